This is an optimization exercise on Yosys and OpenROAD, whose aim is small area, not a production implementation.
Where RTL was checked, it was by simulation tests only, not by an equivalence proof against the original.
The runs stand in the order in which they began. Some may have run side by side, so a run need not build on the results above it, and the first need not be the original design.
The series may have gaps, and a smaller design here may also do less where the tests do not look.
The RTL of run 1 was laid out without a check of its function.

--- flow/design.v ---
`timescale 1ns / 1ps
module delta_mod#(
    parameter DATA_WIDTH = 11,
    parameter STEP_SIZE = 4,  
    parameter MAX_VAL = 2047,
    parameter MIN_VAL = 0
)(
    input logic clk,
    input logic rst_n,
    input logic [DATA_WIDTH-1:0] ecg_in,
    output logic [1:0] dm_spike_out,          
    output logic [DATA_WIDTH-1:0] signal
);
    logic init;
    logic last_cycle_spiked;
    wire [DATA_WIDTH:0] signal_plus = {1'b0, signal} + STEP_SIZE;
    wire [DATA_WIDTH:0] signal_minus = {1'b0, signal} - STEP_SIZE;
    wire [DATA_WIDTH-1:0] next_up = (signal_plus > MAX_VAL) ? MAX_VAL[DATA_WIDTH-1:0] : signal_plus[DATA_WIDTH-1:0];
    wire [DATA_WIDTH-1:0] next_down = (signal < STEP_SIZE) ? MIN_VAL[DATA_WIDTH-1:0] : signal_minus[DATA_WIDTH-1:0];
    always_ff @(posedge clk or negedge rst_n) begin
        if (!rst_n) begin
            signal <= '0;
            dm_spike_out[0] <= 1'b0;
            dm_spike_out[1] <= 1'b0;
            init <= 1'b0;
            last_cycle_spiked <= 1'b0;
        end else begin
            dm_spike_out[0] <= 1'b0;
            dm_spike_out[1] <= 1'b0;
            if (!init) begin
                signal <= ecg_in;
                init <= 1'b1;
            end else if (last_cycle_spiked) begin
                last_cycle_spiked <= 1'b0;
            end else begin
                if ({1'b0, ecg_in} > signal_plus) begin
                    dm_spike_out[0] <= 1'b1;
                    last_cycle_spiked <= 1'b1;
                    signal <= next_up;
                end else if ({1'b0, ecg_in} < signal_minus) begin
                    dm_spike_out[1] <= 1'b1;
                    last_cycle_spiked <= 1'b1;
                    signal <= next_down;
                end
            end
        end    
    end
endmodule
module aer_handler #(
    parameter int NUM_NEURONS = 16
)(
    input  logic                            clk,
    input  logic                            rst_n,
    input  logic                            step_rst,
    input  logic [NUM_NEURONS-1:0]          spike_vec,
    output logic [$clog2(NUM_NEURONS)-1:0]  aer_addr,
    output logic                            aer_valid
);
    localparam int ADDR_WIDTH = $clog2(NUM_NEURONS);
    logic [NUM_NEURONS-1:0]  serviced;
    logic [NUM_NEURONS-1:0]  pending;
    logic [ADDR_WIDTH-1:0]   grant_idx;
    logic                    any_pending;
    assign pending = spike_vec & ~serviced;
    always_comb begin
        grant_idx   = '0;
        any_pending = 1'b0;
        for (int i = 0; i < NUM_NEURONS; i++) begin
            if (pending[i] && !any_pending) begin
                grant_idx   = ADDR_WIDTH'(i);
                any_pending = 1'b1;
            end
        end
    end
    always_ff @(posedge clk or negedge rst_n) begin
        if (!rst_n)
            serviced <= '0;
        else if (step_rst)
            serviced <= '0;
        else if (any_pending)
            serviced[grant_idx] <= 1'b1;
    end
    assign aer_addr  = grant_idx;
    assign aer_valid = any_pending;
endmodule
module synapse_accumulator #(
    parameter int NUM_SYNAPSES = 256,
    parameter int WEIGHT_WIDTH = 8,
    parameter int ACCUM_WIDTH  = 16,
    parameter logic signed [(WEIGHT_WIDTH*NUM_SYNAPSES)-1:0] WEIGHTS = '0
)(
    input  logic                              clk,
    input  logic                              rst_n,
    input  logic                              accum_rst,
    input  logic                              spike_valid,
    input  logic [$clog2(NUM_SYNAPSES)-1:0]   spike_addr,
    output logic signed [ACCUM_WIDTH-1:0]     accum_out
);
    localparam logic signed [ACCUM_WIDTH-1:0] MAX_VAL = {1'b0, {(ACCUM_WIDTH-1){1'b1}}};
    localparam logic signed [ACCUM_WIDTH-1:0] MIN_VAL = {1'b1, {(ACCUM_WIDTH-1){1'b0}}};
    logic signed [ACCUM_WIDTH-1:0] accum_reg;
    logic signed [ACCUM_WIDTH-1:0] next_accum;
    logic signed [ACCUM_WIDTH:0] accum_wide;
    logic signed [WEIGHT_WIDTH-1:0] current_weight;
    assign current_weight = $signed(WEIGHTS[WEIGHT_WIDTH*spike_addr +: WEIGHT_WIDTH]);
    always_comb begin
        accum_wide = '0;
        next_accum = accum_reg;
        if (spike_valid) begin
            accum_wide = accum_reg + ACCUM_WIDTH'(current_weight);
            if (accum_wide > $signed({1'b0, MAX_VAL}))
                next_accum = MAX_VAL;
            else if (accum_wide < $signed({1'b1, MIN_VAL}))
                next_accum = MIN_VAL;
            else
                next_accum = accum_wide[ACCUM_WIDTH-1:0];
        end 
    end
    always_ff @(posedge clk or negedge rst_n) begin
        if (!rst_n)
            accum_reg <= '0;
        else if (accum_rst)
            accum_reg <= '0;
        else
            accum_reg <= next_accum;
    end
    assign accum_out = accum_reg;
endmodule
module lif_neuron_fixed #(
    parameter int I_WIDTH      = 16,
    parameter int I_FRAC_WIDTH = 8,
    parameter int WIDTH        = 16,
    parameter int FRAC_WIDTH   = 8
)(
    input  logic                      clk,
    input  logic                      rst_n,
    input  logic                      en,
    input  logic signed [I_WIDTH-1:0] input_current,
    output logic                      spike
);
    localparam int DECAY_WIDTH = WIDTH + 10;
    localparam int ACCUM_WIDTH = DECAY_WIDTH + 1;
    typedef logic signed [WIDTH-1:0]       state_t;
    typedef logic signed [ACCUM_WIDTH-1:0] accum_t;
    typedef logic signed [DECAY_WIDTH-1:0] decay_t;
    localparam state_t V_RESET = state_t'($signed({1'b1, {(WIDTH-1){1'b0}}}) >>> 1);  
    localparam state_t MAX_VAL = {1'b0, {(WIDTH-1){1'b1}}};
    localparam state_t MIN_VAL = {1'b1, {(WIDTH-1){1'b0}}};
    state_t v_reg, v_next;
    logic   spike_next;
    accum_t term_decay, term_input, v_next_pre;
    decay_t decay_x512, decay_x2, decay_x510;
    always_comb begin
        decay_x512 = decay_t'($signed(v_reg)) <<< 9;
        decay_x2   = decay_t'($signed(v_reg)) <<< 1;
        decay_x510 = decay_x512 - decay_x2;
        term_decay = accum_t'(decay_x510 >>> 9);
        term_input = accum_t'($signed(input_current)) <<< (FRAC_WIDTH - I_FRAC_WIDTH);
        v_next_pre = term_decay + term_input;
        if (v_next_pre >= accum_t'(MAX_VAL)) begin
            v_next     = V_RESET;
            spike_next = 1'b1;
        end else if (v_next_pre <= accum_t'(MIN_VAL)) begin
            v_next     = MIN_VAL;
            spike_next = 1'b0;
        end else begin
            v_next     = state_t'(v_next_pre[WIDTH-1:0]);
            spike_next = 1'b0;
        end
    end
    always_ff @(posedge clk or negedge rst_n) begin
        if (!rst_n) begin
            v_reg <= '0;
            spike <= 1'b0;
        end else if (en) begin
            v_reg <= v_next;
            spike <= spike_next;
        end
    end
endmodule
`timescale 1ns / 1ps
module lpf_unit #(
    parameter int WIDTH = 16,
    parameter int FRAC_WIDTH = 8
)(
    input logic clk,
    input logic rst_n,
    input logic spike_in,
    output logic signed [WIDTH-1:0] y_out
);
    typedef logic signed [WIDTH+10-1:0] decay_t;
    typedef logic signed [(2*WIDTH)+2-1:0] accum_t; 
    logic [WIDTH-1:0] y_reg;
    logic [WIDTH-1:0] y_next;
    decay_t decay_x512, decay_x2, decay_x510;
    accum_t term_decay, term_input, y_next_pre;
    localparam logic [WIDTH-1:0] MAX_VAL = {1'b0, {(WIDTH-1){1'b1}}};
    localparam logic [WIDTH-1:0] MIN_VAL = '0;
    always_comb begin
        decay_x512 = decay_t'($signed(y_reg)) <<< 9;
        decay_x2   = decay_t'($signed(y_reg)) <<< 1;
        decay_x510 = decay_x512 - decay_x2;
        term_decay = accum_t'(decay_x510 >>> 9);
        term_input = spike_in ? (accum_t'(1) << FRAC_WIDTH) : '0;
        y_next_pre = term_decay + term_input;
        if (y_next_pre >= accum_t'(MAX_VAL))
            y_next = MAX_VAL;
        else if (y_next_pre <= accum_t'(MIN_VAL))
            y_next = MIN_VAL;
        else
            y_next = y_next_pre[WIDTH-1:0];
    end
    always_ff @(posedge clk or negedge rst_n) begin
        if (!rst_n) begin
            y_reg <= 16'h0000;
            y_out <= 16'h0000;
        end else begin
            y_reg <= y_next;
            y_out <= y_next;
        end
    end
endmodule
`timescale 1ns / 1ps
module output_decoder#(
    parameter int NUM_NEURONS = 16,
    parameter int WIDTH = 16,
    parameter int FRAC_WIDTH = 8,
    parameter int ADDR_WIDTH = 4,
    parameter logic signed [31:0] THRESHOLD = 32'h0001_0000
)(
    input logic clk,
    input logic rst_n,
    input logic [NUM_NEURONS-1:0] spike_in,
    input logic weight_en,
    input logic [ADDR_WIDTH-1:0] weight_addr,
    input logic signed [WIDTH-1:0] weight_data,
    input logic start,
    output logic done,
    output logic signed [31:0] prediction,
    output logic match
);
    localparam int GUARD_BITS = $clog2(NUM_NEURONS);
    localparam int ACCUM_WIDTH = (2 * WIDTH) + GUARD_BITS;
    logic signed [WIDTH-1:0] lpf_outputs [NUM_NEURONS];
    logic signed [WIDTH-1:0] lpf_snapshot [NUM_NEURONS];
    genvar i;
    generate
        for (i = 0; i < NUM_NEURONS; i++) begin : bank
            lpf_unit #(.WIDTH(WIDTH), .FRAC_WIDTH(FRAC_WIDTH)) lpf_inst (
                .clk(clk), .rst_n(rst_n), .spike_in(spike_in[i]), .y_out(lpf_outputs[i])
            );
        end
    endgenerate
    logic signed [WIDTH-1:0] weights [NUM_NEURONS];
    always_ff @(posedge clk) begin
        if (weight_en)
            weights[weight_addr] <= weight_data;
    end
    typedef enum logic [1:0] {IDLE, COMPUTE, FINISH} out_dec_state_t;
    out_dec_state_t state;
    logic [ADDR_WIDTH-1:0] ptr;
    logic signed [ACCUM_WIDTH-1:0] accum;  
    always_ff @(posedge clk or negedge rst_n) begin
        if (!rst_n) begin
            state <= IDLE;
            prediction <= '0;
            done <= '0;
            match <= '0;
            accum <= '0;
            ptr <= '0;
            for (int idx = 0; idx < NUM_NEURONS; idx++) begin
                lpf_snapshot[idx] <= '0;
            end
        end else begin
            case (state)
                IDLE: begin
                    done <= '0;
                    if (start) begin
                        ptr <= '0;
                        accum <= '0;
                        for (int idx = 0; idx < NUM_NEURONS; idx++) begin
                            lpf_snapshot[idx] <= lpf_outputs[idx];
                        end
                        state <= COMPUTE;
                    end
                end
                COMPUTE: begin
                    accum <= accum + ($signed({1'b0, lpf_snapshot[ptr]}) * weights[ptr]);
                    if (ptr == (ADDR_WIDTH'(NUM_NEURONS - 1)))
                        state <= FINISH;
                    else
                        ptr <= ptr + 1;
                end
                FINISH: begin
                    logic signed [31:0] val_sat;
                    if (accum > 36'sh0_7FFF_FFFF) begin
                        val_sat = 32'sh7FFF_FFFF; 
                    end else if (accum < 36'shF_8000_0000) begin
                        val_sat = 32'sh8000_0000;
                    end else begin
                        val_sat = accum[31:0];
                    end
                    prediction <= val_sat;
                    if ($signed(val_sat) > THRESHOLD)
                        match <= 1'b1;
                    else
                        match <= 1'b0;
                    done <= 1'b1;
                    state <= IDLE;
                end
                default: begin
                    state <= IDLE;
                end
            endcase
        end
    end
endmodule
module snn_top #(
    parameter int ECG_WIDTH          = 11,   
    parameter int DM_STEP_SIZE       = 4,    
    parameter int NUM_HIDDEN_LAYERS  = 4,
    parameter int NEURONS_PER_LAYER  = 8,
    parameter int NEURON_WIDTH       = 16,   
    parameter int NEURON_FRAC_WIDTH  = 8,    
    parameter int CURRENT_WIDTH      = 16,
    parameter int CURRENT_FRAC_WIDTH = 1,
    parameter int WEIGHT_WIDTH       = 8,
    parameter int NUM_TIMESTEPS      = 10,   
    parameter logic signed [31:0] MATCH_THRESHOLD = 32'h0001_0000
)(
    input  logic                                        clk,
    input  logic                                        rst_n,
    input  logic [ECG_WIDTH-1:0]                        ecg_in,
    input  logic                                        inference_start,
    output logic                                        inference_done,
    output logic                                        match,
    output logic [1:0]                                  dm_spike_raster,  
    output logic [NUM_HIDDEN_LAYERS*NEURONS_PER_LAYER-1:0] spike_raster,
    output logic signed [31:0]                          prediction,
    input  logic                                        weight_en,
    input  logic [$clog2(NEURONS_PER_LAYER)-1:0]        weight_addr,
    input  logic signed [NEURON_WIDTH-1:0]              weight_data
);
    localparam logic [127:0] INPUT_WEIGHTS_FLAT = {
        8'sd86,  -8'sd128,  
        -8'sd16,  8'sd112,  
        8'sd104,  8'sd70,   
        8'sd112, -8'sd88,   
        -8'sd86,  8'sd92,   
        8'sd80,   8'sd98,   
        8'sd74,   8'sd120,  
        -8'sd94,  8'sd96    
    };
    localparam logic [511:0] L1_WEIGHTS = {
        -8'sd32,  8'sd56,  8'sd96, -8'sd24,  8'sd48,  8'sd40,  8'sd64,  8'sd16,   
         8'sd20,  8'sd110, 8'sd18,  8'sd80,  8'sd56,  8'sd84,  8'sd102, 8'sd52,   
         8'sd80,  8'sd40, -8'sd88,  8'sd48,  8'sd32,  8'sd104, 8'sd16,  8'sd56,   
         8'sd16,  8'sd64,  8'sd24,  8'sd40,  8'sd88,  8'sd8,   8'sd48,  8'sd72,   
         8'sd64,  8'sd8,   8'sd32,  8'sd112, -8'sd80, 8'sd40,  8'sd56,  8'sd24,   
         8'sd48,  8'sd24,  8'sd72,  8'sd16,  8'sd64,  8'sd96,  8'sd32,  8'sd48,   
         8'sd8,   8'sd88,  8'sd56,  8'sd24,  8'sd40,  8'sd16,  8'sd80,  8'sd64,   
         8'sd48,  8'sd16,  8'sd32,  8'sd72,  8'sd8,   8'sd56, -8'sd24,  8'sd40    
    };
    localparam logic [511:0] L2_WEIGHTS = {
        -8'sd56,  8'sd64,  8'sd88, -8'sd16,  8'sd24,  8'sd48,  8'sd40,  8'sd32,   
         8'sd104, -8'sd72, 8'sd40,  8'sd24,  8'sd32,  8'sd16,  8'sd64,  8'sd56,   
         8'sd16,  8'sd32,  8'sd24,  8'sd88, -8'sd56, 8'sd64,  8'sd48,  8'sd8,    
         8'sd24,  8'sd56,  8'sd40,  8'sd48,  8'sd72,  8'sd32,  8'sd16,  8'sd80,   
         8'sd64,  8'sd8,  -8'sd80,  8'sd56,  8'sd24,  8'sd96,  8'sd32,  8'sd48,   
         8'sd72,  8'sd16,  8'sd64,  8'sd8,   8'sd40,  8'sd88,  8'sd56,  8'sd24,   
         8'sd24,  8'sd80,  8'sd48,  8'sd32,  8'sd64,  8'sd8,   8'sd72,  8'sd40,   
         8'sd40,  8'sd8,   8'sd24,  8'sd56,  8'sd16,  8'sd48, -8'sd32,  8'sd64    
    };
    localparam logic [511:0] L3_WEIGHTS = {
        -8'sd16,  8'sd40,  8'sd80, -8'sd56,  8'sd64,  8'sd24,  8'sd8,   8'sd48,   
         8'sd72, -8'sd88,  8'sd8,   8'sd64,  8'sd48,  8'sd32,  8'sd56,  8'sd16,   
         8'sd88,  8'sd24, -8'sd16,  8'sd48,  8'sd72,  8'sd40,  8'sd32,  8'sd64,   
         8'sd64,  8'sd40,  8'sd8,   8'sd32,  8'sd80,  8'sd48,  8'sd24,  8'sd56,   
         8'sd32,  8'sd56,  8'sd96,  8'sd24, -8'sd40, 8'sd72,  8'sd48,  8'sd16,   
         8'sd24,  8'sd8,   8'sd40,  8'sd64,  8'sd16,  8'sd56,  8'sd80,  8'sd32,   
         8'sd48,  8'sd96,  8'sd56,  8'sd40,  8'sd8,   8'sd64,  8'sd24,  8'sd72,   
         8'sd8,   8'sd32,  8'sd48,  8'sd16,  8'sd56,  8'sd24, -8'sd40,  8'sd88    
    };
    localparam logic [1535:0] HIDDEN_WEIGHTS_FLAT = {L3_WEIGHTS, L2_WEIGHTS, L1_WEIGHTS};
    localparam int NEURON_ADDR_WIDTH = $clog2(NEURONS_PER_LAYER);
    localparam int DM_CHANNELS       = 2;
    localparam int DM_ADDR_WIDTH     = $clog2(DM_CHANNELS);
    typedef enum logic [2:0] {
        S_IDLE, S_SAMPLE, S_PROCESS, S_UPDATE, S_OUTPUT, S_DONE
    } fsm_state_t;
    fsm_state_t state, state_next;
    logic [$clog2(NUM_TIMESTEPS)-1:0] timestep, timestep_next;
    logic neuron_en, timestep_rst, synapse_rst, output_start;
    logic [1:0]           dm_spikes;
    logic [ECG_WIDTH-1:0] dm_reconstructed;
    delta_mod #(
        .DATA_WIDTH(ECG_WIDTH),
        .STEP_SIZE(DM_STEP_SIZE),
        .MAX_VAL((1 << ECG_WIDTH) - 1),
        .MIN_VAL(0)
    ) u_delta_mod (
        .clk        (clk),
        .rst_n      (rst_n),
        .ecg_in     (ecg_in),
        .dm_spike_out(dm_spikes),
        .signal     (dm_reconstructed)
    );
    assign dm_spike_raster = dm_spikes;
    logic [NUM_HIDDEN_LAYERS*NEURONS_PER_LAYER-1:0] layer_spikes_flat;
    logic [NEURONS_PER_LAYER*CURRENT_WIDTH-1:0] layer0_current_flat;
    logic [(NUM_HIDDEN_LAYERS-1)*NEURON_ADDR_WIDTH-1:0] hidden_aer_addr_flat;
    logic [NUM_HIDDEN_LAYERS-1:1] hidden_aer_valid_flat;
    logic [(NUM_HIDDEN_LAYERS-1)*NEURONS_PER_LAYER*CURRENT_WIDTH-1:0] hidden_current_flat;
    logic [NUM_HIDDEN_LAYERS-1:0] layer_aer_active; 
    logic [DM_ADDR_WIDTH-1:0] input_aer_addr;
    logic                     input_aer_valid;
    aer_handler #(
        .NUM_NEURONS(DM_CHANNELS)
    ) u_input_aer (
        .clk        (clk),
        .rst_n      (rst_n),
        .step_rst   (timestep_rst),
        .spike_vec  (dm_spikes),
        .aer_addr   (input_aer_addr),
        .aer_valid  (input_aer_valid)
    );
    assign layer_aer_active[0] = input_aer_valid;
    genvar n;
    generate
        for (n = 0; n < NEURONS_PER_LAYER; n++) begin : gen_layer0_accum
            synapse_accumulator #(
                .NUM_SYNAPSES(DM_CHANNELS),
                .WEIGHT_WIDTH(WEIGHT_WIDTH),
                .ACCUM_WIDTH(CURRENT_WIDTH),
                .WEIGHTS(INPUT_WEIGHTS_FLAT[16*n +: 16])
            ) u_accum (
                .clk        (clk),
                .rst_n      (rst_n),
                .accum_rst  (synapse_rst),
                .spike_valid(input_aer_valid),
                .spike_addr (input_aer_addr),
                .accum_out  (layer0_current_flat[n*CURRENT_WIDTH +: CURRENT_WIDTH])
            );
        end
        for (n = 0; n < NEURONS_PER_LAYER; n++) begin : gen_layer0_neuron
            lif_neuron_fixed #(
                .I_WIDTH(CURRENT_WIDTH),
                .I_FRAC_WIDTH(CURRENT_FRAC_WIDTH),
                .WIDTH(NEURON_WIDTH),
                .FRAC_WIDTH(NEURON_FRAC_WIDTH)
            ) u_neuron (
                .clk          (clk),
                .rst_n        (rst_n),
                .en           (neuron_en),
                .input_current(layer0_current_flat[n*CURRENT_WIDTH +: CURRENT_WIDTH]),
                .spike        (layer_spikes_flat[n])
            );
        end
    endgenerate
    generate
        for (genvar L = 1; L < NUM_HIDDEN_LAYERS; L++) begin : gen_hidden_layer
            aer_handler #(
                .NUM_NEURONS(NEURONS_PER_LAYER)
            ) u_aer (
                .clk       (clk),
                .rst_n     (rst_n),
                .step_rst  (timestep_rst),
                .spike_vec (layer_spikes_flat[(L-1)*NEURONS_PER_LAYER +: NEURONS_PER_LAYER]),
                .aer_addr  (hidden_aer_addr_flat[(L-1)*NEURON_ADDR_WIDTH +: NEURON_ADDR_WIDTH]),
                .aer_valid (hidden_aer_valid_flat[L])
            );
            assign layer_aer_active[L] = hidden_aer_valid_flat[L];
            for (genvar N = 0; N < NEURONS_PER_LAYER; N++) begin : gen_accum
                synapse_accumulator #(
                    .NUM_SYNAPSES(NEURONS_PER_LAYER),
                    .WEIGHT_WIDTH(WEIGHT_WIDTH),
                    .ACCUM_WIDTH(CURRENT_WIDTH),
                    .WEIGHTS(HIDDEN_WEIGHTS_FLAT[((L-1)*512) + (N*64) +: 64])
                ) u_accum (
                    .clk        (clk),
                    .rst_n      (rst_n),
                    .accum_rst  (synapse_rst),
                    .spike_valid(hidden_aer_valid_flat[L]),
                    .spike_addr (hidden_aer_addr_flat[(L-1)*NEURON_ADDR_WIDTH +: NEURON_ADDR_WIDTH]),
                    .accum_out  (hidden_current_flat[((L-1)*NEURONS_PER_LAYER + N)*CURRENT_WIDTH +: CURRENT_WIDTH])
                );
            end
            for (genvar N = 0; N < NEURONS_PER_LAYER; N++) begin : gen_neuron
                lif_neuron_fixed #(
                    .I_WIDTH(CURRENT_WIDTH),
                    .I_FRAC_WIDTH(CURRENT_FRAC_WIDTH),
                    .WIDTH(NEURON_WIDTH),
                    .FRAC_WIDTH(NEURON_FRAC_WIDTH)
                ) u_neuron (
                    .clk          (clk),
                    .rst_n        (rst_n),
                    .en           (neuron_en),
                    .input_current(hidden_current_flat[((L-1)*NEURONS_PER_LAYER + N)*CURRENT_WIDTH +: CURRENT_WIDTH]),
                    .spike        (layer_spikes_flat[L*NEURONS_PER_LAYER + N])
                );
            end
        end
    endgenerate
    logic output_done;
    output_decoder #(
        .NUM_NEURONS(NEURONS_PER_LAYER),
        .WIDTH(NEURON_WIDTH),
        .FRAC_WIDTH(NEURON_FRAC_WIDTH),
        .ADDR_WIDTH(NEURON_ADDR_WIDTH),
        .THRESHOLD(MATCH_THRESHOLD)
    ) u_output_decoder (
        .clk        (clk),
        .rst_n      (rst_n),
        .spike_in   (layer_spikes_flat[(NUM_HIDDEN_LAYERS-1)*NEURONS_PER_LAYER +: NEURONS_PER_LAYER]),
        .weight_en  (weight_en),
        .weight_addr(weight_addr),
        .weight_data(weight_data),
        .start      (output_start),
        .done       (output_done),
        .prediction (prediction),
        .match      (match)
    );
    assign spike_raster = layer_spikes_flat;
    logic all_aer_done;
    logic output_done_seen;
    assign all_aer_done = (layer_aer_active == '0);
    always_comb begin
        state_next     = state;
        timestep_next  = timestep;
        neuron_en      = 1'b0;
        timestep_rst   = 1'b0;
        synapse_rst    = 1'b0;
        output_start   = 1'b0;
        inference_done = 1'b0;
        case (state)
            S_IDLE:
                if (inference_start) begin
                    timestep_next = '0;
                    state_next    = S_SAMPLE;
                end
            S_SAMPLE: begin
                timestep_rst = 1'b1;
                synapse_rst  = 1'b1;
                output_start = 1'b1;
                state_next   = S_PROCESS;
            end
            S_PROCESS:
                if (all_aer_done && (output_done || output_done_seen)) state_next = S_UPDATE;
            S_UPDATE: begin
                neuron_en     = 1'b1;
                timestep_next = timestep + 1;
                if (timestep + 1 >= NUM_TIMESTEPS)
                    state_next = S_OUTPUT;
                else
                    state_next = S_SAMPLE;
            end
            S_OUTPUT: begin
                output_start = 1'b1;
                if (output_done) state_next = S_DONE;
            end
            S_DONE: begin
                inference_done = 1'b1;
                state_next     = S_IDLE;
            end
            default: state_next = S_IDLE;
        endcase
    end
    always_ff @(posedge clk or negedge rst_n) begin
        if (!rst_n) begin
            state    <= S_IDLE;
            timestep <= '0;
            output_done_seen <= 1'b0;
        end else begin
            state    <= state_next;
            timestep <= timestep_next;
            if (state == S_SAMPLE)
                output_done_seen <= 1'b0;
            else if (state == S_PROCESS && output_done)
                output_done_seen <= 1'b1;
        end
    end
endmodule
--- flow/run.sh ---
#!/bin/bash
# synth_recipe.tcl (not shown) runs the flow's synth.tcl, then flattens the netlist and writes it again
# the make line also repeats each setting of config.mk as NAME=value (left out here)
make -C /OpenROAD-flow-scripts/flow DESIGN_CONFIG=/design/flow/config.mk WORK_HOME=/design/flow/orfs CLKGATE_MAP_FILE= SYNTH_SCRIPT=/design/flow/synth_recipe.tcl finish
--- flow/config.mk ---
export PLATFORM = sky130hd
export DESIGN_NAME = snn_top
export DESIGN_NICKNAME = snn_top
export VERILOG_FILES = /design/flow/design.v
export SDC_FILE = /design/flow/constraint.sdc
export NUM_CORES = 4
export LEC_CHECK = 0
export CAP_MARGIN = 20
export CORE_MARGIN = 2
export CORE_UTILIZATION = 40
export PLACE_DENSITY = 0.6
export SLEW_MARGIN = 20
--- flow/constraint.sdc ---
create_clock -name core_clock -period 14.0 [get_ports {clk}]
set_input_delay 2.8000 -clock core_clock [delete_from_list [all_inputs] [get_ports {clk}]]
set_output_delay 2.8000 -clock core_clock [all_outputs]
set_load 0.01 [all_outputs]
==> results.cfg, run 1 <==
[run_status]
outcome = finished clean

[final_layout]
largest_register_ffs = 384
final_core_util_pct = 43.9
drive_above_1_share_pct = 4.80
postLayoutCellArea_sq_um = 148000
areaGrowthSynthToFinish_pct = 9.45
nNetsFinal = 17766

[grt]
gr-total-overflow = 0
grt_start_max_net_pins = 143
antenna_found_initial = 9
grt_pass1_vias = 109621
gr-usage-all-layers_pct = 20.2
grt_pass1_wl_mm = 578

[floorplan]
die_h_microns = 585
pin_count = 102
dieArea_sq_um = 342000
dieWidth_microns = 585
core-area_sq_um = 336000
start_util_pct = 40.1
rows = 213

[route]
top_layer = met5
wl_met2_mm = 158
avgRoutedWirePerCell_microns = 17.1
vias = 113401
post_drt_via_cell_ratio = 5.53
wl_met1_mm = 172
first_iter_violations = 6975
ant_nets = 0
routed_wl_mm = 352
drc = 0
wl_met3_mm = 13.7
dr.pass1.iters = 7

[timing]
fmax_mhz = 85.7
setup_viol = 0
fin_crit_sh_pct = 83.3
fin_skew_ps = 46.3
relSlewSlack_pct = 26.5
hold_violations = 0
worst_pin_slew_ps = 1100
finalSetupTns_ps = 0
grt_setup_unrepaired = false
period_minus_slack_ps = 11670
slew_viol_final = 0

[job]
drv_cap = 0

[clock_network]
cts_root_buf = clkbuf_16
clk_latency_ps = 900
tritoncts = yes
cts_resized = 0
path_clk_slew_ps = 70
numCtsBuffers = 196
h-tree-depth = 4
cts_setup_buffers = 0
hold_buffers = 0
clock_sinks = 1512
clk_path_buf_depth = 4

[critical_path]
max_stage_delay_ps = 1020
path_delay_family = adder cells
r2r_slack_ps = 2330
rr_worst_depth = 37
crit_top_cell = fa_1
crit_slowest_cell = dfrtp_2
r2r_end = u_output_decoder.accum[34]$_DFFE_PN0P_
worstPathRequired_ps = 14800
cp_max_fo = 36
r2r_start = u_output_decoder.ptr[1]$_DFFE_PN0P_
cp.buffers_inverters = 5
crit_path_start_kind = flop
path_class = flop to flop
arrival_ps = 12460
end_kind = flop

[logic_synthesis]
synth.most_common_cell = nand2_1
yosysSeqAreaShare_pct = 28.5
syn_avg_cell_area_sq_um = 8.52
ys.flop_type = dfrtp_1
synthTopCellsByCount = nand2_1, ha_1, dfrtp_1, inv_1, nor2_1
synth_top_area_cell = dfrtp_1
ys_top_cells_by_area = dfrtp_1, ha_1, nand2_1
yosysUniqueCellTypes = 111
yosys_warnings = 42
async_flop_share_pct = 91.5
ys_ff_latch = 1512
synthCells = 15853
synth-edff-count = 128
synth_top_area_share_pct = 25.6
syn-cell-area_sq_um = 135000

[placed_design]
io_buffer_count = 101
placed_area_sq_um = 141000
gp_congestion = 0.882
dp_hpwl_mm = 265

[min_path]
hp-class = flop to flop
worst_hold_path.endpoint = u_output_decoder.lpf_snapshot[6][7]$_DFFE_PN0P_
whs_path_depth = 2
hp-start = u_output_decoder.lpf_snapshot[6][7]$_DFFE_PN0P_
==> cell families after synthesis <==
logic type	count (synthesis)	share of synthesized area [%]
buf+inv	1710	4.87
other cells	2	0.00556
flops	1512	28.5
compound gates	4212	20.3
simple gates	5263	18.8
mux	117	1.22
fa+ha+maj	1892	18.9
xor+xnor	1145	7.44
==> layout by cell type, fill, tap and decap left out, drive strengths merged, types with 108 or more instances in the layout <==
| master | instances |
|---|---|
| nand2 | 1731 |
| ha | 1635 |
| dfrtp | 1384 |
| inv | 1287 |
| nor2 | 1208 |
| o21ai | 1097 |
| a21oi | 935 |
| xnor2 | 676 |
| xor2 | 469 |
| nor3 | 351 |
| nand3 | 347 |
| a21o | 317 |
| clkbuf | 267 |
| nor2b | 266 |
| fa | 255 |
| o21a | 246 |
| nand2b | 237 |
| nor4 | 208 |
| o22ai | 192 |
| nand4 | 165 |
| a31oi | 145 |
| and3 | 142 |
| edfxtp | 128 |
| o31ai | 123 |
| o21bai | 115 |
| buf | 115 |
| a211oi | 108 |
==> cell type report <==
class | instances | area, sq um
clock buffer | 266 | 5510
inverter | 1278 | 4800
tap | 4515 | 5650
clock inverter | 93 | 1180
sequential | 1512 | 38500
multi-input combinational | 12638 | 90200
timing repair buffer | 216 | 1960
antenna | 6 | 15.0
fill | 33414 | 189000
==> layer usage <==
metal  global-route usage [%]  vias to the layer above
met5                        0                        -
met4                     4.50                        4
met3                     2.28                      379
met2                     33.0                     1772
met1                     28.7                    54217
li1                         -                    57029
==> worst max path at each step <==
stage                                        endpoint                           startpoint  cells past startpoint
2_1_floorplan  u_output_decoder.accum[34]$_DFFE_PN0P_  u_output_decoder.ptr[0]$_DFFE_PN0P_                     43
3_3_place_gp   u_output_decoder.accum[34]$_DFFE_PN0P_  u_output_decoder.ptr[1]$_DFFE_PN0P_                     37
3_5_place_dp   u_output_decoder.accum[34]$_DFFE_PN0P_  u_output_decoder.ptr[1]$_DFFE_PN0P_                     37
4_1_cts        u_output_decoder.accum[34]$_DFFE_PN0P_  u_output_decoder.ptr[1]$_DFFE_PN0P_                     37
5_1_grt        u_output_decoder.accum[34]$_DFFE_PN0P_  u_output_decoder.ptr[1]$_DFFE_PN0P_                     38
6_report       u_output_decoder.accum[34]$_DFFE_PN0P_  u_output_decoder.ptr[1]$_DFFE_PN0P_                     37
==> metrics by stage <==
stage	hold slack [ps]	setup WS, ps	std cells
after global routing	499	1820	20520
after floorplan	440	3760	15860
after CTS	475	2490	20516
final	471	2330	20524
after global placement	456	2630	20157
after detailed placement	460	2550	20157
==> tightest hold or removal path: cells and delay by family (launching register included) <==
kind,cells,cell delay [ps]
DFF,1,340
and+or+nand+nor,2,100
Power of run 1 is left out: the tool's default activity adds up to more than one toggle a clock period on the data nets, which glitch-free logic cannot reach.
==> run 2: too many edits to list; what changed since run 1 <==
flow/design.v: 582 -> 2557 lines; modules unchanged: 0
  delta_mod: edited, 47 -> 56 lines
  aer_input2: new, 22 lines
  aer_hidden_busy: new, 24 lines
  synapse_sum_L1: new, 303 lines, not shown
  synapse_sum_L2: new, 275 lines
  synapse_sum_L3: new, 275 lines
  mac_step: new, 1095 lines, shown in part
  popcount8: new, 38 lines
  rca: new, 19 lines
  lif_decay: new, 9 lines
  lif_addsat: new, 21 lines
  lif_spike_ge: new, 14 lines
  lpf_unit: edited, 41 -> 27 lines
  output_decoder: edited, 94 -> 83 lines
  snn_top: edited, 265 -> 296 lines, not shown
  removed: aer_handler, synapse_accumulator, lif_neuron_fixed
  code outside the modules changed too, not shown
==> module delta_mod as of run 2 <==
module delta_mod #(
    parameter DATA_WIDTH = 11,
    parameter STEP_SIZE = 4,
    parameter MAX_VAL = 2047,
    parameter MIN_VAL = 0
)(
    input  logic clk,
    input  logic rst_n,
    input  logic [DATA_WIDTH-1:0] ecg_in,
    output logic [1:0] dm_spike_out,          
    output logic [DATA_WIDTH-1:0] signal
);
    logic init;
    logic last_cycle_spiked;
    logic [11:0] diff;    
    logic unused0;
    rca #(.W(12)) u_diff (
        .a({1'b0, ecg_in}), .b(~{1'b0, signal}), .cin(1'b1), .s(diff), .cout(unused0)
    );
    logic lt4, up, down;
    assign lt4  = ~|signal[10:2];
    assign up   = !diff[11] && ((|diff[10:3]) || (diff[2] && (diff[1] || diff[0])));
    assign down = lt4 || (diff[11] && (!(&diff[10:3]) || !diff[2]));
    logic [8:0] step_hi;
    logic unused1;
    rca #(.W(9)) u_step (
        .a(signal[10:2]), .b({9{~up}}), .cin(up), .s(step_hi), .cout(unused1)
    );
    logic [10:0] next_up, next_down;
    assign next_up   = (&signal[10:2]) ? 11'h7ff : {step_hi, signal[1:0]};
    assign next_down = lt4 ? 11'h000 : {step_hi, signal[1:0]};
    always_ff @(posedge clk or negedge rst_n) begin
        if (!rst_n) begin
            signal <= '0;
            dm_spike_out <= 2'b00;
            init <= 1'b0;
            last_cycle_spiked <= 1'b0;
        end else begin
            dm_spike_out <= 2'b00;
            if (!init) begin
                signal <= ecg_in;
                init <= 1'b1;
            end else if (last_cycle_spiked) begin
                last_cycle_spiked <= 1'b0;
            end else if (up) begin
                dm_spike_out[0] <= 1'b1;
                last_cycle_spiked <= 1'b1;
                signal <= next_up;
            end else if (down) begin
                dm_spike_out[1] <= 1'b1;
                last_cycle_spiked <= 1'b1;
                signal <= next_down;
            end
        end
    end
endmodule
==> module aer_input2 as of run 2 <==
module aer_input2 (
    input  logic       clk,
    input  logic       rst_n,
    input  logic       step_rst,
    input  logic [1:0] spike_vec,
    output logic [1:0] serviced,
    output logic       busy
);
    logic [1:0] pending;
    assign pending = spike_vec & ~serviced;
    assign busy    = |pending;
    always_ff @(posedge clk or negedge rst_n) begin
        if (!rst_n)
            serviced <= '0;
        else if (step_rst)
            serviced <= '0;
        else begin
            serviced[0] <= serviced[0] | pending[0];
            serviced[1] <= serviced[1] | (pending[1] & ~pending[0]);
        end
    end
endmodule
==> module aer_hidden_busy as of run 2 <==
module aer_hidden_busy (
    input  logic        clk,
    input  logic        rst_n,
    input  logic        step_rst,
    input  logic [23:0] spike_vec,    
    output logic        busy
);
    logic [3:0] served;    
    always_ff @(posedge clk or negedge rst_n) begin
        if (!rst_n)
            served <= '0;
        else if (step_rst)
            served <= '0;
        else if (!served[3])
            served <= served + 4'd1;
    end
    logic [3:0] cnt [3];
    generate
        for (genvar l = 0; l < 3; l++) begin : pc
            popcount8 u_pc (.v(spike_vec[8*l +: 8]), .n(cnt[l]));
        end
    endgenerate
    assign busy = (cnt[0] > served) | (cnt[1] > served) | (cnt[2] > served);
endmodule
==> module synapse_sum_L2 as of run 2 <==
module synapse_sum_L2 (
    input  logic [2:0] sel,
    input  logic [7:0] spikes,
    output logic signed [10:0] sum
);
    logic [3:0] w0, g0;
    always_comb begin
        case (sel)
            3'd0: w0 = 4'h8;
            3'd1: w0 = 4'h5;
            3'd2: w0 = 4'h3;
            3'd3: w0 = 4'h6;
            3'd4: w0 = 4'ha;
            3'd5: w0 = 4'h1;
            3'd6: w0 = 4'h7;
            3'd7: w0 = 4'h4;
            default: w0 = '0;
        endcase
    end
    assign g0 = spikes[0] ? w0 : '0;
    logic [4:0] w1, g1;
    always_comb begin
        case (sel)
            3'd0: w1 = 5'h1c;
            3'd1: w1 = 5'h9;
            3'd2: w1 = 5'h7;
            3'd3: w1 = 5'h4;
            3'd4: w1 = 5'h2;
            3'd5: w1 = 5'h6;
            3'd6: w1 = 5'h8;
            3'd7: w1 = 5'h5;
            default: w1 = '0;
        endcase
    end
    assign g1 = spikes[1] ? w1 : '0;
    logic [3:0] w2, g2;
    always_comb begin
        case (sel)
            3'd0: w2 = 4'h6;
            3'd1: w2 = 4'h1;
            3'd2: w2 = 4'hb;
            3'd3: w2 = 4'hc;
            3'd4: w2 = 4'h4;
            3'd5: w2 = 4'h8;
            3'd6: w2 = 4'h2;
            3'd7: w2 = 4'h6;
            default: w2 = '0;
        endcase
    end
    assign g2 = spikes[2] ? w2 : '0;
    logic [4:0] w3, g3;
    always_comb begin
        case (sel)
            3'd0: w3 = 5'h2;
            3'd1: w3 = 5'h8;
            3'd2: w3 = 5'h5;
            3'd3: w3 = 5'h3;
            3'd4: w3 = 5'h9;
            3'd5: w3 = 5'h19;
            3'd6: w3 = 5'h4;
            3'd7: w3 = 5'h3;
            default: w3 = '0;
        endcase
    end
    assign g3 = spikes[3] ? w3 : '0;
    logic [4:0] w4, g4;
    always_comb begin
        case (sel)
            3'd0: w4 = 5'h7;
            3'd1: w4 = 5'h4;
            3'd2: w4 = 5'h1;
            3'd3: w4 = 5'h7;
            3'd4: w4 = 5'h6;
            3'd5: w4 = 5'hb;
            3'd6: w4 = 5'h3;
            3'd7: w4 = 5'h1e;
            default: w4 = '0;
        endcase
    end
    assign g4 = spikes[4] ? w4 : '0;
    logic [4:0] w5, g5;
    always_comb begin
        case (sel)
            3'd0: w5 = 5'h3;
            3'd1: w5 = 5'h6;
            3'd2: w5 = 5'h8;
            3'd3: w5 = 5'h16;
            3'd4: w5 = 5'h5;
            3'd5: w5 = 5'h3;
            3'd6: w5 = 5'h5;
            3'd7: w5 = 5'hb;
            default: w5 = '0;
        endcase
    end
    assign g5 = spikes[5] ? w5 : '0;
    logic [4:0] w6, g6;
    always_comb begin
        case (sel)
            3'd0: w6 = 5'h1;
            3'd1: w6 = 5'ha;
            3'd2: w6 = 5'h2;
            3'd3: w6 = 5'h1;
            3'd4: w6 = 5'h7;
            3'd5: w6 = 5'h4;
            3'd6: w6 = 5'h17;
            3'd7: w6 = 5'h8;
            default: w6 = '0;
        endcase
    end
    assign g6 = spikes[6] ? w6 : '0;
    logic [4:0] w7, g7;
    always_comb begin
        case (sel)
            3'd0: w7 = 5'h5;
            3'd1: w7 = 5'h3;
            3'd2: w7 = 5'h9;
            3'd3: w7 = 5'h8;
            3'd4: w7 = 5'h3;
            3'd5: w7 = 5'h2;
            3'd6: w7 = 5'hd;
            3'd7: w7 = 5'h19;
            default: w7 = '0;
        endcase
    end
    assign g7 = spikes[7] ? w7 : '0;
    logic t_1;
    logic t_2;
    logic t_3;
    logic t_4;
    logic t_5;
    logic t_6;
    logic t_7;
    logic t_8;
    logic t_9;
    logic t_10;
    logic t_11;
    logic t_12;
    logic t_13;
    logic t_14;
    logic t_15;
    logic t_16;
    logic t_17;
    logic t_18;
    logic t_19;
    logic t_20;
    logic t_21;
    logic t_22;
    logic t_23;
    logic t_24;
    logic t_25;
    logic t_26;
    logic t_27;
    logic t_28;
    logic t_29;
    logic t_30;
    logic t_31;
    logic t_32;
    logic t_33;
    logic t_34;
    logic t_35;
    logic t_36;
    logic t_37;
    logic t_38;
    logic t_39;
    logic t_40;
    logic t_41;
    logic t_42;
    logic t_43;
    logic t_44;
    logic t_45;
    logic t_46;
    logic t_47;
    logic t_48;
    logic t_49;
    logic t_50;
    logic t_51;
    logic t_52;
    logic t_53;
    logic t_54;
    logic t_55;
    logic t_56;
    logic t_57;
    logic t_58;
    logic t_59;
    logic t_60;
    logic t_61;
    logic t_62;
    logic t_63;
    logic t_64;
    logic t_65;
    logic t_66;
    logic t_67;
    logic t_68;
    logic t_69;
    logic t_70;
    logic t_71;
    logic t_72;
    logic t_73;
    logic t_74;
    assign t_1 = g0[0] ^ g1[0] ^ g2[0];
    assign t_2 = (g0[0] & g1[0]) | (g0[0] & g2[0]) | (g1[0] & g2[0]);
    assign t_3 = g0[1] ^ g1[1] ^ g2[1];
    assign t_4 = (g0[1] & g1[1]) | (g0[1] & g2[1]) | (g1[1] & g2[1]);
    assign t_5 = g3[1] ^ g4[1];
    assign t_6 = g3[1] & g4[1];
    assign t_7 = g0[2] ^ g1[2] ^ g2[2];
    assign t_8 = (g0[2] & g1[2]) | (g0[2] & g2[2]) | (g1[2] & g2[2]);
    assign t_9 = g3[2] ^ g4[2] ^ g5[2];
    assign t_10 = (g3[2] & g4[2]) | (g3[2] & g5[2]) | (g4[2] & g5[2]);
    assign t_11 = g0[3] ^ g1[3] ^ g2[3];
    assign t_12 = (g0[3] & g1[3]) | (g0[3] & g2[3]) | (g1[3] & g2[3]);
    assign t_13 = g3[3] ^ g4[3] ^ g5[3];
    assign t_14 = (g3[3] & g4[3]) | (g3[3] & g5[3]) | (g4[3] & g5[3]);
    assign t_15 = ~g1[4] ^ ~g3[4] ^ ~g4[4];
    assign t_16 = (~g1[4] & ~g3[4]) | (~g1[4] & ~g4[4]) | (~g3[4] & ~g4[4]);
    assign t_17 = t_1 ^ g3[0] ^ g4[0];
    assign t_18 = (t_1 & g3[0]) | (t_1 & g4[0]) | (g3[0] & g4[0]);
    assign t_19 = t_2 ^ t_3 ^ t_5;
    assign t_20 = (t_2 & t_3) | (t_2 & t_5) | (t_3 & t_5);
    assign t_21 = g5[1] ^ g6[1];
    assign t_22 = g5[1] & g6[1];
    assign t_23 = t_4 ^ t_6 ^ t_7;
    assign t_24 = (t_4 & t_6) | (t_4 & t_7) | (t_6 & t_7);
    assign t_25 = t_9 ^ g6[2] ^ g7[2];
    assign t_26 = (t_9 & g6[2]) | (t_9 & g7[2]) | (g6[2] & g7[2]);
    assign t_27 = t_8 ^ t_10 ^ t_11;
    assign t_28 = (t_8 & t_10) | (t_8 & t_11) | (t_10 & t_11);
    assign t_29 = t_13 ^ g6[3] ^ g7[3];
    assign t_30 = (t_13 & g6[3]) | (t_13 & g7[3]) | (g6[3] & g7[3]);
    assign t_31 = t_12 ^ t_14 ^ t_15;
    assign t_32 = (t_12 & t_14) | (t_12 & t_15) | (t_14 & t_15);
    assign t_33 = ~g5[4] ^ ~g6[4] ^ ~g7[4];
    assign t_34 = (~g5[4] & ~g6[4]) | (~g5[4] & ~g7[4]) | (~g6[4] & ~g7[4]);
    assign t_35 = t_17 ^ g5[0];
    assign t_36 = t_17 & g5[0];
    assign t_37 = t_18 ^ t_19 ^ t_21;
    assign t_38 = (t_18 & t_19) | (t_18 & t_21) | (t_19 & t_21);
    assign t_39 = t_20 ^ t_22 ^ t_23;
    assign t_40 = (t_20 & t_22) | (t_20 & t_23) | (t_22 & t_23);
    assign t_41 = t_24 ^ t_26 ^ t_27;
    assign t_42 = (t_24 & t_26) | (t_24 & t_27) | (t_26 & t_27);
    assign t_43 = t_28 ^ t_30 ^ t_31;
    assign t_44 = (t_28 & t_30) | (t_28 & t_31) | (t_30 & t_31);
    assign t_45 = t_32 ^ t_34 ^ t_16;
    assign t_46 = (t_32 & t_34) | (t_32 & t_16) | (t_34 & t_16);
    assign t_47 = t_35 ^ g6[0];
    assign t_48 = t_35 & g6[0];
    assign t_49 = t_36 ^ t_37 ^ g7[1];
    assign t_50 = (t_36 & t_37) | (t_36 & g7[1]) | (t_37 & g7[1]);
    assign t_51 = t_38 ^ t_39 ^ t_25;
    assign t_52 = (t_38 & t_39) | (t_38 & t_25) | (t_39 & t_25);
    assign t_53 = t_40 ^ t_41 ^ t_29;
    assign t_54 = (t_40 & t_41) | (t_40 & t_29) | (t_41 & t_29);
    assign t_55 = t_42 ^ t_43 ^ t_33;
    assign t_56 = (t_42 & t_43) | (t_42 & t_33) | (t_43 & t_33);
    assign t_57 = t_44 ^ t_45 ^ 1'b1;
    assign t_58 = (t_44 & t_45) | (t_44 & 1'b1) | (t_45 & 1'b1);
    assign t_59 = t_47 ^ g7[0];
    assign t_60 = t_47 & g7[0];
    assign t_61 = t_48 ^ t_49 ^ t_60;
    assign t_62 = (t_48 & t_49) | (t_48 & t_60) | (t_49 & t_60);
    assign t_63 = t_50 ^ t_51 ^ t_62;
    assign t_64 = (t_50 & t_51) | (t_50 & t_62) | (t_51 & t_62);
    assign t_65 = t_52 ^ t_53 ^ t_64;
    assign t_66 = (t_52 & t_53) | (t_52 & t_64) | (t_53 & t_64);
    assign t_67 = t_54 ^ t_55 ^ t_66;
    assign t_68 = (t_54 & t_55) | (t_54 & t_66) | (t_55 & t_66);
    assign t_69 = t_56 ^ t_57 ^ t_68;
    assign t_70 = (t_56 & t_57) | (t_56 & t_68) | (t_57 & t_68);
    assign t_71 = t_58 ^ t_46 ^ t_70;
    assign t_72 = (t_58 & t_46) | (t_58 & t_70) | (t_46 & t_70);
    assign t_73 = 1'b1 ^ t_72;
    assign t_74 = 1'b1 & t_72;
    assign sum = {t_73, t_71, t_69, t_67, t_65, t_63, t_61, t_59, 3'b0};
endmodule
==> module synapse_sum_L3 as of run 2 <==
module synapse_sum_L3 (
    input  logic [2:0] sel,
    input  logic [7:0] spikes,
    output logic signed [10:0] sum
);
    logic [3:0] w0, g0;
    always_comb begin
        case (sel)
            3'd0: w0 = 4'hb;
            3'd1: w0 = 4'h9;
            3'd2: w0 = 4'h4;
            3'd3: w0 = 4'h2;
            3'd4: w0 = 4'h7;
            3'd5: w0 = 4'h8;
            3'd6: w0 = 4'h2;
            3'd7: w0 = 4'h6;
            default: w0 = '0;
        endcase
    end
    assign g0 = spikes[0] ? w0 : '0;
    logic [4:0] w1, g1;
    always_comb begin
        case (sel)
            3'd0: w1 = 5'h1b;
            3'd1: w1 = 5'h3;
            3'd2: w1 = 5'ha;
            3'd3: w1 = 5'h6;
            3'd4: w1 = 5'h3;
            3'd5: w1 = 5'h4;
            3'd6: w1 = 5'h7;
            3'd7: w1 = 5'h1;
            default: w1 = '0;
        endcase
    end
    assign g1 = spikes[1] ? w1 : '0;
    logic [3:0] w2, g2;
    always_comb begin
        case (sel)
            3'd0: w2 = 4'h3;
            3'd1: w2 = 4'h8;
            3'd2: w2 = 4'h7;
            3'd3: w2 = 4'h9;
            3'd4: w2 = 4'h6;
            3'd5: w2 = 4'h5;
            3'd6: w2 = 4'h4;
            3'd7: w2 = 4'h3;
            default: w2 = '0;
        endcase
    end
    assign g2 = spikes[2] ? w2 : '0;
    logic [4:0] w3, g3;
    always_comb begin
        case (sel)
            3'd0: w3 = 5'h7;
            3'd1: w3 = 5'h1;
            3'd2: w3 = 5'h2;
            3'd3: w3 = 5'h1b;
            3'd4: w3 = 5'ha;
            3'd5: w3 = 5'h9;
            3'd6: w3 = 5'h6;
            3'd7: w3 = 5'h8;
            default: w3 = '0;
        endcase
    end
    assign g3 = spikes[3] ? w3 : '0;
    logic [4:0] w4, g4;
    always_comb begin
        case (sel)
            3'd0: w4 = 5'h2;
            3'd1: w4 = 5'h5;
            3'd2: w4 = 5'h8;
            3'd3: w4 = 5'h3;
            3'd4: w4 = 5'h4;
            3'd5: w4 = 5'h6;
            3'd6: w4 = 5'h8;
            3'd7: w4 = 5'h19;
            default: w4 = '0;
        endcase
    end
    assign g4 = spikes[4] ? w4 : '0;
    logic [4:0] w5, g5;
    always_comb begin
        case (sel)
            3'd0: w5 = 5'h6;
            3'd1: w5 = 5'h7;
            3'd2: w5 = 5'h5;
            3'd3: w5 = 5'hc;
            3'd4: w5 = 5'h1;
            3'd5: w5 = 5'h1e;
            3'd6: w5 = 5'h1;
            3'd7: w5 = 5'ha;
            default: w5 = '0;
        endcase
    end
    assign g5 = spikes[5] ? w5 : '0;
    logic [4:0] w6, g6;
    always_comb begin
        case (sel)
            3'd0: w6 = 5'h4;
            3'd1: w6 = 5'hc;
            3'd2: w6 = 5'h1;
            3'd3: w6 = 5'h7;
            3'd4: w6 = 5'h5;
            3'd5: w6 = 5'h3;
            3'd6: w6 = 5'h15;
            3'd7: w6 = 5'h5;
            default: w6 = '0;
        endcase
    end
    assign g6 = spikes[6] ? w6 : '0;
    logic [4:0] w7, g7;
    always_comb begin
        case (sel)
            3'd0: w7 = 5'h1;
            3'd1: w7 = 5'h6;
            3'd2: w7 = 5'h3;
            3'd3: w7 = 5'h4;
            3'd4: w7 = 5'h8;
            3'd5: w7 = 5'hb;
            3'd6: w7 = 5'h9;
            3'd7: w7 = 5'h1e;
            default: w7 = '0;
        endcase
    end
    assign g7 = spikes[7] ? w7 : '0;
    logic t_1;
    logic t_2;
    logic t_3;
    logic t_4;
    logic t_5;
    logic t_6;
    logic t_7;
    logic t_8;
    logic t_9;
    logic t_10;
    logic t_11;
    logic t_12;
    logic t_13;
    logic t_14;
    logic t_15;
    logic t_16;
    logic t_17;
    logic t_18;
    logic t_19;
    logic t_20;
    logic t_21;
    logic t_22;
    logic t_23;
    logic t_24;
    logic t_25;
    logic t_26;
    logic t_27;
    logic t_28;
    logic t_29;
    logic t_30;
    logic t_31;
    logic t_32;
    logic t_33;
    logic t_34;
    logic t_35;
    logic t_36;
    logic t_37;
    logic t_38;
    logic t_39;
    logic t_40;
    logic t_41;
    logic t_42;
    logic t_43;
    logic t_44;
    logic t_45;
    logic t_46;
    logic t_47;
    logic t_48;
    logic t_49;
    logic t_50;
    logic t_51;
    logic t_52;
    logic t_53;
    logic t_54;
    logic t_55;
    logic t_56;
    logic t_57;
    logic t_58;
    logic t_59;
    logic t_60;
    logic t_61;
    logic t_62;
    logic t_63;
    logic t_64;
    logic t_65;
    logic t_66;
    logic t_67;
    logic t_68;
    logic t_69;
    logic t_70;
    logic t_71;
    logic t_72;
    logic t_73;
    logic t_74;
    assign t_1 = g0[0] ^ g1[0] ^ g2[0];
    assign t_2 = (g0[0] & g1[0]) | (g0[0] & g2[0]) | (g1[0] & g2[0]);
    assign t_3 = g0[1] ^ g1[1] ^ g2[1];
    assign t_4 = (g0[1] & g1[1]) | (g0[1] & g2[1]) | (g1[1] & g2[1]);
    assign t_5 = g3[1] ^ g4[1];
    assign t_6 = g3[1] & g4[1];
    assign t_7 = g0[2] ^ g1[2] ^ g2[2];
    assign t_8 = (g0[2] & g1[2]) | (g0[2] & g2[2]) | (g1[2] & g2[2]);
    assign t_9 = g3[2] ^ g4[2] ^ g5[2];
    assign t_10 = (g3[2] & g4[2]) | (g3[2] & g5[2]) | (g4[2] & g5[2]);
    assign t_11 = g0[3] ^ g1[3] ^ g2[3];
    assign t_12 = (g0[3] & g1[3]) | (g0[3] & g2[3]) | (g1[3] & g2[3]);
    assign t_13 = g3[3] ^ g4[3] ^ g5[3];
    assign t_14 = (g3[3] & g4[3]) | (g3[3] & g5[3]) | (g4[3] & g5[3]);
    assign t_15 = ~g1[4] ^ ~g3[4] ^ ~g4[4];
    assign t_16 = (~g1[4] & ~g3[4]) | (~g1[4] & ~g4[4]) | (~g3[4] & ~g4[4]);
    assign t_17 = t_1 ^ g3[0] ^ g4[0];
    assign t_18 = (t_1 & g3[0]) | (t_1 & g4[0]) | (g3[0] & g4[0]);
    assign t_19 = t_2 ^ t_3 ^ t_5;
    assign t_20 = (t_2 & t_3) | (t_2 & t_5) | (t_3 & t_5);
    assign t_21 = g5[1] ^ g6[1];
    assign t_22 = g5[1] & g6[1];
    assign t_23 = t_4 ^ t_6 ^ t_7;
    assign t_24 = (t_4 & t_6) | (t_4 & t_7) | (t_6 & t_7);
    assign t_25 = t_9 ^ g6[2] ^ g7[2];
    assign t_26 = (t_9 & g6[2]) | (t_9 & g7[2]) | (g6[2] & g7[2]);
    assign t_27 = t_8 ^ t_10 ^ t_11;
    assign t_28 = (t_8 & t_10) | (t_8 & t_11) | (t_10 & t_11);
    assign t_29 = t_13 ^ g6[3] ^ g7[3];
    assign t_30 = (t_13 & g6[3]) | (t_13 & g7[3]) | (g6[3] & g7[3]);
    assign t_31 = t_12 ^ t_14 ^ t_15;
    assign t_32 = (t_12 & t_14) | (t_12 & t_15) | (t_14 & t_15);
    assign t_33 = ~g5[4] ^ ~g6[4] ^ ~g7[4];
    assign t_34 = (~g5[4] & ~g6[4]) | (~g5[4] & ~g7[4]) | (~g6[4] & ~g7[4]);
    assign t_35 = t_17 ^ g5[0];
    assign t_36 = t_17 & g5[0];
    assign t_37 = t_18 ^ t_19 ^ t_21;
    assign t_38 = (t_18 & t_19) | (t_18 & t_21) | (t_19 & t_21);
    assign t_39 = t_20 ^ t_22 ^ t_23;
    assign t_40 = (t_20 & t_22) | (t_20 & t_23) | (t_22 & t_23);
    assign t_41 = t_24 ^ t_26 ^ t_27;
    assign t_42 = (t_24 & t_26) | (t_24 & t_27) | (t_26 & t_27);
    assign t_43 = t_28 ^ t_30 ^ t_31;
    assign t_44 = (t_28 & t_30) | (t_28 & t_31) | (t_30 & t_31);
    assign t_45 = t_32 ^ t_34 ^ t_16;
    assign t_46 = (t_32 & t_34) | (t_32 & t_16) | (t_34 & t_16);
    assign t_47 = t_35 ^ g6[0];
    assign t_48 = t_35 & g6[0];
    assign t_49 = t_36 ^ t_37 ^ g7[1];
    assign t_50 = (t_36 & t_37) | (t_36 & g7[1]) | (t_37 & g7[1]);
    assign t_51 = t_38 ^ t_39 ^ t_25;
    assign t_52 = (t_38 & t_39) | (t_38 & t_25) | (t_39 & t_25);
    assign t_53 = t_40 ^ t_41 ^ t_29;
    assign t_54 = (t_40 & t_41) | (t_40 & t_29) | (t_41 & t_29);
    assign t_55 = t_42 ^ t_43 ^ t_33;
    assign t_56 = (t_42 & t_43) | (t_42 & t_33) | (t_43 & t_33);
    assign t_57 = t_44 ^ t_45 ^ 1'b1;
    assign t_58 = (t_44 & t_45) | (t_44 & 1'b1) | (t_45 & 1'b1);
    assign t_59 = t_47 ^ g7[0];
    assign t_60 = t_47 & g7[0];
    assign t_61 = t_48 ^ t_49 ^ t_60;
    assign t_62 = (t_48 & t_49) | (t_48 & t_60) | (t_49 & t_60);
    assign t_63 = t_50 ^ t_51 ^ t_62;
    assign t_64 = (t_50 & t_51) | (t_50 & t_62) | (t_51 & t_62);
    assign t_65 = t_52 ^ t_53 ^ t_64;
    assign t_66 = (t_52 & t_53) | (t_52 & t_64) | (t_53 & t_64);
    assign t_67 = t_54 ^ t_55 ^ t_66;
    assign t_68 = (t_54 & t_55) | (t_54 & t_66) | (t_55 & t_66);
    assign t_69 = t_56 ^ t_57 ^ t_68;
    assign t_70 = (t_56 & t_57) | (t_56 & t_68) | (t_57 & t_68);
    assign t_71 = t_58 ^ t_46 ^ t_70;
    assign t_72 = (t_58 & t_46) | (t_58 & t_70) | (t_46 & t_70);
    assign t_73 = 1'b1 ^ t_72;
    assign t_74 = 1'b1 & t_72;
    assign sum = {t_73, t_71, t_69, t_67, t_65, t_63, t_61, t_59, 3'b0};
endmodule
==> module mac_step as of run 2, first 107 of 1095 lines <==
module mac_step (
    input  logic [14:0] z,
    input  logic [15:0] w,
    input  logic [33:0] s_in,
    input  logic [33:17] c_in,
    input  logic cm_in,
    output logic [33:0] s_out,
    output logic [33:17] c_out,
    output logic cm_out
);
    logic m_1;
    logic m_2;
    logic m_3;
    logic m_4;
    logic m_5;
    logic m_6;
    logic m_7;
    logic m_8;
    logic m_9;
    logic m_10;
    logic m_11;
    logic m_12;
    logic m_13;
    logic m_14;
    logic m_15;
    logic m_16;
    logic m_17;
    logic m_18;
    logic m_19;
    logic m_20;
    logic m_21;
    logic m_22;
    logic m_23;
    logic m_24;
    logic m_25;
    logic m_26;
    logic m_27;
    logic m_28;
    logic m_29;
    logic m_30;
    logic m_31;
    logic m_32;
    logic m_33;
    logic m_34;
    logic m_35;
    logic m_36;
    logic m_37;
    logic m_38;
    logic m_39;
    logic m_40;
    logic m_41;
    logic m_42;
    logic m_43;
    logic m_44;
    logic m_45;
    logic m_46;
    logic m_47;
    logic m_48;
    logic m_49;
    logic m_50;
    logic m_51;
    logic m_52;
    logic m_53;
    logic m_54;
    logic m_55;
    logic m_56;
    logic m_57;
    logic m_58;
    logic m_59;
    logic m_60;
    logic m_61;
    logic m_62;
    logic m_63;
    logic m_64;
    logic m_65;
    logic m_66;
    logic m_67;
    logic m_68;
    logic m_69;
    logic m_70;
    logic m_71;
    logic m_72;
    logic m_73;
    logic m_74;
    logic m_75;
    logic m_76;
    logic m_77;
    logic m_78;
    logic m_79;
    logic m_80;
    logic m_81;
    logic m_82;
    logic m_83;
    logic m_84;
    logic m_85;
    logic m_86;
    logic m_87;
    logic m_88;
    logic m_89;
    logic m_90;
    logic m_91;
    logic m_92;
    logic m_93;
    logic m_94;
    logic m_95;
    logic m_96;
    logic m_97;
==> module popcount8 as of run 2 <==
module popcount8 (
    input  logic [7:0] v,
    output logic [3:0] n
);
    logic p_1;
    logic p_2;
    logic p_3;
    logic p_4;
    logic p_5;
    logic p_6;
    logic p_7;
    logic p_8;
    logic p_9;
    logic p_10;
    logic p_11;
    logic p_12;
    logic p_13;
    logic p_14;
    logic p_15;
    logic p_16;
    assign p_1 = v[0] ^ v[1] ^ v[2];
    assign p_2 = (v[0] & v[1]) | (v[0] & v[2]) | (v[1] & v[2]);
    assign p_3 = p_1 ^ v[3] ^ v[4];
    assign p_4 = (p_1 & v[3]) | (p_1 & v[4]) | (v[3] & v[4]);
    assign p_5 = p_3 ^ v[5];
    assign p_6 = p_3 & v[5];
    assign p_7 = p_5 ^ v[6];
    assign p_8 = p_5 & v[6];
    assign p_9 = p_6 ^ p_4 ^ p_2;
    assign p_10 = (p_6 & p_4) | (p_6 & p_2) | (p_4 & p_2);
    assign p_11 = p_7 ^ v[7];
    assign p_12 = p_7 & v[7];
    assign p_13 = p_8 ^ p_9 ^ p_12;
    assign p_14 = (p_8 & p_9) | (p_8 & p_12) | (p_9 & p_12);
    assign p_15 = p_10 ^ p_14;
    assign p_16 = p_10 & p_14;
    assign n = {p_16, p_15, p_13, p_11};
endmodule
==> module rca as of run 2 <==
module rca #(
    parameter int W = 8
)(
    input  logic [W-1:0] a,
    input  logic [W-1:0] b,
    input  logic         cin,
    output logic [W-1:0] s,
    output logic         cout
);
    logic [W:0] c;
    assign c[0] = cin;
    generate
        for (genvar i = 0; i < W; i++) begin : bit_
            assign s[i]   = a[i] ^ b[i] ^ c[i];
            assign c[i+1] = (a[i] & b[i]) | (a[i] & c[i]) | (b[i] & c[i]);
        end
    endgenerate
    assign cout = c[W];
endmodule
==> module lif_decay as of run 2 <==
module lif_decay (
    input  logic signed [15:0] v,
    output logic signed [15:0] d
);
    logic unused;
    rca #(.W(16)) u_add (
        .a(v), .b(~{{8{v[15]}}, v[15:8]}), .cin(~(|v[7:0])), .s(d), .cout(unused)
    );
endmodule
==> module lif_addsat as of run 2 <==
module lif_addsat #(
    parameter int I_WIDTH = 11
)(
    input  logic signed [15:0]        d,
    input  logic signed [I_WIDTH-1:0] cur,
    output logic signed [15:0]        v_next,
    output logic                      spike
);
    logic [11:0] r;
    logic unused;
    rca #(.W(12)) u_add (
        .a({{3{d[15]}}, d[15:7]}), .b(12'($signed(cur))), .cin(1'b0), .s(r), .cout(unused)
    );
    logic [6:0] lo;
    logic minsat;
    assign lo = d[6:0];
    assign spike  = (!r[11] && (|r[10:8])) || (r[11:8] == 4'h0 && (&r[7:0]) && (&lo));
    assign minsat = (r[11] && !(&r[10:8])) || (r[11:8] == 4'hf && r[7:0] == 8'h00 && lo == 7'h00);
    assign v_next = spike  ? 16'shc000 :
                    minsat ? 16'sh8000 : {r[8:0], lo};
endmodule
==> module lif_spike_ge as of run 2 <==
module lif_spike_ge (
    input  logic signed [15:0] d,
    input  logic [7:0]         q_hi,     
    output logic               spike
);
    logic [8:0] c;
    assign c[0] = &d[6:0];
    generate
        for (genvar i = 0; i < 8; i++) begin : bit_
            assign c[i+1] = (d[7+i] & ~q_hi[i]) | (d[7+i] & c[i]) | (~q_hi[i] & c[i]);
        end
    endgenerate
    assign spike = !d[15] && c[8];
endmodule
==> module lpf_unit as of run 2 <==
module lpf_unit (
    input  logic        clk,
    input  logic        rst_n,
    input  logic        spike_in,
    output logic [14:0] y
);
    logic [7:0] lo;
    logic       co;
    rca #(.W(8)) u_lo (
        .a(y[7:0]), .b({1'b1, ~y[14:8]}), .cin(~(|y[7:0])), .s(lo), .cout(co)
    );
    logic inc, dec, ov;
    assign inc = spike_in & co;
    assign dec = ~spike_in & ~co;
    logic [6:0] hi;
    logic unused;
    rca #(.W(7)) u_hi (
        .a(y[14:8]), .b({7{dec}}), .cin(inc), .s(hi), .cout(unused)
    );
    assign ov = inc & (&y[14:8]);    
    always_ff @(posedge clk or negedge rst_n) begin
        if (!rst_n)
            y <= '0;
        else
            y <= {hi, lo} | {15{ov}};
    end
endmodule
==> module output_decoder as of run 2 <==
module output_decoder #(
    parameter logic signed [31:0] THRESHOLD = 32'h0001_0000
)(
    input  logic               clk,
    input  logic               rst_n,
    input  logic [7:0]         lpf_spike,      
    input  logic               weight_en,
    input  logic [2:0]         weight_addr,
    input  logic signed [15:0] weight_data,
    input  logic               start,
    output logic               done,
    output logic signed [31:0] prediction,
    output logic               match
);
    logic [14:0] z [8];
    genvar i;
    generate
        for (i = 0; i < 8; i++) begin : bank
            lpf_unit lpf_inst (.clk(clk), .rst_n(rst_n), .spike_in(lpf_spike[i]), .y(z[i]));
        end
    endgenerate
    logic signed [15:0] weights [8];
    always_ff @(posedge clk) begin
        if (weight_en)
            weights[weight_addr] <= weight_data;
    end
    logic [3:0] dc;
    logic idle;
    assign idle = (dc == 4'd0) || (dc == 4'd10);
    assign done = (dc == 4'd10);
    always_ff @(posedge clk or negedge rst_n) begin
        if (!rst_n)
            dc <= 4'd0;
        else if (idle)
            dc <= start ? 4'd1 : 4'd0;
        else if (dc == 4'd9)
            dc <= 4'd10;
        else
            dc <= dc + 4'd1;
    end
    logic [2:0] ptr;
    assign ptr = dc[2:0] - 3'd1;
    localparam logic [33:0] ACC_INIT = 34'h2_0004_0000;    
    logic [33:0]  s_acc, s_nx;
    logic [33:17] c_acc, c_nx;
    logic         cm, cm_nx;
    mac_step u_mac (
        .z(z[ptr]), .w(weights[ptr]),
        .s_in(s_acc), .c_in(c_acc), .cm_in(cm),
        .s_out(s_nx), .c_out(c_nx), .cm_out(cm_nx)
    );
    always_ff @(posedge clk) begin
        if (idle) begin
            s_acc <= ACC_INIT;
            c_acc <= '0;
            cm    <= 1'b0;
        end else begin
            s_acc <= s_nx;
            c_acc <= c_nx;
            cm    <= cm_nx;
        end
    end
    logic [33:17] acc_hi;
    logic unused;
    rca #(.W(17)) u_final (
        .a(s_acc[33:17]), .b(c_acc), .cin(cm), .s(acc_hi), .cout(unused)
    );
    logic [31:0] val_sat;
    always_comb begin
        if (acc_hi[33:31] != 3'b000 && acc_hi[33:31] != 3'b111)
            val_sat = acc_hi[33] ? 32'h8000_0000 : 32'h7FFF_FFFF;
        else
            val_sat = {acc_hi[31:17], s_acc[16:0]};
    end
    always_ff @(posedge clk or negedge rst_n) begin
        if (!rst_n)
            prediction <= '0;
        else if (dc == 4'd9)
            prediction <= val_sat;
    end
    assign match = !prediction[31] &&
                   ((|prediction[30:17]) || (prediction[16] && (|prediction[15:0])));
endmodule
==> run 2 against run 1 <==
  * Sequential cell count is 543 lower
  * Register-to-register slack got worse by 1600 ps
  * Worst setup slack lost 1600 ps
  * Global-route usage fell by 2.0 points
  * Core utilization is 1.7 points higher
  * Still clean on timing, DRC and antenna
  * Sequential share of layout area rose by 15 points
  * Non-clock buffer count is 58 lower
  * Via count fell by 74%
  * Synthesized cell count down 74%
  * Cell count shrank 71%
  * Design area decreased by 63%
==> results.cfg, run 2 <==
[placed_design]
post-place-ws_ps = 823
io_buffer_count = 101
gp_congestion = 0.919
dp_hpwl_mm = 79.6
dp_cells = 5745

[logic_synthesis]
synth_top_area_cell = fa_1
synth_simple_gate_area_share_pct = 11.6
synthCells = 4114
synth_top_family_by_area = adder cells
ys.flop_type = dfxtp_1
synth.most_common_cell = inv_1
yosysSeqAreaShare_pct = 46.1
synth_top_area_share_pct = 23.7
yosys.area_share.adder_pct = 26.8
ys_top_cells_by_area = fa_1, dfxtp_1, dfrtp_1
async_flop_share_pct = 24.3
synthTopCellsByCount = inv_1, fa_1, dfxtp_1, nand2_1, nor2_1
ys_ff_latch = 969
syn_avg_cell_area_sq_um = 11.8
syn-cell-area_sq_um = 48300
yosysUniqueCellTypes = 84
yosys_warnings = 51
synth_compound_area_share_pct = 5.43
synth-edff-count = 170
synth.mux.area_fraction_pct = 3.19
synthXorXnorAreaFrac_pct = 0.655

[timing]
period_minus_slack_ps = 13280
relSlewSlack_pct = 32.3
grt_setup_unrepaired = false
hold_violations = 0
worst_slack_ps = 724
finalSetupTns_ps = 0
fmax_mhz = 75.3
setup_viol = 0
fin_skew_ps = 61.3
worst_pin_slew_ps = 1020
slew_viol_final = 0
fin_crit_sh_pct = 94.8

[min_path]
hp-start = ring[9][15]$_DFF_P_
hp-class = flop to flop

[route]
first_iter_violations = 2111
dr.pass1.iters = 10
routed_wl_mm = 108
drc = 0
ant_nets = 0
post_drt_via_cell_ratio = 4.90
vias = 29085
avgRoutedWirePerCell_microns = 18.3

[final_layout]
diodes = 0
final_cells = 5935
areaGrowthSynthToFinish_pct = 13.3
drive_above_1_share_pct = 8.37
fillerInstances = 11039
nNetsFinal = 4960
final_core_util_pct = 45.7
largest_register_ffs = 512
final_cell_mix = inv_1, fa_1, dfxtp_1, nand2_1, nor2_1
layout_commonest_cell = inv_1

[clock_network]
path_clk_slew_ps = 70
clk_latency_ps = 720
cts_setup_buffers = 0
hold_buffers = 0
numCtsBuffers = 101
tritoncts = yes
clk_path_buf_depth = 3
clock_sinks = 969
h-tree-depth = 3
cts_root_buf = clkbuf_16

[grt]
gr-total-overflow = 0
antenna_found_initial = 7
grt_pass1_wl_mm = 175
grt_start_max_net_pins = 113
grt_pass1_vias = 30808
gr-usage-all-layers_pct = 18.3

[critical_path]
arrival_ps = 13830
r2r_start = ph[0]$_DFF_PN0_
path_delay_family = adder cells
crit_top_cell = fa_1
cp_max_fo = 23
max_stage_delay_ps = 690
cp.buffers_inverters = 11
startpoint = ph[0]$_DFF_PN0_
crit_slowest_cell = dfrtp_1
worstPathRequired_ps = 14560
end_kind = flop
crit_path_start_kind = flop
path_class = flop to flop

[floorplan]
start_util_pct = 40.3
pin_count = 102
rows = 127
dieWidth_microns = 352
die_h_microns = 352
dieArea_sq_um = 124000
core-area_sq_um = 120000

[job]
drv_cap = 0

[run_status]
outcome = finished clean
run 2: per-layer routing:
layer / routed length, microns / GRT usage [%]
met1: 50300 / 25.9
met2: 49300 / 28.5
met3: 5910 / 3.06
met4: 2720 / 5.90
met5: 82 / 0
run 2: layout make-up:
cell class	count	area, sq um	share of cell area [%]
multi-input combinational	2389	23100	42.2
clock inverter	62	726	1.33
clock buffer	128	2880	5.25
inverter	617	2320	4.23
tap	1612	2020	3.68
timing repair buffer	158	1440	2.64
sequential	969	22300	40.7
run 2: timing repair:
action / 4_1_cts / 5_1_grt
endpoints found under the setup margin: 0 / 11
resized for setup: 0 / 2
hold endpoints to repair: 0 / 0
run 2: logic make-up after synthesis:
family          count (synthesis)
compound gates                379
xor+xnor                       34
fa+ha+maj                     694
buf+inv                       756
flops                         969
mux                           108
other cells                     1
simple gates                 1173
run 2: worst paths after layout:
| path | end | slack [ps] | cells past startpoint |
|---|---|---|---|
| setup / recovery | l0_cand[1][3]$_DFFE_PP_ | 720 | 47 |
| hold / removal | ring[8][15]$_DFF_P_ | 310 | 0 |
| setup reg to reg | l0_cand[1][3]$_DFFE_PP_ | 720 | 47 |
| hold reg to reg | ring[8][15]$_DFF_P_ | 310 | 0 |
| max in group asynchronous | u_delta_mod.signal[7]$_DFFE_PN0P_ | 10160 | 2 |
| min in group asynchronous | u_output_decoder.bank[4].lpf_inst.y[12]$_DFF_PN0_ | 2150 | 1 |
run 2: metrics by stage:
stage	instance area [sq um]	hold WS, ps
finish	54800	309
global route	54800	313
CTS	54800	308
detailed placement	51200	312
global placement	51200	310
floorplan	48300	310
Power of run 2 is left out for the same reason.
==> run 3: changes to the inputs <==
--- a/flow/config.mk
+++ b/flow/config.mk
@@ -8,5 +8,7 @@
 export CAP_MARGIN = 20
 export CORE_MARGIN = 2
 export CORE_UTILIZATION = 40
+export CTS_BUF_LIST = sky130_fd_sc_hd__clkbuf_4 sky130_fd_sc_hd__clkbuf_8
+export CTS_CLUSTER_SIZE = 30
 export PLACE_DENSITY = 0.6
 export SLEW_MARGIN = 20
==> run 3 against run 2 <==
  * Synthesized cell count stayed put
  * Die area stayed put
  * Global-route usage is 0.27 points higher
  * Core utilization is 0.064 points higher
  * First-iteration DRC count is 2.8% lower
  * Clock skew is 16 ps lower
  * Non-clock buffer count stayed put
  * Register-to-register slack hardly changed
  * Via count is 0.99% higher
  * Critical endpoint is now l0_cand[6][3]$_DFFE_PP_
  * Largest cell class unchanged
  * Routed wire length is 1.3% higher
  * Sequential cell count stayed put
  * Worst setup slack better by 7.6 ps
==> results.cfg, run 3 <==
[run_status]
outcome = finished clean

[route]
ant_nets = 0
vias = 29372
first_iter_violations = 2051
dr.pass1.iters = 8
post_drt_via_cell_ratio = 4.86
drc = 0
avgRoutedWirePerCell_microns = 18.2
routed_wl_mm = 110

[timing]
slew_viol_final = 0
grt_setup_unrepaired = false
fmax_mhz = 75.4
period_minus_slack_ps = 13270
worst_pin_slew_ps = 1020
setup_viol = 0
relSlewSlack_pct = 32.2
finalSetupTns_ps = 0
fin_crit_sh_pct = 94.8
fin_skew_ps = 45.4
hold_violations = 0
whs_ps = 290

[clock_network]
numCtsBuffers = 160
clk_latency_ps = 840
clock_sinks = 969
cts_setup_buffers = 0
path_clk_slew_ps = 60
hold_buffers = 0
h-tree-depth = 4
tritoncts = yes
clk_path_buf_depth = 3
cts_root_buf = clkbuf_8
cts_resized = 0

[grt]
antenna_found_initial = 8
grt_pass1_vias = 31410
gr-total-overflow = 0
gr-usage-all-layers_pct = 18.5
grt_start_max_net_pins = 113
grt_pass1_wl_mm = 177

[final_layout]
nNetsFinal = 5019
drive_above_1_share_pct = 10.6
final-seq-area_sq_um = 22300
final_core_util_pct = 45.7
fillerInstances = 11070
final_cell_mix = inv_1, fa_1, dfxtp_1, nand2_1, nor2_1
multi_input_area_sq_um = 23100
layout_commonest_cell = inv_1
largest_register_ffs = 512
postLayoutCellArea_sq_um = 54800
areaGrowthSynthToFinish_pct = 13.4

[logic_synthesis]
synth_top_area_share_pct = 23.7
yosysUniqueCellTypes = 84
syn_avg_cell_area_sq_um = 11.8
synthTopCellsByCount = inv_1, fa_1, dfxtp_1, nand2_1, nor2_1
ys_ff_latch = 969
syn-cell-area_sq_um = 48300
yosysSeqAreaShare_pct = 46.1
synthCells = 4114
synth_top_area_cell = fa_1
ys.flop_type = dfxtp_1
yosys_warnings = 51
synth.most_common_cell = inv_1
synth-edff-count = 170
async_flop_share_pct = 24.3
ys_top_cells_by_area = fa_1, dfxtp_1, dfrtp_1

[floorplan]
start_util_pct = 40.3
dieWidth_microns = 352
dieArea_sq_um = 124000
die_h_microns = 352
core-area_sq_um = 120000
pin_count = 102
rows = 127

[placed_design]
dp_hpwl_mm = 79.6
io_buffer_count = 101
placed_area_sq_um = 51200
gp_congestion = 0.919

[critical_path]
startpoint = ph[0]$_DFF_PN0_
arrival_ps = 13960
path_class = flop to flop
crit_path_start_kind = flop
end_kind = flop
crit_top_cell = fa_1
max_stage_delay_ps = 670
cp_max_fo = 23
crit_slowest_cell = dfrtp_1
worstPathRequired_ps = 14690
r2r_start = ph[0]$_DFF_PN0_

[min_path]
hp-start = ring[13][11]$_DFF_P_
hp-class = flop to flop

[job]
drv_cap = 0
run 3: cell counts after synthesis:
Identical to the previous run, type by type.
run 3: metrics by stage:
stage                     worst slack (ps)  instances
after floorplan                       1610       4114
after global placement                1070       5745
after detailed placement               823       5745
after CTS                              791       6041
after global routing                  9.38       6044
final                                  731       6044
run 3: cell type report:
| class | instances | share of cell area [%] |
|---|---|---|
| timing repair buffer | 158 | 2.63 |
| tap | 1612 | 3.68 |
| multi-input combinational | 2389 | 42.1 |
| clock inverter | 61 | 1.34 |
| antenna | 3 | 0.0137 |
| clock buffer | 235 | 5.35 |
| inverter | 617 | 4.22 |
| sequential | 969 | 40.6 |
run 3: final timing paths:
kind,endpoint,slack (ps),cells after the start
setup / recovery,l0_cand[6][3]$_DFFE_PP_,730,48
hold / removal,ring[12][11]$_DFF_P_,290,0
setup reg to reg,l0_cand[6][3]$_DFFE_PP_,730,48
hold reg to reg,ring[12][11]$_DFF_P_,290,0
max in group asynchronous,u_delta_mod.signal[8]$_DFFE_PN0P_,10300,2
min in group asynchronous,u_output_decoder.bank[4].lpf_inst.y[12]$_DFF_PN0_,2060,1
run 3: worst max-delay path, delay by kind of cell, from the launching register on:
family	cells	cell delay [ps]
buf+inv	11	1140
flops	1	670
compound gates	5	840
simple gates	6	1260
fa+ha+maj	26	9200
run 3: logic make-up after synthesis:
family / after synthesis / share of synthesized area [%]
xor+xnor: 34 / 0.655
other cells: 1 / 0.00776
fa+ha+maj: 694 / 26.8
buf+inv: 756 / 6.21
mux: 108 / 3.19
simple gates: 1173 / 11.6
compound gates: 379 / 5.43
flops: 969 / 46.1
run 3: routing by layer:
| layer | track usage (%) | vias up | share of wire, % |
|---|---|---|---|
| met5 | 0 | - | 0.082 |
| met4 | 5.98 | 12 | 2.4 |
| met3 | 3.84 | 195 | 5.6 |
| met2 | 28.8 | 759 | 46 |
| met1 | 25.9 | 14880 | 46 |
| li1 | - | 13526 | - |
Power of run 3 is left out for the same reason.
==> run 4: changes to the inputs <==
==> flow/config.mk (replaced) <==
export PLATFORM = sky130hd
export DESIGN_NAME = snn_top
export DESIGN_NICKNAME = snn_top
export VERILOG_FILES = /design/flow/design.v
export SDC_FILE = /design/flow/constraint.sdc
export NUM_CORES = 4
export LEC_CHECK = 0
export CAP_MARGIN = 20
export CORE_MARGIN = 2
export CORE_UTILIZATION = 55
export CTS_BUF_LIST = sky130_fd_sc_hd__clkbuf_16
export CTS_CLUSTER_DIAMETER = 60
export CTS_CLUSTER_SIZE = 24
export PLACE_DENSITY = 0.7
export SLEW_MARGIN = 20
==> run 4 against run 3 <==
  * First-iteration DRC count is 6.7% higher
  * Still clean
  * Cell count is 10% lower
  * Design area is 2.8% lower
  * Count of clock-buffer cells in the layout is 157 lower
  * Clock skew is 15 ps lower
==> results.cfg, run 4 <==
[clock_network]
clock_sinks = 969
hold_buffers = 0
numCtsBuffers = 75
clk_path_buf_depth = 3
cts_resized = 0
path_clk_slew_ps = 90
h-tree-depth = 3
cts_root_buf = clkbuf_16
clk_latency_ps = 650
cts_setup_buffers = 0
tritoncts = yes

[logic_synthesis]
ys.flop_type = dfxtp_1
async_flop_share_pct = 24.3
ys_ff_latch = 969
synth.most_common_cell = inv_1
syn-cell-area_sq_um = 48300
synth-edff-count = 170
synth_top_area_cell = fa_1
synthTopCellsByCount = inv_1, fa_1, dfxtp_1, nand2_1, nor2_1
synth_top_area_share_pct = 23.7
yosys_warnings = 51
syn_avg_cell_area_sq_um = 11.8
synthCells = 4114
yosysUniqueCellTypes = 84
ys_top_cells_by_area = fa_1, dfxtp_1, dfrtp_1
yosysSeqAreaShare_pct = 46.1

[critical_path]
end_kind = flop
startpoint = ph[1]$_DFF_PN0_
rr_worst_depth = 46
crit_path_start_kind = flop
worstPathRequired_ps = 14500
path_delay_family = adder cells
max_stage_delay_ps = 710
crit_cells = 46
crit_path_end = l0_cand[3][3]$_DFFE_PP_
cp.buffers_inverters = 10
r2r_end = l0_cand[3][3]$_DFFE_PP_
path_class = flop to flop
crit_top_cell = fa_1
r2r_slack_ps = 830
r2r_start = ph[1]$_DFF_PN0_
arrival_ps = 13670
cp_max_fo = 18
crit_slowest_cell = dfrtp_1

[grt]
gr-total-overflow = 0
grt_pass1_vias = 30466
grt_start_max_net_pins = 115
antenna_found_initial = 3
gr-usage-all-layers_pct = 23.8
grt_pass1_wl_mm = 168

[route]
dr.pass1.iters = 6
routed_wl_mm = 103
post_drt_via_cell_ratio = 5.37
vias = 29085
ant_nets = 0
drc = 0
avgRoutedWirePerCell_microns = 19.0
first_iter_violations = 2188

[placed_design]
io_buffer_count = 101
dp_hpwl_mm = 76.0
gp_congestion = 0.941

[final_layout]
drive_above_1_share_pct = 7.11
final_cell_mix = inv_1, fa_1, dfxtp_1, nand2_1, nor2_1
largest_register_ffs = 512
nNetsFinal = 4928
layout_commonest_cell = inv_1
fillerInstances = 6893
areaGrowthSynthToFinish_pct = 10.3

[run_status]
outcome = finished clean

[timing]
fin_skew_ps = 30.0
relSlewSlack_pct = 32.1
fin_crit_sh_pct = 94.1
period_minus_slack_ps = 13170
grt_setup_unrepaired = false
setup_viol = 0
fmax_mhz = 75.9
worst_pin_slew_ps = 1020
finalSetupTns_ps = 0
hold_violations = 0
slew_viol_final = 0

[floorplan]
rows = 108
start_util_pct = 55.6
dieWidth_microns = 300
core-area_sq_um = 86900
dieArea_sq_um = 90300
pin_count = 102
die_h_microns = 300

[min_path]
hp-class = flop to flop

[job]
drv_cap = 0
## run 4: worst min path at each step
stage,cells after the start,to,start
final,0,ring[22][14]$_DFF_P_,ring[23][14]$_DFF_P_
after global routing,0,ring[22][14]$_DFF_P_,ring[23][14]$_DFF_P_
after CTS,0,ring[22][14]$_DFF_P_,ring[23][14]$_DFF_P_
after detailed placement,0,ring[10][11]$_DFF_P_,ring[11][11]$_DFF_P_
after global placement,0,ring[8][8]$_DFF_P_,ring[9][8]$_DFF_P_
after floorplan,0,ring[0][0]$_DFF_P_,ring[1][0]$_DFF_P_
## run 4: layout make-up
class                      count  area (sq um)  share of cell area, %
clock inverter                57           807                   1.51
tap                         1155          1450                   2.71
clock buffer                  78          1950                   3.66
antenna                        1          2.50                0.00469
inverter                     617          2320                   4.34
multi-input combinational   2389         23100                   43.3
timing repair buffer         152          1400                   2.63
sequential                   969         22300                   41.8
## run 4: per-layer routing
metal,global-route usage (%),vias to the layer above,wire (microns)
li1,-,13293,-
met2,37.7,834,48300
met5,0,-,39
met3,3.79,179,6380
met1,34.5,14773,45800
met4,6.61,6,2350
## run 4: cell families (layout without fill, tap and decap cells)
kind of cell / after synthesis / in the layout / synth area share, %
other cells: 1 / 2 / 0.00776
buf+inv: 756 / 904 / 6.21
fa+ha+maj: 694 / 694 / 26.8
flops: 969 / 969 / 46.1
mux: 108 / 108 / 3.19
xor+xnor: 34 / 34 / 0.655
simple gates: 1173 / 1173 / 11.6
compound gates: 379 / 379 / 5.43
## run 4: per-stage QoR
stage | hold slack, ps | utilization, % | cells | setup WS (ps) | instance area, sq um
after floorplan | 310 | - | 4114 | 1610 | 48300
after global placement | 310 | 58.2 | 5282 | 1040 | 50500
after detailed placement | 312 | 58.2 | 5282 | 636 | 50500
after CTS | 307 | 61.3 | 5417 | 648 | 53300
after global routing | 302 | 61.4 | 5417 | 84.3 | 53300
final | 307 | 61.4 | 5418 | 829 | 53300
Power of run 4 is left out for the same reason.
==> run 5: changes to the inputs <==
--- a/flow/config.mk
+++ b/flow/config.mk
@@ -8,8 +8,8 @@
 export CAP_MARGIN = 20
 export CORE_MARGIN = 2
 export CORE_UTILIZATION = 55
-export CTS_BUF_LIST = sky130_fd_sc_hd__clkbuf_16
-export CTS_CLUSTER_DIAMETER = 60
-export CTS_CLUSTER_SIZE = 24
+export CTS_BUF_LIST = sky130_fd_sc_hd__clkbuf_8
+export CTS_CLUSTER_DIAMETER = 50
+export CTS_CLUSTER_SIZE = 14
 export PLACE_DENSITY = 0.7
 export SLEW_MARGIN = 20
==> run 5 against run 4 <==
  * Die area did not move
  * Critical path depth did not move
  * Register-to-register slack barely moved
  * Global-route usage barely moved
  * Core utilization fell by 0.68 points
  * Still clean
  * Largest cell class unchanged
  * Cell count rose by 0.92%
  * Sequential share of layout area rose by 0.47 points
  * Synthesized cell count did not move
  * Via count rose by 0.51%
  * Non-clock buffer count did not move
  * Routed wire length fell by 0.25%
==> results.cfg, run 5 <==
[logic_synthesis]
synth_top_area_cell = fa_1
syn-cell-area_sq_um = 48300
synthCells = 4114
yosysUniqueCellTypes = 84
ys.flop_type = dfxtp_1
synth_top_area_share_pct = 23.7
yosysSeqAreaShare_pct = 46.1
yosys_warnings = 51
synth.most_common_cell = inv_1
async_flop_share_pct = 24.3
synth-edff-count = 170
syn_avg_cell_area_sq_um = 11.8
ys_ff_latch = 969
ys_top_cells_by_area = fa_1, dfxtp_1, dfrtp_1
synthTopCellsByCount = inv_1, fa_1, dfxtp_1, nand2_1, nor2_1

[route]
drc = 0
post_drt_via_cell_ratio = 5.35
ant_nets = 0
routed_wl_mm = 103
avgRoutedWirePerCell_microns = 18.8
dr.pass1.iters = 7
first_iter_violations = 2592
vias = 29233

[placed_design]
io_buffer_count = 101
gp_congestion = 0.941
dp_hpwl_mm = 76.0
post-place-ws_ps = 636

[critical_path]
max_stage_delay_ps = 700
end_kind = flop
crit_slowest_cell = dfrtp_1
r2r_start = ph[1]$_DFF_PN0_
path_class = flop to flop
cp_max_fo = 18
rr_worst_depth = 46
cp.buffers_inverters = 10
worstPathRequired_ps = 14630
crit_top_cell = fa_1
path_delay_family = adder cells
r2r_end = l0_cand[3][3]$_DFFE_PP_
arrival_ps = 13810
r2r_slack_ps = 810
startpoint = ph[1]$_DFF_PN0_
crit_path_start_kind = flop

[timing]
slew_viol_final = 0
worst_slack_ps = 815
worst_pin_slew_ps = 959
hold_violations = 0
period_minus_slack_ps = 13190
fmax_mhz = 75.8
setup_viol = 0
grt_setup_unrepaired = false
finalSetupTns_ps = 0
relSlewSlack_pct = 36.1
fin_skew_ps = 46.6
fin_crit_sh_pct = 94.2

[clock_network]
cts_root_buf = clkbuf_8
cts_resized = 0
cts_setup_buffers = 0
path_clk_slew_ps = 80
clk_path_buf_depth = 3
clk_latency_ps = 790
tritoncts = yes
h-tree-depth = 3
hold_buffers = 0
clock_sinks = 969
numCtsBuffers = 103

[grt]
grt_pass1_wl_mm = 168
antenna_found_initial = 3
grt_start_max_net_pins = 115
gr-total-overflow = 0
gr-usage-all-layers_pct = 23.8
grt_pass1_vias = 30704

[final_layout]
final_core_util_pct = 60.7
nNetsFinal = 4956
fillerInstances = 7014
areaGrowthSynthToFinish_pct = 9.06
final-seq-area_sq_um = 22300
layout_commonest_cell = inv_1
final_cell_mix = inv_1, fa_1, dfxtp_1, nand2_1, nor2_1
largest_register_ffs = 512
drive_above_1_share_pct = 7.84
multi_input_area_sq_um = 23100

[floorplan]
rows = 108
core-area_sq_um = 86900
die_h_microns = 300
dieArea_sq_um = 90300
pin_count = 102
start_util_pct = 55.6
dieWidth_microns = 300

[run_status]
outcome = finished clean

[min_path]
hp-start = ring[9][2]$_DFF_P_
hp-class = flop to flop
worst_hold_path.endpoint = ring[8][2]$_DFF_P_
whs_path_depth = 0

[job]
drv_cap = 0
## run 5: cell counts after synthesis
No cell type changed its count.
## run 5: final cells by class
class | count | share of cell area (%)
inverter | 617 | 4.39
timing repair buffer | 152 | 2.66
antenna | 3 | 0.0142
multi-input combinational | 2389 | 43.8
clock buffer | 108 | 2.82
clock inverter | 75 | 1.28
tap | 1155 | 2.74
sequential | 969 | 42.3
## run 5: cell families (layout without fill, tap and decap cells)
kind of cell | after synthesis | count (layout) | synth area share, %
other | 1 | 4 | 0.00776
DFF | 969 | 969 | 46.1
and+or+nand+nor | 1173 | 1173 | 11.6
muxes | 108 | 108 | 3.19
AOI/OAI and AO/OA | 379 | 379 | 5.43
xor gates and xnor gates | 34 | 34 | 0.655
adders and majority gates | 694 | 694 | 26.8
buffers and inverters | 756 | 952 | 6.21
## run 5: per-layer routing
layer	global-route usage [%]	wire length, microns
met5	0	23
met4	7.40	2820
met3	3.82	6140
met2	37.4	48000
met1	34.3	45700
## run 5: worst max path at each step
stage	cells past startpoint	slack (ps)	end
6_report	46	810	l0_cand[3][3]$_DFFE_PP_
5_1_grt	46	80	l0_cand[3][3]$_DFFE_PP_
4_1_cts	45	660	l0_cand[0][1]$_DFFE_PP_
3_5_place_dp	45	640	l0_cand[5][1]$_DFFE_PP_
3_3_place_gp	45	1040	l0_cand[2][1]$_DFFE_PP_
2_1_floorplan	47	1610	l0_cand[0][3]$_DFFE_PP_
## run 5: per-stage QoR
step           cells  instance area, sq um  hold slack [ps]
6_report        5468                 52700              314
3_3_place_gp    5282                 50500              310
5_1_grt         5468                 52700              315
4_1_cts         5465                 52700              301
3_5_place_dp    5282                 50500              312
2_1_floorplan   4114                 48300              310
Power of run 5 is left out for the same reason.
==> run 6: changes to the inputs <==
--- a/flow/design.v
+++ b/flow/design.v
@@ -100,11 +100,14 @@
     endgenerate
     assign busy = (cnt[0] > served) | (cnt[1] > served) | (cnt[2] > served);
 endmodule
-module synapse_sum_L1 (
+module lif_hidden_L1 (
+    input  logic [15:0] v,
     input  logic [2:0] sel,
     input  logic [7:0] spikes,
-    output logic signed [10:0] sum
+    output logic [18:0] p
 );
+    logic nz_n;
+    assign nz_n = ~(|v[7:0]);
     logic [5:0] w0, g0;
     always_comb begin
         case (sel)
@@ -225,189 +228,320 @@
         endcase
     end
     assign g7 = spikes[7] ? w7 : '0;
-    logic t_1;
-    logic t_2;
-    logic t_3;
-    logic t_4;
-    logic t_5;
-    logic t_6;
-    logic t_7;
-    logic t_8;
-    logic t_9;
-    logic t_10;
-    logic t_11;
-    logic t_12;
-    logic t_13;
-    logic t_14;
-    logic t_15;
-    logic t_16;
-    logic t_17;
-    logic t_18;
-    logic t_19;
-    logic t_20;
-    logic t_21;
-    logic t_22;
-    logic t_23;
-    logic t_24;
-    logic t_25;
-    logic t_26;
-    logic t_27;
-    logic t_28;
-    logic t_29;
-    logic t_30;
-    logic t_31;
-    logic t_32;
-    logic t_33;
-    logic t_34;
-    logic t_35;
-    logic t_36;
-    logic t_37;
-    logic t_38;
-    logic t_39;
-    logic t_40;
-    logic t_41;
-    logic t_42;
-    logic t_43;
-    logic t_44;
-    logic t_45;
-    logic t_46;
-    logic t_47;
-    logic t_48;
-    logic t_49;
-    logic t_50;
-    logic t_51;
-    logic t_52;
-    logic t_53;
-    logic t_54;
-    logic t_55;
-    logic t_56;
-    logic t_57;
-    logic t_58;
-    logic t_59;
-    logic t_60;
-    logic t_61;
-    logic t_62;
-    logic t_63;
-    logic t_64;
-    logic t_65;
-    logic t_66;
-    logic t_67;
-    logic t_68;
-    logic t_69;
-    logic t_70;
-    logic t_71;
-    logic t_72;
-    logic t_73;
-    logic t_74;
-    logic t_75;
-    logic t_76;
-    logic t_77;
-    logic t_78;
-    logic t_79;
-    logic t_80;
-    logic t_81;
-    logic t_82;
-    logic t_83;
-    logic t_84;
-    logic t_85;
-    logic t_86;
-    logic t_87;
-    logic t_88;
-    assign t_1 = g0[2] ^ g1[2] ^ g2[2];
-    assign t_2 = (g0[2] & g1[2]) | (g0[2] & g2[2]) | (g1[2] & g2[2]);
-    assign t_3 = g0[3] ^ g1[3] ^ g2[3];
-    assign t_4 = (g0[3] & g1[3]) | (g0[3] & g2[3]) | (g1[3] & g2[3]);
-    assign t_5 = g3[3] ^ g4[3];
-    assign t_6 = g3[3] & g4[3];
-    assign t_7 = g0[4] ^ g1[4] ^ g2[4];
-    assign t_8 = (g0[4] & g1[4]) | (g0[4] & g2[4]) | (g1[4] & g2[4]);
-    assign t_9 = g3[4] ^ g4[4] ^ g5[4];
-    assign t_10 = (g3[4] & g4[4]) | (g3[4] & g5[4]) | (g4[4] & g5[4]);
-    assign t_11 = g0[5] ^ g1[5] ^ g2[5];
-    assign t_12 = (g0[5] & g1[5]) | (g0[5] & g2[5]) | (g1[5] & g2[5]);
-    assign t_13 = g3[5] ^ g4[5] ^ g5[5];
-    assign t_14 = (g3[5] & g4[5]) | (g3[5] & g5[5]) | (g4[5] & g5[5]);
-    assign t_15 = ~g1[6] ^ ~g3[6] ^ ~g4[6];
-    assign t_16 = (~g1[6] & ~g3[6]) | (~g1[6] & ~g4[6]) | (~g3[6] & ~g4[6]);
-    assign t_17 = g0[1] ^ g1[1];
-    assign t_18 = g0[1] & g1[1];
-    assign t_19 = t_1 ^ g3[2] ^ g4[2];
-    assign t_20 = (t_1 & g3[2]) | (t_1 & g4[2]) | (g3[2] & g4[2]);
-    assign t_21 = g5[2] ^ g6[2];
-    assign t_22 = g5[2] & g6[2];
-    assign t_23 = t_2 ^ t_3 ^ t_5;
-    assign t_24 = (t_2 & t_3) | (t_2 & t_5) | (t_3 & t_5);
-    assign t_25 = g5[3] ^ g6[3] ^ g7[3];
-    assign t_26 = (g5[3] & g6[3]) | (g5[3] & g7[3]) | (g6[3] & g7[3]);
-    assign t_27 = t_4 ^ t_6 ^ t_7;
-    assign t_28 = (t_4 & t_6) | (t_4 & t_7) | (t_6 & t_7);
-    assign t_29 = t_9 ^ g6[4] ^ g7[4];
-    assign t_30 = (t_9 & g6[4]) | (t_9 & g7[4]) | (g6[4] & g7[4]);
-    assign t_31 = t_8 ^ t_10 ^ t_11;
-    assign t_32 = (t_8 & t_10) | (t_8 & t_11) | (t_10 & t_11);
-    assign t_33 = t_13 ^ g6[5] ^ g7[5];
-    assign t_34 = (t_13 & g6[5]) | (t_13 & g7[5]) | (g6[5] & g7[5]);
-    assign t_35 = t_12 ^ t_14 ^ t_15;
-    assign t_36 = (t_12 & t_14) | (t_12 & t_15) | (t_14 & t_15);
-    assign t_37 = ~g5[6] ^ ~g7[6] ^ 1'b1;
-    assign t_38 = (~g5[6] & ~g7[6]) | (~g5[6] & 1'b1) | (~g7[6] & 1'b1);
-    assign t_39 = t_17 ^ g2[1];
-    assign t_40 = t_17 & g2[1];
-    assign t_41 = t_18 ^ t_19 ^ t_21;
-    assign t_42 = (t_18 & t_19) | (t_18 & t_21) | (t_19 & t_21);
-    assign t_43 = t_20 ^ t_22 ^ t_23;
-    assign t_44 = (t_20 & t_22) | (t_20 & t_23) | (t_22 & t_23);
-    assign t_45 = t_24 ^ t_26 ^ t_27;
-    assign t_46 = (t_24 & t_26) | (t_24 & t_27) | (t_26 & t_27);
-    assign t_47 = t_28 ^ t_30 ^ t_31;
-    assign t_48 = (t_28 & t_30) | (t_28 & t_31) | (t_30 & t_31);
-    assign t_49 = t_32 ^ t_34 ^ t_35;
-    assign t_50 = (t_32 & t_34) | (t_32 & t_35) | (t_34 & t_35);
-    assign t_51 = t_36 ^ t_38 ^ t_16;
-    assign t_52 = (t_36 & t_38) | (t_36 & t_16) | (t_38 & t_16);
-    assign t_53 = g1[0] ^ g5[0];
-    assign t_54 = g1[0] & g5[0];
-    assign t_55 = t_39 ^ g6[1] ^ g7[1];
-    assign t_56 = (t_39 & g6[1]) | (t_39 & g7[1]) | (g6[1] & g7[1]);
-    assign t_57 = t_40 ^ t_41 ^ g7[2];
-    assign t_58 = (t_40 & t_41) | (t_40 & g7[2]) | (t_41 & g7[2]);
-    assign t_59 = t_42 ^ t_43 ^ t_25;
-    assign t_60 = (t_42 & t_43) | (t_42 & t_25) | (t_43 & t_25);
-    assign t_61 = t_44 ^ t_45 ^ t_29;
-    assign t_62 = (t_44 & t_45) | (t_44 & t_29) | (t_45 & t_29);
-    assign t_63 = t_46 ^ t_47 ^ t_33;
-    assign t_64 = (t_46 & t_47) | (t_46 & t_33) | (t_47 & t_33);
-    assign t_65 = t_48 ^ t_49 ^ t_37;
-    assign t_66 = (t_48 & t_49) | (t_48 & t_37) | (t_49 & t_37);
-    assign t_67 = t_50 ^ t_51 ^ 1'b1;
-    assign t_68 = (t_50 & t_51) | (t_50 & 1'b1) | (t_51 & 1'b1);
-    assign t_69 = t_53 ^ g6[0];
-    assign t_70 = t_53 & g6[0];
-    assign t_71 = t_54 ^ t_55 ^ t_70;
-    assign t_72 = (t_54 & t_55) | (t_54 & t_70) | (t_55 & t_70);
-    assign t_73 = t_56 ^ t_57 ^ t_72;
-    assign t_74 = (t_56 & t_57) | (t_56 & t_72) | (t_57 & t_72);
-    assign t_75 = t_58 ^ t_59 ^ t_74;
-    assign t_76 = (t_58 & t_59) | (t_58 & t_74) | (t_59 & t_74);
-    assign t_77 = t_60 ^ t_61 ^ t_76;
-    assign t_78 = (t_60 & t_61) | (t_60 & t_76) | (t_61 & t_76);
-    assign t_79 = t_62 ^ t_63 ^ t_78;
-    assign t_80 = (t_62 & t_63) | (t_62 & t_78) | (t_63 & t_78);
-    assign t_81 = t_64 ^ t_65 ^ t_80;
-    assign t_82 = (t_64 & t_65) | (t_64 & t_80) | (t_65 & t_80);
-    assign t_83 = t_66 ^ t_67 ^ t_82;
-    assign t_84 = (t_66 & t_67) | (t_66 & t_82) | (t_67 & t_82);
-    assign t_85 = t_68 ^ t_52 ^ t_84;
-    assign t_86 = (t_68 & t_52) | (t_68 & t_84) | (t_52 & t_84);
-    assign t_87 = 1'b1 ^ t_86;
-    assign t_88 = 1'b1 & t_86;
-    assign sum = {t_87, t_85, t_83, t_81, t_79, t_77, t_75, t_73, t_71, t_69, 1'b0};
+    logic h_1;
+    logic h_2;
+    logic h_3;
+    logic h_4;
+    logic h_5;
+    logic h_6;
+    logic h_7;
+    logic h_8;
+    logic h_9;
+    logic h_10;
+    logic h_11;
+    logic h_12;
+    logic h_13;
+    logic h_14;
+    logic h_15;
+    logic h_16;
+    logic h_17;
+    logic h_18;
+    logic h_19;
+    logic h_20;
+    logic h_21;
+    logic h_22;
+    logic h_23;
+    logic h_24;
+    logic h_25;
+    logic h_26;
+    logic h_27;
+    logic h_28;
+    logic h_29;
+    logic h_30;
+    logic h_31;
+    logic h_32;
+    logic h_33;
+    logic h_34;
+    logic h_35;
+    logic h_36;
+    logic h_37;
+    logic h_38;
+    logic h_39;
+    logic h_40;
+    logic h_41;
+    logic h_42;
+    logic h_43;
+    logic h_44;
+    logic h_45;
+    logic h_46;
+    logic h_47;
+    logic h_48;
+    logic h_49;
+    logic h_50;
+    logic h_51;
+    logic h_52;
+    logic h_53;
+    logic h_54;
+    logic h_55;
+    logic h_56;
+    logic h_57;
+    logic h_58;
+    logic h_59;
+    logic h_60;
+    logic h_61;
+    logic h_62;
+    logic h_63;
+    logic h_64;
+    logic h_65;
+    logic h_66;
+    logic h_67;
+    logic h_68;
+    logic h_69;
+    logic h_70;
+    logic h_71;
+    logic h_72;
+    logic h_73;
+    logic h_74;
+    logic h_75;
+    logic h_76;
+    logic h_77;
+    logic h_78;
+    logic h_79;
+    logic h_80;
+    logic h_81;
+    logic h_82;
+    logic h_83;
+    logic h_84;
+    logic h_85;
+    logic h_86;
+    logic h_87;
+    logic h_88;
+    logic h_89;
+    logic h_90;
+    logic h_91;
+    logic h_92;
+    logic h_93;
+    logic h_94;
+    logic h_95;
+    logic h_96;
+    logic h_97;
+    logic h_98;
+    logic h_99;
+    logic h_100;
+    logic h_101;
+    logic h_102;
+    logic h_103;
+    logic h_104;
+    logic h_105;
+    logic h_106;
+    logic h_107;
+    logic h_108;
+    logic h_109;
+    logic h_110;
+    logic h_111;
+    logic h_112;
+    logic h_113;
+    logic h_114;
+    logic h_115;
+    logic h_116;
+    logic h_117;
+    logic h_118;
+    logic h_119;
+    logic h_120;
+    logic h_121;
+    logic h_122;
+    logic h_123;
+    logic h_124;
+    logic h_125;
+    logic h_126;
+    logic h_127;
+    logic h_128;
+    logic h_129;
+    logic h_130;
+    logic h_131;
+    logic h_132;
+    logic h_133;
+    logic h_134;
+    logic h_135;
+    logic h_136;
+    logic h_137;
+    logic h_138;
+    logic h_139;
+    logic h_140;
+    logic h_141;
+    logic h_142;
+    logic h_143;
+    logic h_144;
+    logic h_145;
+    logic h_146;
+    logic h_147;
+    logic h_148;
+    logic h_149;
+    logic h_150;
+    logic h_151;
+    logic h_152;
+    assign h_1 = v[10] ^ g0[2];
+    assign h_2 = v[10] & g0[2];
+    assign h_3 = v[11] ^ g0[3] ^ g1[3];
+    assign h_4 = (v[11] & g0[3]) | (v[11] & g1[3]) | (g0[3] & g1[3]);
+    assign h_5 = v[12] ^ g0[4] ^ g1[4];
+    assign h_6 = (v[12] & g0[4]) | (v[12] & g1[4]) | (g0[4] & g1[4]);
+    assign h_7 = v[13] ^ g0[5] ^ g1[5];
+    assign h_8 = (v[13] & g0[5]) | (v[13] & g1[5]) | (g0[5] & g1[5]);
+    assign h_9 = v[9] ^ g0[1];
+    assign h_10 = v[9] & g0[1];
+    assign h_11 = h_1 ^ g1[2] ^ g2[2];
+    assign h_12 = (h_1 & g1[2]) | (h_1 & g2[2]) | (g1[2] & g2[2]);
+    assign h_13 = g3[2] ^ g4[2] ^ g5[2];
+    assign h_14 = (g3[2] & g4[2]) | (g3[2] & g5[2]) | (g4[2] & g5[2]);
+    assign h_15 = h_2 ^ h_3 ^ g2[3];
+    assign h_16 = (h_2 & h_3) | (h_2 & g2[3]) | (h_3 & g2[3]);
+    assign h_17 = g3[3] ^ g4[3] ^ g5[3];
+    assign h_18 = (g3[3] & g4[3]) | (g3[3] & g5[3]) | (g4[3] & g5[3]);
+    assign h_19 = g6[3] ^ g7[3];
+    assign h_20 = g6[3] & g7[3];
+    assign h_21 = h_4 ^ h_5 ^ g2[4];
+    assign h_22 = (h_4 & h_5) | (h_4 & g2[4]) | (h_5 & g2[4]);
+    assign h_23 = g3[4] ^ g4[4] ^ g5[4];
+    assign h_24 = (g3[4] & g4[4]) | (g3[4] & g5[4]) | (g4[4] & g5[4]);
+    assign h_25 = g6[4] ^ g7[4] ^ 1'b1;
+    assign h_26 = (g6[4] & g7[4]) | (g6[4] & 1'b1) | (g7[4] & 1'b1);
+    assign h_27 = h_6 ^ h_7 ^ g2[5];
+    assign h_28 = (h_6 & h_7) | (h_6 & g2[5]) | (h_7 & g2[5]);
+    assign h_29 = g3[5] ^ g4[5] ^ g5[5];
+    assign h_30 = (g3[5] & g4[5]) | (g3[5] & g5[5]) | (g4[5] & g5[5]);
+    assign h_31 = g6[5] ^ g7[5] ^ 1'b1;
+    assign h_32 = (g6[5] & g7[5]) | (g6[5] & 1'b1) | (g7[5] & 1'b1);
+    assign h_33 = h_8 ^ v[14] ^ ~g1[6];
+    assign h_34 = (h_8 & v[14]) | (h_8 & ~g1[6]) | (v[14] & ~g1[6]);
+    assign h_35 = ~g3[6] ^ ~g4[6] ^ ~g5[6];
+    assign h_36 = (~g3[6] & ~g4[6]) | (~g3[6] & ~g5[6]) | (~g4[6] & ~g5[6]);
+    assign h_37 = v[8] ^ g1[0];
+    assign h_38 = v[8] & g1[0];
+    assign h_39 = h_9 ^ g1[1] ^ g2[1];
+    assign h_40 = (h_9 & g1[1]) | (h_9 & g2[1]) | (g1[1] & g2[1]);
+    assign h_41 = g6[1] ^ g7[1];
+    assign h_42 = g6[1] & g7[1];
+    assign h_43 = h_10 ^ h_11 ^ h_13;
+    assign h_44 = (h_10 & h_11) | (h_10 & h_13) | (h_11 & h_13);
+    assign h_45 = g6[2] ^ g7[2] ^ 1'b1;
+    assign h_46 = (g6[2] & g7[2]) | (g6[2] & 1'b1) | (g7[2] & 1'b1);
+    assign h_47 = h_12 ^ h_14 ^ h_15;
+    assign h_48 = (h_12 & h_14) | (h_12 & h_15) | (h_14 & h_15);
+    assign h_49 = h_17 ^ h_19 ^ 1'b1;
+    assign h_50 = (h_17 & h_19) | (h_17 & 1'b1) | (h_19 & 1'b1);
+    assign h_51 = h_16 ^ h_18 ^ h_20;
+    assign h_52 = (h_16 & h_18) | (h_16 & h_20) | (h_18 & h_20);
+    assign h_53 = h_21 ^ h_23 ^ h_25;
+    assign h_54 = (h_21 & h_23) | (h_21 & h_25) | (h_23 & h_25);
+    assign h_55 = h_22 ^ h_24 ^ h_26;
+    assign h_56 = (h_22 & h_24) | (h_22 & h_26) | (h_24 & h_26);
+    assign h_57 = h_27 ^ h_29 ^ h_31;
+    assign h_58 = (h_27 & h_29) | (h_27 & h_31) | (h_29 & h_31);
+    assign h_59 = h_28 ^ h_30 ^ h_32;
+    assign h_60 = (h_28 & h_30) | (h_28 & h_32) | (h_30 & h_32);
+    assign h_61 = h_33 ^ h_35 ^ ~g7[6];
+    assign h_62 = (h_33 & h_35) | (h_33 & ~g7[6]) | (h_35 & ~g7[6]);
+    assign h_63 = h_34 ^ h_36;
+    assign h_64 = h_34 & h_36;
+    assign h_65 = h_37 ^ g5[0];
+    assign h_66 = h_37 & g5[0];
+    assign h_67 = h_38 ^ h_39 ^ h_41;
+    assign h_68 = (h_38 & h_39) | (h_38 & h_41) | (h_39 & h_41);
+    assign h_69 = h_40 ^ h_42 ^ h_43;
+    assign h_70 = (h_40 & h_42) | (h_40 & h_43) | (h_42 & h_43);
+    assign h_71 = h_44 ^ h_46 ^ h_47;
+    assign h_72 = (h_44 & h_46) | (h_44 & h_47) | (h_46 & h_47);
+    assign h_73 = h_48 ^ h_50 ^ h_51;
+    assign h_74 = (h_48 & h_50) | (h_48 & h_51) | (h_50 & h_51);
+    assign h_75 = h_52 ^ h_54 ^ h_55;
+    assign h_76 = (h_52 & h_54) | (h_52 & h_55) | (h_54 & h_55);
+    assign h_77 = h_56 ^ h_58 ^ h_59;
+    assign h_78 = (h_56 & h_58) | (h_56 & h_59) | (h_58 & h_59);
+    assign h_79 = h_60 ^ h_62 ^ h_63;
+    assign h_80 = (h_60 & h_62) | (h_60 & h_63) | (h_62 & h_63);
+    assign h_81 = v[0] ^ ~v[8];
+    assign h_82 = v[0] & ~v[8];
+    assign h_83 = v[1] ^ ~v[9];
+    assign h_84 = v[1] & ~v[9];
+    assign h_85 = v[2] ^ ~v[10];
+    assign h_86 = v[2] & ~v[10];
+    assign h_87 = v[3] ^ ~v[11];
+    assign h_88 = v[3] & ~v[11];
+    assign h_89 = v[4] ^ ~v[12];
+    assign h_90 = v[4] & ~v[12];
+    assign h_91 = v[5] ^ ~v[13];
+    assign h_92 = v[5] & ~v[13];
+    assign h_93 = v[6] ^ ~v[14];
+    assign h_94 = v[6] & ~v[14];
+    assign h_95 = v[7] ^ v[15] ^ 1'b1;
+    assign h_96 = (v[7] & v[15]) | (v[7] & 1'b1) | (v[15] & 1'b1);
+    assign h_97 = h_65 ^ g6[0] ^ 1'b1;
+    assign h_98 = (h_65 & g6[0]) | (h_65 & 1'b1) | (g6[0] & 1'b1);
+    assign h_99 = h_66 ^ h_67 ^ 1'b1;
+    assign h_100 = (h_66 & h_67) | (h_66 & 1'b1) | (h_67 & 1'b1);
+    assign h_101 = h_68 ^ h_69 ^ h_45;
+    assign h_102 = (h_68 & h_69) | (h_68 & h_45) | (h_69 & h_45);
+    assign h_103 = h_70 ^ h_71 ^ h_49;
+    assign h_104 = (h_70 & h_71) | (h_70 & h_49) | (h_71 & h_49);
+    assign h_105 = h_72 ^ h_73 ^ h_53;
+    assign h_106 = (h_72 & h_73) | (h_72 & h_53) | (h_73 & h_53);
+    assign h_107 = h_74 ^ h_75 ^ h_57;
+    assign h_108 = (h_74 & h_75) | (h_74 & h_57) | (h_75 & h_57);
+    assign h_109 = h_76 ^ h_77 ^ h_61;
+    assign h_110 = (h_76 & h_77) | (h_76 & h_61) | (h_77 & h_61);
+    assign h_111 = h_78 ^ h_79 ^ ~v[15];
+    assign h_112 = (h_78 & h_79) | (h_78 & ~v[15]) | (h_79 & ~v[15]);
+    assign h_113 = h_80 ^ h_64;
+    assign h_114 = h_80 & h_64;
+    assign h_115 = h_81 ^ nz_n;
+    assign h_116 = h_81 & nz_n;
+    assign h_117 = h_82 ^ h_83 ^ h_116;
+    assign h_118 = (h_82 & h_83) | (h_82 & h_116) | (h_83 & h_116);
+    assign h_119 = h_84 ^ h_85 ^ h_118;
+    assign h_120 = (h_84 & h_85) | (h_84 & h_118) | (h_85 & h_118);
+    assign h_121 = h_86 ^ h_87 ^ h_120;
+    assign h_122 = (h_86 & h_87) | (h_86 & h_120) | (h_87 & h_120);
+    assign h_123 = h_88 ^ h_89 ^ h_122;
+    assign h_124 = (h_88 & h_89) | (h_88 & h_122) | (h_89 & h_122);
+    assign h_125 = h_90 ^ h_91 ^ h_124;
+    assign h_126 = (h_90 & h_91) | (h_90 & h_124) | (h_91 & h_124);
+    assign h_127 = h_92 ^ h_93 ^ h_126;
+    assign h_128 = (h_92 & h_93) | (h_92 & h_126) | (h_93 & h_126);
+    assign h_129 = h_94 ^ h_95 ^ h_128;
+    assign h_130 = (h_94 & h_95) | (h_94 & h_128) | (h_95 & h_128);
+    assign h_131 = h_96 ^ h_97 ^ h_130;
+    assign h_132 = (h_96 & h_97) | (h_96 & h_130) | (h_97 & h_130);
+    assign h_133 = h_98 ^ h_99 ^ h_132;
+    assign h_134 = (h_98 & h_99) | (h_98 & h_132) | (h_99 & h_132);
+    assign h_135 = h_100 ^ h_101 ^ h_134;
+    assign h_136 = (h_100 & h_101) | (h_100 & h_134) | (h_101 & h_134);
+    assign h_137 = h_102 ^ h_103 ^ h_136;
+    assign h_138 = (h_102 & h_103) | (h_102 & h_136) | (h_103 & h_136);
+    assign h_139 = h_104 ^ h_105 ^ h_138;
+    assign h_140 = (h_104 & h_105) | (h_104 & h_138) | (h_105 & h_138);
+    assign h_141 = h_106 ^ h_107 ^ h_140;
+    assign h_142 = (h_106 & h_107) | (h_106 & h_140) | (h_107 & h_140);
+    assign h_143 = h_108 ^ h_109 ^ h_142;
+    assign h_144 = (h_108 & h_109) | (h_108 & h_142) | (h_109 & h_142);
+    assign h_145 = h_110 ^ h_111 ^ h_144;
+    assign h_146 = (h_110 & h_111) | (h_110 & h_144) | (h_111 & h_144);
+    assign h_147 = h_112 ^ h_113 ^ h_146;
+    assign h_148 = (h_112 & h_113) | (h_112 & h_146) | (h_113 & h_146);
+    assign h_149 = h_114 ^ 1'b1 ^ h_148;
+    assign h_150 = (h_114 & 1'b1) | (h_114 & h_148) | (1'b1 & h_148);
+    assign h_151 = 1'b1 ^ h_150;
+    assign h_152 = 1'b1 & h_150;
+    assign p = {h_151, h_149, h_147, h_145, h_143, h_141, h_139, h_137, h_135, h_133, h_131, h_129, h_127, h_125, h_123, h_121, h_119, h_117, h_115};
 endmodule
-module synapse_sum_L2 (
+module lif_hidden_L2 (
+    input  logic [15:0] v,
     input  logic [2:0] sel,
     input  logic [7:0] spikes,
-    output logic signed [10:0] sum
+    output logic [18:0] p
 );
+    logic nz_n;
+    assign nz_n = ~(|v[7:0]);
     logic [3:0] w0, g0;
     always_comb begin
         case (sel)
@@ -528,161 +662,304 @@
         endcase
     end
     assign g7 = spikes[7] ? w7 : '0;
-    logic t_1;
-    logic t_2;
-    logic t_3;
-    logic t_4;
-    logic t_5;
-    logic t_6;
-    logic t_7;
-    logic t_8;
-    logic t_9;
-    logic t_10;
-    logic t_11;
-    logic t_12;
-    logic t_13;
-    logic t_14;
-    logic t_15;
-    logic t_16;
-    logic t_17;
-    logic t_18;
-    logic t_19;
-    logic t_20;
-    logic t_21;
-    logic t_22;
-    logic t_23;
-    logic t_24;
-    logic t_25;
-    logic t_26;
-    logic t_27;
-    logic t_28;
-    logic t_29;
-    logic t_30;
-    logic t_31;
-    logic t_32;
-    logic t_33;
-    logic t_34;
-    logic t_35;
-    logic t_36;
-    logic t_37;
-    logic t_38;
-    logic t_39;
-    logic t_40;
-    logic t_41;
-    logic t_42;
-    logic t_43;
-    logic t_44;
-    logic t_45;
-    logic t_46;
-    logic t_47;
-    logic t_48;
-    logic t_49;
-    logic t_50;
-    logic t_51;
-    logic t_52;
-    logic t_53;
-    logic t_54;
-    logic t_55;
-    logic t_56;
-    logic t_57;
-    logic t_58;
-    logic t_59;
-    logic t_60;
-    logic t_61;
-    logic t_62;
-    logic t_63;
-    logic t_64;
-    logic t_65;
-    logic t_66;
-    logic t_67;
-    logic t_68;
-    logic t_69;
-    logic t_70;
-    logic t_71;
-    logic t_72;
-    logic t_73;
-    logic t_74;
-    assign t_1 = g0[0] ^ g1[0] ^ g2[0];
-    assign t_2 = (g0[0] & g1[0]) | (g0[0] & g2[0]) | (g1[0] & g2[0]);
-    assign t_3 = g0[1] ^ g1[1] ^ g2[1];
-    assign t_4 = (g0[1] & g1[1]) | (g0[1] & g2[1]) | (g1[1] & g2[1]);
-    assign t_5 = g3[1] ^ g4[1];
-    assign t_6 = g3[1] & g4[1];
-    assign t_7 = g0[2] ^ g1[2] ^ g2[2];
-    assign t_8 = (g0[2] & g1[2]) | (g0[2] & g2[2]) | (g1[2] & g2[2]);
-    assign t_9 = g3[2] ^ g4[2] ^ g5[2];
-    assign t_10 = (g3[2] & g4[2]) | (g3[2] & g5[2]) | (g4[2] & g5[2]);
-    assign t_11 = g0[3] ^ g1[3] ^ g2[3];
-    assign t_12 = (g0[3] & g1[3]) | (g0[3] & g2[3]) | (g1[3] & g2[3]);
-    assign t_13 = g3[3] ^ g4[3] ^ g5[3];
-    assign t_14 = (g3[3] & g4[3]) | (g3[3] & g5[3]) | (g4[3] & g5[3]);
-    assign t_15 = ~g1[4] ^ ~g3[4] ^ ~g4[4];
-    assign t_16 = (~g1[4] & ~g3[4]) | (~g1[4] & ~g4[4]) | (~g3[4] & ~g4[4]);
-    assign t_17 = t_1 ^ g3[0] ^ g4[0];
-    assign t_18 = (t_1 & g3[0]) | (t_1 & g4[0]) | (g3[0] & g4[0]);
-    assign t_19 = t_2 ^ t_3 ^ t_5;
-    assign t_20 = (t_2 & t_3) | (t_2 & t_5) | (t_3 & t_5);
-    assign t_21 = g5[1] ^ g6[1];
-    assign t_22 = g5[1] & g6[1];
-    assign t_23 = t_4 ^ t_6 ^ t_7;
-    assign t_24 = (t_4 & t_6) | (t_4 & t_7) | (t_6 & t_7);
-    assign t_25 = t_9 ^ g6[2] ^ g7[2];
-    assign t_26 = (t_9 & g6[2]) | (t_9 & g7[2]) | (g6[2] & g7[2]);
-    assign t_27 = t_8 ^ t_10 ^ t_11;
-    assign t_28 = (t_8 & t_10) | (t_8 & t_11) | (t_10 & t_11);
-    assign t_29 = t_13 ^ g6[3] ^ g7[3];
-    assign t_30 = (t_13 & g6[3]) | (t_13 & g7[3]) | (g6[3] & g7[3]);
-    assign t_31 = t_12 ^ t_14 ^ t_15;
-    assign t_32 = (t_12 & t_14) | (t_12 & t_15) | (t_14 & t_15);
-    assign t_33 = ~g5[4] ^ ~g6[4] ^ ~g7[4];
-    assign t_34 = (~g5[4] & ~g6[4]) | (~g5[4] & ~g7[4]) | (~g6[4] & ~g7[4]);
-    assign t_35 = t_17 ^ g5[0];
-    assign t_36 = t_17 & g5[0];
-    assign t_37 = t_18 ^ t_19 ^ t_21;
-    assign t_38 = (t_18 & t_19) | (t_18 & t_21) | (t_19 & t_21);
-    assign t_39 = t_20 ^ t_22 ^ t_23;
-    assign t_40 = (t_20 & t_22) | (t_20 & t_23) | (t_22 & t_23);
-    assign t_41 = t_24 ^ t_26 ^ t_27;
-    assign t_42 = (t_24 & t_26) | (t_24 & t_27) | (t_26 & t_27);
-    assign t_43 = t_28 ^ t_30 ^ t_31;
-    assign t_44 = (t_28 & t_30) | (t_28 & t_31) | (t_30 & t_31);
-    assign t_45 = t_32 ^ t_34 ^ t_16;
-    assign t_46 = (t_32 & t_34) | (t_32 & t_16) | (t_34 & t_16);
-    assign t_47 = t_35 ^ g6[0];
-    assign t_48 = t_35 & g6[0];
-    assign t_49 = t_36 ^ t_37 ^ g7[1];
-    assign t_50 = (t_36 & t_37) | (t_36 & g7[1]) | (t_37 & g7[1]);
-    assign t_51 = t_38 ^ t_39 ^ t_25;
-    assign t_52 = (t_38 & t_39) | (t_38 & t_25) | (t_39 & t_25);
-    assign t_53 = t_40 ^ t_41 ^ t_29;
-    assign t_54 = (t_40 & t_41) | (t_40 & t_29) | (t_41 & t_29);
-    assign t_55 = t_42 ^ t_43 ^ t_33;
-    assign t_56 = (t_42 & t_43) | (t_42 & t_33) | (t_43 & t_33);
-    assign t_57 = t_44 ^ t_45 ^ 1'b1;
-    assign t_58 = (t_44 & t_45) | (t_44 & 1'b1) | (t_45 & 1'b1);
-    assign t_59 = t_47 ^ g7[0];
-    assign t_60 = t_47 & g7[0];
-    assign t_61 = t_48 ^ t_49 ^ t_60;
-    assign t_62 = (t_48 & t_49) | (t_48 & t_60) | (t_49 & t_60);
-    assign t_63 = t_50 ^ t_51 ^ t_62;
-    assign t_64 = (t_50 & t_51) | (t_50 & t_62) | (t_51 & t_62);
-    assign t_65 = t_52 ^ t_53 ^ t_64;
-    assign t_66 = (t_52 & t_53) | (t_52 & t_64) | (t_53 & t_64);
-    assign t_67 = t_54 ^ t_55 ^ t_66;
-    assign t_68 = (t_54 & t_55) | (t_54 & t_66) | (t_55 & t_66);
-    assign t_69 = t_56 ^ t_57 ^ t_68;
-    assign t_70 = (t_56 & t_57) | (t_56 & t_68) | (t_57 & t_68);
-    assign t_71 = t_58 ^ t_46 ^ t_70;
-    assign t_72 = (t_58 & t_46) | (t_58 & t_70) | (t_46 & t_70);
-    assign t_73 = 1'b1 ^ t_72;
-    assign t_74 = 1'b1 & t_72;
-    assign sum = {t_73, t_71, t_69, t_67, t_65, t_63, t_61, t_59, 3'b0};
+    logic h_1;
+    logic h_2;
+    logic h_3;
+    logic h_4;
+    logic h_5;
+    logic h_6;
+    logic h_7;
+    logic h_8;
+    logic h_9;
+    logic h_10;
+    logic h_11;
+    logic h_12;
+    logic h_13;
+    logic h_14;
+    logic h_15;
+    logic h_16;
+    logic h_17;
+    logic h_18;
+    logic h_19;
+    logic h_20;
+    logic h_21;
+    logic h_22;
+    logic h_23;
+    logic h_24;
+    logic h_25;
+    logic h_26;
+    logic h_27;
+    logic h_28;
+    logic h_29;
+    logic h_30;
+    logic h_31;
+    logic h_32;
+    logic h_33;
+    logic h_34;
+    logic h_35;
+    logic h_36;
+    logic h_37;
+    logic h_38;
+    logic h_39;
+    logic h_40;
+    logic h_41;
+    logic h_42;
+    logic h_43;
+    logic h_44;
+    logic h_45;
+    logic h_46;
+    logic h_47;
+    logic h_48;
+    logic h_49;
+    logic h_50;
+    logic h_51;
+    logic h_52;
+    logic h_53;
+    logic h_54;
+    logic h_55;
+    logic h_56;
+    logic h_57;
+    logic h_58;
+    logic h_59;
+    logic h_60;
+    logic h_61;
+    logic h_62;
+    logic h_63;
+    logic h_64;
+    logic h_65;
+    logic h_66;
+    logic h_67;
+    logic h_68;
+    logic h_69;
+    logic h_70;
+    logic h_71;
+    logic h_72;
+    logic h_73;
+    logic h_74;
+    logic h_75;
+    logic h_76;
+    logic h_77;
+    logic h_78;
+    logic h_79;
+    logic h_80;
+    logic h_81;
+    logic h_82;
+    logic h_83;
+    logic h_84;
+    logic h_85;
+    logic h_86;
+    logic h_87;
+    logic h_88;
+    logic h_89;
+    logic h_90;
+    logic h_91;
+    logic h_92;
+    logic h_93;
+    logic h_94;
+    logic h_95;
+    logic h_96;
+    logic h_97;
+    logic h_98;
+    logic h_99;
+    logic h_100;
+    logic h_101;
+    logic h_102;
+    logic h_103;
+    logic h_104;
+    logic h_105;
+    logic h_106;
+    logic h_107;
+    logic h_108;
+    logic h_109;
+    logic h_110;
+    logic h_111;
+    logic h_112;
+    logic h_113;
+    logic h_114;
+    logic h_115;
+    logic h_116;
+    logic h_117;
+    logic h_118;
+    logic h_119;
+    logic h_120;
+    logic h_121;
+    logic h_122;
+    logic h_123;
+    logic h_124;
+    logic h_125;
+    logic h_126;
+    logic h_127;
+    logic h_128;
+    logic h_129;
+    logic h_130;
+    logic h_131;
+    logic h_132;
+    logic h_133;
+    logic h_134;
+    logic h_135;
+    logic h_136;
+    logic h_137;
+    logic h_138;
+    logic h_139;
+    logic h_140;
+    logic h_141;
+    logic h_142;
+    logic h_143;
+    logic h_144;
+    assign h_1 = v[10] ^ g0[0];
+    assign h_2 = v[10] & g0[0];
+    assign h_3 = v[11] ^ g0[1] ^ g1[1];
+    assign h_4 = (v[11] & g0[1]) | (v[11] & g1[1]) | (g0[1] & g1[1]);
+    assign h_5 = v[12] ^ g0[2] ^ g1[2];
+    assign h_6 = (v[12] & g0[2]) | (v[12] & g1[2]) | (g0[2] & g1[2]);
+    assign h_7 = v[13] ^ g0[3] ^ g1[3];
+    assign h_8 = (v[13] & g0[3]) | (v[13] & g1[3]) | (g0[3] & g1[3]);
+    assign h_9 = h_1 ^ g1[0] ^ g2[0];
+    assign h_10 = (h_1 & g1[0]) | (h_1 & g2[0]) | (g1[0] & g2[0]);
+    assign h_11 = g3[0] ^ g4[0];
+    assign h_12 = g3[0] & g4[0];
+    assign h_13 = h_2 ^ h_3 ^ g2[1];
+    assign h_14 = (h_2 & h_3) | (h_2 & g2[1]) | (h_3 & g2[1]);
+    assign h_15 = g3[1] ^ g4[1] ^ g5[1];
+    assign h_16 = (g3[1] & g4[1]) | (g3[1] & g5[1]) | (g4[1] & g5[1]);
+    assign h_17 = g6[1] ^ g7[1];
+    assign h_18 = g6[1] & g7[1];
+    assign h_19 = h_4 ^ h_5 ^ g2[2];
+    assign h_20 = (h_4 & h_5) | (h_4 & g2[2]) | (h_5 & g2[2]);
+    assign h_21 = g3[2] ^ g4[2] ^ g5[2];
+    assign h_22 = (g3[2] & g4[2]) | (g3[2] & g5[2]) | (g4[2] & g5[2]);
+    assign h_23 = g6[2] ^ g7[2] ^ 1'b1;
+    assign h_24 = (g6[2] & g7[2]) | (g6[2] & 1'b1) | (g7[2] & 1'b1);
+    assign h_25 = h_6 ^ h_7 ^ g2[3];
+    assign h_26 = (h_6 & h_7) | (h_6 & g2[3]) | (h_7 & g2[3]);
+    assign h_27 = g3[3] ^ g4[3] ^ g5[3];
+    assign h_28 = (g3[3] & g4[3]) | (g3[3] & g5[3]) | (g4[3] & g5[3]);
+    assign h_29 = g6[3] ^ g7[3] ^ 1'b1;
+    assign h_30 = (g6[3] & g7[3]) | (g6[3] & 1'b1) | (g7[3] & 1'b1);
+    assign h_31 = h_8 ^ v[14] ^ ~g1[4];
+    assign h_32 = (h_8 & v[14]) | (h_8 & ~g1[4]) | (v[14] & ~g1[4]);
+    assign h_33 = ~g3[4] ^ ~g4[4] ^ ~g5[4];
+    assign h_34 = (~g3[4] & ~g4[4]) | (~g3[4] & ~g5[4]) | (~g4[4] & ~g5[4]);
+    assign h_35 = ~g6[4] ^ ~g7[4] ^ 1'b1;
+    assign h_36 = (~g6[4] & ~g7[4]) | (~g6[4] & 1'b1) | (~g7[4] & 1'b1);
+    assign h_37 = h_9 ^ h_11 ^ g5[0];
+    assign h_38 = (h_9 & h_11) | (h_9 & g5[0]) | (h_11 & g5[0]);
+    assign h_39 = h_10 ^ h_12 ^ h_13;
+    assign h_40 = (h_10 & h_12) | (h_10 & h_13) | (h_12 & h_13);
+    assign h_41 = h_15 ^ h_17;
+    assign h_42 = h_15 & h_17;
+    assign h_43 = h_14 ^ h_16 ^ h_18;
+    assign h_44 = (h_14 & h_16) | (h_14 & h_18) | (h_16 & h_18);
+    assign h_45 = h_19 ^ h_21 ^ h_23;
+    assign h_46 = (h_19 & h_21) | (h_19 & h_23) | (h_21 & h_23);
+    assign h_47 = h_20 ^ h_22 ^ h_24;
+    assign h_48 = (h_20 & h_22) | (h_20 & h_24) | (h_22 & h_24);
+    assign h_49 = h_25 ^ h_27 ^ h_29;
+    assign h_50 = (h_25 & h_27) | (h_25 & h_29) | (h_27 & h_29);
+    assign h_51 = h_26 ^ h_28 ^ h_30;
+    assign h_52 = (h_26 & h_28) | (h_26 & h_30) | (h_28 & h_30);
+    assign h_53 = h_31 ^ h_33 ^ h_35;
+    assign h_54 = (h_31 & h_33) | (h_31 & h_35) | (h_33 & h_35);
+    assign h_55 = h_32 ^ h_34 ^ h_36;
+    assign h_56 = (h_32 & h_34) | (h_32 & h_36) | (h_34 & h_36);
+    assign h_57 = ~v[15] ^ 1'b1;
+    assign h_58 = ~v[15] & 1'b1;
+    assign h_59 = h_37 ^ g6[0];
+    assign h_60 = h_37 & g6[0];
+    assign h_61 = h_38 ^ h_39 ^ h_41;
+    assign h_62 = (h_38 & h_39) | (h_38 & h_41) | (h_39 & h_41);
+    assign h_63 = h_40 ^ h_42 ^ h_43;
+    assign h_64 = (h_40 & h_42) | (h_40 & h_43) | (h_42 & h_43);
+    assign h_65 = h_44 ^ h_46 ^ h_47;
+    assign h_66 = (h_44 & h_46) | (h_44 & h_47) | (h_46 & h_47);
+    assign h_67 = h_48 ^ h_50 ^ h_51;
+    assign h_68 = (h_48 & h_50) | (h_48 & h_51) | (h_50 & h_51);
+    assign h_69 = h_52 ^ h_54 ^ h_55;
+    assign h_70 = (h_52 & h_54) | (h_52 & h_55) | (h_54 & h_55);
+    assign h_71 = h_56 ^ h_58;
+    assign h_72 = h_56 & h_58;
+    assign h_73 = v[0] ^ ~v[8];
+    assign h_74 = v[0] & ~v[8];
+    assign h_75 = v[1] ^ ~v[9];
+    assign h_76 = v[1] & ~v[9];
+    assign h_77 = v[2] ^ ~v[10];
+    assign h_78 = v[2] & ~v[10];
+    assign h_79 = v[3] ^ ~v[11];
+    assign h_80 = v[3] & ~v[11];
+    assign h_81 = v[4] ^ ~v[12];
+    assign h_82 = v[4] & ~v[12];
+    assign h_83 = v[5] ^ ~v[13];
+    assign h_84 = v[5] & ~v[13];
+    assign h_85 = v[6] ^ ~v[14];
+    assign h_86 = v[6] & ~v[14];
+    assign h_87 = v[7] ^ v[15] ^ 1'b1;
+    assign h_88 = (v[7] & v[15]) | (v[7] & 1'b1) | (v[15] & 1'b1);
+    assign h_89 = v[8] ^ 1'b1;
+    assign h_90 = v[8] & 1'b1;
+    assign h_91 = v[9] ^ 1'b1;
+    assign h_92 = v[9] & 1'b1;
+    assign h_93 = h_59 ^ g7[0] ^ 1'b1;
+    assign h_94 = (h_59 & g7[0]) | (h_59 & 1'b1) | (g7[0] & 1'b1);
+    assign h_95 = h_60 ^ h_61 ^ 1'b1;
+    assign h_96 = (h_60 & h_61) | (h_60 & 1'b1) | (h_61 & 1'b1);
+    assign h_97 = h_62 ^ h_63 ^ h_45;
+    assign h_98 = (h_62 & h_63) | (h_62 & h_45) | (h_63 & h_45);
+    assign h_99 = h_64 ^ h_65 ^ h_49;
+    assign h_100 = (h_64 & h_65) | (h_64 & h_49) | (h_65 & h_49);
+    assign h_101 = h_66 ^ h_67 ^ h_53;
+    assign h_102 = (h_66 & h_67) | (h_66 & h_53) | (h_67 & h_53);
+    assign h_103 = h_68 ^ h_69 ^ h_57;
+    assign h_104 = (h_68 & h_69) | (h_68 & h_57) | (h_69 & h_57);
+    assign h_105 = h_70 ^ h_71 ^ 1'b1;
+    assign h_106 = (h_70 & h_71) | (h_70 & 1'b1) | (h_71 & 1'b1);
+    assign h_107 = h_73 ^ nz_n;
+    assign h_108 = h_73 & nz_n;
+    assign h_109 = h_74 ^ h_75 ^ h_108;
+    assign h_110 = (h_74 & h_75) | (h_74 & h_108) | (h_75 & h_108);
+    assign h_111 = h_76 ^ h_77 ^ h_110;
+    assign h_112 = (h_76 & h_77) | (h_76 & h_110) | (h_77 & h_110);
+    assign h_113 = h_78 ^ h_79 ^ h_112;
+    assign h_114 = (h_78 & h_79) | (h_78 & h_112) | (h_79 & h_112);
+    assign h_115 = h_80 ^ h_81 ^ h_114;
+    assign h_116 = (h_80 & h_81) | (h_80 & h_114) | (h_81 & h_114);
+    assign h_117 = h_82 ^ h_83 ^ h_116;
+    assign h_118 = (h_82 & h_83) | (h_82 & h_116) | (h_83 & h_116);
+    assign h_119 = h_84 ^ h_85 ^ h_118;
+    assign h_120 = (h_84 & h_85) | (h_84 & h_118) | (h_85 & h_118);
+    assign h_121 = h_86 ^ h_87 ^ h_120;
+    assign h_122 = (h_86 & h_87) | (h_86 & h_120) | (h_87 & h_120);
+    assign h_123 = h_88 ^ h_89 ^ h_122;
+    assign h_124 = (h_88 & h_89) | (h_88 & h_122) | (h_89 & h_122);
+    assign h_125 = h_90 ^ h_91 ^ h_124;
+    assign h_126 = (h_90 & h_91) | (h_90 & h_124) | (h_91 & h_124);
+    assign h_127 = h_92 ^ h_93 ^ h_126;
+    assign h_128 = (h_92 & h_93) | (h_92 & h_126) | (h_93 & h_126);
+    assign h_129 = h_94 ^ h_95 ^ h_128;
+    assign h_130 = (h_94 & h_95) | (h_94 & h_128) | (h_95 & h_128);
+    assign h_131 = h_96 ^ h_97 ^ h_130;
+    assign h_132 = (h_96 & h_97) | (h_96 & h_130) | (h_97 & h_130);
+    assign h_133 = h_98 ^ h_99 ^ h_132;
+    assign h_134 = (h_98 & h_99) | (h_98 & h_132) | (h_99 & h_132);
+    assign h_135 = h_100 ^ h_101 ^ h_134;
+    assign h_136 = (h_100 & h_101) | (h_100 & h_134) | (h_101 & h_134);
+    assign h_137 = h_102 ^ h_103 ^ h_136;
+    assign h_138 = (h_102 & h_103) | (h_102 & h_136) | (h_103 & h_136);
+    assign h_139 = h_104 ^ h_105 ^ h_138;
+    assign h_140 = (h_104 & h_105) | (h_104 & h_138) | (h_105 & h_138);
+    assign h_141 = h_106 ^ h_72 ^ h_140;
+    assign h_142 = (h_106 & h_72) | (h_106 & h_140) | (h_72 & h_140);
+    assign h_143 = 1'b1 ^ h_142;
+    assign h_144 = 1'b1 & h_142;
+    assign p = {h_143, h_141, h_139, h_137, h_135, h_133, h_131, h_129, h_127, h_125, h_123, h_121, h_119, h_117, h_115, h_113, h_111, h_109, h_107};
 endmodule
-module synapse_sum_L3 (
+module lif_hidden_L3 (
+    input  logic [15:0] v,
     input  logic [2:0] sel,
     input  logic [7:0] spikes,
-    output logic signed [10:0] sum
+    output logic [18:0] p
 );
+    logic nz_n;
+    assign nz_n = ~(|v[7:0]);
     logic [3:0] w0, g0;
     always_comb begin
         case (sel)
@@ -803,155 +1080,295 @@
         endcase
     end
     assign g7 = spikes[7] ? w7 : '0;
-    logic t_1;
-    logic t_2;
-    logic t_3;
-    logic t_4;
-    logic t_5;
-    logic t_6;
-    logic t_7;
-    logic t_8;
-    logic t_9;
-    logic t_10;
-    logic t_11;
-    logic t_12;
-    logic t_13;
-    logic t_14;
-    logic t_15;
-    logic t_16;
-    logic t_17;
-    logic t_18;
-    logic t_19;
-    logic t_20;
-    logic t_21;
-    logic t_22;
-    logic t_23;
-    logic t_24;
-    logic t_25;
-    logic t_26;
-    logic t_27;
-    logic t_28;
-    logic t_29;
-    logic t_30;
-    logic t_31;
-    logic t_32;
-    logic t_33;
-    logic t_34;
-    logic t_35;
-    logic t_36;
-    logic t_37;
-    logic t_38;
-    logic t_39;
-    logic t_40;
-    logic t_41;
-    logic t_42;
-    logic t_43;
-    logic t_44;
-    logic t_45;
-    logic t_46;
-    logic t_47;
-    logic t_48;
-    logic t_49;
-    logic t_50;
-    logic t_51;
-    logic t_52;
-    logic t_53;
-    logic t_54;
-    logic t_55;
-    logic t_56;
-    logic t_57;
-    logic t_58;
-    logic t_59;
-    logic t_60;
-    logic t_61;
-    logic t_62;
-    logic t_63;
-    logic t_64;
-    logic t_65;
-    logic t_66;
-    logic t_67;
-    logic t_68;
-    logic t_69;
-    logic t_70;
-    logic t_71;
-    logic t_72;
-    logic t_73;
-    logic t_74;
-    assign t_1 = g0[0] ^ g1[0] ^ g2[0];
-    assign t_2 = (g0[0] & g1[0]) | (g0[0] & g2[0]) | (g1[0] & g2[0]);
-    assign t_3 = g0[1] ^ g1[1] ^ g2[1];
-    assign t_4 = (g0[1] & g1[1]) | (g0[1] & g2[1]) | (g1[1] & g2[1]);
-    assign t_5 = g3[1] ^ g4[1];
-    assign t_6 = g3[1] & g4[1];
-    assign t_7 = g0[2] ^ g1[2] ^ g2[2];
-    assign t_8 = (g0[2] & g1[2]) | (g0[2] & g2[2]) | (g1[2] & g2[2]);
-    assign t_9 = g3[2] ^ g4[2] ^ g5[2];
-    assign t_10 = (g3[2] & g4[2]) | (g3[2] & g5[2]) | (g4[2] & g5[2]);
-    assign t_11 = g0[3] ^ g1[3] ^ g2[3];
-    assign t_12 = (g0[3] & g1[3]) | (g0[3] & g2[3]) | (g1[3] & g2[3]);
-    assign t_13 = g3[3] ^ g4[3] ^ g5[3];
-    assign t_14 = (g3[3] & g4[3]) | (g3[3] & g5[3]) | (g4[3] & g5[3]);
-    assign t_15 = ~g1[4] ^ ~g3[4] ^ ~g4[4];
-    assign t_16 = (~g1[4] & ~g3[4]) | (~g1[4] & ~g4[4]) | (~g3[4] & ~g4[4]);
-    assign t_17 = t_1 ^ g3[0] ^ g4[0];
-    assign t_18 = (t_1 & g3[0]) | (t_1 & g4[0]) | (g3[0] & g4[0]);
-    assign t_19 = t_2 ^ t_3 ^ t_5;
-    assign t_20 = (t_2 & t_3) | (t_2 & t_5) | (t_3 & t_5);
-    assign t_21 = g5[1] ^ g6[1];
-    assign t_22 = g5[1] & g6[1];
-    assign t_23 = t_4 ^ t_6 ^ t_7;
-    assign t_24 = (t_4 & t_6) | (t_4 & t_7) | (t_6 & t_7);
-    assign t_25 = t_9 ^ g6[2] ^ g7[2];
-    assign t_26 = (t_9 & g6[2]) | (t_9 & g7[2]) | (g6[2] & g7[2]);
-    assign t_27 = t_8 ^ t_10 ^ t_11;
-    assign t_28 = (t_8 & t_10) | (t_8 & t_11) | (t_10 & t_11);
-    assign t_29 = t_13 ^ g6[3] ^ g7[3];
-    assign t_30 = (t_13 & g6[3]) | (t_13 & g7[3]) | (g6[3] & g7[3]);
-    assign t_31 = t_12 ^ t_14 ^ t_15;
-    assign t_32 = (t_12 & t_14) | (t_12 & t_15) | (t_14 & t_15);
-    assign t_33 = ~g5[4] ^ ~g6[4] ^ ~g7[4];
-    assign t_34 = (~g5[4] & ~g6[4]) | (~g5[4] & ~g7[4]) | (~g6[4] & ~g7[4]);
-    assign t_35 = t_17 ^ g5[0];
-    assign t_36 = t_17 & g5[0];
-    assign t_37 = t_18 ^ t_19 ^ t_21;
-    assign t_38 = (t_18 & t_19) | (t_18 & t_21) | (t_19 & t_21);
-    assign t_39 = t_20 ^ t_22 ^ t_23;
-    assign t_40 = (t_20 & t_22) | (t_20 & t_23) | (t_22 & t_23);
-    assign t_41 = t_24 ^ t_26 ^ t_27;
-    assign t_42 = (t_24 & t_26) | (t_24 & t_27) | (t_26 & t_27);
-    assign t_43 = t_28 ^ t_30 ^ t_31;
-    assign t_44 = (t_28 & t_30) | (t_28 & t_31) | (t_30 & t_31);
-    assign t_45 = t_32 ^ t_34 ^ t_16;
-    assign t_46 = (t_32 & t_34) | (t_32 & t_16) | (t_34 & t_16);
-    assign t_47 = t_35 ^ g6[0];
-    assign t_48 = t_35 & g6[0];
-    assign t_49 = t_36 ^ t_37 ^ g7[1];
-    assign t_50 = (t_36 & t_37) | (t_36 & g7[1]) | (t_37 & g7[1]);
-    assign t_51 = t_38 ^ t_39 ^ t_25;
-    assign t_52 = (t_38 & t_39) | (t_38 & t_25) | (t_39 & t_25);
-    assign t_53 = t_40 ^ t_41 ^ t_29;
-    assign t_54 = (t_40 & t_41) | (t_40 & t_29) | (t_41 & t_29);
-    assign t_55 = t_42 ^ t_43 ^ t_33;
-    assign t_56 = (t_42 & t_43) | (t_42 & t_33) | (t_43 & t_33);
-    assign t_57 = t_44 ^ t_45 ^ 1'b1;
-    assign t_58 = (t_44 & t_45) | (t_44 & 1'b1) | (t_45 & 1'b1);
-    assign t_59 = t_47 ^ g7[0];
-    assign t_60 = t_47 & g7[0];
-    assign t_61 = t_48 ^ t_49 ^ t_60;
-    assign t_62 = (t_48 & t_49) | (t_48 & t_60) | (t_49 & t_60);
-    assign t_63 = t_50 ^ t_51 ^ t_62;
-    assign t_64 = (t_50 & t_51) | (t_50 & t_62) | (t_51 & t_62);
-    assign t_65 = t_52 ^ t_53 ^ t_64;
-    assign t_66 = (t_52 & t_53) | (t_52 & t_64) | (t_53 & t_64);
-    assign t_67 = t_54 ^ t_55 ^ t_66;
-    assign t_68 = (t_54 & t_55) | (t_54 & t_66) | (t_55 & t_66);
-    assign t_69 = t_56 ^ t_57 ^ t_68;
-    assign t_70 = (t_56 & t_57) | (t_56 & t_68) | (t_57 & t_68);
-    assign t_71 = t_58 ^ t_46 ^ t_70;
-    assign t_72 = (t_58 & t_46) | (t_58 & t_70) | (t_46 & t_70);
-    assign t_73 = 1'b1 ^ t_72;
-    assign t_74 = 1'b1 & t_72;
-    assign sum = {t_73, t_71, t_69, t_67, t_65, t_63, t_61, t_59, 3'b0};
+    logic h_1;
+    logic h_2;
+    logic h_3;
+    logic h_4;
+    logic h_5;
+    logic h_6;
+    logic h_7;
+    logic h_8;
+    logic h_9;
+    logic h_10;
+    logic h_11;
+    logic h_12;
+    logic h_13;
+    logic h_14;
+    logic h_15;
+    logic h_16;
+    logic h_17;
+    logic h_18;
+    logic h_19;
+    logic h_20;
+    logic h_21;
+    logic h_22;
+    logic h_23;
+    logic h_24;
+    logic h_25;
+    logic h_26;
+    logic h_27;
+    logic h_28;
+    logic h_29;
+    logic h_30;
+    logic h_31;
+    logic h_32;
+    logic h_33;
+    logic h_34;
+    logic h_35;
+    logic h_36;
+    logic h_37;
+    logic h_38;
+    logic h_39;
+    logic h_40;
+    logic h_41;
+    logic h_42;
+    logic h_43;
+    logic h_44;
+    logic h_45;
+    logic h_46;
+    logic h_47;
+    logic h_48;
+    logic h_49;
+    logic h_50;
+    logic h_51;
+    logic h_52;
+    logic h_53;
+    logic h_54;
+    logic h_55;
+    logic h_56;
+    logic h_57;
+    logic h_58;
+    logic h_59;
+    logic h_60;
+    logic h_61;
+    logic h_62;
+    logic h_63;
+    logic h_64;
+    logic h_65;
+    logic h_66;
+    logic h_67;
+    logic h_68;
+    logic h_69;
+    logic h_70;
+    logic h_71;
+    logic h_72;
+    logic h_73;
+    logic h_74;
+    logic h_75;
+    logic h_76;
+    logic h_77;
+    logic h_78;
+    logic h_79;
+    logic h_80;
+    logic h_81;
+    logic h_82;
+    logic h_83;
+    logic h_84;
+    logic h_85;
+    logic h_86;
+    logic h_87;
+    logic h_88;
+    logic h_89;
+    logic h_90;
+    logic h_91;
+    logic h_92;
+    logic h_93;
+    logic h_94;
+    logic h_95;
+    logic h_96;
+    logic h_97;
+    logic h_98;
+    logic h_99;
+    logic h_100;
+    logic h_101;
+    logic h_102;
+    logic h_103;
+    logic h_104;
+    logic h_105;
+    logic h_106;
+    logic h_107;
+    logic h_108;
+    logic h_109;
+    logic h_110;
+    logic h_111;
+    logic h_112;
+    logic h_113;
+    logic h_114;
+    logic h_115;
+    logic h_116;
+    logic h_117;
+    logic h_118;
+    logic h_119;
+    logic h_120;
+    logic h_121;
+    logic h_122;
+    logic h_123;
+    logic h_124;
+    logic h_125;
+    logic h_126;
+    logic h_127;
+    logic h_128;
+    logic h_129;
+    logic h_130;
+    logic h_131;
+    logic h_132;
+    logic h_133;
+    logic h_134;
+    logic h_135;
+    logic h_136;
+    logic h_137;
+    logic h_138;
+    logic h_139;
+    logic h_140;
+    logic h_141;
+    logic h_142;
+    logic h_143;
+    logic h_144;
+    assign h_1 = v[10] ^ g0[0];
+    assign h_2 = v[10] & g0[0];
+    assign h_3 = v[11] ^ g0[1] ^ g1[1];
+    assign h_4 = (v[11] & g0[1]) | (v[11] & g1[1]) | (g0[1] & g1[1]);
+    assign h_5 = v[12] ^ g0[2] ^ g1[2];
+    assign h_6 = (v[12] & g0[2]) | (v[12] & g1[2]) | (g0[2] & g1[2]);
+    assign h_7 = v[13] ^ g0[3] ^ g1[3];
+    assign h_8 = (v[13] & g0[3]) | (v[13] & g1[3]) | (g0[3] & g1[3]);
+    assign h_9 = h_1 ^ g1[0] ^ g2[0];
+    assign h_10 = (h_1 & g1[0]) | (h_1 & g2[0]) | (g1[0] & g2[0]);
+    assign h_11 = g3[0] ^ g4[0];
+    assign h_12 = g3[0] & g4[0];
+    assign h_13 = h_2 ^ h_3 ^ g2[1];
+    assign h_14 = (h_2 & h_3) | (h_2 & g2[1]) | (h_3 & g2[1]);
+    assign h_15 = g3[1] ^ g4[1] ^ g5[1];
+    assign h_16 = (g3[1] & g4[1]) | (g3[1] & g5[1]) | (g4[1] & g5[1]);
+    assign h_17 = g6[1] ^ g7[1];
+    assign h_18 = g6[1] & g7[1];
+    assign h_19 = h_4 ^ h_5 ^ g2[2];
+    assign h_20 = (h_4 & h_5) | (h_4 & g2[2]) | (h_5 & g2[2]);
+    assign h_21 = g3[2] ^ g4[2] ^ g5[2];
+    assign h_22 = (g3[2] & g4[2]) | (g3[2] & g5[2]) | (g4[2] & g5[2]);
+    assign h_23 = g6[2] ^ g7[2] ^ 1'b1;
+    assign h_24 = (g6[2] & g7[2]) | (g6[2] & 1'b1) | (g7[2] & 1'b1);
+    assign h_25 = h_6 ^ h_7 ^ g2[3];
+    assign h_26 = (h_6 & h_7) | (h_6 & g2[3]) | (h_7 & g2[3]);
+    assign h_27 = g3[3] ^ g4[3] ^ g5[3];
+    assign h_28 = (g3[3] & g4[3]) | (g3[3] & g5[3]) | (g4[3] & g5[3]);
+    assign h_29 = g6[3] ^ g7[3] ^ 1'b1;
+    assign h_30 = (g6[3] & g7[3]) | (g6[3] & 1'b1) | (g7[3] & 1'b1);
+    assign h_31 = h_8 ^ v[14] ^ ~g1[4];
+    assign h_32 = (h_8 & v[14]) | (h_8 & ~g1[4]) | (v[14] & ~g1[4]);
+    assign h_33 = ~g3[4] ^ ~g4[4] ^ ~g5[4];
+    assign h_34 = (~g3[4] & ~g4[4]) | (~g3[4] & ~g5[4]) | (~g4[4] & ~g5[4]);
+    assign h_35 = ~g6[4] ^ ~g7[4] ^ 1'b1;
+    assign h_36 = (~g6[4] & ~g7[4]) | (~g6[4] & 1'b1) | (~g7[4] & 1'b1);
+    assign h_37 = h_9 ^ h_11 ^ g5[0];
+    assign h_38 = (h_9 & h_11) | (h_9 & g5[0]) | (h_11 & g5[0]);
+    assign h_39 = h_10 ^ h_12 ^ h_13;
+    assign h_40 = (h_10 & h_12) | (h_10 & h_13) | (h_12 & h_13);
+    assign h_41 = h_15 ^ h_17;
+    assign h_42 = h_15 & h_17;
+    assign h_43 = h_14 ^ h_16 ^ h_18;
+    assign h_44 = (h_14 & h_16) | (h_14 & h_18) | (h_16 & h_18);
+    assign h_45 = h_19 ^ h_21 ^ h_23;
+    assign h_46 = (h_19 & h_21) | (h_19 & h_23) | (h_21 & h_23);
+    assign h_47 = h_20 ^ h_22 ^ h_24;
+    assign h_48 = (h_20 & h_22) | (h_20 & h_24) | (h_22 & h_24);
+    assign h_49 = h_25 ^ h_27 ^ h_29;
+    assign h_50 = (h_25 & h_27) | (h_25 & h_29) | (h_27 & h_29);
+    assign h_51 = h_26 ^ h_28 ^ h_30;
+    assign h_52 = (h_26 & h_28) | (h_26 & h_30) | (h_28 & h_30);
+    assign h_53 = h_31 ^ h_33 ^ h_35;
+    assign h_54 = (h_31 & h_33) | (h_31 & h_35) | (h_33 & h_35);
+    assign h_55 = h_32 ^ h_34 ^ h_36;
+    assign h_56 = (h_32 & h_34) | (h_32 & h_36) | (h_34 & h_36);
+    assign h_57 = ~v[15] ^ 1'b1;
+    assign h_58 = ~v[15] & 1'b1;
+    assign h_59 = h_37 ^ g6[0];
+    assign h_60 = h_37 & g6[0];
+    assign h_61 = h_38 ^ h_39 ^ h_41;
+    assign h_62 = (h_38 & h_39) | (h_38 & h_41) | (h_39 & h_41);
+    assign h_63 = h_40 ^ h_42 ^ h_43;
+    assign h_64 = (h_40 & h_42) | (h_40 & h_43) | (h_42 & h_43);
+    assign h_65 = h_44 ^ h_46 ^ h_47;
+    assign h_66 = (h_44 & h_46) | (h_44 & h_47) | (h_46 & h_47);
+    assign h_67 = h_48 ^ h_50 ^ h_51;
+    assign h_68 = (h_48 & h_50) | (h_48 & h_51) | (h_50 & h_51);
+    assign h_69 = h_52 ^ h_54 ^ h_55;
+    assign h_70 = (h_52 & h_54) | (h_52 & h_55) | (h_54 & h_55);
+    assign h_71 = h_56 ^ h_58;
+    assign h_72 = h_56 & h_58;
+    assign h_73 = v[0] ^ ~v[8];
+    assign h_74 = v[0] & ~v[8];
+    assign h_75 = v[1] ^ ~v[9];
+    assign h_76 = v[1] & ~v[9];
+    assign h_77 = v[2] ^ ~v[10];
+    assign h_78 = v[2] & ~v[10];
+    assign h_79 = v[3] ^ ~v[11];
+    assign h_80 = v[3] & ~v[11];
+    assign h_81 = v[4] ^ ~v[12];
+    assign h_82 = v[4] & ~v[12];
+    assign h_83 = v[5] ^ ~v[13];
+    assign h_84 = v[5] & ~v[13];
+    assign h_85 = v[6] ^ ~v[14];
+    assign h_86 = v[6] & ~v[14];
+    assign h_87 = v[7] ^ v[15] ^ 1'b1;
+    assign h_88 = (v[7] & v[15]) | (v[7] & 1'b1) | (v[15] & 1'b1);
+    assign h_89 = v[8] ^ 1'b1;
+    assign h_90 = v[8] & 1'b1;
+    assign h_91 = v[9] ^ 1'b1;
+    assign h_92 = v[9] & 1'b1;
+    assign h_93 = h_59 ^ g7[0] ^ 1'b1;
+    assign h_94 = (h_59 & g7[0]) | (h_59 & 1'b1) | (g7[0] & 1'b1);
+    assign h_95 = h_60 ^ h_61 ^ 1'b1;
+    assign h_96 = (h_60 & h_61) | (h_60 & 1'b1) | (h_61 & 1'b1);
+    assign h_97 = h_62 ^ h_63 ^ h_45;
+    assign h_98 = (h_62 & h_63) | (h_62 & h_45) | (h_63 & h_45);
+    assign h_99 = h_64 ^ h_65 ^ h_49;
+    assign h_100 = (h_64 & h_65) | (h_64 & h_49) | (h_65 & h_49);
+    assign h_101 = h_66 ^ h_67 ^ h_53;
+    assign h_102 = (h_66 & h_67) | (h_66 & h_53) | (h_67 & h_53);
+    assign h_103 = h_68 ^ h_69 ^ h_57;
+    assign h_104 = (h_68 & h_69) | (h_68 & h_57) | (h_69 & h_57);
+    assign h_105 = h_70 ^ h_71 ^ 1'b1;
+    assign h_106 = (h_70 & h_71) | (h_70 & 1'b1) | (h_71 & 1'b1);
+    assign h_107 = h_73 ^ nz_n;
+    assign h_108 = h_73 & nz_n;
+    assign h_109 = h_74 ^ h_75 ^ h_108;
+    assign h_110 = (h_74 & h_75) | (h_74 & h_108) | (h_75 & h_108);
+    assign h_111 = h_76 ^ h_77 ^ h_110;
+    assign h_112 = (h_76 & h_77) | (h_76 & h_110) | (h_77 & h_110);
+    assign h_113 = h_78 ^ h_79 ^ h_112;
+    assign h_114 = (h_78 & h_79) | (h_78 & h_112) | (h_79 & h_112);
+    assign h_115 = h_80 ^ h_81 ^ h_114;
+    assign h_116 = (h_80 & h_81) | (h_80 & h_114) | (h_81 & h_114);
+    assign h_117 = h_82 ^ h_83 ^ h_116;
+    assign h_118 = (h_82 & h_83) | (h_82 & h_116) | (h_83 & h_116);
+    assign h_119 = h_84 ^ h_85 ^ h_118;
+    assign h_120 = (h_84 & h_85) | (h_84 & h_118) | (h_85 & h_118);
+    assign h_121 = h_86 ^ h_87 ^ h_120;
+    assign h_122 = (h_86 & h_87) | (h_86 & h_120) | (h_87 & h_120);
+    assign h_123 = h_88 ^ h_89 ^ h_122;
+    assign h_124 = (h_88 & h_89) | (h_88 & h_122) | (h_89 & h_122);
+    assign h_125 = h_90 ^ h_91 ^ h_124;
+    assign h_126 = (h_90 & h_91) | (h_90 & h_124) | (h_91 & h_124);
+    assign h_127 = h_92 ^ h_93 ^ h_126;
+    assign h_128 = (h_92 & h_93) | (h_92 & h_126) | (h_93 & h_126);
+    assign h_129 = h_94 ^ h_95 ^ h_128;
+    assign h_130 = (h_94 & h_95) | (h_94 & h_128) | (h_95 & h_128);
+    assign h_131 = h_96 ^ h_97 ^ h_130;
+    assign h_132 = (h_96 & h_97) | (h_96 & h_130) | (h_97 & h_130);
+    assign h_133 = h_98 ^ h_99 ^ h_132;
+    assign h_134 = (h_98 & h_99) | (h_98 & h_132) | (h_99 & h_132);
+    assign h_135 = h_100 ^ h_101 ^ h_134;
+    assign h_136 = (h_100 & h_101) | (h_100 & h_134) | (h_101 & h_134);
+    assign h_137 = h_102 ^ h_103 ^ h_136;
+    assign h_138 = (h_102 & h_103) | (h_102 & h_136) | (h_103 & h_136);
+    assign h_139 = h_104 ^ h_105 ^ h_138;
+    assign h_140 = (h_104 & h_105) | (h_104 & h_138) | (h_105 & h_138);
+    assign h_141 = h_106 ^ h_72 ^ h_140;
+    assign h_142 = (h_106 & h_72) | (h_106 & h_140) | (h_72 & h_140);
+    assign h_143 = 1'b1 ^ h_142;
+    assign h_144 = 1'b1 & h_142;
+    assign p = {h_143, h_141, h_139, h_137, h_135, h_133, h_131, h_129, h_127, h_125, h_123, h_121, h_119, h_117, h_115, h_113, h_111, h_109, h_107};
 endmodule
 module mac_step (
     input  logic [14:0] z,
@@ -2149,6 +2566,17 @@
     endgenerate
     assign spike = !d[15] && c[8];
 endmodule
+module lif_sat (
+    input  logic [18:0]        p,
+    output logic signed [15:0] v_next,
+    output logic               spike
+);
+    logic minsat;
+    assign spike  = !p[18] && ((|p[17:15]) || (&p[14:0]));
+    assign minsat = p[18] && (!(&p[17:15]) || !(|p[14:0]));
+    assign v_next = spike  ? 16'shc000 :
+                    minsat ? 16'sh8000 : p[15:0];
+endmodule
 module lpf_unit (
     input  logic        clk,
     input  logic        rst_n,
@@ -2161,19 +2589,19 @@
         .a(y[7:0]), .b({1'b1, ~y[14:8]}), .cin(~(|y[7:0])), .s(lo), .cout(co)
     );
     logic inc, dec, ov;
-    assign inc = spike_in & co;
+    assign ov  = spike_in & co & (&y[14:8]);
+    assign inc = spike_in & co & ~(&y[14:8]);
     assign dec = ~spike_in & ~co;
     logic [6:0] hi;
     logic unused;
     rca #(.W(7)) u_hi (
         .a(y[14:8]), .b({7{dec}}), .cin(inc), .s(hi), .cout(unused)
     );
-    assign ov = inc & (&y[14:8]);    
     always_ff @(posedge clk or negedge rst_n) begin
         if (!rst_n)
             y <= '0;
         else
-            y <= {hi, lo} | {15{ov}};
+            y <= {hi, lo | {8{ov}}};
     end
 endmodule
 module output_decoder #(
@@ -2388,11 +2816,12 @@
     logic signed [15:0] upd  [NUM_HIDDEN_LAYERS];
     generate
         for (genvar L = 0; L < NUM_HIDDEN_LAYERS; L++) begin : gen_ring
-            assign head[L] = zmode ? 16'sd0 : ring[L][0];
+            assign head[L] = ring[L][0];
             always_ff @(posedge clk) begin
                 for (int i = 0; i < NEURONS_PER_LAYER-1; i++)
                     ring[L][i] <= ring[L][i+1];
-                ring[L][NEURONS_PER_LAYER-1] <= pass ? upd[L] : ring[L][0];
+                ring[L][NEURONS_PER_LAYER-1] <= !pass ? ring[L][0] :
+                                                zmode ? 16'sd0 : upd[L];
             end
         end
     endgenerate
@@ -2441,7 +2870,7 @@
                 if (IC > 0) begin : g_reg
                     always_ff @(posedge clk) begin
                         if (pass && ph == 3'(n))
-                            l0_cand[n][c] <= l0_test[c];
+                            l0_cand[n][c] <= l0_test[c] & ~zmode;
                     end
                 end else begin : g_zero
                     assign l0_cand[n][c] = 1'b0;
@@ -2450,19 +2879,17 @@
         end
     endgenerate
     logic [NEURONS_PER_LAYER-1:0] hid_next [1:NUM_HIDDEN_LAYERS-1];
-    logic signed [10:0] hid_cur [1:NUM_HIDDEN_LAYERS-1];
-    synapse_sum_L1 u_sum1 (.sel(ph), .spikes(spk[7:0]),   .sum(hid_cur[1]));
-    synapse_sum_L2 u_sum2 (.sel(ph), .spikes(spk[15:8]),  .sum(hid_cur[2]));
-    synapse_sum_L3 u_sum3 (.sel(ph), .spikes(spk[23:16]), .sum(hid_cur[3]));
+    logic [18:0] hid_p [1:NUM_HIDDEN_LAYERS-1];
+    lif_hidden_L1 u_lif1 (.v(head[1]), .sel(ph), .spikes(spk[7:0]),   .p(hid_p[1]));
+    lif_hidden_L2 u_lif2 (.v(head[2]), .sel(ph), .spikes(spk[15:8]),  .p(hid_p[2]));
+    lif_hidden_L3 u_lif3 (.v(head[3]), .sel(ph), .spikes(spk[23:16]), .p(hid_p[3]));
     generate
         for (genvar L = 1; L < NUM_HIDDEN_LAYERS; L++) begin : gen_hidden
             logic sp;
-            logic signed [15:0] d;
-            lif_decay u_decay (.v(head[L]), .d(d));
-            lif_addsat #(.I_WIDTH(11)) u_add (.d(d), .cur(hid_cur[L]), .v_next(upd[L]), .spike(sp));
+            lif_sat u_sat (.p(hid_p[L]), .v_next(upd[L]), .spike(sp));
             always_ff @(posedge clk) begin
                 if (pass)
-                    hid_next[L][ph] <= sp;
+                    hid_next[L][ph] <= sp & ~zmode;
             end
         end
     endgenerate
--- a/flow/config.mk
+++ b/flow/config.mk
@@ -8,8 +8,8 @@
 export CAP_MARGIN = 20
 export CORE_MARGIN = 2
 export CORE_UTILIZATION = 55
-export CTS_BUF_LIST = sky130_fd_sc_hd__clkbuf_8
-export CTS_CLUSTER_DIAMETER = 50
-export CTS_CLUSTER_SIZE = 14
+export CTS_BUF_LIST = sky130_fd_sc_hd__clkbuf_4
+export CTS_CLUSTER_DIAMETER = 40
+export CTS_CLUSTER_SIZE = 10
 export PLACE_DENSITY = 0.7
 export SLEW_MARGIN = 20
==> run 6 against run 5 <==
  * Core utilization fell by 0.54 points
  * Fmax rose by 2.3%
  * Design area fell by 1.2%
  * Critical endpoint is now l0_cand[5][3]$_DFFE_PP_
==> results.cfg, run 6 <==
[min_path]
whs_path_depth = 0
hp-start = ring[6][15]$_DFF_P_
hp-class = flop to flop
worst_hold_path.endpoint = ring[5][15]$_DFF_P_

[job]
drv_cap = 0

[logic_synthesis]
yosysUniqueCellTypes = 82
async_flop_share_pct = 24.3
syn_avg_cell_area_sq_um = 11.7
syn-cell-area_sq_um = 47900
synth.most_common_cell = inv_1
ys.flop_type = dfxtp_1
synthCells = 4111
synth_top_area_share_pct = 23.6
synth-edff-count = 170
ys_top_cells_by_area = dfxtp_1, fa_1, dfrtp_1
synthTopCellsByCount = inv_1, dfxtp_1, fa_1, nand2_1, nor2_1
yosys_warnings = 51
ys_ff_latch = 969
synth_top_area_cell = dfxtp_1
yosysSeqAreaShare_pct = 46.5

[timing]
relSlewSlack_pct = 24.9
setup_viol = 0
period_minus_slack_ps = 12880
fmax_mhz = 77.6
worst_pin_slew_ps = 1130
fin_crit_sh_pct = 92.0
fin_skew_ps = 70.8
finalSetupTns_ps = 0
grt_setup_unrepaired = false
slew_viol_final = 0
hold_violations = 0
worst_slack_ps = 1120

[clock_network]
tritoncts = yes
clock_sinks = 969
clk_latency_ps = 1080
h-tree-depth = 4
cts_resized = 0
clk_path_buf_depth = 3
hold_buffers = 0
cts_setup_buffers = 0
cts_root_buf = clkbuf_4
numCtsBuffers = 139
path_clk_slew_ps = 110

[floorplan]
pin_count = 102
rows = 108
start_util_pct = 55.3
die_h_microns = 299
core-area_sq_um = 86600
dieWidth_microns = 299
dieArea_sq_um = 89500

[final_layout]
largest_register_ffs = 512
nNetsFinal = 5011
final_cell_mix = inv_1, dfxtp_1, fa_1, nand2_1, nor2_1
areaGrowthSynthToFinish_pct = 8.68
drive_above_1_share_pct = 8.67
fillerInstances = 6968
layout_commonest_cell = inv_1

[critical_path]
crit_path_start_kind = flop
cp_max_fo = 22
rr_worst_depth = 40
startpoint = ph[0]$_DFF_PN0_
r2r_end = l0_cand[5][3]$_DFFE_PP_
crit_top_cell = fa_1
max_stage_delay_ps = 910
end_kind = flop
path_class = flop to flop
arrival_ps = 13570
r2r_start = ph[0]$_DFF_PN0_
worstPathRequired_ps = 14690
crit_slowest_cell = dfrtp_1
r2r_slack_ps = 1120

[route]
ant_nets = 0
first_iter_violations = 2391
avgRoutedWirePerCell_microns = 18.8
vias = 29647
routed_wl_mm = 104
dr.pass1.iters = 6
drc = 0
post_drt_via_cell_ratio = 5.37

[placed_design]
gp_congestion = 0.942
dp_hpwl_mm = 77.1
post-place-ws_ps = 1370
io_buffer_count = 101

[grt]
antenna_found_initial = 5
grt_pass1_vias = 31125
grt_start_max_net_pins = 75
grt_pass1_wl_mm = 170
gr-total-overflow = 0
gr-usage-all-layers_pct = 24.4

[run_status]
outcome = finished clean
-- run 6: cell types whose count changed in the layout (fill, tap and decap cells not counted), sizes merged, moves of 13 or more --
cell    change
clkbuf     +62
nand2b     -47
nand2      -13
nor2       +23
mux2       -17
and3       -17
fa         -21
nor2b      -39
inv        +40
mux2i      -15
ha         +42
-- run 6: layer usage --
| metal | wire (microns) | GRT usage (%) |
|---|---|---|
| met5 | 24 | 0 |
| met4 | 3260 | 9.07 |
| met2 | 47000 | 37.1 |
| met1 | 46300 | 34.8 |
| met3 | 7250 | 5.18 |
-- run 6: worst max path at each step --
stage | to | slack, ps | cells after the start
floorplan | l0_cand[0][3]$_DFFE_PP_ | 2770 | 45
finish | l0_cand[5][3]$_DFFE_PP_ | 1120 | 40
global route | l0_cand[5][1]$_DFFE_PP_ | 380 | 42
detailed placement | l0_cand[0][3]$_DFFE_PP_ | 1370 | 40
global placement | l0_cand[6][3]$_DFFE_PP_ | 1710 | 40
CTS | l0_cand[5][3]$_DFFE_PP_ | 1280 | 40
-- run 6: logic make-up (layout without fill, tap and decap cells) --
| logic type | count (synthesis) | count (layout) | synth area share (%) |
|---|---|---|---|
| and+or+nand+nor | 1078 | 1078 | 10.5 |
| DFF | 969 | 969 | 46.5 |
| buffers and inverters | 817 | 1064 | 6.55 |
| adders and majority gates | 715 | 715 | 27.3 |
| AOI/OAI and AO/OA | 418 | 418 | 5.96 |
| muxes | 76 | 76 | 2.47 |
| xor gates and xnor gates | 37 | 37 | 0.715 |
| other | 1 | 11 | 0.00782 |
-- run 6: layout make-up --
| type | count | area (sq um) | share of cell area [%] |
|---|---|---|---|
| multi-input cells | 2325 | 22600 | 43.3 |
| flip-flops and latches | 969 | 22300 | 42.8 |
| inverters | 685 | 2570 | 4.94 |
| well taps | 1155 | 1450 | 2.77 |
| repair buffers | 146 | 1350 | 2.60 |
| clock buffers | 170 | 1280 | 2.45 |
| clock inverters | 63 | 586 | 1.12 |
| diodes | 10 | 25.0 | 0.0480 |
-- run 6: per-stage QoR --
stage	std cells	hold WS, ps	util, %	instance area (sq um)
2_1_floorplan	4111	310	-	47900
3_3_place_gp	5280	310	58.0	50200
3_5_place_dp	5280	312	58.0	50200
4_1_cts	5513	287	60.1	52100
5_1_grt	5522	298	60.1	52100
6_report	5523	288	60.1	52100
-- run 6: critical path: cells and delay by family (launching register included) --
| family | cells | cell delay (ps) |
|---|---|---|
| compound gates | 7 | 2150 |
| fa+ha+maj | 22 | 7630 |
| buf+inv | 6 | 600 |
| flops | 1 | 910 |
| simple gates | 5 | 1230 |
Power of run 6 is left out for the same reason.
==> run 7: changes to the inputs <==
--- a/flow/config.mk
+++ b/flow/config.mk
@@ -8,8 +8,8 @@
 export CAP_MARGIN = 20
 export CORE_MARGIN = 2
 export CORE_UTILIZATION = 55
-export CTS_BUF_LIST = sky130_fd_sc_hd__clkbuf_4
-export CTS_CLUSTER_DIAMETER = 40
-export CTS_CLUSTER_SIZE = 10
+export CTS_BUF_LIST = sky130_fd_sc_hd__clkbuf_8
+export CTS_CLUSTER_DIAMETER = 60
+export CTS_CLUSTER_SIZE = 18
 export PLACE_DENSITY = 0.7
 export SLEW_MARGIN = 20
==> run 7 against run 6 <==
  * Clock skew decreased by 21 ps
  * Cell count decreased by 1.9%
  * Core utilization decreased by 0.28 points
  * Via count decreased by 1.4%
  * Area after synthesis unchanged
  * Largest cell class unchanged
==> results.cfg, run 7 <==
[route]
routed_wl_mm = 103
post_drt_via_cell_ratio = 5.40
dr.pass1.iters = 8
ant_nets = 0
drc = 0
vias = 29242
first_iter_violations = 2325
avgRoutedWirePerCell_microns = 19.1

[clock_network]
clk_path_buf_depth = 3
h-tree-depth = 3
cts_setup_buffers = 0
numCtsBuffers = 79
cts_root_buf = clkbuf_8
tritoncts = yes
hold_buffers = 0
clock_sinks = 969
cts_resized = 0
path_clk_slew_ps = 110
clk_latency_ps = 760

[final_layout]
drive_above_1_share_pct = 6.41
nNetsFinal = 4951
fillerInstances = 6970
areaGrowthSynthToFinish_pct = 8.17
final_core_util_pct = 59.9
final_cell_mix = inv_1, dfxtp_1, fa_1, nand2_1, nor2_1
largest_register_ffs = 512
layout_commonest_cell = inv_1
postLayoutCellArea_sq_um = 51800

[timing]
grt_setup_unrepaired = false
slew_viol_final = 0
fmax_mhz = 78.3
setup_viol = 0
fin_skew_ps = 49.5
finalSetupTns_ps = 0
period_minus_slack_ps = 12770
fin_crit_sh_pct = 91.2
worst_pin_slew_ps = 1120
relSlewSlack_pct = 25.4
hold_violations = 0

[grt]
grt_pass1_vias = 30497
gr-usage-all-layers_pct = 24.0
grt_pass1_wl_mm = 168
gr-total-overflow = 0
grt_start_max_net_pins = 75
antenna_found_initial = 6

[critical_path]
rr_worst_depth = 40
crit_slowest_cell = dfrtp_1
r2r_start = ph[0]$_DFF_PN0_
crit_top_cell = fa_1
r2r_slack_ps = 1230
end_kind = flop
path_class = flop to flop
worstPathRequired_ps = 14400
crit_path_start_kind = flop
r2r_end = l0_cand[3][3]$_DFFE_PP_
cp_max_fo = 22
max_stage_delay_ps = 880
arrival_ps = 13170

[logic_synthesis]
synthXorXnorAreaFrac_pct = 0.715
syn-cell-area_sq_um = 47900
synthCells = 4111
synth.most_common_cell = inv_1
synth-edff-count = 170
synth_top_area_cell = dfxtp_1
ys_top_cells_by_area = dfxtp_1, fa_1, dfrtp_1
async_flop_share_pct = 24.3
synthTopCellsByCount = inv_1, dfxtp_1, fa_1, nand2_1, nor2_1
synth_top_area_share_pct = 23.6
syn_avg_cell_area_sq_um = 11.7
synth.mux.area_fraction_pct = 2.47
ys_ff_latch = 969
yosys.area_share.adder_pct = 27.3
yosys_warnings = 51
synth_top_family_by_area = adder cells
synth_simple_gate_area_share_pct = 10.5
yosysUniqueCellTypes = 82
yosysSeqAreaShare_pct = 46.5
ys.flop_type = dfxtp_1
synth_compound_area_share_pct = 5.96

[floorplan]
start_util_pct = 55.3
rows = 108
core-area_sq_um = 86600
pin_count = 102
die_h_microns = 299
dieWidth_microns = 299
dieArea_sq_um = 89500

[job]
drv_cap = 0

[min_path]
whs_path_depth = 0
hp-start = ring[17][11]$_DFF_P_
hp-class = flop to flop
worst_hold_path.endpoint = ring[16][11]$_DFF_P_

[placed_design]
dp_hpwl_mm = 77.1
io_buffer_count = 101
placed_area_sq_um = 50200
gp_congestion = 0.942

[run_status]
outcome = finished clean
-- run 7: worst max-delay path by stage --
stage | end | slack [ps] | from | depth (start not counted)
finish | l0_cand[3][3]$_DFFE_PP_ | 1230 | ph[0]$_DFF_PN0_ | 40
global route | l0_cand[0][1]$_DFFE_PP_ | 430 | ph[0]$_DFF_PN0_ | 42
detailed placement | l0_cand[0][3]$_DFFE_PP_ | 1370 | ph[0]$_DFF_PN0_ | 40
CTS | l0_cand[6][3]$_DFFE_PP_ | 1350 | ph[0]$_DFF_PN0_ | 40
global placement | l0_cand[6][3]$_DFFE_PP_ | 1710 | ph[0]$_DFF_PN0_ | 40
floorplan | l0_cand[0][3]$_DFFE_PP_ | 2770 | ph[1]$_DFF_PN0_ | 45
-- run 7: final cells by class --
class,instances,area (sq um),share of cell area [%]
Timing Repair Buffer,146,1350,2.61
Multi-Input combinational cell,2325,22600,43.5
Clock buffer,81,1110,2.15
Inverter,685,2570,4.96
Antenna cell,3,7.51,0.0145
Clock inverter,53,520,1.00
Sequential cell,969,22300,43.0
Tap cell,1155,1450,2.79
-- run 7: stage by stage --
stage                     setup WS [ps]  hold slack (ps)  instances
after floorplan                    2770              310       4111
after global placement             1710              310       5280
after detailed placement           1370              312       5280
after CTS                          1350              316       5414
after global routing                430              317       5417
final                              1230              308       5417
-- run 7: kinds of logic after synthesis --
| logic type | after synthesis |
|---|---|
| DFF | 969 |
| adders and majority gates | 715 |
| buffers and inverters | 817 |
| AOI/OAI and AO/OA | 418 |
| xor gates and xnor gates | 37 |
| and+or+nand+nor | 1078 |
| other | 1 |
| muxes | 76 |
-- run 7: critical path, delay by kind of cell (launching register included) --
family          cells  cell delay, ps
flops               1             880
compound gates      7            2120
simple gates        5            1210
fa+ha+maj          22            7610
buf+inv             6             600
-- run 7: per-layer routing --
layer,vias to the layer above,global-route usage [%],part of all wire [%]
li1,13255,-,-
met2,1085,36.5,45
met3,220,4.84,7.9
met1,14678,34.6,44
met4,4,8.69,3.3
met5,-,0,0.023
Power of run 7 is left out for the same reason.
==> run 8: changes to the inputs <==
--- a/flow/config.mk
+++ b/flow/config.mk
@@ -9,7 +9,7 @@
 export CORE_MARGIN = 2
 export CORE_UTILIZATION = 55
 export CTS_BUF_LIST = sky130_fd_sc_hd__clkbuf_8
-export CTS_CLUSTER_DIAMETER = 60
-export CTS_CLUSTER_SIZE = 18
+export CTS_CLUSTER_DIAMETER = 70
+export CTS_CLUSTER_SIZE = 16
 export PLACE_DENSITY = 0.7
 export SLEW_MARGIN = 20
==> run 8 against run 7 <==
  * Largest cell class unchanged
  * Design area down 0.63%
  * Count of clock-buffer cells in the layout down 1
  * Worst setup slack worse by 93 ps
  * Fmax down 0.72%
  * Synthesized cell count unchanged
  * Die area unchanged
  * Sequential share of layout area up 0.27 points
  * Sequential cell count unchanged
  * Clock skew up 1.8 ps
  * Via count down 0.26%
==> results.cfg, run 8 <==
[critical_path]
crit_top_cell = fa_1
end_kind = flop
crit_slowest_cell = dfrtp_1
worstPathRequired_ps = 14380
r2r_slack_ps = 1140
arrival_ps = 13240
crit_path_start_kind = flop
max_stage_delay_ps = 890
path_class = flop to flop
cp_max_fo = 22

[final_layout]
layout_commonest_cell = inv_1
final_cell_mix = inv_1, dfxtp_1, fa_1, nand2_1, nor2_1
largest_register_ffs = 512
nNetsFinal = 4947
drive_above_1_share_pct = 5.84
areaGrowthSynthToFinish_pct = 7.49
final_cells = 5402
fillerInstances = 6990

[clock_network]
h-tree-depth = 3
tritoncts = yes
path_clk_slew_ps = 110
clk_latency_ps = 750
clk_path_buf_depth = 3
cts_resized = 0
numCtsBuffers = 75
clock_sinks = 969
cts_setup_buffers = 0
hold_buffers = 0
cts_root_buf = clkbuf_8

[logic_synthesis]
synth-edff-count = 170
yosysSeqAreaShare_pct = 46.5
yosys_warnings = 51
yosysUniqueCellTypes = 82
synth_top_area_share_pct = 23.6
synthCells = 4111
synth.most_common_cell = inv_1
ys.flop_type = dfxtp_1
synthTopCellsByCount = inv_1, dfxtp_1, fa_1, nand2_1, nor2_1
ys_ff_latch = 969
ys_top_cells_by_area = dfxtp_1, fa_1, dfrtp_1
syn_avg_cell_area_sq_um = 11.7
syn-cell-area_sq_um = 47900
async_flop_share_pct = 24.3
synth_top_area_cell = dfxtp_1

[floorplan]
start_util_pct = 55.3
die_h_microns = 299
pin_count = 102
rows = 108
core-area_sq_um = 86600
dieWidth_microns = 299
dieArea_sq_um = 89500

[route]
routed_wl_mm = 103
post_drt_via_cell_ratio = 5.40
dr.pass1.iters = 6
avgRoutedWirePerCell_microns = 19.1
ant_nets = 0
first_iter_violations = 2307
vias = 29166
drc = 0

[timing]
grt_setup_unrepaired = false
setup_viol = 0
fmax_mhz = 77.8
worst_pin_slew_ps = 1120
whs_ps = 293
finalSetupTns_ps = 0
period_minus_slack_ps = 12860
relSlewSlack_pct = 25.3
hold_violations = 0
slew_viol_final = 0
fin_skew_ps = 51.2
fin_crit_sh_pct = 91.8

[placed_design]
gp_congestion = 0.942
dp_hpwl_mm = 77.1
io_buffer_count = 101
dp_cells = 5280

[grt]
grt_pass1_wl_mm = 167
antenna_found_initial = 6
gr-usage-all-layers_pct = 24.0
gr-total-overflow = 0
grt_pass1_vias = 30364
grt_start_max_net_pins = 75

[run_status]
outcome = finished clean

[min_path]
hp-class = flop to flop

[job]
drv_cap = 0
run 8: cell count changes in the layout (fill, tap and decap cells not counted), moves of 2 or more:
| cell | previous run | this run |
|---|---|---|
| inv_1 | 698 | 708 |
| inv_8 | 9 | 1 |
| inv_6 | 10 | 4 |
| clkinv_8 | 5 | 0 |
| bufinv_16 | 3 | 0 |
| clkinv_2 | 2 | 4 |
| clkinv_4 | 2 | 0 |
| inv_12 | 3 | 1 |
run 8: cell type report:
type	instances	area [sq um]	area share, %
timing repair buffer	146	1350	2.63
clock inverter	40	209	0.406
tap	1155	1450	2.81
inverter	685	2570	4.99
antenna	2	5.00	0.00971
multi-input combinational	2325	22600	43.8
sequential	969	22300	43.2
clock buffer	80	1100	2.14
run 8: routing by layer:
metal	vias to the layer above	track usage (%)	wire (microns)
li1	13227	-	-
met4	6	8.00	3630
met3	251	5.04	7620
met1	14684	34.5	45500
met5	-	0	38
met2	998	36.7	46200
run 8: kinds of logic after synthesis:
family,after synthesis,share of synthesized area (%)
DFF,969,46.5
AOI/OAI and AO/OA,418,5.96
other,1,0.00782
and+or+nand+nor,1078,10.5
buffers and inverters,817,6.55
muxes,76,2.47
xor gates and xnor gates,37,0.715
adders and majority gates,715,27.3
run 8: final timing paths:
check / cells past startpoint / endpoint / from
max in group asynchronous: 3 / u_hidden_aer.served[1]$_DFFE_PN0P_ / rst_n
setup / recovery: 40 / l0_cand[3][3]$_DFFE_PP_ / ph[0]$_DFF_PN0_
setup reg to reg: 40 / l0_cand[3][3]$_DFFE_PP_ / ph[0]$_DFF_PN0_
hold / removal: 0 / ring[0][1]$_DFF_P_ / ring[1][1]$_DFF_P_
min in group asynchronous: 1 / u_output_decoder.bank[5].lpf_inst.y[10]$_DFF_PN0_ / rst_n
hold reg to reg: 0 / ring[0][1]$_DFF_P_ / ring[1][1]$_DFF_P_
run 8: per-stage QoR:
step           worst slack [ps]  util [%]  area, sq um
2_1_floorplan              2770         -        47900
3_3_place_gp               1710      58.0        50200
3_5_place_dp               1370      58.0        50200
4_1_cts                    1300      59.5        51500
5_1_grt                     389      59.5        51500
6_report                   1140      59.5        51500
run 8: critical path: cells and delay by family, from the launching register on:
kind / cells / cell delay (ps)
and+or+nand+nor: 5 / 1220
buffers and inverters: 6 / 630
AOI/OAI and AO/OA: 7 / 2150
DFF: 1 / 890
adders and majority gates: 22 / 7610
Power of run 8 is left out for the same reason.
==> run 9: changes to the inputs <==
==> flow/flow/run.sh (new file) <==
#!/bin/bash
# Layout: the standard flow (standard.sh, the standard synthesis included),
# with one change: the input and output port buffers are the smallest buffer
# cell (buf_1) rather than the delay buffer the flow picks by default.
set -euo pipefail
export BUFFER_PORTS_ARGS="-buffer_cell sky130_fd_sc_hd__buf_1"
bash standard.sh > standard_flow.log 2>&1
==> flow/standard.sh (new file) <==
#!/bin/bash
# synth_recipe.tcl (not shown) runs the flow's synth.tcl, then flattens the netlist and writes it again
# the make line also repeats each setting of config.mk as NAME=value (left out here)
make -C /OpenROAD-flow-scripts/flow DESIGN_CONFIG=/design/flow/config.mk WORK_HOME=/design/flow/orfs CLKGATE_MAP_FILE= SYNTH_SCRIPT=/design/flow/synth_recipe.tcl "${@:-finish}"
removed: flow/run.sh
==> run 9 against run 8 <==
  * Still clean on timing, DRC and antenna
  * Sequential share of layout area is 0.43 points higher
  * Worst hold slack improved by 11 ps
  * Cell count increased by 0.11%
  * First-iteration DRC count decreased by 1.4%
  * Clock skew down 4.3 ps
  * Core utilization fell by 0.58 points
  * Global-route usage increased by 0.080 points
  * Synthesized cell count unchanged
  * Critical endpoint unchanged
  * Largest cell class unchanged
==> results.cfg, run 9 <==
[timing]
period_minus_slack_ps = 12610
setup_viol = 0
grt_setup_unrepaired = false
whs_ps = 304
finalSetupTns_ps = 0
fmax_mhz = 79.3
fin_skew_ps = 46.9
worst_pin_slew_ps = 990
slew_viol_final = 0
relSlewSlack_pct = 34.0
fin_crit_sh_pct = 90.1
hold_violations = 0

[critical_path]
crit_path_start_kind = flop
r2r_slack_ps = 1390
worstPathRequired_ps = 14420
rr_worst_depth = 40
arrival_ps = 13030
crit_slowest_cell = dfrtp_1
cp_max_fo = 22
max_stage_delay_ps = 830
crit_top_cell = fa_1
path_class = flop to flop
r2r_start = ph[0]$_DFF_PN0_
end_kind = flop
r2r_end = l0_cand[3][3]$_DFFE_PP_

[logic_synthesis]
synthCells = 4111
syn-cell-area_sq_um = 47900
ys_top_cells_by_area = dfxtp_1, fa_1, dfrtp_1
synthTopCellsByCount = inv_1, dfxtp_1, fa_1, nand2_1, nor2_1
yosys_warnings = 51
yosysSeqAreaShare_pct = 46.5
synth_top_area_share_pct = 23.6
synth.most_common_cell = inv_1
ys.flop_type = dfxtp_1
synth_top_area_cell = dfxtp_1
yosysUniqueCellTypes = 82
syn_avg_cell_area_sq_um = 11.7
synth-edff-count = 170
async_flop_share_pct = 24.3
ys_ff_latch = 969

[floorplan]
pin_count = 102
start_util_pct = 55.3
rows = 108
core-area_sq_um = 86600
die_h_microns = 299
dieArea_sq_um = 89500
dieWidth_microns = 299

[clock_network]
cts_resized = 0
cts_setup_buffers = 0
numCtsBuffers = 77
tritoncts = yes
clk_path_buf_depth = 3
hold_buffers = 0
h-tree-depth = 3
path_clk_slew_ps = 110
clk_latency_ps = 740
clock_sinks = 969
cts_root_buf = clkbuf_8

[final_layout]
final_cells = 5408
layout_commonest_cell = inv_1
drive_above_1_share_pct = 5.93
largest_register_ffs = 512
nNetsFinal = 4948
final_cell_mix = inv_1, dfxtp_1, fa_1, nand2_1, nor2_1
areaGrowthSynthToFinish_pct = 6.44

[job]
drv_cap = 0

[route]
vias = 29108
drc = 0
dr.pass1.iters = 8
routed_wl_mm = 103
ant_nets = 0
first_iter_violations = 2274
post_drt_via_cell_ratio = 5.38
avgRoutedWirePerCell_microns = 19.0

[min_path]
worst_hold_path.endpoint = ring[2][9]$_DFF_P_
hp-class = flop to flop
hp-start = ring[3][9]$_DFF_P_
whs_path_depth = 0

[grt]
gr-usage-all-layers_pct = 24.1
grt_start_max_net_pins = 69
grt_pass1_wl_mm = 169
grt_pass1_vias = 30500
gr-total-overflow = 0
antenna_found_initial = 7

[placed_design]
io_buffer_count = 101
gp_congestion = 0.948
dp_hpwl_mm = 76.8
dp_cells = 5278

[run_status]
outcome = finished clean
-- run 9: worst max path at each step --
stage | start | endpoint | cells after the start
global placement | ph[0]$_DFF_PN0_ | l0_cand[6][3]$_DFFE_PP_ | 40
finish | ph[0]$_DFF_PN0_ | l0_cand[3][3]$_DFFE_PP_ | 40
detailed placement | ph[0]$_DFF_PN0_ | l0_cand[2][3]$_DFFE_PP_ | 40
global route | ph[0]$_DFF_PN0_ | l0_cand[1][3]$_DFFE_PP_ | 43
CTS | ph[0]$_DFF_PN0_ | l0_cand[1][3]$_DFFE_PP_ | 40
floorplan | ph[1]$_DFF_PN0_ | l0_cand[0][3]$_DFFE_PP_ | 45
-- run 9: metrics by stage --
step	area (sq um)	setup slack, ps	util, %
4_1_cts	51000	1480	58.9
6_report	51000	1390	58.9
2_1_floorplan	47900	2770	-
3_5_place_dp	49600	1540	57.2
5_1_grt	51000	531	58.9
3_3_place_gp	49600	1750	57.2
-- run 9: area by class of cell --
type	count	area, sq um
Clock buffer	80	1100
Timing Repair Buffer	145	726
Fill cell	7103	35600
Sequential cell	969	22300
Multi-Input combinational cell	2325	22600
Antenna cell	2	5.00
Tap cell	1155	1450
Clock inverter	47	335
Inverter	685	2570
-- run 9: metal layers --
layer	GRT usage, %	routed length, microns
met1	35.4	46100
met2	36.6	46500
met3	4.46	7300
met4	7.55	2800
met5	0	75
-- run 9: logic make-up after synthesis --
| group | count (synthesis) | share of synthesized area, % |
|---|---|---|
| multiplexers | 76 | 2.47 |
| AO/OA/AOI/OAI | 418 | 5.96 |
| flip-flops | 969 | 46.5 |
| AND/OR/NAND/NOR | 1078 | 10.5 |
| adder cells (fa/ha/maj) | 715 | 27.3 |
| buffers and inverters | 817 | 6.55 |
| other | 1 | 0.00782 |
| XOR/XNOR | 37 | 0.715 |
-- run 9: worst max-delay path: cells and delay by family, from the launching register on --
kind,cells,cell delay [ps]
flip-flops,1,830
AO/OA/AOI/OAI,7,2000
adder cells (fa/ha/maj),22,7640
AND/OR/NAND/NOR,5,1220
buffers and inverters,6,630
Power of run 9 is left out for the same reason.
==> run 10: changes to the inputs <==
==> flow/flow/run.sh (replaced) <==
#!/bin/bash
# Layout: the standard flow (standard.sh), with two changes:
#  - after the standard synthesis, flow/polarity.py chooses the polarity of
#    each full-adder cell so that fewer inverters are needed between adders
#    (combinational cells only; every register is left as synthesized);
#  - the input and output port buffers are the smallest buffer cell (buf_1)
#    rather than the delay buffer the flow picks by default.
# Each step writes its full output to its own log file in this folder.
set -euo pipefail
export BUFFER_PORTS_ARGS="-buffer_cell sky130_fd_sc_hd__buf_1"
R=orfs/results/sky130hd/snn_top/base
bash standard.sh synth > standard_synth.log 2>&1
cp "$R/1_2_yosys.v" 1_2_yosys.standard.v
python3 flow/polarity.py 1_2_yosys.standard.v "$R/1_2_yosys.v" > polarity.log 2>&1
touch "$R/1_2_yosys.v"
bash standard.sh > standard_flow.log 2>&1
==> flow/flow/polarity.py (new file) <==
#!/usr/bin/env python3
"""Polarity optimisation of full-adder cells in a mapped sky130 netlist.

A full adder is self-dual: FA(~a, ~b, ~c) = (~sum, ~cout). Synthesis leaves
many inverters between adder cells; choosing, for each full adder, whether it
works on true or complemented signals lets most of them go. Every inverter
(except those driving output ports) is removed, each adder is given a
polarity, and one inverter is added for each signal whose other polarity is
still needed. Only combinational cells change; flip-flops keep their cells,
names and connections' logic values.

usage: polarity.py in.v out.v
"""
import re
import sys

OUT_PINS = {"X", "Y", "Q", "Q_N", "SUM", "COUT", "HI", "LO"}


def is_inv(t):
    return re.match(r"sky130_fd_sc_hd__(inv|clkinv)_\d+$", t) is not None


def is_fa(t):
    return re.match(r"sky130_fd_sc_hd__fa_\d+$", t) is not None


def is_const(n):
    return re.match(r"^1'[bh][01]$", n) is not None


def const_not(n):
    return "1'b1" if n.endswith("0") else "1'b0"


def main():
    src = open(sys.argv[1]).read()
    m = re.search(r"^(module\s.*?;\n)(.*?)(^endmodule)", src, re.S | re.M)
    head, body = m.group(1), m.group(2)
    cell_re = re.compile(r"^  (sky130_fd_sc_hd__\w+)\s+(\S+)\s*\((.*?)\);\n", re.S | re.M)
    decls = []
    cells = []
    pos = 0
    for cm in cell_re.finditer(body):
        pre = body[pos:cm.start()]
        decls.append(pre)
        pins = [(p, n.strip()) for p, n in re.findall(r"\.(\w+)\(([^()]*)\)", cm.group(3))]
        cells.append([cm.group(1), cm.group(2), pins])
        pos = cm.end()
    tail = body[pos:]
    decl_text = "".join(decls) + tail
    assert "assign" not in decl_text, "assign statements not supported"

    outputs = set()
    for om in re.finditer(r"^\s*output\s+(\[(\d+):(\d+)\]\s+)?(\S+);", head + decl_text, re.M):
        name = om.group(4)
        if om.group(1):
            hi, lo = int(om.group(2)), int(om.group(3))
            for i in range(min(hi, lo), max(hi, lo) + 1):
                outputs.add(f"{name}[{i}]")
        else:
            outputs.add(name)

    driver = {}
    for ci, (t, name, pins) in enumerate(cells):
        for p, n in pins:
            if p in OUT_PINS and n:
                driver[n] = (ci, p)

    # inverters kept as ordinary cells: those driving output ports
    removable = set()
    for ci, (t, name, pins) in enumerate(cells):
        if is_inv(t):
            y = dict(pins)["Y"]
            if y not in outputs:
                removable.add(ci)

    memo = {}

    def root(n):
        if is_const(n):
            return (n, 0)
        if n in memo:
            return memo[n]
        d = driver.get(n)
        if d is not None and d[0] in removable:
            a = dict(cells[d[0]][2])["A"]
            r, p = root(a)
            res = (r, p ^ 1)
        else:
            res = (n, 0)
        memo[n] = res
        return res

    fa_ids = [ci for ci, c in enumerate(cells) if is_fa(c[0])]
    flip = {ci: 0 for ci in fa_ids}
    # FAs driving output ports keep their polarity
    fixed = set()
    for ci in fa_ids:
        for p, n in cells[ci][2]:
            if p in OUT_PINS and n in outputs:
                fixed.add(ci)

    # demand counts: dem[r] = [count true, count complement]
    dem = {}
    uses = []   # (ci, pin index, root, pol)
    for ci, (t, name, pins) in enumerate(cells):
        if ci in removable:
            continue
        for k, (p, n) in enumerate(pins):
            if p in OUT_PINS or not n:
                continue
            r, pol = root(n)
            uses.append((ci, k, r, pol))
    for n in outputs:
        pass  # output port nets are driven directly (never renamed)

    fa_in = {ci: [] for ci in fa_ids}
    for (ci, k, r, pol) in uses:
        if ci in flip:
            fa_in[ci].append((r, pol))
    for (ci, k, r, pol) in uses:
        eff = pol ^ flip.get(ci, 0)
        dem.setdefault(r, [0, 0])[eff] += 1

    def natural(r):
        d = driver.get(r)
        if d is not None and d[0] in flip:
            return flip[d[0]]
        return 0

    def cost(r):
        if is_const(r):
            return 0
        dd = dem.get(r, [0, 0])
        return 1 if dd[natural(r) ^ 1] > 0 else 0

    fa_out = {}
    for ci in fa_ids:
        fa_out[ci] = [n for p, n in cells[ci][2] if p in OUT_PINS and n]

    def delta(ci):
        ins = fa_in[ci]
        outs = fa_out[ci]
        touched = set(r for r, _ in ins) | set(outs)
        before = sum(cost(r) for r in touched)
        f = flip[ci]
        for r, pol in ins:
            dem[r][pol ^ f] -= 1
            dem[r][pol ^ f ^ 1] += 1
        flip[ci] ^= 1
        after = sum(cost(r) for r in touched)
        # undo
        flip[ci] ^= 1
        for r, pol in ins:
            dem[r][pol ^ f ^ 1] -= 1
            dem[r][pol ^ f] += 1
        return after - before

    def do_flip(ci):
        f = flip[ci]
        for r, pol in fa_in[ci]:
            dem[r][pol ^ f] -= 1
            dem[r][pol ^ f ^ 1] += 1
        flip[ci] ^= 1

    roots = set(dem) | set(n for ci in fa_ids for n in fa_out[ci])
    start = sum(cost(r) for r in roots)
    improved = True
    passes = 0
    while improved and passes < 50:
        improved = False
        passes += 1
        for ci in fa_ids:
            if ci in fixed:
                continue
            if delta(ci) < 0:
                do_flip(ci)
                improved = True
    end = sum(cost(r) for r in roots)
    print(f"polarity: {len(removable)} inverters before, {end} after "
          f"({sum(flip.values())} of {len(fa_ids)} adders flipped; {start} without flips)",
          file=sys.stderr)

    # ---- rebuild
    new_wires = []
    new_cells = []
    comp_net = {}   # root -> complement net name
    true_net = {}   # root -> true net name
    cnt = [0]

    def fresh():
        cnt[0] += 1
        w = f"_pol{cnt[0]}_"
        new_wires.append(w)
        return w

    for r in roots:
        if is_const(r):
            true_net[r] = r
            comp_net[r] = const_not(r)
            continue
        dd = dem.get(r, [0, 0])
        if natural(r) == 0:
            true_net[r] = r
            if dd[1] > 0:
                c = fresh()
                comp_net[r] = c
                new_cells.append((r, c))
        else:
            c = fresh()
            comp_net[r] = c
            if dd[0] > 0:
                true_net[r] = r
                new_cells.append((c, r))

    # rewire
    for (ci, k, r, pol) in uses:
        eff = pol ^ flip.get(ci, 0)
        if r not in true_net:   # root with no flip involvement (not in roots)
            true_net[r] = r
        if eff == 0:
            net = true_net[r]
        else:
            if r not in comp_net:
                if is_const(r):
                    comp_net[r] = const_not(r)
                else:
                    c = fresh()
                    comp_net[r] = c
                    new_cells.append((r, c))
            net = comp_net[r]
        p, _ = cells[ci][2][k]
        cells[ci][2][k] = (p, net)
    for ci in fa_ids:
        if flip[ci]:
            pins = cells[ci][2]
            for k, (p, n) in enumerate(pins):
                if p in OUT_PINS and n:
                    pins[k] = (p, comp_net[n])

    def v(n):
        return n + " " if n.startswith("\\") else n

    out = [head]
    out.append(decl_text.rstrip("\n") + "\n" if decl_text.strip() else "")
    for w in new_wires:
        out.append(f"  wire {w};\n")
    for ci, (t, name, pins) in enumerate(cells):
        if ci in removable:
            continue
        pl = ",\n".join(f"    .{p}({v(n)})" for p, n in pins)
        out.append(f"  {t} {name} (\n{pl}\n  );\n")
    for i, (a, y) in enumerate(new_cells):
        out.append(f"  sky130_fd_sc_hd__inv_1 _polinv{i}_ (\n    .A({v(a)}),\n    .Y({v(y)})\n  );\n")
    out.append("endmodule\n")
    open(sys.argv[2], "w").write(src[:m.start()] + "".join(out) + src[m.end():])


main()
==> run 10 against run 9 <==
  * Non-clock buffer count down 1
  * Synthesized cell count fell by 7.0%
  * Critical endpoint is now l0_cand[5][3]$_DFFE_PP_
  * Global-route usage is 0.099 points higher
  * Die area fell by 2.2%
  * Critical path depth up 5
  * Count of clock-buffer cells in the layout unchanged
  * Fmax decreased by 2.6%
  * Design area down 2.1%
  * Routed wire length down 0.63%
  * First-iteration DRC count down 11%
  * Area after synthesis fell by 2.3%
==> results.cfg, run 10 <==
[placed_design]
io_buffer_count = 101
gp_congestion = 0.963
post-place-ws_ps = 1170
dp_hpwl_mm = 75.6

[final_layout]
final-seq-area_sq_um = 22300
fillerInstances = 6823
areaGrowthSynthToFinish_pct = 6.58
final_cell_mix = dfxtp_1, fa_1, inv_1, nand2_1, nor2_1
layout_commonest_cell = dfxtp_1
nNetsFinal = 4659
multi_input_area_sq_um = 22600
drive_above_1_share_pct = 6.39
largest_register_ffs = 512

[route]
post_drt_via_cell_ratio = 5.47
dr.pass1.iters = 6
avgRoutedWirePerCell_microns = 20.0
drc = 0
vias = 27932
first_iter_violations = 2034
routed_wl_mm = 102
ant_nets = 0

[critical_path]
worstPathRequired_ps = 14380
crit_top_cell = fa_1
max_stage_delay_ps = 900
rr_worst_depth = 45
crit_path_start_kind = flop
crit_slowest_cell = dfrtp_1
arrival_ps = 13330
cp_max_fo = 24
path_class = flop to flop
end_kind = flop

[floorplan]
core-area_sq_um = 84700
pin_count = 102
dieWidth_microns = 296
dieArea_sq_um = 87500
die_h_microns = 296
rows = 107
start_util_pct = 55.3

[timing]
setup_viol = 0
finalSetupTns_ps = 0
worst_pin_slew_ps = 1040
worst_slack_ps = 1050
grt_setup_unrepaired = false
fin_skew_ps = 59.3
slew_viol_final = 0
hold_violations = 0
relSlewSlack_pct = 30.5
period_minus_slack_ps = 12950
fin_crit_sh_pct = 92.5
fmax_mhz = 77.2

[clock_network]
cts_setup_buffers = 0
cts_root_buf = clkbuf_8
cts_resized = 0
h-tree-depth = 3
path_clk_slew_ps = 100
numCtsBuffers = 78
clk_latency_ps = 750
hold_buffers = 0
clk_path_buf_depth = 3
tritoncts = yes
clock_sinks = 969

[logic_synthesis]
synthCells = 3822
syn_avg_cell_area_sq_um = 12.3
yosys_warnings = 51
syn-cell-area_sq_um = 46800

[grt]
grt_pass1_vias = 29159
grt_pass1_wl_mm = 163
busiest_layer = met2
grt_util_met2_pct = 39.0
grt_start_max_net_pins = 69
grtUsageMet1_pct = 33.2
gr-usage-met3_pct = 4.35
antenna_found_initial = 4
gr-usage-all-layers_pct = 24.2
gr-total-overflow = 0

[min_path]
hp-class = flop to flop
whs_path_depth = 0

[job]
drv_cap = 0

[run_status]
outcome = finished clean
[run 10: changes by cell type in the layout (fill, tap and decap cells not counted), sizes merged]
cell and delta:
buf -1, bufinv +1, clkinv -5, diode +2
inv -286
[run 10: final timing paths]
| kind | end | slack [ps] | startpoint |
|---|---|---|---|
| max | l0_cand[5][3]$_DFFE_PP_ | 1050 | ph[0]$_DFF_PN0_ |
| min | ring[18][12]$_DFF_P_ | 280 | ring[19][12]$_DFF_P_ |
| max reg2reg | l0_cand[5][3]$_DFFE_PP_ | 1050 | ph[0]$_DFF_PN0_ |
| min reg2reg | ring[18][12]$_DFF_P_ | 280 | ring[19][12]$_DFF_P_ |
| max in group asynchronous | u_delta_mod.signal[9]$_DFFE_PN0P_ | 9630 | rst_n |
| min in group asynchronous | u_output_decoder.bank[7].lpf_inst.y[8]$_DFF_PN0_ | 2150 | rst_n |
[run 10: layer usage]
layer  up-vias  routed length [microns]
met3       214                     6650
li1      12666                        -
met4         2                     3240
met2       919                    48600
met1     14131                    43600
met5         -                       11
[run 10: layout make-up]
type	instances	area share [%]
antenna	4	0.0200
clock buffer	80	2.21
clock inverter	46	0.699
inverter	396	2.98
multi-input combinational	2325	45.2
sequential	969	44.6
tap	1144	2.87
timing repair buffer	144	1.41
[run 10: critical path: cells and delay by family (launching register included)]
| family | cells | cell delay, ps |
|---|---|---|
| adders and majority gates | 24 | 7210 |
| AOI/OAI and AO/OA | 8 | 2430 |
| and+or+nand+nor | 4 | 1040 |
| buffers and inverters | 9 | 1030 |
| DFF | 1 | 900 |
[run 10: through the flow]
stage	cells	hold slack [ps]	cell area (sq um)	util, %
2_1_floorplan	3822	310	46800	-
3_3_place_gp	4978	310	48500	57.2
6_report	5108	285	49900	58.9
3_5_place_dp	4978	312	48500	57.2
5_1_grt	5108	307	49900	58.9
4_1_cts	5104	296	49900	58.9
Power of run 10 is left out for the same reason.
==> run 11: changes to the inputs <==
--- a/flow/config.mk
+++ b/flow/config.mk
@@ -7,9 +7,9 @@
 export LEC_CHECK = 0
 export CAP_MARGIN = 20
 export CORE_MARGIN = 2
-export CORE_UTILIZATION = 55
+export CORE_UTILIZATION = 65
 export CTS_BUF_LIST = sky130_fd_sc_hd__clkbuf_8
 export CTS_CLUSTER_DIAMETER = 70
 export CTS_CLUSTER_SIZE = 16
-export PLACE_DENSITY = 0.7
+export PLACE_DENSITY = 0.75
 export SLEW_MARGIN = 20
==> run 11 against run 10 <==
  * Cell count down 3.8%
  * Global-route usage up 4.2 points
  * First-iteration DRC count up 19%
  * Sequential cell count unchanged
  * Sequential share of layout area up 0.28 points
  * Clock skew down 16 ps
  * Via count up 0.93%
  * Synthesized cell count unchanged
  * Critical endpoint is now l0_cand[1][1]$_DFFE_PP_
==> results.cfg, run 11 <==
[clock_network]
cts_resized = 0
clk_latency_ps = 720
cts_root_buf = clkbuf_8
tritoncts = yes
numCtsBuffers = 75
cts_setup_buffers = 0
hold_buffers = 0
path_clk_slew_ps = 110
h-tree-depth = 3
clk_path_buf_depth = 3
clock_sinks = 969

[floorplan]
pin_count = 102
dieWidth_microns = 272
start_util_pct = 65.6
core-area_sq_um = 71400
dieArea_sq_um = 74200
die_h_microns = 272
rows = 98

[final_layout]
final_cell_mix = dfxtp_1, fa_1, inv_1, nand2_1, nor2_1
layout_commonest_cell = dfxtp_1
nNetsFinal = 4661
areaGrowthSynthToFinish_pct = 5.92
largest_register_ffs = 512
drive_above_1_share_pct = 6.39

[run_status]
outcome = finished clean

[logic_synthesis]
syn_avg_cell_area_sq_um = 12.3
syn-cell-area_sq_um = 46800
yosys_warnings = 51
synthCells = 3822

[critical_path]
end_kind = flop
arrival_ps = 13140
crit_top_cell = fa_1
worstPathRequired_ps = 14430
crit_path_start_kind = flop
crit_slowest_cell = dfrtp_1
path_class = flop to flop
cp_max_fo = 22
max_stage_delay_ps = 860

[timing]
period_minus_slack_ps = 12710
worst_pin_slew_ps = 1060
fin_crit_sh_pct = 90.8
setup_viol = 0
slew_viol_final = 0
relSlewSlack_pct = 29.3
hold_violations = 0
fmax_mhz = 78.7
fin_skew_ps = 43.4
finalSetupTns_ps = 0
grt_setup_unrepaired = false

[route]
routed_wl_mm = 101
drc = 0
ant_nets = 0
vias = 28193
dr.pass1.iters = 9
avgRoutedWirePerCell_microns = 20.5
post_drt_via_cell_ratio = 5.74
first_iter_violations = 2421

[grt]
grt_start_max_net_pins = 76
grt_pass1_vias = 29551
gr-usage-all-layers_pct = 28.4
gr-total-overflow = 0
antenna_found_initial = 3
grt_pass1_wl_mm = 164

[min_path]
hp-class = flop to flop

[placed_design]
gp_congestion = 0.991
dp_hpwl_mm = 75.1
io_buffer_count = 101

[job]
drv_cap = 0
run 11: changes by cell type in the layout (fill, tap and decap cells not counted), sizes merged:
| cell | before | now |
|---|---|---|
| buf | 143 | 148 |
| clkinvlp | 1 | 4 |
| clkbuf | 81 | 77 |
| bufinv | 2 | 1 |
| diode | 4 | 3 |
| inv | 436 | 434 |
run 11: area by class of cell:
cell class	count	area (sq um)
clock buffers	76	1050
fillers	5100	21700
diodes	3	7.51
well taps	950	1190
clock inverters	46	305
multi-input cells	2325	22600
inverters	396	1490
repair buffers	149	743
flip-flops and latches	969	22300
run 11: final timing paths:
check	cells past startpoint	startpoint	slack (ps)	endpoint
worst max-delay path	38	ph[0]$_DFF_PN0_	1290	l0_cand[1][1]$_DFFE_PP_
worst min-delay path	0	ring[25][6]$_DFF_P_	310	ring[24][6]$_DFF_P_
worst max register to register	38	ph[0]$_DFF_PN0_	1290	l0_cand[1][1]$_DFFE_PP_
worst min register to register	0	ring[25][6]$_DFF_P_	310	ring[24][6]$_DFF_P_
max in group asynchronous	3	rst_n	9740	u_output_decoder.dc[0]$_DFF_PN0_
min in group asynchronous	1	rst_n	2060	u_output_decoder.bank[3].lpf_inst.y[1]$_DFF_PN0_
run 11: through the flow:
step | instances | cell area [sq um] | worst slack (ps) | utilization, % | hold WS, ps
after floorplan | 3822 | 46800 | 2770 | - | 310
after global placement | 4789 | 48200 | 1670 | 67.6 | 310
after detailed placement | 4789 | 48200 | 1420 | 67.6 | 312
after CTS | 4911 | 49600 | 1390 | 69.5 | 323
after global routing | 4914 | 49600 | 578 | 69.5 | 328
final | 4914 | 49600 | 1290 | 69.5 | 311
run 11: critical path: cells and delay by family, from the launching register on:
kind | cells | cell delay [ps]
AOI/OAI and AO/OA | 5 | 1660
buffers and inverters | 6 | 640
and+or+nand+nor | 5 | 1590
adders and majority gates | 22 | 7670
DFF | 1 | 860
run 11: layer usage:
layer	wire length [microns]	GRT usage, %
met1	43400	40.7
met2	46900	44.2
met3	6970	5.17
met4	3400	10.2
met5	0	0
Power of run 11 is left out for the same reason.
==> run 12: changes to the inputs <==
--- a/flow/flow/polarity.py
+++ b/flow/flow/polarity.py
@@ -239,6 +239,42 @@
                 if p in OUT_PINS and n:
                     pins[k] = (p, comp_net[n])
 
+    # adders with an unused output: a half adder whose sum is unused is an
+    # AND gate, a full adder whose sum is unused is a majority gate, a half
+    # adder whose carry is unused is an XOR gate
+    loads = {}
+    for ci, (t, name, pins) in enumerate(cells):
+        if ci in removable:
+            continue
+        for p, n in pins:
+            if p not in OUT_PINS and n:
+                loads[n] = loads.get(n, 0) + 1
+    for a, y in new_cells:
+        loads[a] = loads.get(a, 0) + 1
+
+    def unused(n):
+        return (not n) or (loads.get(n, 0) == 0 and n not in outputs)
+
+    nrep = 0
+    for ci, c in enumerate(cells):
+        t, name, pins = c
+        pd = dict(pins)
+        if re.match(r"sky130_fd_sc_hd__ha_\d+$", t):
+            if unused(pd.get("SUM")) and not unused(pd.get("COUT")):
+                c[0] = "sky130_fd_sc_hd__and2_1"
+                c[2] = [("A", pd["A"]), ("B", pd["B"]), ("X", pd["COUT"])]
+                nrep += 1
+            elif unused(pd.get("COUT")) and not unused(pd.get("SUM")):
+                c[0] = "sky130_fd_sc_hd__xor2_1"
+                c[2] = [("A", pd["A"]), ("B", pd["B"]), ("X", pd["SUM"])]
+                nrep += 1
+        elif is_fa(t):
+            if unused(pd.get("SUM")) and not unused(pd.get("COUT")):
+                c[0] = "sky130_fd_sc_hd__maj3_1"
+                c[2] = [("A", pd["A"]), ("B", pd["B"]), ("C", pd["CIN"]), ("X", pd["COUT"])]
+                nrep += 1
+    print(f"polarity: {nrep} adders with an unused output replaced by smaller gates", file=sys.stderr)
+
     def v(n):
         return n + " " if n.startswith("\\") else n
 
==> run 12 against run 11 <==
  * Critical path depth is the same
  * Sequential share of layout area increased by 0.20 points
  * Design area decreased by 0.43%
==> results.cfg, run 12 <==
[critical_path]
r2r_slack_ps = 1470
cp.buffers_inverters = 6
r2r_end = l0_cand[0][1]$_DFFE_PP_
rr_worst_depth = 38
path_class = flop to flop
path_delay_family = adder cells
r2r_start = ph[0]$_DFF_PN0_
max_stage_delay_ps = 810
cp_max_fo = 22
end_kind = flop
crit_top_cell = fa_1
crit_slowest_cell = dfrtp_1
worstPathRequired_ps = 14400
arrival_ps = 12930
crit_path_start_kind = flop

[timing]
fin_skew_ps = 44.2
period_minus_slack_ps = 12530
worst_pin_slew_ps = 1080
relSlewSlack_pct = 28.0
hold_violations = 0
slew_viol_final = 0
finalSetupTns_ps = 0
grt_setup_unrepaired = false
setup_viol = 0
fin_crit_sh_pct = 89.5
fmax_mhz = 79.8

[floorplan]
dieArea_sq_um = 73900
rows = 98
pin_count = 102
start_util_pct = 65.5
dieWidth_microns = 272
die_h_microns = 272
core-area_sq_um = 71200

[route]
post_drt_via_cell_ratio = 5.76
routed_wl_mm = 101
avgRoutedWirePerCell_microns = 20.6
ant_nets = 0
drc = 0
first_iter_violations = 2615
dr.pass1.iters = 7
vias = 28297

[min_path]
worst_hold_path.endpoint = ring[16][9]$_DFF_P_
hp-start = ring[17][9]$_DFF_P_
whs_path_depth = 0
hp-class = flop to flop

[logic_synthesis]
syn_avg_cell_area_sq_um = 12.2
synthCells = 3822
syn-cell-area_sq_um = 46700
yosys_warnings = 51

[final_layout]
largest_register_ffs = 512
final_cells = 4909
final_core_util_pct = 69.3
nNetsFinal = 4628
fillerInstances = 5097
areaGrowthSynthToFinish_pct = 5.87
layout_commonest_cell = dfxtp_1
final_cell_mix = dfxtp_1, fa_1, inv_1, nand2_1, nor2_1
drive_above_1_share_pct = 6.32

[grt]
gr-total-overflow = 0
grt_pass1_vias = 29752
grt_start_max_net_pins = 137
gr-usage-all-layers_pct = 28.7
grt_pass1_wl_mm = 164
antenna_found_initial = 3

[placed_design]
io_buffer_count = 101
dp_hpwl_mm = 75.4
dp_cells = 4785
gp_congestion = 0.982

[clock_network]
numCtsBuffers = 74
clk_path_buf_depth = 3
clk_latency_ps = 720
clock_sinks = 969
path_clk_slew_ps = 100
tritoncts = yes
hold_buffers = 0
cts_resized = 0
cts_root_buf = clkbuf_8
h-tree-depth = 3
cts_setup_buffers = 0

[job]
drv_cap = 0

[run_status]
outcome = finished clean
## run 12: final cells by class
cell class / count / area (sq um) / area share (%)
Clock inverter: 44 / 283 / 0.572
Timing Repair Buffer: 145 / 726 / 1.47
Tap cell: 950 / 1190 / 2.41
Antenna cell: 4 / 10.0 / 0.0203
Sequential cell: 969 / 22300 / 45.1
Clock buffer: 76 / 1050 / 2.12
Inverter: 396 / 1490 / 3.01
Multi-Input combinational cell: 2325 / 22400 / 45.3
## run 12: through the flow
stage | setup slack, ps | area, sq um | hold slack [ps]
2_1_floorplan | 2870 | 46700 | 310
3_3_place_gp | 1860 | 48000 | 310
3_5_place_dp | 1510 | 48100 | 312
4_1_cts | 1500 | 49400 | 301
5_1_grt | 776 | 49400 | 314
6_report | 1470 | 49400 | 302
## run 12: worst max path at each step
stage	slack (ps)	to	from	depth (start not counted)
after detailed placement	1510	l0_cand[3][1]$_DFFE_PP_	ph[0]$_DFF_PN0_	38
final	1470	l0_cand[0][1]$_DFFE_PP_	ph[0]$_DFF_PN0_	38
after global placement	1860	l0_cand[0][3]$_DFFE_PP_	ph[0]$_DFF_PN0_	40
after global routing	780	l0_cand[0][1]$_DFFE_PP_	ph[0]$_DFF_PN0_	38
after CTS	1500	l0_cand[6][1]$_DFFE_PP_	ph[0]$_DFF_PN0_	38
after floorplan	2870	l0_cand[0][3]$_DFFE_PP_	ph[1]$_DFF_PN0_	45
## run 12: routing by layer
metal / vias up / track usage, % / share of wire, %
met5: - / 0 / 0
met3: 229 / 4.65 / 7.2
li1: 12653 / - / -
met1: 14326 / 41.4 / 43
met4: 0 / 10.6 / 3.3
met2: 1089 / 44.5 / 47
Power of run 12 is left out for the same reason.
==> run 13: changes to the inputs <==
--- a/flow/flow/run.sh
+++ b/flow/flow/run.sh
@@ -8,6 +8,7 @@
 # Each step writes its full output to its own log file in this folder.
 set -euo pipefail
 export BUFFER_PORTS_ARGS="-buffer_cell sky130_fd_sc_hd__buf_1"
+export CTS_ARGS="-sink_clustering_enable -repair_clock_nets -sink_clustering_size 16 -sink_clustering_max_diameter 70 -buf_list sky130_fd_sc_hd__clkbuf_8 -dont_use_dummy_load"
 R=orfs/results/sky130hd/snn_top/base
 bash standard.sh synth > standard_synth.log 2>&1
 cp "$R/1_2_yosys.v" 1_2_yosys.standard.v
--- a/flow/config.mk
+++ b/flow/config.mk
@@ -5,11 +5,11 @@
 export SDC_FILE = /design/flow/constraint.sdc
 export NUM_CORES = 4
 export LEC_CHECK = 0
-export CAP_MARGIN = 20
+export CAP_MARGIN = 10
 export CORE_MARGIN = 2
 export CORE_UTILIZATION = 65
 export CTS_BUF_LIST = sky130_fd_sc_hd__clkbuf_8
 export CTS_CLUSTER_DIAMETER = 70
 export CTS_CLUSTER_SIZE = 16
 export PLACE_DENSITY = 0.75
-export SLEW_MARGIN = 20
+export SLEW_MARGIN = 10
==> run 13 against run 12 <==
  * Register-to-register slack got worse by 360 ps
  * Global-route usage barely moved
  * Highest routed layer unchanged
  * Clock skew rose by 15 ps
  * Routed wire length rose by 0.22%
  * Design area fell by 0.70%
  * First-iteration DRC count fell by 4.8%
==> results.cfg, run 13 <==
[floorplan]
dieArea_sq_um = 73900
rows = 98
pin_count = 102
core-area_sq_um = 71200
dieWidth_microns = 272
start_util_pct = 65.5
die_h_microns = 272

[timing]
relSlewSlack_pct = 23.5
fin_skew_ps = 59.2
grt_setup_unrepaired = false
hold_violations = 0
slew_viol_final = 0
finalSetupTns_ps = 0
fmax_mhz = 77.6
fin_crit_sh_pct = 92.0
worst_pin_slew_ps = 1150
setup_viol = 0
period_minus_slack_ps = 12890
worst_slack_ps = 1110

[critical_path]
path_class = flop to flop
r2r_slack_ps = 1110
arrival_ps = 13250
end_kind = flop
cp_max_fo = 24
cp.buffers_inverters = 8
crit_path_start_kind = flop
crit_top_cell = fa_1
crit_slowest_cell = and2_1
max_stage_delay_ps = 760
rr_worst_depth = 42
worstPathRequired_ps = 14370
path_delay_family = adder cells
r2r_end = l0_cand[5][1]$_DFFE_PP_
r2r_start = ph[0]$_DFF_PN0_

[clock_network]
tritoncts = yes
clk_latency_ps = 690
h-tree-depth = 3
hold_buffers = 0
clk_path_buf_depth = 3
path_clk_slew_ps = 90
cts_setup_buffers = 0
cts_resized = 0
cts_root_buf = clkbuf_8
clock_sinks = 969
numCtsBuffers = 72

[grt]
gr-total-overflow = 0
grt_start_max_net_pins = 76
gr-usage-all-layers_pct = 28.7
antenna_found_initial = 3
grt_pass1_wl_mm = 164
grt_pass1_vias = 29529

[route]
routed_wl_mm = 101
vias = 28163
ant_nets = 0
avgRoutedWirePerCell_microns = 20.8
first_iter_violations = 2489
post_drt_via_cell_ratio = 5.79
drc = 0
dr.pass1.iters = 6

[placed_design]
io_buffer_count = 101
dp_hpwl_mm = 75.7
dp_cells = 4788
placed_area_sq_um = 48100
post-place-ws_ps = 1270
gp_congestion = 0.946

[job]
drv_cap = 0

[logic_synthesis]
yosys_warnings = 51
syn_avg_cell_area_sq_um = 12.2
syn-cell-area_sq_um = 46700
synthCells = 3822

[min_path]
worst_hold_path.endpoint = ring[26][9]$_DFF_P_
hp-class = flop to flop
hp-start = ring[27][9]$_DFF_P_
whs_path_depth = 0

[final_layout]
final_cells = 4863
nNetsFinal = 4629
drive_above_1_share_pct = 5.83
layout_commonest_cell = dfxtp_1
areaGrowthSynthToFinish_pct = 5.14
postLayoutCellArea_sq_um = 49100
largest_register_ffs = 512
final_cell_mix = dfxtp_1, fa_1, nand2_1, inv_1, nor2_1
fillerInstances = 5103

[run_status]
outcome = finished clean
[run 13: per-stage QoR]
| step | util, % | hold slack [ps] |
|---|---|---|
| 4_1_cts | 68.8 | 294 |
| 5_1_grt | 68.9 | 288 |
| 3_3_place_gp | 67.5 | 309 |
| 6_report | 68.9 | 292 |
| 2_1_floorplan | - | 310 |
| 3_5_place_dp | 67.5 | 312 |
[run 13: worst max path at each step]
| stage | startpoint | end | slack [ps] | cells after the start |
|---|---|---|---|---|
| after floorplan | ph[1]$_DFF_PN0_ | l0_cand[0][3]$_DFFE_PP_ | 2870 | 45 |
| after global placement | ph[0]$_DFF_PN0_ | l0_cand[5][1]$_DFFE_PP_ | 1620 | 42 |
| after detailed placement | ph[0]$_DFF_PN0_ | l0_cand[2][1]$_DFFE_PP_ | 1270 | 42 |
| after CTS | ph[0]$_DFF_PN0_ | l0_cand[5][1]$_DFFE_PP_ | 1240 | 42 |
| after global routing | ph[0]$_DFF_PN0_ | l0_cand[4][3]$_DFFE_PP_ | 340 | 44 |
| final | ph[0]$_DFF_PN0_ | l0_cand[5][1]$_DFFE_PP_ | 1110 | 42 |
[run 13: area by class of cell]
type                    count  area [sq um]  area share, %
diodes                      3          7.51         0.0153
clock buffers              72           991           2.02
inverters                 396          1490           3.03
multi-input cells        2325         22400           45.6
flip-flops and latches    969         22300           45.4
well taps                 950          1190           2.42
repair buffers            148           736           1.50
[run 13: layer usage]
layer | GRT usage [%] | part of all wire [%] | up-vias
met5 | 0 | 0 | -
met4 | 10.1 | 3.9 | 0
li1 | - | - | 12604
met3 | 5.13 | 7.4 | 284
met2 | 44.0 | 46 | 1125
met1 | 41.9 | 43 | 14150
Power of run 13 is left out for the same reason.
==> run 14: changes to the inputs <==
--- a/flow/flow/polarity.py
+++ b/flow/flow/polarity.py
@@ -177,6 +177,35 @@
             if delta(ci) < 0:
                 do_flip(ci)
                 improved = True
+    # then a deterministic annealing search, keeping the best assignment
+    import math
+    import random
+    rng = random.Random(1)
+    cur = sum(cost(r) for r in roots)
+    best = cur
+    best_flip = dict(flip)
+    free = [ci for ci in fa_ids if ci not in fixed]
+    steps = 40 * len(free)
+    for it in range(steps):
+        temp = 1.0 * (1 - it / steps) + 0.02
+        ci = free[rng.randrange(len(free))]
+        dlt = delta(ci)
+        if dlt <= 0 or rng.random() < math.exp(-dlt / temp):
+            do_flip(ci)
+            cur += dlt
+            if cur < best:
+                best = cur
+                best_flip = dict(flip)
+    for ci in fa_ids:
+        if flip[ci] != best_flip[ci]:
+            do_flip(ci)
+    improved = True
+    while improved:
+        improved = False
+        for ci in free:
+            if delta(ci) < 0:
+                do_flip(ci)
+                improved = True
     end = sum(cost(r) for r in roots)
     print(f"polarity: {len(removable)} inverters before, {end} after "
           f"({sum(flip.values())} of {len(fa_ids)} adders flipped; {start} without flips)",
==> run 14 against run 13 <==
  * Non-clock buffer count decreased by 5
  * Routed wire length decreased by 0.32%
  * Sequential cell count stayed put
  * Count of clock-buffer cells in the layout increased by 3
  * Worst hold slack worse by 3.9 ps
  * Core utilization fell by 0.11 points
  * Fmax decreased by 0.23%
  * Register-to-register slack worse by 30 ps
  * Worst setup slack got worse by 30 ps
  * Critical path type unchanged
  * Critical endpoint is now l0_cand[5][3]$_DFFE_PP_
==> results.cfg, run 14 <==
[run_status]
outcome = finished clean

[timing]
fin_skew_ps = 61.6
fmax_mhz = 77.4
relSlewSlack_pct = 26.0
grt_setup_unrepaired = false
setup_viol = 0
slew_viol_final = 0
hold_violations = 0
fin_crit_sh_pct = 92.2
period_minus_slack_ps = 12910
whs_ps = 288
finalSetupTns_ps = 0
worst_pin_slew_ps = 1110

[critical_path]
r2r_end = l0_cand[5][3]$_DFFE_PP_
r2r_slack_ps = 1090
end_kind = flop
cp_max_fo = 24
rr_worst_depth = 42
startpoint = ph[0]$_DFF_PN0_
crit_top_cell = fa_1
r2r_start = ph[0]$_DFF_PN0_
worstPathRequired_ps = 14380
arrival_ps = 13300
path_class = flop to flop
max_stage_delay_ps = 810
crit_slowest_cell = dfrtp_1
crit_path_start_kind = flop

[clock_network]
h-tree-depth = 3
numCtsBuffers = 75
path_clk_slew_ps = 90
hold_buffers = 0
clk_latency_ps = 700
clock_sinks = 969
tritoncts = yes
cts_root_buf = clkbuf_8
cts_setup_buffers = 0
clk_path_buf_depth = 3
cts_resized = 0

[min_path]
worst_hold_path.endpoint = ring[5][8]$_DFF_P_
whs_path_depth = 0
hp-start = ring[6][8]$_DFF_P_
hp-class = flop to flop

[grt]
gr-total-overflow = 0
grt_start_max_net_pins = 75
gr-usage-all-layers_pct = 28.6
grt_pass1_vias = 29521
grt_pass1_wl_mm = 163
antenna_found_initial = 2

[logic_synthesis]
syn_avg_cell_area_sq_um = 12.3
yosys_warnings = 51
synthCells = 3801
syn-cell-area_sq_um = 46600

[route]
routed_wl_mm = 101
dr.pass1.iters = 7
ant_nets = 0
vias = 28132
post_drt_via_cell_ratio = 5.81
drc = 0
first_iter_violations = 2719
avgRoutedWirePerCell_microns = 20.9

[job]
drv_cap = 0

[final_layout]
largest_register_ffs = 512
nNetsFinal = 4606
fillerInstances = 5135
final_cell_mix = dfxtp_1, fa_1, nand2_1, inv_1, nor2_1
areaGrowthSynthToFinish_pct = 5.14
drive_above_1_share_pct = 5.79
layout_commonest_cell = dfxtp_1

[floorplan]
core-area_sq_um = 71200
die_h_microns = 272
pin_count = 102
dieWidth_microns = 272
start_util_pct = 65.4
dieArea_sq_um = 73800
rows = 98

[placed_design]
io_buffer_count = 101
gp_congestion = 0.957
dp_hpwl_mm = 75.1
## run 14: final cells by class
type                            instances  area [sq um]  share of cell area (%)
Inverter                              375          1410                    2.87
Sequential cell                       969         22300                    45.5
Clock buffer                           75          1030                    2.11
Tap cell                              950          1190                    2.43
Antenna cell                            2          5.00                  0.0102
Multi-Input combinational cell       2325         22400                    45.7
Timing Repair Buffer                  143           698                    1.43
## run 14: worst max path at each step
stage,endpoint,slack (ps),cells after the start
floorplan,l0_cand[0][3]$_DFFE_PP_,3010,44
detailed placement,l0_cand[5][3]$_DFFE_PP_,1130,42
CTS,l0_cand[1][3]$_DFFE_PP_,1190,42
global placement,l0_cand[0][3]$_DFFE_PP_,1610,42
global route,l0_cand[6][3]$_DFFE_PP_,350,42
finish,l0_cand[5][3]$_DFFE_PP_,1090,42
## run 14: layer usage
layer / up-vias / track usage, % / part of all wire (%)
met5: - / 0 / 0
met4: 0 / 9.64 / 3.6
met3: 266 / 5.56 / 7.5
met2: 1078 / 45.4 / 47
met1: 14226 / 40.0 / 42
li1: 12562 / - / -
## run 14: critical path, delay by kind of cell (launching register included)
| kind | cells | cell delay [ps] |
|---|---|---|
| simple gates | 5 | 1560 |
| flops | 1 | 810 |
| buf+inv | 6 | 670 |
| compound gates | 8 | 2550 |
| fa+ha+maj | 23 | 7020 |
## run 14: metrics by stage
stage                     cells  util, %  setup slack (ps)  instance area (sq um)
after floorplan            3801        -              3010                  46600
after global placement     4762     67.3              1610                  47900
after detailed placement   4762     67.3              1130                  47900
after CTS                  4837     68.7              1190                  49000
after global routing       4839     68.8               349                  49000
final                      4839     68.8              1090                  49000
Power of run 14 is left out for the same reason.
==> run 15: changes to the inputs <==
==> flow/flow/run.sh (replaced) <==
#!/bin/bash
# Layout: the standard flow (standard.sh), with these changes:
#  - after the standard synthesis, flow/polarity.py chooses the polarity of
#    each full-adder cell so that fewer inverters are needed between adders,
#    then flow/reabc.sh re-maps the other combinational logic with ABC
#    (combinational cells only; every register is left as synthesized);
#  - the input and output port buffers are the smallest buffer cell (buf_1)
#    rather than the delay buffer the flow picks by default;
#  - clock tree synthesis runs without dummy loads (CTS_ARGS repeats the
#    flow's CTS settings from config.mk and adds -dont_use_dummy_load).
# Each step writes its full output to its own log file in this folder.
set -euo pipefail
export BUFFER_PORTS_ARGS="-buffer_cell sky130_fd_sc_hd__buf_1"
export CTS_ARGS="-sink_clustering_enable -repair_clock_nets -sink_clustering_size 16 -sink_clustering_max_diameter 70 -buf_list sky130_fd_sc_hd__clkbuf_8 -dont_use_dummy_load"
R=orfs/results/sky130hd/snn_top/base
bash standard.sh synth > standard_synth.log 2>&1
cp "$R/1_2_yosys.v" 1_2_yosys.standard.v
python3 flow/polarity.py 1_2_yosys.standard.v 1_2_yosys.polarity.v > polarity.log 2>&1
bash flow/reabc.sh 1_2_yosys.polarity.v "$R/1_2_yosys.v" > reabc.log 2>&1
touch "$R/1_2_yosys.v"
bash standard.sh > standard_flow.log 2>&1
==> flow/flow/reabc.sh (new file) <==
#!/bin/bash
# reabc.sh IN.v OUT.v : re-map the netlist's plain combinational logic with
# ABC (as ORFS's synthesis does, same script, liberty and don't-use cells),
# keeping every flip-flop, tie cell and adder cell (fa/ha) as it is.
# Run after polarity.py, so that ABC can fold the inverters that pass added
# into the surrounding logic.
set -euo pipefail
IN=$1
OUT=$2
P=$FLOW_HOME/platforms/sky130hd
LIB=$P/lib/sky130_fd_sc_hd__tt_025C_1v80.lib
YOSYS=${YOSYS_EXE:-$FLOW_HOME/../tools/install/yosys/bin/yosys}
DONT_USE=""
for c in $(sed -n '/^export DONT_USE_CELLS/,/^$/p' $P/config.mk | tr -d '\\' | tr ' ' '\n' | grep '^sky130_'); do
  DONT_USE="$DONT_USE -dont_use $c"
done
cat > reabc.ys <<EOT
read_liberty -ignore_miss_func $LIB
read_verilog $IN
hierarchy -top snn_top
setattr -mod -set keep_hierarchy 1 sky130_fd_sc_hd__fa_* sky130_fd_sc_hd__ha_* sky130_fd_sc_hd__df* sky130_fd_sc_hd__edf* sky130_fd_sc_hd__conb_1
flatten
opt -purge
abc -script $FLOW_HOME/scripts/abc_speed.script -liberty $LIB $DONT_USE -D 14000
setundef -zero
splitnets
opt_clean -purge
hilomap -singleton -hicell sky130_fd_sc_hd__conb_1 HI -locell sky130_fd_sc_hd__conb_1 LO
insbuf -buf sky130_fd_sc_hd__buf_1 A X
opt_clean -purge
select snn_top
write_verilog -noattr -noexpr -nohex -nodec -selected $OUT
EOT
$YOSYS -s reabc.ys
==> run 15 against run 14 <==
  * Still clean
  * Worst hold slack better by 0.86 ps
  * Sequential share of layout area grew 0.14 points
  * Critical path depth increased by 4
  * Fmax increased by 1.7%
  * Worst setup slack better by 220 ps
  * Die area down 0.40%
  * Clock skew rose by 21 ps
  * Register-to-register slack better by 220 ps
==> results.cfg, run 15 <==
[route]
routed_wl_mm = 103
vias = 27869
dr.pass1.iters = 7
ant_nets = 0
drc = 0
avgRoutedWirePerCell_microns = 21.6
first_iter_violations = 2380
post_drt_via_cell_ratio = 5.87

[timing]
grt_setup_unrepaired = false
hold_violations = 0
worst_pin_slew_ps = 1130
fmax_mhz = 78.8
slew_viol_final = 0
fin_crit_sh_pct = 90.7
period_minus_slack_ps = 12690
setup_viol = 0
relSlewSlack_pct = 24.6
finalSetupTns_ps = 0
fin_skew_ps = 82.2

[placed_design]
gp_congestion = 0.965
dp_hpwl_mm = 75.2
placed_area_sq_um = 47800
io_buffer_count = 101

[critical_path]
crit_top_cell = fa_1
r2r_slack_ps = 1310
crit_slowest_cell = dfrtp_1
end_kind = flop
path_class = flop to flop
crit_path_start_kind = flop
cp_max_fo = 23
max_stage_delay_ps = 800
worstPathRequired_ps = 14390
arrival_ps = 13090

[grt]
gr-total-overflow = 0
grt_pass1_wl_mm = 165
grt_start_max_net_pins = 165
grt_pass1_vias = 29763
gr-usage-all-layers_pct = 29.2
antenna_found_initial = 3

[final_layout]
areaGrowthSynthToFinish_pct = 5.26
postLayoutCellArea_sq_um = 48800
nNetsFinal = 4528
largest_register_ffs = 512
final_cell_mix = dfxtp_1, fa_1, nand2_1, nor2_1, inv_1
drive_above_1_share_pct = 6.46
layout_commonest_cell = dfxtp_1

[floorplan]
dieWidth_microns = 271
pin_count = 102
die_h_microns = 271
dieArea_sq_um = 73500
start_util_pct = 65.9
rows = 97
core-area_sq_um = 70400

[clock_network]
tritoncts = yes
numCtsBuffers = 73
clock_sinks = 969
clk_path_buf_depth = 3
cts_root_buf = clkbuf_8
h-tree-depth = 3
path_clk_slew_ps = 110
cts_resized = 0
cts_setup_buffers = 0
clk_latency_ps = 700
hold_buffers = 0

[run_status]
outcome = finished clean

[min_path]
hp-class = flop to flop

[logic_synthesis]
synthCells = 3719
yosys_warnings = 51
syn_avg_cell_area_sq_um = 12.5
syn-cell-area_sq_um = 46400

[job]
drv_cap = 0
run 15: final timing paths:
kind	from	end	cells past startpoint
worst max register to register	ph[0]$_DFF_PN0_	l0_cand[4][3]$_DFFE_PP_	46
min in group asynchronous	rst_n	u_output_decoder.bank[5].lpf_inst.y[12]$_DFF_PN0_	1
worst min register to register	ring[7][8]$_DFF_P_	ring[6][8]$_DFF_P_	0
worst min-delay path	ring[7][8]$_DFF_P_	ring[6][8]$_DFF_P_	0
worst max-delay path	ph[0]$_DFF_PN0_	l0_cand[4][3]$_DFFE_PP_	46
max in group asynchronous	rst_n	u_output_decoder.dc[0]$_DFF_PN0_	2
run 15: metal layers:
layer	wire length, microns	share of wire, %	global-route usage, %
met1	42700	42	40.5
met2	47700	46	45.9
met3	8710	8.5	6.99
met4	3560	3.5	9.99
met5	16	0.016	0
run 15: stage by stage:
stage / cells / hold WS, ps / setup slack, ps / util (%)
after floorplan: 3719 / 310 / 1800 / -
after global placement: 4676 / 310 / 1880 / 67.9
after detailed placement: 4676 / 312 / 1510 / 67.9
after CTS: 4749 / 280 / 1470 / 69.4
after global routing: 4750 / 285 / 756 / 69.4
final: 4750 / 289 / 1310 / 69.4
run 15: critical path: cells and delay by family, from the launching register on:
| family | cells | cell delay (ps) |
|---|---|---|
| AOI/OAI and AO/OA | 9 | 2050 |
| DFF | 1 | 800 |
| buffers and inverters | 9 | 1280 |
| adders and majority gates | 24 | 7400 |
| and+or+nand+nor | 4 | 810 |
run 15: final cells by class:
class / count / area, sq um
Antenna cell: 1 / 2.50
Tap cell: 940 / 1180
Inverter: 281 / 1050
Sequential cell: 969 / 22300
Clock buffer: 73 / 1000
Fill cell: 5095 / 21600
Multi-Input combinational cell: 2331 / 22500
Timing Repair Buffer: 155 / 801
Power of run 15 is left out for the same reason.
==> run 16: changes to the inputs <==
--- a/flow/flow/run.sh
+++ b/flow/flow/run.sh
@@ -11,7 +11,7 @@
 # Each step writes its full output to its own log file in this folder.
 set -euo pipefail
 export BUFFER_PORTS_ARGS="-buffer_cell sky130_fd_sc_hd__buf_1"
-export CTS_ARGS="-sink_clustering_enable -repair_clock_nets -sink_clustering_size 16 -sink_clustering_max_diameter 70 -buf_list sky130_fd_sc_hd__clkbuf_8 -dont_use_dummy_load"
+export CTS_ARGS="-sink_clustering_enable -repair_clock_nets -sink_clustering_size 20 -sink_clustering_max_diameter 55 -buf_list sky130_fd_sc_hd__clkbuf_8 -dont_use_dummy_load"
 R=orfs/results/sky130hd/snn_top/base
 bash standard.sh synth > standard_synth.log 2>&1
 cp "$R/1_2_yosys.v" 1_2_yosys.standard.v
--- a/flow/config.mk
+++ b/flow/config.mk
@@ -9,7 +9,7 @@
 export CORE_MARGIN = 2
 export CORE_UTILIZATION = 65
 export CTS_BUF_LIST = sky130_fd_sc_hd__clkbuf_8
-export CTS_CLUSTER_DIAMETER = 70
-export CTS_CLUSTER_SIZE = 16
+export CTS_CLUSTER_DIAMETER = 55
+export CTS_CLUSTER_SIZE = 20
 export PLACE_DENSITY = 0.75
 export SLEW_MARGIN = 10
==> run 16 against run 15 <==
  * Worst setup slack improved by 160 ps
  * Via count increased by 0.49%
  * Sequential cell count unchanged
  * Routed wire length increased by 0.32%
  * Critical endpoint is now l0_cand[1][3]$_DFFE_PP_
  * Worst hold slack got worse by 20 ps
  * Cell count about the same
  * Non-clock buffer count increased by 10
  * Count of clock-buffer cells in the layout increased by 3
  * Design area increased by 0.14%
  * Die area about the same
  * Synthesized cell count decreased by 0.30%
  * Clock skew decreased by 5.1 ps
==> results.cfg, run 16 <==
[run_status]
outcome = finished clean

[final_layout]
multi_input_area_sq_um = 22500
layout_commonest_cell = dfxtp_1
postLayoutCellArea_sq_um = 48900
final_cell_mix = dfxtp_1, fa_1, nand2_1, nor2_1, inv_1
nNetsFinal = 4530
drive_above_1_share_pct = 6.66
areaGrowthSynthToFinish_pct = 5.50
largest_register_ffs = 512
final-seq-area_sq_um = 22300
fillerInstances = 5057

[job]
drv_cap = 0

[logic_synthesis]
syn-cell-area_sq_um = 46300
synthCells = 3708
yosys_warnings = 51
syn_avg_cell_area_sq_um = 12.5

[grt]
grt_util_met2_pct = 44.5
gr-total-overflow = 0
gr-usage-all-layers_pct = 29.2
grt_start_max_net_pins = 71
grtUsageMet1_pct = 41.9
antenna_found_initial = 2
gr-usage-met3_pct = 6.43
grt_pass1_vias = 29398
grt_pass1_wl_mm = 164
busiest_layer = met2

[floorplan]
dieWidth_microns = 271
pin_count = 102
rows = 97
dieArea_sq_um = 73500
core-area_sq_um = 70300
die_h_microns = 271
start_util_pct = 66.0

[route]
routed_wl_mm = 103
post_drt_via_cell_ratio = 5.89
vias = 28006
avgRoutedWirePerCell_microns = 21.7
dr.pass1.iters = 6
ant_nets = 0
first_iter_violations = 2462
drc = 0

[timing]
fin_crit_sh_pct = 89.6
whs_ps = 269
slew_viol_final = 0
hold_violations = 0
finalSetupTns_ps = 0
grt_setup_unrepaired = false
period_minus_slack_ps = 12540
worst_pin_slew_ps = 1150
fmax_mhz = 79.8
relSlewSlack_pct = 22.9
fin_skew_ps = 77.1
setup_viol = 0
worst_slack_ps = 1460

[placed_design]
post-place-ws_ps = 1640
placed_area_sq_um = 47800
gp_congestion = 0.970
io_buffer_count = 101
dp_hpwl_mm = 75.8

[clock_network]
cts_root_buf = clkbuf_8
numCtsBuffers = 76
clk_latency_ps = 710
clock_sinks = 969
clk_path_buf_depth = 3
cts_resized = 0
h-tree-depth = 3
path_clk_slew_ps = 120
hold_buffers = 0
cts_setup_buffers = 0
tritoncts = yes

[critical_path]
worstPathRequired_ps = 14390
path_class = flop to flop
crit_path_start_kind = flop
crit_top_cell = fa_1
crit_slowest_cell = dfrtp_1
max_stage_delay_ps = 810
end_kind = flop
path_delay_family = adder cells
arrival_ps = 12930
cp_max_fo = 19
cp.buffers_inverters = 7

[min_path]
hp-class = flop to flop
-- run 16: metrics by stage --
step / util [%] / std cells
floorplan: - / 3708
global placement: 68.1 / 4675
detailed placement: 68.1 / 4675
CTS: 69.6 / 4751
global route: 69.6 / 4752
finish: 69.6 / 4752
-- run 16: metal layers --
layer | vias up | share of wire (%)
met5 | - | 0
met4 | 0 | 3.7
met3 | 250 | 8.6
met2 | 1119 | 45
met1 | 14217 | 42
li1 | 12420 | -
-- run 16: final timing paths --
kind,startpoint,slack (ps),end,cells past startpoint
max in group asynchronous,rst_n,9520,u_delta_mod.signal[10]$_DFFE_PN0P_,3
min reg2reg,ring[15][11]$_DFF_P_,270,ring[14][11]$_DFF_P_,0
min in group asynchronous,rst_n,2180,u_output_decoder.bank[5].lpf_inst.y[7]$_DFF_PN0_,1
min,ring[15][11]$_DFF_P_,270,ring[14][11]$_DFF_P_,0
max reg2reg,ph[1]$_DFF_PN0_,1460,l0_cand[1][3]$_DFFE_PP_,44
max,ph[1]$_DFF_PN0_,1460,l0_cand[1][3]$_DFFE_PP_,44
-- run 16: area by class of cell --
class,instances,area share [%]
antenna,1,0.00512
clock buffer,76,2.14
inverter,277,2.13
multi-input combinational,2324,46.0
sequential,969,45.6
tap,940,2.41
timing repair buffer,165,1.77
-- run 16: worst register-to-register path, delay by kind of cell (launching register included) --
kind / cells / cell delay, ps
adder cells (fa/ha/maj): 24 / 7490
AO/OA/AOI/OAI: 8 / 2010
AND/OR/NAND/NOR: 5 / 980
buffers and inverters: 7 / 900
flip-flops: 1 / 810
Power of run 16 is left out for the same reason.
==> run 17: changes to the inputs <==
--- a/flow/flow/run.sh
+++ b/flow/flow/run.sh
@@ -11,11 +11,11 @@
 # Each step writes its full output to its own log file in this folder.
 set -euo pipefail
 export BUFFER_PORTS_ARGS="-buffer_cell sky130_fd_sc_hd__buf_1"
-export CTS_ARGS="-sink_clustering_enable -repair_clock_nets -sink_clustering_size 20 -sink_clustering_max_diameter 55 -buf_list sky130_fd_sc_hd__clkbuf_8 -dont_use_dummy_load"
+export CTS_ARGS="-sink_clustering_enable -repair_clock_nets -sink_clustering_size 16 -sink_clustering_max_diameter 70 -buf_list sky130_fd_sc_hd__clkbuf_8 -dont_use_dummy_load"
 R=orfs/results/sky130hd/snn_top/base
 bash standard.sh synth > standard_synth.log 2>&1
 cp "$R/1_2_yosys.v" 1_2_yosys.standard.v
-python3 flow/polarity.py 1_2_yosys.standard.v 1_2_yosys.polarity.v > polarity.log 2>&1
+python3 flow/polarity.py 1_2_yosys.standard.v 1_2_yosys.polarity.v --remap > polarity.log 2>&1
 bash flow/reabc.sh 1_2_yosys.polarity.v "$R/1_2_yosys.v" > reabc.log 2>&1
 touch "$R/1_2_yosys.v"
 bash standard.sh > standard_flow.log 2>&1
--- a/flow/flow/polarity.py
+++ b/flow/flow/polarity.py
@@ -9,7 +9,7 @@
 still needed. Only combinational cells change; flip-flops keep their cells,
 names and connections' logic values.
 
-usage: polarity.py in.v out.v
+usage: polarity.py in.v out.v [--remap]
 """
 import re
 import sys
@@ -119,9 +119,13 @@
     for (ci, k, r, pol) in uses:
         if ci in flip:
             fa_in[ci].append((r, pol))
+    fa_dem = {}
     for (ci, k, r, pol) in uses:
         eff = pol ^ flip.get(ci, 0)
         dem.setdefault(r, [0, 0])[eff] += 1
+        fa_dem.setdefault(r, [0, 0])
+        if ci in flip:
+            fa_dem[r][eff] += 1
 
     def natural(r):
         d = driver.get(r)
@@ -129,10 +133,24 @@
             return flip[d[0]]
         return 0
 
+    remap = "--remap" in sys.argv
+
+    def boxed(r):
+        # driven by a cell the re-mapping keeps (or an input port)
+        d = driver.get(r)
+        if d is None:
+            return True
+        t = cells[d[0]][0]
+        return is_fa(t) or re.match(r"sky130_fd_sc_hd__(df|edf|sdf|dl|conb)", t) is not None
+
     def cost(r):
         if is_const(r):
             return 0
         dd = dem.get(r, [0, 0])
+        if remap:
+            if not boxed(r):
+                return 0
+            dd = fa_dem.get(r, [0, 0])
         return 1 if dd[natural(r) ^ 1] > 0 else 0
 
     fa_out = {}
@@ -148,6 +166,8 @@
         for r, pol in ins:
             dem[r][pol ^ f] -= 1
             dem[r][pol ^ f ^ 1] += 1
+            fa_dem[r][pol ^ f] -= 1
+            fa_dem[r][pol ^ f ^ 1] += 1
         flip[ci] ^= 1
         after = sum(cost(r) for r in touched)
         # undo
@@ -155,6 +175,8 @@
         for r, pol in ins:
             dem[r][pol ^ f ^ 1] -= 1
             dem[r][pol ^ f] += 1
+            fa_dem[r][pol ^ f ^ 1] -= 1
+            fa_dem[r][pol ^ f] += 1
         return after - before
 
     def do_flip(ci):
@@ -162,6 +184,8 @@
         for r, pol in fa_in[ci]:
             dem[r][pol ^ f] -= 1
             dem[r][pol ^ f ^ 1] += 1
+            fa_dem[r][pol ^ f] -= 1
+            fa_dem[r][pol ^ f ^ 1] += 1
         flip[ci] ^= 1
 
     roots = set(dem) | set(n for ci in fa_ids for n in fa_out[ci])
--- a/flow/flow/reabc.sh
+++ b/flow/flow/reabc.sh
@@ -1,7 +1,8 @@
 #!/bin/bash
 # reabc.sh IN.v OUT.v : re-map the netlist's plain combinational logic with
 # ABC (as ORFS's synthesis does, same script, liberty and don't-use cells),
-# keeping every flip-flop, tie cell and adder cell (fa/ha) as it is.
+# keeping every flip-flop, tie cell and full-adder cell as it is (half
+# adders are re-mapped with the logic around them).
 # Run after polarity.py, so that ABC can fold the inverters that pass added
 # into the surrounding logic.
 set -euo pipefail
@@ -18,7 +19,7 @@
 read_liberty -ignore_miss_func $LIB
 read_verilog $IN
 hierarchy -top snn_top
-setattr -mod -set keep_hierarchy 1 sky130_fd_sc_hd__fa_* sky130_fd_sc_hd__ha_* sky130_fd_sc_hd__df* sky130_fd_sc_hd__edf* sky130_fd_sc_hd__conb_1
+setattr -mod -set keep_hierarchy 1 sky130_fd_sc_hd__fa_* sky130_fd_sc_hd__df* sky130_fd_sc_hd__edf* sky130_fd_sc_hd__conb_1
 flatten
 opt -purge
 abc -script $FLOW_HOME/scripts/abc_speed.script -liberty $LIB $DONT_USE -D 14000
--- a/flow/config.mk
+++ b/flow/config.mk
@@ -9,7 +9,7 @@
 export CORE_MARGIN = 2
 export CORE_UTILIZATION = 65
 export CTS_BUF_LIST = sky130_fd_sc_hd__clkbuf_8
-export CTS_CLUSTER_DIAMETER = 55
-export CTS_CLUSTER_SIZE = 20
+export CTS_CLUSTER_DIAMETER = 70
+export CTS_CLUSTER_SIZE = 16
 export PLACE_DENSITY = 0.75
 export SLEW_MARGIN = 10
==> run 17 against run 16 <==
  * Via count hardly changed
  * Sequential share of layout area is 0.77 points higher
  * Still clean
  * Largest cell class unchanged
  * Non-clock buffer count down 2
  * Design area decreased by 1.6%
==> results.cfg, run 17 <==
[timing]
grt_setup_unrepaired = false
period_minus_slack_ps = 13210
slew_viol_final = 0
fmax_mhz = 75.7
relSlewSlack_pct = 20.1
worst_pin_slew_ps = 1200
fin_skew_ps = 95.7
hold_violations = 0
fin_crit_sh_pct = 94.4
finalSetupTns_ps = 0
setup_viol = 0

[critical_path]
path_class = flop to flop
cp_max_fo = 27
max_stage_delay_ps = 810
arrival_ps = 13590
crit_top_cell = fa_1
end_kind = flop
worstPathRequired_ps = 14380
crit_path_start_kind = flop
crit_slowest_cell = fa_1

[job]
drv_cap = 0

[floorplan]
start_util_pct = 65.3
rows = 97
dieWidth_microns = 269
die_h_microns = 269
pin_count = 102
dieArea_sq_um = 72200
core-area_sq_um = 69700

[placed_design]
gp_congestion = 0.920
dp_hpwl_mm = 76.0
io_buffer_count = 101
dp_cells = 4630

[clock_network]
path_clk_slew_ps = 90
clock_sinks = 969
cts_root_buf = clkbuf_8
numCtsBuffers = 75
clk_path_buf_depth = 3
clk_latency_ps = 690
tritoncts = yes
h-tree-depth = 3
cts_setup_buffers = 0

[final_layout]
final_cells = 4709
layout_commonest_cell = dfxtp_1
areaGrowthSynthToFinish_pct = 5.67
fillerInstances = 5033
final-seq-area_sq_um = 22300
drive_above_1_share_pct = 7.01
final_cell_mix = dfxtp_1, fa_1, nor2_1, nand2_1, dfrtp_1
largest_register_ffs = 512
nNetsFinal = 4350
multi_input_area_sq_um = 22400

[route]
first_iter_violations = 2494
drc = 0
ant_nets = 0
vias = 28023
dr.pass1.iters = 6
routed_wl_mm = 105
post_drt_via_cell_ratio = 5.95
avgRoutedWirePerCell_microns = 22.3

[logic_synthesis]
synthCells = 3679
syn-cell-area_sq_um = 45500
syn_avg_cell_area_sq_um = 12.4
yosys_warnings = 51

[grt]
grt_pass1_wl_mm = 167
grt_start_max_net_pins = 167
antenna_found_initial = 5
gr-usage-all-layers_pct = 30.3
grt_pass1_vias = 29981
gr-total-overflow = 0

[run_status]
outcome = finished clean

[min_path]
hp-class = flop to flop
## run 17: cell types whose count changed in the layout (fill, tap and decap cells not counted), sizes merged, moves of 23 or more
cell / delta
a21boi: +23
o21ai: +37
a21oi: +25
mux2: -23
xnor2: +25
or2: +27
nor2: +144
ha: -135
xor2: +52
inv: -180
nand2: -40
## run 17: area by class of cell
class / count / share of cell area (%)
diodes: 3 / 0.0156
clock buffers: 75 / 2.15
inverters: 98 / 0.765
multi-input cells: 2461 / 46.5
flip-flops and latches: 969 / 46.3
well taps: 940 / 2.45
repair buffers: 163 / 1.81
## run 17: path summary, 6_finish.rpt
| path | startpoint | end | slack, ps | depth (start not counted) |
|---|---|---|---|---|
| worst max-delay path | ph[1]$_DFF_PN0_ | l0_cand[4][3]$_DFFE_PP_ | 790 | 34 |
| worst min-delay path | ring[6][0]$_DFF_P_ | ring[5][0]$_DFF_P_ | 270 | 0 |
| worst max register to register | ph[1]$_DFF_PN0_ | l0_cand[4][3]$_DFFE_PP_ | 790 | 34 |
| worst min register to register | ring[6][0]$_DFF_P_ | ring[5][0]$_DFF_P_ | 270 | 0 |
| max in group asynchronous | rst_n | u_output_decoder.dc[1]$_DFF_PN0_ | 10070 | 2 |
| min in group asynchronous | rst_n | u_output_decoder.bank[1].lpf_inst.y[9]$_DFF_PN0_ | 2290 | 1 |
## run 17: layer usage
metal  global-route usage [%]  part of all wire, %
met1                     39.9                   41
met2                     50.8                   49
met3                     5.36                  6.4
met4                     11.2                  3.8
met5                        0                0.020
## run 17: critical path: cells and delay by family, from the launching register on
family | cells | cell delay (ps)
fa+ha+maj | 21 | 8990
compound gates | 8 | 1860
simple gates | 5 | 1370
flops | 1 | 670
## run 17: metrics by stage
step	worst slack [ps]	hold WS (ps)	util (%)	area (sq um)
2_1_floorplan	895	310	-	45500
3_3_place_gp	929	309	67.5	47000
3_5_place_dp	704	312	67.5	47000
4_1_cts	648	269	69.0	48100
5_1_grt	8.83	280	69.0	48100
6_report	789	274	69.0	48100
## run 17: repair_timing
action                     4_1_cts  5_1_grt
resized for setup                0        2
hold buffers                     0        0
setup endpoints to repair        0       11
Power of run 17 is left out for the same reason.
==> run 18: changes to the inputs <==
--- a/flow/config.mk
+++ b/flow/config.mk
@@ -7,9 +7,9 @@
 export LEC_CHECK = 0
 export CAP_MARGIN = 10
 export CORE_MARGIN = 2
-export CORE_UTILIZATION = 65
+export CORE_UTILIZATION = 72
 export CTS_BUF_LIST = sky130_fd_sc_hd__clkbuf_8
 export CTS_CLUSTER_DIAMETER = 70
 export CTS_CLUSTER_SIZE = 16
-export PLACE_DENSITY = 0.75
+export PLACE_DENSITY = 0.8
 export SLEW_MARGIN = 10
==> run 18 against run 17 <==
  * Still clean
  * Synthesized cell count grew 0.19%
  * Sequential share of layout area is 0.21 points higher
  * Count of clock-buffer cells in the layout shrank 3
==> results.cfg, run 18 <==
[floorplan]
pin_count = 102
die_h_microns = 256
core-area_sq_um = 62900
dieArea_sq_um = 65400
start_util_pct = 72.6
dieWidth_microns = 256
rows = 92

[critical_path]
cp_max_fo = 35
path_class = flop to flop
crit_top_cell = fa_1
r2r_end = l0_cand[0][1]$_DFFE_PP_
r2r_slack_ps = 850
arrival_ps = 13520
rr_worst_depth = 36
crit_slowest_cell = fa_1
crit_path_start_kind = flop
r2r_start = ph[2]$_DFF_PN0_
worstPathRequired_ps = 14370
max_stage_delay_ps = 860
end_kind = flop

[grt]
grt_pass1_vias = 30797
gr-total-overflow = 0
grt_start_max_net_pins = 165
grt_pass1_wl_mm = 174
antenna_found_initial = 5
gr-usage-all-layers_pct = 34.5

[final_layout]
final_core_util_pct = 76.2
layout_commonest_cell = dfxtp_1
final_cells = 4607
fillerInstances = 3922
nNetsFinal = 4343
drive_above_1_share_pct = 6.73
areaGrowthSynthToFinish_pct = 5.00
final-seq-area_sq_um = 22300
largest_register_ffs = 512
postLayoutCellArea_sq_um = 47900
multi_input_area_sq_um = 22400
final_cell_mix = dfxtp_1, fa_1, nor2_1, nand2_1, dfrtp_1

[timing]
setup_viol = 0
relSlewSlack_pct = 14.7
finalSetupTns_ps = 0
hold_violations = 0
fin_crit_sh_pct = 93.9
period_minus_slack_ps = 13150
worst_pin_slew_ps = 1280
fmax_mhz = 76.0
slew_viol_final = 0
grt_setup_unrepaired = false
fin_skew_ps = 84.9

[clock_network]
clk_path_buf_depth = 3
tritoncts = yes
h-tree-depth = 3
clk_latency_ps = 730
cts_root_buf = clkbuf_8
numCtsBuffers = 72
cts_setup_buffers = 0
cts_resized = 0
hold_buffers = 0
path_clk_slew_ps = 100
clock_sinks = 969

[route]
post_drt_via_cell_ratio = 6.33
drc = 0
first_iter_violations = 3312
dr.pass1.iters = 8
avgRoutedWirePerCell_microns = 23.8
ant_nets = 0
vias = 29160
routed_wl_mm = 110

[run_status]
outcome = finished clean

[placed_design]
dp_hpwl_mm = 79.7
placed_area_sq_um = 46900
dp_cells = 4533
io_buffer_count = 101
gp_congestion = 0.943

[job]
drv_cap = 0

[logic_synthesis]
synthCells = 3686
syn-cell-area_sq_um = 45600
syn_avg_cell_area_sq_um = 12.4
yosys_warnings = 51

[min_path]
worst_hold_path.endpoint = ring[13][0]$_DFF_P_
hp-start = ring[14][0]$_DFF_P_
hp-class = flop to flop
whs_path_depth = 0
==> run 18: worst max path at each step <==
stage,from,to,depth (start not counted)
2_1_floorplan,ph[1]$_DFF_PN0_,l0_cand[0][3]$_DFFE_PP_,37
6_report,ph[2]$_DFF_PN0_,l0_cand[0][1]$_DFFE_PP_,36
5_1_grt,ph[2]$_DFF_PN0_,l0_cand[0][1]$_DFFE_PP_,34
3_5_place_dp,ph[2]$_DFF_PN0_,l0_cand[2][1]$_DFFE_PP_,36
4_1_cts,ph[2]$_DFF_PN0_,l0_cand[2][1]$_DFFE_PP_,36
3_3_place_gp,ph[2]$_DFF_PN0_,l0_cand[0][1]$_DFFE_PP_,36
==> run 18: through the flow <==
step / hold WS [ps] / setup WS [ps]
floorplan: 310 / 914
finish: 286 / 847
global route: 282 / 216
detailed placement: 312 / 920
CTS: 284 / 904
global placement: 310 / 1070
==> run 18: cell type report <==
type | instances | area share, %
clock buffers | 72 | 2.07
flip-flops and latches | 969 | 46.5
well taps | 846 | 2.21
inverters | 98 | 0.768
repair buffers | 153 | 1.64
diodes | 2 | 0.0105
multi-input cells | 2467 | 46.8
==> run 18: per-layer routing <==
metal | GRT usage (%) | vias to the layer above | routed length (microns)
met5 | 0 | - | 23
met4 | 9.84 | 4 | 3200
met3 | 7.92 | 305 | 10500
met2 | 53.7 | 1598 | 51200
met1 | 49.9 | 14839 | 44600
li1 | - | 12414 | -
==> run 18: critical path: cells and delay by family (launching register included) <==
family                     cells  cell delay (ps)
AOI/OAI and AO/OA             10             2390
adders and majority gates     21             8960
and+or+nand+nor                4              720
DFF                            1              670
buffers and inverters          1              120
Power of run 18 is left out for the same reason.
==> run 19: changes to the inputs <==
--- a/flow/flow/run.sh
+++ b/flow/flow/run.sh
@@ -11,7 +11,7 @@
 # Each step writes its full output to its own log file in this folder.
 set -euo pipefail
 export BUFFER_PORTS_ARGS="-buffer_cell sky130_fd_sc_hd__buf_1"
-export CTS_ARGS="-sink_clustering_enable -repair_clock_nets -sink_clustering_size 16 -sink_clustering_max_diameter 70 -buf_list sky130_fd_sc_hd__clkbuf_8 -dont_use_dummy_load"
+export CTS_ARGS="-sink_clustering_enable -repair_clock_nets -sink_clustering_size 18 -sink_clustering_max_diameter 60 -buf_list sky130_fd_sc_hd__clkbuf_8 -dont_use_dummy_load"
 R=orfs/results/sky130hd/snn_top/base
 bash standard.sh synth > standard_synth.log 2>&1
 cp "$R/1_2_yosys.v" 1_2_yosys.standard.v
--- a/flow/config.mk
+++ b/flow/config.mk
@@ -7,9 +7,9 @@
 export LEC_CHECK = 0
 export CAP_MARGIN = 10
 export CORE_MARGIN = 2
-export CORE_UTILIZATION = 72
+export CORE_UTILIZATION = 65
 export CTS_BUF_LIST = sky130_fd_sc_hd__clkbuf_8
-export CTS_CLUSTER_DIAMETER = 70
-export CTS_CLUSTER_SIZE = 16
-export PLACE_DENSITY = 0.8
+export CTS_CLUSTER_DIAMETER = 60
+export CTS_CLUSTER_SIZE = 18
+export PLACE_DENSITY = 0.75
 export SLEW_MARGIN = 10
==> run 19 against run 18 <==
  * Core utilization down 7.2 points
  * Critical path depth unchanged
  * Non-clock buffer count up 14
  * Area after synthesis down 0.16%
  * Critical endpoint is now l0_cand[6][1]$_DFFE_PP_
==> results.cfg, run 19 <==
[job]
drv_cap = 0

[final_layout]
nNetsFinal = 4362
postLayoutCellArea_sq_um = 48000
multi_input_area_sq_um = 22300
final-seq-area_sq_um = 22300
areaGrowthSynthToFinish_pct = 5.53
final_cell_mix = dfxtp_1, fa_1, nor2_1, nand2_1, dfrtp_1
drive_above_1_share_pct = 7.01
fillerInstances = 5037
layout_commonest_cell = dfxtp_1
largest_register_ffs = 512

[grt]
grt_pass1_vias = 28388
antenna_found_initial = 1
gr-usage-all-layers_pct = 28.9
gr-total-overflow = 0
grt_pass1_wl_mm = 160
grt_start_max_net_pins = 150

[logic_synthesis]
syn_avg_cell_area_sq_um = 12.3
synthCells = 3687
yosys_warnings = 51
syn-cell-area_sq_um = 45500

[clock_network]
h-tree-depth = 3
hold_buffers = 0
numCtsBuffers = 72
cts_setup_buffers = 0
cts_root_buf = clkbuf_8
cts_resized = 0
tritoncts = yes
clock_sinks = 969
path_clk_slew_ps = 100
clk_path_buf_depth = 3
clk_latency_ps = 710

[critical_path]
crit_path_start_kind = flop
end_kind = flop
crit_slowest_cell = dfrtp_2
path_class = flop to flop
arrival_ps = 13680
max_stage_delay_ps = 890
crit_top_cell = fa_1
worstPathRequired_ps = 14530
cp_max_fo = 43

[timing]
worst_pin_slew_ps = 1190
relSlewSlack_pct = 20.5
fin_crit_sh_pct = 94.0
slew_viol_final = 0
fin_skew_ps = 75.1
hold_violations = 0
fmax_mhz = 76.0
period_minus_slack_ps = 13150
setup_viol = 0
grt_setup_unrepaired = false
whs_ps = 258
finalSetupTns_ps = 0

[route]
routed_wl_mm = 100
post_drt_via_cell_ratio = 5.91
vias = 27883
avgRoutedWirePerCell_microns = 21.3
dr.pass1.iters = 6
ant_nets = 0
first_iter_violations = 2725
drc = 0

[placed_design]
io_buffer_count = 101
gp_congestion = 0.953
dp_hpwl_mm = 72.0
placed_area_sq_um = 47100

[min_path]
hp-class = flop to flop

[floorplan]
rows = 97
dieArea_sq_um = 72200
start_util_pct = 65.4
die_h_microns = 269
dieWidth_microns = 269
core-area_sq_um = 69700
pin_count = 102

[run_status]
outcome = finished clean
==> run 19: stage by stage <==
stage               instances  setup slack [ps]  util [%]
floorplan                3688               981         -
global placement         4646              1110      67.5
detailed placement       4646               968      67.5
CTS                      4718               931      69.0
global route             4719               268      69.0
finish                   4719               847      69.0
==> run 19: path summary, 6_finish.rpt <==
check | endpoint | cells after the start | slack [ps] | start
worst max-delay path | l0_cand[6][1]$_DFFE_PP_ | 36 | 850 | ph[1]$_DFF_PN0_
worst min-delay path | ring[3][8]$_DFF_P_ | 0 | 260 | ring[4][8]$_DFF_P_
worst max register to register | l0_cand[6][1]$_DFFE_PP_ | 36 | 850 | ph[1]$_DFF_PN0_
worst min register to register | ring[3][8]$_DFF_P_ | 0 | 260 | ring[4][8]$_DFF_P_
max in group asynchronous | ph[1]$_DFF_PN0_ | 3 | 9860 | rst_n
min in group asynchronous | u_output_decoder.prediction[23]$_DFFE_PN0P_ | 1 | 2120 | rst_n
==> run 19: worst max-delay path: cells and delay by family, from the launching register on <==
family / cells / cell delay (ps)
AND/OR/NAND/NOR: 7 / 1370
adder cells (fa/ha/maj): 21 / 8890
flip-flops: 1 / 890
AO/OA/AOI/OAI: 7 / 1600
buffers and inverters: 1 / 220
==> run 19: area by class of cell <==
| class | count | share of cell area (%) |
|---|---|---|
| Multi-Input combinational cell | 2468 | 46.4 |
| Sequential cell | 969 | 46.4 |
| Tap cell | 940 | 2.45 |
| Clock buffer | 72 | 2.06 |
| Timing Repair Buffer | 167 | 1.85 |
| Inverter | 102 | 0.797 |
| Antenna cell | 1 | 0.00521 |
==> run 19: routing by layer <==
metal	vias to the layer above	GRT usage (%)	wire (microns)
li1	12423	-	-
met1	14014	44.4	44100
met2	1260	41.7	43600
met3	186	7.11	10400
met4	0	7.66	2260
met5	-	0	0
Power of run 19 is left out for the same reason.
==> run 20: changes to the inputs <==
--- a/flow/design.v
+++ b/flow/design.v
@@ -29,27 +29,31 @@
     logic [10:0] next_up, next_down;
     assign next_up   = (&signal[10:2]) ? 11'h7ff : {step_hi, signal[1:0]};
     assign next_down = lt4 ? 11'h000 : {step_hi, signal[1:0]};
+    always_ff @(posedge clk) begin
+        if (!init)
+            signal <= ecg_in;
+        else if (!last_cycle_spiked && up)
+            signal <= next_up;
+        else if (!last_cycle_spiked && down)
+            signal <= next_down;
+    end
     always_ff @(posedge clk or negedge rst_n) begin
         if (!rst_n) begin
-            signal <= '0;
             dm_spike_out <= 2'b00;
             init <= 1'b0;
             last_cycle_spiked <= 1'b0;
         end else begin
             dm_spike_out <= 2'b00;
             if (!init) begin
-                signal <= ecg_in;
                 init <= 1'b1;
             end else if (last_cycle_spiked) begin
                 last_cycle_spiked <= 1'b0;
             end else if (up) begin
                 dm_spike_out[0] <= 1'b1;
                 last_cycle_spiked <= 1'b1;
-                signal <= next_up;
             end else if (down) begin
                 dm_spike_out[1] <= 1'b1;
                 last_cycle_spiked <= 1'b1;
-                signal <= next_down;
             end
         end
     end
@@ -84,10 +88,8 @@
     output logic        busy
 );
     logic [3:0] served;    
-    always_ff @(posedge clk or negedge rst_n) begin
-        if (!rst_n)
-            served <= '0;
-        else if (step_rst)
+    always_ff @(posedge clk) begin
+        if (step_rst)
             served <= '0;
         else if (!served[3])
             served <= served + 4'd1;
@@ -2826,10 +2828,8 @@
         end
     endgenerate
     logic [1:0] s_lat;      
-    always_ff @(posedge clk or negedge rst_n) begin
-        if (!rst_n)
-            s_lat <= '0;
-        else if (neuron_en)
+    always_ff @(posedge clk) begin
+        if (neuron_en)
             s_lat <= in_serviced;
     end
     logic signed [10:0] itab [4][NEURONS_PER_LAYER];
@@ -2967,14 +2967,14 @@
             default: state_next = S_IDLE;
         endcase
     end
+    always_ff @(posedge clk)
+        timestep <= timestep_next;
     always_ff @(posedge clk or negedge rst_n) begin
         if (!rst_n) begin
             state    <= S_IDLE;
-            timestep <= '0;
             output_done_seen <= 1'b0;
         end else begin
             state    <= state_next;
-            timestep <= timestep_next;
             if (state == S_SAMPLE)
                 output_done_seen <= 1'b0;
             else if (state == S_PROCESS && output_done)
--- a/flow/flow/run.sh
+++ b/flow/flow/run.sh
@@ -11,7 +11,7 @@
 # Each step writes its full output to its own log file in this folder.
 set -euo pipefail
 export BUFFER_PORTS_ARGS="-buffer_cell sky130_fd_sc_hd__buf_1"
-export CTS_ARGS="-sink_clustering_enable -repair_clock_nets -sink_clustering_size 18 -sink_clustering_max_diameter 60 -buf_list sky130_fd_sc_hd__clkbuf_8 -dont_use_dummy_load"
+export CTS_ARGS="-sink_clustering_enable -repair_clock_nets -sink_clustering_size 16 -sink_clustering_max_diameter 70 -buf_list sky130_fd_sc_hd__clkbuf_8 -dont_use_dummy_load"
 R=orfs/results/sky130hd/snn_top/base
 bash standard.sh synth > standard_synth.log 2>&1
 cp "$R/1_2_yosys.v" 1_2_yosys.standard.v
--- a/flow/config.mk
+++ b/flow/config.mk
@@ -9,7 +9,7 @@
 export CORE_MARGIN = 2
 export CORE_UTILIZATION = 65
 export CTS_BUF_LIST = sky130_fd_sc_hd__clkbuf_8
-export CTS_CLUSTER_DIAMETER = 60
-export CTS_CLUSTER_SIZE = 18
+export CTS_CLUSTER_DIAMETER = 70
+export CTS_CLUSTER_SIZE = 16
 export PLACE_DENSITY = 0.75
 export SLEW_MARGIN = 10
==> run 20 against run 19 <==
  * Cell count down 1.0%
  * First-iteration DRC count shrank 4.9%
  * Global-route usage increased by 1.2 points
  * Register-to-register slack gained 1200 ps
  * Critical endpoint is now l0_cand[7][2]$_DFFE_PP_
==> results.cfg, run 20 <==
[run_status]
outcome = finished clean

[min_path]
hp-class = flop to flop
worst_hold_path.endpoint = ring[24][14]$_DFF_P_
whs_path_depth = 0
hp-start = ring[25][14]$_DFF_P_

[placed_design]
gp_congestion = 0.923
io_buffer_count = 101
dp_hpwl_mm = 75.8
dp_cells = 4596

[clock_network]
path_clk_slew_ps = 100
clk_latency_ps = 700
cts_root_buf = clkbuf_8
clock_sinks = 969
numCtsBuffers = 74
h-tree-depth = 3
clk_path_buf_depth = 3
tritoncts = yes
hold_buffers = 0
cts_setup_buffers = 0
cts_resized = 0

[critical_path]
crit_top_cell = fa_1
end_kind = flop
max_stage_delay_ps = 790
cp_max_fo = 41
crit_slowest_cell = dfrtp_2
r2r_slack_ps = 2040
worstPathRequired_ps = 14480
path_class = flop to flop
r2r_end = l0_cand[7][2]$_DFFE_PP_
crit_path_start_kind = flop
r2r_start = ph[0]$_DFF_PN0_
rr_worst_depth = 36
arrival_ps = 12440

[floorplan]
die_h_microns = 268
start_util_pct = 65.7
dieWidth_microns = 268
dieArea_sq_um = 71600
rows = 96
pin_count = 102
core-area_sq_um = 68700

[timing]
worst_pin_slew_ps = 1150
grt_setup_unrepaired = false
slew_viol_final = 0
hold_violations = 0
setup_viol = 0
fin_crit_sh_pct = 85.5
fmax_mhz = 83.6
period_minus_slack_ps = 11960
fin_skew_ps = 67.6
finalSetupTns_ps = 0
relSlewSlack_pct = 23.2

[route]
wl_met3_mm = 10.0
first_iter_violations = 2591
drc = 0
dr.pass1.iters = 6
vias = 28125
routed_wl_mm = 104
wl_met1_mm = 44.6
post_drt_via_cell_ratio = 6.02
top_layer = met5
wl_met2_mm = 46.9
avgRoutedWirePerCell_microns = 22.2
ant_nets = 0

[final_layout]
final_cells = 4672
layout_commonest_cell = dfxtp_1
drive_above_1_share_pct = 6.82
fillerInstances = 4976
nNetsFinal = 4323
final_cell_mix = dfxtp_1, fa_1, nor2_1, nand2_1, dfrtp_1
areaGrowthSynthToFinish_pct = 5.57
largest_register_ffs = 512

[grt]
grt_start_max_net_pins = 83
gr-total-overflow = 0
antenna_found_initial = 4
grt_pass1_wl_mm = 164
grt_pass1_vias = 29445
gr-usage-all-layers_pct = 30.1

[logic_synthesis]
synthCells = 3649
syn-cell-area_sq_um = 45200
syn_avg_cell_area_sq_um = 12.4
yosys_warnings = 51

[job]
drv_cap = 0
run 20: worst max-delay path by stage:
stage	slack (ps)	from	depth (start not counted)	endpoint
2_1_floorplan	2470	ph[0]$_DFF_PN0_	39	l0_cand[0][1]$_DFFE_PP_
3_3_place_gp	2470	ph[0]$_DFF_PN0_	36	l0_cand[2][2]$_DFFE_PP_
3_5_place_dp	2150	ph[0]$_DFF_PN0_	36	l0_cand[7][2]$_DFFE_PP_
4_1_cts	2150	ph[0]$_DFF_PN0_	36	l0_cand[4][2]$_DFFE_PP_
5_1_grt	1390	ph[0]$_DFF_PN0_	36	l0_cand[4][2]$_DFFE_PP_
6_report	2040	ph[0]$_DFF_PN0_	36	l0_cand[7][2]$_DFFE_PP_
run 20: routing by layer:
metal | vias up | track usage (%)
li1 | 12265 | -
met3 | 176 | 6.63
met5 | - | 0
met1 | 14346 | 44.9
met4 | 4 | 8.14
met2 | 1334 | 45.4
run 20: stage by stage:
stage	hold slack (ps)	area [sq um]	utilization, %	setup slack (ps)
after CTS	295	47700	69.4	2150
final	295	47700	69.4	2040
after global routing	296	47700	69.4	1390
after floorplan	310	45200	-	2470
after detailed placement	312	46600	67.9	2150
after global placement	310	46600	67.9	2470
run 20: cell type report:
class | count | area (sq um) | share of cell area (%)
antenna | 2 | 5.00 | 0.0105
multi-input combinational | 2408 | 21800 | 45.7
clock buffer | 74 | 1020 | 2.14
timing repair buffer | 166 | 871 | 1.83
inverter | 122 | 458 | 0.961
tap | 931 | 1160 | 2.44
sequential | 969 | 22400 | 46.9
run 20: worst max-delay path, delay by kind of cell, from the launching register on:
kind | cells | cell delay (ps)
AOI/OAI and AO/OA | 10 | 2800
adders and majority gates | 21 | 7350
buffers and inverters | 2 | 200
DFF | 1 | 790
and+or+nand+nor | 3 | 640
Power of run 20 is left out for the same reason.
==> run 21: changes to the inputs <==
==> flow/flow/abc_remap.script (new file) <==
&get -n
&st
&dch
&nf
&st
&syn2
&if -g -K 6
&synch2
&nf
&st
&syn2
&if -g -K 6
&synch2
&nf
&st
&syn2
&if -g -K 6
&synch2
&nf
&st
&syn2
&if -g -K 6
&synch2
&nf
&st
&syn2
&if -g -K 6
&synch2
&nf
&put
topo
stime -c
dnsize -c
--- a/flow/flow/reabc.sh
+++ b/flow/flow/reabc.sh
@@ -1,6 +1,8 @@
 #!/bin/bash
 # reabc.sh IN.v OUT.v : re-map the netlist's plain combinational logic with
-# ABC (as ORFS's synthesis does, same script, liberty and don't-use cells),
+# ABC (ORFS's speed script without its buffering and upsizing, which the
+# layout's own timing repair does where needed; same liberty and
+# don't-use cells),
 # keeping every flip-flop, tie cell and full-adder cell as it is (half
 # adders are re-mapped with the logic around them).
 # Run after polarity.py, so that ABC can fold the inverters that pass added
@@ -22,7 +24,7 @@
 setattr -mod -set keep_hierarchy 1 sky130_fd_sc_hd__fa_* sky130_fd_sc_hd__df* sky130_fd_sc_hd__edf* sky130_fd_sc_hd__conb_1
 flatten
 opt -purge
-abc -script $FLOW_HOME/scripts/abc_speed.script -liberty $LIB $DONT_USE -D 14000
+abc -script $(pwd)/flow/abc_remap.script -liberty $LIB $DONT_USE -D 14000
 setundef -zero
 splitnets
 opt_clean -purge
==> run 21 against run 20 <==
  * Count of clock-buffer cells in the layout unchanged
  * Still clean
  * Non-clock buffer count unchanged
  * Routed wire length up 0.30%
  * Design area about the same
  * Via count down 0.20%
  * Critical path type unchanged
  * Area after synthesis down 0.67%
  * Worst setup slack worse by 1200 ps
==> results.cfg, run 21 <==
[run_status]
outcome = finished clean

[grt]
gr-usage-all-layers_pct = 30.6
grt_pass1_vias = 29559
grt_pass1_wl_mm = 165
grt_start_max_net_pins = 73
antenna_found_initial = 2
gr-total-overflow = 0

[min_path]
worst_hold_path.endpoint = ring[24][13]$_DFF_P_
hp-class = flop to flop
whs_path_depth = 0
hp-start = ring[25][13]$_DFF_P_

[route]
post_drt_via_cell_ratio = 6.04
vias = 28070
drc = 0
first_iter_violations = 2651
dr.pass1.iters = 7
ant_nets = 0
wl_met2_mm = 47.3
wl_met3_mm = 8.88
routed_wl_mm = 104
avgRoutedWirePerCell_microns = 22.4
top_layer = met5
wl_met1_mm = 45.2

[critical_path]
cp_max_fo = 25
r2r_end = l0_cand[7][2]$_DFFE_PP_
rr_worst_depth = 35
end_kind = flop
arrival_ps = 13530
worstPathRequired_ps = 14400
crit_slowest_cell = nor4b_1
crit_path_start_kind = flop
path_class = flop to flop
max_stage_delay_ps = 870
r2r_slack_ps = 870
crit_top_cell = fa_1
r2r_start = ph[1]$_DFF_PN0_

[clock_network]
cts_resized = 0
clk_path_buf_depth = 3
cts_root_buf = clkbuf_8
tritoncts = yes
path_clk_slew_ps = 90
h-tree-depth = 3
hold_buffers = 0
cts_setup_buffers = 0
clk_latency_ps = 710
clock_sinks = 969
numCtsBuffers = 74

[logic_synthesis]
synthCells = 3588
syn_avg_cell_area_sq_um = 12.5
syn-cell-area_sq_um = 44800
yosys_warnings = 51

[final_layout]
final_cells = 4646
fillerInstances = 4930
layout_commonest_cell = dfxtp_1
postLayoutCellArea_sq_um = 47700
drive_above_1_share_pct = 5.34
largest_register_ffs = 512
final_cell_mix = dfxtp_1, fa_1, nor2_1, nand2_1, dfrtp_1
areaGrowthSynthToFinish_pct = 6.32
nNetsFinal = 4347

[timing]
worst_slack_ps = 873
hold_violations = 0
worst_pin_slew_ps = 1170
grt_setup_unrepaired = false
setup_viol = 0
period_minus_slack_ps = 13130
fin_crit_sh_pct = 93.8
relSlewSlack_pct = 21.1
fmax_mhz = 76.2
slew_viol_final = 0
fin_skew_ps = 75.7
finalSetupTns_ps = 0

[floorplan]
dieArea_sq_um = 71100
die_h_microns = 267
dieWidth_microns = 267
core-area_sq_um = 68500
pin_count = 102
rows = 96
start_util_pct = 65.5

[placed_design]
dp_cells = 4570
gp_congestion = 0.928
placed_area_sq_um = 46600
post-place-ws_ps = 969
io_buffer_count = 101
dp_hpwl_mm = 75.5

[job]
drv_cap = 0
==> run 21: routing by layer <==
layer  global-route usage (%)  vias to the layer above
met5                        0                        -
li1                         -                    12346
met3                     6.23                      240
met4                     9.05                        2
met1                     45.2                    14304
met2                     46.4                     1178
==> run 21: area by class of cell <==
class,count,area [sq um],share of cell area (%)
timing repair buffer,166,878,1.84
inverter,119,447,0.937
clock buffer,74,1020,2.14
multi-input combinational,2435,21900,45.9
antenna,1,2.50,0.00525
tap,882,1100,2.31
sequential,969,22400,46.9
==> run 21: metrics by stage <==
stage | util [%] | hold slack (ps)
2_1_floorplan | - | 310
4_1_cts | 69.6 | 280
5_1_grt | 69.6 | 279
3_5_place_dp | 68.1 | 312
3_3_place_gp | 68.1 | 310
6_report | 69.6 | 280
==> run 21: how the worst max path moves through the flow <==
stage,from,endpoint,slack [ps],cells past startpoint
after floorplan,u_output_decoder.dc[1]$_DFF_PN0_,u_output_decoder.s_acc[16]$_SDFF_PN0_,980,22
after global placement,ph[1]$_DFF_PN0_,l0_cand[4][2]$_DFFE_PP_,1320,37
after detailed placement,ph[1]$_DFF_PN0_,l0_cand[5][2]$_DFFE_PP_,970,35
after CTS,ph[1]$_DFF_PN0_,l0_cand[5][2]$_DFFE_PP_,1020,35
after global routing,ph[1]$_DFF_PN0_,l0_cand[5][2]$_DFFE_PP_,310,35
final,ph[1]$_DFF_PN0_,l0_cand[7][2]$_DFFE_PP_,870,35
==> run 21: worst max-delay path, delay by kind of cell, from the launching register on <==
kind                       cells  cell delay [ps]
AOI/OAI and AO/OA              6             1760
DFF                            1              660
adders and majority gates     22             8140
and+or+nand+nor                5             1670
buffers and inverters          2              670
Power of run 21 is left out for the same reason.
==> run 22: changes to the inputs <==
--- a/flow/flow/run.sh
+++ b/flow/flow/run.sh
@@ -11,7 +11,7 @@
 # Each step writes its full output to its own log file in this folder.
 set -euo pipefail
 export BUFFER_PORTS_ARGS="-buffer_cell sky130_fd_sc_hd__buf_1"
-export CTS_ARGS="-sink_clustering_enable -repair_clock_nets -sink_clustering_size 16 -sink_clustering_max_diameter 70 -buf_list sky130_fd_sc_hd__clkbuf_8 -dont_use_dummy_load"
+export CTS_ARGS="-sink_clustering_enable -repair_clock_nets -sink_clustering_size 17 -sink_clustering_max_diameter 70 -buf_list sky130_fd_sc_hd__clkbuf_8 -dont_use_dummy_load"
 R=orfs/results/sky130hd/snn_top/base
 bash standard.sh synth > standard_synth.log 2>&1
 cp "$R/1_2_yosys.v" 1_2_yosys.standard.v
--- a/flow/flow/reabc.sh
+++ b/flow/flow/reabc.sh
@@ -1,8 +1,6 @@
 #!/bin/bash
 # reabc.sh IN.v OUT.v : re-map the netlist's plain combinational logic with
-# ABC (ORFS's speed script without its buffering and upsizing, which the
-# layout's own timing repair does where needed; same liberty and
-# don't-use cells),
+# ABC (as ORFS's synthesis does, same script, liberty and don't-use cells),
 # keeping every flip-flop, tie cell and full-adder cell as it is (half
 # adders are re-mapped with the logic around them).
 # Run after polarity.py, so that ABC can fold the inverters that pass added
@@ -24,7 +22,7 @@
 setattr -mod -set keep_hierarchy 1 sky130_fd_sc_hd__fa_* sky130_fd_sc_hd__df* sky130_fd_sc_hd__edf* sky130_fd_sc_hd__conb_1
 flatten
 opt -purge
-abc -script $(pwd)/flow/abc_remap.script -liberty $LIB $DONT_USE -D 14000
+abc -script $FLOW_HOME/scripts/abc_speed.script -liberty $LIB $DONT_USE -D 14000
 setundef -zero
 splitnets
 opt_clean -purge
--- a/flow/config.mk
+++ b/flow/config.mk
@@ -10,6 +10,6 @@
 export CORE_UTILIZATION = 65
 export CTS_BUF_LIST = sky130_fd_sc_hd__clkbuf_8
 export CTS_CLUSTER_DIAMETER = 70
-export CTS_CLUSTER_SIZE = 16
+export CTS_CLUSTER_SIZE = 17
 export PLACE_DENSITY = 0.75
 export SLEW_MARGIN = 10
removed: flow/flow/abc_remap.script
==> run 22 against run 21 <==
  * Die area rose by 0.84%
  * Critical path type unchanged
  * Routed wire length rose by 0.38%
  * Highest routed layer is now met4
  * Critical endpoint is now l0_cand[0][3]$_DFFE_PP_
  * Global-route usage fell by 0.27 points
==> results.cfg, run 22 <==
[run_status]
outcome = finished clean

[timing]
setup_viol = 0
hold_violations = 0
finalSetupTns_ps = 0
worst_pin_slew_ps = 1150
fin_crit_sh_pct = 92.0
period_minus_slack_ps = 12880
worst_slack_ps = 1120
fin_skew_ps = 81.6
grt_setup_unrepaired = false
fmax_mhz = 77.6
relSlewSlack_pct = 23.5
slew_viol_final = 0

[clock_network]
hold_buffers = 0
tritoncts = yes
clock_sinks = 969
h-tree-depth = 3
numCtsBuffers = 70
path_clk_slew_ps = 100
cts_resized = 0
cts_root_buf = clkbuf_8
cts_setup_buffers = 0
clk_path_buf_depth = 3
clk_latency_ps = 720

[logic_synthesis]
yosys_warnings = 51
syn_avg_cell_area_sq_um = 12.4
syn-cell-area_sq_um = 45200
synthCells = 3661

[critical_path]
max_stage_delay_ps = 780
end_kind = flop
crit_path_start_kind = flop
path_class = flop to flop
r2r_slack_ps = 1120
r2r_end = l0_cand[0][3]$_DFFE_PP_
r2r_start = ph[2]$_DFF_PN0_
cp_max_fo = 35
worstPathRequired_ps = 14410
crit_slowest_cell = dfrtp_2
crit_top_cell = fa_1
rr_worst_depth = 37
arrival_ps = 13290

[grt]
antenna_found_initial = 4
grt_pass1_wl_mm = 165
grt_start_max_net_pins = 78
gr-total-overflow = 0
grt_pass1_vias = 29424
gr-usage-all-layers_pct = 30.3

[final_layout]
layout_commonest_cell = dfxtp_1
largest_register_ffs = 512
multi_input_area_sq_um = 21900
final_core_util_pct = 69.4
fillerInstances = 4930
areaGrowthSynthToFinish_pct = 5.47
nNetsFinal = 4331
final-seq-area_sq_um = 22400
drive_above_1_share_pct = 6.99
final_cell_mix = dfxtp_1, fa_1, nor2_1, nand2_1, dfrtp_1

[floorplan]
die_h_microns = 268
dieArea_sq_um = 71700
start_util_pct = 65.8
core-area_sq_um = 68700
rows = 96
dieWidth_microns = 268
pin_count = 102

[min_path]
hp-start = ring[6][12]$_DFF_P_
worst_hold_path.endpoint = ring[5][12]$_DFF_P_
whs_path_depth = 0
hp-class = flop to flop

[route]
avgRoutedWirePerCell_microns = 22.3
post_drt_via_cell_ratio = 6.00
dr.pass1.iters = 7
routed_wl_mm = 105
ant_nets = 0
first_iter_violations = 2551
vias = 28101
drc = 0

[placed_design]
post-place-ws_ps = 1210
gp_congestion = 0.935
io_buffer_count = 101
dp_hpwl_mm = 76.2

[job]
drv_cap = 0
## run 22: worst max-delay path: cells and delay by family, from the launching register on
family | cells | cell delay (ps)
AND/OR/NAND/NOR | 6 | 1410
adder cells (fa/ha/maj) | 22 | 7910
flip-flops | 1 | 780
buffers and inverters | 2 | 160
AO/OA/AOI/OAI | 7 | 2340
## run 22: metal layers
layer | up-vias | global-route usage (%) | part of all wire, %
met5 | - | 0 | 0
met4 | 0 | 8.18 | 2.6
met3 | 210 | 6.66 | 8.4
met2 | 1230 | 46.6 | 46
met1 | 14371 | 44.3 | 43
li1 | 12290 | - | -
## run 22: cell type report
type	instances	area share, %
flip-flops and latches	969	46.9
multi-input cells	2427	45.9
well taps	931	2.44
clock buffers	70	2.02
repair buffers	164	1.81
inverters	117	0.921
diodes	4	0.0210
## run 22: stage by stage
| step | cell area (sq um) | std cells | hold slack [ps] |
|---|---|---|---|
| 3_5_place_dp | 46700 | 4607 | 312 |
| 6_report | 47700 | 4682 | 304 |
| 4_1_cts | 47700 | 4677 | 308 |
| 2_1_floorplan | 45200 | 3662 | 310 |
| 5_1_grt | 47700 | 4681 | 302 |
| 3_3_place_gp | 46700 | 4607 | 310 |
## run 22: worst max-delay path by stage
stage	start	end	slack (ps)
6_report	ph[2]$_DFF_PN0_	l0_cand[0][3]$_DFFE_PP_	1120
5_1_grt	ph[2]$_DFF_PN0_	l0_cand[5][3]$_DFFE_PP_	380
3_3_place_gp	ph[2]$_DFF_PN0_	l0_cand[1][2]$_DFFE_PP_	1430
3_5_place_dp	ph[2]$_DFF_PN0_	l0_cand[0][3]$_DFFE_PP_	1210
4_1_cts	ph[2]$_DFF_PN0_	l0_cand[0][3]$_DFFE_PP_	1210
2_1_floorplan	ph[0]$_DFF_PN0_	l0_cand[1][2]$_DFFE_PP_	1810
Power of run 22 is left out for the same reason.
==> run 23: changes to the inputs <==
--- a/flow/flow/run.sh
+++ b/flow/flow/run.sh
@@ -11,7 +11,7 @@
 # Each step writes its full output to its own log file in this folder.
 set -euo pipefail
 export BUFFER_PORTS_ARGS="-buffer_cell sky130_fd_sc_hd__buf_1"
-export CTS_ARGS="-sink_clustering_enable -repair_clock_nets -sink_clustering_size 17 -sink_clustering_max_diameter 70 -buf_list sky130_fd_sc_hd__clkbuf_8 -dont_use_dummy_load"
+export CTS_ARGS="-sink_clustering_enable -repair_clock_nets -sink_clustering_size 18 -sink_clustering_max_diameter 80 -buf_list sky130_fd_sc_hd__clkbuf_8 -dont_use_dummy_load"
 R=orfs/results/sky130hd/snn_top/base
 bash standard.sh synth > standard_synth.log 2>&1
 cp "$R/1_2_yosys.v" 1_2_yosys.standard.v
--- a/flow/config.mk
+++ b/flow/config.mk
@@ -9,7 +9,7 @@
 export CORE_MARGIN = 2
 export CORE_UTILIZATION = 65
 export CTS_BUF_LIST = sky130_fd_sc_hd__clkbuf_8
-export CTS_CLUSTER_DIAMETER = 70
-export CTS_CLUSTER_SIZE = 17
+export CTS_CLUSTER_DIAMETER = 80
+export CTS_CLUSTER_SIZE = 18
 export PLACE_DENSITY = 0.75
 export SLEW_MARGIN = 10
==> run 23 against run 22 <==
  * First-iteration DRC count is 6.1% lower
  * Synthesized cell count is 0.22% lower
  * Cell count fell by 0.41%
  * Worst setup slack worse by 5.9 ps
  * Global-route usage grew 0.17 points
  * Count of clock-buffer cells in the layout decreased by 4
  * Die area about the same
  * Clock skew is 16 ps higher
  * Worst hold slack got worse by 12 ps
  * Via count shrank 0.76%
  * Fmax hardly changed
  * Critical path depth rose by 1
  * Critical endpoint is now l0_cand[1][2]$_DFFE_PP_
  * Largest cell class unchanged
==> results.cfg, run 23 <==
[critical_path]
end_kind = flop
max_stage_delay_ps = 760
cp.buffers_inverters = 3
cp_max_fo = 23
worstPathRequired_ps = 14560
arrival_ps = 13450
path_class = flop to flop
crit_path_start_kind = flop
crit_top_cell = fa_1
path_delay_family = adder cells
crit_slowest_cell = dfrtp_1

[timing]
setup_viol = 0
fin_crit_sh_pct = 92.1
fin_skew_ps = 97.8
hold_violations = 0
worst_pin_slew_ps = 1160
period_minus_slack_ps = 12890
relSlewSlack_pct = 22.5
whs_ps = 292
fmax_mhz = 77.6
finalSetupTns_ps = 0
slew_viol_final = 0
grt_setup_unrepaired = false

[floorplan]
core-area_sq_um = 68700
start_util_pct = 65.8
pin_count = 102
rows = 96
die_h_microns = 268
dieWidth_microns = 268
dieArea_sq_um = 71700

[clock_network]
hold_buffers = 0
clk_path_buf_depth = 3
tritoncts = yes
clk_latency_ps = 710
clock_sinks = 969
cts_root_buf = clkbuf_8
numCtsBuffers = 66
cts_setup_buffers = 0
path_clk_slew_ps = 110
cts_resized = 0
h-tree-depth = 3

[route]
routed_wl_mm = 105
ant_nets = 0
dr.pass1.iters = 6
avgRoutedWirePerCell_microns = 22.5
post_drt_via_cell_ratio = 5.98
vias = 27887
first_iter_violations = 2395
drc = 0

[grt]
grt_pass1_wl_mm = 166
gr-total-overflow = 0
antenna_found_initial = 3
grt_start_max_net_pins = 170
grt_pass1_vias = 29560
gr-usage-all-layers_pct = 30.5

[min_path]
hp-class = flop to flop

[final_layout]
layout_commonest_cell = dfxtp_1
fillerInstances = 4981
nNetsFinal = 4314
final_cells = 4663
areaGrowthSynthToFinish_pct = 5.28
final_core_util_pct = 69.3
final_cell_mix = dfxtp_1, fa_1, nor2_1, nand2_1, dfrtp_1
largest_register_ffs = 512
drive_above_1_share_pct = 6.86

[placed_design]
dp_cells = 4595
gp_congestion = 0.945
dp_hpwl_mm = 75.9
io_buffer_count = 101

[run_status]
outcome = finished clean

[logic_synthesis]
synthCells = 3653
yosys_warnings = 51
syn_avg_cell_area_sq_um = 12.4
syn-cell-area_sq_um = 45200

[job]
drv_cap = 0
## run 23: cell count changes in the layout (fill, tap and decap cells not counted), sizes merged, moves of 5 or more
| cell | change |
|---|---|
| nand2 | -13 |
| inv | +8 |
| nor2 | +6 |
| a22oi | +5 |
| and3 | -5 |
| nand3b | +5 |
## run 23: worst paths after layout
| path | startpoint | endpoint | slack (ps) | cells after the start |
|---|---|---|---|---|
| max in group asynchronous | rst_n | u_output_decoder.dc[1]$_DFF_PN0_ | 10360 | 2 |
| min in group asynchronous | rst_n | u_output_decoder.prediction[22]$_DFFE_PN0P_ | 2160 | 1 |
| hold reg to reg | ring[2][9]$_DFF_P_ | ring[1][9]$_DFF_P_ | 290 | 0 |
| hold / removal | ring[2][9]$_DFF_P_ | ring[1][9]$_DFF_P_ | 290 | 0 |
| setup / recovery | ph[2]$_DFF_PN0_ | l0_cand[1][2]$_DFFE_PP_ | 1110 | 38 |
| setup reg to reg | ph[2]$_DFF_PN0_ | l0_cand[1][2]$_DFFE_PP_ | 1110 | 38 |
## run 23: final cells by class
| cell class | instances | area [sq um] | share of cell area (%) |
|---|---|---|---|
| antenna | 2 | 5.00 | 0.0105 |
| clock buffer | 66 | 908 | 1.91 |
| inverter | 125 | 469 | 0.986 |
| multi-input combinational | 2410 | 21800 | 45.9 |
| sequential | 969 | 22400 | 47.0 |
| tap | 931 | 1160 | 2.45 |
| timing repair buffer | 160 | 838 | 1.76 |
## run 23: per-stage QoR
step	area (sq um)	setup slack [ps]
after floorplan	45200	1580
after global placement	46700	1410
after detailed placement	46700	1110
after CTS	47600	1140
after global routing	47600	352
final	47600	1110
## run 23: per-layer routing
| metal | routed length (microns) | track usage [%] | vias to the layer above |
|---|---|---|---|
| met2 | 48000 | 47.1 | 1229 |
| met5 | 11 | 0 | - |
| met3 | 9320 | 6.71 | 205 |
| met1 | 44200 | 43.7 | 14230 |
| li1 | - | - | 12221 |
| met4 | 3240 | 9.57 | 2 |
Power of run 23 is left out for the same reason.
==> run 24: changes to the inputs <==
--- a/flow/design.v
+++ b/flow/design.v
@@ -1376,10 +1376,10 @@
     input  logic [14:0] z,
     input  logic [15:0] w,
     input  logic [33:0] s_in,
-    input  logic [33:17] c_in,
+    input  logic [33:21] c_in,
     input  logic cm_in,
     output logic [33:0] s_out,
-    output logic [33:17] c_out,
+    output logic [33:21] c_out,
     output logic cm_out
 );
     logic m_1;
@@ -1926,464 +1926,464 @@
     assign m_26 = ((z[14] & w[3]) & (z[13] & w[4])) | ((z[14] & w[3]) & (z[12] & w[5])) | ((z[13] & w[4]) & (z[12] & w[5]));
     assign m_27 = (z[11] & w[6]) ^ (z[10] & w[7]) ^ (z[9] & w[8]);
     assign m_28 = ((z[11] & w[6]) & (z[10] & w[7])) | ((z[11] & w[6]) & (z[9] & w[8])) | ((z[10] & w[7]) & (z[9] & w[8]));
-    assign m_29 = (z[8] & w[9]) ^ (z[7] & w[10]) ^ (z[6] & w[11]);
-    assign m_30 = ((z[8] & w[9]) & (z[7] & w[10])) | ((z[8] & w[9]) & (z[6] & w[11])) | ((z[7] & w[10]) & (z[6] & w[11]));
-    assign m_31 = (z[14] & w[4]) ^ (z[13] & w[5]) ^ (z[12] & w[6]);
-    assign m_32 = ((z[14] & w[4]) & (z[13] & w[5])) | ((z[14] & w[4]) & (z[12] & w[6])) | ((z[13] & w[5]) & (z[12] & w[6]));
-    assign m_33 = (z[11] & w[7]) ^ (z[10] & w[8]) ^ (z[9] & w[9]);
-    assign m_34 = ((z[11] & w[7]) & (z[10] & w[8])) | ((z[11] & w[7]) & (z[9] & w[9])) | ((z[10] & w[8]) & (z[9] & w[9]));
-    assign m_35 = (z[14] & w[5]) ^ (z[13] & w[6]) ^ (z[12] & w[7]);
-    assign m_36 = ((z[14] & w[5]) & (z[13] & w[6])) | ((z[14] & w[5]) & (z[12] & w[7])) | ((z[13] & w[6]) & (z[12] & w[7]));
-    assign m_37 = (z[8] & w[0]) ^ (z[7] & w[1]);
-    assign m_38 = (z[8] & w[0]) & (z[7] & w[1]);
-    assign m_39 = (z[9] & w[0]) ^ (z[8] & w[1]) ^ (z[7] & w[2]);
-    assign m_40 = ((z[9] & w[0]) & (z[8] & w[1])) | ((z[9] & w[0]) & (z[7] & w[2])) | ((z[8] & w[1]) & (z[7] & w[2]));
-    assign m_41 = (z[6] & w[3]) ^ (z[5] & w[4]);
-    assign m_42 = (z[6] & w[3]) & (z[5] & w[4]);
-    assign m_43 = (z[10] & w[0]) ^ (z[9] & w[1]) ^ (z[8] & w[2]);
-    assign m_44 = ((z[10] & w[0]) & (z[9] & w[1])) | ((z[10] & w[0]) & (z[8] & w[2])) | ((z[9] & w[1]) & (z[8] & w[2]));
-    assign m_45 = (z[7] & w[3]) ^ (z[6] & w[4]) ^ (z[5] & w[5]);
-    assign m_46 = ((z[7] & w[3]) & (z[6] & w[4])) | ((z[7] & w[3]) & (z[5] & w[5])) | ((z[6] & w[4]) & (z[5] & w[5]));
-    assign m_47 = (z[4] & w[6]) ^ (z[3] & w[7]);
-    assign m_48 = (z[4] & w[6]) & (z[3] & w[7]);
-    assign m_49 = (z[11] & w[0]) ^ (z[10] & w[1]) ^ (z[9] & w[2]);
-    assign m_50 = ((z[11] & w[0]) & (z[10] & w[1])) | ((z[11] & w[0]) & (z[9] & w[2])) | ((z[10] & w[1]) & (z[9] & w[2]));
-    assign m_51 = (z[8] & w[3]) ^ (z[7] & w[4]) ^ (z[6] & w[5]);
-    assign m_52 = ((z[8] & w[3]) & (z[7] & w[4])) | ((z[8] & w[3]) & (z[6] & w[5])) | ((z[7] & w[4]) & (z[6] & w[5]));
-    assign m_53 = (z[5] & w[6]) ^ (z[4] & w[7]) ^ (z[3] & w[8]);
-    assign m_54 = ((z[5] & w[6]) & (z[4] & w[7])) | ((z[5] & w[6]) & (z[3] & w[8])) | ((z[4] & w[7]) & (z[3] & w[8]));
-    assign m_55 = (z[2] & w[9]) ^ (z[1] & w[10]);
-    assign m_56 = (z[2] & w[9]) & (z[1] & w[10]);
-    assign m_57 = m_1 ^ (z[10] & w[2]) ^ (z[9] & w[3]);
-    assign m_58 = (m_1 & (z[10] & w[2])) | (m_1 & (z[9] & w[3])) | ((z[10] & w[2]) & (z[9] & w[3]));
-    assign m_59 = (z[8] & w[4]) ^ (z[7] & w[5]) ^ (z[6] & w[6]);
-    assign m_60 = ((z[8] & w[4]) & (z[7] & w[5])) | ((z[8] & w[4]) & (z[6] & w[6])) | ((z[7] & w[5]) & (z[6] & w[6]));
-    assign m_61 = (z[5] & w[7]) ^ (z[4] & w[8]) ^ (z[3] & w[9]);
-    assign m_62 = ((z[5] & w[7]) & (z[4] & w[8])) | ((z[5] & w[7]) & (z[3] & w[9])) | ((z[4] & w[8]) & (z[3] & w[9]));
-    assign m_63 = (z[2] & w[10]) ^ (z[1] & w[11]) ^ (z[0] & w[12]);
-    assign m_64 = ((z[2] & w[10]) & (z[1] & w[11])) | ((z[2] & w[10]) & (z[0] & w[12])) | ((z[1] & w[11]) & (z[0] & w[12]));
-    assign m_65 = m_2 ^ m_3 ^ m_5;
-    assign m_66 = (m_2 & m_3) | (m_2 & m_5) | (m_3 & m_5);
-    assign m_67 = (z[8] & w[5]) ^ (z[7] & w[6]) ^ (z[6] & w[7]);
-    assign m_68 = ((z[8] & w[5]) & (z[7] & w[6])) | ((z[8] & w[5]) & (z[6] & w[7])) | ((z[7] & w[6]) & (z[6] & w[7]));
-    assign m_69 = (z[5] & w[8]) ^ (z[4] & w[9]) ^ (z[3] & w[10]);
-    assign m_70 = ((z[5] & w[8]) & (z[4] & w[9])) | ((z[5] & w[8]) & (z[3] & w[10])) | ((z[4] & w[9]) & (z[3] & w[10]));
-    assign m_71 = (z[2] & w[11]) ^ (z[1] & w[12]) ^ (z[0] & w[13]);
-    assign m_72 = ((z[2] & w[11]) & (z[1] & w[12])) | ((z[2] & w[11]) & (z[0] & w[13])) | ((z[1] & w[12]) & (z[0] & w[13]));
-    assign m_73 = m_4 ^ m_6 ^ m_7;
-    assign m_74 = (m_4 & m_6) | (m_4 & m_7) | (m_6 & m_7);
-    assign m_75 = m_9 ^ m_11 ^ (z[6] & w[8]);
-    assign m_76 = (m_9 & m_11) | (m_9 & (z[6] & w[8])) | (m_11 & (z[6] & w[8]));
-    assign m_77 = (z[5] & w[9]) ^ (z[4] & w[10]) ^ (z[3] & w[11]);
-    assign m_78 = ((z[5] & w[9]) & (z[4] & w[10])) | ((z[5] & w[9]) & (z[3] & w[11])) | ((z[4] & w[10]) & (z[3] & w[11]));
-    assign m_79 = (z[2] & w[12]) ^ (z[1] & w[13]) ^ (z[0] & w[14]);
-    assign m_80 = ((z[2] & w[12]) & (z[1] & w[13])) | ((z[2] & w[12]) & (z[0] & w[14])) | ((z[1] & w[13]) & (z[0] & w[14]));
-    assign m_81 = m_8 ^ m_10 ^ m_12;
-    assign m_82 = (m_8 & m_10) | (m_8 & m_12) | (m_10 & m_12);
-    assign m_83 = m_13 ^ m_15 ^ m_17;
-    assign m_84 = (m_13 & m_15) | (m_13 & m_17) | (m_15 & m_17);
-    assign m_85 = (z[5] & w[10]) ^ (z[4] & w[11]) ^ (z[3] & w[12]);
-    assign m_86 = ((z[5] & w[10]) & (z[4] & w[11])) | ((z[5] & w[10]) & (z[3] & w[12])) | ((z[4] & w[11]) & (z[3] & w[12]));
-    assign m_87 = (z[2] & w[13]) ^ (z[1] & w[14]) ^ ~(z[0] & w[15]);
-    assign m_88 = ((z[2] & w[13]) & (z[1] & w[14])) | ((z[2] & w[13]) & ~(z[0] & w[15])) | ((z[1] & w[14]) & ~(z[0] & w[15]));
-    assign m_89 = m_14 ^ m_16 ^ m_18;
-    assign m_90 = (m_14 & m_16) | (m_14 & m_18) | (m_16 & m_18);
-    assign m_91 = m_19 ^ m_21 ^ m_23;
-    assign m_92 = (m_19 & m_21) | (m_19 & m_23) | (m_21 & m_23);
-    assign m_93 = (z[6] & w[10]) ^ (z[5] & w[11]) ^ (z[4] & w[12]);
-    assign m_94 = ((z[6] & w[10]) & (z[5] & w[11])) | ((z[6] & w[10]) & (z[4] & w[12])) | ((z[5] & w[11]) & (z[4] & w[12]));
-    assign m_95 = (z[3] & w[13]) ^ (z[2] & w[14]) ^ ~(z[1] & w[15]);
-    assign m_96 = ((z[3] & w[13]) & (z[2] & w[14])) | ((z[3] & w[13]) & ~(z[1] & w[15])) | ((z[2] & w[14]) & ~(z[1] & w[15]));
-    assign m_97 = m_20 ^ m_22 ^ m_24;
-    assign m_98 = (m_20 & m_22) | (m_20 & m_24) | (m_22 & m_24);
-    assign m_99 = m_25 ^ m_27 ^ m_29;
-    assign m_100 = (m_25 & m_27) | (m_25 & m_29) | (m_27 & m_29);
-    assign m_101 = (z[5] & w[12]) ^ (z[4] & w[13]) ^ (z[3] & w[14]);
-    assign m_102 = ((z[5] & w[12]) & (z[4] & w[13])) | ((z[5] & w[12]) & (z[3] & w[14])) | ((z[4] & w[13]) & (z[3] & w[14]));
-    assign m_103 = ~(z[2] & w[15]) ^ s_in[17] ^ c_in[17];
-    assign m_104 = (~(z[2] & w[15]) & s_in[17]) | (~(z[2] & w[15]) & c_in[17]) | (s_in[17] & c_in[17]);
-    assign m_105 = m_26 ^ m_28 ^ m_30;
-    assign m_106 = (m_26 & m_28) | (m_26 & m_30) | (m_28 & m_30);
-    assign m_107 = m_31 ^ m_33 ^ (z[8] & w[10]);
-    assign m_108 = (m_31 & m_33) | (m_31 & (z[8] & w[10])) | (m_33 & (z[8] & w[10]));
-    assign m_109 = (z[7] & w[11]) ^ (z[6] & w[12]) ^ (z[5] & w[13]);
-    assign m_110 = ((z[7] & w[11]) & (z[6] & w[12])) | ((z[7] & w[11]) & (z[5] & w[13])) | ((z[6] & w[12]) & (z[5] & w[13]));
-    assign m_111 = (z[4] & w[14]) ^ ~(z[3] & w[15]) ^ s_in[18];
-    assign m_112 = ((z[4] & w[14]) & ~(z[3] & w[15])) | ((z[4] & w[14]) & s_in[18]) | (~(z[3] & w[15]) & s_in[18]);
-    assign m_113 = m_32 ^ m_34 ^ m_35;
-    assign m_114 = (m_32 & m_34) | (m_32 & m_35) | (m_34 & m_35);
-    assign m_115 = (z[11] & w[8]) ^ (z[10] & w[9]) ^ (z[9] & w[10]);
-    assign m_116 = ((z[11] & w[8]) & (z[10] & w[9])) | ((z[11] & w[8]) & (z[9] & w[10])) | ((z[10] & w[9]) & (z[9] & w[10]));
-    assign m_117 = (z[8] & w[11]) ^ (z[7] & w[12]) ^ (z[6] & w[13]);
-    assign m_118 = ((z[8] & w[11]) & (z[7] & w[12])) | ((z[8] & w[11]) & (z[6] & w[13])) | ((z[7] & w[12]) & (z[6] & w[13]));
-    assign m_119 = (z[5] & w[14]) ^ ~(z[4] & w[15]) ^ s_in[19];
-    assign m_120 = ((z[5] & w[14]) & ~(z[4] & w[15])) | ((z[5] & w[14]) & s_in[19]) | (~(z[4] & w[15]) & s_in[19]);
-    assign m_121 = m_36 ^ (z[14] & w[6]) ^ (z[13] & w[7]);
-    assign m_122 = (m_36 & (z[14] & w[6])) | (m_36 & (z[13] & w[7])) | ((z[14] & w[6]) & (z[13] & w[7]));
-    assign m_123 = (z[12] & w[8]) ^ (z[11] & w[9]) ^ (z[10] & w[10]);
-    assign m_124 = ((z[12] & w[8]) & (z[11] & w[9])) | ((z[12] & w[8]) & (z[10] & w[10])) | ((z[11] & w[9]) & (z[10] & w[10]));
-    assign m_125 = (z[9] & w[11]) ^ (z[8] & w[12]) ^ (z[7] & w[13]);
-    assign m_126 = ((z[9] & w[11]) & (z[8] & w[12])) | ((z[9] & w[11]) & (z[7] & w[13])) | ((z[8] & w[12]) & (z[7] & w[13]));
-    assign m_127 = (z[6] & w[14]) ^ ~(z[5] & w[15]) ^ s_in[20];
-    assign m_128 = ((z[6] & w[14]) & ~(z[5] & w[15])) | ((z[6] & w[14]) & s_in[20]) | (~(z[5] & w[15]) & s_in[20]);
-    assign m_129 = (z[14] & w[7]) ^ (z[13] & w[8]) ^ (z[12] & w[9]);
-    assign m_130 = ((z[14] & w[7]) & (z[13] & w[8])) | ((z[14] & w[7]) & (z[12] & w[9])) | ((z[13] & w[8]) & (z[12] & w[9]));
-    assign m_131 = (z[11] & w[10]) ^ (z[10] & w[11]) ^ (z[9] & w[12]);
-    assign m_132 = ((z[11] & w[10]) & (z[10] & w[11])) | ((z[11] & w[10]) & (z[9] & w[12])) | ((z[10] & w[11]) & (z[9] & w[12]));
-    assign m_133 = (z[8] & w[13]) ^ (z[7] & w[14]) ^ ~(z[6] & w[15]);
-    assign m_134 = ((z[8] & w[13]) & (z[7] & w[14])) | ((z[8] & w[13]) & ~(z[6] & w[15])) | ((z[7] & w[14]) & ~(z[6] & w[15]));
-    assign m_135 = (z[14] & w[8]) ^ (z[13] & w[9]) ^ (z[12] & w[10]);
-    assign m_136 = ((z[14] & w[8]) & (z[13] & w[9])) | ((z[14] & w[8]) & (z[12] & w[10])) | ((z[13] & w[9]) & (z[12] & w[10]));
-    assign m_137 = (z[11] & w[11]) ^ (z[10] & w[12]) ^ (z[9] & w[13]);
-    assign m_138 = ((z[11] & w[11]) & (z[10] & w[12])) | ((z[11] & w[11]) & (z[9] & w[13])) | ((z[10] & w[12]) & (z[9] & w[13]));
-    assign m_139 = (z[14] & w[9]) ^ (z[13] & w[10]) ^ (z[12] & w[11]);
-    assign m_140 = ((z[14] & w[9]) & (z[13] & w[10])) | ((z[14] & w[9]) & (z[12] & w[11])) | ((z[13] & w[10]) & (z[12] & w[11]));
-    assign m_141 = (z[5] & w[0]) ^ (z[4] & w[1]);
-    assign m_142 = (z[5] & w[0]) & (z[4] & w[1]);
-    assign m_143 = (z[6] & w[0]) ^ (z[5] & w[1]) ^ (z[4] & w[2]);
-    assign m_144 = ((z[6] & w[0]) & (z[5] & w[1])) | ((z[6] & w[0]) & (z[4] & w[2])) | ((z[5] & w[1]) & (z[4] & w[2]));
-    assign m_145 = (z[3] & w[3]) ^ (z[2] & w[4]);
-    assign m_146 = (z[3] & w[3]) & (z[2] & w[4]);
-    assign m_147 = (z[7] & w[0]) ^ (z[6] & w[1]) ^ (z[5] & w[2]);
-    assign m_148 = ((z[7] & w[0]) & (z[6] & w[1])) | ((z[7] & w[0]) & (z[5] & w[2])) | ((z[6] & w[1]) & (z[5] & w[2]));
-    assign m_149 = (z[4] & w[3]) ^ (z[3] & w[4]) ^ (z[2] & w[5]);
-    assign m_150 = ((z[4] & w[3]) & (z[3] & w[4])) | ((z[4] & w[3]) & (z[2] & w[5])) | ((z[3] & w[4]) & (z[2] & w[5]));
-    assign m_151 = (z[1] & w[6]) ^ (z[0] & w[7]);
-    assign m_152 = (z[1] & w[6]) & (z[0] & w[7]);
-    assign m_153 = m_37 ^ (z[6] & w[2]) ^ (z[5] & w[3]);
-    assign m_154 = (m_37 & (z[6] & w[2])) | (m_37 & (z[5] & w[3])) | ((z[6] & w[2]) & (z[5] & w[3]));
-    assign m_155 = (z[4] & w[4]) ^ (z[3] & w[5]) ^ (z[2] & w[6]);
-    assign m_156 = ((z[4] & w[4]) & (z[3] & w[5])) | ((z[4] & w[4]) & (z[2] & w[6])) | ((z[3] & w[5]) & (z[2] & w[6]));
-    assign m_157 = (z[1] & w[7]) ^ (z[0] & w[8]) ^ s_in[8];
-    assign m_158 = ((z[1] & w[7]) & (z[0] & w[8])) | ((z[1] & w[7]) & s_in[8]) | ((z[0] & w[8]) & s_in[8]);
-    assign m_159 = m_38 ^ m_39 ^ m_41;
-    assign m_160 = (m_38 & m_39) | (m_38 & m_41) | (m_39 & m_41);
-    assign m_161 = (z[4] & w[5]) ^ (z[3] & w[6]) ^ (z[2] & w[7]);
-    assign m_162 = ((z[4] & w[5]) & (z[3] & w[6])) | ((z[4] & w[5]) & (z[2] & w[7])) | ((z[3] & w[6]) & (z[2] & w[7]));
-    assign m_163 = (z[1] & w[8]) ^ (z[0] & w[9]) ^ s_in[9];
-    assign m_164 = ((z[1] & w[8]) & (z[0] & w[9])) | ((z[1] & w[8]) & s_in[9]) | ((z[0] & w[9]) & s_in[9]);
-    assign m_165 = m_40 ^ m_42 ^ m_43;
-    assign m_166 = (m_40 & m_42) | (m_40 & m_43) | (m_42 & m_43);
-    assign m_167 = m_45 ^ m_47 ^ (z[2] & w[8]);
-    assign m_168 = (m_45 & m_47) | (m_45 & (z[2] & w[8])) | (m_47 & (z[2] & w[8]));
-    assign m_169 = (z[1] & w[9]) ^ (z[0] & w[10]) ^ s_in[10];
-    assign m_170 = ((z[1] & w[9]) & (z[0] & w[10])) | ((z[1] & w[9]) & s_in[10]) | ((z[0] & w[10]) & s_in[10]);
-    assign m_171 = m_44 ^ m_46 ^ m_48;
-    assign m_172 = (m_44 & m_46) | (m_44 & m_48) | (m_46 & m_48);
-    assign m_173 = m_49 ^ m_51 ^ m_53;
-    assign m_174 = (m_49 & m_51) | (m_49 & m_53) | (m_51 & m_53);
-    assign m_175 = m_55 ^ (z[0] & w[11]) ^ s_in[11];
-    assign m_176 = (m_55 & (z[0] & w[11])) | (m_55 & s_in[11]) | ((z[0] & w[11]) & s_in[11]);
-    assign m_177 = m_50 ^ m_52 ^ m_54;
-    assign m_178 = (m_50 & m_52) | (m_50 & m_54) | (m_52 & m_54);
-    assign m_179 = m_56 ^ m_57 ^ m_59;
-    assign m_180 = (m_56 & m_57) | (m_56 & m_59) | (m_57 & m_59);
-    assign m_181 = m_61 ^ m_63 ^ s_in[12];
-    assign m_182 = (m_61 & m_63) | (m_61 & s_in[12]) | (m_63 & s_in[12]);
-    assign m_183 = m_58 ^ m_60 ^ m_62;
-    assign m_184 = (m_58 & m_60) | (m_58 & m_62) | (m_60 & m_62);
-    assign m_185 = m_64 ^ m_65 ^ m_67;
-    assign m_186 = (m_64 & m_65) | (m_64 & m_67) | (m_65 & m_67);
-    assign m_187 = m_69 ^ m_71 ^ s_in[13];
-    assign m_188 = (m_69 & m_71) | (m_69 & s_in[13]) | (m_71 & s_in[13]);
-    assign m_189 = m_66 ^ m_68 ^ m_70;
-    assign m_190 = (m_66 & m_68) | (m_66 & m_70) | (m_68 & m_70);
-    assign m_191 = m_72 ^ m_73 ^ m_75;
-    assign m_192 = (m_72 & m_73) | (m_72 & m_75) | (m_73 & m_75);
-    assign m_193 = m_77 ^ m_79 ^ s_in[14];
-    assign m_194 = (m_77 & m_79) | (m_77 & s_in[14]) | (m_79 & s_in[14]);
-    assign m_195 = m_74 ^ m_76 ^ m_78;
-    assign m_196 = (m_74 & m_76) | (m_74 & m_78) | (m_76 & m_78);
-    assign m_197 = m_80 ^ m_81 ^ m_83;
-    assign m_198 = (m_80 & m_81) | (m_80 & m_83) | (m_81 & m_83);
-    assign m_199 = m_85 ^ m_87 ^ s_in[15];
-    assign m_200 = (m_85 & m_87) | (m_85 & s_in[15]) | (m_87 & s_in[15]);
-    assign m_201 = m_82 ^ m_84 ^ m_86;
-    assign m_202 = (m_82 & m_84) | (m_82 & m_86) | (m_84 & m_86);
-    assign m_203 = m_88 ^ m_89 ^ m_91;
-    assign m_204 = (m_88 & m_89) | (m_88 & m_91) | (m_89 & m_91);
-    assign m_205 = m_93 ^ m_95 ^ s_in[16];
-    assign m_206 = (m_93 & m_95) | (m_93 & s_in[16]) | (m_95 & s_in[16]);
-    assign m_207 = m_90 ^ m_92 ^ m_94;
-    assign m_208 = (m_90 & m_92) | (m_90 & m_94) | (m_92 & m_94);
-    assign m_209 = m_96 ^ m_97 ^ m_99;
-    assign m_210 = (m_96 & m_97) | (m_96 & m_99) | (m_97 & m_99);
-    assign m_211 = m_101 ^ m_103 ^ cm_in;
-    assign m_212 = (m_101 & m_103) | (m_101 & cm_in) | (m_103 & cm_in);
-    assign m_213 = m_98 ^ m_100 ^ m_102;
-    assign m_214 = (m_98 & m_100) | (m_98 & m_102) | (m_100 & m_102);
-    assign m_215 = m_104 ^ m_105 ^ m_107;
-    assign m_216 = (m_104 & m_105) | (m_104 & m_107) | (m_105 & m_107);
-    assign m_217 = m_109 ^ m_111 ^ c_in[18];
-    assign m_218 = (m_109 & m_111) | (m_109 & c_in[18]) | (m_111 & c_in[18]);
-    assign m_219 = m_106 ^ m_108 ^ m_110;
-    assign m_220 = (m_106 & m_108) | (m_106 & m_110) | (m_108 & m_110);
-    assign m_221 = m_112 ^ m_113 ^ m_115;
-    assign m_222 = (m_112 & m_113) | (m_112 & m_115) | (m_113 & m_115);
-    assign m_223 = m_117 ^ m_119 ^ c_in[19];
-    assign m_224 = (m_117 & m_119) | (m_117 & c_in[19]) | (m_119 & c_in[19]);
-    assign m_225 = m_114 ^ m_116 ^ m_118;
-    assign m_226 = (m_114 & m_116) | (m_114 & m_118) | (m_116 & m_118);
-    assign m_227 = m_120 ^ m_121 ^ m_123;
-    assign m_228 = (m_120 & m_121) | (m_120 & m_123) | (m_121 & m_123);
-    assign m_229 = m_125 ^ m_127 ^ c_in[20];
-    assign m_230 = (m_125 & m_127) | (m_125 & c_in[20]) | (m_127 & c_in[20]);
-    assign m_231 = m_122 ^ m_124 ^ m_126;
-    assign m_232 = (m_122 & m_124) | (m_122 & m_126) | (m_124 & m_126);
-    assign m_233 = m_128 ^ m_129 ^ m_131;
-    assign m_234 = (m_128 & m_129) | (m_128 & m_131) | (m_129 & m_131);
-    assign m_235 = m_133 ^ s_in[21] ^ c_in[21];
-    assign m_236 = (m_133 & s_in[21]) | (m_133 & c_in[21]) | (s_in[21] & c_in[21]);
-    assign m_237 = m_130 ^ m_132 ^ m_134;
-    assign m_238 = (m_130 & m_132) | (m_130 & m_134) | (m_132 & m_134);
-    assign m_239 = m_135 ^ m_137 ^ (z[8] & w[14]);
-    assign m_240 = (m_135 & m_137) | (m_135 & (z[8] & w[14])) | (m_137 & (z[8] & w[14]));
-    assign m_241 = ~(z[7] & w[15]) ^ s_in[22] ^ c_in[22];
-    assign m_242 = (~(z[7] & w[15]) & s_in[22]) | (~(z[7] & w[15]) & c_in[22]) | (s_in[22] & c_in[22]);
-    assign m_243 = m_136 ^ m_138 ^ m_139;
-    assign m_244 = (m_136 & m_138) | (m_136 & m_139) | (m_138 & m_139);
-    assign m_245 = (z[11] & w[12]) ^ (z[10] & w[13]) ^ (z[9] & w[14]);
-    assign m_246 = ((z[11] & w[12]) & (z[10] & w[13])) | ((z[11] & w[12]) & (z[9] & w[14])) | ((z[10] & w[13]) & (z[9] & w[14]));
-    assign m_247 = ~(z[8] & w[15]) ^ s_in[23] ^ c_in[23];
-    assign m_248 = (~(z[8] & w[15]) & s_in[23]) | (~(z[8] & w[15]) & c_in[23]) | (s_in[23] & c_in[23]);
-    assign m_249 = m_140 ^ (z[14] & w[10]) ^ (z[13] & w[11]);
-    assign m_250 = (m_140 & (z[14] & w[10])) | (m_140 & (z[13] & w[11])) | ((z[14] & w[10]) & (z[13] & w[11]));
-    assign m_251 = (z[12] & w[12]) ^ (z[11] & w[13]) ^ (z[10] & w[14]);
-    assign m_252 = ((z[12] & w[12]) & (z[11] & w[13])) | ((z[12] & w[12]) & (z[10] & w[14])) | ((z[11] & w[13]) & (z[10] & w[14]));
-    assign m_253 = ~(z[9] & w[15]) ^ s_in[24] ^ c_in[24];
-    assign m_254 = (~(z[9] & w[15]) & s_in[24]) | (~(z[9] & w[15]) & c_in[24]) | (s_in[24] & c_in[24]);
-    assign m_255 = (z[14] & w[11]) ^ (z[13] & w[12]) ^ (z[12] & w[13]);
-    assign m_256 = ((z[14] & w[11]) & (z[13] & w[12])) | ((z[14] & w[11]) & (z[12] & w[13])) | ((z[13] & w[12]) & (z[12] & w[13]));
-    assign m_257 = (z[11] & w[14]) ^ ~(z[10] & w[15]) ^ s_in[25];
-    assign m_258 = ((z[11] & w[14]) & ~(z[10] & w[15])) | ((z[11] & w[14]) & s_in[25]) | (~(z[10] & w[15]) & s_in[25]);
-    assign m_259 = (z[14] & w[12]) ^ (z[13] & w[13]) ^ (z[12] & w[14]);
-    assign m_260 = ((z[14] & w[12]) & (z[13] & w[13])) | ((z[14] & w[12]) & (z[12] & w[14])) | ((z[13] & w[13]) & (z[12] & w[14]));
-    assign m_261 = (z[3] & w[0]) ^ (z[2] & w[1]);
-    assign m_262 = (z[3] & w[0]) & (z[2] & w[1]);
-    assign m_263 = (z[4] & w[0]) ^ (z[3] & w[1]) ^ (z[2] & w[2]);
-    assign m_264 = ((z[4] & w[0]) & (z[3] & w[1])) | ((z[4] & w[0]) & (z[2] & w[2])) | ((z[3] & w[1]) & (z[2] & w[2]));
-    assign m_265 = (z[1] & w[3]) ^ (z[0] & w[4]);
-    assign m_266 = (z[1] & w[3]) & (z[0] & w[4]);
-    assign m_267 = m_141 ^ (z[3] & w[2]) ^ (z[2] & w[3]);
-    assign m_268 = (m_141 & (z[3] & w[2])) | (m_141 & (z[2] & w[3])) | ((z[3] & w[2]) & (z[2] & w[3]));
-    assign m_269 = (z[1] & w[4]) ^ (z[0] & w[5]) ^ s_in[5];
-    assign m_270 = ((z[1] & w[4]) & (z[0] & w[5])) | ((z[1] & w[4]) & s_in[5]) | ((z[0] & w[5]) & s_in[5]);
-    assign m_271 = m_142 ^ m_143 ^ m_145;
-    assign m_272 = (m_142 & m_143) | (m_142 & m_145) | (m_143 & m_145);
-    assign m_273 = (z[1] & w[5]) ^ (z[0] & w[6]) ^ s_in[6];
-    assign m_274 = ((z[1] & w[5]) & (z[0] & w[6])) | ((z[1] & w[5]) & s_in[6]) | ((z[0] & w[6]) & s_in[6]);
-    assign m_275 = m_144 ^ m_146 ^ m_147;
-    assign m_276 = (m_144 & m_146) | (m_144 & m_147) | (m_146 & m_147);
-    assign m_277 = m_149 ^ m_151 ^ s_in[7];
-    assign m_278 = (m_149 & m_151) | (m_149 & s_in[7]) | (m_151 & s_in[7]);
-    assign m_279 = m_148 ^ m_150 ^ m_152;
-    assign m_280 = (m_148 & m_150) | (m_148 & m_152) | (m_150 & m_152);
-    assign m_281 = m_153 ^ m_155 ^ m_157;
-    assign m_282 = (m_153 & m_155) | (m_153 & m_157) | (m_155 & m_157);
-    assign m_283 = m_154 ^ m_156 ^ m_158;
-    assign m_284 = (m_154 & m_156) | (m_154 & m_158) | (m_156 & m_158);
-    assign m_285 = m_159 ^ m_161 ^ m_163;
-    assign m_286 = (m_159 & m_161) | (m_159 & m_163) | (m_161 & m_163);
-    assign m_287 = m_160 ^ m_162 ^ m_164;
-    assign m_288 = (m_160 & m_162) | (m_160 & m_164) | (m_162 & m_164);
-    assign m_289 = m_165 ^ m_167 ^ m_169;
-    assign m_290 = (m_165 & m_167) | (m_165 & m_169) | (m_167 & m_169);
-    assign m_291 = m_166 ^ m_168 ^ m_170;
-    assign m_292 = (m_166 & m_168) | (m_166 & m_170) | (m_168 & m_170);
-    assign m_293 = m_171 ^ m_173 ^ m_175;
-    assign m_294 = (m_171 & m_173) | (m_171 & m_175) | (m_173 & m_175);
-    assign m_295 = m_172 ^ m_174 ^ m_176;
-    assign m_296 = (m_172 & m_174) | (m_172 & m_176) | (m_174 & m_176);
-    assign m_297 = m_177 ^ m_179 ^ m_181;
-    assign m_298 = (m_177 & m_179) | (m_177 & m_181) | (m_179 & m_181);
-    assign m_299 = m_178 ^ m_180 ^ m_182;
-    assign m_300 = (m_178 & m_180) | (m_178 & m_182) | (m_180 & m_182);
-    assign m_301 = m_183 ^ m_185 ^ m_187;
-    assign m_302 = (m_183 & m_185) | (m_183 & m_187) | (m_185 & m_187);
-    assign m_303 = m_184 ^ m_186 ^ m_188;
-    assign m_304 = (m_184 & m_186) | (m_184 & m_188) | (m_186 & m_188);
-    assign m_305 = m_189 ^ m_191 ^ m_193;
-    assign m_306 = (m_189 & m_191) | (m_189 & m_193) | (m_191 & m_193);
-    assign m_307 = m_190 ^ m_192 ^ m_194;
-    assign m_308 = (m_190 & m_192) | (m_190 & m_194) | (m_192 & m_194);
-    assign m_309 = m_195 ^ m_197 ^ m_199;
-    assign m_310 = (m_195 & m_197) | (m_195 & m_199) | (m_197 & m_199);
-    assign m_311 = m_196 ^ m_198 ^ m_200;
-    assign m_312 = (m_196 & m_198) | (m_196 & m_200) | (m_198 & m_200);
-    assign m_313 = m_201 ^ m_203 ^ m_205;
-    assign m_314 = (m_201 & m_203) | (m_201 & m_205) | (m_203 & m_205);
-    assign m_315 = m_202 ^ m_204 ^ m_206;
-    assign m_316 = (m_202 & m_204) | (m_202 & m_206) | (m_204 & m_206);
-    assign m_317 = m_207 ^ m_209 ^ m_211;
-    assign m_318 = (m_207 & m_209) | (m_207 & m_211) | (m_209 & m_211);
-    assign m_319 = m_208 ^ m_210 ^ m_212;
-    assign m_320 = (m_208 & m_210) | (m_208 & m_212) | (m_210 & m_212);
-    assign m_321 = m_213 ^ m_215 ^ m_217;
-    assign m_322 = (m_213 & m_215) | (m_213 & m_217) | (m_215 & m_217);
-    assign m_323 = m_214 ^ m_216 ^ m_218;
-    assign m_324 = (m_214 & m_216) | (m_214 & m_218) | (m_216 & m_218);
-    assign m_325 = m_219 ^ m_221 ^ m_223;
-    assign m_326 = (m_219 & m_221) | (m_219 & m_223) | (m_221 & m_223);
-    assign m_327 = m_220 ^ m_222 ^ m_224;
-    assign m_328 = (m_220 & m_222) | (m_220 & m_224) | (m_222 & m_224);
-    assign m_329 = m_225 ^ m_227 ^ m_229;
-    assign m_330 = (m_225 & m_227) | (m_225 & m_229) | (m_227 & m_229);
-    assign m_331 = m_226 ^ m_228 ^ m_230;
-    assign m_332 = (m_226 & m_228) | (m_226 & m_230) | (m_228 & m_230);
-    assign m_333 = m_231 ^ m_233 ^ m_235;
-    assign m_334 = (m_231 & m_233) | (m_231 & m_235) | (m_233 & m_235);
-    assign m_335 = m_232 ^ m_234 ^ m_236;
-    assign m_336 = (m_232 & m_234) | (m_232 & m_236) | (m_234 & m_236);
-    assign m_337 = m_237 ^ m_239 ^ m_241;
-    assign m_338 = (m_237 & m_239) | (m_237 & m_241) | (m_239 & m_241);
-    assign m_339 = m_238 ^ m_240 ^ m_242;
-    assign m_340 = (m_238 & m_240) | (m_238 & m_242) | (m_240 & m_242);
-    assign m_341 = m_243 ^ m_245 ^ m_247;
-    assign m_342 = (m_243 & m_245) | (m_243 & m_247) | (m_245 & m_247);
-    assign m_343 = m_244 ^ m_246 ^ m_248;
-    assign m_344 = (m_244 & m_246) | (m_244 & m_248) | (m_246 & m_248);
-    assign m_345 = m_249 ^ m_251 ^ m_253;
-    assign m_346 = (m_249 & m_251) | (m_249 & m_253) | (m_251 & m_253);
-    assign m_347 = m_250 ^ m_252 ^ m_254;
-    assign m_348 = (m_250 & m_252) | (m_250 & m_254) | (m_252 & m_254);
-    assign m_349 = m_255 ^ m_257 ^ c_in[25];
-    assign m_350 = (m_255 & m_257) | (m_255 & c_in[25]) | (m_257 & c_in[25]);
-    assign m_351 = m_256 ^ m_258 ^ m_259;
-    assign m_352 = (m_256 & m_258) | (m_256 & m_259) | (m_258 & m_259);
-    assign m_353 = ~(z[11] & w[15]) ^ s_in[26] ^ c_in[26];
-    assign m_354 = (~(z[11] & w[15]) & s_in[26]) | (~(z[11] & w[15]) & c_in[26]) | (s_in[26] & c_in[26]);
-    assign m_355 = m_260 ^ (z[14] & w[13]) ^ (z[13] & w[14]);
-    assign m_356 = (m_260 & (z[14] & w[13])) | (m_260 & (z[13] & w[14])) | ((z[14] & w[13]) & (z[13] & w[14]));
-    assign m_357 = ~(z[12] & w[15]) ^ s_in[27] ^ c_in[27];
-    assign m_358 = (~(z[12] & w[15]) & s_in[27]) | (~(z[12] & w[15]) & c_in[27]) | (s_in[27] & c_in[27]);
-    assign m_359 = (z[14] & w[14]) ^ ~(z[13] & w[15]) ^ s_in[28];
-    assign m_360 = ((z[14] & w[14]) & ~(z[13] & w[15])) | ((z[14] & w[14]) & s_in[28]) | (~(z[13] & w[15]) & s_in[28]);
-    assign m_361 = (z[2] & w[0]) ^ (z[1] & w[1]);
-    assign m_362 = (z[2] & w[0]) & (z[1] & w[1]);
-    assign m_363 = m_261 ^ (z[1] & w[2]) ^ (z[0] & w[3]);
-    assign m_364 = (m_261 & (z[1] & w[2])) | (m_261 & (z[0] & w[3])) | ((z[1] & w[2]) & (z[0] & w[3]));
-    assign m_365 = m_262 ^ m_263 ^ m_265;
-    assign m_366 = (m_262 & m_263) | (m_262 & m_265) | (m_263 & m_265);
-    assign m_367 = m_264 ^ m_266 ^ m_267;
-    assign m_368 = (m_264 & m_266) | (m_264 & m_267) | (m_266 & m_267);
-    assign m_369 = m_268 ^ m_270 ^ m_271;
-    assign m_370 = (m_268 & m_270) | (m_268 & m_271) | (m_270 & m_271);
-    assign m_371 = m_272 ^ m_274 ^ m_275;
-    assign m_372 = (m_272 & m_274) | (m_272 & m_275) | (m_274 & m_275);
-    assign m_373 = m_276 ^ m_278 ^ m_279;
-    assign m_374 = (m_276 & m_278) | (m_276 & m_279) | (m_278 & m_279);
-    assign m_375 = m_280 ^ m_282 ^ m_283;
-    assign m_376 = (m_280 & m_282) | (m_280 & m_283) | (m_282 & m_283);
-    assign m_377 = m_284 ^ m_286 ^ m_287;
-    assign m_378 = (m_284 & m_286) | (m_284 & m_287) | (m_286 & m_287);
-    assign m_379 = m_288 ^ m_290 ^ m_291;
-    assign m_380 = (m_288 & m_290) | (m_288 & m_291) | (m_290 & m_291);
-    assign m_381 = m_292 ^ m_294 ^ m_295;
-    assign m_382 = (m_292 & m_294) | (m_292 & m_295) | (m_294 & m_295);
-    assign m_383 = m_296 ^ m_298 ^ m_299;
-    assign m_384 = (m_296 & m_298) | (m_296 & m_299) | (m_298 & m_299);
-    assign m_385 = m_300 ^ m_302 ^ m_303;
-    assign m_386 = (m_300 & m_302) | (m_300 & m_303) | (m_302 & m_303);
-    assign m_387 = m_304 ^ m_306 ^ m_307;
-    assign m_388 = (m_304 & m_306) | (m_304 & m_307) | (m_306 & m_307);
-    assign m_389 = m_308 ^ m_310 ^ m_311;
-    assign m_390 = (m_308 & m_310) | (m_308 & m_311) | (m_310 & m_311);
-    assign m_391 = m_312 ^ m_314 ^ m_315;
-    assign m_392 = (m_312 & m_314) | (m_312 & m_315) | (m_314 & m_315);
-    assign m_393 = m_316 ^ m_318 ^ m_319;
-    assign m_394 = (m_316 & m_318) | (m_316 & m_319) | (m_318 & m_319);
-    assign m_395 = m_320 ^ m_322 ^ m_323;
-    assign m_396 = (m_320 & m_322) | (m_320 & m_323) | (m_322 & m_323);
-    assign m_397 = m_324 ^ m_326 ^ m_327;
-    assign m_398 = (m_324 & m_326) | (m_324 & m_327) | (m_326 & m_327);
-    assign m_399 = m_328 ^ m_330 ^ m_331;
-    assign m_400 = (m_328 & m_330) | (m_328 & m_331) | (m_330 & m_331);
-    assign m_401 = m_332 ^ m_334 ^ m_335;
-    assign m_402 = (m_332 & m_334) | (m_332 & m_335) | (m_334 & m_335);
-    assign m_403 = m_336 ^ m_338 ^ m_339;
-    assign m_404 = (m_336 & m_338) | (m_336 & m_339) | (m_338 & m_339);
-    assign m_405 = m_340 ^ m_342 ^ m_343;
-    assign m_406 = (m_340 & m_342) | (m_340 & m_343) | (m_342 & m_343);
-    assign m_407 = m_344 ^ m_346 ^ m_347;
-    assign m_408 = (m_344 & m_346) | (m_344 & m_347) | (m_346 & m_347);
-    assign m_409 = m_348 ^ m_350 ^ m_351;
-    assign m_410 = (m_348 & m_350) | (m_348 & m_351) | (m_350 & m_351);
-    assign m_411 = m_352 ^ m_354 ^ m_355;
-    assign m_412 = (m_352 & m_354) | (m_352 & m_355) | (m_354 & m_355);
-    assign m_413 = m_356 ^ m_358 ^ m_359;
-    assign m_414 = (m_356 & m_358) | (m_356 & m_359) | (m_358 & m_359);
-    assign m_415 = m_360 ^ ~(z[14] & w[15]) ^ s_in[29];
-    assign m_416 = (m_360 & ~(z[14] & w[15])) | (m_360 & s_in[29]) | (~(z[14] & w[15]) & s_in[29]);
-    assign m_417 = (z[1] & w[0]) ^ (z[0] & w[1]);
-    assign m_418 = (z[1] & w[0]) & (z[0] & w[1]);
-    assign m_419 = m_361 ^ (z[0] & w[2]) ^ s_in[2];
-    assign m_420 = (m_361 & (z[0] & w[2])) | (m_361 & s_in[2]) | ((z[0] & w[2]) & s_in[2]);
-    assign m_421 = m_362 ^ m_363 ^ s_in[3];
-    assign m_422 = (m_362 & m_363) | (m_362 & s_in[3]) | (m_363 & s_in[3]);
-    assign m_423 = m_364 ^ m_365 ^ s_in[4];
-    assign m_424 = (m_364 & m_365) | (m_364 & s_in[4]) | (m_365 & s_in[4]);
-    assign m_425 = m_366 ^ m_367 ^ m_269;
-    assign m_426 = (m_366 & m_367) | (m_366 & m_269) | (m_367 & m_269);
-    assign m_427 = m_368 ^ m_369 ^ m_273;
-    assign m_428 = (m_368 & m_369) | (m_368 & m_273) | (m_369 & m_273);
-    assign m_429 = m_370 ^ m_371 ^ m_277;
-    assign m_430 = (m_370 & m_371) | (m_370 & m_277) | (m_371 & m_277);
-    assign m_431 = m_372 ^ m_373 ^ m_281;
-    assign m_432 = (m_372 & m_373) | (m_372 & m_281) | (m_373 & m_281);
-    assign m_433 = m_374 ^ m_375 ^ m_285;
-    assign m_434 = (m_374 & m_375) | (m_374 & m_285) | (m_375 & m_285);
-    assign m_435 = m_376 ^ m_377 ^ m_289;
-    assign m_436 = (m_376 & m_377) | (m_376 & m_289) | (m_377 & m_289);
-    assign m_437 = m_378 ^ m_379 ^ m_293;
-    assign m_438 = (m_378 & m_379) | (m_378 & m_293) | (m_379 & m_293);
-    assign m_439 = m_380 ^ m_381 ^ m_297;
-    assign m_440 = (m_380 & m_381) | (m_380 & m_297) | (m_381 & m_297);
-    assign m_441 = m_382 ^ m_383 ^ m_301;
-    assign m_442 = (m_382 & m_383) | (m_382 & m_301) | (m_383 & m_301);
-    assign m_443 = m_384 ^ m_385 ^ m_305;
-    assign m_444 = (m_384 & m_385) | (m_384 & m_305) | (m_385 & m_305);
-    assign m_445 = m_386 ^ m_387 ^ m_309;
-    assign m_446 = (m_386 & m_387) | (m_386 & m_309) | (m_387 & m_309);
-    assign m_447 = m_388 ^ m_389 ^ m_313;
-    assign m_448 = (m_388 & m_389) | (m_388 & m_313) | (m_389 & m_313);
-    assign m_449 = m_390 ^ m_391 ^ m_317;
-    assign m_450 = (m_390 & m_391) | (m_390 & m_317) | (m_391 & m_317);
-    assign m_451 = m_392 ^ m_393 ^ m_321;
-    assign m_452 = (m_392 & m_393) | (m_392 & m_321) | (m_393 & m_321);
-    assign m_453 = m_394 ^ m_395 ^ m_325;
-    assign m_454 = (m_394 & m_395) | (m_394 & m_325) | (m_395 & m_325);
-    assign m_455 = m_396 ^ m_397 ^ m_329;
-    assign m_456 = (m_396 & m_397) | (m_396 & m_329) | (m_397 & m_329);
-    assign m_457 = m_398 ^ m_399 ^ m_333;
-    assign m_458 = (m_398 & m_399) | (m_398 & m_333) | (m_399 & m_333);
-    assign m_459 = m_400 ^ m_401 ^ m_337;
-    assign m_460 = (m_400 & m_401) | (m_400 & m_337) | (m_401 & m_337);
-    assign m_461 = m_402 ^ m_403 ^ m_341;
-    assign m_462 = (m_402 & m_403) | (m_402 & m_341) | (m_403 & m_341);
-    assign m_463 = m_404 ^ m_405 ^ m_345;
-    assign m_464 = (m_404 & m_405) | (m_404 & m_345) | (m_405 & m_345);
-    assign m_465 = m_406 ^ m_407 ^ m_349;
-    assign m_466 = (m_406 & m_407) | (m_406 & m_349) | (m_407 & m_349);
-    assign m_467 = m_408 ^ m_409 ^ m_353;
-    assign m_468 = (m_408 & m_409) | (m_408 & m_353) | (m_409 & m_353);
-    assign m_469 = m_410 ^ m_411 ^ m_357;
-    assign m_470 = (m_410 & m_411) | (m_410 & m_357) | (m_411 & m_357);
-    assign m_471 = m_412 ^ m_413 ^ c_in[28];
-    assign m_472 = (m_412 & m_413) | (m_412 & c_in[28]) | (m_413 & c_in[28]);
-    assign m_473 = m_414 ^ m_415 ^ c_in[29];
-    assign m_474 = (m_414 & m_415) | (m_414 & c_in[29]) | (m_415 & c_in[29]);
-    assign m_475 = m_416 ^ s_in[30] ^ c_in[30];
-    assign m_476 = (m_416 & s_in[30]) | (m_416 & c_in[30]) | (s_in[30] & c_in[30]);
-    assign m_477 = s_in[31] ^ c_in[31];
-    assign m_478 = s_in[31] & c_in[31];
-    assign m_479 = s_in[32] ^ c_in[32];
-    assign m_480 = s_in[32] & c_in[32];
-    assign m_481 = s_in[33] ^ c_in[33];
-    assign m_482 = s_in[33] & c_in[33];
-    assign m_483 = (z[0] & w[0]) ^ s_in[0];
-    assign m_484 = (z[0] & w[0]) & s_in[0];
-    assign m_485 = m_417 ^ s_in[1] ^ m_484;
-    assign m_486 = (m_417 & s_in[1]) | (m_417 & m_484) | (s_in[1] & m_484);
+    assign m_29 = (z[14] & w[4]) ^ (z[13] & w[5]) ^ (z[12] & w[6]);
+    assign m_30 = ((z[14] & w[4]) & (z[13] & w[5])) | ((z[14] & w[4]) & (z[12] & w[6])) | ((z[13] & w[5]) & (z[12] & w[6]));
+    assign m_31 = (z[8] & w[0]) ^ (z[7] & w[1]);
+    assign m_32 = (z[8] & w[0]) & (z[7] & w[1]);
+    assign m_33 = (z[9] & w[0]) ^ (z[8] & w[1]) ^ (z[7] & w[2]);
+    assign m_34 = ((z[9] & w[0]) & (z[8] & w[1])) | ((z[9] & w[0]) & (z[7] & w[2])) | ((z[8] & w[1]) & (z[7] & w[2]));
+    assign m_35 = (z[6] & w[3]) ^ (z[5] & w[4]);
+    assign m_36 = (z[6] & w[3]) & (z[5] & w[4]);
+    assign m_37 = (z[10] & w[0]) ^ (z[9] & w[1]) ^ (z[8] & w[2]);
+    assign m_38 = ((z[10] & w[0]) & (z[9] & w[1])) | ((z[10] & w[0]) & (z[8] & w[2])) | ((z[9] & w[1]) & (z[8] & w[2]));
+    assign m_39 = (z[7] & w[3]) ^ (z[6] & w[4]) ^ (z[5] & w[5]);
+    assign m_40 = ((z[7] & w[3]) & (z[6] & w[4])) | ((z[7] & w[3]) & (z[5] & w[5])) | ((z[6] & w[4]) & (z[5] & w[5]));
+    assign m_41 = (z[4] & w[6]) ^ (z[3] & w[7]);
+    assign m_42 = (z[4] & w[6]) & (z[3] & w[7]);
+    assign m_43 = (z[11] & w[0]) ^ (z[10] & w[1]) ^ (z[9] & w[2]);
+    assign m_44 = ((z[11] & w[0]) & (z[10] & w[1])) | ((z[11] & w[0]) & (z[9] & w[2])) | ((z[10] & w[1]) & (z[9] & w[2]));
+    assign m_45 = (z[8] & w[3]) ^ (z[7] & w[4]) ^ (z[6] & w[5]);
+    assign m_46 = ((z[8] & w[3]) & (z[7] & w[4])) | ((z[8] & w[3]) & (z[6] & w[5])) | ((z[7] & w[4]) & (z[6] & w[5]));
+    assign m_47 = (z[5] & w[6]) ^ (z[4] & w[7]) ^ (z[3] & w[8]);
+    assign m_48 = ((z[5] & w[6]) & (z[4] & w[7])) | ((z[5] & w[6]) & (z[3] & w[8])) | ((z[4] & w[7]) & (z[3] & w[8]));
+    assign m_49 = (z[2] & w[9]) ^ (z[1] & w[10]);
+    assign m_50 = (z[2] & w[9]) & (z[1] & w[10]);
+    assign m_51 = m_1 ^ (z[10] & w[2]) ^ (z[9] & w[3]);
+    assign m_52 = (m_1 & (z[10] & w[2])) | (m_1 & (z[9] & w[3])) | ((z[10] & w[2]) & (z[9] & w[3]));
+    assign m_53 = (z[8] & w[4]) ^ (z[7] & w[5]) ^ (z[6] & w[6]);
+    assign m_54 = ((z[8] & w[4]) & (z[7] & w[5])) | ((z[8] & w[4]) & (z[6] & w[6])) | ((z[7] & w[5]) & (z[6] & w[6]));
+    assign m_55 = (z[5] & w[7]) ^ (z[4] & w[8]) ^ (z[3] & w[9]);
+    assign m_56 = ((z[5] & w[7]) & (z[4] & w[8])) | ((z[5] & w[7]) & (z[3] & w[9])) | ((z[4] & w[8]) & (z[3] & w[9]));
+    assign m_57 = (z[2] & w[10]) ^ (z[1] & w[11]) ^ (z[0] & w[12]);
+    assign m_58 = ((z[2] & w[10]) & (z[1] & w[11])) | ((z[2] & w[10]) & (z[0] & w[12])) | ((z[1] & w[11]) & (z[0] & w[12]));
+    assign m_59 = m_2 ^ m_3 ^ m_5;
+    assign m_60 = (m_2 & m_3) | (m_2 & m_5) | (m_3 & m_5);
+    assign m_61 = (z[8] & w[5]) ^ (z[7] & w[6]) ^ (z[6] & w[7]);
+    assign m_62 = ((z[8] & w[5]) & (z[7] & w[6])) | ((z[8] & w[5]) & (z[6] & w[7])) | ((z[7] & w[6]) & (z[6] & w[7]));
+    assign m_63 = (z[5] & w[8]) ^ (z[4] & w[9]) ^ (z[3] & w[10]);
+    assign m_64 = ((z[5] & w[8]) & (z[4] & w[9])) | ((z[5] & w[8]) & (z[3] & w[10])) | ((z[4] & w[9]) & (z[3] & w[10]));
+    assign m_65 = (z[2] & w[11]) ^ (z[1] & w[12]) ^ (z[0] & w[13]);
+    assign m_66 = ((z[2] & w[11]) & (z[1] & w[12])) | ((z[2] & w[11]) & (z[0] & w[13])) | ((z[1] & w[12]) & (z[0] & w[13]));
+    assign m_67 = m_4 ^ m_6 ^ m_7;
+    assign m_68 = (m_4 & m_6) | (m_4 & m_7) | (m_6 & m_7);
+    assign m_69 = m_9 ^ m_11 ^ (z[6] & w[8]);
+    assign m_70 = (m_9 & m_11) | (m_9 & (z[6] & w[8])) | (m_11 & (z[6] & w[8]));
+    assign m_71 = (z[5] & w[9]) ^ (z[4] & w[10]) ^ (z[3] & w[11]);
+    assign m_72 = ((z[5] & w[9]) & (z[4] & w[10])) | ((z[5] & w[9]) & (z[3] & w[11])) | ((z[4] & w[10]) & (z[3] & w[11]));
+    assign m_73 = (z[2] & w[12]) ^ (z[1] & w[13]) ^ (z[0] & w[14]);
+    assign m_74 = ((z[2] & w[12]) & (z[1] & w[13])) | ((z[2] & w[12]) & (z[0] & w[14])) | ((z[1] & w[13]) & (z[0] & w[14]));
+    assign m_75 = m_8 ^ m_10 ^ m_12;
+    assign m_76 = (m_8 & m_10) | (m_8 & m_12) | (m_10 & m_12);
+    assign m_77 = m_13 ^ m_15 ^ m_17;
+    assign m_78 = (m_13 & m_15) | (m_13 & m_17) | (m_15 & m_17);
+    assign m_79 = (z[5] & w[10]) ^ (z[4] & w[11]) ^ (z[3] & w[12]);
+    assign m_80 = ((z[5] & w[10]) & (z[4] & w[11])) | ((z[5] & w[10]) & (z[3] & w[12])) | ((z[4] & w[11]) & (z[3] & w[12]));
+    assign m_81 = (z[2] & w[13]) ^ (z[1] & w[14]) ^ ~(z[0] & w[15]);
+    assign m_82 = ((z[2] & w[13]) & (z[1] & w[14])) | ((z[2] & w[13]) & ~(z[0] & w[15])) | ((z[1] & w[14]) & ~(z[0] & w[15]));
+    assign m_83 = m_14 ^ m_16 ^ m_18;
+    assign m_84 = (m_14 & m_16) | (m_14 & m_18) | (m_16 & m_18);
+    assign m_85 = m_19 ^ m_21 ^ m_23;
+    assign m_86 = (m_19 & m_21) | (m_19 & m_23) | (m_21 & m_23);
+    assign m_87 = (z[6] & w[10]) ^ (z[5] & w[11]) ^ (z[4] & w[12]);
+    assign m_88 = ((z[6] & w[10]) & (z[5] & w[11])) | ((z[6] & w[10]) & (z[4] & w[12])) | ((z[5] & w[11]) & (z[4] & w[12]));
+    assign m_89 = (z[3] & w[13]) ^ (z[2] & w[14]) ^ ~(z[1] & w[15]);
+    assign m_90 = ((z[3] & w[13]) & (z[2] & w[14])) | ((z[3] & w[13]) & ~(z[1] & w[15])) | ((z[2] & w[14]) & ~(z[1] & w[15]));
+    assign m_91 = m_20 ^ m_22 ^ m_24;
+    assign m_92 = (m_20 & m_22) | (m_20 & m_24) | (m_22 & m_24);
+    assign m_93 = m_25 ^ m_27 ^ (z[8] & w[9]);
+    assign m_94 = (m_25 & m_27) | (m_25 & (z[8] & w[9])) | (m_27 & (z[8] & w[9]));
+    assign m_95 = (z[7] & w[10]) ^ (z[6] & w[11]) ^ (z[5] & w[12]);
+    assign m_96 = ((z[7] & w[10]) & (z[6] & w[11])) | ((z[7] & w[10]) & (z[5] & w[12])) | ((z[6] & w[11]) & (z[5] & w[12]));
+    assign m_97 = (z[4] & w[13]) ^ (z[3] & w[14]) ^ ~(z[2] & w[15]);
+    assign m_98 = ((z[4] & w[13]) & (z[3] & w[14])) | ((z[4] & w[13]) & ~(z[2] & w[15])) | ((z[3] & w[14]) & ~(z[2] & w[15]));
+    assign m_99 = m_26 ^ m_28 ^ m_29;
+    assign m_100 = (m_26 & m_28) | (m_26 & m_29) | (m_28 & m_29);
+    assign m_101 = (z[11] & w[7]) ^ (z[10] & w[8]) ^ (z[9] & w[9]);
+    assign m_102 = ((z[11] & w[7]) & (z[10] & w[8])) | ((z[11] & w[7]) & (z[9] & w[9])) | ((z[10] & w[8]) & (z[9] & w[9]));
+    assign m_103 = (z[8] & w[10]) ^ (z[7] & w[11]) ^ (z[6] & w[12]);
+    assign m_104 = ((z[8] & w[10]) & (z[7] & w[11])) | ((z[8] & w[10]) & (z[6] & w[12])) | ((z[7] & w[11]) & (z[6] & w[12]));
+    assign m_105 = (z[5] & w[13]) ^ (z[4] & w[14]) ^ ~(z[3] & w[15]);
+    assign m_106 = ((z[5] & w[13]) & (z[4] & w[14])) | ((z[5] & w[13]) & ~(z[3] & w[15])) | ((z[4] & w[14]) & ~(z[3] & w[15]));
+    assign m_107 = m_30 ^ (z[14] & w[5]) ^ (z[13] & w[6]);
+    assign m_108 = (m_30 & (z[14] & w[5])) | (m_30 & (z[13] & w[6])) | ((z[14] & w[5]) & (z[13] & w[6]));
+    assign m_109 = (z[12] & w[7]) ^ (z[11] & w[8]) ^ (z[10] & w[9]);
+    assign m_110 = ((z[12] & w[7]) & (z[11] & w[8])) | ((z[12] & w[7]) & (z[10] & w[9])) | ((z[11] & w[8]) & (z[10] & w[9]));
+    assign m_111 = (z[9] & w[10]) ^ (z[8] & w[11]) ^ (z[7] & w[12]);
+    assign m_112 = ((z[9] & w[10]) & (z[8] & w[11])) | ((z[9] & w[10]) & (z[7] & w[12])) | ((z[8] & w[11]) & (z[7] & w[12]));
+    assign m_113 = (z[6] & w[13]) ^ (z[5] & w[14]) ^ ~(z[4] & w[15]);
+    assign m_114 = ((z[6] & w[13]) & (z[5] & w[14])) | ((z[6] & w[13]) & ~(z[4] & w[15])) | ((z[5] & w[14]) & ~(z[4] & w[15]));
+    assign m_115 = (z[14] & w[6]) ^ (z[13] & w[7]) ^ (z[12] & w[8]);
+    assign m_116 = ((z[14] & w[6]) & (z[13] & w[7])) | ((z[14] & w[6]) & (z[12] & w[8])) | ((z[13] & w[7]) & (z[12] & w[8]));
+    assign m_117 = (z[11] & w[9]) ^ (z[10] & w[10]) ^ (z[9] & w[11]);
+    assign m_118 = ((z[11] & w[9]) & (z[10] & w[10])) | ((z[11] & w[9]) & (z[9] & w[11])) | ((z[10] & w[10]) & (z[9] & w[11]));
+    assign m_119 = (z[8] & w[12]) ^ (z[7] & w[13]) ^ (z[6] & w[14]);
+    assign m_120 = ((z[8] & w[12]) & (z[7] & w[13])) | ((z[8] & w[12]) & (z[6] & w[14])) | ((z[7] & w[13]) & (z[6] & w[14]));
+    assign m_121 = (z[14] & w[7]) ^ (z[13] & w[8]) ^ (z[12] & w[9]);
+    assign m_122 = ((z[14] & w[7]) & (z[13] & w[8])) | ((z[14] & w[7]) & (z[12] & w[9])) | ((z[13] & w[8]) & (z[12] & w[9]));
+    assign m_123 = (z[11] & w[10]) ^ (z[10] & w[11]) ^ (z[9] & w[12]);
+    assign m_124 = ((z[11] & w[10]) & (z[10] & w[11])) | ((z[11] & w[10]) & (z[9] & w[12])) | ((z[10] & w[11]) & (z[9] & w[12]));
+    assign m_125 = (z[8] & w[13]) ^ (z[7] & w[14]) ^ ~(z[6] & w[15]);
+    assign m_126 = ((z[8] & w[13]) & (z[7] & w[14])) | ((z[8] & w[13]) & ~(z[6] & w[15])) | ((z[7] & w[14]) & ~(z[6] & w[15]));
+    assign m_127 = (z[14] & w[8]) ^ (z[13] & w[9]) ^ (z[12] & w[10]);
+    assign m_128 = ((z[14] & w[8]) & (z[13] & w[9])) | ((z[14] & w[8]) & (z[12] & w[10])) | ((z[13] & w[9]) & (z[12] & w[10]));
+    assign m_129 = (z[11] & w[11]) ^ (z[10] & w[12]) ^ (z[9] & w[13]);
+    assign m_130 = ((z[11] & w[11]) & (z[10] & w[12])) | ((z[11] & w[11]) & (z[9] & w[13])) | ((z[10] & w[12]) & (z[9] & w[13]));
+    assign m_131 = (z[14] & w[9]) ^ (z[13] & w[10]) ^ (z[12] & w[11]);
+    assign m_132 = ((z[14] & w[9]) & (z[13] & w[10])) | ((z[14] & w[9]) & (z[12] & w[11])) | ((z[13] & w[10]) & (z[12] & w[11]));
+    assign m_133 = (z[5] & w[0]) ^ (z[4] & w[1]);
+    assign m_134 = (z[5] & w[0]) & (z[4] & w[1]);
+    assign m_135 = (z[6] & w[0]) ^ (z[5] & w[1]) ^ (z[4] & w[2]);
+    assign m_136 = ((z[6] & w[0]) & (z[5] & w[1])) | ((z[6] & w[0]) & (z[4] & w[2])) | ((z[5] & w[1]) & (z[4] & w[2]));
+    assign m_137 = (z[3] & w[3]) ^ (z[2] & w[4]);
+    assign m_138 = (z[3] & w[3]) & (z[2] & w[4]);
+    assign m_139 = (z[7] & w[0]) ^ (z[6] & w[1]) ^ (z[5] & w[2]);
+    assign m_140 = ((z[7] & w[0]) & (z[6] & w[1])) | ((z[7] & w[0]) & (z[5] & w[2])) | ((z[6] & w[1]) & (z[5] & w[2]));
+    assign m_141 = (z[4] & w[3]) ^ (z[3] & w[4]) ^ (z[2] & w[5]);
+    assign m_142 = ((z[4] & w[3]) & (z[3] & w[4])) | ((z[4] & w[3]) & (z[2] & w[5])) | ((z[3] & w[4]) & (z[2] & w[5]));
+    assign m_143 = (z[1] & w[6]) ^ (z[0] & w[7]);
+    assign m_144 = (z[1] & w[6]) & (z[0] & w[7]);
+    assign m_145 = m_31 ^ (z[6] & w[2]) ^ (z[5] & w[3]);
+    assign m_146 = (m_31 & (z[6] & w[2])) | (m_31 & (z[5] & w[3])) | ((z[6] & w[2]) & (z[5] & w[3]));
+    assign m_147 = (z[4] & w[4]) ^ (z[3] & w[5]) ^ (z[2] & w[6]);
+    assign m_148 = ((z[4] & w[4]) & (z[3] & w[5])) | ((z[4] & w[4]) & (z[2] & w[6])) | ((z[3] & w[5]) & (z[2] & w[6]));
+    assign m_149 = (z[1] & w[7]) ^ (z[0] & w[8]) ^ s_in[8];
+    assign m_150 = ((z[1] & w[7]) & (z[0] & w[8])) | ((z[1] & w[7]) & s_in[8]) | ((z[0] & w[8]) & s_in[8]);
+    assign m_151 = m_32 ^ m_33 ^ m_35;
+    assign m_152 = (m_32 & m_33) | (m_32 & m_35) | (m_33 & m_35);
+    assign m_153 = (z[4] & w[5]) ^ (z[3] & w[6]) ^ (z[2] & w[7]);
+    assign m_154 = ((z[4] & w[5]) & (z[3] & w[6])) | ((z[4] & w[5]) & (z[2] & w[7])) | ((z[3] & w[6]) & (z[2] & w[7]));
+    assign m_155 = (z[1] & w[8]) ^ (z[0] & w[9]) ^ s_in[9];
+    assign m_156 = ((z[1] & w[8]) & (z[0] & w[9])) | ((z[1] & w[8]) & s_in[9]) | ((z[0] & w[9]) & s_in[9]);
+    assign m_157 = m_34 ^ m_36 ^ m_37;
+    assign m_158 = (m_34 & m_36) | (m_34 & m_37) | (m_36 & m_37);
+    assign m_159 = m_39 ^ m_41 ^ (z[2] & w[8]);
+    assign m_160 = (m_39 & m_41) | (m_39 & (z[2] & w[8])) | (m_41 & (z[2] & w[8]));
+    assign m_161 = (z[1] & w[9]) ^ (z[0] & w[10]) ^ s_in[10];
+    assign m_162 = ((z[1] & w[9]) & (z[0] & w[10])) | ((z[1] & w[9]) & s_in[10]) | ((z[0] & w[10]) & s_in[10]);
+    assign m_163 = m_38 ^ m_40 ^ m_42;
+    assign m_164 = (m_38 & m_40) | (m_38 & m_42) | (m_40 & m_42);
+    assign m_165 = m_43 ^ m_45 ^ m_47;
+    assign m_166 = (m_43 & m_45) | (m_43 & m_47) | (m_45 & m_47);
+    assign m_167 = m_49 ^ (z[0] & w[11]) ^ s_in[11];
+    assign m_168 = (m_49 & (z[0] & w[11])) | (m_49 & s_in[11]) | ((z[0] & w[11]) & s_in[11]);
+    assign m_169 = m_44 ^ m_46 ^ m_48;
+    assign m_170 = (m_44 & m_46) | (m_44 & m_48) | (m_46 & m_48);
+    assign m_171 = m_50 ^ m_51 ^ m_53;
+    assign m_172 = (m_50 & m_51) | (m_50 & m_53) | (m_51 & m_53);
+    assign m_173 = m_55 ^ m_57 ^ s_in[12];
+    assign m_174 = (m_55 & m_57) | (m_55 & s_in[12]) | (m_57 & s_in[12]);
+    assign m_175 = m_52 ^ m_54 ^ m_56;
+    assign m_176 = (m_52 & m_54) | (m_52 & m_56) | (m_54 & m_56);
+    assign m_177 = m_58 ^ m_59 ^ m_61;
+    assign m_178 = (m_58 & m_59) | (m_58 & m_61) | (m_59 & m_61);
+    assign m_179 = m_63 ^ m_65 ^ s_in[13];
+    assign m_180 = (m_63 & m_65) | (m_63 & s_in[13]) | (m_65 & s_in[13]);
+    assign m_181 = m_60 ^ m_62 ^ m_64;
+    assign m_182 = (m_60 & m_62) | (m_60 & m_64) | (m_62 & m_64);
+    assign m_183 = m_66 ^ m_67 ^ m_69;
+    assign m_184 = (m_66 & m_67) | (m_66 & m_69) | (m_67 & m_69);
+    assign m_185 = m_71 ^ m_73 ^ s_in[14];
+    assign m_186 = (m_71 & m_73) | (m_71 & s_in[14]) | (m_73 & s_in[14]);
+    assign m_187 = m_68 ^ m_70 ^ m_72;
+    assign m_188 = (m_68 & m_70) | (m_68 & m_72) | (m_70 & m_72);
+    assign m_189 = m_74 ^ m_75 ^ m_77;
+    assign m_190 = (m_74 & m_75) | (m_74 & m_77) | (m_75 & m_77);
+    assign m_191 = m_79 ^ m_81 ^ s_in[15];
+    assign m_192 = (m_79 & m_81) | (m_79 & s_in[15]) | (m_81 & s_in[15]);
+    assign m_193 = m_76 ^ m_78 ^ m_80;
+    assign m_194 = (m_76 & m_78) | (m_76 & m_80) | (m_78 & m_80);
+    assign m_195 = m_82 ^ m_83 ^ m_85;
+    assign m_196 = (m_82 & m_83) | (m_82 & m_85) | (m_83 & m_85);
+    assign m_197 = m_87 ^ m_89 ^ s_in[16];
+    assign m_198 = (m_87 & m_89) | (m_87 & s_in[16]) | (m_89 & s_in[16]);
+    assign m_199 = m_84 ^ m_86 ^ m_88;
+    assign m_200 = (m_84 & m_86) | (m_84 & m_88) | (m_86 & m_88);
+    assign m_201 = m_90 ^ m_91 ^ m_93;
+    assign m_202 = (m_90 & m_91) | (m_90 & m_93) | (m_91 & m_93);
+    assign m_203 = m_95 ^ m_97 ^ s_in[17];
+    assign m_204 = (m_95 & m_97) | (m_95 & s_in[17]) | (m_97 & s_in[17]);
+    assign m_205 = m_92 ^ m_94 ^ m_96;
+    assign m_206 = (m_92 & m_94) | (m_92 & m_96) | (m_94 & m_96);
+    assign m_207 = m_98 ^ m_99 ^ m_101;
+    assign m_208 = (m_98 & m_99) | (m_98 & m_101) | (m_99 & m_101);
+    assign m_209 = m_103 ^ m_105 ^ s_in[18];
+    assign m_210 = (m_103 & m_105) | (m_103 & s_in[18]) | (m_105 & s_in[18]);
+    assign m_211 = m_100 ^ m_102 ^ m_104;
+    assign m_212 = (m_100 & m_102) | (m_100 & m_104) | (m_102 & m_104);
+    assign m_213 = m_106 ^ m_107 ^ m_109;
+    assign m_214 = (m_106 & m_107) | (m_106 & m_109) | (m_107 & m_109);
+    assign m_215 = m_111 ^ m_113 ^ s_in[19];
+    assign m_216 = (m_111 & m_113) | (m_111 & s_in[19]) | (m_113 & s_in[19]);
+    assign m_217 = m_108 ^ m_110 ^ m_112;
+    assign m_218 = (m_108 & m_110) | (m_108 & m_112) | (m_110 & m_112);
+    assign m_219 = m_114 ^ m_115 ^ m_117;
+    assign m_220 = (m_114 & m_115) | (m_114 & m_117) | (m_115 & m_117);
+    assign m_221 = m_119 ^ ~(z[5] & w[15]) ^ s_in[20];
+    assign m_222 = (m_119 & ~(z[5] & w[15])) | (m_119 & s_in[20]) | (~(z[5] & w[15]) & s_in[20]);
+    assign m_223 = m_116 ^ m_118 ^ m_120;
+    assign m_224 = (m_116 & m_118) | (m_116 & m_120) | (m_118 & m_120);
+    assign m_225 = m_121 ^ m_123 ^ m_125;
+    assign m_226 = (m_121 & m_123) | (m_121 & m_125) | (m_123 & m_125);
+    assign m_227 = s_in[21] ^ c_in[21] ^ cm_in;
+    assign m_228 = (s_in[21] & c_in[21]) | (s_in[21] & cm_in) | (c_in[21] & cm_in);
+    assign m_229 = m_122 ^ m_124 ^ m_126;
+    assign m_230 = (m_122 & m_124) | (m_122 & m_126) | (m_124 & m_126);
+    assign m_231 = m_127 ^ m_129 ^ (z[8] & w[14]);
+    assign m_232 = (m_127 & m_129) | (m_127 & (z[8] & w[14])) | (m_129 & (z[8] & w[14]));
+    assign m_233 = ~(z[7] & w[15]) ^ s_in[22] ^ c_in[22];
+    assign m_234 = (~(z[7] & w[15]) & s_in[22]) | (~(z[7] & w[15]) & c_in[22]) | (s_in[22] & c_in[22]);
+    assign m_235 = m_128 ^ m_130 ^ m_131;
+    assign m_236 = (m_128 & m_130) | (m_128 & m_131) | (m_130 & m_131);
+    assign m_237 = (z[11] & w[12]) ^ (z[10] & w[13]) ^ (z[9] & w[14]);
+    assign m_238 = ((z[11] & w[12]) & (z[10] & w[13])) | ((z[11] & w[12]) & (z[9] & w[14])) | ((z[10] & w[13]) & (z[9] & w[14]));
+    assign m_239 = ~(z[8] & w[15]) ^ s_in[23] ^ c_in[23];
+    assign m_240 = (~(z[8] & w[15]) & s_in[23]) | (~(z[8] & w[15]) & c_in[23]) | (s_in[23] & c_in[23]);
+    assign m_241 = m_132 ^ (z[14] & w[10]) ^ (z[13] & w[11]);
+    assign m_242 = (m_132 & (z[14] & w[10])) | (m_132 & (z[13] & w[11])) | ((z[14] & w[10]) & (z[13] & w[11]));
+    assign m_243 = (z[12] & w[12]) ^ (z[11] & w[13]) ^ (z[10] & w[14]);
+    assign m_244 = ((z[12] & w[12]) & (z[11] & w[13])) | ((z[12] & w[12]) & (z[10] & w[14])) | ((z[11] & w[13]) & (z[10] & w[14]));
+    assign m_245 = ~(z[9] & w[15]) ^ s_in[24] ^ c_in[24];
+    assign m_246 = (~(z[9] & w[15]) & s_in[24]) | (~(z[9] & w[15]) & c_in[24]) | (s_in[24] & c_in[24]);
+    assign m_247 = (z[14] & w[11]) ^ (z[13] & w[12]) ^ (z[12] & w[13]);
+    assign m_248 = ((z[14] & w[11]) & (z[13] & w[12])) | ((z[14] & w[11]) & (z[12] & w[13])) | ((z[13] & w[12]) & (z[12] & w[13]));
+    assign m_249 = (z[11] & w[14]) ^ ~(z[10] & w[15]) ^ s_in[25];
+    assign m_250 = ((z[11] & w[14]) & ~(z[10] & w[15])) | ((z[11] & w[14]) & s_in[25]) | (~(z[10] & w[15]) & s_in[25]);
+    assign m_251 = (z[14] & w[12]) ^ (z[13] & w[13]) ^ (z[12] & w[14]);
+    assign m_252 = ((z[14] & w[12]) & (z[13] & w[13])) | ((z[14] & w[12]) & (z[12] & w[14])) | ((z[13] & w[13]) & (z[12] & w[14]));
+    assign m_253 = (z[3] & w[0]) ^ (z[2] & w[1]);
+    assign m_254 = (z[3] & w[0]) & (z[2] & w[1]);
+    assign m_255 = (z[4] & w[0]) ^ (z[3] & w[1]) ^ (z[2] & w[2]);
+    assign m_256 = ((z[4] & w[0]) & (z[3] & w[1])) | ((z[4] & w[0]) & (z[2] & w[2])) | ((z[3] & w[1]) & (z[2] & w[2]));
+    assign m_257 = (z[1] & w[3]) ^ (z[0] & w[4]);
+    assign m_258 = (z[1] & w[3]) & (z[0] & w[4]);
+    assign m_259 = m_133 ^ (z[3] & w[2]) ^ (z[2] & w[3]);
+    assign m_260 = (m_133 & (z[3] & w[2])) | (m_133 & (z[2] & w[3])) | ((z[3] & w[2]) & (z[2] & w[3]));
+    assign m_261 = (z[1] & w[4]) ^ (z[0] & w[5]) ^ s_in[5];
+    assign m_262 = ((z[1] & w[4]) & (z[0] & w[5])) | ((z[1] & w[4]) & s_in[5]) | ((z[0] & w[5]) & s_in[5]);
+    assign m_263 = m_134 ^ m_135 ^ m_137;
+    assign m_264 = (m_134 & m_135) | (m_134 & m_137) | (m_135 & m_137);
+    assign m_265 = (z[1] & w[5]) ^ (z[0] & w[6]) ^ s_in[6];
+    assign m_266 = ((z[1] & w[5]) & (z[0] & w[6])) | ((z[1] & w[5]) & s_in[6]) | ((z[0] & w[6]) & s_in[6]);
+    assign m_267 = m_136 ^ m_138 ^ m_139;
+    assign m_268 = (m_136 & m_138) | (m_136 & m_139) | (m_138 & m_139);
+    assign m_269 = m_141 ^ m_143 ^ s_in[7];
+    assign m_270 = (m_141 & m_143) | (m_141 & s_in[7]) | (m_143 & s_in[7]);
+    assign m_271 = m_140 ^ m_142 ^ m_144;
+    assign m_272 = (m_140 & m_142) | (m_140 & m_144) | (m_142 & m_144);
+    assign m_273 = m_145 ^ m_147 ^ m_149;
+    assign m_274 = (m_145 & m_147) | (m_145 & m_149) | (m_147 & m_149);
+    assign m_275 = m_146 ^ m_148 ^ m_150;
+    assign m_276 = (m_146 & m_148) | (m_146 & m_150) | (m_148 & m_150);
+    assign m_277 = m_151 ^ m_153 ^ m_155;
+    assign m_278 = (m_151 & m_153) | (m_151 & m_155) | (m_153 & m_155);
+    assign m_279 = m_152 ^ m_154 ^ m_156;
+    assign m_280 = (m_152 & m_154) | (m_152 & m_156) | (m_154 & m_156);
+    assign m_281 = m_157 ^ m_159 ^ m_161;
+    assign m_282 = (m_157 & m_159) | (m_157 & m_161) | (m_159 & m_161);
+    assign m_283 = m_158 ^ m_160 ^ m_162;
+    assign m_284 = (m_158 & m_160) | (m_158 & m_162) | (m_160 & m_162);
+    assign m_285 = m_163 ^ m_165 ^ m_167;
+    assign m_286 = (m_163 & m_165) | (m_163 & m_167) | (m_165 & m_167);
+    assign m_287 = m_164 ^ m_166 ^ m_168;
+    assign m_288 = (m_164 & m_166) | (m_164 & m_168) | (m_166 & m_168);
+    assign m_289 = m_169 ^ m_171 ^ m_173;
+    assign m_290 = (m_169 & m_171) | (m_169 & m_173) | (m_171 & m_173);
+    assign m_291 = m_170 ^ m_172 ^ m_174;
+    assign m_292 = (m_170 & m_172) | (m_170 & m_174) | (m_172 & m_174);
+    assign m_293 = m_175 ^ m_177 ^ m_179;
+    assign m_294 = (m_175 & m_177) | (m_175 & m_179) | (m_177 & m_179);
+    assign m_295 = m_176 ^ m_178 ^ m_180;
+    assign m_296 = (m_176 & m_178) | (m_176 & m_180) | (m_178 & m_180);
+    assign m_297 = m_181 ^ m_183 ^ m_185;
+    assign m_298 = (m_181 & m_183) | (m_181 & m_185) | (m_183 & m_185);
+    assign m_299 = m_182 ^ m_184 ^ m_186;
+    assign m_300 = (m_182 & m_184) | (m_182 & m_186) | (m_184 & m_186);
+    assign m_301 = m_187 ^ m_189 ^ m_191;
+    assign m_302 = (m_187 & m_189) | (m_187 & m_191) | (m_189 & m_191);
+    assign m_303 = m_188 ^ m_190 ^ m_192;
+    assign m_304 = (m_188 & m_190) | (m_188 & m_192) | (m_190 & m_192);
+    assign m_305 = m_193 ^ m_195 ^ m_197;
+    assign m_306 = (m_193 & m_195) | (m_193 & m_197) | (m_195 & m_197);
+    assign m_307 = m_194 ^ m_196 ^ m_198;
+    assign m_308 = (m_194 & m_196) | (m_194 & m_198) | (m_196 & m_198);
+    assign m_309 = m_199 ^ m_201 ^ m_203;
+    assign m_310 = (m_199 & m_201) | (m_199 & m_203) | (m_201 & m_203);
+    assign m_311 = m_200 ^ m_202 ^ m_204;
+    assign m_312 = (m_200 & m_202) | (m_200 & m_204) | (m_202 & m_204);
+    assign m_313 = m_205 ^ m_207 ^ m_209;
+    assign m_314 = (m_205 & m_207) | (m_205 & m_209) | (m_207 & m_209);
+    assign m_315 = m_206 ^ m_208 ^ m_210;
+    assign m_316 = (m_206 & m_208) | (m_206 & m_210) | (m_208 & m_210);
+    assign m_317 = m_211 ^ m_213 ^ m_215;
+    assign m_318 = (m_211 & m_213) | (m_211 & m_215) | (m_213 & m_215);
+    assign m_319 = m_212 ^ m_214 ^ m_216;
+    assign m_320 = (m_212 & m_214) | (m_212 & m_216) | (m_214 & m_216);
+    assign m_321 = m_217 ^ m_219 ^ m_221;
+    assign m_322 = (m_217 & m_219) | (m_217 & m_221) | (m_219 & m_221);
+    assign m_323 = m_218 ^ m_220 ^ m_222;
+    assign m_324 = (m_218 & m_220) | (m_218 & m_222) | (m_220 & m_222);
+    assign m_325 = m_223 ^ m_225 ^ m_227;
+    assign m_326 = (m_223 & m_225) | (m_223 & m_227) | (m_225 & m_227);
+    assign m_327 = m_224 ^ m_226 ^ m_228;
+    assign m_328 = (m_224 & m_226) | (m_224 & m_228) | (m_226 & m_228);
+    assign m_329 = m_229 ^ m_231 ^ m_233;
+    assign m_330 = (m_229 & m_231) | (m_229 & m_233) | (m_231 & m_233);
+    assign m_331 = m_230 ^ m_232 ^ m_234;
+    assign m_332 = (m_230 & m_232) | (m_230 & m_234) | (m_232 & m_234);
+    assign m_333 = m_235 ^ m_237 ^ m_239;
+    assign m_334 = (m_235 & m_237) | (m_235 & m_239) | (m_237 & m_239);
+    assign m_335 = m_236 ^ m_238 ^ m_240;
+    assign m_336 = (m_236 & m_238) | (m_236 & m_240) | (m_238 & m_240);
+    assign m_337 = m_241 ^ m_243 ^ m_245;
+    assign m_338 = (m_241 & m_243) | (m_241 & m_245) | (m_243 & m_245);
+    assign m_339 = m_242 ^ m_244 ^ m_246;
+    assign m_340 = (m_242 & m_244) | (m_242 & m_246) | (m_244 & m_246);
+    assign m_341 = m_247 ^ m_249 ^ c_in[25];
+    assign m_342 = (m_247 & m_249) | (m_247 & c_in[25]) | (m_249 & c_in[25]);
+    assign m_343 = m_248 ^ m_250 ^ m_251;
+    assign m_344 = (m_248 & m_250) | (m_248 & m_251) | (m_250 & m_251);
+    assign m_345 = ~(z[11] & w[15]) ^ s_in[26] ^ c_in[26];
+    assign m_346 = (~(z[11] & w[15]) & s_in[26]) | (~(z[11] & w[15]) & c_in[26]) | (s_in[26] & c_in[26]);
+    assign m_347 = m_252 ^ (z[14] & w[13]) ^ (z[13] & w[14]);
+    assign m_348 = (m_252 & (z[14] & w[13])) | (m_252 & (z[13] & w[14])) | ((z[14] & w[13]) & (z[13] & w[14]));
+    assign m_349 = ~(z[12] & w[15]) ^ s_in[27] ^ c_in[27];
+    assign m_350 = (~(z[12] & w[15]) & s_in[27]) | (~(z[12] & w[15]) & c_in[27]) | (s_in[27] & c_in[27]);
+    assign m_351 = (z[14] & w[14]) ^ ~(z[13] & w[15]) ^ s_in[28];
+    assign m_352 = ((z[14] & w[14]) & ~(z[13] & w[15])) | ((z[14] & w[14]) & s_in[28]) | (~(z[13] & w[15]) & s_in[28]);
+    assign m_353 = (z[2] & w[0]) ^ (z[1] & w[1]);
+    assign m_354 = (z[2] & w[0]) & (z[1] & w[1]);
+    assign m_355 = m_253 ^ (z[1] & w[2]) ^ (z[0] & w[3]);
+    assign m_356 = (m_253 & (z[1] & w[2])) | (m_253 & (z[0] & w[3])) | ((z[1] & w[2]) & (z[0] & w[3]));
+    assign m_357 = m_254 ^ m_255 ^ m_257;
+    assign m_358 = (m_254 & m_255) | (m_254 & m_257) | (m_255 & m_257);
+    assign m_359 = m_256 ^ m_258 ^ m_259;
+    assign m_360 = (m_256 & m_258) | (m_256 & m_259) | (m_258 & m_259);
+    assign m_361 = m_260 ^ m_262 ^ m_263;
+    assign m_362 = (m_260 & m_262) | (m_260 & m_263) | (m_262 & m_263);
+    assign m_363 = m_264 ^ m_266 ^ m_267;
+    assign m_364 = (m_264 & m_266) | (m_264 & m_267) | (m_266 & m_267);
+    assign m_365 = m_268 ^ m_270 ^ m_271;
+    assign m_366 = (m_268 & m_270) | (m_268 & m_271) | (m_270 & m_271);
+    assign m_367 = m_272 ^ m_274 ^ m_275;
+    assign m_368 = (m_272 & m_274) | (m_272 & m_275) | (m_274 & m_275);
+    assign m_369 = m_276 ^ m_278 ^ m_279;
+    assign m_370 = (m_276 & m_278) | (m_276 & m_279) | (m_278 & m_279);
+    assign m_371 = m_280 ^ m_282 ^ m_283;
+    assign m_372 = (m_280 & m_282) | (m_280 & m_283) | (m_282 & m_283);
+    assign m_373 = m_284 ^ m_286 ^ m_287;
+    assign m_374 = (m_284 & m_286) | (m_284 & m_287) | (m_286 & m_287);
+    assign m_375 = m_288 ^ m_290 ^ m_291;
+    assign m_376 = (m_288 & m_290) | (m_288 & m_291) | (m_290 & m_291);
+    assign m_377 = m_292 ^ m_294 ^ m_295;
+    assign m_378 = (m_292 & m_294) | (m_292 & m_295) | (m_294 & m_295);
+    assign m_379 = m_296 ^ m_298 ^ m_299;
+    assign m_380 = (m_296 & m_298) | (m_296 & m_299) | (m_298 & m_299);
+    assign m_381 = m_300 ^ m_302 ^ m_303;
+    assign m_382 = (m_300 & m_302) | (m_300 & m_303) | (m_302 & m_303);
+    assign m_383 = m_304 ^ m_306 ^ m_307;
+    assign m_384 = (m_304 & m_306) | (m_304 & m_307) | (m_306 & m_307);
+    assign m_385 = m_308 ^ m_310 ^ m_311;
+    assign m_386 = (m_308 & m_310) | (m_308 & m_311) | (m_310 & m_311);
+    assign m_387 = m_312 ^ m_314 ^ m_315;
+    assign m_388 = (m_312 & m_314) | (m_312 & m_315) | (m_314 & m_315);
+    assign m_389 = m_316 ^ m_318 ^ m_319;
+    assign m_390 = (m_316 & m_318) | (m_316 & m_319) | (m_318 & m_319);
+    assign m_391 = m_320 ^ m_322 ^ m_323;
+    assign m_392 = (m_320 & m_322) | (m_320 & m_323) | (m_322 & m_323);
+    assign m_393 = m_324 ^ m_326 ^ m_327;
+    assign m_394 = (m_324 & m_326) | (m_324 & m_327) | (m_326 & m_327);
+    assign m_395 = m_328 ^ m_330 ^ m_331;
+    assign m_396 = (m_328 & m_330) | (m_328 & m_331) | (m_330 & m_331);
+    assign m_397 = m_332 ^ m_334 ^ m_335;
+    assign m_398 = (m_332 & m_334) | (m_332 & m_335) | (m_334 & m_335);
+    assign m_399 = m_336 ^ m_338 ^ m_339;
+    assign m_400 = (m_336 & m_338) | (m_336 & m_339) | (m_338 & m_339);
+    assign m_401 = m_340 ^ m_342 ^ m_343;
+    assign m_402 = (m_340 & m_342) | (m_340 & m_343) | (m_342 & m_343);
+    assign m_403 = m_344 ^ m_346 ^ m_347;
+    assign m_404 = (m_344 & m_346) | (m_344 & m_347) | (m_346 & m_347);
+    assign m_405 = m_348 ^ m_350 ^ m_351;
+    assign m_406 = (m_348 & m_350) | (m_348 & m_351) | (m_350 & m_351);
+    assign m_407 = m_352 ^ ~(z[14] & w[15]) ^ s_in[29];
+    assign m_408 = (m_352 & ~(z[14] & w[15])) | (m_352 & s_in[29]) | (~(z[14] & w[15]) & s_in[29]);
+    assign m_409 = (z[1] & w[0]) ^ (z[0] & w[1]);
+    assign m_410 = (z[1] & w[0]) & (z[0] & w[1]);
+    assign m_411 = m_353 ^ (z[0] & w[2]) ^ s_in[2];
+    assign m_412 = (m_353 & (z[0] & w[2])) | (m_353 & s_in[2]) | ((z[0] & w[2]) & s_in[2]);
+    assign m_413 = m_354 ^ m_355 ^ s_in[3];
+    assign m_414 = (m_354 & m_355) | (m_354 & s_in[3]) | (m_355 & s_in[3]);
+    assign m_415 = m_356 ^ m_357 ^ s_in[4];
+    assign m_416 = (m_356 & m_357) | (m_356 & s_in[4]) | (m_357 & s_in[4]);
+    assign m_417 = m_358 ^ m_359 ^ m_261;
+    assign m_418 = (m_358 & m_359) | (m_358 & m_261) | (m_359 & m_261);
+    assign m_419 = m_360 ^ m_361 ^ m_265;
+    assign m_420 = (m_360 & m_361) | (m_360 & m_265) | (m_361 & m_265);
+    assign m_421 = m_362 ^ m_363 ^ m_269;
+    assign m_422 = (m_362 & m_363) | (m_362 & m_269) | (m_363 & m_269);
+    assign m_423 = m_364 ^ m_365 ^ m_273;
+    assign m_424 = (m_364 & m_365) | (m_364 & m_273) | (m_365 & m_273);
+    assign m_425 = m_366 ^ m_367 ^ m_277;
+    assign m_426 = (m_366 & m_367) | (m_366 & m_277) | (m_367 & m_277);
+    assign m_427 = m_368 ^ m_369 ^ m_281;
+    assign m_428 = (m_368 & m_369) | (m_368 & m_281) | (m_369 & m_281);
+    assign m_429 = m_370 ^ m_371 ^ m_285;
+    assign m_430 = (m_370 & m_371) | (m_370 & m_285) | (m_371 & m_285);
+    assign m_431 = m_372 ^ m_373 ^ m_289;
+    assign m_432 = (m_372 & m_373) | (m_372 & m_289) | (m_373 & m_289);
+    assign m_433 = m_374 ^ m_375 ^ m_293;
+    assign m_434 = (m_374 & m_375) | (m_374 & m_293) | (m_375 & m_293);
+    assign m_435 = m_376 ^ m_377 ^ m_297;
+    assign m_436 = (m_376 & m_377) | (m_376 & m_297) | (m_377 & m_297);
+    assign m_437 = m_378 ^ m_379 ^ m_301;
+    assign m_438 = (m_378 & m_379) | (m_378 & m_301) | (m_379 & m_301);
+    assign m_439 = m_380 ^ m_381 ^ m_305;
+    assign m_440 = (m_380 & m_381) | (m_380 & m_305) | (m_381 & m_305);
+    assign m_441 = m_382 ^ m_383 ^ m_309;
+    assign m_442 = (m_382 & m_383) | (m_382 & m_309) | (m_383 & m_309);
+    assign m_443 = m_384 ^ m_385 ^ m_313;
+    assign m_444 = (m_384 & m_385) | (m_384 & m_313) | (m_385 & m_313);
+    assign m_445 = m_386 ^ m_387 ^ m_317;
+    assign m_446 = (m_386 & m_387) | (m_386 & m_317) | (m_387 & m_317);
+    assign m_447 = m_388 ^ m_389 ^ m_321;
+    assign m_448 = (m_388 & m_389) | (m_388 & m_321) | (m_389 & m_321);
+    assign m_449 = m_390 ^ m_391 ^ m_325;
+    assign m_450 = (m_390 & m_391) | (m_390 & m_325) | (m_391 & m_325);
+    assign m_451 = m_392 ^ m_393 ^ m_329;
+    assign m_452 = (m_392 & m_393) | (m_392 & m_329) | (m_393 & m_329);
+    assign m_453 = m_394 ^ m_395 ^ m_333;
+    assign m_454 = (m_394 & m_395) | (m_394 & m_333) | (m_395 & m_333);
+    assign m_455 = m_396 ^ m_397 ^ m_337;
+    assign m_456 = (m_396 & m_397) | (m_396 & m_337) | (m_397 & m_337);
+    assign m_457 = m_398 ^ m_399 ^ m_341;
+    assign m_458 = (m_398 & m_399) | (m_398 & m_341) | (m_399 & m_341);
+    assign m_459 = m_400 ^ m_401 ^ m_345;
+    assign m_460 = (m_400 & m_401) | (m_400 & m_345) | (m_401 & m_345);
+    assign m_461 = m_402 ^ m_403 ^ m_349;
+    assign m_462 = (m_402 & m_403) | (m_402 & m_349) | (m_403 & m_349);
+    assign m_463 = m_404 ^ m_405 ^ c_in[28];
+    assign m_464 = (m_404 & m_405) | (m_404 & c_in[28]) | (m_405 & c_in[28]);
+    assign m_465 = m_406 ^ m_407 ^ c_in[29];
+    assign m_466 = (m_406 & m_407) | (m_406 & c_in[29]) | (m_407 & c_in[29]);
+    assign m_467 = m_408 ^ s_in[30] ^ c_in[30];
+    assign m_468 = (m_408 & s_in[30]) | (m_408 & c_in[30]) | (s_in[30] & c_in[30]);
+    assign m_469 = s_in[31] ^ c_in[31];
+    assign m_470 = s_in[31] & c_in[31];
+    assign m_471 = s_in[32] ^ c_in[32];
+    assign m_472 = s_in[32] & c_in[32];
+    assign m_473 = s_in[33] ^ c_in[33];
+    assign m_474 = s_in[33] & c_in[33];
+    assign m_475 = (z[0] & w[0]) ^ s_in[0];
+    assign m_476 = (z[0] & w[0]) & s_in[0];
+    assign m_477 = m_409 ^ s_in[1] ^ m_476;
+    assign m_478 = (m_409 & s_in[1]) | (m_409 & m_476) | (s_in[1] & m_476);
+    assign m_479 = m_410 ^ m_411 ^ m_478;
+    assign m_480 = (m_410 & m_411) | (m_410 & m_478) | (m_411 & m_478);
+    assign m_481 = m_412 ^ m_413 ^ m_480;
+    assign m_482 = (m_412 & m_413) | (m_412 & m_480) | (m_413 & m_480);
+    assign m_483 = m_414 ^ m_415 ^ m_482;
+    assign m_484 = (m_414 & m_415) | (m_414 & m_482) | (m_415 & m_482);
+    assign m_485 = m_416 ^ m_417 ^ m_484;
+    assign m_486 = (m_416 & m_417) | (m_416 & m_484) | (m_417 & m_484);
     assign m_487 = m_418 ^ m_419 ^ m_486;
     assign m_488 = (m_418 & m_419) | (m_418 & m_486) | (m_419 & m_486);
     assign m_489 = m_420 ^ m_421 ^ m_488;
@@ -2414,58 +2414,54 @@
     assign m_514 = (m_444 & m_445) | (m_444 & m_512) | (m_445 & m_512);
     assign m_515 = m_446 ^ m_447 ^ m_514;
     assign m_516 = (m_446 & m_447) | (m_446 & m_514) | (m_447 & m_514);
-    assign s_out[0] = m_483;
-    assign s_out[1] = m_485;
-    assign s_out[2] = m_487;
-    assign s_out[3] = m_489;
-    assign s_out[4] = m_491;
-    assign s_out[5] = m_493;
-    assign s_out[6] = m_495;
-    assign s_out[7] = m_497;
-    assign s_out[8] = m_499;
-    assign s_out[9] = m_501;
-    assign s_out[10] = m_503;
-    assign s_out[11] = m_505;
-    assign s_out[12] = m_507;
-    assign s_out[13] = m_509;
-    assign s_out[14] = m_511;
-    assign s_out[15] = m_513;
-    assign s_out[16] = m_515;
+    assign s_out[0] = m_475;
+    assign s_out[1] = m_477;
+    assign s_out[2] = m_479;
+    assign s_out[3] = m_481;
+    assign s_out[4] = m_483;
+    assign s_out[5] = m_485;
+    assign s_out[6] = m_487;
+    assign s_out[7] = m_489;
+    assign s_out[8] = m_491;
+    assign s_out[9] = m_493;
+    assign s_out[10] = m_495;
+    assign s_out[11] = m_497;
+    assign s_out[12] = m_499;
+    assign s_out[13] = m_501;
+    assign s_out[14] = m_503;
+    assign s_out[15] = m_505;
+    assign s_out[16] = m_507;
+    assign s_out[17] = m_509;
+    assign s_out[18] = m_511;
+    assign s_out[19] = m_513;
+    assign s_out[20] = m_515;
     assign cm_out = m_516;
-    assign s_out[17] = m_448;
-    assign c_out[17] = m_449;
-    assign s_out[18] = m_450;
-    assign c_out[18] = m_451;
-    assign s_out[19] = m_452;
-    assign c_out[19] = m_453;
-    assign s_out[20] = m_454;
-    assign c_out[20] = m_455;
-    assign s_out[21] = m_456;
-    assign c_out[21] = m_457;
-    assign s_out[22] = m_458;
-    assign c_out[22] = m_459;
-    assign s_out[23] = m_460;
-    assign c_out[23] = m_461;
-    assign s_out[24] = m_462;
-    assign c_out[24] = m_463;
-    assign s_out[25] = m_464;
-    assign c_out[25] = m_465;
-    assign s_out[26] = m_466;
-    assign c_out[26] = m_467;
-    assign s_out[27] = m_468;
-    assign c_out[27] = m_469;
-    assign s_out[28] = m_470;
-    assign c_out[28] = m_471;
-    assign s_out[29] = m_472;
-    assign c_out[29] = m_473;
-    assign s_out[30] = m_474;
-    assign c_out[30] = m_475;
-    assign s_out[31] = m_476;
-    assign c_out[31] = m_477;
-    assign s_out[32] = m_478;
-    assign c_out[32] = m_479;
-    assign s_out[33] = m_480;
-    assign c_out[33] = m_481;
+    assign s_out[21] = m_448;
+    assign c_out[21] = m_449;
+    assign s_out[22] = m_450;
+    assign c_out[22] = m_451;
+    assign s_out[23] = m_452;
+    assign c_out[23] = m_453;
+    assign s_out[24] = m_454;
+    assign c_out[24] = m_455;
+    assign s_out[25] = m_456;
+    assign c_out[25] = m_457;
+    assign s_out[26] = m_458;
+    assign c_out[26] = m_459;
+    assign s_out[27] = m_460;
+    assign c_out[27] = m_461;
+    assign s_out[28] = m_462;
+    assign c_out[28] = m_463;
+    assign s_out[29] = m_464;
+    assign c_out[29] = m_465;
+    assign s_out[30] = m_466;
+    assign c_out[30] = m_467;
+    assign s_out[31] = m_468;
+    assign c_out[31] = m_469;
+    assign s_out[32] = m_470;
+    assign c_out[32] = m_471;
+    assign s_out[33] = m_472;
+    assign c_out[33] = m_473;
 endmodule
 module popcount8 (
     input  logic [7:0] v,
@@ -2650,7 +2646,7 @@
     assign ptr = dc[2:0] - 3'd1;
     localparam logic [33:0] ACC_INIT = 34'h2_0004_0000;    
     logic [33:0]  s_acc, s_nx;
-    logic [33:17] c_acc, c_nx;
+    logic [33:21] c_acc, c_nx;
     logic         cm, cm_nx;
     mac_step u_mac (
         .z(z[ptr]), .w(weights[ptr]),
@@ -2668,17 +2664,17 @@
             cm    <= cm_nx;
         end
     end
-    logic [33:17] acc_hi;
+    logic [33:21] acc_hi;
     logic unused;
-    rca #(.W(17)) u_final (
-        .a(s_acc[33:17]), .b(c_acc), .cin(cm), .s(acc_hi), .cout(unused)
+    rca #(.W(13)) u_final (
+        .a(s_acc[33:21]), .b(c_acc), .cin(cm), .s(acc_hi), .cout(unused)
     );
     logic [31:0] val_sat;
     always_comb begin
         if (acc_hi[33:31] != 3'b000 && acc_hi[33:31] != 3'b111)
             val_sat = acc_hi[33] ? 32'h8000_0000 : 32'h7FFF_FFFF;
         else
-            val_sat = {acc_hi[31:17], s_acc[16:0]};
+            val_sat = {acc_hi[31:21], s_acc[20:0]};
     end
     always_ff @(posedge clk or negedge rst_n) begin
         if (!rst_n)
==> run 24 against run 23 <==
  * Still clean
  * Fmax rose by 1.6%
  * Worst setup slack improved by 210 ps
  * First-iteration DRC count rose by 18%
  * Register-to-register slack improved by 210 ps
  * Count of clock-buffer cells in the layout did not move
  * Sequential cell count fell by 4
  * Critical endpoint is now l0_cand[3][3]$_DFFE_PP_
==> results.cfg, run 24 <==
[timing]
relSlewSlack_pct = 21.4
setup_viol = 0
finalSetupTns_ps = 0
worst_pin_slew_ps = 1180
fin_skew_ps = 81.5
slew_viol_final = 0
period_minus_slack_ps = 12680
fin_crit_sh_pct = 90.6
fmax_mhz = 78.9
hold_violations = 0
worst_slack_ps = 1320
grt_setup_unrepaired = false

[final_layout]
nNetsFinal = 4298
areaGrowthSynthToFinish_pct = 5.30
layout_commonest_cell = dfxtp_1
final_core_util_pct = 69.1
largest_register_ffs = 512
fillerInstances = 4891
final_cells = 4603
drive_above_1_share_pct = 7.34
final-seq-area_sq_um = 22300
final_cell_mix = dfxtp_1, fa_1, nor2_1, nand2_1, dfrtp_1
multi_input_area_sq_um = 21700

[floorplan]
dieArea_sq_um = 71300
core-area_sq_um = 68500
start_util_pct = 65.6
dieWidth_microns = 267
pin_count = 102
die_h_microns = 267
rows = 96

[logic_synthesis]
syn_avg_cell_area_sq_um = 12.4
yosys_warnings = 51
synthCells = 3635
syn-cell-area_sq_um = 44900

[route]
avgRoutedWirePerCell_microns = 22.9
dr.pass1.iters = 6
drc = 0
vias = 28119
post_drt_via_cell_ratio = 6.11
routed_wl_mm = 105
first_iter_violations = 2815
ant_nets = 0

[grt]
gr-total-overflow = 0
grt_start_max_net_pins = 76
grt_pass1_wl_mm = 167
gr-usage-all-layers_pct = 30.8
antenna_found_initial = 2
grt_pass1_vias = 29327

[job]
drv_cap = 0

[placed_design]
post-place-ws_ps = 1360
dp_hpwl_mm = 77.0
io_buffer_count = 101
dp_cells = 4535
gp_congestion = 0.951

[critical_path]
end_kind = flop
crit_slowest_cell = dfrtp_2
crit_path_start_kind = flop
path_class = flop to flop
cp_max_fo = 40
max_stage_delay_ps = 840
crit_top_cell = fa_1
r2r_start = ph[2]$_DFF_PN0_
r2r_slack_ps = 1320
rr_worst_depth = 35
worstPathRequired_ps = 14550
arrival_ps = 13230
startpoint = ph[2]$_DFF_PN0_

[run_status]
outcome = finished clean

[clock_network]
cts_root_buf = clkbuf_8
numCtsBuffers = 66
cts_setup_buffers = 0
clock_sinks = 965
clk_latency_ps = 720
cts_resized = 0
h-tree-depth = 3
hold_buffers = 0
path_clk_slew_ps = 100
clk_path_buf_depth = 3
tritoncts = yes

[min_path]
whs_path_depth = 0
hp-start = ring[13][5]$_DFF_P_
hp-class = flop to flop
==> run 24: worst max-delay path: cells and delay by family (launching register included) <==
| kind | cells | cell delay, ps |
|---|---|---|
| compound gates | 6 | 1670 |
| fa+ha+maj | 23 | 8280 |
| buf+inv | 2 | 300 |
| flops | 1 | 840 |
| simple gates | 4 | 1490 |
==> run 24: per-stage QoR <==
stage / hold WS, ps / instance area [sq um]
4_1_cts: 285 / 47300
3_5_place_dp: 312 / 46400
2_1_floorplan: 310 / 44900
3_3_place_gp: 310 / 46400
5_1_grt: 285 / 47300
6_report: 281 / 47300
==> run 24: worst paths after layout <==
path,end
min in group asynchronous,u_output_decoder.prediction[4]$_DFFE_PN0P_
worst max register to register,l0_cand[3][3]$_DFFE_PP_
worst max-delay path,l0_cand[3][3]$_DFFE_PP_
worst min register to register,ring[12][5]$_DFF_P_
max in group asynchronous,u_output_decoder.dc[0]$_DFF_PN0_
worst min-delay path,ring[12][5]$_DFF_P_
==> run 24: area by class of cell <==
cell class	instances	area share, %
timing repair buffer	168	1.87
antenna	2	0.0106
inverter	114	0.904
sequential	965	47.1
clock buffer	66	1.92
tap	882	2.33
multi-input combinational	2406	45.9
==> run 24: metal layers <==
metal | global-route usage [%] | up-vias | wire length [microns]
li1 | - | 12234 | -
met1 | 46.0 | 14306 | 45100
met2 | 46.1 | 1368 | 47500
met3 | 6.62 | 211 | 9780
met4 | 9.23 | 0 | 2910
met5 | 0 | - | 0
Power of run 24 is left out for the same reason.
==> run 25: changes to the inputs <==
--- a/flow/flow/run.sh
+++ b/flow/flow/run.sh
@@ -11,7 +11,7 @@
 # Each step writes its full output to its own log file in this folder.
 set -euo pipefail
 export BUFFER_PORTS_ARGS="-buffer_cell sky130_fd_sc_hd__buf_1"
-export CTS_ARGS="-sink_clustering_enable -repair_clock_nets -sink_clustering_size 18 -sink_clustering_max_diameter 80 -buf_list sky130_fd_sc_hd__clkbuf_8 -dont_use_dummy_load"
+export CTS_ARGS="-sink_clustering_enable -repair_clock_nets -sink_clustering_size 16 -sink_clustering_max_diameter 70 -buf_list sky130_fd_sc_hd__clkbuf_8 -dont_use_dummy_load"
 R=orfs/results/sky130hd/snn_top/base
 bash standard.sh synth > standard_synth.log 2>&1
 cp "$R/1_2_yosys.v" 1_2_yosys.standard.v
--- a/flow/config.mk
+++ b/flow/config.mk
@@ -9,7 +9,7 @@
 export CORE_MARGIN = 2
 export CORE_UTILIZATION = 65
 export CTS_BUF_LIST = sky130_fd_sc_hd__clkbuf_8
-export CTS_CLUSTER_DIAMETER = 80
-export CTS_CLUSTER_SIZE = 18
+export CTS_CLUSTER_DIAMETER = 70
+export CTS_CLUSTER_SIZE = 16
 export PLACE_DENSITY = 0.75
 export SLEW_MARGIN = 10
==> run 25 against run 24 <==
  * Still clean on timing, DRC and antenna
  * Count of clock-buffer cells in the layout rose by 7
  * Worst hold slack got worse by 5.9 ps
  * Area after synthesis rose by 0.38%
  * Die area increased by 0.38%
  * Critical path depth is 8 lower
  * Non-clock buffer count fell by 7
  * Design area increased by 0.59%
  * Routed wire length fell by 0.99%
  * Synthesized cell count fell by 0.19%
  * Core utilization up 0.16 points
  * Highest routed layer unchanged
==> results.cfg, run 25 <==
[clock_network]
cts_root_buf = clkbuf_8
clk_latency_ps = 720
clk_path_buf_depth = 3
numCtsBuffers = 73
path_clk_slew_ps = 110
clock_sinks = 965
h-tree-depth = 3
cts_setup_buffers = 0
cts_resized = 0
tritoncts = yes
hold_buffers = 0

[final_layout]
largest_register_ffs = 512
multi_input_area_sq_um = 21900
final-seq-area_sq_um = 22300
fillerInstances = 4984
drive_above_1_share_pct = 7.59
areaGrowthSynthToFinish_pct = 5.51
nNetsFinal = 4293
layout_commonest_cell = dfxtp_1
final_cell_mix = dfxtp_1, fa_1, nor2_1, nand2_1, dfrtp_1
final_cells = 4650

[floorplan]
dieWidth_microns = 267
rows = 96
core-area_sq_um = 68700
die_h_microns = 267
dieArea_sq_um = 71500
pin_count = 102
start_util_pct = 65.7

[route]
ant_nets = 0
post_drt_via_cell_ratio = 5.95
routed_wl_mm = 104
dr.pass1.iters = 9
drc = 0
avgRoutedWirePerCell_microns = 22.4
first_iter_violations = 2548
vias = 27648

[logic_synthesis]
syn_avg_cell_area_sq_um = 12.4
yosys_warnings = 51
syn-cell-area_sq_um = 45100
synthCells = 3628

[grt]
antenna_found_initial = 2
grt_start_max_net_pins = 179
gr-total-overflow = 0
grt_pass1_wl_mm = 165
gr-usage-all-layers_pct = 30.3
grt_pass1_vias = 29201

[critical_path]
arrival_ps = 12950
cp_max_fo = 61
r2r_start = u_output_decoder.dc[1]$_DFF_PN0_
crit_slowest_cell = dfrtp_4
path_delay_family = adder cells
end_kind = flop
crit_top_cell = fa_1
crit_path_start_kind = flop
cp.buffers_inverters = 2
path_class = flop to flop
startpoint = u_output_decoder.dc[1]$_DFF_PN0_
max_stage_delay_ps = 990
crit_cells = 27
rr_worst_depth = 27
worstPathRequired_ps = 14580

[timing]
relSlewSlack_pct = 24.9
fmax_mhz = 80.8
worst_pin_slew_ps = 1120
fin_crit_sh_pct = 88.4
grt_setup_unrepaired = false
setup_viol = 0
finalSetupTns_ps = 0
hold_violations = 0
period_minus_slack_ps = 12370
fin_skew_ps = 68.0
slew_viol_final = 0

[job]
drv_cap = 0

[placed_design]
io_buffer_count = 101
dp_cells = 4572
gp_congestion = 0.944
dp_hpwl_mm = 76.8

[min_path]
hp-start = ring[23][14]$_DFF_P_
whs_path_depth = 0
hp-class = flop to flop

[run_status]
outcome = finished clean
[run 25: per-stage QoR]
stage                     instance area, sq um  hold slack (ps)  utilization (%)  setup slack (ps)
after floorplan                          45100              310                -               751
final                                    47600              275             69.3              1630
after detailed placement                 46600              312             67.8              1580
after CTS                                47600              280             69.3              1580
after global routing                     47600              276             69.3              1070
after global placement                   46600              310             67.8              1740
[run 25: final timing paths]
path                                                                to  slack [ps]
max                              u_output_decoder.s_acc[20]$_SDFF_PN0_        1630
min                                               ring[22][14]$_DFF_P_         270
max reg2reg                      u_output_decoder.s_acc[20]$_SDFF_PN0_        1630
min reg2reg                                       ring[22][14]$_DFF_P_         270
max in group asynchronous                            ucnt[3]$_DFF_PN0_       10420
min in group asynchronous  u_output_decoder.prediction[27]$_DFFE_PN0P_        2080
[run 25: final cells by class]
cell class / instances / area share [%]
flip-flops and latches: 965 / 46.8
repair buffers: 161 / 1.78
well taps: 931 / 2.45
clock buffers: 73 / 2.11
multi-input cells: 2401 / 46.0
diodes: 5 / 0.0263
inverters: 114 / 0.899
[run 25: routing by layer]
metal	global-route usage (%)	routed length, microns
met1	44.8	45400
met2	46.0	47200
met3	6.99	9120
met4	7.96	2630
met5	0	0
[run 25: worst register-to-register path, stage by stage, from the launching register on]
cell     delay (ps)
dfrtp_4         990
nor2_4          130
xnor2_4         670
buf_4           340
mux2i_1         210
buf_4           250
nor2_1           90
fa_1            530
fa_1            450
fa_1            500
fa_1            440
fa_1            460
fa_1            460
fa_1            530
fa_1            480
fa_1            460
fa_1            460
fa_1            470
fa_1            460
fa_1            480
fa_1            480
fa_1            470
fa_1            460
fa_1            470
fa_1            470
fa_1            460
fa_1            470
and2_0          150
Power of run 25 is left out for the same reason.
==> run 26: changes to the inputs <==
--- a/flow/config.mk
+++ b/flow/config.mk
@@ -11,5 +11,6 @@
 export CTS_BUF_LIST = sky130_fd_sc_hd__clkbuf_8
 export CTS_CLUSTER_DIAMETER = 70
 export CTS_CLUSTER_SIZE = 16
+export GPL_TIMING_DRIVEN = 0
 export PLACE_DENSITY = 0.75
 export SLEW_MARGIN = 10
==> run 26 against run 25 <==
  * Still clean
  * Die area decreased by 0.16%
  * Critical endpoint is now l0_cand[5][3]$_DFFE_PP_
  * Register-to-register slack worse by 1100 ps
  * Area after synthesis is 0.16% lower
  * Fmax is 8.0% lower
  * Global-route usage shrank 0.53 points
  * Routed wire length fell by 1.4%
  * Clock skew grew 45 ps
  * Cell count up 2.2%
==> results.cfg, run 26 <==
[floorplan]
pin_count = 102
dieWidth_microns = 267
core-area_sq_um = 68600
dieArea_sq_um = 71400
start_util_pct = 65.7
rows = 96
die_h_microns = 267

[route]
avgRoutedWirePerCell_microns = 21.6
vias = 28247
drc = 0
post_drt_via_cell_ratio = 5.94
ant_nets = 0
first_iter_violations = 2909
dr.pass1.iters = 8
routed_wl_mm = 103

[placed_design]
gp_congestion = 0.952
io_buffer_count = 101
placed_area_sq_um = 47100
dp_hpwl_mm = 76.3

[clock_network]
cts_setup_buffers = 0
clock_sinks = 965
path_clk_slew_ps = 120
hold_buffers = 0
tritoncts = yes
h-tree-depth = 3
cts_root_buf = clkbuf_8
clk_path_buf_depth = 3
numCtsBuffers = 72
clk_latency_ps = 740
cts_resized = 0

[final_layout]
layout_commonest_cell = dfxtp_1
postLayoutCellArea_sq_um = 48100
areaGrowthSynthToFinish_pct = 6.71
final_cell_mix = dfxtp_1, fa_1, nor2_1, nand2_1, dfrtp_1
final_core_util_pct = 70.1
nNetsFinal = 4399
multi_input_area_sq_um = 21800
final-seq-area_sq_um = 22300
drive_above_1_share_pct = 7.20
fillerInstances = 4928
largest_register_ffs = 512

[critical_path]
crit_top_cell = fa_1
arrival_ps = 13910
rr_worst_depth = 39
crit_path_start_kind = flop
crit_slowest_cell = dfrtp_2
path_class = flop to flop
end_kind = flop
worstPathRequired_ps = 14450
max_stage_delay_ps = 660
cp_max_fo = 36

[timing]
grt_setup_unrepaired = false
setup_viol = 0
period_minus_slack_ps = 13450
fin_skew_ps = 113
finalSetupTns_ps = 0
relSlewSlack_pct = 9.25
hold_violations = 0
whs_ps = 211
fmax_mhz = 74.3
worst_pin_slew_ps = 1360
slew_viol_final = 0
fin_crit_sh_pct = 96.1

[grt]
antenna_found_initial = 2
grt_start_max_net_pins = 73
grt_pass1_vias = 28796
grt_pass1_wl_mm = 161
gr-usage-all-layers_pct = 29.8
gr-total-overflow = 0

[min_path]
whs_path_depth = 0
hp-class = flop to flop

[job]
drv_cap = 0

[logic_synthesis]
syn-cell-area_sq_um = 45000
yosys_warnings = 51
synthCells = 3621
syn_avg_cell_area_sq_um = 12.4

[run_status]
outcome = finished clean
-- run 26: changes by cell type in the layout (fill, tap and decap cells not counted), moves of 8 or more --
cell,change
buf_4,-50
nor2b_1,-11
clkbuf_1,+59
nand2b_1,-10
o21ai_0,+8
buf_1,+71
nand2_1,+9
buf_2,+14
-- run 26: layout make-up --
type | instances | area share [%]
buffer | 147 | 1.22
clock buffer | 72 | 2.06
multi-input combinational | 2396 | 45.4
antenna | 1 | 0.00521
sequential | 965 | 46.3
inverter | 113 | 0.882
timing repair buffer | 127 | 1.68
tap | 931 | 2.42
-- run 26: worst max-delay path, delay by kind of cell, from the launching register on --
kind	cells	cell delay, ps
adder cells (fa/ha/maj)	22	7880
AND/OR/NAND/NOR	4	1330
flip-flops	1	660
buffers and inverters	6	1500
AO/OA/AOI/OAI	7	1790
-- run 26: final timing paths --
check | startpoint | end | slack (ps)
worst max-delay path | ph[0]$_DFF_PN0_ | l0_cand[5][3]$_DFFE_PP_ | 550
worst min-delay path | ring[6][14]$_DFF_P_ | ring[5][14]$_DFF_P_ | 210
worst max register to register | ph[0]$_DFF_PN0_ | l0_cand[5][3]$_DFFE_PP_ | 550
worst min register to register | ring[6][14]$_DFF_P_ | ring[5][14]$_DFF_P_ | 210
max in group asynchronous | rst_n | u_output_decoder.bank[7].lpf_inst.y[14]$_DFF_PN0_ | 10650
min in group asynchronous | rst_n | u_output_decoder.prediction[22]$_DFFE_PN0P_ | 2160
-- run 26: through the flow --
stage / setup slack, ps / cells
global route: 10.4 / 4752
global placement: -1220 / 4653
detailed placement: 815 / 4677
CTS: 734 / 4749
floorplan: 789 / 3621
finish: 546 / 4752
-- run 26: metal layers --
layer / track usage (%) / vias to the layer above / routed length, microns
li1: - / 12385 / -
met1: 44.1 / 14155 / 43900
met2: 43.6 / 1443 / 44900
met3: 7.95 / 262 / 10500
met4: 9.13 / 2 / 3530
met5: 0 / - / 8
Power of run 26 is left out for the same reason.
==> run 27: changes to the inputs <==
==> flow/flow/abc_remap.script (new file) <==
&get -n
&st
&dch
&nf
&st
&syn2
&if -g -K 6
&synch2
&nf
&st
&syn2
&if -g -K 6
&synch2
&nf
&st
&syn2
&if -g -K 6
&synch2
&nf
&st
&syn2
&if -g -K 6
&synch2
&nf
&st
&syn2
&if -g -K 6
&synch2
&nf
&put
topo
stime -c
dnsize -c
--- a/flow/flow/reabc.sh
+++ b/flow/flow/reabc.sh
@@ -1,6 +1,8 @@
 #!/bin/bash
 # reabc.sh IN.v OUT.v : re-map the netlist's plain combinational logic with
-# ABC (as ORFS's synthesis does, same script, liberty and don't-use cells),
+# ABC (ORFS's speed script without its buffering and upsizing, which the
+# layout's own timing repair does where needed; same liberty and
+# don't-use cells),
 # keeping every flip-flop, tie cell and full-adder cell as it is (half
 # adders are re-mapped with the logic around them).
 # Run after polarity.py, so that ABC can fold the inverters that pass added
@@ -22,7 +24,7 @@
 setattr -mod -set keep_hierarchy 1 sky130_fd_sc_hd__fa_* sky130_fd_sc_hd__df* sky130_fd_sc_hd__edf* sky130_fd_sc_hd__conb_1
 flatten
 opt -purge
-abc -script $FLOW_HOME/scripts/abc_speed.script -liberty $LIB $DONT_USE -D 14000
+abc -script $(pwd)/flow/abc_remap.script -liberty $LIB $DONT_USE -D 14000
 setundef -zero
 splitnets
 opt_clean -purge
==> run 27 against run 26 <==
  * Still clean
  * Register-to-register slack improved by 50 ps
  * Worst hold slack better by 77 ps
  * Via count down 1.1%
  * Core utilization grew 0.43 points
  * Count of clock-buffer cells in the layout up 2
  * Critical path depth is 4 lower
  * Synthesized cell count shrank 2.4%
  * Non-clock buffer count down 59
  * Cell count is 2.4% lower
  * Worst setup slack gained 49 ps
  * Sequential cell count is the same
==> results.cfg, run 27 <==
[timing]
setup_viol = 0
slew_viol_final = 0
relSlewSlack_pct = 29.8
fin_skew_ps = 77.3
hold_violations = 0
worst_pin_slew_ps = 1050
period_minus_slack_ps = 13400
fmax_mhz = 74.6
fin_crit_sh_pct = 95.7
whs_ps = 288
worst_slack_ps = 596
grt_setup_unrepaired = false

[logic_synthesis]
syn_avg_cell_area_sq_um = 12.6
yosys_warnings = 51
syn-cell-area_sq_um = 44600
synthCells = 3533

[route]
routed_wl_mm = 101
avgRoutedWirePerCell_microns = 21.9
dr.pass1.iters = 6
ant_nets = 0
first_iter_violations = 2703
vias = 27941
post_drt_via_cell_ratio = 6.02
drc = 0

[grt]
grt_pass1_vias = 29347
grt_pass1_wl_mm = 163
grt_start_max_net_pins = 53
gr-usage-all-layers_pct = 29.9
gr-total-overflow = 0
antenna_found_initial = 1

[floorplan]
core-area_sq_um = 68200
dieArea_sq_um = 70700
start_util_pct = 65.3
die_h_microns = 266
dieWidth_microns = 266
pin_count = 102
rows = 96

[final_layout]
final_cell_mix = dfxtp_1, fa_1, nor2_1, nand2_1, dfrtp_1
layout_commonest_cell = dfxtp_1
largest_register_ffs = 512
drive_above_1_share_pct = 6.10
nNetsFinal = 4335
fillerInstances = 4773
areaGrowthSynthToFinish_pct = 7.95

[placed_design]
io_buffer_count = 101
dp_hpwl_mm = 74.8
post-place-ws_ps = 593
gp_congestion = 0.932

[critical_path]
end_kind = flop
startpoint = ph[2]$_DFF_PN0_
worstPathRequired_ps = 14340
max_stage_delay_ps = 800
arrival_ps = 13750
crit_slowest_cell = a211oi_1
crit_top_cell = fa_1
r2r_slack_ps = 600
crit_path_start_kind = flop
r2r_start = ph[2]$_DFF_PN0_
rr_worst_depth = 35
path_class = flop to flop
crit_path_end = l0_cand[5][1]$_DFFE_PP_
cp_max_fo = 19
r2r_end = l0_cand[5][1]$_DFFE_PP_

[clock_network]
tritoncts = yes
path_clk_slew_ps = 100
numCtsBuffers = 74
cts_root_buf = clkbuf_8
clk_latency_ps = 700
h-tree-depth = 3
hold_buffers = 0
clock_sinks = 965
clk_path_buf_depth = 3

[job]
drv_cap = 0

[min_path]
hp-class = flop to flop

[run_status]
outcome = finished clean
[run 27: routing by layer]
metal / vias to the layer above / share of wire (%) / global-route usage [%]
li1: 12252 / - / -
met1: 14186 / 42 / 43.6
met2: 1283 / 46 / 45.8
met3: 220 / 9.5 / 6.48
met4: 0 / 2.8 / 8.97
met5: - / 0 / 0
[run 27: critical path, delay by kind of cell, from the launching register on]
kind                     cells  cell delay [ps]
AND/OR/NAND/NOR              4             1060
buffers and inverters        4             1110
flip-flops                   1              620
AO/OA/AOI/OAI                5             2140
adder cells (fa/ha/maj)     22             8140
[run 27: repair_timing]
action,4_1_cts,5_1_grt
gates resized for setup,0,3
setup buffers,0,0
setup endpoints to repair,0,20
[run 27: worst min path at each step]
stage / start / to / slack, ps / cells after the start
after CTS: ring[31][11]$_DFF_P_ / ring[30][11]$_DFF_P_ / 280 / 0
after global routing: ring[23][13]$_DFF_P_ / ring[22][13]$_DFF_P_ / 290 / 0
after detailed placement: ring[17][2]$_DFF_P_ / ring[16][2]$_DFF_P_ / 310 / 0
after global placement: ring[29][2]$_DFF_P_ / ring[28][2]$_DFF_P_ / 310 / 0
after floorplan: ring[1][0]$_DFF_P_ / ring[0][0]$_DFF_P_ / 310 / 0
final: ring[17][0]$_DFF_P_ / ring[16][0]$_DFF_P_ / 290 / 0
[run 27: through the flow]
step	std cells	TNS, ps	utilization, %	area, sq um
4_1_cts	4638	0	70.5	48100
5_1_grt	4640	0	70.5	48100
6_report	4640	0	70.5	48100
3_3_place_gp	4516	-60810	67.5	46100
2_1_floorplan	3533	0	-	44600
3_5_place_dp	4564	0	69.0	47100
[run 27: final cells by class]
type | count | area [sq um] | area share, %
repair buffers | 149 | 1100 | 2.29
flip-flops and latches | 965 | 22300 | 46.3
clock buffers | 74 | 1020 | 2.12
inverters | 116 | 438 | 0.910
well taps | 882 | 1100 | 2.29
diodes | 2 | 5.00 | 0.0104
plain buffers | 66 | 248 | 0.515
multi-input cells | 2386 | 21900 | 45.6
Power of run 27 is left out for the same reason.

==> re-timing with driven ports <==
How much do the figures lean on ideal ports? The routed layouts below were timed once more, with nothing changed but the port constraints. Step 1 assumes that a clkbuf_16 drives the clock port and a buf_2 every other input. Step 2, shift: input delay + t, output delay - t, t = (earliest + latest rising clock arrival at the registers) / 2. This alone moves slack from input paths to output paths. Slacks: no drivers / after step 1 / after step 2; pairs: no drivers / after step 1.
run	t, ns	setup WS [ns]	hold WS [ns]	latest minus earliest clock arrival (ns)
run 1	0.978	2.333 / 2.333 / 2.333	0.471 / 0.471 / 0.471	0.058 / 0.058
run 2	0.756	0.724 / 0.724 / 0.724	0.309 / 0.309 / 0.309	0.062 / 0.062
run 3	0.885	0.731 / 0.731 / 0.731	0.290 / 0.290 / 0.290	0.053 / 0.053
run 4	0.702	0.829 / 0.829 / 0.829	0.307 / 0.307 / 0.307	0.032 / 0.031
run 5	0.830	0.815 / 0.815 / 0.815	0.314 / 0.314 / 0.314	0.051 / 0.052
run 6	1.097	1.115 / 1.115 / 1.115	0.288 / 0.288 / 0.288	0.085 / 0.085
run 7	0.798	1.234 / 1.234 / 1.234	0.308 / 0.308 / 0.308	0.051 / 0.050
run 8	0.774	1.142 / 1.142 / 1.142	0.293 / 0.293 / 0.293	0.062 / 0.061
run 9	0.776	1.385 / 1.385 / 1.385	0.304 / 0.304 / 0.304	0.052 / 0.051
run 10	0.784	1.048 / 1.048 / 1.048	0.285 / 0.285 / 0.285	0.066 / 0.065
run 11	0.764	1.292 / 1.292 / 1.292	0.311 / 0.311 / 0.311	0.044 / 0.044
run 12	0.764	1.471 / 1.471 / 1.471	0.302 / 0.302 / 0.302	0.052 / 0.052
run 13	0.723	1.115 / 1.115 / 1.115	0.292 / 0.292 / 0.292	0.060 / 0.060
run 14	0.736	1.085 / 1.085 / 1.085	0.288 / 0.288 / 0.288	0.062 / 0.062
run 15	0.726	1.306 / 1.306 / 1.306	0.289 / 0.289 / 0.289	0.082 / 0.082
run 16	0.738	1.462 / 1.462 / 1.462	0.269 / 0.269 / 0.269	0.078 / 0.077
run 17	0.717	0.789 / 0.789 / 0.789	0.274 / 0.274 / 0.274	0.117 / 0.117
run 18	0.751	0.847 / 0.847 / 0.847	0.286 / 0.286 / 0.286	0.086 / 0.086
run 19	0.732	0.847 / 0.847 / 0.847	0.258 / 0.258 / 0.258	0.077 / 0.078
run 20	0.725	2.037 / 2.037 / 2.037	0.295 / 0.295 / 0.295	0.068 / 0.068
run 21	0.734	0.873 / 0.873 / 0.873	0.280 / 0.280 / 0.280	0.075 / 0.076
run 22	0.739	1.118 / 1.118 / 1.118	0.304 / 0.304 / 0.304	0.084 / 0.084
run 23	0.732	1.112 / 1.112 / 1.112	0.292 / 0.292 / 0.292	0.118 / 0.118
run 24	0.748	1.319 / 1.319 / 1.319	0.281 / 0.281 / 0.281	0.081 / 0.081
run 25	0.752	1.629 / 1.629 / 1.629	0.275 / 0.275 / 0.275	0.072 / 0.072
run 26	0.748	0.546 / 0.546 / 0.546	0.211 / 0.211 / 0.211	0.119 / 0.118
run 27	0.716	0.596 / 0.596 / 0.596	0.288 / 0.288 / 0.288	0.078 / 0.078
After both steps every run listed still meets setup and hold.
